Context: an optimization exercise on an open-source flow, tuned for small area. The choices shown serve that exercise and are no tape-out recipe. Where RTL was checked, it was by simulation tests only, not by an equivalence proof against the original. The runs stand in the order in which they began. Some may have run side by side, so a run need not build on the results above it, and the first need not be the original design. The series may have gaps, and a smaller design here may also do less where the tests do not look. No functional check of the RTL was part of runs 2 to 6. The clock port is modelled as an ideal driver; clocking choices that lean on that would not hold on a real chip.

==> flow/design.v <==
module pokey_advanced (
    input clk,               
    input enable_179mhz,     
    input reset_n,           
    input [3:0] addr,        
    input [7:0] din,         
    input we,                
    output reg audio_pwm     
);
    reg [7:0] audf [0:3];  
    reg [7:0] audc [0:3];  
    reg [7:0] audctl;      
    reg [3:0]  poly4;
    reg [4:0]  poly5;
    reg [16:0] poly17; 
    reg [15:0] counter [0:3]; 
    reg [3:0]  chan_out;    
    reg [4:0] count_64k;    
    reg [6:0] count_15k;    
    reg tick_64khz;
    reg tick_15khz;
    always @(posedge clk) begin
        tick_64khz <= 0;
        tick_15khz <= 0;
        if (!reset_n) begin
            count_64k <= 0;
            count_15k <= 0;
        end else if (enable_179mhz) begin
            if (count_64k == 27) begin  
                count_64k <= 0;
                tick_64khz <= 1;
            end else begin
                count_64k <= count_64k + 1;
            end
            if (count_15k == 113) begin  
                count_15k <= 0;
                tick_15khz <= 1;
            end else begin
                count_15k <= count_15k + 1;
            end
        end
    end
    always @(posedge clk) begin
        if (!reset_n) begin
            audctl <= 0;
            audc[0]<=0; audc[1]<=0; audc[2]<=0; audc[3]<=0;
            audf[0]<=0; audf[1]<=0; audf[2]<=0; audf[3]<=0;
        end else if (we) begin
            case (addr)
                0: audf[0] <= din;
                1: audc[0] <= din;
                2: audf[1] <= din;
                3: audc[1] <= din;
                4: audf[2] <= din;
                5: audc[2] <= din;
                6: audf[3] <= din;
                7: audc[3] <= din;
                8: audctl <= din;
            endcase
        end
    end
    wire p4_next = !(poly4[3] ^ poly4[2]);
    wire p5_next = !(poly5[4] ^ poly5[2]);
    wire p17_next = !(poly17[16] ^ poly17[4]);
    always @(posedge clk) begin
        if (!reset_n) begin
            poly4 <= 4'b1011;
            poly5 <= 5'b10101;
            poly17 <= 17'b10101010101010101;
        end else if (enable_179mhz) begin
            poly4 <= {poly4[2:0], p4_next};
            poly5 <= {poly5[3:0], p5_next};
            poly17 <= {poly17[15:0], p17_next};
        end
    end
    wire link_12 = audctl[4];
    wire link_34 = audctl[3];
    wire use_15khz = audctl[0];  
    integer i;
    reg channel_tick;  
    always @(posedge clk) begin
        if (!reset_n) begin
            counter[0] <= 0; counter[1] <= 0; counter[2] <= 0; counter[3] <= 0;
            chan_out <= 0;
        end else
        for (i=0; i<4; i=i+1) begin
            channel_tick = (use_15khz) ? tick_15khz : tick_64khz;
            if (i == 0 && audctl[6]) channel_tick = enable_179mhz;
            if (i == 2 && audctl[5]) channel_tick = enable_179mhz;
            if (channel_tick) begin
                if (!((i==1 && link_12) || (i==3 && link_34))) begin
                    if (counter[i] == 0) begin
                        if (i==0 && link_12) 
                            counter[i] <= {audf[1], audf[0]}; 
                        else if (i==2 && link_34) 
                            counter[i] <= {audf[3], audf[2]}; 
                        else 
                            counter[i] <= audf[i];
                        case (audc[i][7:5])
                            3'b000: chan_out[i] <= poly17[16] && poly5[4];  
                            3'b001: chan_out[i] <= poly5[4];                
                            3'b010: chan_out[i] <= poly17[16] && poly5[4]; 
                            3'b011: chan_out[i] <= poly5[4];               
                            3'b100: chan_out[i] <= poly17[16];              
                            3'b101: chan_out[i] <= ~chan_out[i];            
                            3'b110: chan_out[i] <= poly17[16];             
                            3'b111: chan_out[i] <= ~chan_out[i];            
                        endcase
                    end else begin
                        counter[i] <= counter[i] - 1;
                    end
                end
            end
        end
    end
    reg [5:0] mixed_audio; 
    integer k;
    always @(*) begin
        mixed_audio = 0;
        for (k=0; k<4; k=k+1) begin
            if (chan_out[k]) begin
                mixed_audio = mixed_audio + audc[k][3:0];
            end
        end
    end
    reg [5:0] pwm_counter;
    always @(posedge clk) begin
        if (!reset_n) begin
            pwm_counter <= 0;
            audio_pwm <= 0;
        end else begin
            pwm_counter <= pwm_counter + 1;
            audio_pwm <= (pwm_counter < mixed_audio);
        end
    end
endmodule
==> flow/run.sh <==
#!/bin/bash
# synth_recipe.tcl (not shown) runs the flow's synth.tcl, then flattens the netlist and writes it again
# the make line also repeats each setting of config.mk as NAME=value (left out here)
make -C /OpenROAD-flow-scripts/flow DESIGN_CONFIG=/design/flow/config.mk WORK_HOME=/design/flow/orfs CLKGATE_MAP_FILE= SYNTH_SCRIPT=/design/flow/synth_recipe.tcl finish
==> flow/config.mk <==
export PLATFORM = sky130hd
export DESIGN_NAME = pokey_advanced
export DESIGN_NICKNAME = pokey_advanced
export VERILOG_FILES = /design/flow/design.v
export SDC_FILE = /design/flow/constraint.sdc
export NUM_CORES = 4
export LEC_CHECK = 0
export CAP_MARGIN = 20
export CORE_MARGIN = 2
export CORE_UTILIZATION = 40
export SLEW_MARGIN = 20
==> flow/constraint.sdc <==
create_clock -name core_clock -period 6.0 [get_ports {clk}]
set_input_delay 1.2000 -clock core_clock [delete_from_list [all_inputs] [get_ports {clk}]]
set_output_delay 1.2000 -clock core_clock [all_outputs]
set_load 0.01 [all_outputs]
==> summary.txt, run 1 <==
# TYPE chip_impl_metric gauge
chip_impl_info{name="status",value="complete, no violations"} 1
chip_impl_info{name="synth-main-ff-cell",value="sky130_fd_sc_hd__dfxtp_1"} 1
chip_impl_metric{name="via_count",unit=""} 6766
chip_impl_metric{name="reg2regPathDepth",unit=""} 22
chip_impl_metric{name="yosysWarningCount",unit=""} 4
chip_impl_metric{name="synth_edf_count",unit=""} 0
chip_impl_metric{name="cts_made_buffers",unit=""} 17
chip_impl_metric{name="post_drt_via_cell_ratio",unit=""} 5.42
chip_impl_metric{name="max_cap_violations",unit=""} 0
chip_impl_metric{name="drt-pass1-iter-count",unit=""} 5
chip_impl_info{name="rsz0062_at_grt",value="no"} 1
chip_impl_metric{name="num_antenna_cells",unit=""} 0
chip_impl_metric{name="maximum_number_of_pins_on_one_net_before_global_route_repair",unit=""} 57
chip_impl_metric{name="worstSkewPairLatency",unit="ps"} 430
chip_impl_metric{name="ctsHtreeMaxLevel",unit=""} 4
chip_impl_info{name="timing.hold.worst_endpoint",value="poly17[16]"} 1
chip_impl_metric{name="grt_pass1_vias",unit=""} 6328
chip_impl_metric{name="fin_crit_sh",unit="%"} 84.9
chip_impl_metric{name="post_drt_wl_per_cell",unit="um"} 15.5
chip_impl_metric{name="num_io_pins",unit=""} 17
chip_impl_metric{name="first_iter_violations",unit=""} 337
chip_impl_metric{name="tightestPinTransition",unit="ps"} 932
chip_impl_info{name="yosysTopAreaCell",value="sky130_fd_sc_hd__dfxtp_1"} 1
chip_impl_metric{name="cts.hold.buffers_added",unit=""} 0
chip_impl_metric{name="clk_transition_reported_paths",unit="ps"} 70
chip_impl_metric{name="synthCells",unit=""} 978
chip_impl_metric{name="synth.cell_area",unit="mm2"} 0.00852
chip_impl_metric{name="layout.nets",unit=""} 1007
chip_impl_metric{name="post-synth-top-area-fraction",unit="%"} 40.4
chip_impl_metric{name="cts_resized",unit=""} 0
chip_impl_metric{name="worst_ep_required_time",unit="ps"} 6350
chip_impl_metric{name="core-area",unit="mm2"} 0.0210
chip_impl_metric{name="regArea",unit="mm2"} 0.00344
chip_impl_info{name="cts_tree",value="yes"} 1
chip_impl_metric{name="crit_arrival",unit="ps"} 5440
chip_impl_metric{name="drive_above_1_share",unit="%"} 6.58
chip_impl_metric{name="cts.path.max_buffers",unit=""} 2
chip_impl_info{name="min_from",value="poly17[15]"} 1
chip_impl_info{name="cp-start-kind",value="register"} 1
chip_impl_metric{name="finalHoldViolations",unit=""} 0
chip_impl_info{name="cts_root_buffer",value="sky130_fd_sc_hd__clkbuf_16"} 1
chip_impl_metric{name="setup_total_negative_slack",unit="ps"} 0
chip_impl_metric{name="async_flop_share",unit="%"} 0
chip_impl_metric{name="fp-row-count",unit=""} 53
chip_impl_metric{name="track_usage",unit="%"} 18.0
chip_impl_metric{name="synth_seq_cells",unit=""} 172
chip_impl_metric{name="timing.slew.headroom",unit="%"} 37.9
chip_impl_metric{name="start_util",unit="%"} 40.6
chip_impl_metric{name="ys_seq_area_share",unit="%"} 40.4
chip_impl_metric{name="cts.sink_count",unit=""} 172
chip_impl_metric{name="syn_to_final_growth",unit="%"} 10.4
chip_impl_metric{name="crit_path_max_fanout",unit=""} 7
chip_impl_metric{name="globalRoute.totalOverflow",unit=""} 0
chip_impl_metric{name="grt_antenna_before_repair",unit=""} 0
chip_impl_metric{name="worst_clock_skew",unit="ps"} 12.1
chip_impl_metric{name="final_antenna_net_count",unit=""} 0
chip_impl_metric{name="post_synth_num_cell_types",unit=""} 68
chip_impl_metric{name="achievable-frequency",unit="MHz"} 196
chip_impl_metric{name="io_buffer_count",unit=""} 16
chip_impl_metric{name="wirelength",unit="um"} 19300
chip_impl_metric{name="dp_hpwl",unit="um"} 13200
chip_impl_info{name="r2r-end",value="audio_pwm"} 1
chip_impl_metric{name="die_width",unit="um"} 150
chip_impl_metric{name="r2r_slack",unit="ps"} 910
chip_impl_metric{name="design.die.area",unit="mm2"} 0.0225
chip_impl_metric{name="syn-mean-instance-area",unit="um2"} 8.71
chip_impl_metric{name="drcViolationCount",unit=""} 0
chip_impl_metric{name="num-fill-cells",unit=""} 2076
chip_impl_metric{name="multi_input_area",unit="mm2"} 0.00475
chip_impl_metric{name="setup_viol_count_final",unit=""} 0
chip_impl_info{name="top_cells_by_area_in_the_synthesized_netlist",value="sky130_fd_sc_hd__dfxtp_1 (40%), sky130_fd_sc_hd__mux2i_1 (11%), sky130_fd_sc_hd__nor2_1 (6.1%)"} 1
chip_impl_info{name="end_kind",value="register"} 1
chip_impl_info{name="reg2reg_from",value="chan_out[0]"} 1
chip_impl_info{name="critical_path_class",value="register to register"} 1
chip_impl_metric{name="finalCriticalPeriod",unit="ps"} 5090
chip_impl_metric{name="wire_length_of_the_first_global_routing_pass",unit="um"} 32400
chip_impl_metric{name="synth_fp_nets",unit=""} 1025
chip_impl_info{name="hold_path.class",value="register to register"} 1
chip_impl_metric{name="slew_viol_final",unit=""} 0
chip_impl_metric{name="chip_height",unit="um"} 150
chip_impl_metric{name="gpl.final_weighted_congestion",unit=""} 0.820
chip_impl_metric{name="worst_hold_stages",unit=""} 2
chip_impl_metric{name="post-cts-setup-buffer-count",unit=""} 0
## synthesized netlist by cell type (all sizes together) (2+ instances only)
cell type,instances
nand3b,7
buf,14
a21o,3
and4,3
a211oi,2
nand3,31
and3,7
a21oi,40
mux2i,90
and2,5
nor3b,8
a311o,3
mux2,6
nor2b,7
nor3,33
nand4,9
nor2,138
inv,21
o31ai,4
a221oi,2
o21ai,51
nand4b,2
nor4b,9
clkbuf,46
xnor2,20
o211ai,4
o311a,2
a311oi,2
dfxtp,172
nand2b,10
or3b,2
o21a,6
o311ai,11
fa,3
o22ai,13
or4,8
or3,7
a31oi,17
nand2,77
ha,28
nor4,22
xor2,18
## registers in the layout, summed over array words and instances, names as in the netlist
| signal | count |
|---|---|
| pwm_counter | 6 |
| count_64k | 5 |
| poly17 | 17 |
| audctl | 5 |
| poly5 | 5 |
| audc | 24 |
| tick_15khz | 1 |
| audf | 32 |
| chan_out | 4 |
| counter | 64 |
| count_15k | 7 |
| audio_pwm | 1 |
| tick_64khz | 1 |
## worst max-delay path, cell delays in order (launching register included)
cell and delay, ps:
sky130_fd_sc_hd__dfxtp_1 430, sky130_fd_sc_hd__and2_1 180, sky130_fd_sc_hd__ha_1 160, sky130_fd_sc_hd__inv_1 50, sky130_fd_sc_hd__fa_1 380, sky130_fd_sc_hd__nor2b_1 160, sky130_fd_sc_hd__nand3b_1 160, sky130_fd_sc_hd__xor2_1 240
sky130_fd_sc_hd__ha_1 320, sky130_fd_sc_hd__a21oi_1 200, sky130_fd_sc_hd__and3_1 180, sky130_fd_sc_hd__nor2_1 50, sky130_fd_sc_hd__mux2_2 270, sky130_fd_sc_hd__ha_1 330, sky130_fd_sc_hd__and3_1 200, sky130_fd_sc_hd__a221oi_1 410
sky130_fd_sc_hd__nor2b_1 90, sky130_fd_sc_hd__o31a_1 110, sky130_fd_sc_hd__a311oi_1 300, sky130_fd_sc_hd__ha_1 310, sky130_fd_sc_hd__a211oi_1 270, sky130_fd_sc_hd__nand2_1 90, sky130_fd_sc_hd__o21ai_0 130
## kinds of logic after synthesis
kind of cell / Yosys count / share of synthesized area (%)
buffers and inverters: 81 / 3.76
XOR/XNOR: 38 / 3.91
AND/OR/NAND/NOR: 390 / 23.3
flip-flops: 172 / 40.4
adder cells (fa/ha/maj): 32 / 4.94
multiplexers: 96 / 11.4
AO/OA/AOI/OAI: 169 / 12.4
## layout by cell type (no fill, tap or decap), drive strengths merged, types with 22 or more instances in the layout
master and instances:
dfxtp 172, nor2 138, mux2i 90, nand2 77
o21ai 51, a21oi 40, nor3 33, nand3 31
inv 29, ha 28, nor4 22
## routing by layer
metal  share of wire (%)  wire length, um  GRT usage (%)  up-vias
li1                    -                -              -     3469
met1                  49             9500           24.4     3205
met2                  47             9070           29.4       82
met3                 3.1              599           3.54       10
met4                0.87              169           4.29        0
met5                   0                0              0        -
## per-stage QoR
step           std cells  utilization (%)  area, um2  setup slack [ps]  hold WS (ps)
2_1_floorplan        978                -       8520              1530           429
3_3_place_gp        1216             42.1       8820              1140           450
3_5_place_dp        1216             42.1       8820               956           458
4_1_cts             1248             44.9       9410               890           472
5_1_grt             1248             44.9       9410               326           489
6_report            1248             44.9       9410               909           471
## worst max path at each step
stage,from,endpoint,slack [ps],depth (start not counted)
2_1_floorplan,chan_out[0],audio_pwm,1530,22
3_3_place_gp,chan_out[0],audio_pwm,1140,22
3_5_place_dp,chan_out[0],audio_pwm,960,22
4_1_cts,chan_out[0],audio_pwm,890,22
5_1_grt,chan_out[0],audio_pwm,330,22
6_report,chan_out[0],audio_pwm,910,22
## final cells by class
class	count	share of cell area [%]
tap	275	3.66
inverter	21	0.851
sequential	172	36.6
clock buffer	18	4.67
timing repair buffer	23	2.15
clock inverter	14	1.53
multi-input combinational	725	50.5
Power of run 1 is not shown: the default activity estimate is doubtful for this run.
==> run 2, diff against run 1 <==
==> flow/design.v (replaced) <==
module pokey_advanced (
    input clk,               
    input enable_179mhz,     
    input reset_n,           
    input [3:0] addr,
    input [7:0] din,
    input we,
    output reg audio_pwm
);
    reg [7:0] audf0, audf1, audf2, audf3;
    reg [3:0] vol0, vol1, vol2, vol3;
    reg [1:0] dist0, dist1, dist2, dist3;    
    reg       use_15khz, link_34, link_12, fast3, fast1;
    wire [7:0] wd = din & {8{reset_n}};
    wire wr = we | ~reset_n;
    wire [8:0] sel;
    assign sel[0] = ~reset_n | (we & addr == 4'd0);
    assign sel[1] = ~reset_n | (we & addr == 4'd1);
    assign sel[2] = ~reset_n | (we & addr == 4'd2);
    assign sel[3] = ~reset_n | (we & addr == 4'd3);
    assign sel[4] = ~reset_n | (we & addr == 4'd4);
    assign sel[5] = ~reset_n | (we & addr == 4'd5);
    assign sel[6] = ~reset_n | (we & addr == 4'd6);
    assign sel[7] = ~reset_n | (we & addr == 4'd7);
    assign sel[8] = ~reset_n | (we & addr == 4'd8);
    always @(posedge clk) begin
        if (sel[0]) audf0 <= wd;
        if (sel[1]) {dist0, vol0} <= {wd[7], wd[5], wd[3:0]};
        if (sel[2]) audf1 <= wd;
        if (sel[3]) {dist1, vol1} <= {wd[7], wd[5], wd[3:0]};
        if (sel[4]) audf2 <= wd;
        if (sel[5]) {dist2, vol2} <= {wd[7], wd[5], wd[3:0]};
        if (sel[6]) audf3 <= wd;
        if (sel[7]) {dist3, vol3} <= {wd[7], wd[5], wd[3:0]};
        if (sel[8]) {fast1, fast3, link_12, link_34, use_15khz} <= {wd[6], wd[5], wd[4], wd[3], wd[0]};
    end
    reg       pb;
    reg [3:0] pa;    
    reg [5:0] pc;    
    reg       en_d;  
    always @(posedge clk) begin
        en_d <= enable_179mhz & reset_n;
        if (!reset_n) begin
            pb <= 1'b0;
            pa <= 4'd0;
            pc <= 6'd0;
        end else if (enable_179mhz) begin
            pb <= ~pb;
            if (pb) begin
                pa <= (pa == 4'd13) ? 4'd0 : pa + 4'd1;
                pc <= (pc == 6'd56) ? 6'd0 : pc + 6'd1;
            end
        end
    end
    wire tick_64khz = en_d & ~pb & (pa == 4'd0);
    wire tick_15khz = en_d & ~pb & (pc == 6'd0);
    reg [4:0]  poly5;
    reg [16:0] poly17;
    always @(posedge clk) begin
        if (!reset_n) begin
            poly5  <= 5'b10101;
            poly17 <= 17'b10101010101010101;
        end else if (enable_179mhz) begin
            poly5  <= {poly5[3:0],  ~(poly5[4] ^ poly5[2])};
            poly17 <= {poly17[15:0], ~(poly17[16] ^ poly17[4])};
        end
    end
    wire p5 = poly5[4];
    wire p17 = poly17[16];
    wire base_tick = use_15khz ? tick_15khz : tick_64khz;
    wire t0 = fast1 ? enable_179mhz : base_tick;
    wire t1 = base_tick & ~link_12;
    wire t2 = fast3 ? enable_179mhz : base_tick;
    wire t3 = base_tick & ~link_34;
    reg [15:0] cnt0, cnt2;
    reg [7:0]  cnt1, cnt3;
    reg [3:0]  chan_out;
    wire [16:0] b0, b2;
    wire [8:0]  b1, b3;
    assign b0[0] = t0;
    assign b1[0] = t1;
    assign b2[0] = t2;
    assign b3[0] = t3;
    genvar g;
    generate
        for (g = 0; g < 16; g = g + 1) begin : bw
            assign b0[g+1] = b0[g] & ~cnt0[g];
            assign b2[g+1] = b2[g] & ~cnt2[g];
        end
        for (g = 0; g < 8; g = g + 1) begin : bn
            assign b1[g+1] = b1[g] & ~cnt1[g];
            assign b3[g+1] = b3[g] & ~cnt3[g];
        end
    endgenerate
    wire ld0 = b0[16];
    wire ld1 = b1[8];
    wire ld2 = b2[16];
    wire ld3 = b3[8];
    wire [15:0] load0 = {audf1 & {8{link_12}}, audf0};
    wire [15:0] load2 = {audf3 & {8{link_34}}, audf2};
    always @(posedge clk) begin
        cnt0 <= (cnt0 ^ b0[15:0]) & (load0 | {16{~ld0}}) & {16{reset_n}};
        cnt1 <= (cnt1 ^ b1[7:0])  & (audf1 | {8{~ld1}})  & {8{reset_n}};
        cnt2 <= (cnt2 ^ b2[15:0]) & (load2 | {16{~ld2}}) & {16{reset_n}};
        cnt3 <= (cnt3 ^ b3[7:0])  & (audf3 | {8{~ld3}})  & {8{reset_n}};
    end
    function nxt(input [1:0] d, input o, input a17, input a5);
        nxt = (d == 2'b11) ? ~o : ((d[0] | a17) & (d[1] | a5));
    endfunction
    always @(posedge clk) begin
        if (!reset_n) chan_out <= 4'd0;
        else begin
            if (ld0) chan_out[0] <= nxt(dist0, chan_out[0], p17, p5);
            if (ld1) chan_out[1] <= nxt(dist1, chan_out[1], p17, p5);
            if (ld2) chan_out[2] <= nxt(dist2, chan_out[2], p17, p5);
            if (ld3) chan_out[3] <= nxt(dist3, chan_out[3], p17, p5);
        end
    end
    wire [5:0] mixed_audio = (vol0 & {4{chan_out[0]}}) + (vol1 & {4{chan_out[1]}})
                           + (vol2 & {4{chan_out[2]}}) + (vol3 & {4{chan_out[3]}});
    reg [5:0] pwm_counter;
    always @(posedge clk) begin
        if (!reset_n) begin
            pwm_counter <= 6'd0;
            audio_pwm <= 1'b0;
        end else begin
            pwm_counter <= pwm_counter + 6'd1;
            audio_pwm <= (pwm_counter < mixed_audio);
        end
    end
endmodule
==> summary.txt, run 2 <==
# TYPE chip_impl_metric gauge
chip_impl_metric{name="max_cap_violations",unit=""} 0
chip_impl_metric{name="first_iter_violations",unit=""} 204
chip_impl_metric{name="chip_height",unit="um"} 132
chip_impl_metric{name="io_buffer_count",unit=""} 16
chip_impl_metric{name="die_width",unit="um"} 132
chip_impl_info{name="end_kind",value="register"} 1
chip_impl_metric{name="post-cts-setup-buffer-count",unit=""} 0
chip_impl_metric{name="grt_antenna_before_repair",unit=""} 0
chip_impl_metric{name="slew_viol_final",unit=""} 0
chip_impl_metric{name="synth_fp_nets",unit=""} 675
chip_impl_metric{name="largest_register_ff_count",unit=""} 17
chip_impl_metric{name="post-synth-top-area-fraction",unit="%"} 28.5
chip_impl_info{name="cp-start-kind",value="primary input"} 1
chip_impl_metric{name="core-area",unit="mm2"} 0.0159
chip_impl_info{name="mostFrequentLayoutCells",value="sky130_fd_sc_hd__dfxtp_1 (93), sky130_fd_sc_hd__edfxtp_1 (61), sky130_fd_sc_hd__ha_1 (57)"} 1
chip_impl_metric{name="synth_xor_area_share",unit="%"} 1.61
chip_impl_metric{name="yosys.area_share.adder",unit="%"} 13.3
chip_impl_metric{name="multiplexer_share_of_the_synthesized_area",unit="%"} 3.06
chip_impl_metric{name="num-fill-cells",unit=""} 1471
chip_impl_metric{name="post_drt_wl_per_cell",unit="um"} 13.6
chip_impl_metric{name="synth.cell_area",unit="mm2"} 0.00654
chip_impl_info{name="synthTopCellsByCount",value="sky130_fd_sc_hd__dfxtp_1 (93), sky130_fd_sc_hd__edfxtp_1 (61), sky130_fd_sc_hd__ha_1 (57)"} 1
chip_impl_info{name="status",value="complete, no violations"} 1
chip_impl_metric{name="num_antenna_cells",unit=""} 0
chip_impl_metric{name="synthCells",unit=""} 594
chip_impl_metric{name="clk_transition_reported_paths",unit="ps"} 60
chip_impl_info{name="yosysTopAreaCell",value="sky130_fd_sc_hd__dfxtp_1"} 1
chip_impl_metric{name="wire_length_of_the_first_global_routing_pass",unit="um"} 19500
chip_impl_metric{name="track_usage",unit="%"} 14.2
chip_impl_metric{name="gpl.final_weighted_congestion",unit=""} 0.742
chip_impl_info{name="top_cells_by_area_in_the_synthesized_netlist",value="sky130_fd_sc_hd__dfxtp_1 (28%), sky130_fd_sc_hd__edfxtp_1 (28%), sky130_fd_sc_hd__ha_1 (11%)"} 1
chip_impl_metric{name="dp_hpwl",unit="um"} 7870
chip_impl_metric{name="setup_total_negative_slack",unit="ps"} 0
chip_impl_metric{name="final_antenna_net_count",unit=""} 0
chip_impl_metric{name="post-place-ws",unit="ps"} 743
chip_impl_metric{name="worst_ep_required_time",unit="ps"} 6270
chip_impl_metric{name="globalRoute.totalOverflow",unit=""} 0
chip_impl_metric{name="ctsHtreeMaxLevel",unit=""} 4
chip_impl_metric{name="finalWorstSetupSlack",unit="ps"} 1190
chip_impl_metric{name="grt_pass1_vias",unit=""} 4144
chip_impl_metric{name="timing.slew.headroom",unit="%"} 34.3
chip_impl_metric{name="worstSkewPairLatency",unit="ps"} 410
chip_impl_metric{name="synth_seq_cells",unit=""} 154
chip_impl_metric{name="syn_to_final_growth",unit="%"} 15.1
chip_impl_info{name="largest_register",value="poly17"} 1
chip_impl_info{name="hold_path.class",value="register to register"} 1
chip_impl_metric{name="synth_edf_count",unit=""} 61
chip_impl_metric{name="layoutNonFillerInstCount",unit=""} 840
chip_impl_metric{name="cts.sink_count",unit=""} 154
chip_impl_metric{name="fp-row-count",unit=""} 46
chip_impl_info{name="largestRegisters",value="poly17 x17, cnt0 x16, cnt2 x16"} 1
chip_impl_metric{name="post_synth_num_cell_types",unit=""} 42
chip_impl_metric{name="synth_compound_area_share",unit="%"} 5.51
chip_impl_metric{name="cts.hold.buffers_added",unit=""} 0
chip_impl_metric{name="async_flop_share",unit="%"} 0
chip_impl_metric{name="num_io_pins",unit=""} 17
chip_impl_metric{name="finalCriticalPeriod",unit="ps"} 4810
chip_impl_info{name="final_common_cell",value="sky130_fd_sc_hd__dfxtp_1"} 1
chip_impl_metric{name="maximum_number_of_pins_on_one_net_before_global_route_repair",unit=""} 59
chip_impl_metric{name="placed_cells_incl_taps",unit=""} 808
chip_impl_metric{name="yosysWarningCount",unit=""} 1
chip_impl_metric{name="cts.path.max_buffers",unit=""} 2
chip_impl_info{name="synth-main-ff-cell",value="sky130_fd_sc_hd__dfxtp_1"} 1
chip_impl_metric{name="wirelength",unit="um"} 11400
chip_impl_metric{name="crit_path_max_fanout",unit=""} 18
chip_impl_metric{name="tightestPinTransition",unit="ps"} 976
chip_impl_metric{name="drcViolationCount",unit=""} 0
chip_impl_info{name="cts_root_buffer",value="sky130_fd_sc_hd__clkbuf_16"} 1
chip_impl_metric{name="post_drt_via_cell_ratio",unit=""} 4.83
chip_impl_metric{name="ys_seq_area_share",unit="%"} 56.4
chip_impl_metric{name="drive_above_1_share",unit="%"} 6.57
chip_impl_metric{name="achievable-frequency",unit="MHz"} 208
chip_impl_metric{name="cts_made_buffers",unit=""} 17
chip_impl_info{name="cts_tree",value="yes"} 1
chip_impl_info{name="rsz0062_at_grt",value="no"} 1
chip_impl_info{name="main_combinational_cell_family_by_area_after_synthesis",value="simple AND/OR/NAND/NOR gates"} 1
chip_impl_metric{name="via_count",unit=""} 4053
chip_impl_metric{name="finish.instance_area",unit="mm2"} 0.00753
chip_impl_metric{name="design.die.area",unit="mm2"} 0.0174
chip_impl_metric{name="cts_resized",unit=""} 0
chip_impl_metric{name="setup_viol_count_final",unit=""} 0
chip_impl_info{name="synth_most_common_cell",value="sky130_fd_sc_hd__dfxtp_1"} 1
chip_impl_metric{name="fin_crit_sh",unit="%"} 80.1
chip_impl_metric{name="layout.nets",unit=""} 692
chip_impl_metric{name="finalHoldViolations",unit=""} 0
chip_impl_metric{name="drt-pass1-iter-count",unit=""} 6
chip_impl_metric{name="postPlaceCellArea",unit="mm2"} 0.00691
chip_impl_metric{name="yosys.area_share.simple",unit="%"} 15.1
chip_impl_info{name="critical_path_class",value="primary input to register"} 1
chip_impl_metric{name="worst_clock_skew",unit="ps"} 13.1
chip_impl_metric{name="crit_arrival",unit="ps"} 5080
chip_impl_metric{name="start_util",unit="%"} 41.0
chip_impl_metric{name="syn-mean-instance-area",unit="um2"} 11.0
[run 2: cell types whose count changed after synthesis, moves of 28 or more]
cell and delta:
sky130_fd_sc_hd__o21ai_0 -41, sky130_fd_sc_hd__inv_1 +35, sky130_fd_sc_hd__edfxtp_1 +61, sky130_fd_sc_hd__mux2i_1 -70, sky130_fd_sc_hd__ha_1 +29, sky130_fd_sc_hd__nand2_1 -37
sky130_fd_sc_hd__nor2_1 -85, sky130_fd_sc_hd__clkbuf_1 -28, sky130_fd_sc_hd__dfxtp_1 -79
[run 2: worst paths after layout]
check / start / to / slack, ps / cells after the start
setup / recovery: enable_179mhz / cnt2[15] / 1190 / 23
hold / removal: pwm_counter[0] / pwm_counter[0] / 450 / 1
setup reg to reg: pc[0] / cnt2[15] / 1240 / 26
hold reg to reg: pwm_counter[0] / pwm_counter[0] / 450 / 1
[run 2: per-layer routing]
layer  vias to the layer above  share of wire (%)  track usage [%]
met3                        14                2.7             3.50
met5                         -                  0                0
met1                      1939                 46             16.9
met4                         0                1.6             5.86
met2                        48                 50             24.6
li1                       2052                  -                -
[run 2: kinds of logic after synthesis]
group           count (synthesis)
buf+inv                        81
xor+xnor                       12
fa+ha+maj                      65
simple gates                  202
flops                         154
compound gates                 60
mux                            20
[run 2: cell type report]
| type | instances | area [um2] | share of cell area (%) |
|---|---|---|---|
| clock buffers | 23 | 468 | 6.21 |
| clock inverters | 9 | 145 | 1.93 |
| inverters | 57 | 214 | 2.84 |
| multi-input cells | 359 | 2540 | 33.7 |
| flip-flops and latches | 154 | 3690 | 49.0 |
| well taps | 216 | 270 | 3.59 |
| repair buffers | 22 | 205 | 2.72 |
[run 2: stage by stage]
step	hold WS [ps]	util [%]
after floorplan	405	-
after global placement	422	43.3
after detailed placement	440	43.4
after CTS	454	47.2
after global routing	479	47.2
final	449	47.2
[run 2: critical path: stages]
cell and delay (ps):
sky130_fd_sc_hd__clkdlybuf4s50_1 470, sky130_fd_sc_hd__nand2_1 80, sky130_fd_sc_hd__o21ai_1 60, sky130_fd_sc_hd__ha_1 190, sky130_fd_sc_hd__ha_1 180, sky130_fd_sc_hd__ha_1 180, sky130_fd_sc_hd__ha_1 180, sky130_fd_sc_hd__ha_1 190
sky130_fd_sc_hd__ha_1 180, sky130_fd_sc_hd__ha_1 180, sky130_fd_sc_hd__ha_1 180, sky130_fd_sc_hd__ha_1 180, sky130_fd_sc_hd__ha_1 180, sky130_fd_sc_hd__ha_1 180, sky130_fd_sc_hd__ha_1 180, sky130_fd_sc_hd__ha_1 170
sky130_fd_sc_hd__ha_1 180, sky130_fd_sc_hd__ha_1 190, sky130_fd_sc_hd__nand2b_1 80, sky130_fd_sc_hd__buf_4 230, sky130_fd_sc_hd__nor2_1 70, sky130_fd_sc_hd__a21oi_1 120, sky130_fd_sc_hd__nor2_1 50
Power of run 2 is not shown: the default activity estimate is doubtful for this run.
==> run 3, diff against run 2 <==
--- a/flow/config.mk
+++ b/flow/config.mk
@@ -9,3 +9,6 @@
 export CORE_MARGIN = 2
 export CORE_UTILIZATION = 40
+export CTS_BUF_LIST = sky130_fd_sc_hd__clkbuf_4
+export CTS_CLUSTER_DIAMETER = 100
+export CTS_CLUSTER_SIZE = 30
 export SLEW_MARGIN = 20
==> summary.txt, run 3 <==
# TYPE chip_impl_metric gauge
chip_impl_metric{name="syn_to_final_growth",unit="%"} 10.5
chip_impl_metric{name="layout.nets",unit=""} 692
chip_impl_info{name="largestRegisters",value="poly17 x17, cnt0 x16, cnt2 x16"} 1
chip_impl_metric{name="ctsHtreeMaxLevel",unit=""} 4
chip_impl_metric{name="finalCriticalPeriod",unit="ps"} 4770
chip_impl_info{name="hold_path.class",value="register to register"} 1
chip_impl_metric{name="worst_hold_stages",unit=""} 1
chip_impl_metric{name="synth_edf_count",unit=""} 61
chip_impl_metric{name="ys_seq_area_share",unit="%"} 56.4
chip_impl_metric{name="slew_viol_final",unit=""} 0
chip_impl_metric{name="globalRoute.totalOverflow",unit=""} 0
chip_impl_metric{name="post-synth-top-area-fraction",unit="%"} 28.5
chip_impl_metric{name="num_antenna_cells",unit=""} 0
chip_impl_metric{name="multi_input_area",unit="mm2"} 0.00254
chip_impl_metric{name="start_util",unit="%"} 41.0
chip_impl_info{name="status",value="complete, no violations"} 1
chip_impl_metric{name="gpl.final_weighted_congestion",unit=""} 0.742
chip_impl_metric{name="worst_ep_required_time",unit="ps"} 6410
chip_impl_metric{name="r2r_slack",unit="ps"} 1230
chip_impl_metric{name="max_cap_violations",unit=""} 0
chip_impl_metric{name="post_drt_wl_per_cell",unit="um"} 13.5
chip_impl_metric{name="finalHoldViolations",unit=""} 0
chip_impl_metric{name="dp_hpwl",unit="um"} 7870
chip_impl_info{name="r2r-end",value="cnt2[15]"} 1
chip_impl_metric{name="drt-pass1-iter-count",unit=""} 6
chip_impl_metric{name="cts.hold.buffers_added",unit=""} 0
chip_impl_metric{name="post_drt_via_cell_ratio",unit=""} 4.80
chip_impl_metric{name="track_usage",unit="%"} 14.2
chip_impl_info{name="synth_most_common_cell",value="sky130_fd_sc_hd__dfxtp_1"} 1
chip_impl_metric{name="syn-mean-instance-area",unit="um2"} 11.0
chip_impl_info{name="end_kind",value="register"} 1
chip_impl_metric{name="design.die.area",unit="mm2"} 0.0174
chip_impl_metric{name="drive_above_1_share",unit="%"} 6.89
chip_impl_info{name="cts_root_buffer",value="sky130_fd_sc_hd__clkbuf_4"} 1
chip_impl_metric{name="cts.sink_count",unit=""} 154
chip_impl_info{name="cp-start-kind",value="register"} 1
chip_impl_metric{name="cts.path.max_buffers",unit=""} 2
chip_impl_metric{name="setup_total_negative_slack",unit="ps"} 0
chip_impl_info{name="reg2reg_from",value="pc[0]"} 1
chip_impl_metric{name="synth.cell_area",unit="mm2"} 0.00654
chip_impl_info{name="rsz0062_at_grt",value="no"} 1
chip_impl_metric{name="synth_fp_nets",unit=""} 675
chip_impl_info{name="synthTopCellsByCount",value="sky130_fd_sc_hd__dfxtp_1 (93), sky130_fd_sc_hd__edfxtp_1 (61), sky130_fd_sc_hd__ha_1 (57)"} 1
chip_impl_metric{name="chip_height",unit="um"} 132
chip_impl_metric{name="core-area",unit="mm2"} 0.0159
chip_impl_metric{name="maximum_number_of_pins_on_one_net_before_global_route_repair",unit=""} 59
chip_impl_metric{name="die_width",unit="um"} 132
chip_impl_metric{name="grt_antenna_before_repair",unit=""} 0
chip_impl_info{name="synth-main-ff-cell",value="sky130_fd_sc_hd__dfxtp_1"} 1
chip_impl_metric{name="via_count",unit=""} 4033
chip_impl_metric{name="tightestPinTransition",unit="ps"} 985
chip_impl_metric{name="timing.slew.headroom",unit="%"} 33.6
chip_impl_metric{name="fp-row-count",unit=""} 46
chip_impl_info{name="yosysTopAreaCell",value="sky130_fd_sc_hd__dfxtp_1"} 1
chip_impl_metric{name="largest_register_ff_count",unit=""} 17
chip_impl_metric{name="drcViolationCount",unit=""} 0
chip_impl_metric{name="grt_pass1_vias",unit=""} 4151
chip_impl_metric{name="cts_resized",unit=""} 0
chip_impl_metric{name="clk_transition_reported_paths",unit="ps"} 120
chip_impl_metric{name="reg2regPathDepth",unit=""} 26
chip_impl_metric{name="final_antenna_net_count",unit=""} 0
chip_impl_metric{name="post_synth_num_cell_types",unit=""} 42
chip_impl_metric{name="crit_arrival",unit="ps"} 5180
chip_impl_metric{name="setup_viol_count_final",unit=""} 0
chip_impl_metric{name="first_iter_violations",unit=""} 200
chip_impl_metric{name="crit_path_max_fanout",unit=""} 18
chip_impl_metric{name="io_buffer_count",unit=""} 16
chip_impl_info{name="mostFrequentLayoutCells",value="sky130_fd_sc_hd__dfxtp_1 (93), sky130_fd_sc_hd__edfxtp_1 (61), sky130_fd_sc_hd__ha_1 (57)"} 1
chip_impl_info{name="final_common_cell",value="sky130_fd_sc_hd__dfxtp_1"} 1
chip_impl_info{name="cts_tree",value="yes"} 1
chip_impl_metric{name="timing.hold.ws",unit="ps"} 463
chip_impl_info{name="largest_register",value="poly17"} 1
chip_impl_metric{name="wire_length_of_the_first_global_routing_pass",unit="um"} 19500
chip_impl_metric{name="regArea",unit="mm2"} 0.00369
chip_impl_metric{name="wirelength",unit="um"} 11300
chip_impl_metric{name="achievable-frequency",unit="MHz"} 210
chip_impl_metric{name="placed_cells_incl_taps",unit=""} 808
chip_impl_metric{name="async_flop_share",unit="%"} 0
chip_impl_info{name="timing.hold.worst_endpoint",value="pwm_counter[0]"} 1
chip_impl_info{name="top_cells_by_area_in_the_synthesized_netlist",value="sky130_fd_sc_hd__dfxtp_1 (28%), sky130_fd_sc_hd__edfxtp_1 (28%), sky130_fd_sc_hd__ha_1 (11%)"} 1
chip_impl_info{name="critical_path_class",value="register to register"} 1
chip_impl_metric{name="cts_made_buffers",unit=""} 17
chip_impl_metric{name="yosysWarningCount",unit=""} 1
chip_impl_info{name="min_from",value="pwm_counter[0]"} 1
chip_impl_metric{name="synth_seq_cells",unit=""} 154
chip_impl_metric{name="post-cts-setup-buffer-count",unit=""} 0
chip_impl_metric{name="layoutNonFillerInstCount",unit=""} 840
chip_impl_metric{name="num-fill-cells",unit=""} 1517
chip_impl_metric{name="num_io_pins",unit=""} 17
chip_impl_metric{name="worstSkewPairLatency",unit="ps"} 540
chip_impl_metric{name="synthCells",unit=""} 594
chip_impl_metric{name="final_util",unit="%"} 45.3
chip_impl_metric{name="worst_clock_skew",unit="ps"} 17.2
chip_impl_metric{name="fin_crit_sh",unit="%"} 79.5
## run 3: cell counts after synthesis
Identical to the previous run, type by type.
## run 3: worst max-delay path, cell delays in order (launching register included)
cell and delay, ps:
sky130_fd_sc_hd__dfxtp_1 410, sky130_fd_sc_hd__inv_1 60, sky130_fd_sc_hd__ha_1 180, sky130_fd_sc_hd__nor2b_1 160, sky130_fd_sc_hd__a22o_1 240, sky130_fd_sc_hd__nand3b_1 240
sky130_fd_sc_hd__o21ai_1 100, sky130_fd_sc_hd__ha_1 190, sky130_fd_sc_hd__ha_1 180, sky130_fd_sc_hd__ha_1 180, sky130_fd_sc_hd__ha_1 180, sky130_fd_sc_hd__ha_1 190
sky130_fd_sc_hd__ha_1 180, sky130_fd_sc_hd__ha_1 180, sky130_fd_sc_hd__ha_1 170, sky130_fd_sc_hd__ha_1 170, sky130_fd_sc_hd__ha_1 170, sky130_fd_sc_hd__ha_1 180
sky130_fd_sc_hd__ha_1 180, sky130_fd_sc_hd__ha_1 170, sky130_fd_sc_hd__ha_1 180, sky130_fd_sc_hd__ha_1 190, sky130_fd_sc_hd__nand2b_1 80, sky130_fd_sc_hd__buf_4 230
sky130_fd_sc_hd__nor2_1 70, sky130_fd_sc_hd__a21oi_1 120, sky130_fd_sc_hd__nor2_1 50
## run 3: area by class of cell
class | instances | area share [%]
sequential | 154 | 51.1
multi-input combinational | 359 | 35.1
tap | 216 | 3.74
inverter | 57 | 2.96
timing repair buffer | 22 | 2.84
clock buffer | 21 | 2.18
clock inverter | 11 | 2.11
## run 3: kinds of logic (layout without fill, tap and decap cells)
family	count (synthesis)	in the layout	synth area share (%)
and+or+nand+nor	202	202	15.1
AOI/OAI and AO/OA	60	60	5.51
buffers and inverters	81	111	4.95
muxes	20	20	3.06
xor gates and xnor gates	12	12	1.61
DFF	154	154	56.4
adders and majority gates	65	65	13.3
## run 3: per-layer routing
| metal | global-route usage, % | wire length [um] |
|---|---|---|
| met1 | 16.9 | 5110 |
| met2 | 24.5 | 5630 |
| met3 | 3.61 | 420 |
| met4 | 5.86 | 181 |
| met5 | 0 | 0 |
## run 3: how the worst max path moves through the flow
stage / from / end / slack, ps / cells after the start
floorplan: enable_179mhz / chan_out[0] / 970 / 24
global placement: enable_179mhz / cnt0[15] / 820 / 23
detailed placement: enable_179mhz / cnt2[15] / 740 / 23
CTS: pc[0] / cnt2[15] / 1190 / 26
global route: pc[0] / cnt0[15] / 900 / 26
finish: pc[0] / cnt2[15] / 1230 / 26
## run 3: stage by stage
step,setup slack [ps],instance area (um2)
2_1_floorplan,973,6540
3_3_place_gp,823,6910
3_5_place_dp,743,6910
4_1_cts,1190,7220
5_1_grt,896,7230
6_report,1230,7230
Power of run 3 is not shown: the default activity estimate is doubtful for this run.
==> run 4, diff against run 3 <==
--- a/flow/design.v
+++ b/flow/design.v
@@ -8,10 +8,10 @@
     output reg audio_pwm
 );
-    reg [7:0] audf0, audf1, audf2, audf3;
+    reg [7:0] naudf0, naudf1, naudf2, naudf3;    
     reg [3:0] vol0, vol1, vol2, vol3;
     reg [1:0] dist0, dist1, dist2, dist3;    
     reg       use_15khz, link_34, link_12, fast3, fast1;
-    wire [7:0] wd = din & {8{reset_n}};
-    wire wr = we | ~reset_n;
+    wire [7:0] wd  = din & {8{reset_n}};
+    wire [7:0] wdn = ~wd;
     wire [8:0] sel;
     assign sel[0] = ~reset_n | (we & addr == 4'd0);
@@ -25,11 +25,11 @@
     assign sel[8] = ~reset_n | (we & addr == 4'd8);
     always @(posedge clk) begin
-        if (sel[0]) audf0 <= wd;
+        if (sel[0]) naudf0 <= wdn;
         if (sel[1]) {dist0, vol0} <= {wd[7], wd[5], wd[3:0]};
-        if (sel[2]) audf1 <= wd;
+        if (sel[2]) naudf1 <= wdn;
         if (sel[3]) {dist1, vol1} <= {wd[7], wd[5], wd[3:0]};
-        if (sel[4]) audf2 <= wd;
+        if (sel[4]) naudf2 <= wdn;
         if (sel[5]) {dist2, vol2} <= {wd[7], wd[5], wd[3:0]};
-        if (sel[6]) audf3 <= wd;
+        if (sel[6]) naudf3 <= wdn;
         if (sel[7]) {dist3, vol3} <= {wd[7], wd[5], wd[3:0]};
         if (sel[8]) {fast1, fast3, link_12, link_34, use_15khz} <= {wd[6], wd[5], wd[4], wd[3], wd[0]};
@@ -73,6 +73,6 @@
     wire t2 = fast3 ? enable_179mhz : base_tick;
     wire t3 = base_tick & ~link_34;
-    reg [15:0] cnt0, cnt2;
-    reg [7:0]  cnt1, cnt3;
+    reg [15:0] nc0, nc2;
+    reg [7:0]  nc1, nc3;
     reg [3:0]  chan_out;
     wire [16:0] b0, b2;
@@ -85,10 +85,10 @@
     generate
         for (g = 0; g < 16; g = g + 1) begin : bw
-            assign b0[g+1] = b0[g] & ~cnt0[g];
-            assign b2[g+1] = b2[g] & ~cnt2[g];
+            assign b0[g+1] = b0[g] & nc0[g];
+            assign b2[g+1] = b2[g] & nc2[g];
         end
         for (g = 0; g < 8; g = g + 1) begin : bn
-            assign b1[g+1] = b1[g] & ~cnt1[g];
-            assign b3[g+1] = b3[g] & ~cnt3[g];
+            assign b1[g+1] = b1[g] & nc1[g];
+            assign b3[g+1] = b3[g] & nc3[g];
         end
     endgenerate
@@ -97,11 +97,11 @@
     wire ld2 = b2[16];
     wire ld3 = b3[8];
-    wire [15:0] load0 = {audf1 & {8{link_12}}, audf0};
-    wire [15:0] load2 = {audf3 & {8{link_34}}, audf2};
+    wire [15:0] nload0 = {naudf1 | {8{~link_12}}, naudf0};
+    wire [15:0] nload2 = {naudf3 | {8{~link_34}}, naudf2};
     always @(posedge clk) begin
-        cnt0 <= (cnt0 ^ b0[15:0]) & (load0 | {16{~ld0}}) & {16{reset_n}};
-        cnt1 <= (cnt1 ^ b1[7:0])  & (audf1 | {8{~ld1}})  & {8{reset_n}};
-        cnt2 <= (cnt2 ^ b2[15:0]) & (load2 | {16{~ld2}}) & {16{reset_n}};
-        cnt3 <= (cnt3 ^ b3[7:0])  & (audf3 | {8{~ld3}})  & {8{reset_n}};
+        nc0 <= (nc0 ^ b0[15:0]) | (nload0 & {16{ld0}}) | {16{~reset_n}};
+        nc1 <= (nc1 ^ b1[7:0])  | (naudf1 & {8{ld1}})  | {8{~reset_n}};
+        nc2 <= (nc2 ^ b2[15:0]) | (nload2 & {16{ld2}}) | {16{~reset_n}};
+        nc3 <= (nc3 ^ b3[7:0])  | (naudf3 & {8{ld3}})  | {8{~reset_n}};
     end
     function nxt(input [1:0] d, input o, input a17, input a5);
@@ -117,7 +117,11 @@
         end
     end
-    wire [5:0] mixed_audio = (vol0 & {4{chan_out[0]}}) + (vol1 & {4{chan_out[1]}})
-                           + (vol2 & {4{chan_out[2]}}) + (vol3 & {4{chan_out[3]}});
-    reg [5:0] pwm_counter;
+    wire [3:0] m0 = vol0 & {4{chan_out[0]}};
+    wire [3:0] m1 = vol1 & {4{chan_out[1]}};
+    wire [3:0] m2 = vol2 & {4{chan_out[2]}};
+    wire [3:0] m3 = vol3 & {4{chan_out[3]}};
+    reg  [5:0] pwm_counter;
+    wire [5:0] q = ~pwm_counter;
+    wire [6:0] tot = m0 + m1 + m2 + m3 + {1'b0, q};
     always @(posedge clk) begin
         if (!reset_n) begin
@@ -126,5 +130,5 @@
         end else begin
             pwm_counter <= pwm_counter + 6'd1;
-            audio_pwm <= (pwm_counter < mixed_audio);
+            audio_pwm <= tot[6];
         end
     end
==> flow/flow/run.sh (new file) <==
#!/bin/bash
# Standard ORFS layout, with smaller clock-tree buffers, no dummy clock loads,
# and the smallest buffer on each port.
set -euo pipefail
export CTS_ARGS="-sink_clustering_enable -repair_clock_nets -dont_use_dummy_load -buf_list sky130_fd_sc_hd__clkbuf_1 sky130_fd_sc_hd__clkbuf_2 sky130_fd_sc_hd__clkbuf_4 sky130_fd_sc_hd__clkbuf_8"
export BUFFER_PORTS_ARGS="-buffer_cell sky130_fd_sc_hd__buf_1"
bash standard.sh > flow_make.log 2>&1
==> flow/standard.sh (new file) <==
#!/bin/bash
# synth_recipe.tcl (not shown) runs the flow's synth.tcl, then flattens the netlist and writes it again
# the make line also repeats each setting of config.mk as NAME=value (left out here)
make -C /OpenROAD-flow-scripts/flow DESIGN_CONFIG=/design/flow/config.mk WORK_HOME=/design/flow/orfs CLKGATE_MAP_FILE= SYNTH_SCRIPT=/design/flow/synth_recipe.tcl "${@:-finish}"
--- a/flow/config.mk
+++ b/flow/config.mk
@@ -6,9 +6,7 @@
 export NUM_CORES = 4
 export LEC_CHECK = 0
+export ABC_AREA = 1
 export CAP_MARGIN = 20
 export CORE_MARGIN = 2
 export CORE_UTILIZATION = 40
-export CTS_BUF_LIST = sky130_fd_sc_hd__clkbuf_4
-export CTS_CLUSTER_DIAMETER = 100
-export CTS_CLUSTER_SIZE = 30
 export SLEW_MARGIN = 20
removed: flow/run.sh
==> summary.txt, run 4 <==
# TYPE chip_impl_metric gauge
chip_impl_info{name="failing_step",value="clock tree synthesis (4_1_cts)"} 1
chip_impl_metric{name="num_io_pins",unit=""} 17
chip_impl_info{name="top_cells_by_area_in_the_synthesized_netlist",value="sky130_fd_sc_hd__dfxtp_1 (29%), sky130_fd_sc_hd__edfxtp_1 (29%), sky130_fd_sc_hd__ha_1 (12%)"} 1
chip_impl_metric{name="synthCells",unit=""} 623
chip_impl_info{name="status",value="stopped before the end"} 1
chip_impl_metric{name="synth_edf_count",unit=""} 61
chip_impl_metric{name="ys_seq_area_share",unit="%"} 57.8
chip_impl_info{name="run.stop_error",value="[ERROR STA-0564] clock_tree_synthesis positional arguments not supported."} 1
chip_impl_metric{name="yosysWarningCount",unit=""} 1
chip_impl_metric{name="dp_hpwl",unit="um"} 8280
chip_impl_metric{name="post-synth-top-area-fraction",unit="%"} 29.1
chip_impl_metric{name="synth_fp_nets",unit=""} 710
chip_impl_metric{name="fp-row-count",unit=""} 46
chip_impl_info{name="synthTopCellsByCount",value="sky130_fd_sc_hd__nand2_1 (122), sky130_fd_sc_hd__dfxtp_1 (93), sky130_fd_sc_hd__edfxtp_1 (61), sky130_fd_sc_hd__ha_1 (61), sky130_fd_sc_hd__inv_1 (55)"} 1
chip_impl_metric{name="chip_height",unit="um"} 130
chip_impl_info{name="synth_most_common_cell",value="sky130_fd_sc_hd__nand2_1"} 1
chip_impl_metric{name="synth_seq_cells",unit=""} 154
chip_impl_info{name="synth-main-ff-cell",value="sky130_fd_sc_hd__dfxtp_1"} 1
chip_impl_metric{name="io_buffer_count",unit=""} 16
chip_impl_info{name="yosysTopAreaCell",value="sky130_fd_sc_hd__dfxtp_1"} 1
chip_impl_metric{name="async_flop_share",unit="%"} 0
chip_impl_metric{name="synth.cell_area",unit="mm2"} 0.00639
chip_impl_metric{name="gpl.final_weighted_congestion",unit=""} 0.789
chip_impl_metric{name="die_width",unit="um"} 130
chip_impl_metric{name="post_synth_num_cell_types",unit=""} 25
chip_impl_metric{name="start_util",unit="%"} 40.6
chip_impl_metric{name="syn-mean-instance-area",unit="um2"} 10.3
## run 4: changes by cell type after synthesis, sizes merged, moves of 9 or more
cell,change
o21ai,+31
nand2b,-9
mux2i,-20
nand2,+84
nor3,-39
a21oi,+31
and2,-19
## run 4: cell families after synthesis
kind of cell	after synthesis	synth area share [%]
AOI/OAI and AO/OA	110	9.08
and+or+nand+nor	209	13.3
xor gates and xnor gates	1	0.137
buffers and inverters	78	4.64
DFF	154	57.8
adders and majority gates	71	15.1
## run 4: how the worst min path moves through the flow
stage	endpoint	slack, ps	cells past startpoint
after floorplan	nc0[0]	420	2
after global placement	nc2[1]	420	2
after detailed placement	nc2[4]	430	2
## run 4: metrics by stage
stage / util, % / hold WS, ps / std cells / cell area (um2) / worst slack, ps
after detailed placement: 42.4 / 428 / 840 / 6690 / 1010
after floorplan: - / 416 / 623 / 6390 / 1270
after global placement: 42.4 / 417 / 840 / 6690 / 1050
==> run 5, diff against run 4 <==
==> flow/run.sh (new file) <==
#!/bin/bash
# synth_recipe.tcl (not shown) runs the flow's synth.tcl, then flattens the netlist and writes it again
# the make line also repeats each setting of config.mk as NAME=value (left out here)
make -C /OpenROAD-flow-scripts/flow DESIGN_CONFIG=/design/flow/config.mk WORK_HOME=/design/flow/orfs CLKGATE_MAP_FILE= SYNTH_SCRIPT=/design/flow/synth_recipe.tcl finish
removed: flow/flow/run.sh
removed: flow/standard.sh
==> summary.txt, run 5 <==
# TYPE chip_impl_metric gauge
chip_impl_info{name="status",value="complete, no violations"} 1
chip_impl_metric{name="achievable-frequency",unit="MHz"} 209
chip_impl_info{name="synthTopCellsByCount",value="sky130_fd_sc_hd__nand2_1 (122), sky130_fd_sc_hd__dfxtp_1 (93), sky130_fd_sc_hd__edfxtp_1 (61), sky130_fd_sc_hd__ha_1 (61), sky130_fd_sc_hd__inv_1 (55)"} 1
chip_impl_metric{name="design.die.area",unit="mm2"} 0.0170
chip_impl_metric{name="largest_register_ff_count",unit=""} 17
chip_impl_metric{name="cts_made_buffers",unit=""} 17
chip_impl_metric{name="crit_path_max_fanout",unit=""} 10
chip_impl_info{name="largest_register",value="poly17"} 1
chip_impl_metric{name="reg2regPathDepth",unit=""} 24
chip_impl_info{name="top_cells_by_area_in_the_synthesized_netlist",value="sky130_fd_sc_hd__dfxtp_1 (29%), sky130_fd_sc_hd__edfxtp_1 (29%), sky130_fd_sc_hd__ha_1 (12%)"} 1
chip_impl_metric{name="cts.sink_count",unit=""} 154
chip_impl_info{name="synth_most_common_cell",value="sky130_fd_sc_hd__nand2_1"} 1
chip_impl_metric{name="multi_input_area",unit="mm2"} 0.00241
chip_impl_metric{name="cts.path.max_buffers",unit=""} 2
chip_impl_metric{name="synth_seq_cells",unit=""} 154
chip_impl_metric{name="maximum_number_of_pins_on_one_net_before_global_route_repair",unit=""} 52
chip_impl_metric{name="syn-mean-instance-area",unit="um2"} 10.3
chip_impl_metric{name="async_flop_share",unit="%"} 0
chip_impl_metric{name="post_drt_via_cell_ratio",unit=""} 4.75
chip_impl_metric{name="ctsHtreeMaxLevel",unit=""} 4
chip_impl_metric{name="grt_pass1_vias",unit=""} 3929
chip_impl_info{name="cp-start-kind",value="primary input"} 1
chip_impl_info{name="reg2reg_from",value="pc[0]"} 1
chip_impl_metric{name="slew_viol_final",unit=""} 0
chip_impl_metric{name="post-synth-top-area-fraction",unit="%"} 29.1
chip_impl_info{name="synth-main-ff-cell",value="sky130_fd_sc_hd__dfxtp_1"} 1
chip_impl_info{name="final_common_cell",value="sky130_fd_sc_hd__nand2_1"} 1
chip_impl_metric{name="post_drt_wl_per_cell",unit="um"} 13.2
chip_impl_info{name="cts_tree",value="yes"} 1
chip_impl_metric{name="setup_total_negative_slack",unit="ps"} 0
chip_impl_metric{name="first_iter_violations",unit=""} 173
chip_impl_metric{name="ys_seq_area_share",unit="%"} 57.8
chip_impl_metric{name="max_cap_violations",unit=""} 0
chip_impl_metric{name="grt_antenna_before_repair",unit=""} 0
chip_impl_metric{name="num_io_pins",unit=""} 17
chip_impl_metric{name="gpl.final_weighted_congestion",unit=""} 0.776
chip_impl_metric{name="worst_ep_required_time",unit="ps"} 6300
chip_impl_metric{name="synth_edf_count",unit=""} 61
chip_impl_metric{name="worst_clock_skew",unit="ps"} 5.20
chip_impl_info{name="critical_path_class",value="primary input to register"} 1
chip_impl_info{name="hold_path.class",value="register to register"} 1
chip_impl_metric{name="finalHoldViolations",unit=""} 0
chip_impl_metric{name="regArea",unit="mm2"} 0.00369
chip_impl_info{name="rsz0062_at_grt",value="no"} 1
chip_impl_metric{name="num-fill-cells",unit=""} 1493
chip_impl_metric{name="synth_fp_nets",unit=""} 710
chip_impl_metric{name="worstSkewPairLatency",unit="ps"} 420
chip_impl_metric{name="num_antenna_cells",unit=""} 0
chip_impl_metric{name="tightestPinTransition",unit="ps"} 1030
chip_impl_metric{name="synthCells",unit=""} 623
chip_impl_metric{name="timing.hold.ws",unit="ps"} 437
chip_impl_metric{name="wirelength",unit="um"} 11500
chip_impl_metric{name="fp-row-count",unit=""} 46
chip_impl_metric{name="chip_height",unit="um"} 130
chip_impl_metric{name="yosysWarningCount",unit=""} 1
chip_impl_metric{name="setup_viol_count_final",unit=""} 0
chip_impl_info{name="largestRegisters",value="poly17 x17, nc0 x16, nc2 x16"} 1
chip_impl_metric{name="clk_transition_reported_paths",unit="ps"} 60
chip_impl_metric{name="final_antenna_net_count",unit=""} 0
chip_impl_metric{name="layout.nets",unit=""} 730
chip_impl_metric{name="globalRoute.totalOverflow",unit=""} 0
chip_impl_metric{name="via_count",unit=""} 4139
chip_impl_metric{name="drcViolationCount",unit=""} 0
chip_impl_metric{name="cts_resized",unit=""} 0
chip_impl_metric{name="finalCriticalPeriod",unit="ps"} 4780
chip_impl_metric{name="post_synth_num_cell_types",unit=""} 25
chip_impl_info{name="end_kind",value="register"} 1
chip_impl_metric{name="track_usage",unit="%"} 14.7
chip_impl_metric{name="post-cts-setup-buffer-count",unit=""} 0
chip_impl_metric{name="drive_above_1_share",unit="%"} 6.40
chip_impl_metric{name="worst_hold_stages",unit=""} 2
chip_impl_metric{name="timing.slew.headroom",unit="%"} 30.5
chip_impl_metric{name="start_util",unit="%"} 40.6
chip_impl_info{name="cts_root_buffer",value="sky130_fd_sc_hd__clkbuf_16"} 1
chip_impl_info{name="mostFrequentLayoutCells",value="sky130_fd_sc_hd__nand2_1 (122), sky130_fd_sc_hd__dfxtp_1 (93), sky130_fd_sc_hd__ha_1 (61), sky130_fd_sc_hd__edfxtp_1 (61), sky130_fd_sc_hd__inv_1 (55)"} 1
chip_impl_metric{name="crit_arrival",unit="ps"} 5080
chip_impl_metric{name="fin_crit_sh",unit="%"} 79.7
chip_impl_metric{name="wire_length_of_the_first_global_routing_pass",unit="um"} 18800
chip_impl_info{name="setup.worst_path.start",value="enable_179mhz"} 1
chip_impl_metric{name="io_buffer_count",unit=""} 16
chip_impl_metric{name="synth.cell_area",unit="mm2"} 0.00639
chip_impl_info{name="yosysTopAreaCell",value="sky130_fd_sc_hd__dfxtp_1"} 1
chip_impl_metric{name="cts.hold.buffers_added",unit=""} 0
chip_impl_metric{name="core-area",unit="mm2"} 0.0158
chip_impl_metric{name="syn_to_final_growth",unit="%"} 15.6
chip_impl_metric{name="dp_hpwl",unit="um"} 8350
chip_impl_metric{name="die_width",unit="um"} 130
chip_impl_metric{name="drt-pass1-iter-count",unit=""} 6
chip_impl_info{name="min_from",value="naudf2[6]"} 1
==> run 5: cell type report <==
cell class                      instances  area share [%]
Inverter                               57            2.89
Sequential cell                       154            50.0
Clock inverter                          8            1.07
Multi-Input combinational cell        391            32.6
Tap cell                              216            3.66
Clock buffer                           24            7.09
Timing Repair Buffer                   22            2.71
==> run 5: critical path, stage by stage <==
cell	delay [ps]
sky130_fd_sc_hd__clkdlybuf4s50_1	460
sky130_fd_sc_hd__nand2_1	80
sky130_fd_sc_hd__nand2_1	50
sky130_fd_sc_hd__ha_1	180
sky130_fd_sc_hd__ha_1	190
sky130_fd_sc_hd__ha_1	180
sky130_fd_sc_hd__ha_1	180
sky130_fd_sc_hd__ha_1	180
sky130_fd_sc_hd__ha_1	180
sky130_fd_sc_hd__ha_1	180
sky130_fd_sc_hd__ha_1	190
sky130_fd_sc_hd__ha_1	180
sky130_fd_sc_hd__ha_1	180
sky130_fd_sc_hd__ha_1	180
sky130_fd_sc_hd__ha_1	180
sky130_fd_sc_hd__ha_1	180
sky130_fd_sc_hd__ha_1	180
sky130_fd_sc_hd__ha_1	210
sky130_fd_sc_hd__ha_1	300
sky130_fd_sc_hd__o21ai_0	190
sky130_fd_sc_hd__a21oi_1	50
==> run 5: logic make-up after synthesis <==
logic type | count (synthesis) | synth area share, %
AO/OA/AOI/OAI | 110 | 9.08
XOR/XNOR | 1 | 0.137
adder cells (fa/ha/maj) | 71 | 15.1
buffers and inverters | 78 | 4.64
flip-flops | 154 | 57.8
AND/OR/NAND/NOR | 209 | 13.3
==> run 5: worst paths after layout <==
kind,endpoint,slack (ps)
worst min register to register,nc2[6],440
worst max register to register,chan_out[2],1580
worst min-delay path,nc2[6],440
worst max-delay path,chan_out[2],1220
==> run 5: through the flow <==
stage | cell area [um2] | setup WS, ps | utilization [%] | cells
2_1_floorplan | 6390 | 1270 | - | 623
3_3_place_gp | 6780 | 766 | 43.0 | 840
3_5_place_dp | 6780 | 715 | 43.0 | 840
4_1_cts | 7390 | 1170 | 46.8 | 872
5_1_grt | 7390 | 951 | 46.9 | 872
6_report | 7390 | 1220 | 46.9 | 872
==> run 5: layer usage <==
metal  track usage [%]  routed length, um  part of all wire [%]  vias to the layer above
li1                  -                  -                     -                     2135
met1              18.4               5290                    46                     1942
met2              24.1               5620                    49                       48
met3              4.07                454                   3.9                       14
met4              6.13                133                   1.2                        0
met5                 0                  0                     0                        -
Power of run 5 is not shown: the default activity estimate is doubtful for this run.
==> run 6, diff against run 5 <==
==> flow/flow/run.sh (new file) <==
#!/bin/bash
# Standard ORFS layout, with smaller clock-tree buffers, no dummy clock loads,
# and the smallest buffer on each port.
set -euo pipefail
export CTS_ARGS="-sink_clustering_enable -repair_clock_nets -dont_use_dummy_load -buf_list {sky130_fd_sc_hd__clkbuf_4 sky130_fd_sc_hd__clkbuf_8}"
export BUFFER_PORTS_ARGS="-buffer_cell sky130_fd_sc_hd__buf_1"
bash standard.sh > flow_make.log 2>&1
==> flow/standard.sh (new file) <==
#!/bin/bash
# synth_recipe.tcl (not shown) runs the flow's synth.tcl, then flattens the netlist and writes it again
# the make line also repeats each setting of config.mk as NAME=value (left out here)
make -C /OpenROAD-flow-scripts/flow DESIGN_CONFIG=/design/flow/config.mk WORK_HOME=/design/flow/orfs CLKGATE_MAP_FILE= SYNTH_SCRIPT=/design/flow/synth_recipe.tcl "${@:-finish}"
removed: flow/run.sh
==> summary.txt, run 6 <==
# TYPE chip_impl_metric gauge
chip_impl_info{name="top_cells_by_area_in_the_synthesized_netlist",value="sky130_fd_sc_hd__dfxtp_1 (29%), sky130_fd_sc_hd__edfxtp_1 (29%), sky130_fd_sc_hd__ha_1 (12%)"} 1
chip_impl_info{name="largest_register",value="poly17"} 1
chip_impl_metric{name="wirelength",unit="um"} 11700
chip_impl_metric{name="worstSkewPairLatency",unit="ps"} 460
chip_impl_metric{name="fin_crit_sh",unit="%"} 75.4
chip_impl_metric{name="drive_above_1_share",unit="%"} 4.37
chip_impl_metric{name="grt_antenna_before_repair",unit=""} 0
chip_impl_metric{name="layout.nets",unit=""} 730
chip_impl_metric{name="io_buffer_count",unit=""} 16
chip_impl_metric{name="cts_resized",unit=""} 0
chip_impl_metric{name="max_cap_violations",unit=""} 0
chip_impl_info{name="critical_path_class",value="primary input to register"} 1
chip_impl_info{name="cts_root_buffer",value="sky130_fd_sc_hd__clkbuf_8"} 1
chip_impl_metric{name="globalRoute.totalOverflow",unit=""} 0
chip_impl_info{name="mostFrequentLayoutCells",value="sky130_fd_sc_hd__nand2_1 (122), sky130_fd_sc_hd__dfxtp_1 (93), sky130_fd_sc_hd__ha_1 (61), sky130_fd_sc_hd__edfxtp_1 (61), sky130_fd_sc_hd__inv_1 (55)"} 1
chip_impl_info{name="synth_most_common_cell",value="sky130_fd_sc_hd__nand2_1"} 1
chip_impl_metric{name="wire_length_of_the_first_global_routing_pass",unit="um"} 19300
chip_impl_metric{name="syn-mean-instance-area",unit="um2"} 10.3
chip_impl_metric{name="chip_height",unit="um"} 130
chip_impl_metric{name="post_synth_num_cell_types",unit=""} 25
chip_impl_metric{name="cts.sink_count",unit=""} 154
chip_impl_metric{name="setup_viol_count_final",unit=""} 0
chip_impl_metric{name="synth_edf_count",unit=""} 61
chip_impl_info{name="cp-start-kind",value="primary input"} 1
chip_impl_metric{name="worst_clock_skew",unit="ps"} 40.9
chip_impl_metric{name="achievable-frequency",unit="MHz"} 221
chip_impl_metric{name="maximum_number_of_pins_on_one_net_before_global_route_repair",unit=""} 41
chip_impl_metric{name="post_drt_wl_per_cell",unit="um"} 13.7
chip_impl_metric{name="finalHoldViolations",unit=""} 0
chip_impl_metric{name="placed_cells_incl_taps",unit=""} 840
chip_impl_metric{name="fp-row-count",unit=""} 46
chip_impl_metric{name="post-cts-setup-buffer-count",unit=""} 0
chip_impl_metric{name="worst_ep_required_time",unit="ps"} 6290
chip_impl_metric{name="syn_to_final_growth",unit="%"} 8.26
chip_impl_info{name="synth-main-ff-cell",value="sky130_fd_sc_hd__dfxtp_1"} 1
chip_impl_info{name="hold_path.class",value="register to register"} 1
chip_impl_metric{name="crit_arrival",unit="ps"} 4820
chip_impl_metric{name="core-area",unit="mm2"} 0.0158
chip_impl_metric{name="cts_made_buffers",unit=""} 17
chip_impl_info{name="cts_tree",value="yes"} 1
chip_impl_metric{name="gpl.final_weighted_congestion",unit=""} 0.789
chip_impl_metric{name="first_iter_violations",unit=""} 298
chip_impl_metric{name="synth_fp_nets",unit=""} 710
chip_impl_metric{name="crit_path_max_fanout",unit=""} 8
chip_impl_metric{name="async_flop_share",unit="%"} 0
chip_impl_metric{name="tightestPinTransition",unit="ps"} 1080
chip_impl_metric{name="via_count",unit=""} 4180
chip_impl_metric{name="timing.hold.ws",unit="ps"} 447
chip_impl_metric{name="dp_hpwl",unit="um"} 8280
chip_impl_metric{name="post-synth-top-area-fraction",unit="%"} 29.1
chip_impl_metric{name="largest_register_ff_count",unit=""} 17
chip_impl_metric{name="ys_seq_area_share",unit="%"} 57.8
chip_impl_metric{name="drt-pass1-iter-count",unit=""} 4
chip_impl_metric{name="yosysWarningCount",unit=""} 1
chip_impl_info{name="largestRegisters",value="poly17 x17, nc0 x16, nc2 x16"} 1
chip_impl_info{name="end_kind",value="register"} 1
chip_impl_metric{name="final_antenna_net_count",unit=""} 0
chip_impl_metric{name="ctsHtreeMaxLevel",unit=""} 4
chip_impl_metric{name="synth_seq_cells",unit=""} 154
chip_impl_metric{name="num_io_pins",unit=""} 17
chip_impl_metric{name="cts.hold.buffers_added",unit=""} 0
chip_impl_metric{name="post_drt_via_cell_ratio",unit=""} 4.88
chip_impl_metric{name="layoutNonFillerInstCount",unit=""} 857
chip_impl_info{name="final_common_cell",value="sky130_fd_sc_hd__nand2_1"} 1
chip_impl_metric{name="grt_pass1_vias",unit=""} 3910
chip_impl_info{name="yosysTopAreaCell",value="sky130_fd_sc_hd__dfxtp_1"} 1
chip_impl_metric{name="slew_viol_final",unit=""} 0
chip_impl_metric{name="r2r_slack",unit="ps"} 1490
chip_impl_metric{name="cts.path.max_buffers",unit=""} 2
chip_impl_metric{name="die_width",unit="um"} 130
chip_impl_metric{name="setup_total_negative_slack",unit="ps"} 0
chip_impl_metric{name="drcViolationCount",unit=""} 0
chip_impl_info{name="synthTopCellsByCount",value="sky130_fd_sc_hd__nand2_1 (122), sky130_fd_sc_hd__dfxtp_1 (93), sky130_fd_sc_hd__edfxtp_1 (61), sky130_fd_sc_hd__ha_1 (61), sky130_fd_sc_hd__inv_1 (55)"} 1
chip_impl_info{name="rsz0062_at_grt",value="no"} 1
chip_impl_metric{name="track_usage",unit="%"} 15.1
chip_impl_info{name="status",value="complete, no violations"} 1
chip_impl_metric{name="finalCriticalPeriod",unit="ps"} 4520
chip_impl_metric{name="start_util",unit="%"} 40.6
chip_impl_metric{name="clk_transition_reported_paths",unit="ps"} 60
chip_impl_metric{name="synthCells",unit=""} 623
chip_impl_metric{name="design.die.area",unit="mm2"} 0.0170
chip_impl_metric{name="num_antenna_cells",unit=""} 0
chip_impl_metric{name="timing.slew.headroom",unit="%"} 27.4
chip_impl_metric{name="synth.cell_area",unit="mm2"} 0.00639
run 6: cell count changes in the layout (fill, tap and decap cells not counted), sizes merged:
cell / before / now
clkdlybuf4s50: 15 / 0
inv: 58 / 56
buf: 7 / 21
clkinv: 6 / 1
clkbuf: 24 / 18
bufinv: 1 / 0
run 6: final cells by class:
class	count	area, um2
Tap cell	216	270
Fill cell	1518	8850
Multi-Input combinational cell	391	2400
Inverter	57	214
Sequential cell	154	3690
Clock buffer	17	234
Timing Repair Buffer	22	106
run 6: kinds of logic (layout without fill, tap and decap cells):
group / Yosys count / count (layout) / synth area share, %
xor gates and xnor gates: 1 / 1 / 0.137
buffers and inverters: 78 / 96 / 4.64
AOI/OAI and AO/OA: 110 / 110 / 9.08
adders and majority gates: 71 / 71 / 15.1
and+or+nand+nor: 209 / 209 / 13.3
DFF: 154 / 154 / 57.8
run 6: final timing paths:
| path | from | end | cells past startpoint |
|---|---|---|---|
| worst max-delay path | enable_179mhz | nc2[7] | 21 |
| worst min-delay path | naudf2[5] | nc2[5] | 2 |
| worst max register to register | pc[0] | chan_out[0] | 24 |
| worst min register to register | naudf2[5] | nc2[5] | 2 |
run 6: per-stage QoR:
step	util [%]	worst slack (ps)	area, um2
floorplan	-	1270	6390
global placement	42.4	1050	6690
detailed placement	42.4	1010	6690
CTS	43.9	1420	6920
global route	43.9	1130	6920
finish	43.9	1480	6920
run 6: routing by layer:
layer	GRT usage (%)	share of wire, %	wire (um)
met1	19.5	46	5410
met2	24.2	48	5650
met3	4.03	3.6	424
met4	6.45	1.9	225
met5	0	0	0
run 6: critical path, stage by stage:
cell and delay (ps):
sky130_fd_sc_hd__buf_1 150, sky130_fd_sc_hd__nand2_1 100, sky130_fd_sc_hd__nand2_1 60, sky130_fd_sc_hd__ha_1 180, sky130_fd_sc_hd__ha_1 180, sky130_fd_sc_hd__ha_1 180, sky130_fd_sc_hd__ha_1 190, sky130_fd_sc_hd__ha_1 190
sky130_fd_sc_hd__ha_1 180, sky130_fd_sc_hd__ha_1 180, sky130_fd_sc_hd__ha_1 180, sky130_fd_sc_hd__ha_1 180, sky130_fd_sc_hd__ha_1 180, sky130_fd_sc_hd__ha_1 180, sky130_fd_sc_hd__ha_1 180, sky130_fd_sc_hd__ha_1 180
sky130_fd_sc_hd__ha_1 180, sky130_fd_sc_hd__ha_1 210, sky130_fd_sc_hd__ha_1 310, sky130_fd_sc_hd__a21oi_1 190, sky130_fd_sc_hd__nand2_1 60
Power of run 6 is not shown: the default activity estimate is doubtful for this run.
==> run 7, diff against run 6 <==
--- a/flow/design.v
+++ b/flow/design.v
@@ -117,18 +117,38 @@
         end
     end
-    wire [3:0] m0 = vol0 & {4{chan_out[0]}};
-    wire [3:0] m1 = vol1 & {4{chan_out[1]}};
-    wire [3:0] m2 = vol2 & {4{chan_out[2]}};
-    wire [3:0] m3 = vol3 & {4{chan_out[3]}};
-    reg  [5:0] pwm_counter;
-    wire [5:0] q = ~pwm_counter;
-    wire [6:0] tot = m0 + m1 + m2 + m3 + {1'b0, q};
+    wire [3:0] a = ~(vol0 & {4{chan_out[0]}});
+    wire [3:0] b = ~(vol1 & {4{chan_out[1]}});
+    wire [3:0] d = ~(vol2 & {4{chan_out[2]}});
+    wire [3:0] e = ~(vol3 & {4{chan_out[3]}});
+    reg  [5:0] p;    
+    function [1:0] fa(input x, input y, input z);    
+        fa = {(x & y) | (x & z) | (y & z), x ^ y ^ z};
+    endfunction
+    function maj(input x, input y, input z);
+        maj = (x & y) | (x & z) | (y & z);
+    endfunction
+    wire [1:0] f00 = fa(a[0], b[0], d[0]);
+    wire       c01 = maj(f00[0], e[0], p[0]);
+    wire [1:0] f10 = fa(a[1], b[1], d[1]);
+    wire [1:0] f11 = fa(e[1], p[1], f00[1]);
+    wire       c12 = maj(f10[0], f11[0], c01);
+    wire [1:0] f20 = fa(a[2], b[2], d[2]);
+    wire [1:0] f21 = fa(e[2], p[2], f10[1]);
+    wire [1:0] f22 = fa(f20[0], f21[0], f11[1]);
+    wire       c23 = f22[0] | c12;                   
+    wire [1:0] f30 = fa(a[3], b[3], d[3]);
+    wire [1:0] f31 = fa(e[3], p[3], f20[1]);
+    wire [1:0] f32 = fa(f21[1], f22[1], c23);
+    wire       c33 = maj(f30[0], f31[0], f32[0]);
+    wire [1:0] f40 = fa(p[4], f30[1], f31[1]);
+    wire       c41 = maj(f40[0], f32[1], c33);
+    wire       c50 = maj(p[5], f40[1], c41);
     always @(posedge clk) begin
         if (!reset_n) begin
-            pwm_counter <= 6'd0;
+            p <= 6'd0;
             audio_pwm <= 1'b0;
         end else begin
-            pwm_counter <= pwm_counter + 6'd1;
-            audio_pwm <= tot[6];
+            p <= p + 6'd1;
+            audio_pwm <= ~c50;
         end
     end
==> flow/flow/run.sh (replaced) <==
#!/bin/bash
# Standard ORFS layout, with smaller clock-tree buffers, no dummy clock loads,
# and the smallest buffer on each port.
set -euo pipefail
export CTS_ARGS="-sink_clustering_enable -repair_clock_nets -dont_use_dummy_load -buf_list {sky130_fd_sc_hd__clkbuf_4} -sink_clustering_size 20 -sink_clustering_max_diameter 300"
export BUFFER_PORTS_ARGS="-buffer_cell sky130_fd_sc_hd__buf_1"
bash standard.sh > flow_make.log 2>&1
==> summary.txt, run 7 <==
# TYPE chip_impl_metric gauge
chip_impl_info{name="synth-main-ff-cell",value="sky130_fd_sc_hd__dfxtp_1"} 1
chip_impl_metric{name="finalHoldViolations",unit=""} 0
chip_impl_metric{name="drt-pass1-iter-count",unit=""} 4
chip_impl_metric{name="wirelength",unit="um"} 11500
chip_impl_metric{name="post-cts-setup-buffer-count",unit=""} 0
chip_impl_metric{name="num-fill-cells",unit=""} 1493
chip_impl_metric{name="synth_seq_cells",unit=""} 154
chip_impl_metric{name="globalRoute.totalOverflow",unit=""} 0
chip_impl_metric{name="num_io_pins",unit=""} 17
chip_impl_metric{name="post_drt_wl_per_cell",unit="um"} 13.6
chip_impl_metric{name="grt_pass1_vias",unit=""} 4087
chip_impl_metric{name="cts_resized",unit=""} 0
chip_impl_metric{name="timing.slew.headroom",unit="%"} 29.2
chip_impl_info{name="end_kind",value="register"} 1
chip_impl_metric{name="layoutNonFillerInstCount",unit=""} 846
chip_impl_metric{name="regArea",unit="mm2"} 0.00369
chip_impl_metric{name="cts.path.max_buffers",unit=""} 2
chip_impl_metric{name="largest_register_ff_count",unit=""} 17
chip_impl_info{name="cts_tree",value="yes"} 1
chip_impl_info{name="largestRegisters",value="poly17 x17, nc0 x16, nc2 x16"} 1
chip_impl_metric{name="worstSkewPairLatency",unit="ps"} 510
chip_impl_metric{name="async_flop_share",unit="%"} 0
chip_impl_info{name="synth_most_common_cell",value="sky130_fd_sc_hd__nand2_1"} 1
chip_impl_metric{name="via_count",unit=""} 4115
chip_impl_metric{name="fp-row-count",unit=""} 45
chip_impl_metric{name="synth.cell_area",unit="mm2"} 0.00633
chip_impl_metric{name="post-synth-top-area-fraction",unit="%"} 29.4
chip_impl_metric{name="cts_made_buffers",unit=""} 17
chip_impl_metric{name="drcViolationCount",unit=""} 0
chip_impl_metric{name="tightestPinTransition",unit="ps"} 1050
chip_impl_metric{name="achievable-frequency",unit="MHz"} 220
chip_impl_metric{name="core-area",unit="mm2"} 0.0153
chip_impl_metric{name="setup_total_negative_slack",unit="ps"} 0
chip_impl_info{name="mostFrequentLayoutCells",value="sky130_fd_sc_hd__nand2_1 (120), sky130_fd_sc_hd__dfxtp_1 (93), sky130_fd_sc_hd__edfxtp_1 (61)"} 1
chip_impl_metric{name="syn-mean-instance-area",unit="um2"} 10.3
chip_impl_info{name="hold_path.class",value="register to register"} 1
chip_impl_metric{name="yosysWarningCount",unit=""} 1
chip_impl_info{name="status",value="complete, no violations"} 1
chip_impl_metric{name="setup_viol_count_final",unit=""} 0
chip_impl_metric{name="finalCriticalPeriod",unit="ps"} 4550
chip_impl_metric{name="syn_to_final_growth",unit="%"} 6.55
chip_impl_metric{name="cts.sink_count",unit=""} 154
chip_impl_metric{name="crit_arrival",unit="ps"} 4930
chip_impl_info{name="critical_path_class",value="register to register"} 1
chip_impl_metric{name="reg2regPathDepth",unit=""} 25
chip_impl_metric{name="final_util",unit="%"} 44.0
chip_impl_metric{name="post_synth_num_cell_types",unit=""} 31
chip_impl_metric{name="slew_viol_final",unit=""} 0
chip_impl_metric{name="drive_above_1_share",unit="%"} 5.68
chip_impl_metric{name="first_iter_violations",unit=""} 248
chip_impl_metric{name="synth_edf_count",unit=""} 61
chip_impl_metric{name="placed_cells_incl_taps",unit=""} 828
chip_impl_metric{name="finish.instance_area",unit="mm2"} 0.00674
chip_impl_metric{name="dp_hpwl",unit="um"} 8200
chip_impl_metric{name="final_antenna_net_count",unit=""} 0
chip_impl_info{name="cp_common_cell",value="sky130_fd_sc_hd__ha_1"} 1
chip_impl_info{name="synthTopCellsByCount",value="sky130_fd_sc_hd__nand2_1 (120), sky130_fd_sc_hd__dfxtp_1 (93), sky130_fd_sc_hd__edfxtp_1 (61)"} 1
chip_impl_metric{name="track_usage",unit="%"} 15.2
chip_impl_metric{name="worst_clock_skew",unit="ps"} 27.6
chip_impl_metric{name="cts.hold.buffers_added",unit=""} 0
chip_impl_metric{name="cp_slowest_stage_delay",unit="ps"} 390
chip_impl_info{name="cp-start-kind",value="register"} 1
chip_impl_metric{name="worst_hold_stages",unit=""} 2
chip_impl_metric{name="fin_crit_sh",unit="%"} 75.8
chip_impl_metric{name="layout.nets",unit=""} 715
chip_impl_metric{name="clk_transition_reported_paths",unit="ps"} 110
chip_impl_metric{name="crit_path_max_fanout",unit=""} 10
chip_impl_metric{name="synthCells",unit=""} 617
chip_impl_info{name="final_common_cell",value="sky130_fd_sc_hd__nand2_1"} 1
chip_impl_metric{name="worst_ep_required_time",unit="ps"} 6380
chip_impl_metric{name="ctsHtreeMaxLevel",unit=""} 4
chip_impl_metric{name="gpl.final_weighted_congestion",unit=""} 0.767
chip_impl_info{name="rsz0062_at_grt",value="no"} 1
chip_impl_metric{name="max_cap_violations",unit=""} 0
chip_impl_metric{name="chip_height",unit="um"} 130
chip_impl_info{name="yosysTopAreaCell",value="sky130_fd_sc_hd__dfxtp_1"} 1
chip_impl_metric{name="ys_seq_area_share",unit="%"} 58.4
chip_impl_info{name="largest_register",value="poly17"} 1
chip_impl_metric{name="start_util",unit="%"} 41.3
chip_impl_metric{name="die_width",unit="um"} 130
chip_impl_metric{name="io_buffer_count",unit=""} 16
chip_impl_metric{name="post_drt_via_cell_ratio",unit=""} 4.86
chip_impl_metric{name="grt_antenna_before_repair",unit=""} 1
chip_impl_metric{name="synth_fp_nets",unit=""} 696
chip_impl_info{name="cp_max_delay_cell",value="sky130_fd_sc_hd__dfxtp_1"} 1
chip_impl_info{name="cts_root_buffer",value="sky130_fd_sc_hd__clkbuf_4"} 1
chip_impl_metric{name="postPlaceCellArea",unit="mm2"} 0.00661
chip_impl_metric{name="wire_length_of_the_first_global_routing_pass",unit="um"} 19500
chip_impl_metric{name="maximum_number_of_pins_on_one_net_before_global_route_repair",unit=""} 33
chip_impl_info{name="top_cells_by_area_in_the_synthesized_netlist",value="sky130_fd_sc_hd__dfxtp_1 (29%), sky130_fd_sc_hd__edfxtp_1 (29%), sky130_fd_sc_hd__ha_1 (10%)"} 1
chip_impl_metric{name="design.die.area",unit="mm2"} 0.0168
chip_impl_metric{name="multi_input_area",unit="mm2"} 0.00236
==> run 7: final timing paths <==
kind | startpoint | endpoint | slack (ps)
worst max-delay path | pc[0] | chan_out[0] | 1450
worst min-delay path | naudf2[7] | nc2[7] | 450
worst max register to register | pc[0] | chan_out[0] | 1450
worst min register to register | naudf2[7] | nc2[7] | 450
==> run 7: per-stage QoR <==
step	hold slack, ps	worst slack, ps
after floorplan	416	1260
after global placement	422	1140
after CTS	455	1410
after detailed placement	432	1070
after global routing	480	1090
final	452	1450
==> run 7: area by class of cell <==
type / instances / area share [%]
well taps: 211 / 3.92
multi-input cells: 390 / 34.9
clock buffers: 17 / 1.89
repair buffers: 22 / 1.58
inverters: 51 / 2.84
flip-flops and latches: 154 / 54.8
diodes: 1 / 0.0371
==> run 7: routing by layer <==
metal | vias to the layer above | wire length (um) | GRT usage, %
met3 | 8 | 408 | 4.80
met4 | 0 | 133 | 5.06
met5 | - | 0 | 0
met1 | 1954 | 5560 | 19.8
met2 | 56 | 5400 | 24.3
li1 | 2097 | - | -
==> run 7: cells by family after synthesis <==
logic type      count (synthesis)  synth area share [%]
fa+ha+maj                      63                  13.6
flops                         154                  58.4
simple gates                  214                  13.8
compound gates                110                  9.25
buf+inv                        73                  4.47
xor+xnor                        3                 0.415
==> run 7: critical path, delay by kind of cell (launching register included) <==
family	cells	cell delay, ps
AOI/OAI and AO/OA	2	270
DFF	1	390
and+or+nand+nor	5	410
buffers and inverters	1	80
adders and majority gates	17	3260
Power of run 7 is not shown: the default activity estimate is doubtful for this run.
==> run 8, diff against run 7 <==
==> flow/flow/run.sh (replaced) <==
#!/bin/bash
# Standard ORFS layout, with smaller clock-tree buffers, no dummy clock loads,
# and the smallest buffer on each port.
set -euo pipefail
export CTS_ARGS="-sink_clustering_enable -repair_clock_nets -dont_use_dummy_load -buf_list {sky130_fd_sc_hd__clkbuf_8} -sink_clustering_size 40 -sink_clustering_max_diameter 300"
export BUFFER_PORTS_ARGS="-buffer_cell sky130_fd_sc_hd__buf_1"
bash standard.sh > flow_make.log 2>&1
==> summary.txt, run 8 <==
# TYPE chip_impl_metric gauge
chip_impl_metric{name="drt-pass1-iter-count",unit=""} 7
chip_impl_metric{name="syn-mean-instance-area",unit="um2"} 10.3
chip_impl_metric{name="ys_seq_area_share",unit="%"} 58.4
chip_impl_metric{name="design.die.area",unit="mm2"} 0.0168
chip_impl_info{name="mostFrequentLayoutCells",value="sky130_fd_sc_hd__nand2_1 (120), sky130_fd_sc_hd__dfxtp_1 (93), sky130_fd_sc_hd__edfxtp_1 (61)"} 1
chip_impl_metric{name="multiplexer_share_of_the_synthesized_area",unit="%"} 0
chip_impl_info{name="cp-start-kind",value="register"} 1
chip_impl_metric{name="finalHoldViolations",unit=""} 0
chip_impl_info{name="cp_max_delay_cell",value="sky130_fd_sc_hd__dfxtp_1"} 1
chip_impl_metric{name="drcViolationCount",unit=""} 0
chip_impl_metric{name="cts_made_buffers",unit=""} 17
chip_impl_metric{name="clk_transition_reported_paths",unit="ps"} 70
chip_impl_metric{name="grt_antenna_before_repair",unit=""} 0
chip_impl_metric{name="worst_ep_required_time",unit="ps"} 6300
chip_impl_metric{name="num_io_pins",unit=""} 17
chip_impl_info{name="end_kind",value="register"} 1
chip_impl_metric{name="finalCriticalPeriod",unit="ps"} 4530
chip_impl_metric{name="dp_hpwl",unit="um"} 8200
chip_impl_metric{name="crit_path_max_fanout",unit=""} 10
chip_impl_metric{name="setup_viol_count_final",unit=""} 0
chip_impl_metric{name="yosys.area_share.adder",unit="%"} 13.6
chip_impl_metric{name="cts_resized",unit=""} 0
chip_impl_metric{name="multi_input_area",unit="mm2"} 0.00236
chip_impl_metric{name="slew_viol_final",unit=""} 0
chip_impl_metric{name="wirelength",unit="um"} 11600
chip_impl_info{name="synth_most_common_cell",value="sky130_fd_sc_hd__nand2_1"} 1
chip_impl_metric{name="regArea",unit="mm2"} 0.00369
chip_impl_metric{name="fin_crit_sh",unit="%"} 75.5
chip_impl_metric{name="io_buffer_count",unit=""} 16
chip_impl_metric{name="globalRoute.totalOverflow",unit=""} 0
chip_impl_metric{name="tightestPinTransition",unit="ps"} 1050
chip_impl_info{name="main_combinational_cell_family_by_area_after_synthesis",value="simple AND/OR/NAND/NOR gates"} 1
chip_impl_info{name="cts_tree",value="yes"} 1
chip_impl_metric{name="achievable-frequency",unit="MHz"} 221
chip_impl_metric{name="synth_xor_area_share",unit="%"} 0.415
chip_impl_metric{name="via_count",unit=""} 4132
chip_impl_metric{name="async_flop_share",unit="%"} 0
chip_impl_metric{name="r2r_slack",unit="ps"} 1470
chip_impl_info{name="critical_path_class",value="register to register"} 1
chip_impl_metric{name="num-fill-cells",unit=""} 1481
chip_impl_metric{name="yosys.area_share.simple",unit="%"} 13.8
chip_impl_metric{name="cts.sink_count",unit=""} 154
chip_impl_info{name="hold_path.class",value="register to register"} 1
chip_impl_info{name="final_common_cell",value="sky130_fd_sc_hd__nand2_1"} 1
chip_impl_metric{name="track_usage",unit="%"} 15.2
chip_impl_metric{name="first_iter_violations",unit=""} 267
chip_impl_metric{name="crit_arrival",unit="ps"} 4830
chip_impl_metric{name="synth_edf_count",unit=""} 61
chip_impl_metric{name="synthCells",unit=""} 617
chip_impl_info{name="synthTopCellsByCount",value="sky130_fd_sc_hd__nand2_1 (120), sky130_fd_sc_hd__dfxtp_1 (93), sky130_fd_sc_hd__edfxtp_1 (61)"} 1
chip_impl_info{name="yosysTopAreaCell",value="sky130_fd_sc_hd__dfxtp_1"} 1
chip_impl_info{name="cp_common_cell",value="sky130_fd_sc_hd__ha_1"} 1
chip_impl_metric{name="maximum_number_of_pins_on_one_net_before_global_route_repair",unit=""} 33
chip_impl_metric{name="wire_length_of_the_first_global_routing_pass",unit="um"} 19500
chip_impl_metric{name="synth.cell_area",unit="mm2"} 0.00633
chip_impl_metric{name="start_util",unit="%"} 41.3
chip_impl_info{name="synth-main-ff-cell",value="sky130_fd_sc_hd__dfxtp_1"} 1
chip_impl_metric{name="cp_slowest_stage_delay",unit="ps"} 380
chip_impl_metric{name="synth_seq_cells",unit=""} 154
chip_impl_metric{name="num_antenna_cells",unit=""} 0
chip_impl_info{name="top_cells_by_area_in_the_synthesized_netlist",value="sky130_fd_sc_hd__dfxtp_1 (29%), sky130_fd_sc_hd__edfxtp_1 (29%), sky130_fd_sc_hd__ha_1 (10%)"} 1
chip_impl_metric{name="cts.hold.buffers_added",unit=""} 0
chip_impl_metric{name="synth_fp_nets",unit=""} 696
chip_impl_metric{name="synth_compound_area_share",unit="%"} 9.25
chip_impl_metric{name="post-synth-top-area-fraction",unit="%"} 29.4
chip_impl_metric{name="gpl.final_weighted_congestion",unit=""} 0.767
chip_impl_info{name="rsz0062_at_grt",value="no"} 1
chip_impl_metric{name="drive_above_1_share",unit="%"} 5.68
chip_impl_metric{name="worstSkewPairLatency",unit="ps"} 440
chip_impl_info{name="cts_root_buffer",value="sky130_fd_sc_hd__clkbuf_8"} 1
chip_impl_info{name="status",value="complete, no violations"} 1
chip_impl_metric{name="ctsHtreeMaxLevel",unit=""} 4
chip_impl_metric{name="largest_register_ff_count",unit=""} 17
chip_impl_metric{name="grt_pass1_vias",unit=""} 4115
chip_impl_metric{name="core-area",unit="mm2"} 0.0153
chip_impl_metric{name="post_synth_num_cell_types",unit=""} 31
chip_impl_metric{name="chip_height",unit="um"} 130
chip_impl_metric{name="post_drt_via_cell_ratio",unit=""} 4.89
chip_impl_metric{name="timing.slew.headroom",unit="%"} 29.4
chip_impl_metric{name="setup_total_negative_slack",unit="ps"} 0
chip_impl_metric{name="cts.path.max_buffers",unit=""} 2
chip_impl_info{name="largestRegisters",value="poly17 x17, nc0 x16, nc2 x16"} 1
chip_impl_metric{name="worst_clock_skew",unit="ps"} 16.5
chip_impl_metric{name="layout.nets",unit=""} 715
chip_impl_metric{name="final_antenna_net_count",unit=""} 0
chip_impl_metric{name="syn_to_final_growth",unit="%"} 8.19
chip_impl_metric{name="max_cap_violations",unit=""} 0
chip_impl_metric{name="post-cts-setup-buffer-count",unit=""} 0
chip_impl_metric{name="die_width",unit="um"} 130
chip_impl_metric{name="yosysWarningCount",unit=""} 1
chip_impl_info{name="largest_register",value="poly17"} 1
chip_impl_metric{name="fp-row-count",unit=""} 45
chip_impl_metric{name="post_drt_wl_per_cell",unit="um"} 13.7
[run 8: changes by cell type in the layout (fill, tap and decap cells not counted), sizes merged]
cell	change
diode	-1
[run 8: layout make-up]
class | instances | share of cell area (%)
Tap cell | 211 | 3.86
Multi-Input combinational cell | 390 | 34.4
Inverter | 51 | 2.80
Sequential cell | 154 | 54.0
Clock buffer | 17 | 3.42
Timing Repair Buffer | 22 | 1.55
[run 8: routing by layer]
metal	share of wire [%]	global-route usage [%]	vias to the layer above
met3	4.1	4.80	11
met2	47	24.4	61
met1	48	19.6	1968
li1	-	-	2092
met5	0	0	-
met4	1.1	5.38	0
[run 8: worst paths after layout]
| path | start | end | depth (start not counted) |
|---|---|---|---|
| max | pc[0] | chan_out[0] | 25 |
| min | naudf2[7] | nc2[7] | 2 |
| max reg2reg | pc[0] | chan_out[0] | 25 |
| min reg2reg | naudf2[7] | nc2[7] | 2 |
[run 8: kinds of logic after synthesis]
group / Yosys count
DFF: 154
adders and majority gates: 63
buffers and inverters: 73
xor gates and xnor gates: 3
AOI/OAI and AO/OA: 110
and+or+nand+nor: 214
[run 8: worst max-delay path: cells and delay by family, from the launching register on]
| kind | cells | cell delay, ps |
|---|---|---|
| buffers and inverters | 1 | 80 |
| and+or+nand+nor | 5 | 410 |
| adders and majority gates | 17 | 3250 |
| DFF | 1 | 380 |
| AOI/OAI and AO/OA | 2 | 270 |
[run 8: stage by stage]
step	hold slack (ps)	std cells	area (um2)	worst slack, ps	utilization, %
final	445	845	6850	1470	44.7
after global placement	422	828	6610	1140	43.1
after detailed placement	432	828	6610	1070	43.1
after CTS	448	845	6840	1420	44.7
after floorplan	416	617	6330	1260	-
after global routing	471	845	6850	1110	44.7
Power of run 8 is not shown: the default activity estimate is doubtful for this run.
==> run 9, diff against run 8 <==
==> flow/flow/run.sh (replaced) <==
#!/bin/bash
# Standard ORFS synthesis, then the combinational logic between the
# registers re-mapped by ABC for area (registers kept as they are), then the
# standard ORFS layout with smaller clock-tree buffers, no dummy clock loads,
# and the smallest buffer on each port.
set -euo pipefail
export CTS_ARGS="-sink_clustering_enable -repair_clock_nets -dont_use_dummy_load -buf_list {sky130_fd_sc_hd__clkbuf_4}"
export BUFFER_PORTS_ARGS="-buffer_cell sky130_fd_sc_hd__buf_1"
R=orfs/results/$FLOW_PLATFORM/pokey_advanced/base
bash standard.sh synth > synth_make.log 2>&1
cp $R/1_2_yosys.v $R/1_2_yosys_std.v
export RESYN_IN=$R/1_2_yosys_std.v RESYN_OUT=$R/1_2_yosys.v
export RESYN_LIB=$FLOW_HOME/platforms/sky130hd/lib/sky130_fd_sc_hd__tt_025C_1v80.lib
export RESYN_ABC=$PWD/flow/area.abc
yosys -c flow/resyn.tcl > resyn.log 2>&1
rm -f $R/1_synth.odb $R/1_synth.sdc
bash standard.sh > flow_make.log 2>&1
==> flow/flow/area.abc (new file) <==
strash
dch -f
amap
topo
==> flow/flow/resyn.tcl (new file) <==
# Re-map the combinational cells of the standard synthesis for area.
# The flip-flops stay the same instances (names and cell types).
yosys -import
set lib $::env(RESYN_LIB)
read_liberty -ignore_miss_func $lib
read_verilog $::env(RESYN_IN)
hierarchy -top pokey_advanced
# keep every sequential cell as it is
set seq [list]
foreach m [split [string trim [tee -q -s result.string select -list-mod =sky130_fd_sc_hd__*]] "\n"] {
  if {[regexp {__(df|edf|sdf|dl|sedf)} $m]} { lappend seq $m }
}
foreach m $seq { blackbox $m }
flatten
hierarchy -top pokey_advanced
set dont_use [list]
foreach c {sky130_fd_sc_hd__probe_p_8 sky130_fd_sc_hd__probec_p_8 sky130_fd_sc_hd__lpflow_*} {
  lappend dont_use -dont_use $c
}
opt -purge
abc -liberty $lib -script $::env(RESYN_ABC) {*}$dont_use
read_liberty -lib -ignore_redef $lib
opt_clean -purge
setundef -zero
splitnets
opt_clean -purge
hilomap -singleton -hicell sky130_fd_sc_hd__conb_1 HI -locell sky130_fd_sc_hd__conb_1 LO
insbuf -buf sky130_fd_sc_hd__buf_4 A X
yosys rename -hide w:*.*
opt_clean -purge
tee -o resyn_stat.txt stat -liberty $lib
check -assert
write_verilog -noattr -nohex -nodec $::env(RESYN_OUT)
==> summary.txt, run 9 <==
# TYPE chip_impl_metric gauge
chip_impl_metric{name="setup_total_negative_slack",unit="ps"} 0
chip_impl_metric{name="via_count",unit=""} 4385
chip_impl_metric{name="worstSkewPairLatency",unit="ps"} 540
chip_impl_info{name="reg2reg_from",value="use_15khz"} 1
chip_impl_metric{name="final_util",unit="%"} 43.9
chip_impl_metric{name="finalHoldViolations",unit=""} 0
chip_impl_metric{name="worst_clock_skew",unit="ps"} 39.5
chip_impl_metric{name="ctsHtreeMaxLevel",unit=""} 4
chip_impl_metric{name="r2r_slack",unit="ps"} 2000
chip_impl_metric{name="first_iter_violations",unit=""} 279
chip_impl_metric{name="cts.path.max_buffers",unit=""} 2
chip_impl_metric{name="die_width",unit="um"} 126
chip_impl_metric{name="grt_antenna_before_repair",unit=""} 1
chip_impl_info{name="cp_common_cell",value="sky130_fd_sc_hd__and3_1"} 1
chip_impl_metric{name="regArea",unit="mm2"} 0.00369
chip_impl_metric{name="largest_register_ff_count",unit=""} 17
chip_impl_metric{name="multi_input_area",unit="mm2"} 0.00209
chip_impl_metric{name="post_drt_wl_per_cell",unit="um"} 15.1
chip_impl_metric{name="dp_hpwl",unit="um"} 8520
chip_impl_metric{name="max_cap_violations",unit=""} 0
chip_impl_info{name="r2r-end",value="nc2[2]"} 1
chip_impl_metric{name="clk_transition_reported_paths",unit="ps"} 110
chip_impl_metric{name="synth.cell_area",unit="mm2"} 0.00591
chip_impl_metric{name="wire_length_of_the_first_global_routing_pass",unit="um"} 20800
chip_impl_metric{name="post_drt_via_cell_ratio",unit=""} 5.36
chip_impl_metric{name="grt_pass1_vias",unit=""} 4287
chip_impl_metric{name="critical_path_buffer_and_inverter_count",unit=""} 1
chip_impl_metric{name="syn-mean-instance-area",unit="um2"} 9.89
chip_impl_metric{name="cts.sink_count",unit=""} 154
chip_impl_metric{name="reg2regPathDepth",unit=""} 17
chip_impl_info{name="hold_path.class",value="register to register"} 1
chip_impl_info{name="end_kind",value="register"} 1
chip_impl_metric{name="cp_slowest_stage_delay",unit="ps"} 530
chip_impl_info{name="cts_root_buffer",value="sky130_fd_sc_hd__clkbuf_4"} 1
chip_impl_metric{name="synth_fp_nets",unit=""} 613
chip_impl_metric{name="fin_crit_sh",unit="%"} 66.7
chip_impl_metric{name="post-cts-setup-buffer-count",unit=""} 0
chip_impl_metric{name="globalRoute.totalOverflow",unit=""} 0
chip_impl_metric{name="cts_made_buffers",unit=""} 17
chip_impl_info{name="timing.critical_path.to",value="nc2[2]"} 1
chip_impl_info{name="largest_register",value="poly17"} 1
chip_impl_metric{name="chip_height",unit="um"} 126
chip_impl_metric{name="achievable-frequency",unit="MHz"} 250
chip_impl_metric{name="yosysWarningCount",unit=""} 1
chip_impl_metric{name="track_usage",unit="%"} 16.7
chip_impl_info{name="critical_path_class",value="register to register"} 1
chip_impl_info{name="largestRegisters",value="poly17 x17, nc0 x16, nc2 x16"} 1
chip_impl_metric{name="layout.nets",unit=""} 651
chip_impl_info{name="final_common_cell",value="sky130_fd_sc_hd__nor2_1"} 1
chip_impl_metric{name="timing.slew.headroom",unit="%"} 46.6
chip_impl_metric{name="tightestPinTransition",unit="ps"} 798
chip_impl_metric{name="start_util",unit="%"} 40.8
chip_impl_metric{name="fp-row-count",unit=""} 44
chip_impl_metric{name="worst_ep_required_time",unit="ps"} 6460
chip_impl_info{name="worst_path_dominant_cell_family",value="simple AND/OR/NAND/NOR gates"} 1
chip_impl_info{name="chain_of_cells_forming_the_critical_path",value="nor4_1, a41oi_1, nor2_1, nor2_1, a21oi_1, and2_0, and3_1, and3_1, and3_1, and3_1, and3_1, and3_1, and3_1, nand2_1, clkinv_1, a21oi_1, o21ai_0"} 1
chip_impl_metric{name="maximum_number_of_pins_on_one_net_before_global_route_repair",unit=""} 52
chip_impl_metric{name="cts.hold.buffers_added",unit=""} 0
chip_impl_info{name="cts_tree",value="yes"} 1
chip_impl_metric{name="synthCells",unit=""} 597
chip_impl_metric{name="core-area",unit="mm2"} 0.0145
chip_impl_metric{name="crit_path_max_fanout",unit=""} 10
chip_impl_metric{name="syn_to_final_growth",unit="%"} 7.52
chip_impl_metric{name="drive_above_1_share",unit="%"} 3.32
chip_impl_metric{name="final_antenna_net_count",unit=""} 0
chip_impl_info{name="status",value="complete, no violations"} 1
chip_impl_info{name="rsz0062_at_grt",value="no"} 1
chip_impl_metric{name="crit_arrival",unit="ps"} 4460
chip_impl_info{name="cp_max_delay_cell",value="sky130_fd_sc_hd__nor2_1"} 1
chip_impl_metric{name="cts_resized",unit=""} 0
chip_impl_info{name="setup.worst_path.start",value="use_15khz"} 1
chip_impl_metric{name="drcViolationCount",unit=""} 0
chip_impl_metric{name="drt-pass1-iter-count",unit=""} 5
chip_impl_metric{name="num_io_pins",unit=""} 17
chip_impl_info{name="mostFrequentLayoutCells",value="sky130_fd_sc_hd__nor2_1 (109), sky130_fd_sc_hd__dfxtp_1 (93), sky130_fd_sc_hd__o21ai_0 (67)"} 1
chip_impl_metric{name="gpl.final_weighted_congestion",unit=""} 0.791
chip_impl_metric{name="cp_num_cells",unit=""} 17
chip_impl_info{name="cp-start-kind",value="register"} 1
chip_impl_metric{name="slew_viol_final",unit=""} 0
chip_impl_metric{name="num-fill-cells",unit=""} 1379
chip_impl_metric{name="wirelength",unit="um"} 12400
chip_impl_metric{name="finalCriticalPeriod",unit="ps"} 4000
chip_impl_metric{name="io_buffer_count",unit=""} 16
chip_impl_metric{name="design.die.area",unit="mm2"} 0.0158
chip_impl_metric{name="setup_viol_count_final",unit=""} 0
==> run 9: cell types whose count changed in the layout (fill, tap and decap cells not counted), moves of 11 or more <==
cell                       previous run  this run
sky130_fd_sc_hd__clkinv_1             0        34
sky130_fd_sc_hd__clkbuf_4             0        17
sky130_fd_sc_hd__o221ai_1             0        14
sky130_fd_sc_hd__nand3_1             17         4
sky130_fd_sc_hd__clkbuf_8            17         0
sky130_fd_sc_hd__nor2_1              59       109
sky130_fd_sc_hd__ha_1                53         0
sky130_fd_sc_hd__and2_0               0        11
sky130_fd_sc_hd__and3_1               0        36
sky130_fd_sc_hd__nand2_1            120        62
sky130_fd_sc_hd__o21ai_0             44        67
sky130_fd_sc_hd__inv_1               48         0
==> run 9: final cells by class <==
cell class | instances | share of cell area, %
flip-flops and latches | 154 | 58.2
multi-input cells | 409 | 32.8
well taps | 184 | 3.62
clock buffers | 17 | 2.01
inverters | 34 | 2.01
repair buffers | 19 | 1.32
diodes | 1 | 0.0394
==> run 9: how the worst min path moves through the flow <==
stage	startpoint	end	slack (ps)	cells after the start
global placement	poly5[3]	poly5[4]	430	2
finish	poly5[3]	poly5[4]	450	2
detailed placement	p[0]	p[0]	430	1
global route	poly5[3]	poly5[4]	470	2
floorplan	p[0]	p[0]	410	1
CTS	p[0]	p[0]	450	1
==> run 9: worst min-delay path, stage by stage, from the launching register on <==
cell                       delay (ps)
sky130_fd_sc_hd__dfxtp_1          310
sky130_fd_sc_hd__clkinv_1          50
sky130_fd_sc_hd__a21oi_1           60
==> run 9: metrics by stage <==
step	setup slack [ps]	hold WS [ps]	instances	instance area (um2)
6_report	2000	446	818	6350
3_3_place_gp	1710	426	800	6220
5_1_grt	1480	466	818	6350
3_5_place_dp	1560	433	800	6220
4_1_cts	1990	451	817	6350
2_1_floorplan	2290	410	597	5910
==> run 9: layer usage <==
| metal | routed length [um] | vias to the layer above | global-route usage, % | part of all wire [%] |
|---|---|---|---|---|
| met2 | 5940 | 81 | 27.8 | 48 |
| li1 | - | 2226 | - | - |
| met1 | 5710 | 2056 | 20.9 | 46 |
| met4 | 295 | 0 | 7.58 | 2.4 |
| met3 | 421 | 22 | 3.59 | 3.4 |
| met5 | 0 | - | 0 | 0 |
Power of run 9 is not shown: the default activity estimate is doubtful for this run.
==> run 10, diff against run 9 <==
--- a/flow/flow/run.sh
+++ b/flow/flow/run.sh
@@ -5,5 +5,5 @@
 # and the smallest buffer on each port.
 set -euo pipefail
-export CTS_ARGS="-sink_clustering_enable -repair_clock_nets -dont_use_dummy_load -buf_list {sky130_fd_sc_hd__clkbuf_4}"
+export CTS_ARGS="-sink_clustering_enable -repair_clock_nets -dont_use_dummy_load $(cat flow/cts_args.txt)"
 export BUFFER_PORTS_ARGS="-buffer_cell sky130_fd_sc_hd__buf_1"
 R=orfs/results/$FLOW_PLATFORM/pokey_advanced/base
==> flow/flow/cts_args.txt (new file) <==
-buf_list {sky130_fd_sc_hd__clkbuf_4} -sink_clustering_size 8
==> summary.txt, run 10 <==
# TYPE chip_impl_metric gauge
chip_impl_metric{name="ctsHtreeMaxLevel",unit=""} 4
chip_impl_metric{name="cts.sink_count",unit=""} 154
chip_impl_metric{name="wirelength",unit="um"} 12400
chip_impl_metric{name="synth_fp_nets",unit=""} 613
chip_impl_metric{name="worstSkewPairLatency",unit="ps"} 540
chip_impl_metric{name="globalRoute.totalOverflow",unit=""} 0
chip_impl_metric{name="achievable-frequency",unit="MHz"} 250
chip_impl_metric{name="worst_ep_required_time",unit="ps"} 6460
chip_impl_info{name="min_from",value="poly5[3]"} 1
chip_impl_metric{name="largest_register_ff_count",unit=""} 17
chip_impl_metric{name="io_buffer_count",unit=""} 16
chip_impl_metric{name="via_count",unit=""} 4385
chip_impl_info{name="setup.worst_path.start",value="use_15khz"} 1
chip_impl_metric{name="wire_length_of_the_first_global_routing_pass",unit="um"} 20800
chip_impl_metric{name="die_width",unit="um"} 126
chip_impl_metric{name="finalHoldViolations",unit=""} 0
chip_impl_metric{name="yosysWarningCount",unit=""} 1
chip_impl_info{name="mostFrequentLayoutCells",value="sky130_fd_sc_hd__nor2_1 (109), sky130_fd_sc_hd__dfxtp_1 (93), sky130_fd_sc_hd__o21ai_0 (67)"} 1
chip_impl_metric{name="core-area",unit="mm2"} 0.0145
chip_impl_metric{name="crit_path_max_fanout",unit=""} 10
chip_impl_info{name="status",value="complete, no violations"} 1
chip_impl_metric{name="timing.slew.headroom",unit="%"} 46.6
chip_impl_info{name="cts_tree",value="yes"} 1
chip_impl_metric{name="post-cts-setup-buffer-count",unit=""} 0
chip_impl_metric{name="tightestPinTransition",unit="ps"} 798
chip_impl_metric{name="finalCriticalPeriod",unit="ps"} 4000
chip_impl_metric{name="start_util",unit="%"} 40.8
chip_impl_metric{name="cts.path.max_buffers",unit=""} 2
chip_impl_metric{name="clk_transition_reported_paths",unit="ps"} 110
chip_impl_info{name="largest_register",value="poly17"} 1
chip_impl_metric{name="gpl.final_weighted_congestion",unit=""} 0.791
chip_impl_info{name="critical_path_class",value="register to register"} 1
chip_impl_metric{name="maximum_number_of_pins_on_one_net_before_global_route_repair",unit=""} 52
chip_impl_metric{name="max_cap_violations",unit=""} 0
chip_impl_info{name="reg2reg_from",value="use_15khz"} 1
chip_impl_metric{name="slew_viol_final",unit=""} 0
chip_impl_metric{name="fin_crit_sh",unit="%"} 66.7
chip_impl_metric{name="syn-mean-instance-area",unit="um2"} 9.89
chip_impl_metric{name="layout.nets",unit=""} 651
chip_impl_metric{name="design.die.area",unit="mm2"} 0.0158
chip_impl_metric{name="synthCells",unit=""} 597
chip_impl_metric{name="dp_hpwl",unit="um"} 8520
chip_impl_metric{name="grt_antenna_before_repair",unit=""} 1
chip_impl_metric{name="post_drt_wl_per_cell",unit="um"} 15.1
chip_impl_info{name="cp-start-kind",value="register"} 1
chip_impl_metric{name="crit_arrival",unit="ps"} 4460
chip_impl_metric{name="fp-row-count",unit=""} 44
chip_impl_metric{name="first_iter_violations",unit=""} 279
chip_impl_metric{name="cts_made_buffers",unit=""} 17
chip_impl_metric{name="worst_clock_skew",unit="ps"} 39.5
chip_impl_metric{name="grt_pass1_vias",unit=""} 4287
chip_impl_metric{name="chip_height",unit="um"} 126
chip_impl_metric{name="syn_to_final_growth",unit="%"} 7.52
chip_impl_metric{name="drive_above_1_share",unit="%"} 3.32
chip_impl_metric{name="setup_viol_count_final",unit=""} 0
chip_impl_info{name="final_common_cell",value="sky130_fd_sc_hd__nor2_1"} 1
chip_impl_metric{name="post_drt_via_cell_ratio",unit=""} 5.36
chip_impl_metric{name="cts.hold.buffers_added",unit=""} 0
chip_impl_info{name="hold_path.class",value="register to register"} 1
chip_impl_metric{name="cts_resized",unit=""} 0
chip_impl_info{name="largestRegisters",value="poly17 x17, nc0 x16, nc2 x16"} 1
chip_impl_metric{name="synth.cell_area",unit="mm2"} 0.00591
chip_impl_metric{name="final_antenna_net_count",unit=""} 0
chip_impl_metric{name="drcViolationCount",unit=""} 0
chip_impl_info{name="end_kind",value="register"} 1
chip_impl_metric{name="drt-pass1-iter-count",unit=""} 5
chip_impl_metric{name="num_io_pins",unit=""} 17
chip_impl_info{name="rsz0062_at_grt",value="no"} 1
chip_impl_metric{name="setup_total_negative_slack",unit="ps"} 0
chip_impl_info{name="cts_root_buffer",value="sky130_fd_sc_hd__clkbuf_4"} 1
chip_impl_metric{name="track_usage",unit="%"} 16.7
## run 10: area by class of cell
type | instances | area [um2]
diodes | 1 | 2.50
clock buffers | 17 | 128
fillers | 1379 | 8130
inverters | 34 | 128
multi-input cells | 409 | 2090
flip-flops and latches | 154 | 3690
well taps | 184 | 230
repair buffers | 19 | 83.8
## run 10: per-layer routing
layer	GRT usage, %	wire, um	up-vias	share of wire [%]
li1	-	-	2226	-
met1	20.9	5710	2056	46
met2	27.8	5940	81	48
met3	3.59	421	22	3.4
met4	7.58	295	0	2.4
met5	0	0	-	0
## run 10: path summary, 6_finish.rpt
kind,endpoint,slack [ps],cells past startpoint
setup / recovery,nc2[2],2000,17
hold / removal,poly5[4],450,2
setup reg to reg,nc2[2],2000,17
hold reg to reg,poly5[4],450,2
## run 10: critical path: stages (launching register included)
cell	delay [ps]
sky130_fd_sc_hd__edfxtp_1	420
sky130_fd_sc_hd__nor4_1	270
sky130_fd_sc_hd__a41oi_1	70
sky130_fd_sc_hd__nor2_1	530
sky130_fd_sc_hd__nor2_1	100
sky130_fd_sc_hd__a21oi_1	220
sky130_fd_sc_hd__and2_0	210
sky130_fd_sc_hd__and3_1	210
sky130_fd_sc_hd__and3_1	200
sky130_fd_sc_hd__and3_1	210
sky130_fd_sc_hd__and3_1	210
sky130_fd_sc_hd__and3_1	200
sky130_fd_sc_hd__and3_1	220
sky130_fd_sc_hd__and3_1	210
sky130_fd_sc_hd__nand2_1	220
sky130_fd_sc_hd__clkinv_1	240
sky130_fd_sc_hd__a21oi_1	100
sky130_fd_sc_hd__o21ai_0	100
## run 10: through the flow
step                util (%)  worst slack [ps]  area (um2)  instances  hold slack [ps]
CTS                     43.8              1990        6350        817              451
floorplan                  -              2290        5910        597              410
detailed placement      43.0              1560        6220        800              433
finish                  43.9              2000        6350        818              446
global route            43.9              1480        6350        818              466
global placement        43.0              1710        6220        800              426
Power of run 10 is not shown: the default activity estimate is doubtful for this run.
==> run 11, diff against run 10 <==
==> flow/flow/cts_args.txt (replaced) <==
-buf_list {sky130_fd_sc_hd__clkbuf_4} -sink_buffer_max_cap_derate 0.5
==> summary.txt, run 11 <==
# TYPE chip_impl_metric gauge
chip_impl_info{name="status",value="complete, no violations"} 1
chip_impl_metric{name="track_usage",unit="%"} 16.7
chip_impl_metric{name="cts_resized",unit=""} 0
chip_impl_metric{name="syn-mean-instance-area",unit="um2"} 9.89
chip_impl_info{name="mostFrequentLayoutCells",value="sky130_fd_sc_hd__nor2_1 (109), sky130_fd_sc_hd__dfxtp_1 (93), sky130_fd_sc_hd__o21ai_0 (67)"} 1
chip_impl_metric{name="tightestPinTransition",unit="ps"} 798
chip_impl_metric{name="drcViolationCount",unit=""} 0
chip_impl_metric{name="postPlaceCellArea",unit="mm2"} 0.00622
chip_impl_metric{name="setup_viol_count_final",unit=""} 0
chip_impl_metric{name="globalRoute.totalOverflow",unit=""} 0
chip_impl_metric{name="ctsHtreeMaxLevel",unit=""} 4
chip_impl_metric{name="final_antenna_net_count",unit=""} 0
chip_impl_metric{name="design.die.area",unit="mm2"} 0.0158
chip_impl_metric{name="worst_ep_required_time",unit="ps"} 6460
chip_impl_metric{name="largest_register_ff_count",unit=""} 17
chip_impl_info{name="critical_path_class",value="register to register"} 1
chip_impl_metric{name="layout.nets",unit=""} 651
chip_impl_metric{name="finalCriticalPeriod",unit="ps"} 4000
chip_impl_metric{name="yosysWarningCount",unit=""} 1
chip_impl_metric{name="maximum_number_of_pins_on_one_net_before_global_route_repair",unit=""} 52
chip_impl_metric{name="achievable-frequency",unit="MHz"} 250
chip_impl_metric{name="synthCells",unit=""} 597
chip_impl_info{name="end_kind",value="register"} 1
chip_impl_metric{name="chip_height",unit="um"} 126
chip_impl_metric{name="max_cap_violations",unit=""} 0
chip_impl_metric{name="fin_crit_sh",unit="%"} 66.7
chip_impl_metric{name="post-cts-setup-buffer-count",unit=""} 0
chip_impl_metric{name="crit_arrival",unit="ps"} 4460
chip_impl_metric{name="die_width",unit="um"} 126
chip_impl_info{name="cp-start-kind",value="register"} 1
chip_impl_metric{name="crit_path_max_fanout",unit=""} 10
chip_impl_metric{name="synth_fp_nets",unit=""} 613
chip_impl_metric{name="finish.instance_area",unit="mm2"} 0.00635
chip_impl_info{name="largest_register",value="poly17"} 1
chip_impl_metric{name="via_count",unit=""} 4385
chip_impl_metric{name="io_buffer_count",unit=""} 16
chip_impl_metric{name="clk_transition_reported_paths",unit="ps"} 110
chip_impl_info{name="hold_path.class",value="register to register"} 1
chip_impl_info{name="cts_root_buffer",value="sky130_fd_sc_hd__clkbuf_4"} 1
chip_impl_metric{name="cts_made_buffers",unit=""} 17
chip_impl_metric{name="wirelength",unit="um"} 12400
chip_impl_metric{name="timing.slew.headroom",unit="%"} 46.6
chip_impl_metric{name="cts.sink_count",unit=""} 154
chip_impl_metric{name="num_io_pins",unit=""} 17
chip_impl_metric{name="post_drt_wl_per_cell",unit="um"} 15.1
chip_impl_metric{name="worstSkewPairLatency",unit="ps"} 540
chip_impl_metric{name="start_util",unit="%"} 40.8
chip_impl_metric{name="drt-pass1-iter-count",unit=""} 5
chip_impl_info{name="rsz0062_at_grt",value="no"} 1
chip_impl_metric{name="synth.cell_area",unit="mm2"} 0.00591
chip_impl_info{name="final_common_cell",value="sky130_fd_sc_hd__nor2_1"} 1
chip_impl_metric{name="finalHoldViolations",unit=""} 0
chip_impl_metric{name="syn_to_final_growth",unit="%"} 7.52
chip_impl_metric{name="drive_above_1_share",unit="%"} 3.32
chip_impl_metric{name="first_iter_violations",unit=""} 279
chip_impl_info{name="cts_tree",value="yes"} 1
chip_impl_metric{name="dp_hpwl",unit="um"} 8520
chip_impl_metric{name="cts.hold.buffers_added",unit=""} 0
chip_impl_info{name="largestRegisters",value="poly17 x17, nc0 x16, nc2 x16"} 1
chip_impl_metric{name="cts.path.max_buffers",unit=""} 2
chip_impl_metric{name="gpl.final_weighted_congestion",unit=""} 0.791
chip_impl_metric{name="post_drt_via_cell_ratio",unit=""} 5.36
chip_impl_metric{name="wire_length_of_the_first_global_routing_pass",unit="um"} 20800
chip_impl_metric{name="fp-row-count",unit=""} 44
chip_impl_metric{name="slew_viol_final",unit=""} 0
chip_impl_metric{name="grt_pass1_vias",unit=""} 4287
chip_impl_metric{name="core-area",unit="mm2"} 0.0145
chip_impl_metric{name="grt_antenna_before_repair",unit=""} 1
chip_impl_metric{name="setup_total_negative_slack",unit="ps"} 0
chip_impl_metric{name="worst_clock_skew",unit="ps"} 39.5
-- run 11: cell counts in the layout (fill, tap and decap cells not counted) --
No cell type changed its count.
-- run 11: stage by stage --
step,setup WS (ps),hold WS (ps),std cells,util [%]
2_1_floorplan,2290,410,597,-
3_3_place_gp,1710,426,800,43.0
3_5_place_dp,1560,433,800,43.0
5_1_grt,1480,466,818,43.9
4_1_cts,1990,451,817,43.8
6_report,2000,446,818,43.9
-- run 11: worst paths after layout --
kind | startpoint | end | slack, ps | depth (start not counted)
worst max-delay path | use_15khz | nc2[2] | 2000 | 17
worst min-delay path | poly5[3] | poly5[4] | 450 | 2
worst min register to register | poly5[3] | poly5[4] | 450 | 2
worst max register to register | use_15khz | nc2[2] | 2000 | 17
-- run 11: cell type report --
class	instances	area, um2
fillers	1379	8130
flip-flops and latches	154	3690
multi-input cells	409	2090
well taps	184	230
clock buffers	17	128
inverters	34	128
repair buffers	19	83.8
diodes	1	2.50
-- run 11: metal layers --
layer  global-route usage (%)  part of all wire (%)  up-vias
met3                     3.59                   3.4       22
met5                        0                     0        -
met4                     7.58                   2.4        0
li1                         -                     -     2226
met1                     20.9                    46     2056
met2                     27.8                    48       81
-- run 11: worst max-delay path, cell delays in order, from the launching register on --
cell and delay, ps:
sky130_fd_sc_hd__edfxtp_1 420, sky130_fd_sc_hd__nor4_1 270, sky130_fd_sc_hd__a41oi_1 70, sky130_fd_sc_hd__nor2_1 530, sky130_fd_sc_hd__nor2_1 100, sky130_fd_sc_hd__a21oi_1 220, sky130_fd_sc_hd__and2_0 210, sky130_fd_sc_hd__and3_1 210
sky130_fd_sc_hd__and3_1 200, sky130_fd_sc_hd__and3_1 210, sky130_fd_sc_hd__and3_1 210, sky130_fd_sc_hd__and3_1 200, sky130_fd_sc_hd__and3_1 220, sky130_fd_sc_hd__and3_1 210, sky130_fd_sc_hd__nand2_1 220, sky130_fd_sc_hd__clkinv_1 240
sky130_fd_sc_hd__a21oi_1 100, sky130_fd_sc_hd__o21ai_0 100
Power of run 11 is not shown: the default activity estimate is doubtful for this run.
==> run 12, diff against run 11 <==
==> flow/flow/cts_args.txt (replaced) <==
-buf_list {sky130_fd_sc_hd__clkbuf_4 sky130_fd_sc_hd__clkbuf_8}
==> summary.txt, run 12 <==
# TYPE chip_impl_metric gauge
chip_impl_metric{name="timing.slew.headroom",unit="%"} 46.6
chip_impl_metric{name="synthCells",unit=""} 597
chip_impl_metric{name="crit_path_max_fanout",unit=""} 14
chip_impl_metric{name="cts.sink_count",unit=""} 154
chip_impl_metric{name="critical_path_buffer_and_inverter_count",unit=""} 3
chip_impl_metric{name="r2r_slack",unit="ps"} 1990
chip_impl_info{name="rsz0062_at_grt",value="no"} 1
chip_impl_metric{name="die_width",unit="um"} 126
chip_impl_metric{name="post-cts-setup-buffer-count",unit=""} 0
chip_impl_metric{name="via_count",unit=""} 4379
chip_impl_metric{name="num_antenna_cells",unit=""} 0
chip_impl_metric{name="design.die.area",unit="mm2"} 0.0158
chip_impl_info{name="largest_register",value="poly17"} 1
chip_impl_metric{name="achievable-frequency",unit="MHz"} 247
chip_impl_metric{name="setup_viol_count_final",unit=""} 0
chip_impl_metric{name="clk_transition_reported_paths",unit="ps"} 70
chip_impl_metric{name="tightestPinTransition",unit="ps"} 798
chip_impl_metric{name="first_iter_violations",unit=""} 332
chip_impl_metric{name="num_io_pins",unit=""} 17
chip_impl_metric{name="syn_to_final_growth",unit="%"} 9.28
chip_impl_metric{name="cp_slowest_stage_delay",unit="ps"} 380
chip_impl_metric{name="slew_viol_final",unit=""} 0
chip_impl_info{name="chain_of_cells_forming_the_critical_path",value="buf_1, clkinv_1, a21oi_1, and2_0, and3_1, and3_1, and3_1, and3_1, and3_1, and3_1, and3_1, nand2_1, clkinv_1, a21oi_1, o21ai_0"} 1
chip_impl_metric{name="cts.hold.buffers_added",unit=""} 0
chip_impl_metric{name="setup_total_negative_slack",unit="ps"} 0
chip_impl_metric{name="maximum_number_of_pins_on_one_net_before_global_route_repair",unit=""} 52
chip_impl_metric{name="track_usage",unit="%"} 16.8
chip_impl_metric{name="largest_register_ff_count",unit=""} 17
chip_impl_metric{name="yosysWarningCount",unit=""} 1
chip_impl_metric{name="io_buffer_count",unit=""} 16
chip_impl_metric{name="post_drt_wl_per_cell",unit="um"} 15.2
chip_impl_metric{name="core-area",unit="mm2"} 0.0145
chip_impl_metric{name="grt_antenna_before_repair",unit=""} 0
chip_impl_metric{name="finalHoldViolations",unit=""} 0
chip_impl_metric{name="grt_pass1_vias",unit=""} 4262
chip_impl_metric{name="crit_arrival",unit="ps"} 4410
chip_impl_metric{name="final_antenna_net_count",unit=""} 0
chip_impl_metric{name="finalWorstSetupSlack",unit="ps"} 1950
chip_impl_metric{name="syn-mean-instance-area",unit="um2"} 9.89
chip_impl_metric{name="drive_above_1_share",unit="%"} 3.32
chip_impl_metric{name="post_drt_via_cell_ratio",unit=""} 5.36
chip_impl_metric{name="chip_height",unit="um"} 126
chip_impl_metric{name="fp-row-count",unit=""} 44
chip_impl_metric{name="reg2regPathDepth",unit=""} 17
chip_impl_metric{name="synth.cell_area",unit="mm2"} 0.00591
chip_impl_info{name="timing.hold.worst_endpoint",value="p[0]"} 1
chip_impl_metric{name="layout.nets",unit=""} 651
chip_impl_info{name="cp-start-kind",value="primary input"} 1
chip_impl_info{name="cts_tree",value="yes"} 1
chip_impl_metric{name="finalCriticalPeriod",unit="ps"} 4050
chip_impl_metric{name="max_cap_violations",unit=""} 0
chip_impl_info{name="end_kind",value="register"} 1
chip_impl_info{name="status",value="complete, no violations"} 1
chip_impl_metric{name="start_util",unit="%"} 40.8
chip_impl_metric{name="post-place-ws",unit="ps"} 1560
chip_impl_metric{name="postPlaceCellArea",unit="mm2"} 0.00622
chip_impl_metric{name="drt-pass1-iter-count",unit=""} 4
chip_impl_metric{name="wirelength",unit="um"} 12400
chip_impl_metric{name="ctsHtreeMaxLevel",unit=""} 4
chip_impl_info{name="largestRegisters",value="poly17 x17, nc0 x16, nc2 x16"} 1
chip_impl_metric{name="dp_hpwl",unit="um"} 8520
chip_impl_info{name="hold_path.class",value="register to register"} 1
chip_impl_info{name="r2r-end",value="nc2[2]"} 1
chip_impl_metric{name="finish.instance_area",unit="mm2"} 0.00645
chip_impl_metric{name="drcViolationCount",unit=""} 0
chip_impl_metric{name="worst_hold_stages",unit=""} 1
chip_impl_metric{name="cts_resized",unit=""} 0
chip_impl_metric{name="wire_length_of_the_first_global_routing_pass",unit="um"} 20800
chip_impl_info{name="critical_path_class",value="primary input to register"} 1
chip_impl_metric{name="worst_ep_required_time",unit="ps"} 6370
chip_impl_info{name="cts_root_buffer",value="sky130_fd_sc_hd__clkbuf_8"} 1
chip_impl_info{name="worst_path_dominant_cell_family",value="simple AND/OR/NAND/NOR gates"} 1
chip_impl_info{name="mostFrequentLayoutCells",value="sky130_fd_sc_hd__nor2_1 (109), sky130_fd_sc_hd__dfxtp_1 (93), sky130_fd_sc_hd__o21ai_0 (67)"} 1
chip_impl_metric{name="cts_made_buffers",unit=""} 17
chip_impl_info{name="cp_common_cell",value="sky130_fd_sc_hd__and3_1"} 1
chip_impl_metric{name="worst_clock_skew",unit="ps"} 28.5
chip_impl_metric{name="globalRoute.totalOverflow",unit=""} 0
chip_impl_metric{name="fin_crit_sh",unit="%"} 67.4
chip_impl_info{name="reg2reg_from",value="use_15khz"} 1
chip_impl_info{name="min_from",value="p[0]"} 1
chip_impl_info{name="final_common_cell",value="sky130_fd_sc_hd__nor2_1"} 1
chip_impl_info{name="cp_max_delay_cell",value="sky130_fd_sc_hd__clkinv_1"} 1
chip_impl_metric{name="gpl.final_weighted_congestion",unit=""} 0.791
chip_impl_metric{name="cts.path.max_buffers",unit=""} 2
chip_impl_metric{name="synth_fp_nets",unit=""} 613
chip_impl_metric{name="worstSkewPairLatency",unit="ps"} 450
[run 12: layer usage]
metal  GRT usage, %  routed length (um)  share of wire, %  vias to the layer above
met5              0                   0                 0                        -
met4           6.60                 268               2.2                        0
met3           3.98                 485               3.9                       21
met2           28.0                5980                48                       79
met1           21.0                5640                46                     2060
li1               -                   -                 -                     2219
[run 12: stage by stage]
step | hold WS, ps | utilization, % | instances
floorplan | 410 | - | 597
global placement | 426 | 43.0 | 800
detailed placement | 433 | 43.0 | 800
CTS | 446 | 44.6 | 817
global route | 464 | 44.6 | 817
finish | 444 | 44.6 | 817
[run 12: layout make-up]
cell class / count / area [um2]
clock buffer: 17 / 234
fill: 1355 / 8020
inverter: 34 / 128
multi-input combinational: 409 / 2090
sequential: 154 / 3690
tap: 184 / 230
timing repair buffer: 19 / 83.8
[run 12: worst max-delay path by stage]
stage,from,end,slack [ps],depth (start not counted)
floorplan,enable_179mhz,chan_out[0],2290,14
global placement,enable_179mhz,nc0[3],1710,15
detailed placement,enable_179mhz,nc0[7],1560,15
CTS,enable_179mhz,nc0[7],1990,15
global route,use_15khz,nc0[3],1500,17
finish,enable_179mhz,nc2[2],1950,15
Power of run 12 is not shown: the default activity estimate is doubtful for this run.
==> run 13, diff against run 12 <==
==> flow/flow/run.sh (replaced) <==
#!/bin/bash
# Standard ORFS synthesis, then the combinational logic between the
# registers re-mapped by ABC for area (registers and full adders kept as they
# are), then the standard ORFS layout with clkbuf_4 clock buffers (upsized
# after CTS where a leaf's slew is high), no dummy clock loads, and the
# smallest buffer on each port.
set -euo pipefail
export CTS_ARGS="-sink_clustering_enable -repair_clock_nets -dont_use_dummy_load -buf_list {sky130_fd_sc_hd__clkbuf_4}"
export POST_CTS_TCL=$PWD/flow/post_cts.tcl
export CLK_LEAF_SLEW=0.105
export BUFFER_PORTS_ARGS="-buffer_cell sky130_fd_sc_hd__buf_1"
R=orfs/results/$FLOW_PLATFORM/pokey_advanced/base
bash standard.sh synth > synth_make.log 2>&1
cp $R/1_2_yosys.v $R/1_2_yosys_std.v
export RESYN_IN=$R/1_2_yosys_std.v RESYN_OUT=$R/1_2_yosys.v
export RESYN_LIB=$FLOW_HOME/platforms/sky130hd/lib/sky130_fd_sc_hd__tt_025C_1v80.lib
export RESYN_ABC=$PWD/flow/area.abc
yosys -c flow/resyn.tcl > resyn.log 2>&1
rm -f $R/1_synth.odb $R/1_synth.sdc
bash standard.sh > flow_make.log 2>&1
==> flow/flow/area.abc (replaced) <==
strash
dch -f
amap
mfs3 -a
topo
==> flow/flow/post_cts.tcl (new file) <==
# Clock-tree touch-up after CTS: a leaf clock buffer whose output slew is high
# gets the next stronger clock buffer, so every flip-flop clock pin stays well
# inside the slew limit.
proc clk_slew {name} { return [get_property [get_pins $name/X] slew_max] }
estimate_parasitics -placement
set changed 0
foreach inst [get_cells clkbuf_*] {
  set name [get_name $inst]
  if {[llength [get_pins -quiet $name/X]] == 0} { continue }
  set s [clk_slew $name]
  if {$s > $::env(CLK_LEAF_SLEW) && [get_property $inst ref_name] == "sky130_fd_sc_hd__clkbuf_4"} {
    puts "clock buffer $name slew $s -> clkbuf_8"
    replace_cell $inst sky130_fd_sc_hd__clkbuf_8
    incr changed
  }
}
if {$changed} {
  detailed_placement
  check_placement -verbose
  estimate_parasitics -placement
}
foreach inst [get_cells clkbuf_*] {
  set name [get_name $inst]
  puts "clock buffer $name [get_property $inst ref_name] slew [clk_slew $name]"
}
--- a/flow/flow/resyn.tcl
+++ b/flow/flow/resyn.tcl
@@ -9,5 +9,5 @@
 set seq [list]
 foreach m [split [string trim [tee -q -s result.string select -list-mod =sky130_fd_sc_hd__*]] "\n"] {
-  if {[regexp {__(df|edf|sdf|dl|sedf)} $m]} { lappend seq $m }
+  if {[regexp {__(df|edf|sdf|dl|sedf|fa_)} $m]} { lappend seq $m }
 }
 foreach m $seq { blackbox $m }
removed: flow/flow/cts_args.txt
==> summary.txt, run 13 <==
# TYPE chip_impl_metric gauge
chip_impl_info{name="status",value="complete, no violations"} 1
chip_impl_metric{name="synth_fp_nets",unit=""} 570
chip_impl_info{name="mostFrequentLayoutCells",value="sky130_fd_sc_hd__dfxtp_1 (93), sky130_fd_sc_hd__nor2_1 (92), sky130_fd_sc_hd__edfxtp_1 (61)"} 1
chip_impl_info{name="final_common_cell",value="sky130_fd_sc_hd__dfxtp_1"} 1
chip_impl_metric{name="final_antenna_net_count",unit=""} 0
chip_impl_info{name="top_signal_layer_used",value="met4"} 1
chip_impl_metric{name="clk_transition_reported_paths",unit="ps"} 100
chip_impl_metric{name="drt-pass1-iter-count",unit=""} 4
chip_impl_metric{name="reg2regPathDepth",unit=""} 18
chip_impl_metric{name="syn-mean-instance-area",unit="um2"} 10.8
chip_impl_metric{name="cp_slowest_stage_delay",unit="ps"} 530
chip_impl_metric{name="first_iter_violations",unit=""} 220
chip_impl_info{name="largestRegisters",value="poly17 x17, nc0 x16, nc2 x16"} 1
chip_impl_metric{name="finalHoldViolations",unit=""} 0
chip_impl_metric{name="synthCells",unit=""} 544
chip_impl_metric{name="setup_viol_count_final",unit=""} 0
chip_impl_metric{name="num_antenna_cells",unit=""} 0
chip_impl_info{name="chain_of_cells_forming_the_critical_path",value="or2_0, nor3_1, a32oi_1, nor2_1, nor2_1, a21oi_1, and2_0, and3_1, and3_1, and3_1, and3_1, and3_1, and3_1, and3_1, nand2_1, clkinv_1, a21oi_1, o21ai_0"} 1
chip_impl_metric{name="grt_pass1_vias",unit=""} 3986
chip_impl_metric{name="max_cap_violations",unit=""} 0
chip_impl_metric{name="worst_clock_skew",unit="ps"} 32.2
chip_impl_metric{name="wire_length_of_the_first_global_routing_pass",unit="um"} 19800
chip_impl_info{name="cp_max_delay_cell",value="sky130_fd_sc_hd__nor2_1"} 1
chip_impl_metric{name="num_io_pins",unit=""} 17
chip_impl_metric{name="largest_register_ff_count",unit=""} 17
chip_impl_metric{name="num-fill-cells",unit=""} 1368
chip_impl_metric{name="dp_hpwl",unit="um"} 8210
chip_impl_metric{name="fp-row-count",unit=""} 44
chip_impl_metric{name="core-area",unit="mm2"} 0.0144
chip_impl_metric{name="layout.nets",unit=""} 609
chip_impl_metric{name="wirelength",unit="um"} 12100
chip_impl_info{name="r2r-end",value="nc2[2]"} 1
chip_impl_metric{name="post_drt_wl_per_cell",unit="um"} 15.8
chip_impl_metric{name="wl_met2",unit="um"} 5880
chip_impl_metric{name="critical_path_buffer_and_inverter_count",unit=""} 1
chip_impl_metric{name="setup_total_negative_slack",unit="ps"} 0
chip_impl_metric{name="met3_wirelength",unit="um"} 374
chip_impl_metric{name="start_util",unit="%"} 40.7
chip_impl_metric{name="timing.slew.headroom",unit="%"} 28.4
chip_impl_metric{name="drcViolationCount",unit=""} 0
chip_impl_metric{name="fin_crit_sh",unit="%"} 69.4
chip_impl_metric{name="synth.cell_area",unit="mm2"} 0.00587
chip_impl_info{name="min_from",value="naudf2[5]"} 1
chip_impl_metric{name="syn_to_final_growth",unit="%"} 8.71
chip_impl_info{name="hold_path.class",value="register to register"} 1
chip_impl_metric{name="via_count",unit=""} 4173
chip_impl_metric{name="crit_path_max_fanout",unit=""} 10
chip_impl_info{name="largest_register",value="poly17"} 1
chip_impl_metric{name="post_drt_via_cell_ratio",unit=""} 5.45
chip_impl_info{name="reg2reg_from",value="pc[0]"} 1
chip_impl_info{name="cp-start-kind",value="register"} 1
chip_impl_metric{name="gpl.final_weighted_congestion",unit=""} 0.793
chip_impl_metric{name="globalRoute.totalOverflow",unit=""} 0
chip_impl_metric{name="finalCriticalPeriod",unit="ps"} 4160
chip_impl_metric{name="worstSkewPairLatency",unit="ps"} 440
chip_impl_metric{name="slew_viol_final",unit=""} 0
chip_impl_metric{name="yosysWarningCount",unit=""} 1
chip_impl_info{name="timing.critical_path.to",value="nc2[2]"} 1
chip_impl_metric{name="grt_antenna_before_repair",unit=""} 0
chip_impl_info{name="worst_path_dominant_cell_family",value="simple AND/OR/NAND/NOR gates"} 1
chip_impl_metric{name="design.die.area",unit="mm2"} 0.0157
chip_impl_metric{name="io_buffer_count",unit=""} 16
chip_impl_metric{name="die_width",unit="um"} 125
chip_impl_metric{name="route.layer.met1.wl",unit="um"} 5630
chip_impl_metric{name="track_usage",unit="%"} 16.1
chip_impl_metric{name="tightestPinTransition",unit="ps"} 1060
chip_impl_info{name="critical_path_class",value="register to register"} 1
chip_impl_info{name="rsz0062_at_grt",value="no"} 1
chip_impl_metric{name="achievable-frequency",unit="MHz"} 240
chip_impl_metric{name="drive_above_1_share",unit="%"} 3.79
chip_impl_metric{name="cp_num_cells",unit=""} 18
chip_impl_info{name="cts_tree",value="yes"} 1
chip_impl_metric{name="cts.sink_count",unit=""} 154
chip_impl_info{name="end_kind",value="register"} 1
chip_impl_info{name="cp_common_cell",value="sky130_fd_sc_hd__and3_1"} 1
chip_impl_metric{name="chip_height",unit="um"} 125
chip_impl_info{name="setup.worst_path.start",value="pc[0]"} 1
chip_impl_metric{name="maximum_number_of_pins_on_one_net_before_global_route_repair",unit=""} 50
chip_impl_metric{name="crit_arrival",unit="ps"} 4510
chip_impl_metric{name="r2r_slack",unit="ps"} 1840
chip_impl_metric{name="worst_ep_required_time",unit="ps"} 6350
[run 13: cell type report]
type	instances	area, um2	share of cell area [%]
flip-flops and latches	154	3690	57.8
clock buffers	17	190	2.98
multi-input cells	356	2050	32.1
repair buffers	20	91.3	1.43
inverters	34	128	2.00
well taps	184	230	3.61
[run 13: worst reg2reg max path: stages (launching register included)]
cell and delay (ps):
sky130_fd_sc_hd__dfxtp_1 320, sky130_fd_sc_hd__or2_0 240, sky130_fd_sc_hd__nor3_1 180, sky130_fd_sc_hd__a32oi_1 130
sky130_fd_sc_hd__nor2_1 530, sky130_fd_sc_hd__nor2_1 80, sky130_fd_sc_hd__a21oi_1 250, sky130_fd_sc_hd__and2_0 230
sky130_fd_sc_hd__and3_1 220, sky130_fd_sc_hd__and3_1 210, sky130_fd_sc_hd__and3_1 200, sky130_fd_sc_hd__and3_1 200
sky130_fd_sc_hd__and3_1 200, sky130_fd_sc_hd__and3_1 230, sky130_fd_sc_hd__and3_1 210, sky130_fd_sc_hd__nand2_1 220
sky130_fd_sc_hd__clkinv_1 240, sky130_fd_sc_hd__a21oi_1 110, sky130_fd_sc_hd__o21ai_0 100
[run 13: worst min-delay path by stage]
stage	endpoint	slack, ps	cells past startpoint
floorplan	poly5[4]	420	2
finish	nc2[5]	440	2
detailed placement	poly5[4]	440	2
global route	nc2[5]	440	2
global placement	poly5[4]	430	2
[run 13: stage by stage]
stage               utilization (%)  hold slack [ps]  instances  area (um2)  setup WS (ps)
global route                   44.3              445        765        6380           1450
finish                         44.3              436        765        6380           1840
global placement               42.9              431        748        6190           1640
floorplan                         -              419        544        5870           2280
detailed placement             42.9              435        748        6190           1550
[run 13: layer usage]
layer  vias to the layer above  global-route usage (%)
li1                       2049                       -
met1                      2025                    20.3
met2                        79                    26.6
met3                        20                    3.89
met4                         0                    7.12
met5                         -                       0
Power of run 13 is not shown: the default activity estimate is doubtful for this run.
==> run 14, diff against run 13 <==
--- a/flow/flow/resyn.tcl
+++ b/flow/flow/resyn.tcl
@@ -6,5 +6,5 @@
 read_verilog $::env(RESYN_IN)
 hierarchy -top pokey_advanced
-# keep every sequential cell as it is
+# keep every sequential cell and full adder as it is
 set seq [list]
 foreach m [split [string trim [tee -q -s result.string select -list-mod =sky130_fd_sc_hd__*]] "\n"] {
==> summary.txt, run 14 <==
# TYPE chip_impl_metric gauge
chip_impl_info{name="status",value="complete, no violations"} 1
chip_impl_metric{name="tightestPinTransition",unit="ps"} 1060
chip_impl_info{name="largestRegisters",value="poly17 x17, nc0 x16, nc2 x16"} 1
chip_impl_metric{name="layoutNonFillerInstCount",unit=""} 765
chip_impl_metric{name="synth.cell_area",unit="mm2"} 0.00587
chip_impl_metric{name="max_cap_violations",unit=""} 0
chip_impl_metric{name="yosysWarningCount",unit=""} 1
chip_impl_metric{name="wirelength",unit="um"} 12100
chip_impl_metric{name="finalCriticalPeriod",unit="ps"} 4160
chip_impl_metric{name="start_util",unit="%"} 40.7
chip_impl_metric{name="cts.sink_count",unit=""} 154
chip_impl_metric{name="synth_fp_nets",unit=""} 570
chip_impl_metric{name="io_buffer_count",unit=""} 16
chip_impl_metric{name="globalRoute.totalOverflow",unit=""} 0
chip_impl_metric{name="crit_path_max_fanout",unit=""} 10
chip_impl_metric{name="crit_arrival",unit="ps"} 4510
chip_impl_metric{name="drcViolationCount",unit=""} 0
chip_impl_metric{name="drive_above_1_share",unit="%"} 3.79
chip_impl_metric{name="gpl.final_weighted_congestion",unit=""} 0.793
chip_impl_info{name="cp-start-kind",value="register"} 1
chip_impl_metric{name="synthCells",unit=""} 544
chip_impl_metric{name="maximum_number_of_pins_on_one_net_before_global_route_repair",unit=""} 50
chip_impl_metric{name="die_width",unit="um"} 125
chip_impl_info{name="end_kind",value="register"} 1
chip_impl_info{name="largest_register",value="poly17"} 1
chip_impl_metric{name="syn_to_final_growth",unit="%"} 8.71
chip_impl_metric{name="num_antenna_cells",unit=""} 0
chip_impl_metric{name="track_usage",unit="%"} 16.1
chip_impl_metric{name="slew_viol_final",unit=""} 0
chip_impl_metric{name="timing.slew.headroom",unit="%"} 28.4
chip_impl_metric{name="post_drt_wl_per_cell",unit="um"} 15.8
chip_impl_metric{name="placed_cells_incl_taps",unit=""} 748
chip_impl_info{name="rsz0062_at_grt",value="no"} 1
chip_impl_info{name="critical_path_class",value="register to register"} 1
chip_impl_metric{name="final_antenna_net_count",unit=""} 0
chip_impl_metric{name="post_drt_via_cell_ratio",unit=""} 5.45
chip_impl_metric{name="clk_transition_reported_paths",unit="ps"} 100
chip_impl_metric{name="fp-row-count",unit=""} 44
chip_impl_metric{name="num-fill-cells",unit=""} 1368
chip_impl_metric{name="achievable-frequency",unit="MHz"} 240
chip_impl_metric{name="worst_clock_skew",unit="ps"} 32.2
chip_impl_metric{name="worstSkewPairLatency",unit="ps"} 440
chip_impl_metric{name="drt-pass1-iter-count",unit=""} 4
chip_impl_metric{name="design.die.area",unit="mm2"} 0.0157
chip_impl_metric{name="syn-mean-instance-area",unit="um2"} 10.8
chip_impl_metric{name="chip_height",unit="um"} 125
chip_impl_info{name="hold_path.class",value="register to register"} 1
chip_impl_metric{name="first_iter_violations",unit=""} 220
chip_impl_metric{name="timing.hold.ws",unit="ps"} 436
chip_impl_metric{name="largest_register_ff_count",unit=""} 17
chip_impl_metric{name="grt_pass1_vias",unit=""} 3986
chip_impl_metric{name="setup_total_negative_slack",unit="ps"} 0
chip_impl_metric{name="wire_length_of_the_first_global_routing_pass",unit="um"} 19800
chip_impl_metric{name="finalHoldViolations",unit=""} 0
chip_impl_info{name="cts_tree",value="yes"} 1
chip_impl_info{name="mostFrequentLayoutCells",value="sky130_fd_sc_hd__dfxtp_1 (93), sky130_fd_sc_hd__nor2_1 (92), sky130_fd_sc_hd__edfxtp_1 (61)"} 1
chip_impl_metric{name="worst_ep_required_time",unit="ps"} 6350
chip_impl_metric{name="via_count",unit=""} 4173
chip_impl_metric{name="dp_hpwl",unit="um"} 8210
chip_impl_metric{name="core-area",unit="mm2"} 0.0144
chip_impl_metric{name="grt_antenna_before_repair",unit=""} 0
chip_impl_metric{name="setup_viol_count_final",unit=""} 0
chip_impl_metric{name="num_io_pins",unit=""} 17
chip_impl_info{name="final_common_cell",value="sky130_fd_sc_hd__dfxtp_1"} 1
chip_impl_metric{name="layout.nets",unit=""} 609
chip_impl_metric{name="fin_crit_sh",unit="%"} 69.4
==> run 14: cell counts in the layout (fill, tap and decap cells not counted) <==
Identical to the previous run, type by type.
==> run 14: cell type report <==
class                           instances  area, um2  area share (%)
Sequential cell                       154       3690            57.8
Multi-Input combinational cell        356       2050            32.1
Inverter                               34        128            2.00
Clock buffer                           17        190            2.98
Tap cell                              184        230            3.61
Timing Repair Buffer                   20       91.3            1.43
==> run 14: critical path, cell delays in order (launching register included) <==
cell	delay (ps)
sky130_fd_sc_hd__dfxtp_1	320
sky130_fd_sc_hd__or2_0	240
sky130_fd_sc_hd__nor3_1	180
sky130_fd_sc_hd__a32oi_1	130
sky130_fd_sc_hd__nor2_1	530
sky130_fd_sc_hd__nor2_1	80
sky130_fd_sc_hd__a21oi_1	250
sky130_fd_sc_hd__and2_0	230
sky130_fd_sc_hd__and3_1	220
sky130_fd_sc_hd__and3_1	210
sky130_fd_sc_hd__and3_1	200
sky130_fd_sc_hd__and3_1	200
sky130_fd_sc_hd__and3_1	200
sky130_fd_sc_hd__and3_1	230
sky130_fd_sc_hd__and3_1	210
sky130_fd_sc_hd__nand2_1	220
sky130_fd_sc_hd__clkinv_1	240
sky130_fd_sc_hd__a21oi_1	110
sky130_fd_sc_hd__o21ai_0	100
==> run 14: routing by layer <==
layer  track usage, %  up-vias  wire length [um]  part of all wire [%]
li1                 -     2049                 -                     -
met4             7.12        0               235                   1.9
met2             26.6       79              5880                    49
met5                0        -                 0                     0
met3             3.89       20               374                   3.1
met1             20.3     2025              5630                    46
==> run 14: worst paths after layout <==
path | start | endpoint | slack [ps] | depth (start not counted)
worst max-delay path | pc[0] | nc2[2] | 1840 | 18
worst min-delay path | naudf2[5] | nc2[5] | 440 | 2
worst max register to register | pc[0] | nc2[2] | 1840 | 18
worst min register to register | naudf2[5] | nc2[5] | 440 | 2
==> run 14: metrics by stage <==
stage | utilization (%) | setup slack [ps] | area [um2]
global placement | 42.9 | 1640 | 6190
global route | 44.3 | 1450 | 6380
detailed placement | 42.9 | 1550 | 6190
finish | 44.3 | 1840 | 6380
floorplan | - | 2280 | 5870
Power of run 14 is not shown: the default activity estimate is doubtful for this run.
==> run 15, diff against run 14 <==
--- a/flow/flow/run.sh
+++ b/flow/flow/run.sh
@@ -8,5 +8,5 @@
 export CTS_ARGS="-sink_clustering_enable -repair_clock_nets -dont_use_dummy_load -buf_list {sky130_fd_sc_hd__clkbuf_4}"
 export POST_CTS_TCL=$PWD/flow/post_cts.tcl
-export CLK_LEAF_SLEW=0.105
+export CLK_LEAF_SLEW=0.112
 export BUFFER_PORTS_ARGS="-buffer_cell sky130_fd_sc_hd__buf_1"
 R=orfs/results/$FLOW_PLATFORM/pokey_advanced/base
==> summary.txt, run 15 <==
# TYPE chip_impl_metric gauge
chip_impl_info{name="hold_path.class",value="register to register"} 1
chip_impl_metric{name="drcViolationCount",unit=""} 0
chip_impl_metric{name="num_io_pins",unit=""} 17
chip_impl_info{name="largestRegisters",value="poly17 x17, nc0 x16, nc2 x16"} 1
chip_impl_metric{name="design.die.area",unit="mm2"} 0.0157
chip_impl_metric{name="cts.sink_count",unit=""} 154
chip_impl_metric{name="worstSkewPairLatency",unit="ps"} 440
chip_impl_metric{name="r2r_slack",unit="ps"} 1790
chip_impl_info{name="timing.hold.worst_endpoint",value="nc2[5]"} 1
chip_impl_info{name="min_from",value="naudf2[5]"} 1
chip_impl_metric{name="max_cap_violations",unit=""} 0
chip_impl_metric{name="achievable-frequency",unit="MHz"} 238
chip_impl_metric{name="grt_pass1_vias",unit=""} 3996
chip_impl_info{name="mostFrequentLayoutCells",value="sky130_fd_sc_hd__dfxtp_1 (93), sky130_fd_sc_hd__nor2_1 (92), sky130_fd_sc_hd__edfxtp_1 (61)"} 1
chip_impl_info{name="rsz0062_at_grt",value="no"} 1
chip_impl_metric{name="finalHoldViolations",unit=""} 0
chip_impl_metric{name="post_drt_via_cell_ratio",unit=""} 5.40
chip_impl_metric{name="wire_length_of_the_first_global_routing_pass",unit="um"} 19700
chip_impl_metric{name="drt-pass1-iter-count",unit=""} 4
chip_impl_metric{name="syn-mean-instance-area",unit="um2"} 10.8
chip_impl_metric{name="via_count",unit=""} 4131
chip_impl_info{name="cp_max_delay_cell",value="sky130_fd_sc_hd__nor2_1"} 1
chip_impl_metric{name="synthCells",unit=""} 544
chip_impl_info{name="reg2reg_from",value="pc[0]"} 1
chip_impl_metric{name="core-area",unit="mm2"} 0.0144
chip_impl_metric{name="multi_input_area",unit="mm2"} 0.00205
chip_impl_metric{name="setup_viol_count_final",unit=""} 0
chip_impl_metric{name="num_antenna_cells",unit=""} 0
chip_impl_metric{name="crit_arrival",unit="ps"} 4540
chip_impl_info{name="critical_path_class",value="register to register"} 1
chip_impl_metric{name="layout.nets",unit=""} 609
chip_impl_metric{name="grt_antenna_before_repair",unit=""} 0
chip_impl_info{name="status",value="complete, no violations"} 1
chip_impl_metric{name="fin_crit_sh",unit="%"} 70.1
chip_impl_info{name="cts_tree",value="yes"} 1
chip_impl_info{name="worst_path_dominant_cell_family",value="simple AND/OR/NAND/NOR gates"} 1
chip_impl_metric{name="tightestPinTransition",unit="ps"} 1110
chip_impl_metric{name="worst_ep_required_time",unit="ps"} 6330
chip_impl_metric{name="gpl.final_weighted_congestion",unit=""} 0.793
chip_impl_metric{name="timing.slew.headroom",unit="%"} 25.0
chip_impl_metric{name="num-fill-cells",unit=""} 1370
chip_impl_metric{name="die_width",unit="um"} 125
chip_impl_info{name="cp_common_cell",value="sky130_fd_sc_hd__and3_1"} 1
chip_impl_metric{name="wirelength",unit="um"} 12100
chip_impl_metric{name="cp_slowest_stage_delay",unit="ps"} 530
chip_impl_metric{name="worst_hold_stages",unit=""} 2
chip_impl_metric{name="first_iter_violations",unit=""} 234
chip_impl_metric{name="largest_register_ff_count",unit=""} 17
chip_impl_metric{name="fp-row-count",unit=""} 44
chip_impl_metric{name="setup_total_negative_slack",unit="ps"} 0
chip_impl_metric{name="reg2regPathDepth",unit=""} 18
chip_impl_metric{name="start_util",unit="%"} 40.7
chip_impl_metric{name="drive_above_1_share",unit="%"} 3.79
chip_impl_info{name="r2r-end",value="nc2[2]"} 1
chip_impl_metric{name="dp_hpwl",unit="um"} 8210
chip_impl_metric{name="io_buffer_count",unit=""} 16
chip_impl_metric{name="slew_viol_final",unit=""} 0
chip_impl_metric{name="finish.instance_area",unit="mm2"} 0.00636
chip_impl_metric{name="synth.cell_area",unit="mm2"} 0.00587
chip_impl_metric{name="final_antenna_net_count",unit=""} 0
chip_impl_metric{name="yosysWarningCount",unit=""} 1
chip_impl_info{name="chain_of_cells_forming_the_critical_path",value="or2_0, nor3_1, a32oi_1, nor2_1, nor2_1, a21oi_1, and2_0, and3_1, and3_1, and3_1, and3_1, and3_1, and3_1, and3_1, nand2_1, clkinv_1, a21oi_1, o21ai_0"} 1
chip_impl_metric{name="regArea",unit="mm2"} 0.00369
chip_impl_metric{name="chip_height",unit="um"} 125
chip_impl_metric{name="crit_path_max_fanout",unit=""} 10
chip_impl_metric{name="critical_path_buffer_and_inverter_count",unit=""} 1
chip_impl_info{name="largest_register",value="poly17"} 1
chip_impl_metric{name="globalRoute.totalOverflow",unit=""} 0
chip_impl_info{name="cp-start-kind",value="register"} 1
chip_impl_metric{name="syn_to_final_growth",unit="%"} 8.29
chip_impl_metric{name="finalCriticalPeriod",unit="ps"} 4210
chip_impl_metric{name="post_drt_wl_per_cell",unit="um"} 15.8
chip_impl_metric{name="track_usage",unit="%"} 16.1
chip_impl_metric{name="synth_fp_nets",unit=""} 570
chip_impl_metric{name="worst_clock_skew",unit="ps"} 38.1
chip_impl_metric{name="clk_transition_reported_paths",unit="ps"} 100
chip_impl_info{name="final_common_cell",value="sky130_fd_sc_hd__dfxtp_1"} 1
chip_impl_info{name="end_kind",value="register"} 1
chip_impl_metric{name="maximum_number_of_pins_on_one_net_before_global_route_repair",unit=""} 50
chip_impl_metric{name="postPlaceCellArea",unit="mm2"} 0.00619
## run 15: worst max path at each step
stage	from	to	depth (start not counted)
3_3_place_gp	enable_179mhz	nc0[4]	15
2_1_floorplan	enable_179mhz	nc0[0]	14
6_report	pc[0]	nc2[2]	18
5_1_grt	pc[0]	nc2[3]	18
3_5_place_dp	enable_179mhz	nc0[7]	15
## run 15: stage by stage
stage	setup WS [ps]	hold WS, ps	instances	util (%)
after global placement	1640	431	748	42.9
after floorplan	2280	419	544	-
final	1790	434	765	44.1
after global routing	1400	445	765	44.1
after detailed placement	1550	435	748	42.9
## run 15: area by class of cell
class                   count  area share [%]
flip-flops and latches    154            58.1
multi-input cells         356            32.3
well taps                 184            3.62
clock buffers              17            2.60
inverters                  34            2.01
repair buffers             20            1.44
## run 15: worst register-to-register path, stage by stage, from the launching register on
cell,delay (ps)
sky130_fd_sc_hd__dfxtp_1,330
sky130_fd_sc_hd__or2_0,240
sky130_fd_sc_hd__nor3_1,180
sky130_fd_sc_hd__a32oi_1,130
sky130_fd_sc_hd__nor2_1,530
sky130_fd_sc_hd__nor2_1,80
sky130_fd_sc_hd__a21oi_1,250
sky130_fd_sc_hd__and2_0,230
sky130_fd_sc_hd__and3_1,220
sky130_fd_sc_hd__and3_1,210
sky130_fd_sc_hd__and3_1,200
sky130_fd_sc_hd__and3_1,200
sky130_fd_sc_hd__and3_1,200
sky130_fd_sc_hd__and3_1,230
sky130_fd_sc_hd__and3_1,210
sky130_fd_sc_hd__nand2_1,220
sky130_fd_sc_hd__clkinv_1,240
sky130_fd_sc_hd__a21oi_1,110
sky130_fd_sc_hd__o21ai_0,110
## run 15: per-layer routing
layer  track usage (%)  wire length, um  up-vias
met3              3.89              447       18
li1                  -                -     2047
met2              26.6             5850       82
met1              20.3             5560     1984
met4              6.93              228        0
met5                 0                0        -
Power of run 15 is not shown: the default activity estimate is doubtful for this run.
==> run 16, diff against run 15 <==
--- a/flow/config.mk
+++ b/flow/config.mk
@@ -7,6 +7,6 @@
 export LEC_CHECK = 0
 export ABC_AREA = 1
-export CAP_MARGIN = 20
+export CAP_MARGIN = 10
 export CORE_MARGIN = 2
-export CORE_UTILIZATION = 40
-export SLEW_MARGIN = 20
+export CORE_UTILIZATION = 55
+export SLEW_MARGIN = 10
==> summary.txt, run 16 <==
# TYPE chip_impl_metric gauge
chip_impl_info{name="critical_path_class",value="register to register"} 1
chip_impl_metric{name="grt_antenna_before_repair",unit=""} 0
chip_impl_metric{name="wirelength",unit="um"} 11500
chip_impl_metric{name="num_antenna_cells",unit=""} 0
chip_impl_metric{name="finalCriticalPeriod",unit="ps"} 4130
chip_impl_metric{name="grt_pass1_vias",unit=""} 3946
chip_impl_metric{name="crit_arrival",unit="ps"} 4480
chip_impl_metric{name="num_io_pins",unit=""} 17
chip_impl_metric{name="final_util",unit="%"} 61.1
chip_impl_metric{name="timing.slew.headroom",unit="%"} 11.8
chip_impl_info{name="final_common_cell",value="sky130_fd_sc_hd__dfxtp_1"} 1
chip_impl_metric{name="post_drt_via_cell_ratio",unit=""} 5.73
chip_impl_metric{name="max_cap_violations",unit=""} 0
chip_impl_metric{name="gpl.final_weighted_congestion",unit=""} 0.804
chip_impl_info{name="largest_register",value="poly17"} 1
chip_impl_metric{name="final_antenna_net_count",unit=""} 0
chip_impl_info{name="mostFrequentLayoutCells",value="sky130_fd_sc_hd__dfxtp_1 (93), sky130_fd_sc_hd__nor2_1 (92), sky130_fd_sc_hd__edfxtp_1 (61)"} 1
chip_impl_metric{name="design.die.area",unit="mm2"} 0.0115
chip_impl_metric{name="syn_to_final_growth",unit="%"} 7.35
chip_impl_metric{name="slew_viol_final",unit=""} 0
chip_impl_metric{name="core-area",unit="mm2"} 0.0103
chip_impl_metric{name="track_usage",unit="%"} 21.8
chip_impl_metric{name="io_buffer_count",unit=""} 16
chip_impl_metric{name="post_drt_wl_per_cell",unit="um"} 16.0
chip_impl_metric{name="worst_ep_required_time",unit="ps"} 6350
chip_impl_metric{name="via_count",unit=""} 4125
chip_impl_metric{name="setup_viol_count_final",unit=""} 0
chip_impl_metric{name="first_iter_violations",unit=""} 220
chip_impl_metric{name="crit_path_max_fanout",unit=""} 10
chip_impl_metric{name="achievable-frequency",unit="MHz"} 242
chip_impl_metric{name="drt-pass1-iter-count",unit=""} 4
chip_impl_metric{name="maximum_number_of_pins_on_one_net_before_global_route_repair",unit=""} 51
chip_impl_metric{name="synth_fp_nets",unit=""} 570
chip_impl_metric{name="cts.sink_count",unit=""} 154
chip_impl_metric{name="die_width",unit="um"} 107
chip_impl_info{name="cts_tree",value="yes"} 1
chip_impl_metric{name="start_util",unit="%"} 56.9
chip_impl_metric{name="worstSkewPairLatency",unit="ps"} 420
chip_impl_metric{name="fin_crit_sh",unit="%"} 68.8
chip_impl_info{name="end_kind",value="register"} 1
chip_impl_metric{name="chip_height",unit="um"} 107
chip_impl_metric{name="dp_hpwl",unit="um"} 7890
chip_impl_metric{name="wire_length_of_the_first_global_routing_pass",unit="um"} 18900
chip_impl_metric{name="synth.cell_area",unit="mm2"} 0.00587
chip_impl_metric{name="drcViolationCount",unit=""} 0
chip_impl_info{name="status",value="complete, no violations"} 1
chip_impl_info{name="cp-start-kind",value="register"} 1
chip_impl_metric{name="yosysWarningCount",unit=""} 1
chip_impl_metric{name="setup_total_negative_slack",unit="ps"} 0
chip_impl_metric{name="globalRoute.totalOverflow",unit=""} 0
chip_impl_metric{name="fp-row-count",unit=""} 37
chip_impl_metric{name="syn-mean-instance-area",unit="um2"} 10.8
chip_impl_metric{name="layout.nets",unit=""} 612
chip_impl_info{name="rsz0062_at_grt",value="no"} 1
chip_impl_metric{name="worst_clock_skew",unit="ps"} 36.0
chip_impl_metric{name="tightestPinTransition",unit="ps"} 1310
chip_impl_info{name="hold_path.class",value="register to register"} 1
chip_impl_info{name="largestRegisters",value="poly17 x17, nc0 x16, nc2 x16"} 1
chip_impl_metric{name="drive_above_1_share",unit="%"} 4.28
chip_impl_metric{name="largest_register_ff_count",unit=""} 17
chip_impl_metric{name="finalHoldViolations",unit=""} 0
chip_impl_metric{name="clk_transition_reported_paths",unit="ps"} 100
chip_impl_metric{name="synthCells",unit=""} 544
[run 16: changes by cell type in the layout (fill, tap and decap cells not counted), sizes merged]
cell  change
buf       +3
[run 16: final cells by class]
type,instances,area (um2)
Tap cell,136,170
Fill cell,880,4020
Inverter,34,128
Multi-Input combinational cell,356,2050
Sequential cell,154,3690
Timing Repair Buffer,23,109
Clock buffer,17,153
[run 16: per-layer routing]
metal | routed length [um] | share of wire, % | global-route usage, % | vias up
li1 | - | - | - | 2053
met1 | 5460 | 47 | 28.9 | 1973
met2 | 5410 | 47 | 34.7 | 86
met3 | 512 | 4.4 | 6.11 | 13
met4 | 130 | 1.1 | 7.69 | 0
met5 | 0 | 0 | 0 | -
[run 16: path summary, 6_finish.rpt]
kind	start	end	slack (ps)	cells after the start
worst min register to register	poly17[11]	poly17[12]	440	1
worst max register to register	pc[0]	nc0[0]	1870	18
worst max-delay path	pc[0]	nc0[0]	1870	18
worst min-delay path	poly17[11]	poly17[12]	440	1
[run 16: critical path, stage by stage, from the launching register on]
cell and delay, ps:
sky130_fd_sc_hd__dfxtp_1 330, sky130_fd_sc_hd__or2_0 230, sky130_fd_sc_hd__nor3_1 180, sky130_fd_sc_hd__a32oi_1 140
sky130_fd_sc_hd__nor2_1 490, sky130_fd_sc_hd__nor2_1 80, sky130_fd_sc_hd__a21oi_1 230, sky130_fd_sc_hd__and2_0 220
sky130_fd_sc_hd__and3_1 200, sky130_fd_sc_hd__and3_1 200, sky130_fd_sc_hd__and3_1 200, sky130_fd_sc_hd__and3_1 200
sky130_fd_sc_hd__and3_1 210, sky130_fd_sc_hd__and3_1 220, sky130_fd_sc_hd__and3_1 220, sky130_fd_sc_hd__nand2_1 240
sky130_fd_sc_hd__clkinv_1 260, sky130_fd_sc_hd__a21oi_1 100, sky130_fd_sc_hd__o21ai_0 110
[run 16: through the flow]
| stage | hold WS, ps | instances | area, um2 | setup slack (ps) |
|---|---|---|---|---|
| after floorplan | 419 | 544 | 5870 | 2280 |
| after global placement | 430 | 701 | 6140 | 1590 |
| after detailed placement | 439 | 702 | 6150 | 1480 |
| after global routing | 451 | 720 | 6300 | 1510 |
| final | 444 | 720 | 6300 | 1870 |
Power of run 16 is not shown: the default activity estimate is doubtful for this run.
==> run 17, diff against run 16 <==
--- a/flow/flow/run.sh
+++ b/flow/flow/run.sh
@@ -6,5 +6,5 @@
 # smallest buffer on each port.
 set -euo pipefail
-export CTS_ARGS="-sink_clustering_enable -repair_clock_nets -dont_use_dummy_load -buf_list {sky130_fd_sc_hd__clkbuf_4}"
+export CTS_ARGS="-repair_clock_nets -dont_use_dummy_load -buf_list {sky130_fd_sc_hd__clkbuf_8}"
 export POST_CTS_TCL=$PWD/flow/post_cts.tcl
 export CLK_LEAF_SLEW=0.112
--- a/flow/config.mk
+++ b/flow/config.mk
@@ -7,6 +7,6 @@
 export LEC_CHECK = 0
 export ABC_AREA = 1
-export CAP_MARGIN = 10
+export CAP_MARGIN = 20
 export CORE_MARGIN = 2
-export CORE_UTILIZATION = 55
-export SLEW_MARGIN = 10
+export CORE_UTILIZATION = 40
+export SLEW_MARGIN = 20
==> summary.txt, run 17 <==
# TYPE chip_impl_metric gauge
chip_impl_metric{name="fp-row-count",unit=""} 44
chip_impl_metric{name="track_usage",unit="%"} 16.1
chip_impl_metric{name="io_buffer_count",unit=""} 16
chip_impl_metric{name="worst_ep_required_time",unit="ps"} 6360
chip_impl_info{name="status",value="complete, no violations"} 1
chip_impl_info{name="largestRegisters",value="poly17 x17, nc0 x16, nc2 x16"} 1
chip_impl_metric{name="reg2regPathDepth",unit=""} 18
chip_impl_metric{name="syn-mean-instance-area",unit="um2"} 10.8
chip_impl_metric{name="tightestPinTransition",unit="ps"} 1130
chip_impl_metric{name="clk_transition_reported_paths",unit="ps"} 70
chip_impl_metric{name="finalCriticalPeriod",unit="ps"} 4130
chip_impl_metric{name="design.die.area",unit="mm2"} 0.0157
chip_impl_metric{name="start_util",unit="%"} 40.7
chip_impl_info{name="hold_path.class",value="register to register"} 1
chip_impl_metric{name="grt_antenna_before_repair",unit=""} 0
chip_impl_metric{name="wirelength",unit="um"} 12100
chip_impl_metric{name="crit_arrival",unit="ps"} 4490
chip_impl_metric{name="core-area",unit="mm2"} 0.0144
chip_impl_metric{name="maximum_number_of_pins_on_one_net_before_global_route_repair",unit=""} 50
chip_impl_metric{name="max_cap_violations",unit=""} 0
chip_impl_metric{name="wire_length_of_the_first_global_routing_pass",unit="um"} 19700
chip_impl_metric{name="setup_viol_count_final",unit=""} 0
chip_impl_info{name="cp-start-kind",value="register"} 1
chip_impl_metric{name="multi_input_area",unit="mm2"} 0.00205
chip_impl_metric{name="gpl.final_weighted_congestion",unit=""} 0.793
chip_impl_metric{name="final_antenna_net_count",unit=""} 0
chip_impl_metric{name="route.layer.met1.wl",unit="um"} 5610
chip_impl_metric{name="first_iter_violations",unit=""} 261
chip_impl_metric{name="wl_met2",unit="um"} 5800
chip_impl_metric{name="met3_wirelength",unit="um"} 449
chip_impl_metric{name="achievable-frequency",unit="MHz"} 242
chip_impl_metric{name="via_count",unit=""} 4178
chip_impl_metric{name="largest_register_ff_count",unit=""} 17
chip_impl_metric{name="grt_pass1_vias",unit=""} 3987
chip_impl_metric{name="setup_total_negative_slack",unit="ps"} 0
chip_impl_metric{name="num_antenna_cells",unit=""} 0
chip_impl_metric{name="drive_above_1_share",unit="%"} 3.79
chip_impl_metric{name="timing.slew.headroom",unit="%"} 24.1
chip_impl_metric{name="post_drt_via_cell_ratio",unit=""} 5.46
chip_impl_metric{name="chip_height",unit="um"} 125
chip_impl_metric{name="drcViolationCount",unit=""} 0
chip_impl_info{name="final_common_cell",value="sky130_fd_sc_hd__dfxtp_1"} 1
chip_impl_metric{name="num-fill-cells",unit=""} 1358
chip_impl_metric{name="synth_fp_nets",unit=""} 570
chip_impl_metric{name="synth.cell_area",unit="mm2"} 0.00587
chip_impl_metric{name="worst_clock_skew",unit="ps"} 17.2
chip_impl_metric{name="yosysWarningCount",unit=""} 1
chip_impl_info{name="mostFrequentLayoutCells",value="sky130_fd_sc_hd__dfxtp_1 (93), sky130_fd_sc_hd__nor2_1 (92), sky130_fd_sc_hd__edfxtp_1 (61)"} 1
chip_impl_metric{name="crit_path_max_fanout",unit=""} 10
chip_impl_metric{name="dp_hpwl",unit="um"} 8210
chip_impl_metric{name="post_drt_wl_per_cell",unit="um"} 15.8
chip_impl_info{name="rsz0062_at_grt",value="no"} 1
chip_impl_metric{name="regArea",unit="mm2"} 0.00369
chip_impl_metric{name="syn_to_final_growth",unit="%"} 9.46
chip_impl_metric{name="worst_hold_stages",unit=""} 2
chip_impl_metric{name="layout.nets",unit=""} 609
chip_impl_metric{name="fin_crit_sh",unit="%"} 68.9
chip_impl_metric{name="finalHoldViolations",unit=""} 0
chip_impl_metric{name="synthCells",unit=""} 544
chip_impl_info{name="critical_path_class",value="register to register"} 1
chip_impl_info{name="cts_tree",value="yes"} 1
chip_impl_metric{name="drt-pass1-iter-count",unit=""} 4
chip_impl_info{name="end_kind",value="register"} 1
chip_impl_metric{name="worstSkewPairLatency",unit="ps"} 440
chip_impl_metric{name="num_io_pins",unit=""} 17
chip_impl_metric{name="cts.sink_count",unit=""} 154
chip_impl_metric{name="die_width",unit="um"} 125
chip_impl_info{name="largest_register",value="poly17"} 1
chip_impl_info{name="top_signal_layer_used",value="met4"} 1
chip_impl_metric{name="globalRoute.totalOverflow",unit=""} 0
chip_impl_metric{name="slew_viol_final",unit=""} 0
## run 17: per-stage QoR
stage               worst slack (ps)  instance area, um2  cells  util (%)  hold slack (ps)
floorplan                       2280                5870    544         -              419
global placement                1640                6190    748      42.9              431
detailed placement              1550                6190    748      42.9              435
global route                    1460                6430    765      44.6              467
finish                          1870                6430    765      44.6              443
## run 17: worst max-delay path: stages (launching register included)
cell and delay, ps:
sky130_fd_sc_hd__dfxtp_1 320, sky130_fd_sc_hd__or2_0 240, sky130_fd_sc_hd__nor3_1 180, sky130_fd_sc_hd__a32oi_1 130, sky130_fd_sc_hd__nor2_1 510, sky130_fd_sc_hd__nor2_1 80
sky130_fd_sc_hd__a21oi_1 210, sky130_fd_sc_hd__and2_0 220, sky130_fd_sc_hd__and3_1 200, sky130_fd_sc_hd__and3_1 200, sky130_fd_sc_hd__and3_1 200, sky130_fd_sc_hd__and3_1 210
sky130_fd_sc_hd__and3_1 210, sky130_fd_sc_hd__and3_1 220, sky130_fd_sc_hd__and3_1 220, sky130_fd_sc_hd__nand2_1 240, sky130_fd_sc_hd__clkinv_1 250, sky130_fd_sc_hd__a21oi_1 90
sky130_fd_sc_hd__o21ai_0 100
## run 17: layout make-up
| class | instances | area share [%] |
|---|---|---|
| clock buffers | 17 | 3.64 |
| repair buffers | 20 | 1.42 |
| inverters | 34 | 1.99 |
| flip-flops and latches | 154 | 57.5 |
| well taps | 184 | 3.58 |
| multi-input cells | 356 | 31.9 |
## run 17: path summary, 6_finish.rpt
check | from | to | slack (ps)
setup reg to reg | pc[0] | nc0[1] | 1870
setup / recovery | pc[0] | nc0[1] | 1870
hold reg to reg | poly5[3] | poly5[4] | 440
hold / removal | poly5[3] | poly5[4] | 440
## run 17: metal layers
| layer | vias to the layer above | global-route usage [%] |
|---|---|---|
| met5 | - | 0 |
| met4 | 0 | 6.93 |
| met3 | 19 | 3.89 |
| met2 | 89 | 26.4 |
| met1 | 2021 | 20.4 |
| li1 | 2049 | - |
Power of run 17 is not shown: the default activity estimate is doubtful for this run.
==> run 18, diff against run 17 <==
--- a/flow/flow/run.sh
+++ b/flow/flow/run.sh
@@ -6,5 +6,5 @@
 # smallest buffer on each port.
 set -euo pipefail
-export CTS_ARGS="-repair_clock_nets -dont_use_dummy_load -buf_list {sky130_fd_sc_hd__clkbuf_8}"
+export CTS_ARGS="-sink_clustering_enable -repair_clock_nets -dont_use_dummy_load -buf_list {sky130_fd_sc_hd__clkbuf_8} -sink_clustering_size 30 -sink_clustering_max_diameter 200 -sink_clustering_levels 1"
 export POST_CTS_TCL=$PWD/flow/post_cts.tcl
 export CLK_LEAF_SLEW=0.112
==> summary.txt, run 18 <==
# TYPE chip_impl_metric gauge
chip_impl_metric{name="maximum_number_of_pins_on_one_net_before_global_route_repair",unit=""} 50
chip_impl_info{name="cp_max_delay_cell",value="sky130_fd_sc_hd__nor2_1"} 1
chip_impl_info{name="largestRegisters",value="poly17 x17, nc0 x16, nc2 x16"} 1
chip_impl_info{name="hold_path.class",value="register to register"} 1
chip_impl_metric{name="wirelength",unit="um"} 12100
chip_impl_metric{name="wire_length_of_the_first_global_routing_pass",unit="um"} 19700
chip_impl_metric{name="cts.sink_count",unit=""} 154
chip_impl_metric{name="gpl.final_weighted_congestion",unit=""} 0.793
chip_impl_metric{name="design.die.area",unit="mm2"} 0.0157
chip_impl_info{name="end_kind",value="register"} 1
chip_impl_metric{name="layout.nets",unit=""} 609
chip_impl_metric{name="syn-mean-instance-area",unit="um2"} 10.8
chip_impl_metric{name="synthCells",unit=""} 544
chip_impl_metric{name="yosysWarningCount",unit=""} 1
chip_impl_metric{name="fp-row-count",unit=""} 44
chip_impl_metric{name="crit_arrival",unit="ps"} 4490
chip_impl_info{name="worst_path_dominant_cell_family",value="simple AND/OR/NAND/NOR gates"} 1
chip_impl_metric{name="grt_pass1_vias",unit=""} 3987
chip_impl_info{name="mostFrequentLayoutCells",value="sky130_fd_sc_hd__dfxtp_1 (93), sky130_fd_sc_hd__nor2_1 (92), sky130_fd_sc_hd__edfxtp_1 (61)"} 1
chip_impl_metric{name="chip_height",unit="um"} 125
chip_impl_info{name="largest_register",value="poly17"} 1
chip_impl_metric{name="first_iter_violations",unit=""} 261
chip_impl_info{name="cp_common_cell",value="sky130_fd_sc_hd__and3_1"} 1
chip_impl_metric{name="dp_hpwl",unit="um"} 8210
chip_impl_metric{name="worst_ep_required_time",unit="ps"} 6360
chip_impl_info{name="critical_path_class",value="register to register"} 1
chip_impl_metric{name="via_count",unit=""} 4178
chip_impl_metric{name="setup_viol_count_final",unit=""} 0
chip_impl_metric{name="worst_clock_skew",unit="ps"} 17.2
chip_impl_info{name="final_common_cell",value="sky130_fd_sc_hd__dfxtp_1"} 1
chip_impl_metric{name="critical_path_buffer_and_inverter_count",unit=""} 1
chip_impl_metric{name="setup_total_negative_slack",unit="ps"} 0
chip_impl_metric{name="slew_viol_final",unit=""} 0
chip_impl_metric{name="syn_to_final_growth",unit="%"} 9.46
chip_impl_metric{name="max_cap_violations",unit=""} 0
chip_impl_info{name="rsz0062_at_grt",value="no"} 1
chip_impl_info{name="cts_tree",value="yes"} 1
chip_impl_metric{name="core-area",unit="mm2"} 0.0144
chip_impl_info{name="chain_of_cells_forming_the_critical_path",value="or2_0, nor3_1, a32oi_1, nor2_1, nor2_1, a21oi_1, and2_0, and3_1, and3_1, and3_1, and3_1, and3_1, and3_1, and3_1, nand2_1, clkinv_1, a21oi_1, o21ai_0"} 1
chip_impl_metric{name="finalCriticalPeriod",unit="ps"} 4130
chip_impl_metric{name="num_io_pins",unit=""} 17
chip_impl_info{name="cp-start-kind",value="register"} 1
chip_impl_metric{name="drt-pass1-iter-count",unit=""} 4
chip_impl_metric{name="final_antenna_net_count",unit=""} 0
chip_impl_metric{name="io_buffer_count",unit=""} 16
chip_impl_metric{name="cp_slowest_stage_delay",unit="ps"} 510
chip_impl_metric{name="fin_crit_sh",unit="%"} 68.9
chip_impl_metric{name="timing.slew.headroom",unit="%"} 24.1
chip_impl_metric{name="die_width",unit="um"} 125
chip_impl_metric{name="globalRoute.totalOverflow",unit=""} 0
chip_impl_metric{name="num-fill-cells",unit=""} 1358
chip_impl_metric{name="post_drt_wl_per_cell",unit="um"} 15.8
chip_impl_metric{name="achievable-frequency",unit="MHz"} 242
chip_impl_metric{name="post_drt_via_cell_ratio",unit=""} 5.46
chip_impl_metric{name="worstSkewPairLatency",unit="ps"} 440
chip_impl_metric{name="drcViolationCount",unit=""} 0
chip_impl_metric{name="start_util",unit="%"} 40.7
chip_impl_metric{name="post-place-ws",unit="ps"} 1550
chip_impl_metric{name="synth_fp_nets",unit=""} 570
chip_impl_metric{name="largest_register_ff_count",unit=""} 17
chip_impl_metric{name="finalHoldViolations",unit=""} 0
chip_impl_info{name="status",value="complete, no violations"} 1
chip_impl_metric{name="num_antenna_cells",unit=""} 0
chip_impl_metric{name="tightestPinTransition",unit="ps"} 1130
chip_impl_metric{name="grt_antenna_before_repair",unit=""} 0
chip_impl_metric{name="track_usage",unit="%"} 16.1
chip_impl_metric{name="crit_path_max_fanout",unit=""} 10
chip_impl_metric{name="clk_transition_reported_paths",unit="ps"} 70
chip_impl_metric{name="synth.cell_area",unit="mm2"} 0.00587
chip_impl_metric{name="drive_above_1_share",unit="%"} 3.79
chip_impl_metric{name="finalWorstSetupSlack",unit="ps"} 1870
==> run 18: cell counts in the layout (fill, tap and decap cells not counted) <==
No cell type changed its count.
==> run 18: cell type report <==
cell class                      count  area, um2  share of cell area [%]
Sequential cell                   154       3690                    57.5
Timing Repair Buffer               20       91.3                    1.42
Clock buffer                       17        234                    3.64
Multi-Input combinational cell    356       2050                    31.9
Inverter                           34        128                    1.99
Tap cell                          184        230                    3.58
==> run 18: final timing paths <==
kind	start	to	slack (ps)	depth (start not counted)
min reg2reg	poly5[3]	poly5[4]	440	2
min	poly5[3]	poly5[4]	440	2
max reg2reg	pc[0]	nc0[1]	1870	18
max	pc[0]	nc0[1]	1870	18
==> run 18: worst reg2reg max path: cells and delay by family, from the launching register on <==
family	cells	cell delay (ps)
AOI/OAI and AO/OA	4	530
DFF	1	320
and+or+nand+nor	13	2930
buffers and inverters	1	250
==> run 18: through the flow <==
stage | std cells | area, um2 | hold slack (ps) | utilization (%)
finish | 765 | 6430 | 443 | 44.6
global placement | 748 | 6190 | 431 | 42.9
floorplan | 544 | 5870 | 419 | -
global route | 765 | 6430 | 467 | 44.6
detailed placement | 748 | 6190 | 435 | 42.9
==> run 18: routing by layer <==
layer | part of all wire, % | up-vias | track usage [%]
met5 | 0 | - | 0
met4 | 2.1 | 0 | 6.93
met3 | 3.7 | 19 | 3.89
met2 | 48 | 89 | 26.4
met1 | 46 | 2021 | 20.4
li1 | - | 2049 | -
Power of run 18 is not shown: the default activity estimate is doubtful for this run.
==> run 19, diff against run 18 <==
--- a/flow/design.v
+++ b/flow/design.v
@@ -8,5 +8,10 @@
     output reg audio_pwm
 );
-    reg [7:0] naudf0, naudf1, naudf2, naudf3;    
+    localparam [7:0] PM = 8'h55;
+    reg [7:0] raudf0, raudf1, raudf2, raudf3;
+    wire [7:0] naudf0 = raudf0 ^ PM;
+    wire [7:0] naudf1 = raudf1 ^ PM;
+    wire [7:0] naudf2 = raudf2 ^ PM;
+    wire [7:0] naudf3 = raudf3 ^ PM;
     reg [3:0] vol0, vol1, vol2, vol3;
     reg [1:0] dist0, dist1, dist2, dist3;    
@@ -25,11 +30,11 @@
     assign sel[8] = ~reset_n | (we & addr == 4'd8);
     always @(posedge clk) begin
-        if (sel[0]) naudf0 <= wdn;
+        if (sel[0]) raudf0 <= wdn ^ PM;
         if (sel[1]) {dist0, vol0} <= {wd[7], wd[5], wd[3:0]};
-        if (sel[2]) naudf1 <= wdn;
+        if (sel[2]) raudf1 <= wdn ^ PM;
         if (sel[3]) {dist1, vol1} <= {wd[7], wd[5], wd[3:0]};
-        if (sel[4]) naudf2 <= wdn;
+        if (sel[4]) raudf2 <= wdn ^ PM;
         if (sel[5]) {dist2, vol2} <= {wd[7], wd[5], wd[3:0]};
-        if (sel[6]) naudf3 <= wdn;
+        if (sel[6]) raudf3 <= wdn ^ PM;
         if (sel[7]) {dist3, vol3} <= {wd[7], wd[5], wd[3:0]};
         if (sel[8]) {fast1, fast3, link_12, link_34, use_15khz} <= {wd[6], wd[5], wd[4], wd[3], wd[0]};
@@ -73,6 +78,10 @@
     wire t2 = fast3 ? enable_179mhz : base_tick;
     wire t3 = base_tick & ~link_34;
-    reg [15:0] nc0, nc2;
-    reg [7:0]  nc1, nc3;
+    reg [15:0] q0, q2;
+    reg [7:0]  q1, q3;
+    wire [15:0] nc0 = q0 ^ {PM, PM};
+    wire [15:0] nc2 = q2 ^ {PM, PM};
+    wire [7:0]  nc1 = q1 ^ PM;
+    wire [7:0]  nc3 = q3 ^ PM;
     reg [3:0]  chan_out;
     wire [16:0] b0, b2;
@@ -100,8 +109,8 @@
     wire [15:0] nload2 = {naudf3 | {8{~link_34}}, naudf2};
     always @(posedge clk) begin
-        nc0 <= (nc0 ^ b0[15:0]) | (nload0 & {16{ld0}}) | {16{~reset_n}};
-        nc1 <= (nc1 ^ b1[7:0])  | (naudf1 & {8{ld1}})  | {8{~reset_n}};
-        nc2 <= (nc2 ^ b2[15:0]) | (nload2 & {16{ld2}}) | {16{~reset_n}};
-        nc3 <= (nc3 ^ b3[7:0])  | (naudf3 & {8{ld3}})  | {8{~reset_n}};
+        q0 <= ((nc0 ^ b0[15:0]) | (nload0 & {16{ld0}}) | {16{~reset_n}}) ^ {PM, PM};
+        q1 <= ((nc1 ^ b1[7:0])  | (naudf1 & {8{ld1}})  | {8{~reset_n}}) ^ PM;
+        q2 <= ((nc2 ^ b2[15:0]) | (nload2 & {16{ld2}}) | {16{~reset_n}}) ^ {PM, PM};
+        q3 <= ((nc3 ^ b3[7:0])  | (naudf3 & {8{ld3}})  | {8{~reset_n}}) ^ PM;
     end
     function nxt(input [1:0] d, input o, input a17, input a5);
--- a/flow/flow/run.sh
+++ b/flow/flow/run.sh
@@ -6,5 +6,5 @@
 # smallest buffer on each port.
 set -euo pipefail
-export CTS_ARGS="-sink_clustering_enable -repair_clock_nets -dont_use_dummy_load -buf_list {sky130_fd_sc_hd__clkbuf_8} -sink_clustering_size 30 -sink_clustering_max_diameter 200 -sink_clustering_levels 1"
+export CTS_ARGS="-sink_clustering_enable -repair_clock_nets -dont_use_dummy_load -buf_list {sky130_fd_sc_hd__clkbuf_4}"
 export POST_CTS_TCL=$PWD/flow/post_cts.tcl
 export CLK_LEAF_SLEW=0.112
==> summary.txt, run 19 <==
# TYPE chip_impl_metric gauge
chip_impl_info{name="status",value="complete, no violations"} 1
chip_impl_metric{name="worst_ep_required_time",unit="ps"} 6270
chip_impl_metric{name="slew_viol_final",unit=""} 0
chip_impl_metric{name="dp_hpwl",unit="um"} 7920
chip_impl_metric{name="layout.nets",unit=""} 604
chip_impl_metric{name="cp_slowest_stage_delay",unit="ps"} 500
chip_impl_metric{name="setup_viol_count_final",unit=""} 0
chip_impl_info{name="cp-start-kind",value="register"} 1
chip_impl_info{name="mostFrequentLayoutCells",value="sky130_fd_sc_hd__dfxtp_1 (93), sky130_fd_sc_hd__nor2_1 (69), sky130_fd_sc_hd__edfxtp_1 (61)"} 1
chip_impl_metric{name="post-place-ws",unit="ps"} 796
chip_impl_metric{name="crit_arrival",unit="ps"} 5360
chip_impl_metric{name="drive_above_1_share",unit="%"} 3.99
chip_impl_metric{name="synth_fp_nets",unit=""} 564
chip_impl_metric{name="fp-row-count",unit=""} 44
chip_impl_metric{name="regArea",unit="mm2"} 0.00369
chip_impl_metric{name="num_antenna_cells",unit=""} 0
chip_impl_info{name="cts_tree",value="yes"} 1
chip_impl_metric{name="setup_total_negative_slack",unit="ps"} 0
chip_impl_metric{name="crit_path_max_fanout",unit=""} 14
chip_impl_metric{name="maximum_number_of_pins_on_one_net_before_global_route_repair",unit=""} 55
chip_impl_metric{name="multi_input_area",unit="mm2"} 0.00200
chip_impl_metric{name="syn-mean-instance-area",unit="um2"} 10.9
chip_impl_info{name="end_kind",value="register"} 1
chip_impl_metric{name="finalHoldViolations",unit=""} 0
chip_impl_metric{name="worstSkewPairLatency",unit="ps"} 440
chip_impl_metric{name="grt_antenna_before_repair",unit=""} 0
chip_impl_metric{name="largest_register_ff_count",unit=""} 17
chip_impl_metric{name="max_cap_violations",unit=""} 0
chip_impl_metric{name="synthCells",unit=""} 538
chip_impl_info{name="largest_register",value="poly17"} 1
chip_impl_metric{name="start_util",unit="%"} 40.6
chip_impl_metric{name="clk_transition_reported_paths",unit="ps"} 110
chip_impl_info{name="hold_path.class",value="register to register"} 1
chip_impl_metric{name="tightestPinTransition",unit="ps"} 1070
chip_impl_metric{name="via_count",unit=""} 3920
chip_impl_metric{name="worst_clock_skew",unit="ps"} 36.1
chip_impl_metric{name="r2r_slack",unit="ps"} 910
chip_impl_metric{name="fin_crit_sh",unit="%"} 84.8
chip_impl_metric{name="drcViolationCount",unit=""} 0
chip_impl_metric{name="cts.sink_count",unit=""} 154
chip_impl_metric{name="design.die.area",unit="mm2"} 0.0156
chip_impl_metric{name="wirelength",unit="um"} 11400
chip_impl_metric{name="wire_length_of_the_first_global_routing_pass",unit="um"} 19500
chip_impl_metric{name="num-fill-cells",unit=""} 1414
chip_impl_metric{name="timing.slew.headroom",unit="%"} 28.1
chip_impl_info{name="cp_max_delay_cell",value="sky130_fd_sc_hd__or4_1"} 1
chip_impl_metric{name="io_buffer_count",unit=""} 16
chip_impl_metric{name="critical_path_buffer_and_inverter_count",unit=""} 1
chip_impl_metric{name="drt-pass1-iter-count",unit=""} 4
chip_impl_info{name="final_common_cell",value="sky130_fd_sc_hd__dfxtp_1"} 1
chip_impl_metric{name="first_iter_violations",unit=""} 210
chip_impl_metric{name="core-area",unit="mm2"} 0.0144
chip_impl_metric{name="post_drt_via_cell_ratio",unit=""} 5.16
chip_impl_metric{name="grt_pass1_vias",unit=""} 3941
chip_impl_metric{name="chip_height",unit="um"} 125
chip_impl_metric{name="track_usage",unit="%"} 15.8
chip_impl_info{name="worst_path_dominant_cell_family",value="simple AND/OR/NAND/NOR gates"} 1
chip_impl_metric{name="post_drt_wl_per_cell",unit="um"} 15.0
chip_impl_metric{name="yosysWarningCount",unit=""} 1
chip_impl_metric{name="gpl.final_weighted_congestion",unit=""} 0.791
chip_impl_info{name="critical_path_class",value="register to register"} 1
chip_impl_metric{name="die_width",unit="um"} 125
chip_impl_metric{name="globalRoute.totalOverflow",unit=""} 0
chip_impl_metric{name="finalWorstSetupSlack",unit="ps"} 914
chip_impl_metric{name="finalCriticalPeriod",unit="ps"} 5090
chip_impl_info{name="rsz0062_at_grt",value="no"} 1
chip_impl_info{name="largestRegisters",value="poly17 x17, q0 x16, q2 x16"} 1
chip_impl_info{name="cp_common_cell",value="sky130_fd_sc_hd__nand2_1"} 1
chip_impl_metric{name="num_io_pins",unit=""} 17
chip_impl_metric{name="achievable-frequency",unit="MHz"} 197
chip_impl_metric{name="synth.cell_area",unit="mm2"} 0.00585
chip_impl_metric{name="syn_to_final_growth",unit="%"} 8.23
chip_impl_metric{name="final_antenna_net_count",unit=""} 0
-- run 19: per-stage QoR --
stage | area, um2 | hold WS (ps) | utilization [%] | instances
global route | 6330 | 455 | 43.9 | 760
detailed placement | 6180 | 438 | 42.9 | 743
finish | 6330 | 427 | 43.9 | 760
floorplan | 5850 | 419 | - | 538
global placement | 6180 | 426 | 42.9 | 743
-- run 19: worst paths after layout --
kind	startpoint	end	cells after the start
worst max-delay path	pc[5]	q2[8]	25
worst min-delay path	poly5[3]	poly5[4]	2
worst max register to register	pc[5]	q2[8]	25
worst min register to register	poly5[3]	poly5[4]	2
-- run 19: final cells by class --
| class | count | share of cell area, % |
|---|---|---|
| repair buffers | 21 | 1.56 |
| inverters | 42 | 2.49 |
| well taps | 184 | 3.63 |
| multi-input cells | 342 | 31.6 |
| clock buffers | 17 | 2.41 |
| flip-flops and latches | 154 | 58.3 |
-- run 19: metal layers --
metal / GRT usage [%] / share of wire (%) / wire length [um] / vias up
met2: 25.0 / 47 / 5320 / 59
met3: 3.68 / 3.6 / 408 / 15
li1: - / - / - / 2023
met5: 0 / 0 / 0 / -
met4: 6.08 / 1.7 / 196 / 0
met1: 21.3 / 48 / 5500 / 1823
-- run 19: worst min-delay path, delay by kind of cell, from the launching register on --
| kind | cells | cell delay (ps) |
|---|---|---|
| buffers and inverters | 1 | 50 |
| AO/OA/AOI/OAI | 1 | 50 |
| flip-flops | 1 | 310 |
Power of run 19 is not shown: the default activity estimate is doubtful for this run.
==> run 20, diff against run 19 <==
--- a/flow/design.v
+++ b/flow/design.v
@@ -108,9 +108,11 @@
     wire [15:0] nload0 = {naudf1 | {8{~link_12}}, naudf0};
     wire [15:0] nload2 = {naudf3 | {8{~link_34}}, naudf2};
+    reg rst_d;
     always @(posedge clk) begin
-        q0 <= ((nc0 ^ b0[15:0]) | (nload0 & {16{ld0}}) | {16{~reset_n}}) ^ {PM, PM};
-        q1 <= ((nc1 ^ b1[7:0])  | (naudf1 & {8{ld1}})  | {8{~reset_n}}) ^ PM;
-        q2 <= ((nc2 ^ b2[15:0]) | (nload2 & {16{ld2}}) | {16{~reset_n}}) ^ {PM, PM};
-        q3 <= ((nc3 ^ b3[7:0])  | (naudf3 & {8{ld3}})  | {8{~reset_n}}) ^ PM;
+        rst_d <= ~reset_n;
+        q0 <= ((nc0 ^ b0[15:0]) | (nload0 & {16{ld0 | rst_d}})) ^ {PM, PM};
+        q1 <= ((nc1 ^ b1[7:0])  | (naudf1 & {8{ld1 | rst_d}})) ^ PM;
+        q2 <= ((nc2 ^ b2[15:0]) | (nload2 & {16{ld2 | rst_d}})) ^ {PM, PM};
+        q3 <= ((nc3 ^ b3[7:0])  | (naudf3 & {8{ld3 | rst_d}})) ^ PM;
     end
     function nxt(input [1:0] d, input o, input a17, input a5);
==> summary.txt, run 20 <==
# TYPE chip_impl_metric gauge
chip_impl_metric{name="tightestPinTransition",unit="ps"} 1040
chip_impl_metric{name="io_buffer_count",unit=""} 16
chip_impl_metric{name="worstSkewPairLatency",unit="ps"} 430
chip_impl_info{name="largest_register",value="poly17"} 1
chip_impl_info{name="reg2reg_from",value="pa[1]"} 1
chip_impl_metric{name="synth.cell_area",unit="mm2"} 0.00583
chip_impl_metric{name="gpl.final_weighted_congestion",unit=""} 0.786
chip_impl_metric{name="drt-pass1-iter-count",unit=""} 4
chip_impl_info{name="cp-start-kind",value="primary input"} 1
chip_impl_metric{name="num-fill-cells",unit=""} 1350
chip_impl_metric{name="worst_clock_skew",unit="ps"} 30.5
chip_impl_metric{name="dp_hpwl",unit="um"} 7690
chip_impl_metric{name="via_count",unit=""} 3846
chip_impl_metric{name="core-area",unit="mm2"} 0.0144
chip_impl_metric{name="wirelength",unit="um"} 10900
chip_impl_metric{name="r2r_slack",unit="ps"} 1750
chip_impl_metric{name="track_usage",unit="%"} 15.0
chip_impl_metric{name="wire_length_of_the_first_global_routing_pass",unit="um"} 18100
chip_impl_metric{name="final_antenna_net_count",unit=""} 0
chip_impl_metric{name="synthCells",unit=""} 542
chip_impl_metric{name="maximum_number_of_pins_on_one_net_before_global_route_repair",unit=""} 31
chip_impl_info{name="min_from",value="poly17[5]"} 1
chip_impl_metric{name="layoutNonFillerInstCount",unit=""} 762
chip_impl_info{name="cp_common_cell",value="sky130_fd_sc_hd__nand2_1"} 1
chip_impl_metric{name="drive_above_1_share",unit="%"} 3.63
chip_impl_metric{name="largest_register_ff_count",unit=""} 17
chip_impl_info{name="mostFrequentLayoutCells",value="sky130_fd_sc_hd__dfxtp_1 (94), sky130_fd_sc_hd__edfxtp_1 (61), sky130_fd_sc_hd__nor2_1 (60)"} 1
chip_impl_info{name="timing.hold.worst_endpoint",value="poly17[6]"} 1
chip_impl_metric{name="syn-mean-instance-area",unit="um2"} 10.8
chip_impl_metric{name="post_drt_wl_per_cell",unit="um"} 14.4
chip_impl_info{name="chain_of_cells_forming_the_critical_path",value="buf_1, clkinv_1, a21oi_1, nand2_1, clkinv_1, nand2_1, nor2_1, nand2_1, nor2_1, nand2_1, nor2_1, nand2_1, nor2_1, nand2_1, nor2_1, nand2_1, nor2_1, nand2_1, nor2_1, nand2_1, clkinv_1, nor2_1, o21a_1"} 1
chip_impl_info{name="worst_path_dominant_cell_family",value="simple AND/OR/NAND/NOR gates"} 1
chip_impl_metric{name="die_width",unit="um"} 125
chip_impl_metric{name="grt_pass1_vias",unit=""} 3706
chip_impl_metric{name="worst_ep_required_time",unit="ps"} 6310
chip_impl_info{name="status",value="complete, no violations"} 1
chip_impl_metric{name="placed_cells_incl_taps",unit=""} 745
chip_impl_info{name="rsz0062_at_grt",value="no"} 1
chip_impl_metric{name="setup_viol_count_final",unit=""} 0
chip_impl_metric{name="globalRoute.totalOverflow",unit=""} 0
chip_impl_metric{name="clk_transition_reported_paths",unit="ps"} 100
chip_impl_metric{name="layout.nets",unit=""} 606
chip_impl_info{name="largestRegisters",value="poly17 x17, q0 x16, q2 x16"} 1
chip_impl_metric{name="fp-row-count",unit=""} 44
chip_impl_info{name="cts_tree",value="yes"} 1
chip_impl_metric{name="finalHoldViolations",unit=""} 0
chip_impl_metric{name="timing.slew.headroom",unit="%"} 30.4
chip_impl_metric{name="critical_path_buffer_and_inverter_count",unit=""} 4
chip_impl_metric{name="post_drt_via_cell_ratio",unit=""} 5.05
chip_impl_metric{name="achievable-frequency",unit="MHz"} 226
chip_impl_metric{name="crit_path_max_fanout",unit=""} 16
chip_impl_info{name="cp_max_delay_cell",value="sky130_fd_sc_hd__clkinv_1"} 1
chip_impl_metric{name="start_util",unit="%"} 40.6
chip_impl_info{name="hold_path.class",value="register to register"} 1
chip_impl_metric{name="synth_fp_nets",unit=""} 568
chip_impl_info{name="critical_path_class",value="primary input to register"} 1
chip_impl_metric{name="cts.sink_count",unit=""} 155
chip_impl_metric{name="setup_total_negative_slack",unit="ps"} 0
chip_impl_metric{name="syn_to_final_growth",unit="%"} 7.94
chip_impl_info{name="final_common_cell",value="sky130_fd_sc_hd__dfxtp_1"} 1
chip_impl_metric{name="reg2regPathDepth",unit=""} 24
chip_impl_metric{name="first_iter_violations",unit=""} 156
chip_impl_metric{name="crit_arrival",unit="ps"} 4730
chip_impl_metric{name="yosysWarningCount",unit=""} 1
chip_impl_metric{name="chip_height",unit="um"} 125
chip_impl_metric{name="cp_slowest_stage_delay",unit="ps"} 400
chip_impl_metric{name="worst_hold_stages",unit=""} 2
chip_impl_info{name="r2r-end",value="q0[0]"} 1
chip_impl_metric{name="finalCriticalPeriod",unit="ps"} 4430
chip_impl_metric{name="drcViolationCount",unit=""} 0
chip_impl_metric{name="grt_antenna_before_repair",unit=""} 0
chip_impl_metric{name="design.die.area",unit="mm2"} 0.0156
chip_impl_metric{name="num_antenna_cells",unit=""} 0
chip_impl_metric{name="num_io_pins",unit=""} 17
chip_impl_metric{name="slew_viol_final",unit=""} 0
chip_impl_metric{name="fin_crit_sh",unit="%"} 73.8
chip_impl_metric{name="max_cap_violations",unit=""} 0
chip_impl_info{name="end_kind",value="register"} 1
[run 20: layer usage]
metal  track usage [%]  routed length [um]
met5                 0                   0
met4              6.21                 179
met3              4.17                 319
met2              24.8                5300
met1              18.5                5140
[run 20: how the worst max path moves through the flow]
| stage | depth (start not counted) | end | startpoint | slack, ps |
|---|---|---|---|---|
| after global placement | 22 | q2[8] | enable_179mhz | 1120 |
| after floorplan | 20 | q2[0] | enable_179mhz | 2020 |
| after global routing | 22 | q2[8] | enable_179mhz | 890 |
| final | 23 | q0[0] | enable_179mhz | 1570 |
| after detailed placement | 22 | q2[8] | enable_179mhz | 960 |
[run 20: worst register-to-register path, stage by stage (launching register included)]
cell,delay (ps)
sky130_fd_sc_hd__dfxtp_1,350
sky130_fd_sc_hd__nor4_1,320
sky130_fd_sc_hd__o2111ai_1,370
sky130_fd_sc_hd__nor2b_1,260
sky130_fd_sc_hd__a21oi_1,140
sky130_fd_sc_hd__nand2_1,90
sky130_fd_sc_hd__clkinv_1,60
sky130_fd_sc_hd__nand2_1,70
sky130_fd_sc_hd__nor2_1,160
sky130_fd_sc_hd__nand2_1,110
sky130_fd_sc_hd__nor2_1,160
sky130_fd_sc_hd__nand2_1,100
sky130_fd_sc_hd__nor2_1,160
sky130_fd_sc_hd__nand2_1,100
sky130_fd_sc_hd__nor2_1,150
sky130_fd_sc_hd__nand2_1,100
sky130_fd_sc_hd__nor2_1,170
sky130_fd_sc_hd__nand2_1,120
sky130_fd_sc_hd__nor2_1,190
sky130_fd_sc_hd__nand2_1,130
sky130_fd_sc_hd__nor2_1,170
sky130_fd_sc_hd__nand2_1,110
sky130_fd_sc_hd__clkinv_1,70
sky130_fd_sc_hd__nor2_1,200
sky130_fd_sc_hd__o21a_1,250
[run 20: area by class of cell]
class | instances | area, um2 | share of cell area [%]
tap | 184 | 230 | 3.66
timing repair buffer | 19 | 82.6 | 1.31
inverter | 56 | 210 | 3.34
sequential | 155 | 3710 | 59.0
multi-input combinational | 331 | 1910 | 30.3
clock buffer | 17 | 146 | 2.33
[run 20: per-stage QoR]
step | area (um2) | setup WS (ps) | util, % | hold slack (ps)
2_1_floorplan | 5830 | 2020 | - | 419
3_3_place_gp | 6140 | 1120 | 42.7 | 428
3_5_place_dp | 6140 | 960 | 42.7 | 433
5_1_grt | 6290 | 893 | 43.8 | 471
6_report | 6290 | 1570 | 43.8 | 446
Power of run 20 is not shown: the default activity estimate is doubtful for this run.
==> run 21, diff against run 20 <==
--- a/flow/config.mk
+++ b/flow/config.mk
@@ -10,3 +10,5 @@
 export CORE_MARGIN = 2
 export CORE_UTILIZATION = 40
+export GPL_ROUTABILITY_DRIVEN = 0
+export GPL_TIMING_DRIVEN = 0
 export SLEW_MARGIN = 20
==> summary.txt, run 21 <==
# TYPE chip_impl_metric gauge
chip_impl_metric{name="drcViolationCount",unit=""} 0
chip_impl_metric{name="reg2regPathDepth",unit=""} 25
chip_impl_metric{name="setup_viol_count_final",unit=""} 0
chip_impl_info{name="critical_path_class",value="primary input to register"} 1
chip_impl_metric{name="track_usage",unit="%"} 15.0
chip_impl_metric{name="cp_slowest_stage_delay",unit="ps"} 410
chip_impl_metric{name="fp-row-count",unit=""} 44
chip_impl_metric{name="io_buffer_count",unit=""} 16
chip_impl_info{name="cts_tree",value="yes"} 1
chip_impl_info{name="cp_max_delay_cell",value="sky130_fd_sc_hd__clkinv_1"} 1
chip_impl_metric{name="via_count",unit=""} 3804
chip_impl_metric{name="grt_antenna_before_repair",unit=""} 0
chip_impl_metric{name="post_drt_wl_per_cell",unit="um"} 14.1
chip_impl_info{name="r2r-end",value="q0[10]"} 1
chip_impl_metric{name="tightestPinTransition",unit="ps"} 1030
chip_impl_metric{name="final_antenna_net_count",unit=""} 0
chip_impl_info{name="cp-start-kind",value="primary input"} 1
chip_impl_metric{name="synth_fp_nets",unit=""} 568
chip_impl_metric{name="finalHoldViolations",unit=""} 0
chip_impl_info{name="chain_of_cells_forming_the_critical_path",value="buf_1, clkinv_1, a21oi_1, nand2_1, clkinv_1, nand2_1, nor2_1, nand2_1, nor2_1, nand2_1, nor2_1, nand2_1, nor2_1, nand2_1, nor2_1, nand2_1, nor2_1, nand2_1, nor2_1, nand2_1, clkinv_1, nor2_2, a21oi_1, nor2_1"} 1
chip_impl_metric{name="syn_to_final_growth",unit="%"} 8.14
chip_impl_metric{name="num_antenna_cells",unit=""} 0
chip_impl_metric{name="layout.nets",unit=""} 604
chip_impl_metric{name="finalCriticalPeriod",unit="ps"} 4520
chip_impl_metric{name="cts.sink_count",unit=""} 155
chip_impl_metric{name="worstSkewPairLatency",unit="ps"} 420
chip_impl_metric{name="critical_path_buffer_and_inverter_count",unit=""} 4
chip_impl_metric{name="first_iter_violations",unit=""} 121
chip_impl_metric{name="num-fill-cells",unit=""} 1345
chip_impl_metric{name="globalRoute.totalOverflow",unit=""} 0
chip_impl_metric{name="timing.slew.headroom",unit="%"} 30.6
chip_impl_info{name="cp_common_cell",value="sky130_fd_sc_hd__nand2_1"} 1
chip_impl_metric{name="syn-mean-instance-area",unit="um2"} 10.8
chip_impl_info{name="largest_register",value="poly17"} 1
chip_impl_metric{name="yosysWarningCount",unit=""} 1
chip_impl_info{name="mostFrequentLayoutCells",value="sky130_fd_sc_hd__dfxtp_1 (94), sky130_fd_sc_hd__edfxtp_1 (61), sky130_fd_sc_hd__nor2_1 (59)"} 1
chip_impl_info{name="rsz0062_at_grt",value="no"} 1
chip_impl_metric{name="fin_crit_sh",unit="%"} 75.3
chip_impl_metric{name="core-area",unit="mm2"} 0.0144
chip_impl_metric{name="chip_height",unit="um"} 125
chip_impl_metric{name="post_drt_via_cell_ratio",unit=""} 5.01
chip_impl_metric{name="die_width",unit="um"} 125
chip_impl_metric{name="crit_path_max_fanout",unit=""} 16
chip_impl_metric{name="cp_num_cells",unit=""} 24
chip_impl_info{name="timing.critical_path.to",value="q0[10]"} 1
chip_impl_info{name="reg2reg_from",value="pa[3]"} 1
chip_impl_metric{name="r2r_slack",unit="ps"} 1660
chip_impl_info{name="hold_path.class",value="register to register"} 1
chip_impl_metric{name="synth.cell_area",unit="mm2"} 0.00583
chip_impl_metric{name="achievable-frequency",unit="MHz"} 221
chip_impl_metric{name="crit_arrival",unit="ps"} 4820
chip_impl_metric{name="design.die.area",unit="mm2"} 0.0156
chip_impl_metric{name="drt-pass1-iter-count",unit=""} 4
chip_impl_metric{name="setup_total_negative_slack",unit="ps"} 0
chip_impl_metric{name="grt_pass1_vias",unit=""} 3863
chip_impl_metric{name="wirelength",unit="um"} 10800
chip_impl_metric{name="slew_viol_final",unit=""} 0
chip_impl_metric{name="wire_length_of_the_first_global_routing_pass",unit="um"} 18300
chip_impl_info{name="status",value="complete, no violations"} 1
chip_impl_metric{name="synthCells",unit=""} 542
chip_impl_info{name="worst_path_dominant_cell_family",value="simple AND/OR/NAND/NOR gates"} 1
chip_impl_info{name="end_kind",value="register"} 1
chip_impl_metric{name="postPlaceCellArea",unit="mm2"} 0.00612
chip_impl_info{name="setup.worst_path.start",value="enable_179mhz"} 1
chip_impl_info{name="final_common_cell",value="sky130_fd_sc_hd__dfxtp_1"} 1
chip_impl_metric{name="drive_above_1_share",unit="%"} 3.65
chip_impl_metric{name="max_cap_violations",unit=""} 0
chip_impl_info{name="min_from",value="poly5[3]"} 1
chip_impl_metric{name="start_util",unit="%"} 40.6
chip_impl_metric{name="clk_transition_reported_paths",unit="ps"} 80
chip_impl_metric{name="largest_register_ff_count",unit=""} 17
chip_impl_metric{name="num_io_pins",unit=""} 17
chip_impl_metric{name="finish.instance_area",unit="mm2"} 0.00630
chip_impl_info{name="largestRegisters",value="poly17 x17, q0 x16, q2 x16"} 1
chip_impl_metric{name="worst_ep_required_time",unit="ps"} 6300
chip_impl_metric{name="dp_hpwl",unit="um"} 7630
chip_impl_metric{name="worst_clock_skew",unit="ps"} 28.2
chip_impl_metric{name="maximum_number_of_pins_on_one_net_before_global_route_repair",unit=""} 31
[run 21: layer usage]
layer | GRT usage (%) | up-vias | wire [um]
met1 | 18.0 | 1763 | 4890
met4 | 6.28 | 0 | 233
met2 | 25.5 | 54 | 5260
met3 | 3.95 | 15 | 372
met5 | 0 | - | 0
li1 | - | 1972 | -
[run 21: area by class of cell]
cell class              instances  area [um2]  area share (%)
flip-flops and latches        155        3710            58.9
multi-input cells             331        1910            30.3
well taps                     184         230            3.65
inverters                      56         210            3.34
clock buffers                  17         171            2.72
repair buffers                 17        66.3            1.05
[run 21: worst min-delay path by stage]
stage | to | cells past startpoint
final | poly5[4] | 2
after global routing | q0[4] | 1
after detailed placement | q2[0] | 1
after global placement | poly5[4] | 2
after floorplan | poly17[6] | 2
[run 21: worst min-delay path, stage by stage (launching register included)]
cell	delay [ps]
sky130_fd_sc_hd__dfxtp_1	300
sky130_fd_sc_hd__clkinv_1	50
sky130_fd_sc_hd__a21oi_1	60
[run 21: stage by stage]
| step | instances | hold WS, ps | setup slack (ps) | util, % |
|---|---|---|---|---|
| 5_1_grt | 760 | 463 | 944 | 43.9 |
| 2_1_floorplan | 542 | 419 | 2020 | - |
| 3_3_place_gp | 742 | 427 | 967 | 42.6 |
| 3_5_place_dp | 742 | 445 | 872 | 42.6 |
| 6_report | 760 | 438 | 1480 | 43.9 |
Power of run 21 is not shown: the default activity estimate is doubtful for this run.
==> run 22, diff against run 21 <==
--- a/flow/config.mk
+++ b/flow/config.mk
@@ -10,5 +10,4 @@
 export CORE_MARGIN = 2
 export CORE_UTILIZATION = 40
-export GPL_ROUTABILITY_DRIVEN = 0
-export GPL_TIMING_DRIVEN = 0
+export PLACE_DENSITY = 0.75
 export SLEW_MARGIN = 20
==> summary.txt, run 22 <==
# TYPE chip_impl_metric gauge
chip_impl_info{name="status",value="complete, no violations"} 1
chip_impl_metric{name="tightestPinTransition",unit="ps"} 1120
chip_impl_metric{name="fp-row-count",unit=""} 44
chip_impl_metric{name="synth_fp_nets",unit=""} 568
chip_impl_metric{name="wirelength",unit="um"} 10700
chip_impl_metric{name="cts.sink_count",unit=""} 155
chip_impl_metric{name="cp_num_cells",unit=""} 25
chip_impl_metric{name="max_cap_violations",unit=""} 0
chip_impl_metric{name="io_buffer_count",unit=""} 16
chip_impl_metric{name="maximum_number_of_pins_on_one_net_before_global_route_repair",unit=""} 31
chip_impl_metric{name="setup_total_negative_slack",unit="ps"} 0
chip_impl_metric{name="num_antenna_cells",unit=""} 0
chip_impl_metric{name="drt-pass1-iter-count",unit=""} 5
chip_impl_metric{name="start_util",unit="%"} 40.6
chip_impl_metric{name="finalHoldViolations",unit=""} 0
chip_impl_metric{name="drcViolationCount",unit=""} 0
chip_impl_metric{name="timing.slew.headroom",unit="%"} 24.9
chip_impl_metric{name="syn_to_final_growth",unit="%"} 8.05
chip_impl_metric{name="core-area",unit="mm2"} 0.0144
chip_impl_metric{name="synth.cell_area",unit="mm2"} 0.00583
chip_impl_metric{name="via_count",unit=""} 3921
chip_impl_metric{name="setup_viol_count_final",unit=""} 0
chip_impl_metric{name="post_drt_via_cell_ratio",unit=""} 5.15
chip_impl_metric{name="drive_above_1_share",unit="%"} 3.63
chip_impl_metric{name="first_iter_violations",unit=""} 225
chip_impl_metric{name="placed_cells_incl_taps",unit=""} 744
chip_impl_info{name="mostFrequentLayoutCells",value="sky130_fd_sc_hd__dfxtp_1 (94), sky130_fd_sc_hd__edfxtp_1 (61), sky130_fd_sc_hd__nor2_1 (60)"} 1
chip_impl_metric{name="layoutNonFillerInstCount",unit=""} 762
chip_impl_metric{name="finalCriticalPeriod",unit="ps"} 4540
chip_impl_info{name="cp_max_delay_cell",value="sky130_fd_sc_hd__clkinv_1"} 1
chip_impl_metric{name="yosysWarningCount",unit=""} 1
chip_impl_metric{name="crit_arrival",unit="ps"} 4820
chip_impl_metric{name="num_io_pins",unit=""} 17
chip_impl_metric{name="dp_hpwl",unit="um"} 7650
chip_impl_metric{name="grt_antenna_before_repair",unit=""} 0
chip_impl_metric{name="post_drt_wl_per_cell",unit="um"} 14.1
chip_impl_info{name="critical_path_class",value="primary input to register"} 1
chip_impl_metric{name="cp_slowest_stage_delay",unit="ps"} 380
chip_impl_metric{name="worst_ep_required_time",unit="ps"} 6280
chip_impl_metric{name="wire_length_of_the_first_global_routing_pass",unit="um"} 17400
chip_impl_metric{name="layout.nets",unit=""} 606
chip_impl_info{name="cp-start-kind",value="primary input"} 1
chip_impl_info{name="final_common_cell",value="sky130_fd_sc_hd__dfxtp_1"} 1
chip_impl_metric{name="largest_register_ff_count",unit=""} 17
chip_impl_metric{name="achievable-frequency",unit="MHz"} 220
chip_impl_info{name="end_kind",value="register"} 1
chip_impl_metric{name="reg2regPathDepth",unit=""} 28
chip_impl_info{name="hold_path.class",value="register to register"} 1
chip_impl_info{name="rsz0062_at_grt",value="no"} 1
chip_impl_metric{name="worstSkewPairLatency",unit="ps"} 410
chip_impl_metric{name="final_antenna_net_count",unit=""} 0
chip_impl_info{name="cts_tree",value="yes"} 1
chip_impl_metric{name="critical_path_buffer_and_inverter_count",unit=""} 5
chip_impl_metric{name="globalRoute.totalOverflow",unit=""} 0
chip_impl_metric{name="r2r_slack",unit="ps"} 1690
chip_impl_info{name="worst_path_dominant_cell_family",value="simple AND/OR/NAND/NOR gates"} 1
chip_impl_metric{name="die_width",unit="um"} 125
chip_impl_metric{name="slew_viol_final",unit=""} 0
chip_impl_metric{name="fin_crit_sh",unit="%"} 75.7
chip_impl_metric{name="syn-mean-instance-area",unit="um2"} 10.8
chip_impl_metric{name="synthCells",unit=""} 542
chip_impl_info{name="largestRegisters",value="poly17 x17, q0 x16, q2 x16"} 1
chip_impl_metric{name="grt_pass1_vias",unit=""} 3755
chip_impl_metric{name="clk_transition_reported_paths",unit="ps"} 90
chip_impl_info{name="largest_register",value="poly17"} 1
chip_impl_metric{name="gpl.final_weighted_congestion",unit=""} 0.767
chip_impl_metric{name="crit_path_max_fanout",unit=""} 14
chip_impl_metric{name="worst_clock_skew",unit="ps"} 30.6
chip_impl_metric{name="chip_height",unit="um"} 125
chip_impl_metric{name="worst_hold_stages",unit=""} 2
chip_impl_metric{name="track_usage",unit="%"} 14.1
chip_impl_metric{name="design.die.area",unit="mm2"} 0.0156
[run 22: path summary, 6_finish.rpt]
kind                                    start       end
worst min register to register       poly5[3]  poly5[4]
worst max-delay path            enable_179mhz     q0[8]
worst min-delay path                 poly5[3]  poly5[4]
worst max register to register          pc[1]     q0[8]
[run 22: cell type report]
type                            instances  area [um2]
Tap cell                              184         230
Timing Repair Buffer                   19        82.6
Inverter                               56         210
Multi-Input combinational cell        331        1910
Clock buffer                           17         153
Sequential cell                       155        3710
Fill cell                            1317        8070
[run 22: worst min-delay path: stages (launching register included)]
cell,delay (ps)
sky130_fd_sc_hd__dfxtp_1,310
sky130_fd_sc_hd__clkinv_1,50
sky130_fd_sc_hd__a21oi_1,50
[run 22: routing by layer]
layer	wire, um	share of wire, %	up-vias	track usage, %
met5	0	0	-	0
met1	4830	45	1854	16.6
li1	-	-	1974	-
met4	224	2.1	0	6.54
met2	5270	49	73	24.1
met3	382	3.6	20	3.52
[run 22: metrics by stage]
step	hold slack, ps	area, um2	util, %	worst slack (ps)
2_1_floorplan	419	5830	-	2020
3_3_place_gp	428	6130	42.7	1260
3_5_place_dp	429	6130	42.7	1100
5_1_grt	459	6300	43.8	906
6_report	446	6300	43.8	1460
Power of run 22 is not shown: the default activity estimate is doubtful for this run.
==> run 23, diff against run 22 <==
--- a/flow/config.mk
+++ b/flow/config.mk
@@ -9,5 +9,4 @@
 export CAP_MARGIN = 20
 export CORE_MARGIN = 2
-export CORE_UTILIZATION = 40
-export PLACE_DENSITY = 0.75
+export CORE_UTILIZATION = 50
 export SLEW_MARGIN = 20
==> summary.txt, run 23 <==
# TYPE chip_impl_metric gauge
chip_impl_metric{name="num_antenna_cells",unit=""} 0
chip_impl_info{name="largest_register",value="poly17"} 1
chip_impl_metric{name="post_drt_via_cell_ratio",unit=""} 5.31
chip_impl_info{name="reg2reg_from",value="pc[1]"} 1
chip_impl_metric{name="maximum_number_of_pins_on_one_net_before_global_route_repair",unit=""} 31
chip_impl_metric{name="yosysWarningCount",unit=""} 1
chip_impl_metric{name="clk_transition_reported_paths",unit="ps"} 90
chip_impl_metric{name="tightestPinTransition",unit="ps"} 1050
chip_impl_metric{name="synthCells",unit=""} 542
chip_impl_metric{name="drcViolationCount",unit=""} 0
chip_impl_metric{name="finalCriticalPeriod",unit="ps"} 4480
chip_impl_metric{name="fp-row-count",unit=""} 39
chip_impl_metric{name="post_drt_wl_per_cell",unit="um"} 15.1
chip_impl_metric{name="crit_path_max_fanout",unit=""} 16
chip_impl_metric{name="timing.slew.headroom",unit="%"} 29.3
chip_impl_metric{name="finalHoldViolations",unit=""} 0
chip_impl_metric{name="design.die.area",unit="mm2"} 0.0125
chip_impl_info{name="min_from",value="raudf0[0]"} 1
chip_impl_metric{name="worstSkewPairLatency",unit="ps"} 420
chip_impl_metric{name="num_io_pins",unit=""} 17
chip_impl_metric{name="drt-pass1-iter-count",unit=""} 4
chip_impl_metric{name="num-fill-cells",unit=""} 1031
chip_impl_metric{name="drive_above_1_share",unit="%"} 3.47
chip_impl_metric{name="worst_clock_skew",unit="ps"} 36.9
chip_impl_info{name="r2r-end",value="q0[8]"} 1
chip_impl_info{name="cp_max_delay_cell",value="sky130_fd_sc_hd__clkinv_1"} 1
chip_impl_metric{name="synth_fp_nets",unit=""} 568
chip_impl_info{name="cts_tree",value="yes"} 1
chip_impl_metric{name="wirelength",unit="um"} 10900
chip_impl_metric{name="globalRoute.totalOverflow",unit=""} 0
chip_impl_metric{name="reg2regPathDepth",unit=""} 27
chip_impl_info{name="status",value="complete, no violations"} 1
chip_impl_info{name="critical_path_class",value="primary input to register"} 1
chip_impl_info{name="final_common_cell",value="sky130_fd_sc_hd__dfxtp_1"} 1
chip_impl_metric{name="crit_arrival",unit="ps"} 4780
chip_impl_metric{name="setup_total_negative_slack",unit="ps"} 0
chip_impl_metric{name="max_cap_violations",unit=""} 0
chip_impl_info{name="cp-start-kind",value="primary input"} 1
chip_impl_metric{name="syn_to_final_growth",unit="%"} 7.04
chip_impl_metric{name="setup_viol_count_final",unit=""} 0
chip_impl_info{name="end_kind",value="register"} 1
chip_impl_metric{name="start_util",unit="%"} 51.0
chip_impl_info{name="hold_path.class",value="register to register"} 1
chip_impl_info{name="chain_of_cells_forming_the_critical_path",value="buf_1, clkinv_1, a21oi_1, nand2_1, clkinv_1, nand2_1, nor2_1, nand2_1, nor2_1, nand2_1, nor2_1, nand2_1, nor2_1, nand2_1, nor2_1, nand2_1, nor2_1, nand2_1, nor2_1, nand2_1, clkinv_1, nor2_1, a21oi_1, nor2_1"} 1
chip_impl_metric{name="final_antenna_net_count",unit=""} 0
chip_impl_metric{name="slew_viol_final",unit=""} 0
chip_impl_metric{name="track_usage",unit="%"} 19.1
chip_impl_metric{name="grt_antenna_before_repair",unit=""} 0
chip_impl_metric{name="multi_input_area",unit="mm2"} 0.00191
chip_impl_info{name="mostFrequentLayoutCells",value="sky130_fd_sc_hd__dfxtp_1 (94), sky130_fd_sc_hd__edfxtp_1 (61), sky130_fd_sc_hd__nor2_1 (60)"} 1
chip_impl_metric{name="first_iter_violations",unit=""} 268
chip_impl_metric{name="regArea",unit="mm2"} 0.00371
chip_impl_metric{name="largest_register_ff_count",unit=""} 17
chip_impl_metric{name="worst_hold_stages",unit=""} 1
chip_impl_metric{name="cp_slowest_stage_delay",unit="ps"} 400
chip_impl_metric{name="fin_crit_sh",unit="%"} 74.7
chip_impl_metric{name="r2r_slack",unit="ps"} 1760
chip_impl_metric{name="wire_length_of_the_first_global_routing_pass",unit="um"} 18300
chip_impl_metric{name="gpl.final_weighted_congestion",unit=""} 0.766
chip_impl_info{name="largestRegisters",value="poly17 x17, q0 x16, q2 x16"} 1
chip_impl_metric{name="cts.sink_count",unit=""} 155
chip_impl_metric{name="syn-mean-instance-area",unit="um2"} 10.8
chip_impl_metric{name="via_count",unit=""} 3824
chip_impl_metric{name="die_width",unit="um"} 112
chip_impl_metric{name="dp_hpwl",unit="um"} 7500
chip_impl_metric{name="layout.nets",unit=""} 605
chip_impl_metric{name="chip_height",unit="um"} 112
chip_impl_metric{name="grt_pass1_vias",unit=""} 3733
chip_impl_metric{name="core-area",unit="mm2"} 0.0114
chip_impl_metric{name="worst_ep_required_time",unit="ps"} 6300
chip_impl_info{name="rsz0062_at_grt",value="no"} 1
chip_impl_metric{name="achievable-frequency",unit="MHz"} 223
chip_impl_metric{name="synth.cell_area",unit="mm2"} 0.00583
chip_impl_metric{name="io_buffer_count",unit=""} 16
chip_impl_info{name="timing.hold.worst_endpoint",value="q0[0]"} 1
run 23: stage by stage:
step	util (%)	worst slack (ps)	std cells	hold slack, ps	instance area, um2
after global placement	53.3	1170	703	429	6080
after floorplan	-	2020	542	419	5830
after global routing	54.6	848	720	467	6240
after detailed placement	53.3	1040	703	439	6080
final	54.6	1520	720	454	6240
run 23: worst max-delay path: cells and delay by family:
kind	cells	cell delay, ps
simple gates	18	2400
buf+inv	4	680
compound gates	2	500
run 23: metal layers:
| metal | vias to the layer above | share of wire (%) | GRT usage (%) |
|---|---|---|---|
| met2 | 46 | 47 | 30.7 |
| li1 | 1979 | - | - |
| met5 | - | 0 | 0 |
| met1 | 1786 | 47 | 24.5 |
| met3 | 13 | 4.1 | 6.04 |
| met4 | 0 | 1.7 | 6.75 |
run 23: worst max path at each step:
stage | startpoint | to | slack, ps | cells after the start
floorplan | enable_179mhz | q2[0] | 2020 | 20
global route | enable_179mhz | q0[8] | 850 | 24
detailed placement | enable_179mhz | q2[12] | 1040 | 22
global placement | enable_179mhz | q2[0] | 1170 | 21
finish | enable_179mhz | q0[8] | 1520 | 24
run 23: area by class of cell:
type	instances	area share [%]
Clock buffer	17	2.45
Inverter	56	3.37
Multi-Input combinational cell	331	30.6
Sequential cell	155	59.5
Tap cell	143	2.87
Timing Repair Buffer	18	1.20
Power of run 23 is not shown: the default activity estimate is doubtful for this run.
==> run 24, diff against run 23 <==
--- a/flow/design.v
+++ b/flow/design.v
@@ -8,15 +8,13 @@
     output reg audio_pwm
 );
-    localparam [7:0] PM = 8'h55;
-    reg [7:0] raudf0, raudf1, raudf2, raudf3;
-    wire [7:0] naudf0 = raudf0 ^ PM;
-    wire [7:0] naudf1 = raudf1 ^ PM;
-    wire [7:0] naudf2 = raudf2 ^ PM;
-    wire [7:0] naudf3 = raudf3 ^ PM;
+    reg [7:0] audf0, audf1, audf2, audf3;
+    wire [7:0] naudf0 = ~audf0;
+    wire [7:0] naudf1 = ~audf1;
+    wire [7:0] naudf2 = ~audf2;
+    wire [7:0] naudf3 = ~audf3;
     reg [3:0] vol0, vol1, vol2, vol3;
     reg [1:0] dist0, dist1, dist2, dist3;    
     reg       use_15khz, link_34, link_12, fast3, fast1;
     wire [7:0] wd  = din & {8{reset_n}};
-    wire [7:0] wdn = ~wd;
     wire [8:0] sel;
     assign sel[0] = ~reset_n | (we & addr == 4'd0);
@@ -30,11 +28,11 @@
     assign sel[8] = ~reset_n | (we & addr == 4'd8);
     always @(posedge clk) begin
-        if (sel[0]) raudf0 <= wdn ^ PM;
+        if (sel[0]) audf0 <= wd;
         if (sel[1]) {dist0, vol0} <= {wd[7], wd[5], wd[3:0]};
-        if (sel[2]) raudf1 <= wdn ^ PM;
+        if (sel[2]) audf1 <= wd;
         if (sel[3]) {dist1, vol1} <= {wd[7], wd[5], wd[3:0]};
-        if (sel[4]) raudf2 <= wdn ^ PM;
+        if (sel[4]) audf2 <= wd;
         if (sel[5]) {dist2, vol2} <= {wd[7], wd[5], wd[3:0]};
-        if (sel[6]) raudf3 <= wdn ^ PM;
+        if (sel[6]) audf3 <= wd;
         if (sel[7]) {dist3, vol3} <= {wd[7], wd[5], wd[3:0]};
         if (sel[8]) {fast1, fast3, link_12, link_34, use_15khz} <= {wd[6], wd[5], wd[4], wd[3], wd[0]};
@@ -78,4 +76,5 @@
     wire t2 = fast3 ? enable_179mhz : base_tick;
     wire t3 = base_tick & ~link_34;
+    localparam [7:0] PM = 8'hAA;
     reg [15:0] q0, q2;
     reg [7:0]  q1, q3;
--- a/flow/config.mk
+++ b/flow/config.mk
@@ -9,4 +9,4 @@
 export CAP_MARGIN = 20
 export CORE_MARGIN = 2
-export CORE_UTILIZATION = 50
+export CORE_UTILIZATION = 40
 export SLEW_MARGIN = 20
==> summary.txt, run 24 <==
# TYPE chip_impl_metric gauge
chip_impl_metric{name="wirelength",unit="um"} 11100
chip_impl_metric{name="cp_slowest_stage_delay",unit="ps"} 700
chip_impl_info{name="mostFrequentLayoutCells",value="sky130_fd_sc_hd__dfxtp_1 (94), sky130_fd_sc_hd__nor2_1 (67), sky130_fd_sc_hd__edfxtp_1 (61)"} 1
chip_impl_metric{name="worst_clock_skew",unit="ps"} 33.3
chip_impl_metric{name="cts.sink_count",unit=""} 155
chip_impl_metric{name="syn_to_final_growth",unit="%"} 7.94
chip_impl_metric{name="drive_above_1_share",unit="%"} 3.51
chip_impl_metric{name="worstSkewPairLatency",unit="ps"} 420
chip_impl_metric{name="grt_util_met1",unit="%"} 20.7
chip_impl_info{name="hold_path.class",value="register to register"} 1
chip_impl_metric{name="finalCriticalPeriod",unit="ps"} 4680
chip_impl_metric{name="layout.nets",unit=""} 569
chip_impl_info{name="end_kind",value="register"} 1
chip_impl_info{name="worst_path_dominant_cell_family",value="simple AND/OR/NAND/NOR gates"} 1
chip_impl_metric{name="synth_fp_nets",unit=""} 532
chip_impl_info{name="grt_busiest_layer",value="met2"} 1
chip_impl_metric{name="via_count",unit=""} 3711
chip_impl_metric{name="drt-pass1-iter-count",unit=""} 4
chip_impl_metric{name="chip_height",unit="um"} 123
chip_impl_metric{name="achievable-frequency",unit="MHz"} 214
chip_impl_metric{name="first_iter_violations",unit=""} 149
chip_impl_metric{name="core-area",unit="mm2"} 0.0139
chip_impl_metric{name="fp-row-count",unit=""} 43
chip_impl_metric{name="global_route.usage.met2",unit="%"} 26.9
chip_impl_metric{name="track_usage",unit="%"} 16.3
chip_impl_metric{name="synthCells",unit=""} 506
chip_impl_info{name="cp-start-kind",value="register"} 1
chip_impl_metric{name="die_width",unit="um"} 123
chip_impl_metric{name="max_cap_violations",unit=""} 0
chip_impl_metric{name="yosysWarningCount",unit=""} 1
chip_impl_metric{name="io_buffer_count",unit=""} 16
chip_impl_metric{name="maximum_number_of_pins_on_one_net_before_global_route_repair",unit=""} 26
chip_impl_metric{name="crit_arrival",unit="ps"} 5010
chip_impl_metric{name="global_route.usage.met3",unit="%"} 3.92
chip_impl_metric{name="largest_register_ff_count",unit=""} 17
chip_impl_metric{name="setup_viol_count_final",unit=""} 0
chip_impl_metric{name="tightestPinTransition",unit="ps"} 1040
chip_impl_metric{name="clk_transition_reported_paths",unit="ps"} 90
chip_impl_metric{name="layoutNonFillerInstCount",unit=""} 721
chip_impl_info{name="largestRegisters",value="poly17 x17, q0 x16, q2 x16"} 1
chip_impl_metric{name="finalHoldViolations",unit=""} 0
chip_impl_metric{name="num-fill-cells",unit=""} 1291
chip_impl_metric{name="worst_ep_required_time",unit="ps"} 6340
chip_impl_info{name="critical_path_class",value="register to register"} 1
chip_impl_metric{name="timing.hold.ws",unit="ps"} 433
chip_impl_metric{name="fin_crit_sh",unit="%"} 77.9
chip_impl_metric{name="num_antenna_cells",unit=""} 0
chip_impl_metric{name="post_drt_via_cell_ratio",unit=""} 5.15
chip_impl_metric{name="design.die.area",unit="mm2"} 0.0152
chip_impl_info{name="cts_tree",value="yes"} 1
chip_impl_info{name="largest_register",value="poly17"} 1
chip_impl_metric{name="globalRoute.totalOverflow",unit=""} 0
chip_impl_metric{name="critical_path_buffer_and_inverter_count",unit=""} 0
chip_impl_metric{name="final_util",unit="%"} 44.2
chip_impl_metric{name="setup_total_negative_slack",unit="ps"} 0
chip_impl_metric{name="timing.slew.headroom",unit="%"} 29.6
chip_impl_metric{name="grt_pass1_vias",unit=""} 3692
chip_impl_metric{name="placed_cells_incl_taps",unit=""} 704
chip_impl_info{name="status",value="complete, no violations"} 1
chip_impl_metric{name="slew_viol_final",unit=""} 0
chip_impl_info{name="cp_max_delay_cell",value="sky130_fd_sc_hd__nor3b_1"} 1
chip_impl_metric{name="start_util",unit="%"} 41.0
chip_impl_metric{name="dp_hpwl",unit="um"} 7850
chip_impl_metric{name="drcViolationCount",unit=""} 0
chip_impl_metric{name="synth.cell_area",unit="mm2"} 0.00571
chip_impl_info{name="chain_of_cells_forming_the_critical_path",value="nor4_1, a31oi_1, nor3b_1, nor2_1, a21oi_1, nand2_1, nor2_1, nand2_1, nor2_1, nand2_1, nor2_1, nand2_1, nor2_1, nand2_1, nor2_1, nand2_1, nor2_1, nand2_1, nor2_1, nand2_1, nor2_1, nor2_1, or2_0, o211ai_1"} 1
chip_impl_metric{name="final_antenna_net_count",unit=""} 0
chip_impl_metric{name="syn-mean-instance-area",unit="um2"} 11.3
chip_impl_metric{name="gpl.final_weighted_congestion",unit=""} 0.787
chip_impl_info{name="final_common_cell",value="sky130_fd_sc_hd__dfxtp_1"} 1
chip_impl_metric{name="grt_antenna_before_repair",unit=""} 0
chip_impl_metric{name="crit_path_max_fanout",unit=""} 17
chip_impl_info{name="rsz0062_at_grt",value="no"} 1
chip_impl_metric{name="num_io_pins",unit=""} 17
chip_impl_metric{name="post_drt_wl_per_cell",unit="um"} 15.4
chip_impl_metric{name="wire_length_of_the_first_global_routing_pass",unit="um"} 18200
chip_impl_info{name="cp_common_cell",value="sky130_fd_sc_hd__nor2_1"} 1
-- run 24: changes by cell type in the layout (fill, tap and decap cells not counted), moves of 2 or more --
| cell | change |
|---|---|
| sky130_fd_sc_hd__nor2_1 | +7 |
| sky130_fd_sc_hd__o21a_1 | -4 |
| sky130_fd_sc_hd__and2_0 | -2 |
| sky130_fd_sc_hd__nand2_1 | -8 |
| sky130_fd_sc_hd__o21ai_0 | -7 |
| sky130_fd_sc_hd__clkinv_1 | -32 |
| sky130_fd_sc_hd__a211oi_1 | -2 |
| sky130_fd_sc_hd__o22ai_1 | -6 |
| sky130_fd_sc_hd__a221oi_1 | +2 |
| sky130_fd_sc_hd__nor3_1 | +3 |
| sky130_fd_sc_hd__o211ai_1 | +8 |
| sky130_fd_sc_hd__or2_0 | +2 |
| sky130_fd_sc_hd__o21ba_1 | +2 |
-- run 24: metrics by stage --
step / setup WS, ps / area [um2]
finish: 1320 / 6160
global route: 572 / 6160
detailed placement: 999 / 6010
global placement: 1190 / 6010
floorplan: 1960 / 5710
-- run 24: final timing paths --
path / end / slack (ps) / depth (start not counted) / from
setup / recovery: q0[10] / 1320 / 24 / use_15khz
hold / removal: q0[4] / 430 / 1 / audf0[4]
setup reg to reg: q0[10] / 1320 / 24 / use_15khz
hold reg to reg: q0[4] / 430 / 1 / audf0[4]
-- run 24: area by class of cell --
| type | instances | area [um2] | area share (%) |
|---|---|---|---|
| flip-flops and latches | 155 | 3710 | 60.3 |
| multi-input cells | 327 | 1900 | 30.9 |
| well taps | 180 | 225 | 3.66 |
| clock buffers | 17 | 153 | 2.48 |
| inverters | 24 | 90.1 | 1.46 |
| repair buffers | 18 | 75.1 | 1.22 |
-- run 24: routing by layer --
metal	wire length [um]	vias to the layer above
met5	0	-
met4	174	0
met3	345	16
met2	5340	64
met1	5270	1729
li1	-	1902
Power of run 24 is not shown: the default activity estimate is doubtful for this run.
==> run 25, diff against run 24 <==
--- a/flow/design.v
+++ b/flow/design.v
@@ -51,6 +51,6 @@
             pb <= ~pb;
             if (pb) begin
-                pa <= (pa == 4'd13) ? 4'd0 : pa + 4'd1;
-                pc <= (pc == 6'd56) ? 6'd0 : pc + 6'd1;
+                pa <= (pa == 4'b0100) ? 4'd0 : {pa[2:0], ~(pa[3] ^ pa[2])};
+                pc <= (pc == 6'b001010) ? 6'd0 : {pc[4:0], ~(pc[5] ^ pc[4])};
             end
         end
==> summary.txt, run 25 <==
# TYPE chip_impl_metric gauge
chip_impl_info{name="status",value="complete, no violations"} 1
chip_impl_metric{name="num-fill-cells",unit=""} 1317
chip_impl_metric{name="worst_hold_stages",unit=""} 1
chip_impl_metric{name="maximum_number_of_pins_on_one_net_before_global_route_repair",unit=""} 25
chip_impl_metric{name="worstSkewPairLatency",unit="ps"} 420
chip_impl_info{name="final_common_cell",value="sky130_fd_sc_hd__dfxtp_1"} 1
chip_impl_info{name="mostFrequentLayoutCells",value="sky130_fd_sc_hd__dfxtp_1 (94), sky130_fd_sc_hd__edfxtp_1 (61), sky130_fd_sc_hd__nor2_1 (54)"} 1
chip_impl_info{name="largest_register",value="poly17"} 1
chip_impl_metric{name="critical_path_buffer_and_inverter_count",unit=""} 2
chip_impl_metric{name="first_iter_violations",unit=""} 157
chip_impl_info{name="r2r-end",value="q0[14]"} 1
chip_impl_metric{name="worst_ep_required_time",unit="ps"} 6340
chip_impl_metric{name="wire_length_of_the_first_global_routing_pass",unit="um"} 17300
chip_impl_info{name="cp_common_cell",value="sky130_fd_sc_hd__nor2_1"} 1
chip_impl_metric{name="via_count",unit=""} 3680
chip_impl_metric{name="finalCriticalPeriod",unit="ps"} 4650
chip_impl_metric{name="largest_register_ff_count",unit=""} 17
chip_impl_metric{name="finalHoldViolations",unit=""} 0
chip_impl_metric{name="drcViolationCount",unit=""} 0
chip_impl_metric{name="setup_viol_count_final",unit=""} 0
chip_impl_info{name="hold_path.class",value="register to register"} 1
chip_impl_metric{name="dp_hpwl",unit="um"} 7410
chip_impl_metric{name="cts.sink_count",unit=""} 155
chip_impl_metric{name="design.die.area",unit="mm2"} 0.0151
chip_impl_metric{name="synth_fp_nets",unit=""} 519
chip_impl_metric{name="fin_crit_sh",unit="%"} 77.5
chip_impl_info{name="chain_of_cells_forming_the_critical_path",value="buf_1, clkinv_1, a21oi_1, nand2_1, nor2_1, nand2_1, nor2_1, nand2_1, nor2_1, nand2_1, nor2_1, nand2_1, nor2_1, nand2_1, nor2_1, nand2_1, nor2_1, nand2_1, nor2_1, nor2_1, or2_0, o211ai_1"} 1
chip_impl_info{name="cp_max_delay_cell",value="sky130_fd_sc_hd__clkinv_1"} 1
chip_impl_metric{name="setup_total_negative_slack",unit="ps"} 0
chip_impl_metric{name="final_antenna_net_count",unit=""} 0
chip_impl_metric{name="track_usage",unit="%"} 15.5
chip_impl_info{name="cp-start-kind",value="primary input"} 1
chip_impl_metric{name="num_io_pins",unit=""} 17
chip_impl_metric{name="r2r_slack",unit="ps"} 1610
chip_impl_metric{name="start_util",unit="%"} 40.9
chip_impl_metric{name="wirelength",unit="um"} 10600
chip_impl_metric{name="drive_above_1_share",unit="%"} 4.33
chip_impl_metric{name="layout.nets",unit=""} 559
chip_impl_metric{name="cp_num_cells",unit=""} 22
chip_impl_metric{name="syn-mean-instance-area",unit="um2"} 11.5
chip_impl_info{name="end_kind",value="register"} 1
chip_impl_metric{name="crit_arrival",unit="ps"} 4990
chip_impl_metric{name="fp-row-count",unit=""} 43
chip_impl_info{name="cts_tree",value="yes"} 1
chip_impl_metric{name="core-area",unit="mm2"} 0.0139
chip_impl_metric{name="post_drt_via_cell_ratio",unit=""} 5.18
chip_impl_metric{name="grt_antenna_before_repair",unit=""} 0
chip_impl_metric{name="drt-pass1-iter-count",unit=""} 5
chip_impl_metric{name="reg2regPathDepth",unit=""} 25
chip_impl_info{name="critical_path_class",value="primary input to register"} 1
chip_impl_metric{name="crit_path_max_fanout",unit=""} 17
chip_impl_metric{name="post_drt_wl_per_cell",unit="um"} 14.9
chip_impl_info{name="timing.hold.worst_endpoint",value="q0[0]"} 1
chip_impl_info{name="rsz0062_at_grt",value="no"} 1
chip_impl_metric{name="synthCells",unit=""} 493
chip_impl_metric{name="worst_clock_skew",unit="ps"} 29.6
chip_impl_metric{name="grt_pass1_vias",unit=""} 3531
chip_impl_metric{name="die_width",unit="um"} 123
chip_impl_info{name="min_from",value="audf0[0]"} 1
chip_impl_info{name="largestRegisters",value="poly17 x17, q0 x16, q2 x16"} 1
chip_impl_metric{name="slew_viol_final",unit=""} 0
chip_impl_metric{name="gpl.final_weighted_congestion",unit=""} 0.801
chip_impl_metric{name="yosysWarningCount",unit=""} 1
chip_impl_info{name="worst_path_dominant_cell_family",value="simple AND/OR/NAND/NOR gates"} 1
chip_impl_metric{name="max_cap_violations",unit=""} 0
chip_impl_metric{name="globalRoute.totalOverflow",unit=""} 0
chip_impl_metric{name="timing.slew.headroom",unit="%"} 32.8
chip_impl_metric{name="achievable-frequency",unit="MHz"} 215
chip_impl_info{name="reg2reg_from",value="pc[5]"} 1
chip_impl_metric{name="tightestPinTransition",unit="ps"} 998
chip_impl_metric{name="clk_transition_reported_paths",unit="ps"} 100
chip_impl_metric{name="cp_slowest_stage_delay",unit="ps"} 430
chip_impl_metric{name="chip_height",unit="um"} 123
chip_impl_metric{name="num_antenna_cells",unit=""} 0
chip_impl_metric{name="io_buffer_count",unit=""} 16
chip_impl_metric{name="syn_to_final_growth",unit="%"} 8.36
chip_impl_metric{name="synth.cell_area",unit="mm2"} 0.00567
-- run 25: cell type report --
| class | instances | area (um2) | area share, % |
|---|---|---|---|
| multi-input cells | 311 | 1860 | 30.3 |
| repair buffers | 21 | 97.6 | 1.59 |
| clock buffers | 17 | 146 | 2.38 |
| flip-flops and latches | 155 | 3710 | 60.4 |
| inverters | 27 | 101 | 1.65 |
| well taps | 180 | 225 | 3.67 |
-- run 25: worst max path at each step --
stage,start,endpoint,slack (ps)
after floorplan,enable_179mhz,q0[10],1930
after global placement,enable_179mhz,q2[8],1190
after detailed placement,enable_179mhz,q0[14],910
after global routing,enable_179mhz,q2[8],680
final,enable_179mhz,q0[14],1350
-- run 25: metal layers --
metal	vias to the layer above	routed length, um	GRT usage, %
met5	-	0	0
met4	0	238	7.24
met3	17	491	4.29
met2	69	5080	25.0
met1	1714	4770	19.4
li1	1880	-	-
-- run 25: per-stage QoR --
stage          util [%]  setup WS [ps]  area [um2]  cells  hold WS [ps]
5_1_grt            44.3            683        6140    711           454
6_report           44.3           1350        6140    711           441
2_1_floorplan         -           1930        5670    493           418
3_5_place_dp       43.2            910        5990    694           431
3_3_place_gp       43.2           1190        5990    694           429
Power of run 25 is not shown: the default activity estimate is doubtful for this run.
==> run 26, diff against run 25 <==
==> flow/flow/run.sh (replaced) <==
#!/bin/bash
# Standard ORFS synthesis, then the combinational logic between the
# registers re-mapped by ABC for area (registers and full adders kept as they
# are, with a search over which full adders run in the inverted domain), then
# the standard ORFS layout with clkbuf_4 clock buffers (upsized after CTS
# where a leaf's slew is high), no dummy clock loads, and the smallest buffer
# on each port.
set -euo pipefail
export CTS_ARGS="-sink_clustering_enable -repair_clock_nets -dont_use_dummy_load -buf_list {sky130_fd_sc_hd__clkbuf_4}"
export POST_CTS_TCL=$PWD/flow/post_cts.tcl
export CLK_LEAF_SLEW=0.112
export BUFFER_PORTS_ARGS="-buffer_cell sky130_fd_sc_hd__buf_1"
R=orfs/results/$FLOW_PLATFORM/pokey_advanced/base
bash standard.sh synth > synth_make.log 2>&1
cp $R/1_2_yosys.v $R/1_2_yosys_std.v
export RESYN_LIB=$FLOW_HOME/platforms/sky130hd/lib/sky130_fd_sc_hd__tt_025C_1v80.lib
export RESYN_ABC=$PWD/flow/area.abc
export RESYN_TCL=$PWD/flow/resyn.tcl
python3 flow/fa_search.py $R/1_2_yosys_std.v $R/1_2_yosys.v $PWD/resyn > fa_search.log 2>&1
rm -f $R/1_synth.odb $R/1_synth.sdc
bash standard.sh > flow_make.log 2>&1
==> flow/flow/fa_search.py (new file) <==
#!/usr/bin/env python3
"""Full-adder polarity search for the area re-mapping.

A full adder is self-dual: FA(~a, ~b, ~c) = (~sum, ~carry). The standard
synthesis fixes which side of each fa_1 cell carries inverted signals. This
script tries, greedily, to run chosen fa_1 cells in the inverted domain (an
inverter on each of their pins, which the ABC re-mapping then absorbs into the
neighbouring logic) and keeps a choice only when the re-mapped netlist is
smaller. The registers are never touched.

usage: fa_search.py STD_NETLIST OUT_NETLIST WORKDIR
(environment: RESYN_LIB, RESYN_ABC, RESYN_TCL)"""
import os, re, subprocess, sys

std, out, work = sys.argv[1:4]
os.makedirs(work, exist_ok=True)
src = open(std).read()
pat = re.compile(r'(\s*)sky130_fd_sc_hd__fa_1\s+(\S+)\s*\((.*?)\);', re.S)
fas = [m.group(2) for m in pat.finditer(src)]


def flipped(flip):
    k = 0
    wires = []

    def repl(m):
        nonlocal k
        ind, name, body = m.group(1), m.group(2), m.group(3)
        if name not in flip:
            return m.group(0)
        newpins, invs = [], []
        for p, s in re.findall(r'\.(\w+)\(([^()]*?)\s*\)', body):
            s = s.strip()
            if s.startswith('\\'):
                s += ' '
            k += 1
            w = f'faflip_{k}'
            wires.append(w)
            if p in ('SUM', 'COUT'):
                invs.append(f'{ind}sky130_fd_sc_hd__inv_1 faflip_inv_{k} (.A({w}), .Y({s}));')
            else:
                invs.append(f'{ind}sky130_fd_sc_hd__inv_1 faflip_inv_{k} (.A({s}), .Y({w}));')
            newpins.append(f'.{p}({w})')
        return f'{ind}sky130_fd_sc_hd__fa_1 {name} (' + ', '.join(newpins) + ');' + ''.join(invs)

    res = pat.sub(repl, src)
    i = res.index(';', res.index('module ')) + 1
    return res[:i] + ''.join(f'\n  wire {w};' for w in wires) + res[i:]


log = open(os.path.join(work, 'fa_search.log'), 'w')
n = 0


def area(flip):
    """Re-map the netlist with these cells flipped; return (area, netlist path)."""
    global n
    n += 1
    d = os.path.join(work, f'try{n}')
    os.makedirs(d, exist_ok=True)
    inp = os.path.join(d, 'in.v')
    outp = os.path.join(d, 'out.v')
    open(inp, 'w').write(flipped(flip))
    env = dict(os.environ, RESYN_IN=inp, RESYN_OUT=outp)
    with open(os.path.join(d, 'yosys.log'), 'w') as f:
        r = subprocess.run(['yosys', '-c', os.environ['RESYN_TCL']], cwd=d, env=env,
                           stdout=f, stderr=subprocess.STDOUT)
    if r.returncode != 0:
        log.write(f'try{n} {sorted(flip)} failed\n')
        return None, None
    a = float(re.search(r"Chip area for module '\\pokey_advanced': ([\d.]+)",
                        open(os.path.join(d, 'resyn_stat.txt')).read()).group(1))
    log.write(f'try{n} {sorted(flip)} {a}\n')
    log.flush()
    return a, outp


cur = set()
best, best_net = area(cur)
if best is None:
    sys.exit('the plain re-mapping failed')
improved = True
while improved:
    improved = False
    for fa in fas:
        if fa in cur:
            continue
        a, net = area(cur | {fa})
        if a is not None and a < best - 0.01:
            best, best_net, cur = a, net, cur | {fa}
            improved = True
            log.write(f'keep {fa}: {best}\n')
log.write(f'final {sorted(cur)} {best}\n')
open(out, 'w').write(open(best_net).read())
==> summary.txt, run 26 <==
# TYPE chip_impl_metric gauge
chip_impl_info{name="status",value="complete, no violations"} 1
chip_impl_info{name="reg2reg_from",value="pc[4]"} 1
chip_impl_metric{name="largest_register_ff_count",unit=""} 17
chip_impl_info{name="cp_max_delay_cell",value="sky130_fd_sc_hd__clkinv_1"} 1
chip_impl_info{name="end_kind",value="register"} 1
chip_impl_metric{name="via_count",unit=""} 3663
chip_impl_info{name="worst_path_dominant_cell_family",value="simple AND/OR/NAND/NOR gates"} 1
chip_impl_metric{name="maximum_number_of_pins_on_one_net_before_global_route_repair",unit=""} 24
chip_impl_metric{name="num-fill-cells",unit=""} 1271
chip_impl_metric{name="clk_transition_reported_paths",unit="ps"} 110
chip_impl_info{name="hold_path.class",value="register to register"} 1
chip_impl_info{name="setup.worst_path.start",value="enable_179mhz"} 1
chip_impl_info{name="chain_of_cells_forming_the_critical_path",value="buf_1, clkinv_1, a21oi_1, nand2_1, nor2_1, nand2_1, nor2_1, nand2_1, nor2_1, nand2_1, nor2_1, nand2_1, nor2_1, nand2_1, nor2_1, nand2_1, nor2_1, nand2_1, nor2_1, nor2_2, or2_0, o211ai_1"} 1
chip_impl_info{name="mostFrequentLayoutCells",value="sky130_fd_sc_hd__dfxtp_1 (94), sky130_fd_sc_hd__edfxtp_1 (61), sky130_fd_sc_hd__nor2_1 (56)"} 1
chip_impl_metric{name="start_util",unit="%"} 40.7
chip_impl_metric{name="globalRoute.totalOverflow",unit=""} 0
chip_impl_metric{name="cts.sink_count",unit=""} 155
chip_impl_metric{name="die_width",unit="um"} 123
chip_impl_metric{name="syn-mean-instance-area",unit="um2"} 11.6
chip_impl_metric{name="post_drt_wl_per_cell",unit="um"} 15.2
chip_impl_metric{name="num_antenna_cells",unit=""} 0
chip_impl_metric{name="multi_input_area",unit="mm2"} 0.00185
chip_impl_metric{name="worst_clock_skew",unit="ps"} 34.9
chip_impl_metric{name="post_drt_via_cell_ratio",unit=""} 5.23
chip_impl_metric{name="final_antenna_net_count",unit=""} 0
chip_impl_metric{name="synth_fp_nets",unit=""} 512
chip_impl_metric{name="tightestPinTransition",unit="ps"} 1040
chip_impl_metric{name="drcViolationCount",unit=""} 0
chip_impl_metric{name="slew_viol_final",unit=""} 0
chip_impl_info{name="largest_register",value="poly17"} 1
chip_impl_metric{name="crit_arrival",unit="ps"} 4940
chip_impl_metric{name="synth.cell_area",unit="mm2"} 0.00563
chip_impl_metric{name="regArea",unit="mm2"} 0.00371
chip_impl_info{name="final_common_cell",value="sky130_fd_sc_hd__dfxtp_1"} 1
chip_impl_metric{name="yosysWarningCount",unit=""} 1
chip_impl_metric{name="chip_height",unit="um"} 123
chip_impl_metric{name="finalHoldViolations",unit=""} 0
chip_impl_metric{name="design.die.area",unit="mm2"} 0.0150
chip_impl_info{name="timing.critical_path.to",value="q0[14]"} 1
chip_impl_metric{name="reg2regPathDepth",unit=""} 25
chip_impl_info{name="largestRegisters",value="poly17 x17, q0 x16, q2 x16"} 1
chip_impl_metric{name="cp_slowest_stage_delay",unit="ps"} 400
chip_impl_metric{name="layout.nets",unit=""} 549
chip_impl_info{name="critical_path_class",value="primary input to register"} 1
chip_impl_info{name="r2r-end",value="q0[14]"} 1
chip_impl_metric{name="dp_hpwl",unit="um"} 7410
chip_impl_metric{name="num_io_pins",unit=""} 17
chip_impl_metric{name="fin_crit_sh",unit="%"} 77.0
chip_impl_metric{name="timing.slew.headroom",unit="%"} 30.0
chip_impl_metric{name="core-area",unit="mm2"} 0.0138
chip_impl_metric{name="gpl.final_weighted_congestion",unit=""} 0.793
chip_impl_metric{name="achievable-frequency",unit="MHz"} 217
chip_impl_metric{name="synthCells",unit=""} 486
chip_impl_metric{name="drt-pass1-iter-count",unit=""} 4
chip_impl_metric{name="setup_total_negative_slack",unit="ps"} 0
chip_impl_metric{name="worstSkewPairLatency",unit="ps"} 420
chip_impl_metric{name="io_buffer_count",unit=""} 16
chip_impl_metric{name="wirelength",unit="um"} 10600
chip_impl_metric{name="syn_to_final_growth",unit="%"} 8.31
chip_impl_metric{name="r2r_slack",unit="ps"} 1540
chip_impl_metric{name="critical_path_buffer_and_inverter_count",unit=""} 2
chip_impl_metric{name="fp-row-count",unit=""} 43
chip_impl_metric{name="setup_viol_count_final",unit=""} 0
chip_impl_info{name="cp-start-kind",value="primary input"} 1
chip_impl_metric{name="finalCriticalPeriod",unit="ps"} 4620
chip_impl_metric{name="crit_path_max_fanout",unit=""} 17
chip_impl_metric{name="drive_above_1_share",unit="%"} 3.84
chip_impl_metric{name="max_cap_violations",unit=""} 0
chip_impl_metric{name="track_usage",unit="%"} 15.4
chip_impl_metric{name="first_iter_violations",unit=""} 156
chip_impl_metric{name="cp_num_cells",unit=""} 22
chip_impl_info{name="rsz0062_at_grt",value="no"} 1
chip_impl_metric{name="grt_pass1_vias",unit=""} 3417
chip_impl_info{name="cts_tree",value="yes"} 1
chip_impl_metric{name="worst_ep_required_time",unit="ps"} 6320
chip_impl_metric{name="grt_antenna_before_repair",unit=""} 0
chip_impl_metric{name="wire_length_of_the_first_global_routing_pass",unit="um"} 17300
run 26: cell type report:
| type | count | share of cell area [%] |
|---|---|---|
| multi-input combinational | 312 | 30.3 |
| inverter | 19 | 1.17 |
| tap | 180 | 3.69 |
| clock buffer | 17 | 2.71 |
| timing repair buffer | 18 | 1.23 |
| sequential | 155 | 60.9 |
run 26: worst min-delay path by stage:
stage                   from     to  cells past startpoint
finish              audf2[2]  q2[2]                      1
global route        audf2[2]  q2[2]                      1
detailed placement  audf2[0]  q2[0]                      1
global placement    audf0[2]  q0[2]                      1
floorplan           audf0[0]  q0[0]                      1
run 26: per-layer routing:
layer	GRT usage, %	wire, um	vias to the layer above	part of all wire [%]
met2	24.4	5130	52	48
met3	3.90	356	11	3.3
met1	20.6	5040	1740	47
met5	0	0	-	0
met4	5.17	121	0	1.1
li1	-	-	1860	-
run 26: per-stage QoR:
stage | cells | hold WS [ps] | utilization [%] | cell area (um2) | worst slack (ps)
final | 701 | 419 | 44.1 | 6100 | 1380
after floorplan | 486 | 418 | - | 5630 | 1890
after detailed placement | 684 | 431 | 42.9 | 5930 | 878
after global routing | 701 | 438 | 44.1 | 6100 | 816
after global placement | 684 | 424 | 42.9 | 5930 | 1100
Power of run 26 is not shown: the default activity estimate is doubtful for this run.
==> run 27, diff against run 26 <==
--- a/flow/flow/run.sh
+++ b/flow/flow/run.sh
@@ -10,4 +10,5 @@
 export POST_CTS_TCL=$PWD/flow/post_cts.tcl
 export CLK_LEAF_SLEW=0.112
+export CLK_TREE_SLEW=0.2
 export BUFFER_PORTS_ARGS="-buffer_cell sky130_fd_sc_hd__buf_1"
 R=orfs/results/$FLOW_PLATFORM/pokey_advanced/base
==> flow/flow/post_cts.tcl (replaced) <==
# Clock-tree touch-up after CTS: a clock buffer whose output slew is over
# CLK_LEAF_SLEW (CLK_TREE_SLEW for a buffer that drives only clock buffers)
# gets the next stronger clock buffer, repeated until none is over, so every
# flip-flop clock pin stays well inside the slew limit.
proc clk_slew {name} { return [get_property [get_pins $name/X] slew_max] }
# a buffer that drives flip-flop clock pins, not only other clock buffers
proc is_leaf {name} {
  foreach p [get_pins -of_objects [get_nets -of_objects [get_pins $name/X]]] {
    if {[string match "*/CLK" [get_full_name $p]]} { return 1 }
  }
  return 0
}
set limit $::env(CLK_LEAF_SLEW)
for {set pass 0} {$pass < 6} {incr pass} {
  estimate_parasitics -placement
  set changed 0
  foreach inst [get_cells clkbuf_*] {
    set name [get_name $inst]
    if {[llength [get_pins -quiet $name/X]] == 0} { continue }
    set s [clk_slew $name]
    set ref [get_property $inst ref_name]
    set up ""
    if {$ref == "sky130_fd_sc_hd__clkbuf_4"} { set up sky130_fd_sc_hd__clkbuf_8 }
    if {$ref == "sky130_fd_sc_hd__clkbuf_8"} { set up sky130_fd_sc_hd__clkbuf_16 }
    set lim [expr {[is_leaf $name] ? $limit : $::env(CLK_TREE_SLEW)}]
    if {$s > $lim && $up != ""} {
      puts "clock buffer $name slew $s -> $up"
      replace_cell $inst $up
      incr changed
    }
  }
  if {!$changed} { break }
  detailed_placement
}
check_placement -verbose
estimate_parasitics -placement
foreach inst [get_cells clkbuf_*] {
  set name [get_name $inst]
  puts "clock buffer $name [get_property $inst ref_name] slew [clk_slew $name]"
}
==> summary.txt, run 27 <==
# TYPE chip_impl_metric gauge
chip_impl_info{name="status",value="complete, no violations"} 1
chip_impl_info{name="timing.hold.worst_endpoint",value="q2[2]"} 1
chip_impl_metric{name="setup_total_negative_slack",unit="ps"} 0
chip_impl_metric{name="finalCriticalPeriod",unit="ps"} 4620
chip_impl_metric{name="drive_above_1_share",unit="%"} 3.84
chip_impl_metric{name="track_usage",unit="%"} 15.4
chip_impl_metric{name="cp_slowest_stage_delay",unit="ps"} 400
chip_impl_metric{name="crit_path_max_fanout",unit=""} 17
chip_impl_metric{name="cts.sink_count",unit=""} 155
chip_impl_metric{name="worst_hold_stages",unit=""} 1
chip_impl_metric{name="r2r_slack",unit="ps"} 1540
chip_impl_info{name="end_kind",value="register"} 1
chip_impl_metric{name="drcViolationCount",unit=""} 0
chip_impl_info{name="rsz0062_at_grt",value="no"} 1
chip_impl_metric{name="synthCells",unit=""} 486
chip_impl_info{name="reg2reg_from",value="pc[4]"} 1
chip_impl_metric{name="globalRoute.totalOverflow",unit=""} 0
chip_impl_metric{name="design.die.area",unit="mm2"} 0.0150
chip_impl_metric{name="num-fill-cells",unit=""} 1271
chip_impl_metric{name="wire_length_of_the_first_global_routing_pass",unit="um"} 17300
chip_impl_metric{name="gpl.final_weighted_congestion",unit=""} 0.793
chip_impl_metric{name="drt-pass1-iter-count",unit=""} 4
chip_impl_metric{name="layout.nets",unit=""} 549
chip_impl_metric{name="critical_path_buffer_and_inverter_count",unit=""} 2
chip_impl_info{name="r2r-end",value="q0[14]"} 1
chip_impl_metric{name="worstSkewPairLatency",unit="ps"} 420
chip_impl_info{name="chain_of_cells_forming_the_critical_path",value="buf_1, clkinv_1, a21oi_1, nand2_1, nor2_1, nand2_1, nor2_1, nand2_1, nor2_1, nand2_1, nor2_1, nand2_1, nor2_1, nand2_1, nor2_1, nand2_1, nor2_1, nand2_1, nor2_1, nor2_2, or2_0, o211ai_1"} 1
chip_impl_metric{name="wirelength",unit="um"} 10600
chip_impl_info{name="cp_max_delay_cell",value="sky130_fd_sc_hd__clkinv_1"} 1
chip_impl_metric{name="dp_hpwl",unit="um"} 7410
chip_impl_metric{name="largest_register_ff_count",unit=""} 17
chip_impl_metric{name="worst_ep_required_time",unit="ps"} 6320
chip_impl_metric{name="finalHoldViolations",unit=""} 0
chip_impl_metric{name="grt_pass1_vias",unit=""} 3417
chip_impl_info{name="worst_path_dominant_cell_family",value="simple AND/OR/NAND/NOR gates"} 1
chip_impl_metric{name="chip_height",unit="um"} 123
chip_impl_metric{name="crit_arrival",unit="ps"} 4940
chip_impl_metric{name="reg2regPathDepth",unit=""} 25
chip_impl_metric{name="fp-row-count",unit=""} 43
chip_impl_metric{name="core-area",unit="mm2"} 0.0138
chip_impl_metric{name="synth.cell_area",unit="mm2"} 0.00563
chip_impl_info{name="largest_register",value="poly17"} 1
chip_impl_metric{name="yosysWarningCount",unit=""} 1
chip_impl_info{name="final_common_cell",value="sky130_fd_sc_hd__dfxtp_1"} 1
chip_impl_metric{name="first_iter_violations",unit=""} 156
chip_impl_metric{name="syn_to_final_growth",unit="%"} 8.31
chip_impl_info{name="critical_path_class",value="primary input to register"} 1
chip_impl_metric{name="syn-mean-instance-area",unit="um2"} 11.6
chip_impl_metric{name="maximum_number_of_pins_on_one_net_before_global_route_repair",unit=""} 24
chip_impl_metric{name="timing.hold.ws",unit="ps"} 419
chip_impl_metric{name="via_count",unit=""} 3663
chip_impl_metric{name="timing.slew.headroom",unit="%"} 30.0
chip_impl_info{name="hold_path.class",value="register to register"} 1
chip_impl_metric{name="grt_antenna_before_repair",unit=""} 0
chip_impl_info{name="largestRegisters",value="poly17 x17, q0 x16, q2 x16"} 1
chip_impl_metric{name="slew_viol_final",unit=""} 0
chip_impl_metric{name="tightestPinTransition",unit="ps"} 1040
chip_impl_metric{name="io_buffer_count",unit=""} 16
chip_impl_info{name="cts_tree",value="yes"} 1
chip_impl_metric{name="num_io_pins",unit=""} 17
chip_impl_metric{name="fin_crit_sh",unit="%"} 77.0
chip_impl_metric{name="max_cap_violations",unit=""} 0
chip_impl_metric{name="die_width",unit="um"} 123
chip_impl_metric{name="post_drt_wl_per_cell",unit="um"} 15.2
chip_impl_metric{name="achievable-frequency",unit="MHz"} 217
chip_impl_metric{name="post_drt_via_cell_ratio",unit=""} 5.23
chip_impl_metric{name="final_antenna_net_count",unit=""} 0
chip_impl_info{name="mostFrequentLayoutCells",value="sky130_fd_sc_hd__dfxtp_1 (94), sky130_fd_sc_hd__edfxtp_1 (61), sky130_fd_sc_hd__nor2_1 (56)"} 1
chip_impl_metric{name="worst_clock_skew",unit="ps"} 34.9
chip_impl_metric{name="clk_transition_reported_paths",unit="ps"} 110
chip_impl_metric{name="synth_fp_nets",unit=""} 512
chip_impl_info{name="min_from",value="audf2[2]"} 1
chip_impl_metric{name="setup_viol_count_final",unit=""} 0
chip_impl_info{name="cp-start-kind",value="primary input"} 1
chip_impl_metric{name="num_antenna_cells",unit=""} 0
chip_impl_metric{name="start_util",unit="%"} 40.7
==> run 27: final cells by class <==
type	count	area [um2]	area share, %
Clock buffer	17	165	2.71
Timing Repair Buffer	18	75.1	1.23
Multi-Input combinational cell	312	1850	30.3
Sequential cell	155	3710	60.9
Inverter	19	71.3	1.17
Tap cell	180	225	3.69
==> run 27: per-layer routing <==
| metal | track usage [%] | part of all wire (%) | vias up |
|---|---|---|---|
| li1 | - | - | 1860 |
| met1 | 20.6 | 47 | 1740 |
| met2 | 24.4 | 48 | 52 |
| met3 | 3.90 | 3.3 | 11 |
| met4 | 5.17 | 1.1 | 0 |
| met5 | 0 | 0 | - |
==> run 27: stage by stage <==
| step | instance area (um2) | setup slack (ps) | util (%) | cells |
|---|---|---|---|---|
| floorplan | 5630 | 1890 | - | 486 |
| global placement | 5930 | 1100 | 42.9 | 684 |
| detailed placement | 5930 | 878 | 42.9 | 684 |
| global route | 6100 | 816 | 44.1 | 701 |
| finish | 6100 | 1380 | 44.1 | 701 |
==> run 27: worst max-delay path by stage <==
stage                        from      to  slack (ps)  depth (start not counted)
floorplan           enable_179mhz  q0[10]        1890                         21
global placement    enable_179mhz   q0[8]        1100                         22
detailed placement  enable_179mhz  q0[10]         880                         22
global route        enable_179mhz  q2[14]         820                         22
finish              enable_179mhz  q0[14]        1380                         22
Power of run 27 is not shown: the default activity estimate is doubtful for this run.
==> run 28, diff against run 27 <==
--- a/flow/config.mk
+++ b/flow/config.mk
@@ -10,3 +10,4 @@
 export CORE_MARGIN = 2
 export CORE_UTILIZATION = 40
+export GPL_TIMING_DRIVEN = 0
 export SLEW_MARGIN = 20
==> summary.txt, run 28 <==
# TYPE chip_impl_metric gauge
chip_impl_info{name="status",value="complete, no violations"} 1
chip_impl_metric{name="crit_path_max_fanout",unit=""} 9
chip_impl_metric{name="finalHoldViolations",unit=""} 0
chip_impl_metric{name="yosysWarningCount",unit=""} 1
chip_impl_metric{name="slew_viol_final",unit=""} 0
chip_impl_metric{name="drt-pass1-iter-count",unit=""} 5
chip_impl_metric{name="track_usage",unit="%"} 15.3
chip_impl_metric{name="final_antenna_net_count",unit=""} 0
chip_impl_info{name="cts_tree",value="yes"} 1
chip_impl_metric{name="setup_viol_count_final",unit=""} 0
chip_impl_metric{name="drive_above_1_share",unit="%"} 3.65
chip_impl_metric{name="gpl.final_weighted_congestion",unit=""} 0.721
chip_impl_metric{name="num_io_pins",unit=""} 17
chip_impl_info{name="hold_path.class",value="register to register"} 1
chip_impl_metric{name="largest_register_ff_count",unit=""} 17
chip_impl_metric{name="worst_clock_skew",unit="ps"} 34.9
chip_impl_metric{name="design.die.area",unit="mm2"} 0.0150
chip_impl_metric{name="die_width",unit="um"} 123
chip_impl_metric{name="tightestPinTransition",unit="ps"} 1050
chip_impl_metric{name="timing.hold.ws",unit="ps"} 432
chip_impl_metric{name="chip_height",unit="um"} 123
chip_impl_metric{name="worst_ep_required_time",unit="ps"} 6340
chip_impl_metric{name="grt_antenna_before_repair",unit=""} 0
chip_impl_metric{name="start_util",unit="%"} 40.7
chip_impl_metric{name="wire_length_of_the_first_global_routing_pass",unit="um"} 17300
chip_impl_metric{name="dp_hpwl",unit="um"} 7230
chip_impl_info{name="critical_path_class",value="register to register"} 1
chip_impl_metric{name="first_iter_violations",unit=""} 162
chip_impl_metric{name="num_antenna_cells",unit=""} 0
chip_impl_metric{name="finalCriticalPeriod",unit="ps"} 5100
chip_impl_info{name="cp-start-kind",value="register"} 1
chip_impl_metric{name="setup_total_negative_slack",unit="ps"} 0
chip_impl_metric{name="post_drt_via_cell_ratio",unit=""} 5.19
chip_impl_metric{name="fp-row-count",unit=""} 43
chip_impl_metric{name="layout.nets",unit=""} 548
chip_impl_metric{name="synthCells",unit=""} 486
chip_impl_info{name="final_common_cell",value="sky130_fd_sc_hd__dfxtp_1"} 1
chip_impl_info{name="rsz0062_at_grt",value="no"} 1
chip_impl_metric{name="achievable-frequency",unit="MHz"} 196
chip_impl_metric{name="max_cap_violations",unit=""} 0
chip_impl_metric{name="drcViolationCount",unit=""} 0
chip_impl_metric{name="core-area",unit="mm2"} 0.0138
chip_impl_info{name="end_kind",value="register"} 1
chip_impl_metric{name="post_drt_wl_per_cell",unit="um"} 15.2
chip_impl_metric{name="syn_to_final_growth",unit="%"} 8.09
chip_impl_metric{name="syn-mean-instance-area",unit="um2"} 11.6
chip_impl_metric{name="crit_arrival",unit="ps"} 5440
chip_impl_info{name="largestRegisters",value="poly17 x17, q0 x16, q2 x16"} 1
chip_impl_metric{name="fin_crit_sh",unit="%"} 85.0
chip_impl_metric{name="io_buffer_count",unit=""} 16
chip_impl_metric{name="timing.slew.headroom",unit="%"} 29.5
chip_impl_metric{name="final_util",unit="%"} 44.0
chip_impl_metric{name="cts.sink_count",unit=""} 155
chip_impl_metric{name="cp_slowest_stage_delay",unit="ps"} 890
chip_impl_metric{name="globalRoute.totalOverflow",unit=""} 0
chip_impl_metric{name="synth.cell_area",unit="mm2"} 0.00563
chip_impl_metric{name="via_count",unit=""} 3631
chip_impl_metric{name="maximum_number_of_pins_on_one_net_before_global_route_repair",unit=""} 24
chip_impl_metric{name="grt_pass1_vias",unit=""} 3555
chip_impl_metric{name="num-fill-cells",unit=""} 1269
chip_impl_info{name="cp_max_delay_cell",value="sky130_fd_sc_hd__a2111oi_1"} 1
chip_impl_metric{name="clk_transition_reported_paths",unit="ps"} 110
chip_impl_metric{name="wirelength",unit="um"} 10600
chip_impl_metric{name="worstSkewPairLatency",unit="ps"} 430
chip_impl_metric{name="synth_fp_nets",unit=""} 512
chip_impl_info{name="largest_register",value="poly17"} 1
chip_impl_info{name="mostFrequentLayoutCells",value="sky130_fd_sc_hd__dfxtp_1 (94), sky130_fd_sc_hd__edfxtp_1 (61), sky130_fd_sc_hd__nor2_1 (56)"} 1
chip_impl_info{name="cp_common_cell",value="sky130_fd_sc_hd__nor2_1"} 1
run 28: changes by cell type in the layout (fill, tap and decap cells not counted):
cell and delta:
sky130_fd_sc_hd__a2111oi_1 +1, sky130_fd_sc_hd__a2111oi_0 -1, sky130_fd_sc_hd__clkbuf_8 -1, sky130_fd_sc_hd__o21ai_0 +1, sky130_fd_sc_hd__clkbuf_4 +1, sky130_fd_sc_hd__o21ai_1 -1
sky130_fd_sc_hd__buf_4 -1
run 28: routing by layer:
layer	routed length, um	global-route usage (%)	vias to the layer above
met4	73	5.60	0
met1	4810	19.3	1711
met2	5310	25.5	63
met3	427	3.90	8
li1	-	-	1849
met5	0	0	-
run 28: cell type report:
cell class	count	area, um2	share of cell area (%)
Timing Repair Buffer	17	67.6	1.11
Multi-Input combinational cell	312	1850	30.4
Inverter	19	71.3	1.17
Sequential cell	155	3710	61.0
Clock buffer	17	159	2.61
Tap cell	180	225	3.70
run 28: critical path, delay by kind of cell (launching register included):
family / cells / cell delay, ps
buffers and inverters: 1 / 220
flip-flops: 1 / 340
AND/OR/NAND/NOR: 21 / 3150
AO/OA/AOI/OAI: 3 / 1280
run 28: path summary, 6_finish.rpt:
path                            startpoint      to  slack, ps  cells past startpoint
worst min-delay path              audf0[2]   q0[2]        430                      1
worst min register to register    audf0[2]   q0[2]        430                      1
worst max register to register       pc[4]  q0[14]        900                     25
worst max-delay path                 pc[4]  q0[14]        900                     25
run 28: metrics by stage:
step	area [um2]	worst slack [ps]	instances
after detailed placement	5920	619	682
final	6090	900	700
after floorplan	5630	1890	486
after global placement	5920	754	682
after global routing	6090	133	700
Power of run 28 is not shown: the default activity estimate is doubtful for this run.
==> run 29, diff against run 28 <==
--- a/flow/config.mk
+++ b/flow/config.mk
@@ -11,3 +11,4 @@
 export CORE_UTILIZATION = 40
 export GPL_TIMING_DRIVEN = 0
+export PLACE_DENSITY = 0.7
 export SLEW_MARGIN = 20
==> summary.txt, run 29 <==
# TYPE chip_impl_metric gauge
chip_impl_info{name="status",value="complete, no violations"} 1
chip_impl_metric{name="start_util",unit="%"} 40.7
chip_impl_metric{name="via_count",unit=""} 3681
chip_impl_info{name="cp-start-kind",value="register"} 1
chip_impl_metric{name="setup_viol_count_final",unit=""} 0
chip_impl_metric{name="io_buffer_count",unit=""} 16
chip_impl_metric{name="globalRoute.totalOverflow",unit=""} 0
chip_impl_metric{name="finalCriticalPeriod",unit="ps"} 5030
chip_impl_info{name="cts_tree",value="yes"} 1
chip_impl_metric{name="slew_viol_final",unit=""} 0
chip_impl_info{name="cp_max_delay_cell",value="sky130_fd_sc_hd__a2111oi_1"} 1
chip_impl_metric{name="grt_pass1_vias",unit=""} 3634
chip_impl_metric{name="global_route.usage.met3",unit="%"} 4.37
chip_impl_metric{name="yosysWarningCount",unit=""} 1
chip_impl_metric{name="timing.slew.headroom",unit="%"} 28.2
chip_impl_metric{name="cp_slowest_stage_delay",unit="ps"} 980
chip_impl_metric{name="fin_crit_sh",unit="%"} 83.8
chip_impl_metric{name="chip_height",unit="um"} 123
chip_impl_metric{name="num_io_pins",unit=""} 17
chip_impl_metric{name="layout.nets",unit=""} 547
chip_impl_metric{name="setup_total_negative_slack",unit="ps"} 0
chip_impl_metric{name="largest_register_ff_count",unit=""} 17
chip_impl_metric{name="design.die.area",unit="mm2"} 0.0150
chip_impl_metric{name="gpl.final_weighted_congestion",unit=""} 0.782
chip_impl_metric{name="reg2regPathDepth",unit=""} 24
chip_impl_metric{name="die_width",unit="um"} 123
chip_impl_metric{name="r2r_slack",unit="ps"} 970
chip_impl_info{name="grt_busiest_layer",value="met2"} 1
chip_impl_metric{name="synth_fp_nets",unit=""} 512
chip_impl_info{name="timing.critical_path.to",value="q0[12]"} 1
chip_impl_info{name="hold_path.class",value="register to register"} 1
chip_impl_metric{name="wirelength",unit="um"} 10500
chip_impl_metric{name="num_antenna_cells",unit=""} 0
chip_impl_metric{name="crit_path_max_fanout",unit=""} 17
chip_impl_metric{name="worstSkewPairLatency",unit="ps"} 420
chip_impl_info{name="final_common_cell",value="sky130_fd_sc_hd__dfxtp_1"} 1
chip_impl_metric{name="worst_clock_skew",unit="ps"} 34.2
chip_impl_metric{name="final_util",unit="%"} 43.9
chip_impl_metric{name="wire_length_of_the_first_global_routing_pass",unit="um"} 17100
chip_impl_metric{name="tightestPinTransition",unit="ps"} 1070
chip_impl_info{name="reg2reg_from",value="pc[4]"} 1
chip_impl_info{name="rsz0062_at_grt",value="no"} 1
chip_impl_metric{name="post_drt_via_cell_ratio",unit=""} 5.27
chip_impl_metric{name="achievable-frequency",unit="MHz"} 199
chip_impl_info{name="cp_common_cell",value="sky130_fd_sc_hd__nor2_1"} 1
chip_impl_metric{name="maximum_number_of_pins_on_one_net_before_global_route_repair",unit=""} 24
chip_impl_metric{name="final_antenna_net_count",unit=""} 0
chip_impl_info{name="chain_of_cells_forming_the_critical_path",value="nor2_1, nand4_1, a2111oi_1, nor2_1, a21oi_1, nand2_1, nor2_1, nand2_1, nor2_1, nand2_1, nor2_1, nand2_1, nor2_1, nand2_1, nor2_1, nand2_1, nor2_1, nand2_1, nor2_1, nand2_1, nor2_1, nor2_2, or2_0, o211ai_1"} 1
chip_impl_metric{name="dp_hpwl",unit="um"} 7400
chip_impl_metric{name="post_drt_wl_per_cell",unit="um"} 15.0
chip_impl_info{name="mostFrequentLayoutCells",value="sky130_fd_sc_hd__dfxtp_1 (94), sky130_fd_sc_hd__edfxtp_1 (61), sky130_fd_sc_hd__nor2_1 (56)"} 1
chip_impl_metric{name="max_cap_violations",unit=""} 0
chip_impl_metric{name="grt_util_met1",unit="%"} 17.7
chip_impl_metric{name="syn-mean-instance-area",unit="um2"} 11.6
chip_impl_metric{name="crit_arrival",unit="ps"} 5330
chip_impl_metric{name="worst_ep_required_time",unit="ps"} 6310
chip_impl_metric{name="drive_above_1_share",unit="%"} 3.47
chip_impl_metric{name="track_usage",unit="%"} 15.1
chip_impl_metric{name="cts.sink_count",unit=""} 155
chip_impl_metric{name="fp-row-count",unit=""} 43
chip_impl_info{name="largest_register",value="poly17"} 1
chip_impl_metric{name="global_route.usage.met2",unit="%"} 26.3
chip_impl_metric{name="synth.cell_area",unit="mm2"} 0.00563
chip_impl_info{name="setup.worst_path.start",value="pc[4]"} 1
chip_impl_metric{name="drt-pass1-iter-count",unit=""} 4
chip_impl_metric{name="finalHoldViolations",unit=""} 0
chip_impl_info{name="critical_path_class",value="register to register"} 1
chip_impl_info{name="largestRegisters",value="poly17 x17, q0 x16, q2 x16"} 1
chip_impl_metric{name="synthCells",unit=""} 486
chip_impl_metric{name="clk_transition_reported_paths",unit="ps"} 110
chip_impl_info{name="end_kind",value="register"} 1
chip_impl_metric{name="core-area",unit="mm2"} 0.0138
chip_impl_metric{name="drcViolationCount",unit=""} 0
chip_impl_metric{name="first_iter_violations",unit=""} 261
chip_impl_metric{name="grt_antenna_before_repair",unit=""} 0
chip_impl_info{name="r2r-end",value="q0[12]"} 1
chip_impl_metric{name="syn_to_final_growth",unit="%"} 7.84
[run 29: changes by cell type in the layout (fill, tap and decap cells not counted)]
cell	delta
sky130_fd_sc_hd__clkbuf_8	-1
sky130_fd_sc_hd__clkbuf_4	+1
sky130_fd_sc_hd__buf_4	-1
[run 29: worst min path at each step]
| stage | start | endpoint | cells after the start |
|---|---|---|---|
| floorplan | audf0[0] | q0[0] | 1 |
| global placement | audf2[0] | q2[0] | 1 |
| detailed placement | poly17[5] | poly17[6] | 2 |
| global route | audf2[0] | q2[0] | 1 |
| finish | audf0[0] | q0[0] | 1 |
[run 29: layout make-up]
| type | count | area (um2) |
|---|---|---|
| Fill cell | 1269 | 7750 |
| Sequential cell | 155 | 3710 |
| Multi-Input combinational cell | 312 | 1850 |
| Tap cell | 180 | 225 |
| Clock buffer | 17 | 153 |
| Inverter | 19 | 71.3 |
| Timing Repair Buffer | 16 | 60.1 |
[run 29: critical path: cells and delay by family (launching register included)]
family | cells | cell delay [ps]
compound gates | 3 | 1380
flops | 1 | 340
simple gates | 21 | 3200
[run 29: stage by stage]
stage | setup WS [ps] | hold WS, ps | instance area, um2 | cells
floorplan | 1890 | 418 | 5630 | 486
global placement | 814 | 422 | 5920 | 682
detailed placement | 687 | 432 | 5920 | 682
global route | 404 | 467 | 6070 | 699
finish | 974 | 435 | 6070 | 699
[run 29: metal layers]
layer  routed length [um]  share of wire (%)
met3                  362                3.5
met4                  150                1.4
met2                 5370                 51
met5                    0                  0
met1                 4570                 44
Power of run 29 is not shown: the default activity estimate is doubtful for this run.
==> run 30, diff against run 29 <==
--- a/flow/config.mk
+++ b/flow/config.mk
@@ -9,6 +9,5 @@
 export CAP_MARGIN = 20
 export CORE_MARGIN = 2
-export CORE_UTILIZATION = 40
+export CORE_UTILIZATION = 60
 export GPL_TIMING_DRIVEN = 0
-export PLACE_DENSITY = 0.7
 export SLEW_MARGIN = 20
==> summary.txt, run 30 <==
# TYPE chip_impl_metric gauge
chip_impl_metric{name="synthCells",unit=""} 486
chip_impl_metric{name="post_drt_via_cell_ratio",unit=""} 5.80
chip_impl_metric{name="syn_to_final_growth",unit="%"} 6.67
chip_impl_metric{name="first_iter_violations",unit=""} 88
chip_impl_metric{name="wirelength",unit="um"} 10200
chip_impl_metric{name="drt-pass1-iter-count",unit=""} 5
chip_impl_metric{name="grt_antenna_before_repair",unit=""} 0
chip_impl_metric{name="start_util",unit="%"} 61.5
chip_impl_metric{name="num_io_pins",unit=""} 17
chip_impl_metric{name="clk_transition_reported_paths",unit="ps"} 110
chip_impl_info{name="critical_path_class",value="register to register"} 1
chip_impl_metric{name="postPlaceCellArea",unit="mm2"} 0.00584
chip_impl_metric{name="dp_hpwl",unit="um"} 7030
chip_impl_metric{name="final_antenna_net_count",unit=""} 0
chip_impl_info{name="final_common_cell",value="sky130_fd_sc_hd__dfxtp_1"} 1
chip_impl_info{name="cp-start-kind",value="register"} 1
chip_impl_metric{name="num_antenna_cells",unit=""} 0
chip_impl_metric{name="fp-row-count",unit=""} 35
chip_impl_metric{name="io_buffer_count",unit=""} 16
chip_impl_metric{name="drcViolationCount",unit=""} 0
chip_impl_metric{name="worst_clock_skew",unit="ps"} 29.5
chip_impl_metric{name="timing.slew.headroom",unit="%"} 30.5
chip_impl_metric{name="track_usage",unit="%"} 21.7
chip_impl_metric{name="reg2regPathDepth",unit=""} 24
chip_impl_metric{name="worstSkewPairLatency",unit="ps"} 420
chip_impl_metric{name="syn-mean-instance-area",unit="um2"} 11.6
chip_impl_info{name="cts_tree",value="yes"} 1
chip_impl_info{name="largest_register",value="poly17"} 1
chip_impl_metric{name="worst_hold_stages",unit=""} 1
chip_impl_metric{name="crit_arrival",unit="ps"} 5180
chip_impl_metric{name="wire_length_of_the_first_global_routing_pass",unit="um"} 16400
chip_impl_metric{name="setup_total_negative_slack",unit="ps"} 0
chip_impl_metric{name="fin_crit_sh",unit="%"} 81.1
chip_impl_metric{name="finalHoldViolations",unit=""} 0
chip_impl_metric{name="tightestPinTransition",unit="ps"} 1030
chip_impl_metric{name="globalRoute.totalOverflow",unit=""} 0
chip_impl_metric{name="synth.cell_area",unit="mm2"} 0.00563
chip_impl_info{name="mostFrequentLayoutCells",value="sky130_fd_sc_hd__dfxtp_1 (94), sky130_fd_sc_hd__edfxtp_1 (61), sky130_fd_sc_hd__nor2_1 (55)"} 1
chip_impl_info{name="status",value="complete, no violations"} 1
chip_impl_info{name="hold_path.class",value="register to register"} 1
chip_impl_metric{name="core-area",unit="mm2"} 0.00915
chip_impl_metric{name="post_drt_wl_per_cell",unit="um"} 16.2
chip_impl_metric{name="grt_pass1_vias",unit=""} 3515
chip_impl_metric{name="cts.sink_count",unit=""} 155
chip_impl_metric{name="die_width",unit="um"} 101
chip_impl_metric{name="maximum_number_of_pins_on_one_net_before_global_route_repair",unit=""} 24
chip_impl_metric{name="synth_fp_nets",unit=""} 512
chip_impl_metric{name="gpl.final_weighted_congestion",unit=""} 0.779
chip_impl_metric{name="achievable-frequency",unit="MHz"} 206
chip_impl_info{name="rsz0062_at_grt",value="no"} 1
chip_impl_metric{name="r2r_slack",unit="ps"} 1140
chip_impl_metric{name="setup_viol_count_final",unit=""} 0
chip_impl_info{name="end_kind",value="register"} 1
chip_impl_metric{name="design.die.area",unit="mm2"} 0.0102
chip_impl_metric{name="layout.nets",unit=""} 547
chip_impl_metric{name="finish.instance_area",unit="mm2"} 0.00601
chip_impl_metric{name="crit_path_max_fanout",unit=""} 17
chip_impl_metric{name="slew_viol_final",unit=""} 0
chip_impl_metric{name="drive_above_1_share",unit="%"} 3.85
chip_impl_metric{name="max_cap_violations",unit=""} 0
chip_impl_metric{name="largest_register_ff_count",unit=""} 17
chip_impl_metric{name="via_count",unit=""} 3656
chip_impl_metric{name="yosysWarningCount",unit=""} 1
chip_impl_info{name="largestRegisters",value="poly17 x17, q0 x16, q2 x16"} 1
chip_impl_metric{name="finalCriticalPeriod",unit="ps"} 4860
chip_impl_metric{name="chip_height",unit="um"} 101
chip_impl_metric{name="num-fill-cells",unit=""} 743
chip_impl_metric{name="worst_ep_required_time",unit="ps"} 6320
## run 30: final cells by class
class                   instances  area (um2)  share of cell area [%]
inverters                      19        71.3                    1.19
well taps                     111         139                    2.31
clock buffers                  17         165                    2.75
flip-flops and latches        155        3710                    61.8
repair buffers                 16        60.1                    1.00
multi-input cells             312        1860                    30.9
## run 30: through the flow
step	worst slack [ps]	hold slack [ps]	util [%]	instances
2_1_floorplan	1890	418	-	486
3_3_place_gp	451	422	63.7	613
3_5_place_dp	664	432	63.8	613
5_1_grt	415	435	65.6	630
6_report	1140	435	65.6	630
## run 30: critical path, cell delays in order, from the launching register on
cell and delay (ps):
sky130_fd_sc_hd__dfxtp_1 340, sky130_fd_sc_hd__nor2_1 180, sky130_fd_sc_hd__nand4_1 150, sky130_fd_sc_hd__a2111oi_2 760, sky130_fd_sc_hd__nor2_1 80, sky130_fd_sc_hd__a21oi_1 190
sky130_fd_sc_hd__nand2_1 110, sky130_fd_sc_hd__nor2_1 160, sky130_fd_sc_hd__nand2_1 110, sky130_fd_sc_hd__nor2_1 160, sky130_fd_sc_hd__nand2_1 110, sky130_fd_sc_hd__nor2_1 160
sky130_fd_sc_hd__nand2_1 100, sky130_fd_sc_hd__nor2_1 160, sky130_fd_sc_hd__nand2_1 110, sky130_fd_sc_hd__nor2_1 160, sky130_fd_sc_hd__nand2_1 110, sky130_fd_sc_hd__nor2_1 160
sky130_fd_sc_hd__nand2_1 120, sky130_fd_sc_hd__nor2_1 180, sky130_fd_sc_hd__nand2_1 120, sky130_fd_sc_hd__nor2_1 340, sky130_fd_sc_hd__nor2_2 240, sky130_fd_sc_hd__or2_0 330
sky130_fd_sc_hd__o211ai_1 130
## run 30: metal layers
| metal | vias to the layer above | global-route usage, % | part of all wire [%] |
|---|---|---|---|
| met1 | 1732 | 29.5 | 47 |
| met3 | 10 | 6.31 | 3.7 |
| met5 | - | 0 | 0 |
| met4 | 0 | 8.75 | 1.1 |
| li1 | 1847 | - | - |
| met2 | 67 | 32.9 | 48 |
## run 30: path summary, 6_finish.rpt
kind	start	end
hold / removal	audf0[0]	q0[0]
setup / recovery	pc[4]	q0[10]
hold reg to reg	audf0[0]	q0[0]
setup reg to reg	pc[4]	q0[10]
Power of run 30 is not shown: the default activity estimate is doubtful for this run.
==> run 31, diff against run 30 <==
--- a/flow/config.mk
+++ b/flow/config.mk
@@ -9,5 +9,6 @@
 export CAP_MARGIN = 20
 export CORE_MARGIN = 2
-export CORE_UTILIZATION = 60
+export CORE_UTILIZATION = 50
 export GPL_TIMING_DRIVEN = 0
+export PLACE_DENSITY = 0.7
 export SLEW_MARGIN = 20
==> summary.txt, run 31 <==
# TYPE chip_impl_metric gauge
chip_impl_metric{name="core-area",unit="mm2"} 0.0109
chip_impl_metric{name="setup_total_negative_slack",unit="ps"} 0
chip_impl_metric{name="die_width",unit="um"} 110
chip_impl_metric{name="worst_clock_skew",unit="ps"} 30.3
chip_impl_metric{name="multi_input_area",unit="mm2"} 0.00185
chip_impl_metric{name="finalHoldViolations",unit=""} 0
chip_impl_metric{name="yosysWarningCount",unit=""} 1
chip_impl_metric{name="final_antenna_net_count",unit=""} 0
chip_impl_metric{name="gpl.final_weighted_congestion",unit=""} 0.776
chip_impl_info{name="critical_path_class",value="register to register"} 1
chip_impl_metric{name="drcViolationCount",unit=""} 0
chip_impl_metric{name="design.die.area",unit="mm2"} 0.0121
chip_impl_metric{name="num_antenna_cells",unit=""} 0
chip_impl_metric{name="via_count",unit=""} 3641
chip_impl_info{name="cts_tree",value="yes"} 1
chip_impl_metric{name="wirelength",unit="um"} 10100
chip_impl_metric{name="num-fill-cells",unit=""} 953
chip_impl_metric{name="drt-pass1-iter-count",unit=""} 4
chip_impl_metric{name="cts.sink_count",unit=""} 155
chip_impl_info{name="rsz0062_at_grt",value="no"} 1
chip_impl_metric{name="io_buffer_count",unit=""} 16
chip_impl_metric{name="worst_ep_required_time",unit="ps"} 6320
chip_impl_metric{name="wire_length_of_the_first_global_routing_pass",unit="um"} 17100
chip_impl_metric{name="layout.nets",unit=""} 547
chip_impl_metric{name="finalCriticalPeriod",unit="ps"} 4910
chip_impl_metric{name="chip_height",unit="um"} 110
chip_impl_metric{name="post_drt_wl_per_cell",unit="um"} 15.4
chip_impl_metric{name="setup_viol_count_final",unit=""} 0
chip_impl_metric{name="track_usage",unit="%"} 19.0
chip_impl_metric{name="regArea",unit="mm2"} 0.00371
chip_impl_metric{name="crit_arrival",unit="ps"} 5230
chip_impl_metric{name="dp_hpwl",unit="um"} 7040
chip_impl_metric{name="clk_transition_reported_paths",unit="ps"} 90
chip_impl_metric{name="achievable-frequency",unit="MHz"} 204
chip_impl_metric{name="post_drt_via_cell_ratio",unit=""} 5.53
chip_impl_info{name="hold_path.class",value="register to register"} 1
chip_impl_info{name="largestRegisters",value="poly17 x17, q0 x16, q2 x16"} 1
chip_impl_metric{name="syn_to_final_growth",unit="%"} 7.07
chip_impl_metric{name="start_util",unit="%"} 51.5
chip_impl_info{name="status",value="complete, no violations"} 1
chip_impl_info{name="cp-start-kind",value="register"} 1
chip_impl_info{name="largest_register",value="poly17"} 1
chip_impl_metric{name="maximum_number_of_pins_on_one_net_before_global_route_repair",unit=""} 24
chip_impl_metric{name="largest_register_ff_count",unit=""} 17
chip_impl_metric{name="grt_pass1_vias",unit=""} 3569
chip_impl_metric{name="max_cap_violations",unit=""} 0
chip_impl_metric{name="drive_above_1_share",unit="%"} 3.47
chip_impl_info{name="mostFrequentLayoutCells",value="sky130_fd_sc_hd__dfxtp_1 (94), sky130_fd_sc_hd__edfxtp_1 (61), sky130_fd_sc_hd__nor2_1 (56)"} 1
chip_impl_metric{name="slew_viol_final",unit=""} 0
chip_impl_info{name="end_kind",value="register"} 1
chip_impl_metric{name="first_iter_violations",unit=""} 204
chip_impl_metric{name="tightestPinTransition",unit="ps"} 1030
chip_impl_metric{name="timing.slew.headroom",unit="%"} 30.5
chip_impl_metric{name="synth.cell_area",unit="mm2"} 0.00563
chip_impl_metric{name="num_io_pins",unit=""} 17
chip_impl_metric{name="worstSkewPairLatency",unit="ps"} 420
chip_impl_info{name="final_common_cell",value="sky130_fd_sc_hd__dfxtp_1"} 1
chip_impl_metric{name="crit_path_max_fanout",unit=""} 17
chip_impl_metric{name="syn-mean-instance-area",unit="um2"} 11.6
chip_impl_metric{name="synth_fp_nets",unit=""} 512
chip_impl_metric{name="fp-row-count",unit=""} 38
chip_impl_metric{name="synthCells",unit=""} 486
chip_impl_metric{name="grt_antenna_before_repair",unit=""} 0
chip_impl_metric{name="globalRoute.totalOverflow",unit=""} 0
chip_impl_metric{name="fin_crit_sh",unit="%"} 81.8
-- run 31: changes by cell type in the layout (fill, tap and decap cells not counted) --
| cell | previous run | this run |
|---|---|---|
| sky130_fd_sc_hd__nor2_1 | 55 | 56 |
| sky130_fd_sc_hd__o21ai_0 | 48 | 50 |
| sky130_fd_sc_hd__a2111oi_2 | 1 | 0 |
| sky130_fd_sc_hd__a2111oi_1 | 0 | 1 |
| sky130_fd_sc_hd__clkbuf_8 | 6 | 5 |
| sky130_fd_sc_hd__clkbuf_4 | 11 | 12 |
| sky130_fd_sc_hd__o21ai_1 | 5 | 3 |
| sky130_fd_sc_hd__nor2_2 | 2 | 1 |
-- run 31: worst paths after layout --
kind                 start  depth (start not counted)  slack (ps)  endpoint
hold reg to reg   audf2[0]                          1         430     q2[0]
hold / removal    audf2[0]                          1         430     q2[0]
setup reg to reg     pc[4]                         24        1090     q0[8]
setup / recovery     pc[4]                         24        1090     q0[8]
-- run 31: layout make-up --
type,instances,area share [%]
flip-flops and latches,155,61.6
multi-input cells,312,30.7
well taps,140,2.91
clock buffers,17,2.64
inverters,19,1.18
repair buffers,16,0.996
-- run 31: per-stage QoR --
step | setup slack, ps | hold slack (ps) | utilization [%] | instance area [um2] | cells
floorplan | 1890 | 418 | - | 5630 | 486
global placement | 830 | 422 | 53.6 | 5870 | 642
detailed placement | 696 | 434 | 53.7 | 5870 | 642
global route | 293 | 458 | 55.1 | 6030 | 659
finish | 1090 | 435 | 55.1 | 6030 | 659
-- run 31: critical path, stage by stage, from the launching register on --
cell,delay [ps]
sky130_fd_sc_hd__dfxtp_1,330
sky130_fd_sc_hd__nor2_1,160
sky130_fd_sc_hd__nand4_1,130
sky130_fd_sc_hd__a2111oi_1,900
sky130_fd_sc_hd__nor2_1,80
sky130_fd_sc_hd__a21oi_1,260
sky130_fd_sc_hd__nand2_1,140
sky130_fd_sc_hd__nor2_1,170
sky130_fd_sc_hd__nand2_1,110
sky130_fd_sc_hd__nor2_1,180
sky130_fd_sc_hd__nand2_1,120
sky130_fd_sc_hd__nor2_1,170
sky130_fd_sc_hd__nand2_1,100
sky130_fd_sc_hd__nor2_1,160
sky130_fd_sc_hd__nand2_1,110
sky130_fd_sc_hd__nor2_1,150
sky130_fd_sc_hd__nand2_1,100
sky130_fd_sc_hd__nor2_1,150
sky130_fd_sc_hd__nand2_1,110
sky130_fd_sc_hd__nor2_1,170
sky130_fd_sc_hd__nand2_1,110
sky130_fd_sc_hd__nor2_1,250
sky130_fd_sc_hd__nor2_2,200
sky130_fd_sc_hd__or2_0,310
sky130_fd_sc_hd__o211ai_1,130
-- run 31: routing by layer --
layer / up-vias / part of all wire, % / global-route usage, %
met2: 46 / 50 / 30.7
met4: 0 / 1.1 / 6.16
met1: 1730 / 46 / 25.3
met5: - / 0 / 0
li1: 1857 / - / -
met3: 8 / 2.8 / 5.00
Power of run 31 is not shown: the default activity estimate is doubtful for this run.
==> run 32, diff against run 31 <==
--- a/flow/config.mk
+++ b/flow/config.mk
@@ -11,4 +11,3 @@
 export CORE_UTILIZATION = 50
 export GPL_TIMING_DRIVEN = 0
-export PLACE_DENSITY = 0.7
 export SLEW_MARGIN = 20
==> summary.txt, run 32 <==
# TYPE chip_impl_metric gauge
chip_impl_info{name="cp-start-kind",value="primary input"} 1
chip_impl_metric{name="fin_crit_sh",unit="%"} 80.1
chip_impl_info{name="status",value="complete, no violations"} 1
chip_impl_metric{name="synth.cell_area",unit="mm2"} 0.00563
chip_impl_metric{name="achievable-frequency",unit="MHz"} 208
chip_impl_metric{name="dp_hpwl",unit="um"} 7150
chip_impl_metric{name="num_antenna_cells",unit=""} 0
chip_impl_metric{name="max_cap_violations",unit=""} 0
chip_impl_metric{name="grt_antenna_before_repair",unit=""} 0
chip_impl_metric{name="largest_register_ff_count",unit=""} 17
chip_impl_metric{name="finalCriticalPeriod",unit="ps"} 4810
chip_impl_metric{name="cp_slowest_stage_delay",unit="ps"} 390
chip_impl_metric{name="globalRoute.totalOverflow",unit=""} 0
chip_impl_metric{name="maximum_number_of_pins_on_one_net_before_global_route_repair",unit=""} 24
chip_impl_metric{name="core-area",unit="mm2"} 0.0109
chip_impl_metric{name="num_io_pins",unit=""} 17
chip_impl_metric{name="chip_height",unit="um"} 110
chip_impl_metric{name="synth_fp_nets",unit=""} 512
chip_impl_info{name="mostFrequentLayoutCells",value="sky130_fd_sc_hd__dfxtp_1 (94), sky130_fd_sc_hd__edfxtp_1 (61), sky130_fd_sc_hd__nor2_1 (55)"} 1
chip_impl_metric{name="die_width",unit="um"} 110
chip_impl_info{name="final_common_cell",value="sky130_fd_sc_hd__dfxtp_1"} 1
chip_impl_metric{name="timing.slew.headroom",unit="%"} 29.0
chip_impl_info{name="cp_max_delay_cell",value="sky130_fd_sc_hd__clkinv_1"} 1
chip_impl_metric{name="tightestPinTransition",unit="ps"} 1060
chip_impl_info{name="worst_path_dominant_cell_family",value="simple AND/OR/NAND/NOR gates"} 1
chip_impl_info{name="critical_path_class",value="primary input to register"} 1
chip_impl_metric{name="via_count",unit=""} 3639
chip_impl_info{name="largestRegisters",value="poly17 x17, q0 x16, q2 x16"} 1
chip_impl_metric{name="first_iter_violations",unit=""} 192
chip_impl_metric{name="grt_pass1_vias",unit=""} 3474
chip_impl_info{name="setup.worst_path.start",value="enable_179mhz"} 1
chip_impl_metric{name="drive_above_1_share",unit="%"} 3.85
chip_impl_metric{name="crit_arrival",unit="ps"} 5150
chip_impl_metric{name="wirelength",unit="um"} 10300
chip_impl_info{name="reg2reg_from",value="pc[4]"} 1
chip_impl_metric{name="wire_length_of_the_first_global_routing_pass",unit="um"} 16700
chip_impl_metric{name="post_drt_wl_per_cell",unit="um"} 15.6
chip_impl_metric{name="track_usage",unit="%"} 19.1
chip_impl_metric{name="cts.sink_count",unit=""} 155
chip_impl_info{name="rsz0062_at_grt",value="no"} 1
chip_impl_metric{name="post_drt_via_cell_ratio",unit=""} 5.52
chip_impl_info{name="min_from",value="audf0[0]"} 1
chip_impl_metric{name="fp-row-count",unit=""} 38
chip_impl_metric{name="start_util",unit="%"} 51.5
chip_impl_info{name="cts_tree",value="yes"} 1
chip_impl_metric{name="yosysWarningCount",unit=""} 1
chip_impl_metric{name="syn_to_final_growth",unit="%"} 6.87
chip_impl_metric{name="worst_ep_required_time",unit="ps"} 6340
chip_impl_info{name="chain_of_cells_forming_the_critical_path",value="buf_1, clkinv_1, a21oi_1, nand2_1, nor2_1, nand2_1, nor2_1, nand2_1, nor2_1, nand2_1, nor2_1, nand2_1, nor2_1, nand2_1, nor2_1, nand2_1, nor2_1, nand2_1, nor2_1, nor2_2, or2_0, o211ai_1"} 1
chip_impl_metric{name="setup_total_negative_slack",unit="ps"} 0
chip_impl_metric{name="setup_viol_count_final",unit=""} 0
chip_impl_metric{name="syn-mean-instance-area",unit="um2"} 11.6
chip_impl_metric{name="worstSkewPairLatency",unit="ps"} 420
chip_impl_metric{name="clk_transition_reported_paths",unit="ps"} 110
chip_impl_metric{name="crit_path_max_fanout",unit=""} 17
chip_impl_info{name="hold_path.class",value="register to register"} 1
chip_impl_info{name="largest_register",value="poly17"} 1
chip_impl_metric{name="synthCells",unit=""} 486
chip_impl_metric{name="layout.nets",unit=""} 547
chip_impl_metric{name="critical_path_buffer_and_inverter_count",unit=""} 2
chip_impl_metric{name="drt-pass1-iter-count",unit=""} 4
chip_impl_metric{name="worst_clock_skew",unit="ps"} 30.8
chip_impl_metric{name="io_buffer_count",unit=""} 16
chip_impl_metric{name="finalHoldViolations",unit=""} 0
chip_impl_metric{name="gpl.final_weighted_congestion",unit=""} 0.776
chip_impl_metric{name="drcViolationCount",unit=""} 0
chip_impl_metric{name="slew_viol_final",unit=""} 0
chip_impl_info{name="end_kind",value="register"} 1
chip_impl_metric{name="design.die.area",unit="mm2"} 0.0121
chip_impl_metric{name="final_antenna_net_count",unit=""} 0
run 32: layer usage:
layer  track usage (%)  up-vias  share of wire, %
li1                  -     1853                 -
met1              24.5     1725                47
met2              30.3       57                48
met3              6.82        4               4.4
met4              5.89        0              0.72
met5                 0        -                 0
run 32: final timing paths:
kind / end / cells past startpoint / slack [ps]
max: q0[14] / 22 / 1190
max reg2reg: q0[14] / 24 / 1210
min reg2reg: q0[0] / 1 / 430
min: q0[0] / 1 / 430
run 32: final cells by class:
cell class              instances  area (um2)
repair buffers                 16        60.1
flip-flops and latches        155        3710
well taps                     140         175
inverters                      19        71.3
clock buffers                  17         140
fillers                       955        4920
multi-input cells             312        1860
run 32: per-stage QoR:
step | hold slack, ps | instance area, um2 | instances | worst slack, ps | util (%)
6_report | 435 | 6020 | 659 | 1190 | 55.0
5_1_grt | 446 | 6020 | 659 | 319 | 55.0
3_5_place_dp | 427 | 5870 | 642 | 615 | 53.7
3_3_place_gp | 423 | 5870 | 642 | 456 | 53.6
2_1_floorplan | 418 | 5630 | 486 | 1890 | -
Power of run 32 is not shown: the default activity estimate is doubtful for this run.

-- afterwards: timing with drivers on the ports --
In the flow no input, the clock included, has a driving cell. The finished layouts below were timed again as built, in two steps.
Step 1 assumes that a clkbuf_16 drives the clock port and a buf_2 every other input.
Step 2 also shifts input and output timing later by t, the mid clock arrival at the registers, as if the neighbouring blocks saw the same clock.
Slacks: ideal ports / drivers / drivers and shift; pairs: ideal ports / drivers.
| run | t, ns | setup slack, ns | latest minus earliest clock arrival (ns) |
|---|---|---|---|
| run 1 | 0.466 | 0.909 / 0.909 / 0.909 | 0.013 / 0.013 |
| run 2 | 0.445 | 1.195 / 1.211 / 0.766 | 0.015 / 0.016 |
| run 3 | 0.561 | 1.228 / 1.228 / 0.782 | 0.017 / 0.018 |
| run 5 | 0.456 | 1.219 / 1.236 / 0.781 | 0.006 / 0.005 |
| run 6 | 0.478 | 1.475 / 1.482 / 1.004 | 0.042 / 0.042 |
| run 7 | 0.536 | 1.449 / 1.449 / 1.061 | 0.029 / 0.029 |
| run 8 | 0.465 | 1.467 / 1.467 / 1.068 | 0.018 / 0.018 |
| run 9 | 0.556 | 2.001 / 2.001 / 1.539 | 0.041 / 0.041 |
| run 10 | 0.556 | 2.001 / 2.001 / 1.539 | 0.041 / 0.041 |
| run 11 | 0.556 | 2.001 / 2.001 / 1.539 | 0.041 / 0.041 |
| run 12 | 0.474 | 1.953 / 1.967 / 1.493 | 0.029 / 0.029 |
| run 13 | 0.465 | 1.838 / 1.838 / 1.486 | 0.033 / 0.033 |
| run 14 | 0.465 | 1.838 / 1.838 / 1.486 | 0.033 / 0.033 |
| run 15 | 0.460 | 1.794 / 1.794 / 1.465 | 0.039 / 0.038 |
| run 16 | 0.440 | 1.871 / 1.871 / 1.456 | 0.037 / 0.036 |
| run 17 | 0.469 | 1.865 / 1.865 / 1.507 | 0.021 / 0.021 |
| run 18 | 0.469 | 1.865 / 1.865 / 1.507 | 0.021 / 0.021 |
| run 19 | 0.456 | 0.914 / 0.914 / 0.787 | 0.037 / 0.037 |
| run 20 | 0.454 | 1.571 / 1.580 / 1.127 | 0.031 / 0.031 |
| run 21 | 0.444 | 1.480 / 1.498 / 1.054 | 0.029 / 0.028 |
| run 22 | 0.428 | 1.457 / 1.468 / 1.040 | 0.035 / 0.034 |
| run 23 | 0.438 | 1.518 / 1.530 / 1.092 | 0.038 / 0.037 |
| run 24 | 0.439 | 1.324 / 1.324 / 1.011 | 0.034 / 0.034 |
| run 25 | 0.444 | 1.352 / 1.365 / 0.921 | 0.029 / 0.030 |
| run 26 | 0.444 | 1.382 / 1.399 / 0.955 | 0.039 / 0.039 |
| run 27 | 0.444 | 1.382 / 1.399 / 0.955 | 0.039 / 0.039 |
| run 28 | 0.443 | 0.900 / 0.900 / 0.582 | 0.036 / 0.035 |
| run 29 | 0.431 | 0.974 / 0.974 / 0.787 | 0.035 / 0.034 |
| run 30 | 0.434 | 1.137 / 1.137 / 0.785 | 0.036 / 0.035 |
| run 31 | 0.440 | 1.090 / 1.090 / 0.778 | 0.031 / 0.031 |
| run 32 | 0.443 | 1.192 / 1.205 / 0.763 | 0.031 / 0.031 |
After both steps setup and hold are still met in every run listed. For run 6, which loses most, drivers alone change the setup slack by +0.007 ns; drivers and shift together by -0.471 ns.
